Source: an optimization exercise on an open RTL-to-GDS flow (aim: small area). Production flows keep margins and buffers that such runs may drop. Only simulation tests tie the RTL to the original design; equivalence was not proved. The runs stand in the order in which they began. Some may have run side by side, so a run need not build on the results above it, and the first need not be the original design. Some runs may be left out. An edit can pass the tests and still lose a function that they never use. Power figures rest on the tool's default switching activity, not on a simulated workload.

<file path="flow/run.sh">
#!/bin/bash
# synth_recipe.tcl (not shown) runs the flow's synth.tcl, then flattens the netlist and writes it again
# the make line also repeats each setting of config.mk as NAME=value (left out here)
make -C /OpenROAD-flow-scripts/flow DESIGN_CONFIG=/design/flow/config.mk WORK_HOME=/design/flow/orfs CLKGATE_MAP_FILE= SYNTH_SCRIPT=/design/flow/synth_recipe.tcl finish
</file>
<file path="flow/config.mk">
export PLATFORM = sky130hd
export DESIGN_NAME = PWMC
export DESIGN_NICKNAME = PWMC
export VERILOG_FILES = /design/flow/design.v
export SDC_FILE = /design/flow/constraint.sdc
export NUM_CORES = 4
export LEC_CHECK = 0
export CAP_MARGIN = 20
export CORE_MARGIN = 2
export CORE_UTILIZATION = 40
export SLEW_MARGIN = 20
</file>
<file path="flow/constraint.sdc">
create_clock -name core_clock -period 10.0 [get_ports {sys_clk}]
set_input_delay 2.0000 -clock core_clock [delete_from_list [all_inputs] [get_ports {sys_clk}]]
set_output_delay 2.0000 -clock core_clock [all_outputs]
set_load 0.01 [all_outputs]
</file>
<file path="flow/design.v">
module hlcp_sync(
                sys_clk,
                sys_resetb,
                scl_in,
                sda_in,
                scl_in_rs,
                sda_in_rs
               );
input                        sys_clk;             
input                        sys_resetb;         
input                        scl_in;           
input                        sda_in;           
output                       scl_in_rs;        
output                       sda_in_rs;        
reg         scl_in_s, sda_in_s;              
reg         scl_in_rs, sda_in_rs;            
always @(posedge sys_clk or negedge sys_resetb)
  if (!sys_resetb)
    begin
        scl_in_s <=  1'b1;
        sda_in_s <=  1'b1;
        scl_in_rs <=  1'b1;
        sda_in_rs <=  1'b1;
    end
  else
    begin
        scl_in_s <=  scl_in;
        sda_in_s <=  sda_in;
        scl_in_rs <=  scl_in_s;
        sda_in_rs <=  sda_in_s;
    end
endmodule
module serial_crc_ccitt (
sys_clk     ,
sys_resetb   ,
enable  ,
data_in ,
CMD, 
CRC_M,
init,
CTS,
CTS_error
);
input        sys_clk;
input        sys_resetb;
input        enable;               
input       data_in;              
input [3:0] CMD;
input [3:0] CRC_M;          
input       init;           
output       CTS;           
output       CTS_error;     
reg  [3:0] lfsr;
reg  [2:0] count_init;
reg        flag;
reg  [3:0] enable_counter;
reg        report_flag;
reg  [5:0] count_enable;
wire [3:0] crc_out;
assign crc_out = lfsr;
assign CTS           = (init==1'b1&&crc_out==CRC_M)? 1'b1 : 1'b0;  
assign CTS_error     = (init==1'b1&&crc_out!=CRC_M)? 1'b1 : 1'b0;  
always @ (posedge sys_clk or negedge sys_resetb)
if (!sys_resetb) begin
  lfsr <= 4'b0000;
end 
else if (init) begin
  lfsr <= 4'b0000;
end
else if (enable==1'b1&&flag==1'b1&&!report_flag&&enable_counter<4'h8) begin  
    lfsr[0]  <= data_in ^ lfsr[3];                             
    lfsr[1]  <= lfsr[0] ^ data_in ^ lfsr[3];
    lfsr[2]  <= lfsr[1];
    lfsr[3]  <= lfsr[2];
end 
always@(posedge sys_clk or negedge sys_resetb) begin
  if(!sys_resetb) begin
    report_flag <= 1'b0;
  end
  else if(count_enable==5'd17) begin
    report_flag <= 1'b0;
  end  
  else if(CMD==4'b1110&&init)begin
    report_flag <= 1'b1;
  end
end
always@(posedge sys_clk or negedge sys_resetb) begin
  if(!sys_resetb) begin
    count_enable <= 5'b0;
  end
  else if(report_flag==1'b1&&enable) begin
    count_enable <= count_enable + 1'b1;
  end  
  else if(count_enable==5'd17) begin
    count_enable <= 5'b0;
  end
  else begin
    count_enable <= count_enable;
  end
end
always @ (posedge sys_clk or negedge sys_resetb)begin
if (!sys_resetb) begin
  flag <= 1'b0;
  count_init <= 1'b1;
end
else if (init) begin
  flag <= 1'b0;
  count_init <= 3'd1;
end
else if(report_flag) begin
  count_init <= 3'b1;
end
else if (enable==1'b1&&flag==1'b0) begin
  count_init <= count_init + 1'b1;
  if(count_init==3'd4) begin
    flag <= 1'b1;
  end
end
end
always @ (posedge sys_clk or negedge sys_resetb)
begin
if (!sys_resetb) begin
    enable_counter <= 1'b0;
end
else if(init)
    enable_counter <= 1'b0;
else if(report_flag)
    enable_counter <= 4'b0;    
else if(enable) begin
    enable_counter <= enable_counter + 1'b1;
    if(enable_counter==4'd8)
       enable_counter <= 1'b0; 
end
else
    enable_counter <= enable_counter;
end
endmodule
module hlcp_bit_ctrl(
                    sys_clk,        
                    sys_resetb,     
                    cmd,            
                    core_txd,       
                    scl_i,          
                    sda_i,          
                    clk_r,          
                    pending,        
                    con_stop,       
                    con_start,      
                    start,          
                    stop,           
                    wait_start,     
                    wait_stop,      
                    mb_state,       
                    fetch,          
                    bit_ack,        
                    bit_ack_stop,   
                    bit_ack_start,  
                    busy,           
                    al,             
                    core_rxd,       
                    scl_oen,        
                    sda_oen,         
                    master_busy_o,
                    sr,
                    flag_for_SDA_stabilize
                   );
input        sys_clk;                  
input        sys_resetb;              
input  [4:0] cmd;                   
input        core_txd;              
input        scl_i;                 
input        sda_i;                 
input        clk_r;                 
input        pending;               
input        start;                 
input        stop;                  
input        wait_start;            
input        wait_stop;             
input        flag_for_SDA_stabilize;
output [4:0] mb_state;              
output       fetch;                 
output       bit_ack;               
output       bit_ack_stop;          
output       bit_ack_start;         
output       busy;                  
output       al;                    
output       core_rxd;              
output       scl_oen;               
output       sda_oen;               
output       con_stop;              
output       con_start;             
output wire master_busy_o;
reg   master_busy;        
input wire [7:0] sr;
wire        sys_clk;
wire        sys_resetb;
wire  [4:0] cmd;
wire        core_txd;
wire        scl_i;
wire        sda_i;
wire        clk_r;
wire        pending;
wire        con_stop;
wire        con_start;
wire        start;
wire        stop;
reg         fetch;
reg         bit_ack;
reg         bit_ack_stop;
reg         bit_ack_start;
reg         busy;
reg         al;
reg         core_rxd;
reg         scl_oen;
reg         sda_oen;
reg         scl_c, sda_c;            
reg         dscl_oen;                
reg         sda_chk;                 
wire        clk_en;                  
wire        slave_wait;
wire        al_ignore;
always @(posedge sys_clk or negedge sys_resetb)
if(!sys_resetb)
  dscl_oen <= 1'b0;
else
  dscl_oen <=  scl_oen;
wire start_t = (wait_start) ? start : 1'b0;
wire stop_t  = (wait_stop ) ? stop  : 1'b0;
assign slave_wait = ((dscl_oen && !scl_c)||(!dscl_oen && scl_c)) & !start_t & !stop_t;
assign al_ignore = (scl_oen && !scl_i)||(!scl_oen && scl_i);
assign clk_en = !slave_wait & clk_r & !pending;
reg scl_p, sda_p;
reg sta_condition;
reg sto_condition;
always @(posedge sys_clk or negedge sys_resetb)
  if (!sys_resetb)
    begin
        scl_c <=  1'b1;
        sda_c <=  1'b1;
        scl_p <=  1'b1;
        sda_p <=  1'b1;
    end
  else
    begin
        scl_c <=  scl_i;
        sda_c <=  sda_i;
        scl_p <=  scl_c;
        sda_p <=  sda_c;
    end
always @(posedge sys_clk or negedge sys_resetb)
  if (~sys_resetb)
    begin
        sta_condition <=  1'b0;
        sto_condition <=  1'b0;
    end
  else
    begin
        sta_condition <=  ~sda_c &  sda_p & scl_c & scl_p;
        sto_condition <=   sda_c & ~sda_p & scl_c & scl_p;
    end
assign con_stop =  sto_condition;
assign con_start = sta_condition;
always @(posedge sys_clk or negedge sys_resetb)
  if(!sys_resetb)
    busy <=  1'b0;
  else
    busy <=  (sta_condition | busy) & ~sto_condition;
reg cmd_stop;
reg cmd_stop_d;
always @(posedge sys_clk or negedge sys_resetb)
  if (~sys_resetb)
    cmd_stop <=  1'b0;
  else if (clk_en)
    cmd_stop <=  cmd == 5'b01000;
  else
    cmd_stop <= cmd_stop;
 always @(posedge sys_clk or negedge sys_resetb)
  if (~sys_resetb)
    cmd_stop_d <=  1'b0;
  else if (clk_en)
    cmd_stop_d <= cmd_stop ;
  else
    cmd_stop_d <= cmd_stop_d;
always @(posedge sys_clk or negedge sys_resetb)
  if (~sys_resetb)
    master_busy <=  1'b0;
  else if (sta_condition)
    master_busy <=  1'b1;
  else if (sto_condition)
    master_busy <=  1'b0;
  else if (al)
    master_busy <=  1'b0;
  else
    master_busy <=  master_busy;
assign master_busy_o = master_busy;
always @(posedge sys_clk or negedge sys_resetb)
  if (~sys_resetb)
    al <=  1'b0;
  else
      al <= (sda_chk & ~sda_c & sda_oen & ~al_ignore) | (sto_condition & ~cmd_stop_d & master_busy);
always @(posedge sys_clk or negedge sys_resetb)
   if (~sys_resetb)
     core_rxd <= 0;
   else if(scl_c & ~scl_p)
     core_rxd <=  sda_c;
   else
     core_rxd <= core_rxd;
reg [4:0] c_state;
reg [4:0] count_fetch;
always@(posedge sys_clk or negedge sys_resetb)begin
    if(!sys_resetb) begin
        count_fetch <= 5'd0;
    end
    else if(pending) begin
        count_fetch <= 5'b0;
    end
    else if(count_fetch==5'd20) begin
        count_fetch <= count_fetch;
    end
    else if(bit_ack&&count_fetch!=5'd20) begin
        count_fetch <= count_fetch + 1'b1;
    end
    else begin
        count_fetch <= count_fetch;
    end
end
parameter  IDLE    = 5'b0_0000; 
parameter  START1  = 5'b0_0001; 
parameter  START2  = 5'b0_0010; 
parameter  START3  = 5'b0_0011; 
parameter  START4  = 5'b0_0100; 
parameter  START5  = 5'b0_0101; 
parameter  STOP1   = 5'b0_0110; 
parameter  STOP2   = 5'b0_0111; 
parameter  STOP3   = 5'b0_1000; 
parameter  STOP4   = 5'b0_1001; 
parameter  RD1     = 5'b0_1010; 
parameter  RD2     = 5'b0_1011; 
parameter  RD3     = 5'b0_1100; 
parameter  RD4     = 5'b0_1101; 
parameter  WR1     = 5'b0_1110; 
parameter  WR2     = 5'b0_1111; 
parameter  WR3     = 5'b1_0000;
parameter  WR4     = 5'b1_0001;
parameter  WAITING = 5'b1_0010;
always @(posedge sys_clk or negedge sys_resetb)
  if (!sys_resetb)
    begin
        c_state       <=  IDLE;
        bit_ack       <=  1'b0;
        bit_ack_stop  <=  1'b0;
        bit_ack_start <=  1'b0;
        scl_oen       <=  1'b1;
        sda_oen       <=  1'b1;
        sda_chk       <=  1'b0;
        fetch         <=  1'b0;
    end
  else if (al)
    begin
        c_state       <=  IDLE;
        bit_ack       <=  1'b0;
        bit_ack_stop  <=  1'b0;
        bit_ack_start <=  1'b0;
        scl_oen       <=  1'b1;
        sda_oen       <=  1'b1;
        sda_chk       <=  1'b0;
        fetch         <=  1'b0;
    end
  else
    begin
        bit_ack       <=  1'b0;       
        bit_ack_stop  <=  1'b0;
        bit_ack_start <=  1'b0;
        fetch <= 1'b0;
        if(flag_for_SDA_stabilize)
                  sda_oen <=  1'b0;
        if (clk_en)       
          case (c_state)  
            IDLE:
            begin
                case (cmd)  
                  5'b00001:
                     c_state <=  START1;
                  5'b01000:
                     c_state <=  STOP1;
                  5'b00010:
                     c_state <=  WR1;
                  5'b00100:
                     c_state <=  RD1;
                  5'b10000:
                     c_state <=  WAITING;
                  default:
                    c_state  <=  IDLE;
                endcase
                scl_oen <=  scl_oen;  
                sda_oen <=  sda_oen;  
                sda_chk <=  1'b0;     
            end
            START1:
            begin
                c_state <=  START2;
                scl_oen <=  scl_oen;  
                sda_oen <=  1'b1;     
                sda_chk <=  1'b0;     
            end
            START2:
            begin
                c_state <=  START3;
                scl_oen <=  1'b1;  
                sda_oen <=  1'b1;  
                sda_chk <=  1'b0;  
            end
            START3:
            begin
                c_state <=  START4;
                scl_oen <=  1'b1;  
                sda_oen <=  1'b0;  
                sda_chk <=  1'b0;  
            end
            START4:
            begin
                c_state <=  START5;
                scl_oen <=  1'b1;  
                sda_oen <=  1'b0;  
                sda_chk <=  1'b0;  
            end
            START5:
            begin
                c_state <=  IDLE;
                bit_ack <=  1'b1;
                bit_ack_start  <=  1'b1;
                scl_oen <=  1'b0;  
                sda_oen <=  1'b0;  
                sda_chk <=  1'b0;  
            end
            STOP1:
            begin
                c_state <=  STOP2;
                scl_oen <=  1'b0;  
                sda_oen <=  1'b0;  
                sda_chk <=  1'b0;  
            end
            STOP2:
            begin
                c_state <=  STOP3;
                scl_oen <=  1'b1;  
                sda_oen <=  1'b0;  
                sda_chk <=  1'b0;  
            end
            STOP3:
            begin
                c_state <=  STOP4;
                scl_oen <=  1'b1;  
                sda_oen <=  1'b0;  
                sda_chk <=  1'b0;  
            end
            STOP4:
            begin
                c_state      <=  IDLE;
                bit_ack      <=  1'b1;
                bit_ack_stop <=  1'b1;
                scl_oen      <=  1'b1;  
                sda_oen      <=  1'b1;  
                sda_chk      <=  1'b0;  
            end
            RD1:
            begin
                if(flag_for_SDA_stabilize)
                  sda_oen <=  1'b0;
                else                  
                  sda_oen <=  1'b1;  
                c_state <=  RD2;
                scl_oen <=  1'b0; 
                sda_chk <=  1'b0;  
            end
            RD2:
            begin
                if(stop)
                  scl_oen <=  1'b0;  
                else
                  scl_oen <=  1'b1;
                if(flag_for_SDA_stabilize)
                  sda_oen <=  1'b0;
                else                  
                  sda_oen <=  1'b1;  
                c_state <=  RD3;
                sda_chk <=  1'b0;  
            end
            RD3:
            begin
                if(stop)
                  scl_oen <=  1'b0;  
                else
                  scl_oen <=  1'b1;              
                if(flag_for_SDA_stabilize)
                  sda_oen <=  1'b0;
                else                  
                  sda_oen <=  1'b1;  
                c_state <=  RD4;
                sda_chk <=  1'b0;  
            end
            RD4:
            begin
                if(flag_for_SDA_stabilize)
                  sda_oen <=  1'b0;
                else                  
                  sda_oen <=  1'b1;  
                c_state <=  IDLE;
                bit_ack <=  1'b1;
                scl_oen <=  1'b0;  
                sda_chk <=  1'b0;  
                fetch   <=  1'b1;
            end
            WR1:
            begin
                c_state <=  WR2;
                scl_oen <=  1'b0;  
                sda_oen <=  core_txd;   
                sda_chk <=  1'b0;  
            end
            WR2:
            begin
                c_state <=  WR3;
                scl_oen <=  1'b1;  
                sda_oen <=  core_txd;   
                sda_chk <=  1'b1;  
            end
            WR3:
            begin
                c_state <=  WR4;
                scl_oen <=  1'b1;  
                sda_oen <=  core_txd;
                sda_chk <=  1'b1;  
            end
            WR4:
            begin
                c_state <=  IDLE;
                bit_ack <=  1'b1;
                scl_oen <=  1'b0;  
                sda_oen <=  core_txd;
                sda_chk <=  1'b0;  
            end
            WAITING:
             begin
                 c_state <=  IDLE;
                 scl_oen <=  1'b0;  
                 sda_oen <=  sda_oen;   
                 sda_chk <=  1'b0;  
             end
       default:
            c_state <= IDLE;
       endcase
       else
                 c_state <= c_state;
    end
assign mb_state = c_state;
endmodule
module hlcp_master      (sys_clk,
                        clk_r,
                        sys_resetb,
                        txd,
                        ack_in,
                        ack_out,
                        rxd,
                        scl_i,
                        sda_i,
                        scl_oen,
                        sda_oen,
                        busy,
                        al,
                        start,
                        stop,
                        wait_start,
                        wait_stop,
                        m_rd,
                        m_wr,
                        pending,
                        m_state,
                        mb_state,
                        int_mtx,
                        int_mrx_w,
                        con_stop,
                        con_start,
                        start_off,
                        stop_off,
                        fetch,
                        rxd_report
                        );
input        sys_clk;           
input        clk_r;             
input        sys_resetb;        
input        start;             
input        stop;              
input        wait_start;        
input        wait_stop;         
input  [7:0] txd;               
input        ack_in;            
output       ack_out;           
output [7:0] rxd;               
output       busy;              
output       al;                
input        scl_i;             
input        sda_i;             
output       scl_oen;           
output       sda_oen;           
input        m_rd;              
input        m_wr;              
input        pending;           
output [2:0] m_state;           
output [4:0] mb_state;          
output       int_mtx;           
output       int_mrx_w;         
output       con_stop;          
output       con_start;         
output       start_off;         
output       stop_off;          
output       fetch;
output [15:0]    rxd_report;
wire       sys_clk;
wire       clk_r;
wire       sys_resetb;
wire       start;          
wire       stop;           
wire [7:0] txd;            
wire       ack_in;         
reg        ack_out;        
reg        byte_ack;       
reg [7:0]  rxd;            
wire       busy;           
wire       al;             
wire       scl_i;          
wire       sda_i;          
wire       scl_oen;        
wire       sda_oen;        
wire       m_rd;           
wire       m_wr;           
wire       pending;        
wire       int_mtx;        
wire       int_mrx_w;        
wire       con_stop;       
wire       con_start;      
reg        start_off;      
reg        stop_off;       
wire       fetch;          
reg [4:0] core_cmd;   
reg       core_txd;   
reg       shift;      
reg       ld;         
reg [3:0] c_state;    
reg       handshake;  
wire      core_rxd;
reg [3:0] counter;
wire      cnt_done;
reg [7:0] sr;
reg [15:0] rxd_report;
wire edge_detect;
wire int_mrx;
always@(posedge sys_clk or negedge sys_resetb)
    if(!sys_resetb)
        rxd_report <= 16'b0;
    else if(int_mrx)
        rxd_report <= {rxd_report[7:0],rxd};
    else
        rxd_report <= rxd_report;            
wire bit_ack;
wire bit_ack_stop;
wire bit_ack_start;
reg [7:0] ld_cnt;
parameter  ST_IDLE    = 3'b000;
parameter  ST_START   = 3'b001;
parameter  ST_READ    = 3'b010;
parameter  ST_WRITE   = 3'b011;
parameter  ST_ACK     = 3'b100;
parameter  ST_STOP    = 3'b101;
parameter  ST_WAIT    = 3'b110;
parameter  ST_ACK2    = 3'b111;
parameter  ST_READ2   = 4'd8;
reg [4:0] count_fetch;
always@(posedge sys_clk or negedge sys_resetb)begin
    if(!sys_resetb) begin
        count_fetch <= 5'd0;
    end
    else if(count_fetch==5'b10001) begin
        count_fetch <= 5'b0;
    end
    else if(c_state==4'h2&&bit_ack) begin
        count_fetch <= count_fetch + 1'b1;
    end
    else begin
        count_fetch <= count_fetch;
    end
end
reg ld_two;
reg flag_for_SDA_stabilize;
wire done0;
reg  done1;
always@(posedge sys_clk or negedge sys_resetb)begin
    if(!sys_resetb)
        flag_for_SDA_stabilize <= 1'b0;
    else if(m_rd && (count_fetch == 5'h10))
        flag_for_SDA_stabilize <= 1'b1;
    else if(mb_state == 5'h7)
        flag_for_SDA_stabilize <= 1'b0;
    else
        flag_for_SDA_stabilize <= flag_for_SDA_stabilize;
end
always@(posedge sys_clk or negedge sys_resetb)begin
if(!sys_resetb)
 counter <= 4'h7;
else if(ld_two)      
 counter <= 4'h7;
else if(ld)
 counter <= 4'h7;
else if(shift|fetch)
 counter <= counter-1;
 else
 counter <= counter;
end
assign cnt_done = ~(|counter);
assign done0 = ~(|counter) & scl_i;
always@(posedge sys_clk or negedge sys_resetb)begin
if(!sys_resetb)
   done1 <= 1'b0;
else
   done1 <= done0;
 end
wire ld_data;
reg pending_d;   
always@(posedge sys_clk or negedge sys_resetb)begin
   if(!sys_resetb)
     pending_d <= 1'b0;
   else
     pending_d <= pending;
end
assign ld_data = pending_d & !pending;
assign edge_detect = pending_d!=pending;
wire edge_detect_bit_ack;
reg   bit_ack_d;
assign edge_detect_bit_ack = bit_ack!=bit_ack_d;
always@(posedge sys_clk or negedge sys_resetb)begin
   if(!sys_resetb)
     bit_ack_d <= 1'b0;
   else
     bit_ack_d <= bit_ack;
end
always@(posedge sys_clk or negedge sys_resetb)begin
if(!sys_resetb)             
  sr <= 8'b0;
else if(((ld_data & (m_wr))|(m_wr & ld & !pending)))  
  sr <= txd;
else if ((shift|fetch|handshake))           
  sr <= {sr[6:0], core_rxd};
else
  sr <= sr;
end
always@(posedge sys_clk or negedge sys_resetb)begin
if(!sys_resetb)             
  ld_cnt <= 8'd0;
else if (stop_off)
  ld_cnt <= 8'd0;
else if (byte_ack)          
  ld_cnt <= ld_cnt + 1'b1;
else
  ld_cnt <= ld_cnt;
end
always@(posedge sys_clk or negedge sys_resetb) begin
if(!sys_resetb)
        rxd <= 1'b0;
    else if(count_fetch==5'b01000)
        rxd <= sr;
    else if(count_fetch==5'b10000)
        rxd <= sr;
    else
        rxd <= rxd;
end
assign int_mtx = byte_ack & m_wr & !start & !stop;
assign int_mrx = !done0 & done1 & m_rd & (c_state == ST_ACK) ;
reg int_mrx_r;
always@(posedge sys_clk or negedge sys_resetb)
begin
    if(!sys_resetb) begin
        int_mrx_r <= 1'b0;
    end
    else
        int_mrx_r <= int_mrx;
end
assign int_mrx_w = int_mrx_r;
reg [3:0] flag;
always @(posedge sys_clk or negedge sys_resetb )
        if(!sys_resetb)
        begin
            core_cmd <= 5'b00000;
            core_txd <= 1'b0;
            shift    <= 1'b0;
            ld       <= 1'b0;
            byte_ack  <= 1'b0;
            c_state  <= ST_IDLE;
            ack_out  <= 1'b0;
            start_off <=1'b0;
            stop_off <=1'b0;
            handshake <= 1'b0;
            flag <= 1'b0;
            ld_two <= 1'b0;
        end
        else if(al)       
        begin
            core_cmd <= 5'b00000;
            core_txd <= 1'b0;
            shift    <= 1'b0;
            ld       <= 1'b0;
            byte_ack  <= 1'b0;
            c_state  <= ST_IDLE;
            ack_out  <= 1'b0;
            start_off <=1'b0;
            stop_off <=1'b0;
            handshake <= 1'b0;
        end
        else  begin       
            core_txd  <=  sr[7];
            shift     <=  1'b0;
            ld        <=  1'b0;
            byte_ack  <=  1'b0;
            start_off <=  1'b0;
            stop_off  <=  1'b0;
            handshake <=  1'b0;
            case(c_state)
                ST_IDLE:
                    if (start & (m_wr||m_rd))          
                    begin
                        c_state  <=  ST_START;
                        core_cmd <=  5'b00001;
                        ld <=  1'b1;
                    end
                    else begin 
                        c_state <= ST_IDLE;
                        core_cmd <= 5'b00000;
                    end
                ST_START:
                    if(bit_ack_start && m_rd) begin
                        start_off <= 1'b1;
                        ld_two <= 1'b1;          
                        c_state  <=  ST_READ;
                        core_cmd <=  5'b00100;
                    end
                    else if (bit_ack_start && m_wr) begin       
                        start_off <= 1'b1;
                        ld <=  1'b1;
                        c_state  <=  ST_WRITE;
                        core_cmd <=  5'b00010;
                    end
                    else    
                        c_state <= ST_START;
                ST_READ:
                    if (bit_ack) begin        
                        if (cnt_done)       
                        begin
                            c_state  <=  ST_ACK;
                            core_cmd <=  5'b00100;
                        end
                        else               
                        begin
                            c_state  <=  ST_READ;    
                            core_cmd <=  5'b00100;  
                            ld_two   <=  1'b0;
                        end
                    end
                    else begin 
                        c_state  <=  ST_READ;
                    end
                ST_WRITE:
                    if (pending) begin
                        if(stop)
                        begin
                            c_state  <=  ST_STOP;
                            core_cmd <=  5'b01000;
                        end
                        else if(start)
                        begin
                            c_state  <=  ST_START;
                            core_cmd <=  5'b00001;
                        end
                        else if(m_wr)
                        begin
                            c_state  <=  ST_WRITE;
                            core_cmd <=  5'b00010;
                        end
                        else if(m_rd)
                        begin
                            handshake <= 1'b1;
                            c_state  <=  ST_READ;
                            core_cmd <=  5'b00100;
                        end
                        else    
                            c_state <= ST_WRITE;
                    end
                    else
                    if (bit_ack) begin        
                        if (cnt_done)       
                        begin
                            c_state  <=  ST_ACK;
                            core_cmd <=  5'b00100;
                        end
                        else               
                        begin
                            c_state  <=  ST_WRITE;    
                            core_cmd <=  5'b00010;  
                            shift    <=  1'b1;
                        end
                    end
                    else   
                        c_state <= ST_WRITE;
                ST_ACK:
                    if(bit_ack)begin
                        ld <= 1'b1;
                        byte_ack <= 1'b1;
                        c_state  <= ST_WAIT;
                        core_cmd <= 5'b10000;
                        ack_out  <= sda_i;
                    end
                ST_STOP:
                    if (bit_ack_stop)begin
                        stop_off <= 1'b1;
                        c_state  <=  ST_IDLE;
                        core_cmd <=  5'b00000;
                    end
                    else   
                        c_state  <=  ST_STOP;
                ST_WAIT:
                    if(!pending||sr==8'hff) begin
                        if(stop) begin
                            c_state  <=  ST_STOP;
                            core_cmd <=  5'b01000;
                            ld <= 1'b1;
                        end
                        else if(start) begin
                            c_state  <=  ST_START;
                            core_cmd <=  5'b00001;
                            ld <= 1'b1;
                        end
                        else if(m_wr) begin
                            c_state  <=  ST_WRITE;
                            core_cmd <=  5'b00010;
                            ld <= 1'b1;
                        end
                        else if(m_rd) begin
                            c_state  <=  ST_READ;
                            core_cmd <=  5'b00100;
                            ld <= 1'b1;
                        end
                        else  begin  
                            c_state  <=  ST_WAIT;
                            core_cmd <=  5'b10000;
                            ld <= 1'b1;
                        end
                    end
                    else begin  
                        c_state  <=  ST_WAIT;
                    end
                default: begin
                    c_state  <=  ST_IDLE;
                    core_txd  <=  sr[7];
                    shift     <=  1'b0;
                    ld        <=  1'b0;
                    byte_ack  <=  1'b0;
                    start_off <=  1'b0;
                    stop_off  <=  1'b0;
                    handshake <=  1'b0;
                    end
            endcase
        end
assign m_state = c_state;
hlcp_bit_ctrl  u_bit_ctrl (
                         .sys_clk(sys_clk),
                         .sys_resetb(sys_resetb),
                         .cmd(core_cmd),
                         .bit_ack(bit_ack),
                         .bit_ack_stop(bit_ack_stop),
                         .bit_ack_start(bit_ack_start),
                         .busy(busy),
                         .al(al),
                         .core_txd(core_txd),
                         .core_rxd(core_rxd),
                         .scl_i(scl_i),
                         .scl_oen(scl_oen),
                         .sda_i(sda_i),
                         .sda_oen(sda_oen),
                         .clk_r(clk_r),
                         .pending(pending),
                         .con_stop(con_stop),
                         .con_start(con_start),
                         .fetch(fetch),
                         .mb_state(mb_state),
                         .start(start),
                         .stop(stop),
                         .wait_start(wait_start),
                         .wait_stop(wait_stop),
                         .sr(sr),
                         .flag_for_SDA_stabilize(flag_for_SDA_stabilize)
                        );
endmodule
module hlcp_divider (sys_clk,
                    sys_resetb,
                    ck_ratio,
                    clk_r,
                    core_en
                    );
input       sys_clk;     
input       sys_resetb;  
input [5:0] ck_ratio;    
output      clk_r;       
input       core_en;     
wire        sys_clk;
wire        sys_resetb;
wire  [5:0] ck_ratio;
wire        clk_r;
wire        core_en;
reg [6:0]   count1;
reg         div1;
always@(posedge sys_clk or negedge sys_resetb) begin
if(!sys_resetb)
  count1 <= 0;
else
  count1 <= count1+1;
end
always@(count1 or ck_ratio) begin
  case(ck_ratio[2:0])
  3'b000: div1 = 1;                              
  3'b001: div1 = (count1[0]   == 1'b1);          
  3'b010: div1 = (count1[1:0] == 2'b11);         
  3'b011: div1 = (count1[2:0] == 3'b111);        
  3'b100: div1 = (count1[3:0] == 4'b1111);       
  3'b101: div1 = (count1[4:0] == 5'b11111);      
  3'b110: div1 = (count1[5:0] == 6'b111111);     
  3'b111: div1 = (count1[6:0] == 7'b1111111);    
  default: div1 = 1;
  endcase
end
reg [3:0] count2;
reg       div2;
always@(posedge sys_clk or negedge sys_resetb) begin
if(!sys_resetb)
  count2 <= 0;
else if(div2)
  count2 <= 0;
else if(div1)
  count2 <= count2+1;
else
  count2 <= count2;
end
always@(div1 or count2 or ck_ratio) begin
if(ck_ratio[2:0]!=0) begin
  case(ck_ratio[5:3])
  3'b000: div2 = div1;
  3'b001: div2 = (count2 == 4'h2);
  3'b010: div2 = (count2 == 4'h3);
  3'b011: div2 = (count2 == 4'h4);
  3'b100: div2 = (count2 == 4'h5);
  3'b101: div2 = (count2 == 4'h6);
  3'b110: div2 = (count2 == 4'h7);
  3'b111: div2 = (count2 == 4'h8);
  default: div2 = div1;
  endcase
end
else begin
   case(ck_ratio[5:3])
   3'b000: div2 = div1;
   3'b001: div2 = (count2 == 4'h1);
   3'b010: div2 = (count2 == 4'h2);
   3'b011: div2 = (count2 == 4'h3);
   3'b100: div2 = (count2 == 4'h4);
   3'b101: div2 = (count2 == 4'h5);
   3'b110: div2 = (count2 == 4'h6);
   3'b111: div2 = (count2 == 4'h7);
   default: div2 = div1;
   endcase
end
end
reg div_clk;
always@(posedge sys_clk or negedge sys_resetb) begin
if(!sys_resetb)
  div_clk <= 0;
else if(div2)
  div_clk <= ~div_clk;
else
  div_clk <= div_clk;
end
assign clk_r = core_en & div2 & !div_clk;
endmodule
module hlcp_reg  (sys_clk,
                 sys_resetb,
                 sys_addr,
                 sys_wr,
                 sys_sel,
                 sys_rd,
                 sys_wdata,
                 sys_rdata,
                 ck_ratio,
                 hlcp_ackout,
                 start,
                 stop,
                 wait_start,
                 wait_stop,
                 hlcp_saddr_70,
                 al,
                 busy,
                 m_rxd,
                 s_rxd,
                 m_txd,
                 s_txd,
                 core_en,
                 m_rd,
                 m_wr,
                 s_rd,
                 s_wr,
                 g_call,
                 addr_match,
                 m_ack_in,
                 s_ack_in,
                 pending,
                 m_state,
                 mb_state,
                 s_state,
                 int_mtx,
                 int_mrx,
                 int_stx,
                 int_srx,
                 int_stop,
                 rst_sm_n,
                 add_mode,
                 hlcp_int,
                 start_off,
                 stop_off,
                 ack_check,
                 s_stretching,
                 stxr_change
                 );
input                         sys_clk;          
input                         sys_resetb;       
input  [3:0]                  sys_addr;         
input                         sys_wr;           
input                         sys_sel;          
input                         sys_rd;           
input  [31:0]                  sys_wdata;        
output [31:0]                  sys_rdata;        
output [5:0]                  ck_ratio;         
output                        hlcp_ackout;       
output                        start;            
output                        stop;             
output                        wait_start;       
output                        wait_stop;        
output [7:0]                  hlcp_saddr_70;     
input                         al;               
input                         busy;             
input  [7:0]                  m_rxd;            
input  [7:0]                  s_rxd;            
output [7:0]                  m_txd;            
output [7:0]                  s_txd;            
output                        core_en;          
output                        m_rd;             
output                        m_wr;             
output                        s_rd;             
output                        s_wr;             
input                         g_call;           
input                         addr_match;       
input                         m_ack_in;         
input                         s_ack_in;         
output                        pending;          
input  [2:0]                  m_state;          
input  [4:0]                  mb_state;         
input  [3:0]                  s_state;          
input                         int_mtx;          
input                         int_mrx;          
input                         int_stx;          
input                         int_srx;          
input                         int_stop;         
output                        rst_sm_n;         
output                        add_mode;         
output                        hlcp_int;          
input                         start_off;        
input                         stop_off;         
output                        ack_check;        
output                        s_stretching;     
output                        stxr_change;      
parameter ADDR_HLCPMTXR  = 4'h0; 
parameter ADDR_HLCPMRXR  = 4'h1;
parameter ADDR_HLCPSTXR  = 4'h2; 
parameter ADDR_HLCPSRXR  = 4'h3;
parameter ADDR_HLCPIER   = 4'h4; 
parameter ADDR_HLCPISR   = 4'h5; 
parameter ADDR_HLCPLCMR  = 4'h6;
parameter ADDR_HLCPLSR   = 4'h7;
parameter ADDR_HLCPCONR  = 4'h8; 
parameter ADDR_HLCPOPR   = 4'h9; 
parameter ADDR_HLCPDIV   = 4'hA; 
parameter ADDR_HLCPSADDL = 4'hB;
parameter ADDR_HLCPSADDH = 4'hC;
parameter ADDR_CRCTRANSDCNT = 4'hD;
wire  [31:0]                   sys_rdata;
wire [5:0]                    ck_ratio;
wire                          hlcp_ackout;
wire                          start;
wire                          stop;
wire                          resume;
wire [7:0]                    hlcp_saddr_70;
wire                         hlcp_single_device_write;
wire                          al;
wire                          busy;
wire [7:0]                    m_rxd;
wire [7:0]                    s_rxd;
wire [7:0]                    m_txd;
wire [7:0]                    s_txd;
wire                          core_en;
wire                          m_rd;
wire                          m_wr;
wire                          s_rd;
wire                          s_wr;
wire                          g_call;
wire                          addr_match;
wire                          m_ack_in;
wire                          s_ack_in;
reg                           pending;
wire                          int_mtx;
wire                          int_mrx;
wire                          int_stx;
wire                          int_srx;
wire                          int_stop;
wire                          rst_sm_n;
wire                          add_mode;
wire                           hlcp_int;
wire                          hlcp_int_i;
wire                          start_off;
wire                          stop_off;
wire                          ack_check;
reg                           s_stretching;
wire                          stxr_change;
reg   [7:0]                  hlcpmtxr;
reg   [7:0]                  hlcpmrxr;
reg   [7:0]                  hlcpstxr;
reg   [7:0]                  hlcpsrxr;
reg   [7:0]                  hlcpsaddr_h;
reg   [9:0]                  hlcpier;
reg   [9:0]                  hlcpisr;
reg   [2:0]                  hlcplcmr;
reg   [1:0]                  hlcplsr;
reg   [7:0]                  hlcpconr;
reg   [2:0]                  hlcpopr;
reg   [5:0]                  hlcpdiv;
wire hlcpmtxr_wen;       
wire hlcpstxr_wen;       
wire hlcpsaddh_wen;      
wire hlcpsaddl_wen;      
wire hlcpier_wen;        
wire hlcpisr_wen;        
wire hlcplcmr_wen;       
wire hlcpconr_wen;       
wire hlcpopr_wen;        
wire hlcpdiv_wen;        
wire wr_enable;
wire rd_enable;
assign wr_enable = sys_sel & sys_wr; 
reg sys_wr_reg;
always @(posedge sys_clk or negedge sys_resetb) begin
    if (!sys_resetb)
        sys_wr_reg  <= 1'b0;
    else
        sys_wr_reg  <= sys_wr;
end
assign rd_enable = sys_sel & sys_rd;
assign hlcpmtxr_wen  =  wr_enable & (sys_addr == ADDR_HLCPMTXR);
assign hlcpstxr_wen  =  wr_enable & (sys_addr == ADDR_HLCPSTXR);
assign hlcpier_wen   =  wr_enable & (sys_addr == ADDR_HLCPIER);
assign hlcpisr_wen   =  wr_enable & (sys_addr == ADDR_HLCPISR);
assign hlcplcmr_wen  =  wr_enable & (sys_addr == ADDR_HLCPLCMR);
assign hlcpconr_wen  =  wr_enable & (sys_addr == ADDR_HLCPCONR);
assign hlcpopr_wen   =  wr_enable & (sys_addr == ADDR_HLCPOPR);
assign hlcpdiv_wen   =  wr_enable & (sys_addr == ADDR_HLCPDIV);
assign hlcpsaddh_wen =  wr_enable & (sys_addr == ADDR_HLCPSADDH);
always@(posedge sys_clk or negedge sys_resetb)begin
    if(!sys_resetb)
      hlcpmtxr <= 0;
    else if (hlcpmtxr_wen)
      hlcpmtxr[7:0] <= sys_wdata[7:0];
    else
      hlcpmtxr[7:0] <=  hlcpmtxr[7:0];
  end
assign m_txd = hlcpmtxr[7:0];
always@(posedge sys_clk or negedge sys_resetb) begin
   if(!sys_resetb)
     hlcpmrxr <= 0;
   else if(m_rd)
     hlcpmrxr <= m_rxd;
   else
     hlcpmrxr[7:0] <=  hlcpmrxr[7:0];
 end
reg  [7:0] hlcpstxr_d;  
  always@(posedge sys_clk or negedge sys_resetb)begin
    if(!sys_resetb)
      hlcpstxr <= 0;
    else if (hlcpstxr_wen)
      hlcpstxr[7:0] <= sys_wdata[7:0];
    else
      hlcpstxr[7:0] <=  hlcpstxr[7:0];
  end
assign s_txd = hlcpstxr[7:0];
always@(posedge sys_clk or negedge sys_resetb) begin
   if(!sys_resetb)
     hlcpstxr_d <= 0;
   else
     hlcpstxr_d <= hlcpstxr;
end
assign stxr_change = (hlcpstxr_d != hlcpstxr);
always@(posedge sys_clk or negedge sys_resetb) begin
   if(!sys_resetb)
     hlcpsrxr <= 0;
   else if(s_rd)
     hlcpsrxr <= s_rxd; 
   else
     hlcpsrxr[7:0] <=  hlcpsrxr[7:0];
end
   always@(posedge sys_clk or negedge sys_resetb)begin
    if(!sys_resetb)
      hlcpsaddr_h <= 8'hff;
    else if (hlcpsaddh_wen)
      hlcpsaddr_h <= sys_wdata[7:0];
    else
      hlcpsaddr_h <=  hlcpsaddr_h;
  end
assign hlcp_saddr_70  = hlcpsaddr_h[7:0];
always@(posedge sys_clk or negedge sys_resetb)begin
    if(!sys_resetb)
      hlcpier <= 0;
    else if (hlcpier_wen)
      hlcpier <= sys_wdata[9:0];
    else
      hlcpier <= hlcpier;
  end
wire    int_mtx_i;
wire    int_mrx_i;
wire    int_stx_i;
wire    int_srx_i;
wire    addr_match_i;
wire    g_call_i;
wire    int_stop_i;
wire    al_i;
assign  al_i          = hlcpier[7] & hlcpisr[7];
assign  int_stop_i    = hlcpier[6] & hlcpisr[6];
assign  g_call_i      = hlcpier[5] & hlcpisr[5];
assign  addr_match_i  = hlcpier[4] & hlcpisr[4];
assign  int_srx_i     = hlcpier[3] & hlcpisr[3];
assign  int_stx_i     = hlcpier[2] & hlcpisr[2];
assign  int_mrx_i     = hlcpier[1] & hlcpisr[1];
assign  int_mtx_i     = hlcpier[0] & hlcpisr[0];
assign hlcp_int = (al_i | int_stop_i |g_call_i |addr_match_i|int_srx_i |int_stx_i|int_mrx_i |int_mtx_i);
always@(posedge sys_clk or negedge sys_resetb)begin
    if(!sys_resetb)
      hlcpisr <= 0;
    else if (hlcpisr_wen) begin
      hlcpisr[9] <= sys_wdata[9]?hlcpisr[9]:1'b0;
      hlcpisr[8] <= sys_wdata[8]?hlcpisr[8]:1'b0;
      hlcpisr[7] <= sys_wdata[7]?hlcpisr[7]:1'b0;
      hlcpisr[6] <= sys_wdata[6]?hlcpisr[6]:1'b0;
      hlcpisr[5] <= sys_wdata[5]?hlcpisr[5]:1'b0;
      hlcpisr[4] <= sys_wdata[4]?hlcpisr[4]:1'b0;
      hlcpisr[3] <= sys_wdata[3]?hlcpisr[3]:1'b0;
      hlcpisr[2] <= sys_wdata[2]?hlcpisr[2]:1'b0;
      hlcpisr[1] <= sys_wdata[1]?hlcpisr[1]:1'b0;
      hlcpisr[0] <= sys_wdata[0]?hlcpisr[0]:1'b0;
     end
    else if(int_mtx)
       hlcpisr[0] <= 1'b1;
    else if(int_mrx)
       hlcpisr[1] <= 1'b1;
    else if(int_stx)
       hlcpisr[2] <= 1'b1;
    else if(int_srx)
       hlcpisr[3] <= 1'b1;
    else if(addr_match)
       hlcpisr[4] <= 1'b1;
    else if(g_call)
       hlcpisr[5] <= 1'b1;
    else if(int_stop)
       hlcpisr[6] <= 1'b1;
    else if(al && hlcpconr[2])
       hlcpisr[7] <= 1'b1;
    else
       hlcpisr <= hlcpisr;
  end
wire   pending_i;
assign pending_i = |hlcpisr;   
wire   stretching_i;
assign stretching_i = |hlcpisr[6:2];   
always@(posedge sys_clk or negedge sys_resetb)begin
   if(!sys_resetb)
      pending <= 0;
   else if(resume)
      pending <= 0;
   else if(pending_i)
      pending <= 1'b1;
   else
      pending <= pending;
  end
always@(posedge sys_clk or negedge sys_resetb)begin
   if(!sys_resetb)
      s_stretching <= 0;
   else if(resume)
      s_stretching <= 0;
   else if(stretching_i)
      s_stretching <= 1'b1;
   else
      s_stretching <= s_stretching;
  end
always@(posedge sys_clk or negedge sys_resetb)begin
    if(!sys_resetb)
      hlcplcmr <= 0;
    else if (hlcplcmr_wen)
      hlcplcmr <= sys_wdata[2 :0];
    else if (start_off)
      hlcplcmr[0] <= 1'b0;
    else if (stop_off)
      hlcplcmr[1] <= 1'b0;
    else if(!pending)
      hlcplcmr[2] <= 1'b0;
    else
      hlcplcmr <= hlcplcmr;
  end
assign start  = hlcplcmr[0];
assign stop   = hlcplcmr[1];
assign resume = hlcplcmr[2];
wire    ack_bit;    
assign  ack_bit = (s_wr)? s_ack_in : m_ack_in;
always@(posedge sys_clk or negedge sys_resetb) begin
    if(!sys_resetb)
      hlcplsr <= 0;
    else
      hlcplsr<= {ack_bit,busy};
  end
assign ack_check = hlcplsr[1];
always@(posedge sys_clk or negedge sys_resetb)begin
    if(!sys_resetb)
      hlcpconr <= 0;
    else if (hlcpconr_wen)
      hlcpconr <= sys_wdata[7 :0];
    else
      hlcpconr <= hlcpconr;
  end
assign wait_stop  = hlcpconr[7];
assign wait_start = hlcpconr[6];
assign hlcp_ackout = hlcpconr[4];
assign m_wr       = (hlcpconr[2] &  hlcpconr[3]);
assign m_rd       = (hlcpconr[2] & !hlcpconr[3]);
assign s_wr       = (hlcpconr[0] &  hlcpconr[1]);
assign s_rd       = (hlcpconr[0] & !hlcpconr[1]);
always@(posedge sys_clk or negedge sys_resetb)begin
    if(!sys_resetb)
      hlcpopr <= 0;
    else if (hlcpopr_wen)
      hlcpopr <= sys_wdata[2 :0];
    else
      hlcpopr <= hlcpopr;
  end
assign core_en   = hlcpopr[0];
assign rst_sm_n  = !(hlcpopr[1] && hlcpopr[2]);
assign add_mode  = hlcpopr[2];
always@(posedge sys_clk or negedge sys_resetb) begin
    if(!sys_resetb)
      hlcpdiv <= 0;
    else if(hlcpdiv_wen)
      hlcpdiv <= sys_wdata[5:0];
    else
      hlcpdiv <= hlcpdiv;
  end
assign ck_ratio  = hlcpdiv[5:0];
reg [31:0] pre_rdata;
always@(*) begin
  if(rd_enable) begin
    case (sys_addr)
      ADDR_HLCPMTXR : pre_rdata = {24'd0, hlcpmtxr};
      ADDR_HLCPMRXR : pre_rdata = {24'd0, hlcpmrxr};
      ADDR_HLCPSTXR : pre_rdata = {24'd0, hlcpstxr};
      ADDR_HLCPSRXR : pre_rdata = {24'd0, hlcpsrxr};
      ADDR_HLCPIER  : pre_rdata = {22'd0, hlcpier};
      ADDR_HLCPISR  : pre_rdata = {22'd0, hlcpisr};
      ADDR_HLCPLCMR : pre_rdata = {24'd0, s_state, 1'b0, hlcplcmr};
      ADDR_HLCPLSR  : pre_rdata = {24'd0, 1'b0, m_state, 2'h0, hlcplsr};
      ADDR_HLCPCONR : pre_rdata = {24'd0, hlcpconr};
      ADDR_HLCPOPR  : pre_rdata = {24'd0, mb_state, hlcpopr};
      ADDR_HLCPDIV  : pre_rdata = {24'd0, 2'h0, hlcpdiv};
      ADDR_HLCPSADDH: pre_rdata = {24'd0, hlcpsaddr_h};
      default      : pre_rdata = 32'h0;
    endcase
  end
  else
    pre_rdata = 32'h0;
end
assign sys_rdata = pre_rdata;
endmodule
module hlcp_slv (  sys_clk,
                  sys_resetb,
                  scl_i,
                  scl_oen,
                  sda_i,
                  sda_oen,
                  clk_r,
                  hlcp_saddr_70,
                  int_stx,
                  int_srx,
                  pending,
                  s_state,
                  con_start,
                  con_stop,
                  s_rd,
                  s_wr,
                  addr_match,
                  g_call,
                  core_en,
                  ack_in,
                  ack_out,
                  txd,
                  rxd,
                  rst_sm_n,
                  add_mode,
                  int_stop,
                  ack_check,
                  s_stretching,
                  stxr_change,
                  CMD,
                  ID_i,
                  busy,
                  CTS,
                  CTS_error,
                  init_output,
                  CRC_M,
                  match_w
                  );
input             sys_clk;          
input             sys_resetb;      
input             scl_i;         
output            scl_oen;       
input             sda_i;         
output            sda_oen;       
input             clk_r;
input  [7:0]      hlcp_saddr_70;  
output            int_stx;       
output            int_srx;       
input             pending;       
output [3:0]      s_state;       
input             con_start;     
input             con_stop;      
input             s_rd;          
input             s_wr;          
output            addr_match;    
output            g_call;        
input             core_en;       
input             ack_in;        
output            ack_out;       
input  [7:0]      txd;           
output [7:0]      rxd;           
output            CTS;
output            CTS_error;
input             rst_sm_n;      
input             add_mode;      
output            int_stop;      
input             ack_check;     
input             s_stretching;  
input             stxr_change;   
input  wire   [3:0]      CMD;
input  wire   [7:0]      ID_i;
input  wire              busy;
output wire              init_output;
output                   match_w;
input  [3:0]             CRC_M;
wire             sys_clk;
wire             sys_resetb;
wire             scl_i;
wire             scl_oen;
wire             sda_i;
reg              sda_oen;
wire   [7:0]     hlcp_saddr_70;
reg              int_stx;
reg              int_srx;
wire             pending;
wire             con_start;
wire             con_stop;
wire             s_rd;
wire             s_wr;
reg              addr_match;
reg              g_call;
wire             core_en;
wire             ack_in;
reg              ack_out;
wire   [7:0]     txd;
reg    [7:0]     rxd;
wire             rst_sm_n;
wire             add_mode;
wire             int_stop;
wire             ack_check;
wire             s_stretching;
wire             stxr_change;
reg    [4:0]     fetch_r;  
wire             CTS_error;
reg              load;
reg              shift;
reg              shift_wr;   
reg              stop_check;  
reg              addr_chk;  
reg              counter_flag;
reg              flag_once;
reg scl_d1;
reg scl_d2;
wire scl_r;
wire scl_f;
reg init; 
reg [3:0] counter_CSTX;
wire CMD_report;
assign CMD_report = (CMD==4'b1110) ? 1'b1 : 1'b0;
reg [3:0]  s_state;
parameter   IDLE          = 4'b0000;
parameter   GET_ADD       = 4'b0001;  
parameter   ADD_ACK       = 4'b0010;
parameter   READ          = 4'b0011;
parameter   WRITE         = 4'b0100;
parameter   DATA_ACK      = 4'b0101;
parameter   INT_RD        = 4'b0110;
parameter   INT_ADD       = 4'b0111;
parameter   STANDBY       = 4'b1000;
parameter   POST_ADD_ACK  = 4'b1001;
parameter   POST_ACK      = 4'b1010;
parameter   PRE_WRITE     = 4'b1011;
parameter   ROW           = 5'd0;
parameter   COLUMN        = 3'd0;
always@(posedge sys_clk or negedge sys_resetb) begin
  if (!sys_resetb) begin
     scl_d1 <= 0;
     scl_d2 <= 0;
     end
  else begin
     scl_d1 <= scl_i;
     scl_d2 <= scl_d1;
     end
end
assign scl_r = scl_d1 & !scl_d2 & core_en;    
assign scl_f = !scl_d1 & scl_d2 & core_en;    
reg data_in;
always@(posedge sys_clk or negedge sys_resetb) begin
if(!sys_resetb)
   data_in <= 1'b0;
else if(scl_r)
   data_in <= sda_i;
else
   data_in <= data_in;
end
reg [2:0] s_cnt;
wire      cnt_done0;
reg       cnt_done1;
reg       cnt_done;
always@(posedge sys_clk or negedge sys_resetb) begin
if(!sys_resetb)
   s_cnt <= 3'h7;
else if (load)
   s_cnt <= 3'h7;
else if (shift)             
   s_cnt <= s_cnt -1'h1;
else
   s_cnt <= s_cnt;
end
assign  cnt_done0 = (~|s_cnt);
always@(posedge sys_clk or negedge sys_resetb) begin
if(!sys_resetb)
 cnt_done1 <= 1'b0;
else if(scl_f)
 cnt_done1 <= cnt_done0;
else if(scl_r)
 cnt_done1 <= 1'b0;
else
 cnt_done1 <= cnt_done1;
end
always@(posedge sys_clk or negedge sys_resetb) begin
if(!sys_resetb)
 cnt_done <= 1'b0;
else if (cnt_done1)
 cnt_done <= 1'b1;
else
 cnt_done <= 1'b0;
end
reg stxr_change_d;  
always@(posedge sys_clk or negedge sys_resetb) begin
if(!sys_resetb) begin
  stxr_change_d <= 1'b0;
end
else begin
  stxr_change_d <= stxr_change;
end
end
reg load_d;  
always@(posedge sys_clk or negedge sys_resetb) begin
if(!sys_resetb)
  load_d <= 1'b0;
else
  load_d <= load;
end
reg  match2_r;
always@(posedge sys_clk or negedge sys_resetb) begin
   if(!sys_resetb) begin
      match2_r <= 1'b0;
   end
   else if(CMD==4'b1110&&CTS==1'b1)
      match2_r <= 1'b1;
   else if(init)
      match2_r <= 1'b0;
   else begin
      match2_r <= match2_r;
   end
end
wire             match_w;
wire             match0;
wire             match1;
wire             match2;
assign match0 = (CMD==4'b1110) ? 1'b1 : 1'b0;
assign match1 = (ID_i=={ROW,COLUMN}||ID_i=={ROW,COLUMN+1'b1}||ID_i=={ROW+1'b1,COLUMN}||ID_i=={ROW+1'b1,COLUMN+1'b1})? 1'b1 : 1'b0;
assign match2 = match2_r; 
assign match_w = match0 & match1 & match2;
reg [7:0] sr;
always@(posedge sys_clk or negedge sys_resetb) begin
if(!sys_resetb)
  sr <= 8'b0;
else if((load | stxr_change))
  sr <= txd;
else if(((shift & s_rd)   ) )  
  sr <= {sr[6:0], data_in};                     
else if(((load_d | stxr_change_d) | ( shift & s_wr) | shift_wr))              
  sr <= {sr[6:0], sda_i};
else
  sr <= sr;
end
wire     CMD_reserved;
assign   CMD_reserved = (CMD==4'b0000||CMD==4'b0001||CMD==4'b0010||CMD==4'b0011||CMD==4'b1111) ? 1'b1 : 1'b0;
reg counter_flag_d;  
always@(posedge sys_clk or negedge sys_resetb) begin
   if(!sys_resetb) begin
      counter_flag_d <= 1'b0;
   end
   else begin
      counter_flag_d <= counter_flag;
   end
end
assign CMD_1B = ((CMD==4'b1100)||(CMD==4'b1101)) ? 1'b1 : 1'b0;
reg [4:0] count_init;
wire      done_init;
reg       done_init_d;
reg       done_init_dd;
always@(posedge sys_clk or negedge sys_resetb) begin
	if(!sys_resetb) begin
		count_init <= 5'd15;
	end
	else if(init==1'b1) begin
		count_init <= 5'd10;
	end
	else if(count_init==5'd0) begin
		count_init <= count_init;
	end
	else begin
		count_init <= count_init - 1'b1;
	end
end
assign done_init  = (count_init==4'd1)  ? 5'b1 : 4'b0;
always@(posedge sys_clk or negedge sys_resetb) begin
	if(!sys_resetb) begin
		done_init_d <= 1'b0;
	end
	else begin
		done_init_d <= done_init;
	end
end
always@(posedge sys_clk or negedge sys_resetb) begin
	if(!sys_resetb) begin
		done_init_dd <= 1'b0;
	end
	else begin
		done_init_dd <= done_init_d;
	end
end
reg    flag_1B;  
reg    init_delay_flag;
always@(posedge sys_clk or negedge sys_resetb) begin
   if(!sys_resetb)
      flag_1B <= 1'b0;
   else if(s_state==STANDBY)
      flag_1B <= 1'b0;
   else if(s_state==ADD_ACK&&!flag_1B&&s_rd)
      flag_1B <= 1'b1;
end
always@(posedge sys_clk or negedge sys_resetb) begin
   if(!sys_resetb) begin
      init    <= 1'b0;
      fetch_r <= 5'b0;
      init_delay_flag <= 1'b0;
   end
   else if(s_state==STANDBY) begin
      init_delay_flag <= 1'b0;
      fetch_r <= 5'b0;
   end
   else if(s_state==READ&&s_rd)begin
         if(cnt_done&&!(CMD_report)) begin
            fetch_r <= fetch_r + 1'b1;
         end
   end 
   else if(s_state==ADD_ACK&&!flag_1B&&s_rd)begin
            fetch_r <= fetch_r + 1'b1;
   end     
   else if(s_state==4'h6&&CMD_report&&s_rd) begin
            fetch_r <= fetch_r + 1'b1;
   end   
   else if(s_state==DATA_ACK) begin
      case(CMD)
         4'b0100 : begin
            if(fetch_r==5'd8) begin
               init    <= 1'b1;
               fetch_r <= 5'b0;
            end
            else begin
               init <= 1'b0;
               fetch_r <= fetch_r;
            end
         end
         4'b0101 : begin
            if((fetch_r==5'd8)&&(ID_i[7:3]==5'd31)) begin
               init    <= 1'b1;
               fetch_r <= 5'b0;
            end
            else if(fetch_r==5'd14) begin
               init    <= 1'b1;
               fetch_r <= 5'b0;
            end
            else begin
               init <= 1'b0;
               fetch_r <= fetch_r;
            end         
         end
         4'b0110 : begin
            if((fetch_r==5'd8)&&(ID_i[2:0]==3'd7)) begin
               init    <= 1'b1;
               fetch_r <= 5'b0;
            end
            else if(fetch_r==5'd14) begin
               init    <= 1'b1;
               fetch_r <= 5'b0;
            end
            else begin
               init <= 1'b0;
               fetch_r <= fetch_r;
            end 
         end
         4'b0111 : begin
            if(fetch_r==5'd8&&(ID_i[2:0]==3'd7&&ID_i[7:3]==5'd31)) begin
               init    <= 1'b1;
               fetch_r <= 5'b0;
            end
            else if(fetch_r==5'd14&&(ID_i[7:3]==5'd31)) begin
               init    <= 1'b1;
               fetch_r <= 5'b0;
            end
            else if(fetch_r==4'd14&&(ID_i[2:0]==3'd7))  begin
               init    <= 1'b1;
               fetch_r <= 5'b0;
            end
            else if(fetch_r==5'd26) begin
               init    <= 1'b1;
               fetch_r <= 5'b0;
            end
            else begin
               init <= 1'b0;
               fetch_r <= fetch_r;
            end             
         end
         4'b1000 : begin
           if(fetch_r==5'd2) begin
               init    <= 1'b1;
               fetch_r <= 5'b0;
            end
            else begin
               init <= 1'b0;
               fetch_r <= fetch_r;
            end
         end
         4'b1001: begin
            if(fetch_r==5'd2) begin
               init    <= 1'b1;
               fetch_r <= 5'b0;
            end
            else begin
               init <= 1'b0;
               fetch_r <= fetch_r;
            end
         end 
         4'b1010 : begin
           if(fetch_r==5'd3) begin
               init    <= 1'b1;
               fetch_r <= 5'b0;
            end
            else begin
               init <= 1'b0;
               fetch_r <= fetch_r;
            end
         end
         4'b1011 : begin
           if(fetch_r==5'd3) begin
               init    <= 1'b1;
               fetch_r <= 5'b0;
            end
            else begin
               init <= 1'b0;
               fetch_r <= fetch_r;
            end
         end
         4'b1100 : begin
            if(fetch_r==5'd1&&!counter_flag_d) begin
               init    <= 1'b1;
               fetch_r <= 5'b0;
            end
            else begin
               init <= 1'b0;
               fetch_r <= fetch_r;
            end            
         end 
         4'b1101 : begin
            if(fetch_r==5'd1&&!counter_flag_d) begin
               init    <= 1'b1;
               fetch_r <= 5'b0;
            end
            else begin
               init <= 1'b0;
               fetch_r <= fetch_r;
            end
         end    
         4'b1110 : begin
            if(fetch_r==5'd2&&(!init_delay_flag))begin
               init    <= 1'b1;
               fetch_r <= 5'b0;
               if(CMD_report)
                  init_delay_flag <= 1'b1;
            end            
            else if(fetch_r==5'd2&&init_delay_flag)begin
               fetch_r <= 5'b0;
               if(CMD_report)
                  init_delay_flag <= 1'b0;
            end
            else begin
               init <= 1'b0;
               fetch_r <= fetch_r;
            end
         end
         4'b0001 : begin
            if(fetch_r==5'd1&&!counter_flag_d) begin
               init    <= 1'b1;
               fetch_r <= 5'b0;
            end
            else begin
               init <= 1'b0;
               fetch_r <= fetch_r;
            end
         end
         4'b0010 : begin
            if(fetch_r==5'd1&&!counter_flag_d) begin
               init    <= 1'b1;
               fetch_r <= 5'b0;
            end
            else begin
               init <= 1'b0;
               fetch_r <= fetch_r;
            end
         end
         4'b0011 : begin
            if(fetch_r==5'd1&&!counter_flag_d) begin
               init    <= 1'b1;
               fetch_r <= 5'b0;
            end
            else begin
               init <= 1'b0;
               fetch_r <= fetch_r;
            end
         end
         4'b1111 : begin
            if(fetch_r==5'd1&&!counter_flag_d) begin
               init    <= 1'b1;
               fetch_r <= 5'b0;
            end
            else begin
               init <= 1'b0;
               fetch_r <= fetch_r;
            end
         end                                    
         default : begin
            init <= 1'b0;
            fetch_r <= fetch_r;
         end                                             
      endcase
   end
   else begin
      init    <= 1'b0;
      fetch_r <= fetch_r;
   end
end
always@(*) begin
   if((CMD==4'b1100&&sr[3:0]==4'h9)||(CMD==4'b1101&&sr[3:0]==4'hb))
      counter_flag = 1'b0;
   else if(((CMD==4'b0000)&&(sr[3:0]==4'h1))||((CMD==4'b0001)&&(sr[3:0]==4'h3))||((CMD==4'b0010)&&(sr[3:0]==4'h5))||((CMD==4'b0011)&&(sr[3:0]==4'h7)))   
      counter_flag = 1'b0;
   else if(CMD_1B||CMD_reserved)
      counter_flag = 1'b1;
   else
      counter_flag = 1'b0;
end
always@(posedge sys_clk or negedge sys_resetb) begin
if(!sys_resetb) begin
   s_state <= IDLE;
   load <= 1'b0;
   addr_match <= 1'b0;
   g_call <= 1'b0;
   sda_oen <= 1'b1;
   int_srx <= 1'b0;
   int_stx <= 1'b0;
   ack_out <=1'b0;
   shift <= 1'b0;
   shift_wr <= 1'b0;
   stop_check <= 1'b0;
   addr_chk <= 1'b0;
   flag_once      <= 1'b0;
   counter_CSTX   <= 4'b0;
   end
else if(!rst_sm_n) begin   
   s_state <= IDLE;
   load <= 1'b0;
   addr_match <= 1'b0;
   g_call <= 1'b0;
   sda_oen <= 1'b1;
   int_srx <= 1'b0;
   int_stx <= 1'b0;
   ack_out <=1'b0;
   shift <= 1'b0;
   shift_wr <= 1'b0;
   stop_check <= 1'b0;
   addr_chk <= 1'b0;
   counter_CSTX   <= 4'b0;
   end
else if(con_stop) begin  
   s_state <= IDLE;
   load <= 1'b0;
   addr_match <= 1'b0;
   g_call <= 1'b0;
   sda_oen <= 1'b1;
   int_srx <= 1'b0;
   int_stx <= 1'b0;
   ack_out <=1'b0;
   shift <= 1'b0;
   shift_wr <= 1'b0;
   stop_check <= 1'b0;
   addr_chk <= 1'b0;
   counter_CSTX   <= 4'b0;   
   end
else begin
    load <= 1'b0;
    addr_match <= 1'b0;
    int_srx <= 1'b0;
    int_stx <= 1'b0;
    shift <= 1'b0;
    shift_wr <= 1'b0;
    addr_chk <= 1'b0;
  case(s_state)
  IDLE:
    if( (((CMD==4'b1110))&&counter_CSTX<2'd2) | (con_start & (s_rd | s_wr))) begin      
       s_state <= STANDBY;
    end
    else
       s_state <= IDLE;
  STANDBY:
     if(scl_f) begin
       s_state <= GET_ADD;
       load <= 1'b1;
       stop_check <= 1'b1;
     end
     else
       s_state <= STANDBY;
  GET_ADD:                  
     if(cnt_done)begin      
        sda_oen <= 1'b1;
        s_state <=  INT_ADD;
     end
     else if(scl_f)begin   
       s_state <=  GET_ADD ;
       shift   <= 1'b1;
       addr_chk <= 1'b1;
       stop_check <= 1'b0;
     end
     else
       s_state <= GET_ADD;
  INT_ADD: begin
       if(!pending) begin
          s_state <= ADD_ACK;  
       end
       else
          sda_oen <= ~ack_in;    
      end
  ADD_ACK:
      if(scl_f) begin
          shift <= 1'b1;
          load <= 1'b1;
        if(s_wr) begin
            s_state <= POST_ADD_ACK;
        end
        else if(s_rd) begin
            s_state <= DATA_ACK;
            int_srx <= 1'b1;
        end
        else
            s_state <= READ;
      end
      else begin
        sda_oen <= ~ack_in;
      end
 READ: begin
     if(con_start) begin
       s_state <= STANDBY;
        load <= 1'b1;
        end
     else if(con_stop)
        s_state <= IDLE;
     else begin
       if(cnt_done) begin
         s_state <= INT_RD;
         int_srx <= 1'b1;
       end
       else if(scl_f) begin
         shift <= 1'b1;
       end
       else begin
        sda_oen <= 1'b1;
       end
     end
 end
 POST_ADD_ACK:
       begin
        int_stx <= 1'b1;
        s_state <= PRE_WRITE;
        shift_wr <= 1'b1;
       end
 PRE_WRITE:
       begin
       sda_oen <= sr[7]; 
       s_state <= WRITE;
       end
  INT_RD:
      if(!pending) begin
          s_state <= DATA_ACK;  
      end
      else begin
          sda_oen <= ~ack_in;    
      end
  WRITE:
     if(con_stop)
       s_state <= IDLE;
     else if(con_start) begin
       s_state <= STANDBY;
     end
     else if((CMD_report)&&(counter_CSTX<2'd2))begin
      if(cnt_done) begin
         s_state <= DATA_ACK;
         counter_CSTX <= counter_CSTX + 1'b1;
      end        
      else 
         if(scl_f) begin
            sda_oen   <= sr[7]; 
            shift <= 1'b1;
         end
         else if(stxr_change_d|load_d)
            sda_oen   <= sr[7]; 
         else
            sda_oen   <= sda_oen;
     end
     else begin
      s_state <= DATA_ACK;
     end    
   DATA_ACK: begin
      if(s_rd) begin                            
        if(scl_f) begin
          s_state <= READ;
          shift <= 1'b1;
          load <= 1'b1;
         end
        else begin
          sda_oen <= ~ack_in;
          s_state <= DATA_ACK;
         end
      end
      else  begin
        if(scl_f) begin
          s_state <= POST_ACK;
          load <= 1'b1;
        end
        else  begin
          ack_out <= sda_i;
          sda_oen <= 1'b1;
        end
      end
   end
  POST_ACK: begin
     if(ack_check) begin
        s_state <= WRITE;
        int_stx <= 1'b1;
     end
     else begin
        s_state <= WRITE;
        shift_wr <= 1'b1;
        sda_oen <= sda_oen;
     end
  end
   default:
         s_state <= IDLE;
endcase
end
end
assign scl_oen = !s_stretching;
assign int_stop = con_stop & ((stop_check && s_cnt == 3'b111) || s_cnt != 3'b111);
wire   [3:0] CRC_M;               
wire   [3:0] crc_out;
wire         CTS;
wire         CTS_w;
assign CTS = !(CMD_reserved) ? CTS_w : 1'b0;
serial_crc_ccitt	u_hlcp_crc_s (
			.sys_clk(sys_clk),
			.sys_resetb(sys_resetb),
			.enable(shift),      
			.data_in(sda_i),      
         .CMD(CMD),        
         .CRC_M(CRC_M),        
         .init(done_init_d),   
         .CTS(CTS_w),          
         .CTS_error(CTS_error) 
);
assign                   init_output = done_init_d;
always@(posedge sys_clk or negedge sys_resetb) begin
   if(!sys_resetb)
     rxd <= 8'b0;
   else if((s_state==4'h3)&&(s_cnt==3'h0))
     rxd <= sr;     
   else if(((s_state==4'h2)&&(s_cnt==3'h7)))
     rxd <= sr;
   else
     rxd <= rxd;
end
endmodule
module hlcp_top( 
                sys_resetb,
                sys_clk,
                sys_sel,
                sys_rd,
                sys_wr,
                sys_addr,
                sys_wdata,
                sys_rdata,
                scl_in,
                scl_out,
                scl_oen,
                sda_in,
                sda_out,
                sda_oen,
                hlcp_int,
                CMD,
                ID_i,
                CTS,
                CTS_error,
                CRC_M,
                init,
                con_start,
                con_stop,
                match_w,
                rxd_report
               );
input                       sys_resetb;         
input                       sys_clk;            
input                       sys_sel;            
input                       sys_rd;             
input                       sys_wr;             
input [3:0]                 sys_addr;           
input [31:0]                 sys_wdata;          
output[31:0]                 sys_rdata;          
input                       scl_in;             
output                      scl_out;            
output                      scl_oen;            
input                       sda_in;             
output                      sda_out;            
output                      sda_oen;            
output                      hlcp_int;            
output wire                 CTS;
output wire                 CTS_error;
input     [3:0]             CMD;
input     [7:0]             ID_i;
output                      init;
output                      con_start;
output                      con_stop;
output    [15:0]            rxd_report;
wire                        scl_out;
wire                        scl_oen;
wire                        sda_out;
wire                        sda_oen;
wire                        sda_oen_o;
wire  [31:0]                sys_rdata;
wire                        hlcp_int;
wire                        scl_oen_m;
wire                        scl_oen_s;
wire                        sda_oen_m;
wire                        sda_oen_s;
wire                        clk_r;
wire  [7:0]                 m_txd;
wire  [7:0]                 s_txd;
wire  [7:0]                 m_rxd;
wire  [7:0]                 s_rxd;
wire                        busy;
wire                        al;
wire                        core_en;
wire                        start;
wire                        stop;
wire                        wait_start;
wire                        wait_stop;
wire                        m_rd;
wire                        m_wr;
wire                        s_rd;
wire                        s_wr;
wire                        g_call;  
wire                        addr_match;
wire                        pending;
wire [2:0]                  m_state;
wire [4:0]                  mb_state;
wire [3:0]                  s_state;
wire [7:0]                  hlcp_saddr_70;
wire [5:0]                  ck_ratio;
wire                        hlcp_ackout;
wire                        m_ackout;
wire                        s_ackout;
wire                        int_mtx;
wire                        int_mrx;
wire                        int_stx;
wire                        int_srx;
wire                        con_stop;
wire                        con_start;
wire                        rst_sm_n;
wire                        add_mode;
wire                        int_stop;
wire                        start_off;
wire                        stop_off;
wire                        ack_check;
wire                        s_stretching;
wire                        stxr_change;
wire                        scl_in_rs;
wire                        sda_in_rs;
output                        match_w;
assign scl_out = 1'b0;
assign sda_out = 1'b0;
assign scl_oen = scl_oen_m & scl_oen_s;
assign sda_oen = sda_oen_m & sda_oen_s;
input [3:0]                 CRC_M;
parameter   ROW           = 5'd0;
parameter   COLUMN        = 3'd0;
hlcp_sync    u_hlcp_sync(.sys_clk(sys_clk),
                       .sys_resetb(sys_resetb),
                       .scl_in(scl_in),
                       .sda_in(sda_in),
                       .scl_in_rs(scl_in_rs),
                       .sda_in_rs(sda_in_rs)
                       );
hlcp_reg    u_hlcp_reg  (
			.sys_clk(sys_clk),
                       .sys_addr(sys_addr),
                       .sys_wr(sys_wr),
                       .sys_sel(sys_sel),
                       .sys_rd(sys_rd),
                       .sys_wdata(sys_wdata),
                       .sys_rdata(sys_rdata),
                       .sys_resetb(sys_resetb),
                       .ck_ratio(ck_ratio),
                       .hlcp_ackout(hlcp_ackout),
                       .start(start),
                       .stop(stop),
                       .start_off(start_off),
                       .stop_off(stop_off),		
                       .wait_start(wait_start),
                       .wait_stop(wait_stop),
                       .hlcp_saddr_70(hlcp_saddr_70),
                       .busy(busy),
                       .m_rxd(m_rxd),
                       .s_rxd(s_rxd),
                       .m_txd(m_txd),
                       .s_txd(s_txd),
                       .core_en(core_en),
                       .m_rd(m_rd),
                       .m_wr(m_wr),
                       .s_rd(s_rd),
                       .s_wr(s_wr),
                       .int_mtx(int_mtx),			 
                       .int_mrx(int_mrx),			 
                       .int_stx(int_stx),			 
                       .int_srx(int_srx),			 
                       .addr_match(addr_match),		 
                       .g_call(g_call),				 
                       .int_stop(int_stop),			 
                       .al(al),						 
                       .m_ack_in(m_ackout),
                       .s_ack_in(s_ackout),
                       .pending(pending),
                       .m_state(m_state),
                       .mb_state(mb_state),
					   .s_state(s_state),
					   .rst_sm_n(rst_sm_n),
                       .add_mode(add_mode),
                       .hlcp_int(hlcp_int),
                       .ack_check(ack_check),
                       .s_stretching(s_stretching),
                       .stxr_change(stxr_change)
                       );
hlcp_master u_hlcp_master (.sys_clk(sys_clk),
                         .clk_r(clk_r),
                         .sys_resetb(sys_resetb),
                         .txd(m_txd),
                         .ack_in(hlcp_ackout),
                         .ack_out(m_ackout),
                         .rxd(m_rxd),
                         .scl_i(scl_in_rs),
                         .sda_i(sda_in_rs),
                         .scl_oen(scl_oen_m),
                         .sda_oen(sda_oen_m),
                         .busy(busy),
                         .al(al),
                         .start(start),
                         .stop(stop),
                         .wait_start(wait_start),
                         .wait_stop(wait_stop),
                         .m_rd(m_rd),
                         .m_wr(m_wr),
                         .pending(pending),
                         .m_state(m_state),
                         .mb_state(mb_state),
                         .int_mtx(int_mtx),
                         .int_mrx_w(int_mrx),
                         .con_stop(con_stop),
                         .con_start(con_start),
                         .start_off(start_off),
                         .stop_off(stop_off),
                         .rxd_report(rxd_report)
                          );
hlcp_divider u_hlcp_divider (.sys_clk(sys_clk),
                           .sys_resetb(sys_resetb),
                           .ck_ratio(ck_ratio),
                           .clk_r(clk_r),
                           .core_en(core_en)
                          );
hlcp_slv  #(.ROW(ROW), .COLUMN(COLUMN))
            u_hlcp_slave    ( .sys_clk(sys_clk),
                           .sys_resetb(sys_resetb),
                           .scl_i(scl_in_rs),
                           .scl_oen(scl_oen_s),
                           .sda_i(sda_in_rs),
                           .sda_oen(sda_oen_s),
                           .clk_r(clk_r),
                           .hlcp_saddr_70(hlcp_saddr_70),
                           .int_stx(int_stx),
                           .int_srx(int_srx),
                           .pending(pending),
                           .s_state(s_state),
                           .s_rd(s_rd),
                           .s_wr(s_wr),
                           .addr_match(addr_match),
                           .g_call(g_call),
                           .core_en(core_en),
                           .con_stop(con_stop),
                           .con_start(con_start),
                           .ack_in(hlcp_ackout),
                           .ack_out(s_ackout),
                           .txd(s_txd),
                           .rxd(s_rxd),
                           .rst_sm_n(rst_sm_n),
                           .add_mode(add_mode),
                           .int_stop(int_stop),
                           .ack_check(ack_check),
                           .s_stretching(s_stretching),
                           .stxr_change(stxr_change),
                           .CMD(CMD),
                           .ID_i(ID_i),
                           .busy(busy),
                           .CTS(CTS),
                           .CTS_error(CTS_error),
                           .init_output(init),
                           .CRC_M(CRC_M),
                           .match_w(match_w)
                         );
endmodule
module command_processor(
    sys_clk,
    sys_resetb,
    start_count,  
    error_flag     
);
input           sys_clk;
input           sys_resetb;
input           start_count;
output          error_flag;
parameter       THRESHOLD = 20; 
parameter       SIZE      = THRESHOLD << 2;
parameter       ERROR_THRESHOLD = (2**THRESHOLD-1);  
reg [SIZE-1:0] error_counter;
reg            error_flag;
reg            en;
always@(posedge sys_clk or negedge sys_resetb) begin
    if(!sys_resetb)
        en <= 1'b0;
    else if(start_count)
        en <= 1'b1;
    else
        en <= en;
end
always@(posedge sys_clk or negedge sys_resetb) begin
    if(!sys_resetb)
        error_counter <= 16'b0;
    else if(en)
        if(start_count)         
            error_counter <= 16'b0;
        else if(error_counter==ERROR_THRESHOLD-1'b1)
            error_counter <= error_counter;
        else
            error_counter <= error_counter + 1'b1;
end
always@*
    if (error_counter >= (ERROR_THRESHOLD>>1)-1'b1) begin
        error_flag = 1'b1;
    end else begin
        error_flag = 1'b0;
    end
endmodule
module	state_machine(
            sys_clk,
            sys_resetb,
			scl_in,				
			sda_in,				
			LED_Error_Frame_0_i,
			LED_Error_Frame_1_i,
			CMD,				
			Operand_ID,			
			DATA_o,
			loop_count,
			sda_oen,				
			scl_oen,				
			init,					
			CTS,				 
			CTS_error,			 
			error_flag
);
parameter ROW = 5'b0;				
parameter COLUMN = 3'b0;			
input sys_clk;
input sys_resetb;
input scl_in;
input sda_in;
input [7:0] LED_Error_Frame_0_i;
input [7:0] LED_Error_Frame_1_i;
output [3:0]  CMD;
output [7:0]  Operand_ID;
output [47:0] DATA_o;
output [1:0]  loop_count;
output		  sda_oen;
output		  scl_oen;
output		  init;
output		  CTS;
output		  CTS_error;
output 	      error_flag;
reg  PSEL;
reg  PREAD;
reg  PWRITE;
reg  PWRITE_reg;
reg  [5:0] PADDR;
reg  [5:0] PADDR_reg;
reg  [31:0] PWDATA;
reg  [31:0] PWDATA_reg;
reg   [4:0]  cnt;
wire [31:0] PRDATA;
reg	[1:0] state_APB;
reg [1:0] state_APB_nxt;
reg [7:0]    data_reg[7:0];
reg			 count_flag;
reg 		 flag_enable;
reg [1:0] 	 loop_count;
reg 	  CTS_error_occur;  
reg 	  CTS_error_flag; 			 
reg		  CTS_error_flag_init;		 
reg [7:0] LED_Error_Frame_0_r;		 
reg [7:0] LED_Error_Frame_1_r;		 
wire [3:0] CRC;
wire [3:0] CMD_w;
wire [7:0] Operand_ID;
wire [7:0] DATA0;
wire [7:0] DATA1;
wire [7:0] DATA2;
wire [7:0] DATA3;
wire [7:0] DATA4;
wire [7:0] DATA5;
wire hlcp_int;
wire con_start;
wire con_stop;
wire scl_in_rs, sda_in_rs;
wire match_w;
wire hlcp_int_falling;
wire error_flag;
hlcp_sync    u_hlcp_sync(.sys_clk(sys_clk),
                       .sys_resetb(sys_resetb),
                       .scl_in(scl_in),
                       .sda_in(sda_in),
                       .scl_in_rs(scl_in_rs),
                       .sda_in_rs(sda_in_rs)
                       );
hlcp_top #(.ROW(ROW), .COLUMN(COLUMN)) 
			u_hlcp_brightness( 
                .sys_resetb(sys_resetb),
                .sys_clk(sys_clk),
                .sys_sel(PSEL),
                .sys_rd(PREAD),
                .sys_wr(PWRITE),
                .sys_addr(PADDR),
                .sys_wdata(PWDATA),
                .sys_rdata(PRDATA),
                .scl_in(scl_in_rs),
                .scl_out(scl_out),
                .scl_oen(scl_oen),
                .sda_in(sda_in_rs),
                .sda_out(sda_out),
                .sda_oen(sda_oen),
                .hlcp_int(hlcp_int),
				.CMD(CMD),
				.ID_i(Operand_ID),
				.CTS(CTS),
				.CTS_error(CTS_error),
				.CRC_M(CRC),
				.init(init),
				.con_start(con_start),
				.con_stop(con_stop),
				.match_w(match_w),
				.rxd_report()
               );
assign     CMD = CMD_w;			   
reg [4:0]  Data_rx_cnt;
wire       CMD_report;
wire 	   CMD_report_wire;
assign 	   CMD_report = (CMD==4'b1110) ? 1'b1 : 1'b0;
assign     CMD_report_wire = (CMD==4'b1110&&state_APB==2'h2) ? 1'b1 : 1'b0;
always@(posedge sys_clk or negedge sys_resetb) begin
	if(!sys_resetb)
		count_flag <= 1'b0;  
	else if(CMD_report&&cnt==6'd22)
		count_flag <= 1'h0;										 
	else if(CMD_report_wire&&(cnt==6'd9)&&(hlcp_int))
		count_flag <= 1'b1;
	else 
		count_flag <= count_flag;
end
always@(posedge sys_clk or negedge sys_resetb) begin
	if(!sys_resetb) begin
		cnt 			 <= 5'd0;  
		flag_enable 	 <= 1'b1;  
	end
	else if(CMD_report_wire&&count_flag) begin
		case(cnt)
		5'd9 :  cnt <= 5'd10;
		5'd15 : cnt <= 5'd16;
		5'd19 : begin 
			flag_enable <= 1'b0;
			if(hlcp_int) cnt <= 5'd20;
		end
		5'd22 : cnt <= 5'd0;
		default : cnt <= cnt + 1'b1;
		endcase
	end
	else if(state_APB==2'h2) begin
		if((cnt==5'd5||cnt==5'd9)&&(hlcp_int)) begin
			cnt <= 5'd6;												 
			flag_enable <= 1'b1;
		end
		else if(cnt==5'd5||cnt==5'd9) begin								 
			flag_enable <= 1'b0;
		end
		else begin
			cnt <= cnt + 1'b1;
			flag_enable <= flag_enable;
		end
	end
	else if(hlcp_int) begin						 
			flag_enable <= 1'b1;
	end
	else begin
			cnt 		 <= cnt;
			flag_enable  <= flag_enable;
	end
end
always@(posedge sys_clk or negedge sys_resetb) begin
	if(!sys_resetb) begin
		PSEL <= 1'b0; PWRITE  <=  1'b0;
		PREAD   <=  1'b0; PADDR   <=  'b0;
		PWDATA <= 'b0;
	end
	else if((flag_enable))begin
		case(state_APB)
		2'h0 : begin
					PSEL    <=  1'b0;
					PWRITE  <=  1'b0;
					PREAD   <=  1'b0;
			end
		2'h1 : begin
					PSEL    <=  1'b1;
					PWRITE  <=  PWRITE_reg;
					PADDR   <=  PADDR_reg;										
					PWDATA  <=  PWDATA_reg;
			end
		2'h2 : begin
					PREAD   <=  1'b1;
			end
		default : begin
					PSEL    <=  1'b0;
					PWRITE  <=  1'b0;
					PREAD   <=  1'b0;
			end
		endcase
	end
	else begin
		PSEL <= PSEL; PWRITE  <=  PWRITE;
		PREAD   <=  PREAD; PADDR   <=  PADDR;
		PWDATA <= PWDATA;
	end
end
always @(posedge sys_clk or negedge sys_resetb) begin
	if(!sys_resetb) begin
		state_APB <= 2'h0;
	end
	else if((flag_enable)) begin
		case(state_APB)
			2'h0 : state_APB   <= 2'h1;
			2'h1 : state_APB   <= 2'h2;
			2'h2 : state_APB <= 2'h0;
			default : state_APB <= 2'h0;
		endcase
	end
	else begin
		state_APB 	<= 2'h0;
	end
end
always @(posedge sys_clk or negedge sys_resetb) begin
if(!sys_resetb) begin
	state_APB_nxt<=2'h0;
	PWRITE_reg <='b0;
	PADDR_reg  <='b0;
	PWDATA_reg <='b0;
end
else begin	
	state_APB_nxt <= 2'h0;
	PWRITE_reg<=PWRITE_reg;
	PADDR_reg<=PADDR_reg;
	PWDATA_reg <= PWDATA_reg;
	case(cnt)
		5'd0 : begin
			PWRITE_reg<='b1;
			PADDR_reg<=4'h8;
			PWDATA_reg<='b0000_0001;
		end	
		5'd1 : begin
			PWRITE_reg<='b1;
			PADDR_reg<=4'h5;
			PWDATA_reg<='b0;			
		end
		5'd2 : begin
			PWRITE_reg<='b1;
			PADDR_reg<=4'h4;
			PWDATA_reg<='hFF;
		end
		5'd3 : begin
			PWRITE_reg<='b1;
			PADDR_reg<=4'h6;
			PWDATA_reg<='b001;
		end
		5'd4 : begin
			PWRITE_reg<='b1;
			PADDR_reg<=4'h9;
			PWDATA_reg<='b1;
		end
		5'd6 : begin
			PWRITE_reg<='b0;
			PADDR_reg<=4'h3;
			PWDATA_reg<='b0;
		end
		5'd7 : begin
			PWRITE_reg<='b1;
			PADDR_reg<=4'h5;
			PWDATA_reg<='b0;
		end
		5'd8 : begin
			PWRITE_reg<='b1;
			PADDR_reg<=4'h6;
			PWDATA_reg<='h4;
		end
		5'd10 : begin
			PWRITE_reg<='b1;
			PADDR_reg  <=4'hC;
			PWDATA_reg <='b0;
		end					
		5'd11 : begin
			PWRITE_reg<='b1;
			PADDR_reg<=4'h8;
			PWDATA_reg<='b0000_0011;
		end
		5'd12 : begin
			PWRITE_reg<='b1;
			PADDR_reg<=4'h5;
			PWDATA_reg<='b0;
		end
		5'd13 : begin
			PWRITE_reg<='b1;
			PADDR_reg<=4'h4;
			PWDATA_reg<='hFF;
		end
		5'd14 : begin
			PWRITE_reg<='b1;
			PADDR_reg<=4'h6;
			PWDATA_reg<='b0001;
		end		
		5'd16 : begin
			PWRITE_reg <= 'b1;
			PADDR_reg  <= 4'h2;
			PWDATA_reg <= LED_Error_Frame_0_r;
		end
		5'd17 : begin
			PWRITE_reg<='b1;
			PADDR_reg<=4'h5;
			PWDATA_reg<='b0000;
		end	
		5'd18 : begin
			PWRITE_reg<='b1;
			PADDR_reg<=4'h6;
			PWDATA_reg<='b0100;
		end	
		5'd20 : begin
			PWRITE_reg <= 'b1;
			PADDR_reg  <= 4'h2;
			PWDATA_reg <= LED_Error_Frame_1_r;
		end
		5'd21 : begin
			PWRITE_reg<='b1;
			PADDR_reg<=4'h5;
			PWDATA_reg<='b0000;
		end	
		5'd22 : begin
			PWRITE_reg<='b1;
			PADDR_reg<=4'h6;
			PWDATA_reg<='b0110;
		end
	endcase
	end
end
always@(posedge sys_clk or negedge sys_resetb) begin
	if(!sys_resetb)
		CTS_error_flag_init <= 1'b0;
	else if(con_stop&&(match_w))  
		CTS_error_flag_init <= ~CTS_error_flag_init; 	
	else
		CTS_error_flag_init <= CTS_error_flag_init; 	
end
reg hlcp_int_r0;
always@(posedge sys_clk or negedge sys_resetb) begin
	if(!sys_resetb)
		hlcp_int_r0 <= 1'b0;
	else
		hlcp_int_r0 <= hlcp_int;
end
assign hlcp_int_falling = (hlcp_int_r0&~hlcp_int);
always@(posedge sys_clk) begin
	if(!sys_resetb) begin
		data_reg[0] <= 8'b0; data_reg[1] <= 8'b0;
		data_reg[2] <= 8'b0; data_reg[3] <= 8'b0;
		data_reg[4] <= 8'b0; data_reg[5] <= 8'b0;
		data_reg[6] <= 8'b0; data_reg[7] <= 8'b0;		
	end	
	else if(state_APB==2'h0&&cnt==6'h7) begin		 
		data_reg[Data_rx_cnt] <= PRDATA[7:0];
	end
	else begin
		data_reg[0] <= data_reg[0]; data_reg[1] <= data_reg[1];
		data_reg[2] <= data_reg[2]; data_reg[3] <= data_reg[3];
		data_reg[4] <= data_reg[4]; data_reg[5] <= data_reg[5];
		data_reg[6] <= data_reg[6]; data_reg[7] <= data_reg[7];		
	end
end
always@(posedge sys_clk or negedge sys_resetb) begin
	if(!sys_resetb) 
		Data_rx_cnt <= 5'b0; 
	else if(init)									 
		Data_rx_cnt <= 5'd0;
	else if(hlcp_int_falling)							     
		Data_rx_cnt <= Data_rx_cnt + 1'b1;
	else if(con_start)										 
		Data_rx_cnt <= 5'b0;
	else if(Data_rx_cnt==5'd8) 								 
		Data_rx_cnt <= 5'd2;
	else 
		Data_rx_cnt <= Data_rx_cnt;		
end
always@(posedge sys_clk or negedge sys_resetb) begin
	if(!sys_resetb)
		loop_count <= 2'b0;
	else if(init)											 
		loop_count  <= 2'b0;
	else if(Data_rx_cnt==5'd8)								 
		loop_count  <= loop_count + 1'b1;
	else
		loop_count <= loop_count;		
end
assign CRC = data_reg[0][7:4];
assign CMD_w = data_reg[0][3:0];
assign Operand_ID = data_reg[1];
assign DATA0 = data_reg[2];
assign DATA1 = data_reg[3];
assign DATA2 = data_reg[4];
assign DATA3 = data_reg[5];
assign DATA4 = data_reg[6];
assign DATA5 = data_reg[7];
assign DATA_o = {DATA5,DATA4,DATA3,DATA2,DATA1,DATA0};
reg error_flag_r2;
wire error_flag_w;
reg [4:0] Data_rx_cnt_d;
wire Data_rx_cnt_edge;
reg  Data_rx_cnt_edge_d;
always@(posedge sys_clk or negedge sys_resetb)
	if(!sys_resetb) begin
		Data_rx_cnt_d <= 5'b0;
	end
	else begin
		Data_rx_cnt_d <= Data_rx_cnt;
	end
always@(posedge sys_clk or negedge sys_resetb)
	if(!sys_resetb) begin
		Data_rx_cnt_edge_d <= 1'b0;
	end
	else begin
		Data_rx_cnt_edge_d <= Data_rx_cnt_edge;
	end
assign Data_rx_cnt_edge = (~Data_rx_cnt_d&Data_rx_cnt)? 1'b1 : 1'b0;
reg delay;
always@(posedge sys_clk or negedge sys_resetb) begin
	if(!sys_resetb)
		delay <= 1'b0;
	else
		delay <= error_flag_w;
end
always@(posedge sys_clk or negedge sys_resetb) begin
	if(!sys_resetb)
		error_flag_r2 <= 1'b0;
	else if((Data_rx_cnt==5'b1)&&Data_rx_cnt_edge)
		error_flag_r2 <= 1'b0;
	else if((delay)&&Data_rx_cnt_edge)
		error_flag_r2 <= 1'b1;
	else
		error_flag_r2 <= error_flag_r2;	
end
command_processor DATA_FORMAT_maintain(
	.sys_clk(sys_clk),
	.sys_resetb(sys_resetb),
	.start_count(hlcp_int_falling),
	.error_flag(error_flag_w)
);
assign error_flag = error_flag_r2;
	always@(posedge sys_clk or negedge sys_resetb) begin
		if(!sys_resetb)
			CTS_error_occur <= 1'b0;
		else if(CTS_error_flag_init)
			CTS_error_occur <= 1'b0;					 
		else if(CTS_error)
			CTS_error_occur <= 1'b1;   
		else 
			CTS_error_occur <= CTS_error_occur;
	end
	always@(posedge sys_clk or negedge sys_resetb) begin
		if(~sys_resetb) begin
			LED_Error_Frame_0_r <= 8'hff;
		end
		else if(CTS_error_flag_init)begin
			LED_Error_Frame_0_r <=	8'b0000_0000;															 
		end
		else if(!CTS_error_flag_init && init)begin
			LED_Error_Frame_0_r <= LED_Error_Frame_0_i;														 
		end
		else begin
			LED_Error_Frame_0_r <= LED_Error_Frame_0_r;
		end
	end
	always@(posedge sys_clk or negedge sys_resetb) begin
		if(~sys_resetb) begin
			LED_Error_Frame_1_r <= 8'hff;
		end
		else if(CTS_error_flag_init)begin
			LED_Error_Frame_1_r <=	8'b0000_0000;															 
		end
		else if(!CTS_error_flag_init && init)begin
			LED_Error_Frame_1_r <= {LED_Error_Frame_1_i[7:4],CTS_error_occur,LED_Error_Frame_1_i[2:0]};		 
		end
		else begin
			LED_Error_Frame_1_r <= LED_Error_Frame_1_r;
		end
		end
endmodule
module CMD_reciever(
        sys_clk,
        sys_resetb,
        scl_in,
        sda_in,
        LED_Error_Frame_0_i,
        LED_Error_Frame_1_i,
        sda_oen,
        scl_oen,        
        CMD,
        Operand_ID,
        DATA_o,
        loop_count,
        init,
        CTS,
        CTS_error,
        error_flag
);
input               sys_clk;
input               sys_resetb;
input               sda_in;
input               scl_in;
input [7:0]         LED_Error_Frame_0_i;
input [7:0]         LED_Error_Frame_1_i;
output        sda_oen;
output        scl_oen;
output     [3:0]    CMD;
output     [7:0]    Operand_ID;
output     [47:0]   DATA_o;
output     [1:0]    loop_count;
output        init;
output        CTS;
output        CTS_error;
output        error_flag;
wire              sys_clk;
wire              sys_resetb;
wire              sda_in;
wire              scl_in;
wire     [3:0]    CMD;
wire     [7:0]    Operand_ID;
wire     [47:0]   DATA_o;
wire      [1:0]   loop_count;
wire              sda_oen;
wire              scl_oen;
wire              init;
wire              CTS;
wire              CTS_error;
wire              error_flag;
parameter ROW = 5'b0;
parameter COLUMN = 3'b0;
hlcp_sync    u_hlcp_sync(.sys_clk(sys_clk),
                       .sys_resetb(sys_resetb),
                       .scl_in(scl_in),
                       .sda_in(sda_in),
                       .scl_in_rs(scl_in_rs),
                       .sda_in_rs(sda_in_rs)
                       );
state_machine #(.ROW(ROW), .COLUMN(COLUMN)) brighteness_state_machine 
        (
        .sys_clk(sys_clk),
        .sys_resetb(sys_resetb),
        .scl_in(scl_in_rs),
        .sda_in(sda_in_rs),
        .LED_Error_Frame_0_i(LED_Error_Frame_0_i),
        .LED_Error_Frame_1_i(LED_Error_Frame_1_i),
        .CMD(CMD),              
        .Operand_ID(Operand_ID),                
        .DATA_o(DATA_o),
        .loop_count(loop_count),
        .sda_oen(sda_oen),
        .scl_oen(scl_oen),
        .init(init),            
        .CTS(CTS),                                       
        .CTS_error(CTS_error),                            
        .error_flag(error_flag)
        );
endmodule
(* DONT_TOUCH = "yes" *)
module DATA_Process_IDU(
    sys_clk,
    sys_resetb,
    CMD,
    Operand_ID,
    DATA_loop_0,
    DATA_loop_1,
    DATA_loop_2,
    DATA_loop_3,
    DATA0_i,
    DATA1_i,
    DATA2_i,
    DATA3_i,
    init,
    DATA0_o,
    DATA1_o,
    DATA2_o,
    DATA3_o
);
parameter ROW = 5'd0;
parameter COLUMN = 3'd0;
input sys_clk;
input sys_resetb;
input [3:0] CMD;
input [7:0] Operand_ID;
input [47:0] DATA_loop_0;
input [47:0] DATA_loop_1;
input [47:0] DATA_loop_2;
input [47:0] DATA_loop_3;
input [47:0] DATA0_i;
input [47:0] DATA1_i;
input [47:0] DATA2_i;
input [47:0] DATA3_i;
input       init;
output [47:0] DATA0_o;
output [47:0] DATA1_o;
output [47:0] DATA2_o;
output [47:0] DATA3_o;
wire [2:0]  signal;
reg  [4:0]  select;
wire  [3:0]  PWMC_Boundary;
wire   Immediate_6x1;
wire   Immediate_6x2;
wire   Immediate_12x1;
wire   Immediate_12x2;
reg [47:0] DATA0_o;
reg [47:0] DATA1_o;
reg [47:0] DATA2_o;
reg [47:0] DATA3_o;
wire EDGE_between_PWMC_COLUMN0;
wire EDGE_between_PWMC_COLUMN1;
wire EDGE_between_PWMC_ROW0;
wire EDGE_between_PWMC_ROW1;
wire EDGE_Immediate_12x2_right;
wire EDGE_Immediate_12x2_bottom;
wire EDGE_Immediate_12x2_edge;
wire [2:0] Immediate_12x2_merge;
assign EDGE_between_PWMC_COLUMN0 =   ((!(COLUMN==3'b0))&&(ROW==Operand_ID[7:3])&&((COLUMN-1)==Operand_ID[2:0])&&(Operand_ID[3]==1'b0))         ? 1'b1 : 1'b0;
assign EDGE_between_PWMC_COLUMN1 =   ((!(COLUMN==3'b0))&&(ROW+1'b1==Operand_ID[7:3])&&((COLUMN-1)==Operand_ID[2:0])&&(Operand_ID[3]==1'b1))    ? 1'b1 : 1'b0;
assign EDGE_between_PWMC_ROW0    =   ((!(ROW==5'b0))&&(COLUMN==Operand_ID[2:0])&&((ROW-1)==Operand_ID[7:3])&&(Operand_ID[0]==1'b0))            ? 1'b1 : 1'b0;
assign EDGE_between_PWMC_ROW1    =   ((!(ROW==5'b0))&&(COLUMN+1'b1==Operand_ID[2:0])&&((ROW-1)==Operand_ID[7:3])&&(Operand_ID[0]==1'b1))       ? 1'b1 : 1'b0;
assign EDGE_Immediate_12x2_right =  ((!(COLUMN==3'b0))&&(ROW+1'b1==Operand_ID[7:3])&&((COLUMN-1)==Operand_ID[2:0]))                            ? 1'b1 : 1'b0;
assign EDGE_Immediate_12x2_bottom = ((!(ROW==5'b0))&&(ROW-1'b1==Operand_ID[7:3])&&((COLUMN+1)==Operand_ID[2:0]))                               ? 1'b1 : 1'b0;
assign EDGE_Immediate_12x2_edge = ((!(ROW==5'b0)&&!(COLUMN==3'b0))&&(ROW-1'b1==Operand_ID[7:3])&&((COLUMN-1)==Operand_ID[2:0]))                ? 1'b1 : 1'b0;
assign   Immediate_6x1  = (CMD==4'b0100) ? 1'b1 : 1'b0;
assign   Immediate_6x2  = (CMD==4'b0101) ? 1'b1 : 1'b0;
assign   Immediate_12x1 = (CMD==4'b0110) ? 1'b1 : 1'b0;
assign   Immediate_12x2 = (CMD==4'b0111) ? 1'b1 : 1'b0;
assign   signal =    {Operand_ID=={ROW,COLUMN}} ? 3'd0 :
                     {Operand_ID=={ROW,COLUMN+1'b1}} ? 3'd1 :
                     {Operand_ID=={ROW+1'b1,COLUMN}} ? 3'd2 :
                     {Operand_ID=={ROW+1'b1,COLUMN+1'b1}} ? 3'd3: 3'd4;
assign PWMC_Boundary = (CMD!=4'b0111) ? {EDGE_between_PWMC_ROW1,EDGE_between_PWMC_ROW0,EDGE_between_PWMC_COLUMN1,EDGE_between_PWMC_COLUMN0} : 1'b0;
assign Immediate_12x2_merge = (CMD==4'b0111) ? {EDGE_Immediate_12x2_right,EDGE_Immediate_12x2_bottom,EDGE_Immediate_12x2_edge} : 1'b0;
always@* begin
    select = 1'b0;
    case(CMD)
        4'b0100: begin
             case(signal)
                3'd0 : select = 5'd13;
                3'd1 : select = 5'd14;
                3'd2 : select = 5'd15;
                3'd3 : select = 5'd16;      
            endcase
        end
        4'b0101: begin
             case(signal)
                3'd0 : select = 5'd1;
                3'd1 : select = 5'd2;
                3'd2 : select = 5'd3;
                3'd3 : select = 5'd4;      
            endcase           
        end
        4'b0110: begin
            case(signal)
                3'd0 : select = 5'd5;
                3'd1 : select = 5'd6;
                3'd2 : select = 5'd7;
                3'd3 : select = 5'd8;     
            endcase
        end
        4'b0111: begin
            case(signal)
                3'd0 : select = 5'd9;
                3'd1 : select = 5'd10;
                3'd2 : select = 5'd11;
                3'd3 : select = 5'd12;                
            endcase
        end
    endcase
end
always@* begin
DATA0_o = DATA_loop_0;
DATA1_o = DATA_loop_1;
DATA2_o = DATA_loop_2;
DATA3_o = DATA_loop_3;
if(init) begin
case(select)
  5'd0 : begin
    case(PWMC_Boundary)
      4'b0000 : begin
          case(Immediate_12x2_merge)
          3'b001 : begin
            DATA0_o = DATA3_i;
          end
          3'b010 : begin
            DATA0_o = DATA2_i;
            DATA1_o = DATA3_i;
          end
          3'b100 : begin
            DATA0_o = DATA1_i;
            DATA2_o = DATA3_i;
          end         
          endcase
      end
      4'b0001 : begin
        DATA0_o = DATA1_i;
      end
      4'b0010 : begin
        DATA2_o = DATA1_i;
      end
      4'b0100 : begin
        DATA0_o = DATA1_i;
      end
      4'b1000 : begin
        DATA1_o = DATA1_i;         
      end
    endcase
  end
  5'd1 :  begin
    DATA0_o = DATA0_i;
    DATA2_o = DATA1_i;
  end
  5'd2 : begin
    DATA1_o = DATA0_i;
    DATA3_o = DATA1_i;        
  end
  5'd3 : begin
    DATA2_o = DATA0_i;
  end
  5'd4 : begin
    DATA3_o = DATA0_i;
  end
  5'd5 : begin
    DATA0_o = DATA0_i;
    DATA1_o = DATA1_i;
  end
  5'd6 : begin
    DATA1_o = DATA0_i;
  end
  5'd7 : begin
    DATA2_o = DATA0_i;
    DATA3_o = DATA1_i;
  end
  5'd8 : begin
    DATA3_o = DATA0_i;  
  end
  5'd9 : begin
    DATA0_o = DATA0_i;
    DATA1_o = DATA1_i;
    DATA2_o = DATA2_i;
    DATA3_o = DATA3_i;
  end
  5'd10 : begin
    DATA1_o = DATA0_i;
    DATA3_o = DATA3_i;
    if(Operand_ID[2:0]==3'd7) begin
      DATA1_o = DATA0_i;
      DATA3_o = DATA1_i;
    end  
  end
  5'd11 : begin
    DATA2_o = DATA0_i;
    DATA3_o = DATA0_i;
  end
  5'd12 : begin
    DATA3_o = DATA0_i;  
  end
  5'd13 : begin
    DATA0_o = DATA0_i;
  end
  5'd14 : begin
    DATA1_o = DATA0_i;
  end
  5'd15 : begin
    DATA2_o = DATA0_i;
  end
  5'd16 : begin
    DATA3_o = DATA0_i;
  end      
endcase
end
end
endmodule
module Linear_Save_Restore(
    sys_clk,
    sys_resetb,
    CMD,
    Operand_ID,
    DATA_i,
    init,
    CTS,
    DATA_o
);
input sys_clk;
input sys_resetb;
input [3:0] CMD;
input [7:0] Operand_ID;
input [95:0]  DATA_i;
input         init;
input         CTS;
output [95:0] DATA_o;
wire [95:0]          DATA_o;
reg [1:0]           coeff;   
reg [5:0]           offset;  
reg signed  [10:0]  signed_offset_r;  
reg  [10:0] linear_r;
reg  [7:0]  prev_pwm[11:0];
reg [3:0] count_init;
wire      done_init;
reg       done_init_d;
always@(posedge sys_clk or negedge sys_resetb) begin
	if(!sys_resetb) begin
		count_init <= 4'd15;
	end
	else if(init) begin
		count_init <= 4'd15;
	end
	else if(count_init==4'd0) begin
		count_init <= count_init;
	end
	else begin
		count_init <= count_init - 1'b1;
	end
end
assign done_init = (count_init==4'd1) ? 4'b1 : 4'b0;
always@(posedge sys_clk or negedge sys_resetb) begin
	if(!sys_resetb) begin
		done_init_d <= 1'b0;
	end
	else begin
		done_init_d <= done_init;
	end
end
always@(*) begin
    coeff = 2'b0;
    offset = 6'b0;
    signed_offset_r = 11'b0;
    if((CMD==4'b1001)&&count_init) begin                                                       
        coeff  = Operand_ID[7:6];                                                               
        offset = Operand_ID[5:0];                                                               
        signed_offset_r = {offset[5],offset[5],offset[5],offset[5],offset[5],offset};   
    end
end
reg [7:0] DATA;
always@*begin
case(count_init)
4'd15 : DATA = DATA_i[95:88];
4'd14 : DATA = DATA_i[87:80];
4'd13 : DATA = DATA_i[79:72];
4'd12 : DATA = DATA_i[71:64];
4'd11 : DATA = DATA_i[63:56];
4'd10 : DATA = DATA_i[55:48];
4'd9 : DATA = DATA_i[47:40];
4'd8 : DATA = DATA_i[39:32];
4'd7 : DATA = DATA_i[31:24];
4'd6 : DATA = DATA_i[23:16];
4'd5 : DATA = DATA_i[15:8];
4'd4 : DATA = DATA_i[7:0];
default : DATA = 96'b0;
endcase
end
reg [95:0]  DATA_linear;
always@(*) begin
    linear_r = DATA;        
    if(CMD==4'b1001&&count_init) begin
    case(coeff)
            2'b00 : begin
                linear_r  = {4'b0,linear_r[7:1]} + signed_offset_r;
            end
            2'b01 : begin
                linear_r  = linear_r + signed_offset_r;
            end
            2'b10 : begin
                linear_r  = linear_r + {4'b0,linear_r[7:1]} + signed_offset_r;
            end
            2'b11 : begin
                linear_r  = {2'b0,linear_r[7:0],1'b0} + signed_offset_r;
            end               
    endcase
    end
    if(linear_r[10])
            linear_r = 8'b0;
    else if((linear_r[9]||linear_r[8]))    
            linear_r = 8'd255;
end
always@(posedge sys_clk or negedge sys_resetb) begin
    if(!sys_resetb)
        DATA_linear <= 96'b0;
    else if(CMD==4'b1001&&count_init>4'h3)
        DATA_linear <= {DATA_linear[87:0],linear_r[7:0]};
    else
        DATA_linear <= DATA_linear;
end
always@(posedge sys_clk or negedge sys_resetb) begin
    if(!sys_resetb) begin
        prev_pwm[11] <= 8'b0; prev_pwm[10] <= 8'b0;
        prev_pwm[9]  <= 8'b0; prev_pwm[8]   <= 8'b0;
        prev_pwm[7]  <= 8'b0; prev_pwm[6]   <= 8'b0;
        prev_pwm[5]  <= 8'b0; prev_pwm[4]   <= 8'b0;
        prev_pwm[3]  <= 8'b0; prev_pwm[2]   <= 8'b0;
        prev_pwm[1]  <= 8'b0; prev_pwm[0]   <= 8'b0;                
    end
    else if(CMD==4'b1100&&CTS) begin
        prev_pwm[11] <=  DATA_i[95:88]; prev_pwm[10] <=  DATA_i[87:80];
        prev_pwm[9] <= DATA_i[79:72]; prev_pwm[8] <=  DATA_i[71:64];
        prev_pwm[7] <= DATA_i[63:56]; prev_pwm[6] <=  DATA_i[55:48];
        prev_pwm[5] <= DATA_i[47:40]; prev_pwm[4] <= DATA_i[39:32];
        prev_pwm[3] <= DATA_i[31:24]; prev_pwm[2] <= DATA_i[23:16];
        prev_pwm[1] <= DATA_i[15:8];  prev_pwm[0] <= DATA_i[7:0];
    end
    else begin
        prev_pwm[11] <= prev_pwm[11]; prev_pwm[10] <= prev_pwm[10];
        prev_pwm[9] <= prev_pwm[9]; prev_pwm[8] <= prev_pwm[8];
        prev_pwm[7] <= prev_pwm[7]; prev_pwm[6] <= prev_pwm[6];        
        prev_pwm[5] <= prev_pwm[5]; prev_pwm[4] <= prev_pwm[4];
        prev_pwm[3] <= prev_pwm[3]; prev_pwm[2] <= prev_pwm[2];
        prev_pwm[1] <= prev_pwm[1]; prev_pwm[0] <= prev_pwm[0];
    end
end
assign DATA_o = (CMD==4'b1001&&done_init_d) ? DATA_linear :
                (CMD==4'b1101&&done_init_d) ? {prev_pwm[11],prev_pwm[10],prev_pwm[9],prev_pwm[8],prev_pwm[7],prev_pwm[6],prev_pwm[5],prev_pwm[4],prev_pwm[3],prev_pwm[2],prev_pwm[1],prev_pwm[0]} :
                DATA_i;
endmodule
module Instruction_Decoder_Unit(
    sys_clk,
    sys_resetb,
    CMD,
    Operand_ID,
    DATA_i0,
    DATA_i1,
    DATA_i2,
    DATA_i3,
    DATA_loop_0,
    DATA_loop_1,
    DATA_loop_2,
    DATA_loop_3,        
    init,
    CTS,
    DATA_output_0,
    DATA_output_1,
    DATA_output_2,
    DATA_output_3
);
parameter ROW = 5'b0;
parameter COLUMN = 3'b0;
input       sys_clk;
input       sys_resetb;
input   [3:0] CMD;
input   [7:0] Operand_ID;
input   [47:0] DATA_i0;
input   [47:0] DATA_i1;
input   [47:0] DATA_i2;
input   [47:0] DATA_i3;
input   [47:0] DATA_loop_0;         
input   [47:0] DATA_loop_1;
input   [47:0] DATA_loop_2;
input   [47:0] DATA_loop_3;
input          init;
input          CTS;
output   [47:0] DATA_output_0;
output   [47:0] DATA_output_1;
output   [47:0] DATA_output_2;
output   [47:0] DATA_output_3;
wire       sys_clk;
wire       sys_resetb;
wire   [3:0] CMD;
wire   [7:0] Operand_ID;
wire [47:0] DATA0_w;
wire [47:0] DATA1_w;
wire [47:0] DATA2_w;
wire [47:0] DATA3_w;
wire [47:0] Wire_B0;
wire [47:0] Wire_B1;
wire [47:0] Wire_B2;
wire [47:0] Wire_B3;
wire [47:0] Wire_C0;
wire [47:0] Wire_C1;
wire [47:0] Wire_C2;
wire [47:0] Wire_C3;
wire [47:0] Wire_D0;
wire [47:0] Wire_D1;
wire [47:0] Wire_D2;
wire [47:0] Wire_D3;
reg [3:0] count_init;
reg [3:0] count_CTS;
wire      done_init;
wire      done_CTS;
reg       done_init_d;
reg       done_CTS_d;
always@(posedge sys_clk or negedge sys_resetb) begin
	if(!sys_resetb) begin
		count_init <= 4'd15;
	end
	else if(init) begin
		count_init <= 4'd15;
	end
	else if(count_init==4'd0) begin
		count_init <= count_init;
	end
	else begin
		count_init <= count_init - 1'b1;
	end
end
always@(posedge sys_clk or negedge sys_resetb) begin
	if(!sys_resetb) begin
		count_CTS <= 4'd15;
	end
	else if(CTS) begin
		count_CTS <= 4'd15;
	end
	else if(count_CTS==4'd0) begin
		count_CTS <= count_CTS;
	end
	else begin
		count_CTS <= count_CTS - 1'b1;
	end
end
assign done_init = (count_init==4'd1) ? 4'b1 : 4'b0;
assign done_CTS  = (count_CTS==4'd1)  ? 4'b1 : 4'b0;
always@(posedge sys_clk or negedge sys_resetb) begin
	if(!sys_resetb) begin
		done_init_d <= 1'b0;
	end
	else begin
		done_init_d <= done_init;
	end
end
always@(posedge sys_clk or negedge sys_resetb) begin
	if(!sys_resetb) begin
		done_CTS_d <= 1'b0;
	end
	else begin
		done_CTS_d <= done_CTS;
	end
end
wire   Immediate_6x1;
wire   Immediate_6x2;
wire   Immediate_12x1;
wire   Immediate_12x2;
wire   Fill;
wire   CMD_COLUMN0;
wire   CMD_COLUMN1;
wire   CMD_ROW0;
wire   CMD_ROW1;
wire [2:0] position;
assign position = ((CMD==4'b1011)&&((Operand_ID[2:0]==COLUMN||Operand_ID[2:0]==COLUMN+1'b1))) ? Operand_ID[7:5] : 3'd6;
wire [47:0] DATA_COLUMN0;
assign DATA_COLUMN0 = (position == 3'd5) ? {DATA_i0[7:0],Wire_B0[39:0]} :
                      (position == 3'd4) ? {Wire_B0[47:40],DATA_i0[7:0],Wire_B0[31:0]} :
                      (position == 3'd3) ? {Wire_B0[47:32],DATA_i0[7:0],Wire_B0[23:0]} :
                      (position == 3'd2) ? {Wire_B0[47:32],DATA_i0[7:0],Wire_B0[23:0]} :
                      (position == 3'd1) ? {Wire_B0[47:32],DATA_i0[7:0],Wire_B0[23:0]} :
                      (position == 3'd0) ? {Wire_B0[47:32],DATA_i0[7:0],Wire_B0[23:0]} : Wire_B0;
wire [47:0] DATA_COLUMN1;
assign DATA_COLUMN1 = (position == 3'd5) ? {DATA_i0[7:0],Wire_B1[39:0]} :
                      (position == 3'd4) ? {Wire_B1[47:40],DATA_i0[7:0],Wire_B1[31:0]} :
                      (position == 3'd3) ? {Wire_B1[47:32],DATA_i0[7:0],Wire_B1[23:0]} :
                      (position == 3'd2) ? {Wire_B1[47:32],DATA_i0[7:0],Wire_B1[23:0]} :
                      (position == 3'd1) ? {Wire_B1[47:32],DATA_i0[7:0],Wire_B1[23:0]} :
                      (position == 3'd0) ? {Wire_B1[47:32],DATA_i0[7:0],Wire_B1[23:0]} : Wire_B1;
wire [47:0] DATA_COLUMN2;
assign DATA_COLUMN2 = (position == 3'd5) ? {DATA_i0[7:0],Wire_B2[39:0]} :
                      (position == 3'd4) ? {Wire_B2[47:40],DATA_i0[7:0],Wire_B2[31:0]} :
                      (position == 3'd3) ? {Wire_B2[47:32],DATA_i0[7:0],Wire_B2[23:0]} :
                      (position == 3'd2) ? {Wire_B2[47:32],DATA_i0[7:0],Wire_B2[23:0]} :
                      (position == 3'd1) ? {Wire_B2[47:32],DATA_i0[7:0],Wire_B2[23:0]} :
                      (position == 3'd0) ? {Wire_B2[47:32],DATA_i0[7:0],Wire_B2[23:0]} : Wire_B2;
wire [47:0] DATA_COLUMN3;
assign DATA_COLUMN3 = (position == 3'd5) ? {DATA_i0[7:0],Wire_B3[39:0]} :
                      (position == 3'd4) ? {Wire_B3[47:40],DATA_i0[7:0],Wire_B3[31:0]} :
                      (position == 3'd3) ? {Wire_B3[47:32],DATA_i0[7:0],Wire_B3[23:0]} :
                      (position == 3'd2) ? {Wire_B3[47:32],DATA_i0[7:0],Wire_B3[23:0]} :
                      (position == 3'd1) ? {Wire_B3[47:32],DATA_i0[7:0],Wire_B3[23:0]} :
                      (position == 3'd0) ? {Wire_B3[47:32],DATA_i0[7:0],Wire_B3[23:0]} : Wire_B3;                                            
assign   Immediate_6x1  = (CMD==4'b0100) ? 1'b1 : 1'b0;
assign   Immediate_6x2  = (CMD==4'b0101) ? 1'b1 : 1'b0;
assign   Immediate_12x1 = (CMD==4'b0110) ? 1'b1 : 1'b0;
assign   Immediate_12x2 = (CMD==4'b0111) ? 1'b1 : 1'b0;
assign   Fill           = (CMD==4'b1000) ? 1'b1 : 1'b0;
assign   CMD_COLUMN0 = (CMD==4'b1011&&(Operand_ID[2:0]==(COLUMN)))      ? 1'b1 : 1'b0;
assign   CMD_COLUMN1 = (CMD==4'b1011&&(Operand_ID[2:0]==(COLUMN+1'b1))) ? 1'b1 : 1'b0;
assign   CMD_ROW0    = (CMD==4'b1010&&(Operand_ID[7:3]==(ROW)))         ? 1'b1 : 1'b0;
assign   CMD_ROW1    = (CMD==4'b1010&&(Operand_ID[7:3]==(ROW+1'b1)))    ? 1'b1 : 1'b0;
DATA_Process_IDU #(.ROW(ROW), .COLUMN(COLUMN)) IMMEDIATE_Process(
    .sys_clk(sys_clk),
    .sys_resetb(sys_resetb),
    .CMD(CMD),
    .Operand_ID(Operand_ID),
    .DATA_loop_0(DATA_loop_0),
    .DATA_loop_1(DATA_loop_1),
    .DATA_loop_2(DATA_loop_2),
    .DATA_loop_3(DATA_loop_3),            
    .DATA0_i(DATA_i0),
    .DATA1_i(DATA_i1),
    .DATA2_i(DATA_i2),
    .DATA3_i(DATA_i3),
    .init(done_init_d),
    .DATA0_o(DATA0_w),
    .DATA1_o(DATA1_w),
    .DATA2_o(DATA2_w),
    .DATA3_o(DATA3_w)
);
assign Wire_B0 = (done_init_d & (Fill)) ? {6{Operand_ID}} : DATA0_w;      
assign Wire_B1 = (done_init_d & (Fill)) ? {6{Operand_ID}} : DATA1_w;
assign Wire_B2 = (done_init_d & (Fill)) ? {6{Operand_ID}} : DATA2_w;
assign Wire_B3 = (done_init_d & (Fill)) ? {6{Operand_ID}} : DATA3_w;
assign Wire_C0 = (done_init_d & CMD_COLUMN0)      ? DATA_COLUMN0 : Wire_B0;  
assign Wire_C1 = (done_init_d & CMD_COLUMN1)      ? DATA_COLUMN1 : Wire_B1;
assign Wire_C2 = (done_init_d & CMD_COLUMN0)      ? DATA_COLUMN2 : Wire_B2;
assign Wire_C3 = (done_init_d & CMD_COLUMN1)      ? DATA_COLUMN3 : Wire_B3;
assign Wire_D0 = ((done_init_d & CMD_ROW0))      ? {6{DATA_i0[7:0]}} : Wire_C0;  
assign Wire_D1 = ((done_init_d & CMD_ROW0))      ? {6{DATA_i0[7:0]}} : Wire_C1;
assign Wire_D2 = ((done_init_d & CMD_ROW1))      ? {6{DATA_i0[7:0]}} : Wire_C2;
assign Wire_D3 = ((done_init_d & CMD_ROW1))      ? {6{DATA_i0[7:0]}} : Wire_C3;
Linear_Save_Restore Process0(
    .sys_clk(sys_clk),
    .sys_resetb(sys_resetb),
    .CMD(CMD),
    .Operand_ID(Operand_ID),
    .DATA_i({Wire_D1,Wire_D0}),
    .init(init),
    .CTS(done_CTS_d),
    .DATA_o({DATA_output_1,DATA_output_0})
);
Linear_Save_Restore Process1(
    .sys_clk(sys_clk),
    .sys_resetb(sys_resetb),
    .CMD(CMD),
    .Operand_ID(Operand_ID),
    .DATA_i({Wire_D3,Wire_D2}),
    .init(init),
    .CTS(done_CTS_d),
    .DATA_o({DATA_output_3,DATA_output_2})
);
endmodule
module Brightness_PWM(
    sys_clk,
    sys_resetb,
    DATA_i,
    CTS,
    DATA_Brightness_o,
    pwm_o
);
input                  sys_clk;
input                  sys_resetb;
input    [47:0]        DATA_i;
input                  CTS;
output  [5:0]           pwm_o;
output  [47:0]          DATA_Brightness_o;
reg     [47:0]          DATA_Brightness_o;
reg     [5:0]           pwm;
reg     [7:0]           PWM_COUNT;
wire    [5:0]           pwm_o;
always @(posedge sys_clk or negedge sys_resetb) begin
    if (!sys_resetb) begin
        DATA_Brightness_o <= 48'b0;
    end
    else if(CTS) begin
        DATA_Brightness_o <= DATA_i;                     
    end
    else begin
        DATA_Brightness_o <= DATA_Brightness_o;
    end
end
always@(posedge sys_clk or negedge sys_resetb) 
if(!sys_resetb)
    PWM_COUNT <= 8'b0;
else  begin
    PWM_COUNT <= PWM_COUNT + 1'b1;
end
always@(posedge sys_clk or negedge sys_resetb) begin
    if(!sys_resetb) begin
        pwm[5] <= 1'b0;
    end
    else if(PWM_COUNT < DATA_Brightness_o[47:40]) begin         
        pwm[5] <= 1'b1;
    end
    else begin
        pwm[5] <= 1'b0;
    end
end
always@(posedge sys_clk or negedge sys_resetb) begin
    if(!sys_resetb) begin
        pwm[4] <= 1'b0;
    end
    else if(PWM_COUNT < DATA_Brightness_o[39:32]) begin
        pwm[4] <= 1'b1;
    end
    else begin
        pwm[4] <= 1'b0;
    end
end
always@(posedge sys_clk or negedge sys_resetb) begin
    if(!sys_resetb) begin
        pwm[3] <= 1'b0;
    end
    else if(PWM_COUNT < DATA_Brightness_o[31:24]) begin
        pwm[3] <= 1'b1;
    end
    else begin
        pwm[3] <= 1'b0;
    end
end
always@(posedge sys_clk or negedge sys_resetb) begin
    if(!sys_resetb) begin
        pwm[2] <= 1'b0;
    end
    else if(PWM_COUNT < DATA_Brightness_o[23:16]) begin
        pwm[2] <= 1'b1;
    end
    else begin
        pwm[2] <= 1'b0;
    end
end
always@(posedge sys_clk or negedge sys_resetb) begin
    if(!sys_resetb) begin
        pwm[1] <= 1'b0;
    end
    else if(PWM_COUNT < DATA_Brightness_o[15:8]) begin
        pwm[1] <= 1'b1;
    end
    else begin
        pwm[1] <= 1'b0;
    end
end
always@(posedge sys_clk or negedge sys_resetb) begin
    if(!sys_resetb) begin
        pwm[0] <= 1'b0;
    end
    else if(PWM_COUNT < DATA_Brightness_o[7:0]) begin
        pwm[0] <= 1'b1;
    end
    else begin
        pwm[0] <= 1'b0;
    end
end
assign pwm_o = {pwm[5],pwm[4],pwm[3],pwm[2],pwm[1],pwm[0]};
endmodule
(* DONT_TOUCH = "yes" *)
module TURN_ON_PWM(
    sys_clk,
    sys_resetb,
    CMD,
    DATA_i0,
    DATA_i1,
    DATA_i2,
    DATA_i3,
    CTS,
    error_flag,
    DATA_loop_0,
    DATA_loop_1,
    DATA_loop_2,
    DATA_loop_3,
    pwm_o
);
input           sys_clk;
input           sys_resetb;
input  [3:0]    CMD;
input  [47:0]   DATA_i0;
input  [47:0]   DATA_i1;
input  [47:0]   DATA_i2;
input  [47:0]   DATA_i3;
input           CTS;
input           error_flag;
output [47:0] DATA_loop_0;
output [47:0] DATA_loop_1;
output [47:0] DATA_loop_2;
output [47:0] DATA_loop_3;
output [23:0]   pwm_o;
reg [3:0] count_CTS;
wire done_CTS;
reg done_CTS_d;
wire  [47:0]   DATA_w0;
wire  [47:0]   DATA_w1;
wire  [47:0]   DATA_w2;
wire  [47:0]   DATA_w3;
assign DATA_w0 = (!(CMD==4'b1110)&&!error_flag) ? DATA_i0 : DATA_loop_0;
assign DATA_w1 = (!(CMD==4'b1110)&&!error_flag) ? DATA_i1 : DATA_loop_1;
assign DATA_w2 = (!(CMD==4'b1110)&&!error_flag) ? DATA_i2 : DATA_loop_2;
assign DATA_w3 = (!(CMD==4'b1110)&&!error_flag) ? DATA_i3 : DATA_loop_3;
always@(posedge sys_clk or negedge sys_resetb) begin 
	if(!sys_resetb) begin
		count_CTS <= 4'd15;
	end
	else if(CTS) begin
		count_CTS <= 4'd15;
	end
	else if(count_CTS==1'b0) begin
		count_CTS <= count_CTS;
	end
	else begin
		count_CTS <= count_CTS - 1'b1;
	end
end
assign done_CTS  = (count_CTS==4'd1)  ? 4'b1 : 4'b0;
always@(posedge sys_clk or negedge sys_resetb) begin
	if(!sys_resetb) begin
		done_CTS_d <= 1'b0;
	end
	else begin
		done_CTS_d <= done_CTS;
	end
end
Brightness_PWM PWMG00(
    .sys_clk(sys_clk),
    .sys_resetb(sys_resetb),
    .DATA_i(DATA_w0),
    .CTS(done_CTS_d),
	.DATA_Brightness_o(DATA_loop_0),                      
    .pwm_o(pwm_o[5:0])
);
Brightness_PWM PWMG01(
    .sys_clk(sys_clk),
    .sys_resetb(sys_resetb),
    .DATA_i(DATA_w1),
    .CTS(done_CTS_d),
    .DATA_Brightness_o(DATA_loop_1),
    .pwm_o(pwm_o[11:6])
);
Brightness_PWM PWMG10(
    .sys_clk(sys_clk),
    .sys_resetb(sys_resetb),
    .DATA_i(DATA_w2),
    .CTS(done_CTS_d),
    .DATA_Brightness_o(DATA_loop_2),
    .pwm_o(pwm_o[17:12])
);
Brightness_PWM PWMG11(
    .sys_clk(sys_clk),
    .sys_resetb(sys_resetb),
    .DATA_i(DATA_w3),
    .CTS(done_CTS_d),
    .DATA_Brightness_o(DATA_loop_3),
    .pwm_o(pwm_o[23:18])
);
endmodule
module PWMC(
        sys_clk,             
        sys_resetb,          
        SCL,
        SDA,
        sda_in,
        scl_in,
        short_i_0,
        open_i_0,
        overheat_0,
        overvoltage_0,
        undervoltage_0,
        short_i_1,
        open_i_1,
        overheat_1,
        overvoltage_1,
        undervoltage_1,
        short_i_2,
        open_i_2,
        overheat_2,
        overvoltage_2,
        undervoltage_2,
        short_i_3,
        open_i_3,
        overheat_3,
        overvoltage_3,
        undervoltage_3,                
        DATA_Brightness_o,
        CTS,
        pwm_o
        );
parameter ROW = 5'd0;                           
parameter COLUMN = 3'b1;                        
input               sys_clk;
input               sys_resetb;
output              SCL;
output              SDA;
input               sda_in;
input               scl_in;
input    [5:0]           short_i_0;
input    [5:0]           open_i_0;
input                    overheat_0;
input                    overvoltage_0;
input                    undervoltage_0;
input    [5:0]           short_i_1;
input    [5:0]           open_i_1;
input                    overheat_1;
input                    overvoltage_1;
input                    undervoltage_1;
input    [5:0]           short_i_2;
input    [5:0]           open_i_2;
input                    overheat_2;
input                    overvoltage_2;
input                    undervoltage_2;
input    [5:0]           short_i_3;
input    [5:0]           open_i_3;
input                    overheat_3;
input                    overvoltage_3;
input                    undervoltage_3;
output [191:0]       DATA_Brightness_o;
output              CTS;
output [23:0]       pwm_o;
wire                        scl_in_rs;
wire                        sda_in_rs;
wire                        scl_oen, sda_oen;
wire    [3:0]               CMD;
wire    [7:0]               Operand_ID;
wire    [1:0]               loop_count;
wire       init;
wire       CTS;                        
wire       CTS_error;                  
wire       error_flag;
wire [47:0] DATA_LED_w;
wire [47:0] DATA_LED0_w;
wire [47:0] DATA_LED1_w;
wire [47:0] DATA_LED2_w;
wire [47:0] DATA_LED3_w;
wire [47:0] DATA_LED0_w2;
wire [47:0] DATA_LED1_w2;
wire [47:0] DATA_LED2_w2;
wire [47:0] DATA_LED3_w2;
assign SDA = (~sda_oen) ?  1'b0 : 1'b1;
assign SCL = (~scl_oen) ?  1'b0 : 1'b1;
reg   [7:0] LED_Error_Frame_0;
reg   [7:0] LED_Error_Frame_1;
reg [47:0] DATA0_r;
reg [47:0] DATA1_r;
reg [47:0] DATA2_r;
reg [47:0] DATA3_r;
always@(*) begin
        LED_Error_Frame_0 = 8'b11111111;
        LED_Error_Frame_1 = 8'b11111111;
        if(CMD==4'b1110&&CTS)begin
                case(Operand_ID)
                  {ROW,COLUMN} : begin
                        LED_Error_Frame_0 = {short_i_0,open_i_0[5:4]};
                        LED_Error_Frame_1 = {open_i_0[3:0],1'b1,overheat_0,overvoltage_0,undervoltage_0};
                  end              
                  {ROW,COLUMN+1'b1} : begin
                        LED_Error_Frame_0 = {short_i_1,open_i_1[5:4]};
                        LED_Error_Frame_1 = {open_i_1[3:0],1'b1,overheat_1,overvoltage_1,undervoltage_1};                        
                  end
                  {ROW+1'b1,COLUMN} : begin
                        LED_Error_Frame_0 = {short_i_2,open_i_2[5:4]};
                        LED_Error_Frame_1 = {open_i_2[3:0],1'b1,overheat_2,overvoltage_2,undervoltage_2};
                  end
                  {ROW+1'b1,COLUMN+1'b1} : begin
                        LED_Error_Frame_0 = {short_i_3,open_i_3[5:4]};
                        LED_Error_Frame_1 = {open_i_3[3:0],1'b1,overheat_3,overvoltage_3,undervoltage_3};
                  end                                 
                endcase
        end                
end
CMD_reciever#(.ROW(ROW), .COLUMN(COLUMN)) Reciever(
        .sys_clk(sys_clk),
        .sys_resetb(sys_resetb),
        .scl_in(scl_in),
        .sda_in(sda_in),
        .sda_oen(sda_oen),
        .scl_oen(scl_oen),
        .CMD(CMD),
        .Operand_ID(Operand_ID),
        .DATA_o(DATA_LED_w),
        .loop_count(loop_count),
        .LED_Error_Frame_0_i(LED_Error_Frame_0),
        .LED_Error_Frame_1_i(LED_Error_Frame_1),
        .init(init),
        .CTS(CTS),
        .CTS_error(CTS_error),
        .error_flag(error_flag)
);
reg [47:0] DATA0_h;
reg [47:0] DATA1_h;
reg [47:0] DATA2_h;
reg [47:0] DATA3_h;
always @(posedge sys_clk or negedge sys_resetb) begin
        if(!sys_resetb) begin
                DATA0_h <= 48'b0;
                DATA1_h <= 48'b0;
                DATA2_h <= 48'b0;
                DATA3_h <= 48'b0;
        end
        else begin
                if(loop_count==2'd0) DATA0_h <= DATA_LED_w;
                if(loop_count==2'd1) DATA1_h <= DATA_LED_w;
                if(loop_count==2'd2) DATA2_h <= DATA_LED_w;
                if(loop_count==2'd3) DATA3_h <= DATA_LED_w;
        end
end
always @(*) begin
        DATA0_r = (loop_count==2'd0) ? DATA_LED_w : DATA0_h;
        DATA1_r = (loop_count==2'd1) ? DATA_LED_w : DATA1_h;
        DATA2_r = (loop_count==2'd2) ? DATA_LED_w : DATA2_h;
        DATA3_r = (loop_count==2'd3) ? DATA_LED_w : DATA3_h;
end
Instruction_Decoder_Unit #(.ROW(ROW), .COLUMN(COLUMN)) IDU(
        .sys_clk(sys_clk),
        .sys_resetb(sys_resetb),
        .CMD(CMD),
        .Operand_ID(Operand_ID),
        .DATA_i0(DATA0_r),
        .DATA_i1(DATA1_r),
        .DATA_i2(DATA2_r),
        .DATA_i3(DATA3_r),
        .DATA_loop_0(DATA_LED0_w2),  
        .DATA_loop_1(DATA_LED1_w2),
        .DATA_loop_2(DATA_LED2_w2),
        .DATA_loop_3(DATA_LED3_w2),                        
        .init(init),
        .CTS(CTS),
        .DATA_output_0(DATA_LED0_w),
        .DATA_output_1(DATA_LED1_w),
        .DATA_output_2(DATA_LED2_w),
        .DATA_output_3(DATA_LED3_w)
);
TURN_ON_PWM PWMGenerate(
    .sys_clk(sys_clk),
    .sys_resetb(sys_resetb),
    .DATA_i0(DATA_LED0_w),
    .DATA_i1(DATA_LED1_w),
    .DATA_i2(DATA_LED2_w),
    .DATA_i3(DATA_LED3_w),
    .CTS(CTS),
    .CMD(CMD),
    .DATA_loop_0(DATA_LED0_w2),   
    .DATA_loop_1(DATA_LED1_w2),
    .DATA_loop_2(DATA_LED2_w2),
    .DATA_loop_3(DATA_LED3_w2),
    .error_flag(error_flag),
    .pwm_o(pwm_o)
);
assign DATA_Brightness_o = {DATA_LED3_w2,DATA_LED2_w2,DATA_LED1_w2,DATA_LED0_w2};
endmodule
</file>
==> key figures, run 1 <==
Critical path
  – WP data arrival: 9.71 ns
  – R2r setup slk: 0.96 ns
  – R2R Path End: IDU.Process0.DATA_linear[4]
  – Critical path class: register to register
  – Max incr delay on CP: 0.81 ns
  – Worst R2R Path Depth: 22
  – Critical Path Slowest Stage Cell: a221oi_1
  – CP endpoint kind: register
  – Critical path fanouts, max: 15
  – Crit path cell chain: buf_4 -> nor3_1 -> nand2_1 -> o21ai_0 -> nand2_1 -> a221oi_1 -> o22ai_1 -> a221oi_1 -> o221ai_1 -> nor3_1 -> buf_4 -> inv_1 -> fa_1 -> ha_1 -> a21boi_0 -> o21a_1 -> nor2_1 -> o21bai_1 -> mux2_2 -> o31ai_1 -> a21o_1 -> a22oi_1
  – Startpoint types: register
  – Worst Path Required: 10.67 ns

Finish
  – Fin util: 46.84%
  – Finished Cell Area: 0.09020 sq mm
  – Nets: 9451
  – Most frequent cells in the layout: nand2_1, dfrtp_1, nor2_1
  – Reg area: 0.03352 sq mm
  – Area delta synth->final: 16.32%
  – Area of the multi-input gates: 0.04073 sq mm
  – Cell Count, Final, Fillers Out: 11772
  – Most common cell after layout, fill and taps aside: nand2_1
  – Fillers: 18455
  – Layout cells sized above 1: 11.56%

CTS
  – Resized cells post-CTS: 0
  – Clk Tree Root Cell: clkbuf_16
  – CTS clk-pin slew, worst paths: 0.06 ns
  – Cts hold-fix bufs: 0
  – Clk sink count: 1323
  – CTS tree: yes
  – TritonCTS Buffers: 157
  – Clock latency (worst-skew pair): 0.84 ns
  – CTS H-Tree Depth: 4
  – Post CTS Setup Buffer Count: 0
  – Clock buffer depth: 3

Timing
  – Final setup skew: 0.04698 ns
  – Hold Fails Final Rpt: 0
  – Slew @ Worst Pin: 1.320 ns
  – Fmax: 0.1106 GHz
  – RSZ-0062 raised after global routing: false
  – Fin. max-slew vios: 0
  – Final setup viols: 0
  – Fin Setup TNS: 0 ns
  – Final Hold Slack: 0.3547 ns
  – Worst slew margin: 10.29%
  – Final Worst Setup Slack: 0.9618 ns
  – Min cycle time layout: 9.038 ns
  – Final period util: 90.38%

Pwr
  – Leak pwr: 40.32 nW
  – Pwr dens: 132.7 mW/mm^2
  – Tot Pwr: 11.97 mW
  – VDD IR-drop max: 0.1865 mV

Global route
  – Initial antenna violation count: 53
  – Vias in the first global route: 70505
  – GR Overflow Total: 0
  – Tot GR Track Use: 43.26%
  – Largest net degree at the start of global routing: 163
  – First-pass GRT wire length: 594.9 mm

Yosys
  – Seq/Total Area, Yosys: 43.23%
  – Ys async rst share: 95.16%
  – Cells after synthesis: 8852
  – Largest area contributor in the netlist: dfrtp_1
  – Post-Syn Nets: 9221
  – Distinct cells, synth: 105
  – Ys Warns: 22
  – Synth top area cells: dfrtp_1, nand2_1, ha_1, o21ai_0, nor2_1
  – Most used DFF post-synth: dfrtp_1
  – #FFs+latches synth: 1323
  – EDFF count, synth: 64
  – Mapped Area: 0.07755 sq mm
  – Post-synth top area share: 38.21%
  – Post-synthesis area per instance: 8.760 sq um

Min path
  – Worst hold path type: register to register
  – Hold depth: 0

Placement
  – DP Area: 0.08472 sq mm
  – Port bufs: 282
  – Placed Instances: 11449
  – Pre-CTS setup slack: 1.222 ns
  – RD Place Congestion: 1.090
  – Hpwl dp: 329.6 mm

Routing
  – Routed Antenna Nets: 0
  – DR vias/cell: 6.494
  – DR WL/cell: 37.16 um
  – Iter 0 DRT Violations: 10883
  – Via count: 76453
  – Total wire length: 437.4 mm
  – Drt drc: 0
  – Drt pass-1 iters: 7

Floorplan
  – Initial core utilization: 40.27%
  – Row cnt: 161
  – Die width: 444.3 um
  – Core area: 0.1926 sq mm
  – Die H: 444.3 um
  – Ports: 283
  – Die area: 0.1974 sq mm

Status
  – Status: timing/DRC/antenna clean

Run
  – MaxCap Viol Count: 0
area by class of cell:
| type | instances | area share [%] |
|---|---|---|
| Antenna cell | 32 | 0.08877 |
| Clock buffer | 218 | 4.945 |
| Clock inverter | 73 | 1.020 |
| Inverter | 416 | 1.731 |
| Multi-Input combinational cell | 6539 | 45.15 |
| Sequential cell | 1323 | 37.16 |
| Tap cell | 2526 | 3.504 |
| Timing Repair Buffer | 645 | 6.396 |
power breakdown:
group / internal, mW / switching [mW] / total (mW) / leakage, nW
combinational: 0.0980 / 0.357 / 0.455 / 20.0
sequential: 5.43 / 0.0678 / 5.50 / 17.7
clock: 3.43 / 2.58 / 6.01 / 2.63
total: 8.96 / 3.01 / 12.0 / 40.3
how the worst max path moves through the flow:
stage                                                                start                     endpoint  slack (ns)
after floorplan           Reciever.brighteness_state_machine.loop_count[0]  IDU.Process1.DATA_linear[7]        3.03
after global placement                                            register  IDU.Process1.DATA_linear[2]        1.14
after detailed placement                                          register  IDU.Process0.DATA_linear[4]        1.22
after CTS                                                         register  IDU.Process0.DATA_linear[4]        1.22
after global routing                                              register  IDU.Process0.DATA_linear[4]        0.81
final                                                             register  IDU.Process0.DATA_linear[4]        0.96
metal layers:
layer	routed length (um)	part of all wire (%)	up-vias	global-route usage [%]
li1	-	-	32124	-
met1	178700	41	38440	57.86
met2	181500	41	4799	61.52
met3	47680	11	1044	13.58
met4	28870	6.6	46	24.30
met5	690	0.16	-	1.563
Yosys cell counts (all sizes together) (77+ instances only):
| master | number |
|---|---|
| a211oi | 145 |
| a21oi | 474 |
| a22oi | 118 |
| a31oi | 104 |
| buf | 100 |
| clkbuf | 474 |
| dfrtp | 1184 |
| ha | 283 |
| inv | 412 |
| mux2 | 217 |
| mux2i | 196 |
| nand2 | 1558 |
| nand2b | 98 |
| nand3 | 236 |
| nor2 | 674 |
| nor3 | 166 |
| nor4 | 77 |
| o211ai | 166 |
| o21ai | 656 |
| o22ai | 97 |
| xnor2 | 83 |
| xor2 | 95 |
cell families (layout without fill, tap and decap cells):
logic type	after synthesis	count (layout)	share of synthesized area [%]
adders and majority gates	306	306	5.147
and+or+nand+nor	3231	3231	18.57
DFF	1323	1323	43.23
xor gates and xnor gates	178	178	2.010
buffers and inverters	990	1352	4.860
muxes	415	415	5.739
AOI/OAI and AO/OA	2409	2409	20.45
other	0	32	0
worst max-delay path, delay by kind of cell (launching register included):
family | cells | cell delay [ns]
mux | 1 | 0.34
simple gates | 5 | 2.55
buf+inv | 3 | 0.70
flops | 1 | 0.66
fa+ha+maj | 2 | 0.81
compound gates | 11 | 3.78
==> run 2: changes to the inputs <==
--- a/flow/design.v
+++ b/flow/design.v
@@ -136,954 +136,56 @@
 end
 endmodule
-module hlcp_bit_ctrl(
-                    sys_clk,        
-                    sys_resetb,     
-                    cmd,            
-                    core_txd,       
-                    scl_i,          
-                    sda_i,          
-                    clk_r,          
-                    pending,        
-                    con_stop,       
-                    con_start,      
-                    start,          
-                    stop,           
-                    wait_start,     
-                    wait_stop,      
-                    mb_state,       
-                    fetch,          
-                    bit_ack,        
-                    bit_ack_stop,   
-                    bit_ack_start,  
-                    busy,           
-                    al,             
-                    core_rxd,       
-                    scl_oen,        
-                    sda_oen,         
-                    master_busy_o,
-                    sr,
-                    flag_for_SDA_stabilize
-                   );
-input        sys_clk;                  
-input        sys_resetb;              
-input  [4:0] cmd;                   
-input        core_txd;              
-input        scl_i;                 
-input        sda_i;                 
-input        clk_r;                 
-input        pending;               
-input        start;                 
-input        stop;                  
-input        wait_start;            
-input        wait_stop;             
-input        flag_for_SDA_stabilize;
-output [4:0] mb_state;              
-output       fetch;                 
-output       bit_ack;               
-output       bit_ack_stop;          
-output       bit_ack_start;         
-output       busy;                  
-output       al;                    
-output       core_rxd;              
-output       scl_oen;               
-output       sda_oen;               
-output       con_stop;              
-output       con_start;             
-output wire master_busy_o;
-reg   master_busy;        
-input wire [7:0] sr;
-wire        sys_clk;
-wire        sys_resetb;
-wire  [4:0] cmd;
-wire        core_txd;
-wire        scl_i;
-wire        sda_i;
-wire        clk_r;
-wire        pending;
-wire        con_stop;
-wire        con_start;
-wire        start;
-wire        stop;
-reg         fetch;
-reg         bit_ack;
-reg         bit_ack_stop;
-reg         bit_ack_start;
-reg         busy;
-reg         al;
-reg         core_rxd;
-reg         scl_oen;
-reg         sda_oen;
-reg         scl_c, sda_c;            
-reg         dscl_oen;                
-reg         sda_chk;                 
-wire        clk_en;                  
-wire        slave_wait;
-wire        al_ignore;
-always @(posedge sys_clk or negedge sys_resetb)
-if(!sys_resetb)
-  dscl_oen <= 1'b0;
-else
-  dscl_oen <=  scl_oen;
-wire start_t = (wait_start) ? start : 1'b0;
-wire stop_t  = (wait_stop ) ? stop  : 1'b0;
-assign slave_wait = ((dscl_oen && !scl_c)||(!dscl_oen && scl_c)) & !start_t & !stop_t;
-assign al_ignore = (scl_oen && !scl_i)||(!scl_oen && scl_i);
-assign clk_en = !slave_wait & clk_r & !pending;
-reg scl_p, sda_p;
-reg sta_condition;
-reg sto_condition;
+module hlcp_master(
+                sys_clk,
+                sys_resetb,
+                scl_i,
+                sda_i,
+                busy,
+                con_stop,
+                con_start,
+                scl_c,
+                scl_p
+               );
+input        sys_clk;
+input        sys_resetb;
+input        scl_i;
+input        sda_i;
+output       busy;
+output       con_stop;
+output       con_start;
+output       scl_c;
+output       scl_p;
+reg scl_c, sda_c, scl_p, sda_p;
+reg sta_condition, sto_condition;
+reg busy;
 always @(posedge sys_clk or negedge sys_resetb)
-  if (!sys_resetb)
-    begin
-        scl_c <=  1'b1;
-        sda_c <=  1'b1;
-        scl_p <=  1'b1;
-        sda_p <=  1'b1;
-    end
-  else
-    begin
-        scl_c <=  scl_i;
-        sda_c <=  sda_i;
-        scl_p <=  scl_c;
-        sda_p <=  sda_c;
-    end
+  if (!sys_resetb) begin
+    scl_c <= 1'b1;
+    sda_c <= 1'b1;
+    scl_p <= 1'b1;
+    sda_p <= 1'b1;
+  end
+  else begin
+    scl_c <= scl_i;
+    sda_c <= sda_i;
+    scl_p <= scl_c;
+    sda_p <= sda_c;
+  end
 always @(posedge sys_clk or negedge sys_resetb)
-  if (~sys_resetb)
-    begin
-        sta_condition <=  1'b0;
-        sto_condition <=  1'b0;
-    end
-  else
-    begin
-        sta_condition <=  ~sda_c &  sda_p & scl_c & scl_p;
-        sto_condition <=   sda_c & ~sda_p & scl_c & scl_p;
-    end
-assign con_stop =  sto_condition;
+  if (!sys_resetb) begin
+    sta_condition <= 1'b0;
+    sto_condition <= 1'b0;
+  end
+  else begin
+    sta_condition <= ~sda_c &  sda_p & scl_c & scl_p;
+    sto_condition <=  sda_c & ~sda_p & scl_c & scl_p;
+  end
+assign con_stop  = sto_condition;
 assign con_start = sta_condition;
 always @(posedge sys_clk or negedge sys_resetb)
-  if(!sys_resetb)
-    busy <=  1'b0;
-  else
-    busy <=  (sta_condition | busy) & ~sto_condition;
-reg cmd_stop;
-reg cmd_stop_d;
-always @(posedge sys_clk or negedge sys_resetb)
-  if (~sys_resetb)
-    cmd_stop <=  1'b0;
-  else if (clk_en)
-    cmd_stop <=  cmd == 5'b01000;
-  else
-    cmd_stop <= cmd_stop;
- always @(posedge sys_clk or negedge sys_resetb)
-  if (~sys_resetb)
-    cmd_stop_d <=  1'b0;
-  else if (clk_en)
-    cmd_stop_d <= cmd_stop ;
-  else
-    cmd_stop_d <= cmd_stop_d;
-always @(posedge sys_clk or negedge sys_resetb)
-  if (~sys_resetb)
-    master_busy <=  1'b0;
-  else if (sta_condition)
-    master_busy <=  1'b1;
-  else if (sto_condition)
-    master_busy <=  1'b0;
-  else if (al)
-    master_busy <=  1'b0;
-  else
-    master_busy <=  master_busy;
-assign master_busy_o = master_busy;
-always @(posedge sys_clk or negedge sys_resetb)
-  if (~sys_resetb)
-    al <=  1'b0;
-  else
-      al <= (sda_chk & ~sda_c & sda_oen & ~al_ignore) | (sto_condition & ~cmd_stop_d & master_busy);
-always @(posedge sys_clk or negedge sys_resetb)
-   if (~sys_resetb)
-     core_rxd <= 0;
-   else if(scl_c & ~scl_p)
-     core_rxd <=  sda_c;
-   else
-     core_rxd <= core_rxd;
-reg [4:0] c_state;
-reg [4:0] count_fetch;
-always@(posedge sys_clk or negedge sys_resetb)begin
-    if(!sys_resetb) begin
-        count_fetch <= 5'd0;
-    end
-    else if(pending) begin
-        count_fetch <= 5'b0;
-    end
-    else if(count_fetch==5'd20) begin
-        count_fetch <= count_fetch;
-    end
-    else if(bit_ack&&count_fetch!=5'd20) begin
-        count_fetch <= count_fetch + 1'b1;
-    end
-    else begin
-        count_fetch <= count_fetch;
-    end
-end
-parameter  IDLE    = 5'b0_0000; 
-parameter  START1  = 5'b0_0001; 
-parameter  START2  = 5'b0_0010; 
-parameter  START3  = 5'b0_0011; 
-parameter  START4  = 5'b0_0100; 
-parameter  START5  = 5'b0_0101; 
-parameter  STOP1   = 5'b0_0110; 
-parameter  STOP2   = 5'b0_0111; 
-parameter  STOP3   = 5'b0_1000; 
-parameter  STOP4   = 5'b0_1001; 
-parameter  RD1     = 5'b0_1010; 
-parameter  RD2     = 5'b0_1011; 
-parameter  RD3     = 5'b0_1100; 
-parameter  RD4     = 5'b0_1101; 
-parameter  WR1     = 5'b0_1110; 
-parameter  WR2     = 5'b0_1111; 
-parameter  WR3     = 5'b1_0000;
-parameter  WR4     = 5'b1_0001;
-parameter  WAITING = 5'b1_0010;
-always @(posedge sys_clk or negedge sys_resetb)
   if (!sys_resetb)
-    begin
-        c_state       <=  IDLE;
-        bit_ack       <=  1'b0;
-        bit_ack_stop  <=  1'b0;
-        bit_ack_start <=  1'b0;
-        scl_oen       <=  1'b1;
-        sda_oen       <=  1'b1;
-        sda_chk       <=  1'b0;
-        fetch         <=  1'b0;
-    end
-  else if (al)
-    begin
-        c_state       <=  IDLE;
-        bit_ack       <=  1'b0;
-        bit_ack_stop  <=  1'b0;
-        bit_ack_start <=  1'b0;
-        scl_oen       <=  1'b1;
-        sda_oen       <=  1'b1;
-        sda_chk       <=  1'b0;
-        fetch         <=  1'b0;
-    end
+    busy <= 1'b0;
   else
-    begin
-        bit_ack       <=  1'b0;       
-        bit_ack_stop  <=  1'b0;
-        bit_ack_start <=  1'b0;
-        fetch <= 1'b0;
-        if(flag_for_SDA_stabilize)
-                  sda_oen <=  1'b0;
-        if (clk_en)       
-          case (c_state)  
-            IDLE:
-            begin
-                case (cmd)  
-                  5'b00001:
-                     c_state <=  START1;
-                  5'b01000:
-                     c_state <=  STOP1;
-                  5'b00010:
-                     c_state <=  WR1;
-                  5'b00100:
-                     c_state <=  RD1;
-                  5'b10000:
-                     c_state <=  WAITING;
-                  default:
-                    c_state  <=  IDLE;
-                endcase
-                scl_oen <=  scl_oen;  
-                sda_oen <=  sda_oen;  
-                sda_chk <=  1'b0;     
-            end
-            START1:
-            begin
-                c_state <=  START2;
-                scl_oen <=  scl_oen;  
-                sda_oen <=  1'b1;     
-                sda_chk <=  1'b0;     
-            end
-            START2:
-            begin
-                c_state <=  START3;
-                scl_oen <=  1'b1;  
-                sda_oen <=  1'b1;  
-                sda_chk <=  1'b0;  
-            end
-            START3:
-            begin
-                c_state <=  START4;
-                scl_oen <=  1'b1;  
-                sda_oen <=  1'b0;  
-                sda_chk <=  1'b0;  
-            end
-            START4:
-            begin
-                c_state <=  START5;
-                scl_oen <=  1'b1;  
-                sda_oen <=  1'b0;  
-                sda_chk <=  1'b0;  
-            end
-            START5:
-            begin
-                c_state <=  IDLE;
-                bit_ack <=  1'b1;
-                bit_ack_start  <=  1'b1;
-                scl_oen <=  1'b0;  
-                sda_oen <=  1'b0;  
-                sda_chk <=  1'b0;  
-            end
-            STOP1:
-            begin
-                c_state <=  STOP2;
-                scl_oen <=  1'b0;  
-                sda_oen <=  1'b0;  
-                sda_chk <=  1'b0;  
-            end
-            STOP2:
-            begin
-                c_state <=  STOP3;
-                scl_oen <=  1'b1;  
-                sda_oen <=  1'b0;  
-                sda_chk <=  1'b0;  
-            end
-            STOP3:
-            begin
-                c_state <=  STOP4;
-                scl_oen <=  1'b1;  
-                sda_oen <=  1'b0;  
-                sda_chk <=  1'b0;  
-            end
-            STOP4:
-            begin
-                c_state      <=  IDLE;
-                bit_ack      <=  1'b1;
-                bit_ack_stop <=  1'b1;
-                scl_oen      <=  1'b1;  
-                sda_oen      <=  1'b1;  
-                sda_chk      <=  1'b0;  
-            end
-            RD1:
-            begin
-                if(flag_for_SDA_stabilize)
-                  sda_oen <=  1'b0;
-                else                  
-                  sda_oen <=  1'b1;  
-                c_state <=  RD2;
-                scl_oen <=  1'b0; 
-                sda_chk <=  1'b0;  
-            end
-            RD2:
-            begin
-                if(stop)
-                  scl_oen <=  1'b0;  
-                else
-                  scl_oen <=  1'b1;
-                if(flag_for_SDA_stabilize)
-                  sda_oen <=  1'b0;
-                else                  
-                  sda_oen <=  1'b1;  
-                c_state <=  RD3;
-                sda_chk <=  1'b0;  
-            end
-            RD3:
-            begin
-                if(stop)
-                  scl_oen <=  1'b0;  
-                else
-                  scl_oen <=  1'b1;              
-                if(flag_for_SDA_stabilize)
-                  sda_oen <=  1'b0;
-                else                  
-                  sda_oen <=  1'b1;  
-                c_state <=  RD4;
-                sda_chk <=  1'b0;  
-            end
-            RD4:
-            begin
-                if(flag_for_SDA_stabilize)
-                  sda_oen <=  1'b0;
-                else                  
-                  sda_oen <=  1'b1;  
-                c_state <=  IDLE;
-                bit_ack <=  1'b1;
-                scl_oen <=  1'b0;  
-                sda_chk <=  1'b0;  
-                fetch   <=  1'b1;
-            end
-            WR1:
-            begin
-                c_state <=  WR2;
-                scl_oen <=  1'b0;  
-                sda_oen <=  core_txd;   
-                sda_chk <=  1'b0;  
-            end
-            WR2:
-            begin
-                c_state <=  WR3;
-                scl_oen <=  1'b1;  
-                sda_oen <=  core_txd;   
-                sda_chk <=  1'b1;  
-            end
-            WR3:
-            begin
-                c_state <=  WR4;
-                scl_oen <=  1'b1;  
-                sda_oen <=  core_txd;
-                sda_chk <=  1'b1;  
-            end
-            WR4:
-            begin
-                c_state <=  IDLE;
-                bit_ack <=  1'b1;
-                scl_oen <=  1'b0;  
-                sda_oen <=  core_txd;
-                sda_chk <=  1'b0;  
-            end
-            WAITING:
-             begin
-                 c_state <=  IDLE;
-                 scl_oen <=  1'b0;  
-                 sda_oen <=  sda_oen;   
-                 sda_chk <=  1'b0;  
-             end
-       default:
-            c_state <= IDLE;
-       endcase
-       else
-                 c_state <= c_state;
-    end
-assign mb_state = c_state;
-endmodule
-module hlcp_master      (sys_clk,
-                        clk_r,
-                        sys_resetb,
-                        txd,
-                        ack_in,
-                        ack_out,
-                        rxd,
-                        scl_i,
-                        sda_i,
-                        scl_oen,
-                        sda_oen,
-                        busy,
-                        al,
-                        start,
-                        stop,
-                        wait_start,
-                        wait_stop,
-                        m_rd,
-                        m_wr,
-                        pending,
-                        m_state,
-                        mb_state,
-                        int_mtx,
-                        int_mrx_w,
-                        con_stop,
-                        con_start,
-                        start_off,
-                        stop_off,
-                        fetch,
-                        rxd_report
-                        );
-input        sys_clk;           
-input        clk_r;             
-input        sys_resetb;        
-input        start;             
-input        stop;              
-input        wait_start;        
-input        wait_stop;         
-input  [7:0] txd;               
-input        ack_in;            
-output       ack_out;           
-output [7:0] rxd;               
-output       busy;              
-output       al;                
-input        scl_i;             
-input        sda_i;             
-output       scl_oen;           
-output       sda_oen;           
-input        m_rd;              
-input        m_wr;              
-input        pending;           
-output [2:0] m_state;           
-output [4:0] mb_state;          
-output       int_mtx;           
-output       int_mrx_w;         
-output       con_stop;          
-output       con_start;         
-output       start_off;         
-output       stop_off;          
-output       fetch;
-output [15:0]    rxd_report;
-wire       sys_clk;
-wire       clk_r;
-wire       sys_resetb;
-wire       start;          
-wire       stop;           
-wire [7:0] txd;            
-wire       ack_in;         
-reg        ack_out;        
-reg        byte_ack;       
-reg [7:0]  rxd;            
-wire       busy;           
-wire       al;             
-wire       scl_i;          
-wire       sda_i;          
-wire       scl_oen;        
-wire       sda_oen;        
-wire       m_rd;           
-wire       m_wr;           
-wire       pending;        
-wire       int_mtx;        
-wire       int_mrx_w;        
-wire       con_stop;       
-wire       con_start;      
-reg        start_off;      
-reg        stop_off;       
-wire       fetch;          
-reg [4:0] core_cmd;   
-reg       core_txd;   
-reg       shift;      
-reg       ld;         
-reg [3:0] c_state;    
-reg       handshake;  
-wire      core_rxd;
-reg [3:0] counter;
-wire      cnt_done;
-reg [7:0] sr;
-reg [15:0] rxd_report;
-wire edge_detect;
-wire int_mrx;
-always@(posedge sys_clk or negedge sys_resetb)
-    if(!sys_resetb)
-        rxd_report <= 16'b0;
-    else if(int_mrx)
-        rxd_report <= {rxd_report[7:0],rxd};
-    else
-        rxd_report <= rxd_report;            
-wire bit_ack;
-wire bit_ack_stop;
-wire bit_ack_start;
-reg [7:0] ld_cnt;
-parameter  ST_IDLE    = 3'b000;
-parameter  ST_START   = 3'b001;
-parameter  ST_READ    = 3'b010;
-parameter  ST_WRITE   = 3'b011;
-parameter  ST_ACK     = 3'b100;
-parameter  ST_STOP    = 3'b101;
-parameter  ST_WAIT    = 3'b110;
-parameter  ST_ACK2    = 3'b111;
-parameter  ST_READ2   = 4'd8;
-reg [4:0] count_fetch;
-always@(posedge sys_clk or negedge sys_resetb)begin
-    if(!sys_resetb) begin
-        count_fetch <= 5'd0;
-    end
-    else if(count_fetch==5'b10001) begin
-        count_fetch <= 5'b0;
-    end
-    else if(c_state==4'h2&&bit_ack) begin
-        count_fetch <= count_fetch + 1'b1;
-    end
-    else begin
-        count_fetch <= count_fetch;
-    end
-end
-reg ld_two;
-reg flag_for_SDA_stabilize;
-wire done0;
-reg  done1;
-always@(posedge sys_clk or negedge sys_resetb)begin
-    if(!sys_resetb)
-        flag_for_SDA_stabilize <= 1'b0;
-    else if(m_rd && (count_fetch == 5'h10))
-        flag_for_SDA_stabilize <= 1'b1;
-    else if(mb_state == 5'h7)
-        flag_for_SDA_stabilize <= 1'b0;
-    else
-        flag_for_SDA_stabilize <= flag_for_SDA_stabilize;
-end
-always@(posedge sys_clk or negedge sys_resetb)begin
-if(!sys_resetb)
- counter <= 4'h7;
-else if(ld_two)      
- counter <= 4'h7;
-else if(ld)
- counter <= 4'h7;
-else if(shift|fetch)
- counter <= counter-1;
- else
- counter <= counter;
-end
-assign cnt_done = ~(|counter);
-assign done0 = ~(|counter) & scl_i;
-always@(posedge sys_clk or negedge sys_resetb)begin
-if(!sys_resetb)
-   done1 <= 1'b0;
-else
-   done1 <= done0;
- end
-wire ld_data;
-reg pending_d;   
-always@(posedge sys_clk or negedge sys_resetb)begin
-   if(!sys_resetb)
-     pending_d <= 1'b0;
-   else
-     pending_d <= pending;
-end
-assign ld_data = pending_d & !pending;
-assign edge_detect = pending_d!=pending;
-wire edge_detect_bit_ack;
-reg   bit_ack_d;
-assign edge_detect_bit_ack = bit_ack!=bit_ack_d;
-always@(posedge sys_clk or negedge sys_resetb)begin
-   if(!sys_resetb)
-     bit_ack_d <= 1'b0;
-   else
-     bit_ack_d <= bit_ack;
-end
-always@(posedge sys_clk or negedge sys_resetb)begin
-if(!sys_resetb)             
-  sr <= 8'b0;
-else if(((ld_data & (m_wr))|(m_wr & ld & !pending)))  
-  sr <= txd;
-else if ((shift|fetch|handshake))           
-  sr <= {sr[6:0], core_rxd};
-else
-  sr <= sr;
-end
-always@(posedge sys_clk or negedge sys_resetb)begin
-if(!sys_resetb)             
-  ld_cnt <= 8'd0;
-else if (stop_off)
-  ld_cnt <= 8'd0;
-else if (byte_ack)          
-  ld_cnt <= ld_cnt + 1'b1;
-else
-  ld_cnt <= ld_cnt;
-end
-always@(posedge sys_clk or negedge sys_resetb) begin
-if(!sys_resetb)
-        rxd <= 1'b0;
-    else if(count_fetch==5'b01000)
-        rxd <= sr;
-    else if(count_fetch==5'b10000)
-        rxd <= sr;
-    else
-        rxd <= rxd;
-end
-assign int_mtx = byte_ack & m_wr & !start & !stop;
-assign int_mrx = !done0 & done1 & m_rd & (c_state == ST_ACK) ;
-reg int_mrx_r;
-always@(posedge sys_clk or negedge sys_resetb)
-begin
-    if(!sys_resetb) begin
-        int_mrx_r <= 1'b0;
-    end
-    else
-        int_mrx_r <= int_mrx;
-end
-assign int_mrx_w = int_mrx_r;
-reg [3:0] flag;
-always @(posedge sys_clk or negedge sys_resetb )
-        if(!sys_resetb)
-        begin
-            core_cmd <= 5'b00000;
-            core_txd <= 1'b0;
-            shift    <= 1'b0;
-            ld       <= 1'b0;
-            byte_ack  <= 1'b0;
-            c_state  <= ST_IDLE;
-            ack_out  <= 1'b0;
-            start_off <=1'b0;
-            stop_off <=1'b0;
-            handshake <= 1'b0;
-            flag <= 1'b0;
-            ld_two <= 1'b0;
-        end
-        else if(al)       
-        begin
-            core_cmd <= 5'b00000;
-            core_txd <= 1'b0;
-            shift    <= 1'b0;
-            ld       <= 1'b0;
-            byte_ack  <= 1'b0;
-            c_state  <= ST_IDLE;
-            ack_out  <= 1'b0;
-            start_off <=1'b0;
-            stop_off <=1'b0;
-            handshake <= 1'b0;
-        end
-        else  begin       
-            core_txd  <=  sr[7];
-            shift     <=  1'b0;
-            ld        <=  1'b0;
-            byte_ack  <=  1'b0;
-            start_off <=  1'b0;
-            stop_off  <=  1'b0;
-            handshake <=  1'b0;
-            case(c_state)
-                ST_IDLE:
-                    if (start & (m_wr||m_rd))          
-                    begin
-                        c_state  <=  ST_START;
-                        core_cmd <=  5'b00001;
-                        ld <=  1'b1;
-                    end
-                    else begin 
-                        c_state <= ST_IDLE;
-                        core_cmd <= 5'b00000;
-                    end
-                ST_START:
-                    if(bit_ack_start && m_rd) begin
-                        start_off <= 1'b1;
-                        ld_two <= 1'b1;          
-                        c_state  <=  ST_READ;
-                        core_cmd <=  5'b00100;
-                    end
-                    else if (bit_ack_start && m_wr) begin       
-                        start_off <= 1'b1;
-                        ld <=  1'b1;
-                        c_state  <=  ST_WRITE;
-                        core_cmd <=  5'b00010;
-                    end
-                    else    
-                        c_state <= ST_START;
-                ST_READ:
-                    if (bit_ack) begin        
-                        if (cnt_done)       
-                        begin
-                            c_state  <=  ST_ACK;
-                            core_cmd <=  5'b00100;
-                        end
-                        else               
-                        begin
-                            c_state  <=  ST_READ;    
-                            core_cmd <=  5'b00100;  
-                            ld_two   <=  1'b0;
-                        end
-                    end
-                    else begin 
-                        c_state  <=  ST_READ;
-                    end
-                ST_WRITE:
-                    if (pending) begin
-                        if(stop)
-                        begin
-                            c_state  <=  ST_STOP;
-                            core_cmd <=  5'b01000;
-                        end
-                        else if(start)
-                        begin
-                            c_state  <=  ST_START;
-                            core_cmd <=  5'b00001;
-                        end
-                        else if(m_wr)
-                        begin
-                            c_state  <=  ST_WRITE;
-                            core_cmd <=  5'b00010;
-                        end
-                        else if(m_rd)
-                        begin
-                            handshake <= 1'b1;
-                            c_state  <=  ST_READ;
-                            core_cmd <=  5'b00100;
-                        end
-                        else    
-                            c_state <= ST_WRITE;
-                    end
-                    else
-                    if (bit_ack) begin        
-                        if (cnt_done)       
-                        begin
-                            c_state  <=  ST_ACK;
-                            core_cmd <=  5'b00100;
-                        end
-                        else               
-                        begin
-                            c_state  <=  ST_WRITE;    
-                            core_cmd <=  5'b00010;  
-                            shift    <=  1'b1;
-                        end
-                    end
-                    else   
-                        c_state <= ST_WRITE;
-                ST_ACK:
-                    if(bit_ack)begin
-                        ld <= 1'b1;
-                        byte_ack <= 1'b1;
-                        c_state  <= ST_WAIT;
-                        core_cmd <= 5'b10000;
-                        ack_out  <= sda_i;
-                    end
-                ST_STOP:
-                    if (bit_ack_stop)begin
-                        stop_off <= 1'b1;
-                        c_state  <=  ST_IDLE;
-                        core_cmd <=  5'b00000;
-                    end
-                    else   
-                        c_state  <=  ST_STOP;
-                ST_WAIT:
-                    if(!pending||sr==8'hff) begin
-                        if(stop) begin
-                            c_state  <=  ST_STOP;
-                            core_cmd <=  5'b01000;
-                            ld <= 1'b1;
-                        end
-                        else if(start) begin
-                            c_state  <=  ST_START;
-                            core_cmd <=  5'b00001;
-                            ld <= 1'b1;
-                        end
-                        else if(m_wr) begin
-                            c_state  <=  ST_WRITE;
-                            core_cmd <=  5'b00010;
-                            ld <= 1'b1;
-                        end
-                        else if(m_rd) begin
-                            c_state  <=  ST_READ;
-                            core_cmd <=  5'b00100;
-                            ld <= 1'b1;
-                        end
-                        else  begin  
-                            c_state  <=  ST_WAIT;
-                            core_cmd <=  5'b10000;
-                            ld <= 1'b1;
-                        end
-                    end
-                    else begin  
-                        c_state  <=  ST_WAIT;
-                    end
-                default: begin
-                    c_state  <=  ST_IDLE;
-                    core_txd  <=  sr[7];
-                    shift     <=  1'b0;
-                    ld        <=  1'b0;
-                    byte_ack  <=  1'b0;
-                    start_off <=  1'b0;
-                    stop_off  <=  1'b0;
-                    handshake <=  1'b0;
-                    end
-            endcase
-        end
-assign m_state = c_state;
-hlcp_bit_ctrl  u_bit_ctrl (
-                         .sys_clk(sys_clk),
-                         .sys_resetb(sys_resetb),
-                         .cmd(core_cmd),
-                         .bit_ack(bit_ack),
-                         .bit_ack_stop(bit_ack_stop),
-                         .bit_ack_start(bit_ack_start),
-                         .busy(busy),
-                         .al(al),
-                         .core_txd(core_txd),
-                         .core_rxd(core_rxd),
-                         .scl_i(scl_i),
-                         .scl_oen(scl_oen),
-                         .sda_i(sda_i),
-                         .sda_oen(sda_oen),
-                         .clk_r(clk_r),
-                         .pending(pending),
-                         .con_stop(con_stop),
-                         .con_start(con_start),
-                         .fetch(fetch),
-                         .mb_state(mb_state),
-                         .start(start),
-                         .stop(stop),
-                         .wait_start(wait_start),
-                         .wait_stop(wait_stop),
-                         .sr(sr),
-                         .flag_for_SDA_stabilize(flag_for_SDA_stabilize)
-                        );
-endmodule
-module hlcp_divider (sys_clk,
-                    sys_resetb,
-                    ck_ratio,
-                    clk_r,
-                    core_en
-                    );
-input       sys_clk;     
-input       sys_resetb;  
-input [5:0] ck_ratio;    
-output      clk_r;       
-input       core_en;     
-wire        sys_clk;
-wire        sys_resetb;
-wire  [5:0] ck_ratio;
-wire        clk_r;
-wire        core_en;
-reg [6:0]   count1;
-reg         div1;
-always@(posedge sys_clk or negedge sys_resetb) begin
-if(!sys_resetb)
-  count1 <= 0;
-else
-  count1 <= count1+1;
-end
-always@(count1 or ck_ratio) begin
-  case(ck_ratio[2:0])
-  3'b000: div1 = 1;                              
-  3'b001: div1 = (count1[0]   == 1'b1);          
-  3'b010: div1 = (count1[1:0] == 2'b11);         
-  3'b011: div1 = (count1[2:0] == 3'b111);        
-  3'b100: div1 = (count1[3:0] == 4'b1111);       
-  3'b101: div1 = (count1[4:0] == 5'b11111);      
-  3'b110: div1 = (count1[5:0] == 6'b111111);     
-  3'b111: div1 = (count1[6:0] == 7'b1111111);    
-  default: div1 = 1;
-  endcase
-end
-reg [3:0] count2;
-reg       div2;
-always@(posedge sys_clk or negedge sys_resetb) begin
-if(!sys_resetb)
-  count2 <= 0;
-else if(div2)
-  count2 <= 0;
-else if(div1)
-  count2 <= count2+1;
-else
-  count2 <= count2;
-end
-always@(div1 or count2 or ck_ratio) begin
-if(ck_ratio[2:0]!=0) begin
-  case(ck_ratio[5:3])
-  3'b000: div2 = div1;
-  3'b001: div2 = (count2 == 4'h2);
-  3'b010: div2 = (count2 == 4'h3);
-  3'b011: div2 = (count2 == 4'h4);
-  3'b100: div2 = (count2 == 4'h5);
-  3'b101: div2 = (count2 == 4'h6);
-  3'b110: div2 = (count2 == 4'h7);
-  3'b111: div2 = (count2 == 4'h8);
-  default: div2 = div1;
-  endcase
-end
-else begin
-   case(ck_ratio[5:3])
-   3'b000: div2 = div1;
-   3'b001: div2 = (count2 == 4'h1);
-   3'b010: div2 = (count2 == 4'h2);
-   3'b011: div2 = (count2 == 4'h3);
-   3'b100: div2 = (count2 == 4'h4);
-   3'b101: div2 = (count2 == 4'h5);
-   3'b110: div2 = (count2 == 4'h6);
-   3'b111: div2 = (count2 == 4'h7);
-   default: div2 = div1;
-   endcase
-end
-end
-reg div_clk;
-always@(posedge sys_clk or negedge sys_resetb) begin
-if(!sys_resetb)
-  div_clk <= 0;
-else if(div2)
-  div_clk <= ~div_clk;
-else
-  div_clk <= div_clk;
-end
-assign clk_r = core_en & div2 & !div_clk;
+    busy <= (sta_condition | busy) & ~sto_condition;
 endmodule
 module hlcp_reg  (sys_clk,
@@ -1095,401 +197,158 @@
                  sys_wdata,
                  sys_rdata,
-                 ck_ratio,
-                 hlcp_ackout,
-                 start,
-                 stop,
-                 wait_start,
-                 wait_stop,
-                 hlcp_saddr_70,
-                 al,
                  busy,
-                 m_rxd,
                  s_rxd,
-                 m_txd,
                  s_txd,
                  core_en,
-                 m_rd,
-                 m_wr,
                  s_rd,
                  s_wr,
-                 g_call,
-                 addr_match,
-                 m_ack_in,
                  s_ack_in,
                  pending,
-                 m_state,
-                 mb_state,
                  s_state,
-                 int_mtx,
-                 int_mrx,
                  int_stx,
                  int_srx,
                  int_stop,
-                 rst_sm_n,
-                 add_mode,
                  hlcp_int,
-                 start_off,
-                 stop_off,
                  ack_check,
-                 s_stretching,
                  stxr_change
                  );
-input                         sys_clk;          
-input                         sys_resetb;       
-input  [3:0]                  sys_addr;         
-input                         sys_wr;           
-input                         sys_sel;          
-input                         sys_rd;           
-input  [31:0]                  sys_wdata;        
-output [31:0]                  sys_rdata;        
-output [5:0]                  ck_ratio;         
-output                        hlcp_ackout;       
-output                        start;            
-output                        stop;             
-output                        wait_start;       
-output                        wait_stop;        
-output [7:0]                  hlcp_saddr_70;     
-input                         al;               
-input                         busy;             
-input  [7:0]                  m_rxd;            
-input  [7:0]                  s_rxd;            
-output [7:0]                  m_txd;            
-output [7:0]                  s_txd;            
-output                        core_en;          
-output                        m_rd;             
-output                        m_wr;             
-output                        s_rd;             
-output                        s_wr;             
-input                         g_call;           
-input                         addr_match;       
-input                         m_ack_in;         
-input                         s_ack_in;         
-output                        pending;          
-input  [2:0]                  m_state;          
-input  [4:0]                  mb_state;         
-input  [3:0]                  s_state;          
-input                         int_mtx;          
-input                         int_mrx;          
-input                         int_stx;          
-input                         int_srx;          
-input                         int_stop;         
-output                        rst_sm_n;         
-output                        add_mode;         
-output                        hlcp_int;          
-input                         start_off;        
-input                         stop_off;         
-output                        ack_check;        
-output                        s_stretching;     
-output                        stxr_change;      
-parameter ADDR_HLCPMTXR  = 4'h0; 
-parameter ADDR_HLCPMRXR  = 4'h1;
-parameter ADDR_HLCPSTXR  = 4'h2; 
-parameter ADDR_HLCPSRXR  = 4'h3;
-parameter ADDR_HLCPIER   = 4'h4; 
-parameter ADDR_HLCPISR   = 4'h5; 
-parameter ADDR_HLCPLCMR  = 4'h6;
-parameter ADDR_HLCPLSR   = 4'h7;
-parameter ADDR_HLCPCONR  = 4'h8; 
-parameter ADDR_HLCPOPR   = 4'h9; 
-parameter ADDR_HLCPDIV   = 4'hA; 
-parameter ADDR_HLCPSADDL = 4'hB;
-parameter ADDR_HLCPSADDH = 4'hC;
-parameter ADDR_CRCTRANSDCNT = 4'hD;
-wire  [31:0]                   sys_rdata;
-wire [5:0]                    ck_ratio;
-wire                          hlcp_ackout;
-wire                          start;
-wire                          stop;
-wire                          resume;
-wire [7:0]                    hlcp_saddr_70;
-wire                         hlcp_single_device_write;
-wire                          al;
-wire                          busy;
-wire [7:0]                    m_rxd;
-wire [7:0]                    s_rxd;
-wire [7:0]                    m_txd;
-wire [7:0]                    s_txd;
-wire                          core_en;
-wire                          m_rd;
-wire                          m_wr;
-wire                          s_rd;
-wire                          s_wr;
-wire                          g_call;
-wire                          addr_match;
-wire                          m_ack_in;
-wire                          s_ack_in;
-reg                           pending;
-wire                          int_mtx;
-wire                          int_mrx;
-wire                          int_stx;
-wire                          int_srx;
-wire                          int_stop;
-wire                          rst_sm_n;
-wire                          add_mode;
-wire                           hlcp_int;
-wire                          hlcp_int_i;
-wire                          start_off;
-wire                          stop_off;
-wire                          ack_check;
-reg                           s_stretching;
-wire                          stxr_change;
-reg   [7:0]                  hlcpmtxr;
-reg   [7:0]                  hlcpmrxr;
-reg   [7:0]                  hlcpstxr;
-reg   [7:0]                  hlcpsrxr;
-reg   [7:0]                  hlcpsaddr_h;
-reg   [9:0]                  hlcpier;
-reg   [9:0]                  hlcpisr;
-reg   [2:0]                  hlcplcmr;
-reg   [1:0]                  hlcplsr;
-reg   [7:0]                  hlcpconr;
-reg   [2:0]                  hlcpopr;
-reg   [5:0]                  hlcpdiv;
-wire hlcpmtxr_wen;       
-wire hlcpstxr_wen;       
-wire hlcpsaddh_wen;      
-wire hlcpsaddl_wen;      
-wire hlcpier_wen;        
-wire hlcpisr_wen;        
-wire hlcplcmr_wen;       
-wire hlcpconr_wen;       
-wire hlcpopr_wen;        
-wire hlcpdiv_wen;        
-wire wr_enable;
-wire rd_enable;
-assign wr_enable = sys_sel & sys_wr; 
-reg sys_wr_reg;
-always @(posedge sys_clk or negedge sys_resetb) begin
-    if (!sys_resetb)
-        sys_wr_reg  <= 1'b0;
-    else
-        sys_wr_reg  <= sys_wr;
-end
-assign rd_enable = sys_sel & sys_rd;
-assign hlcpmtxr_wen  =  wr_enable & (sys_addr == ADDR_HLCPMTXR);
-assign hlcpstxr_wen  =  wr_enable & (sys_addr == ADDR_HLCPSTXR);
-assign hlcpier_wen   =  wr_enable & (sys_addr == ADDR_HLCPIER);
-assign hlcpisr_wen   =  wr_enable & (sys_addr == ADDR_HLCPISR);
-assign hlcplcmr_wen  =  wr_enable & (sys_addr == ADDR_HLCPLCMR);
-assign hlcpconr_wen  =  wr_enable & (sys_addr == ADDR_HLCPCONR);
-assign hlcpopr_wen   =  wr_enable & (sys_addr == ADDR_HLCPOPR);
-assign hlcpdiv_wen   =  wr_enable & (sys_addr == ADDR_HLCPDIV);
-assign hlcpsaddh_wen =  wr_enable & (sys_addr == ADDR_HLCPSADDH);
-always@(posedge sys_clk or negedge sys_resetb)begin
-    if(!sys_resetb)
-      hlcpmtxr <= 0;
-    else if (hlcpmtxr_wen)
-      hlcpmtxr[7:0] <= sys_wdata[7:0];
-    else
-      hlcpmtxr[7:0] <=  hlcpmtxr[7:0];
-  end
-assign m_txd = hlcpmtxr[7:0];
-always@(posedge sys_clk or negedge sys_resetb) begin
-   if(!sys_resetb)
-     hlcpmrxr <= 0;
-   else if(m_rd)
-     hlcpmrxr <= m_rxd;
-   else
-     hlcpmrxr[7:0] <=  hlcpmrxr[7:0];
- end
-reg  [7:0] hlcpstxr_d;  
-  always@(posedge sys_clk or negedge sys_resetb)begin
-    if(!sys_resetb)
-      hlcpstxr <= 0;
-    else if (hlcpstxr_wen)
-      hlcpstxr[7:0] <= sys_wdata[7:0];
-    else
-      hlcpstxr[7:0] <=  hlcpstxr[7:0];
-  end
-assign s_txd = hlcpstxr[7:0];
-always@(posedge sys_clk or negedge sys_resetb) begin
-   if(!sys_resetb)
-     hlcpstxr_d <= 0;
-   else
-     hlcpstxr_d <= hlcpstxr;
-end
-assign stxr_change = (hlcpstxr_d != hlcpstxr);
-always@(posedge sys_clk or negedge sys_resetb) begin
-   if(!sys_resetb)
-     hlcpsrxr <= 0;
-   else if(s_rd)
-     hlcpsrxr <= s_rxd; 
-   else
-     hlcpsrxr[7:0] <=  hlcpsrxr[7:0];
-end
-   always@(posedge sys_clk or negedge sys_resetb)begin
-    if(!sys_resetb)
-      hlcpsaddr_h <= 8'hff;
-    else if (hlcpsaddh_wen)
-      hlcpsaddr_h <= sys_wdata[7:0];
-    else
-      hlcpsaddr_h <=  hlcpsaddr_h;
-  end
-assign hlcp_saddr_70  = hlcpsaddr_h[7:0];
-always@(posedge sys_clk or negedge sys_resetb)begin
-    if(!sys_resetb)
-      hlcpier <= 0;
-    else if (hlcpier_wen)
-      hlcpier <= sys_wdata[9:0];
-    else
-      hlcpier <= hlcpier;
-  end
-wire    int_mtx_i;
-wire    int_mrx_i;
-wire    int_stx_i;
-wire    int_srx_i;
-wire    addr_match_i;
-wire    g_call_i;
-wire    int_stop_i;
-wire    al_i;
-assign  al_i          = hlcpier[7] & hlcpisr[7];
-assign  int_stop_i    = hlcpier[6] & hlcpisr[6];
-assign  g_call_i      = hlcpier[5] & hlcpisr[5];
-assign  addr_match_i  = hlcpier[4] & hlcpisr[4];
-assign  int_srx_i     = hlcpier[3] & hlcpisr[3];
-assign  int_stx_i     = hlcpier[2] & hlcpisr[2];
-assign  int_mrx_i     = hlcpier[1] & hlcpisr[1];
-assign  int_mtx_i     = hlcpier[0] & hlcpisr[0];
-assign hlcp_int = (al_i | int_stop_i |g_call_i |addr_match_i|int_srx_i |int_stx_i|int_mrx_i |int_mtx_i);
-always@(posedge sys_clk or negedge sys_resetb)begin
-    if(!sys_resetb)
-      hlcpisr <= 0;
-    else if (hlcpisr_wen) begin
-      hlcpisr[9] <= sys_wdata[9]?hlcpisr[9]:1'b0;
-      hlcpisr[8] <= sys_wdata[8]?hlcpisr[8]:1'b0;
-      hlcpisr[7] <= sys_wdata[7]?hlcpisr[7]:1'b0;
-      hlcpisr[6] <= sys_wdata[6]?hlcpisr[6]:1'b0;
-      hlcpisr[5] <= sys_wdata[5]?hlcpisr[5]:1'b0;
-      hlcpisr[4] <= sys_wdata[4]?hlcpisr[4]:1'b0;
-      hlcpisr[3] <= sys_wdata[3]?hlcpisr[3]:1'b0;
-      hlcpisr[2] <= sys_wdata[2]?hlcpisr[2]:1'b0;
-      hlcpisr[1] <= sys_wdata[1]?hlcpisr[1]:1'b0;
-      hlcpisr[0] <= sys_wdata[0]?hlcpisr[0]:1'b0;
-     end
-    else if(int_mtx)
-       hlcpisr[0] <= 1'b1;
-    else if(int_mrx)
-       hlcpisr[1] <= 1'b1;
-    else if(int_stx)
-       hlcpisr[2] <= 1'b1;
-    else if(int_srx)
-       hlcpisr[3] <= 1'b1;
-    else if(addr_match)
-       hlcpisr[4] <= 1'b1;
-    else if(g_call)
-       hlcpisr[5] <= 1'b1;
-    else if(int_stop)
-       hlcpisr[6] <= 1'b1;
-    else if(al && hlcpconr[2])
-       hlcpisr[7] <= 1'b1;
-    else
-       hlcpisr <= hlcpisr;
-  end
-wire   pending_i;
-assign pending_i = |hlcpisr;   
-wire   stretching_i;
-assign stretching_i = |hlcpisr[6:2];   
-always@(posedge sys_clk or negedge sys_resetb)begin
-   if(!sys_resetb)
-      pending <= 0;
-   else if(resume)
-      pending <= 0;
-   else if(pending_i)
-      pending <= 1'b1;
-   else
-      pending <= pending;
-  end
-always@(posedge sys_clk or negedge sys_resetb)begin
-   if(!sys_resetb)
-      s_stretching <= 0;
-   else if(resume)
-      s_stretching <= 0;
-   else if(stretching_i)
-      s_stretching <= 1'b1;
-   else
-      s_stretching <= s_stretching;
-  end
-always@(posedge sys_clk or negedge sys_resetb)begin
-    if(!sys_resetb)
-      hlcplcmr <= 0;
-    else if (hlcplcmr_wen)
-      hlcplcmr <= sys_wdata[2 :0];
-    else if (start_off)
-      hlcplcmr[0] <= 1'b0;
-    else if (stop_off)
-      hlcplcmr[1] <= 1'b0;
-    else if(!pending)
-      hlcplcmr[2] <= 1'b0;
-    else
-      hlcplcmr <= hlcplcmr;
-  end
-assign start  = hlcplcmr[0];
-assign stop   = hlcplcmr[1];
-assign resume = hlcplcmr[2];
-wire    ack_bit;    
-assign  ack_bit = (s_wr)? s_ack_in : m_ack_in;
-always@(posedge sys_clk or negedge sys_resetb) begin
-    if(!sys_resetb)
-      hlcplsr <= 0;
-    else
-      hlcplsr<= {ack_bit,busy};
+input                         sys_clk;
+input                         sys_resetb;
+input  [3:0]                  sys_addr;
+input                         sys_wr;
+input                         sys_sel;
+input                         sys_rd;
+input  [7:0]                  sys_wdata;
+output [7:0]                  sys_rdata;
+input                         busy;
+input  [7:0]                  s_rxd;
+output [7:0]                  s_txd;
+output                        core_en;
+output                        s_rd;
+output                        s_wr;
+input                         s_ack_in;
+output                        pending;
+input  [3:0]                  s_state;
+input                         int_stx;
+input                         int_srx;
+input                         int_stop;
+output                        hlcp_int;
+output                        ack_check;
+output                        stxr_change;
+wire wr_enable = sys_sel & sys_wr;
+wire rd_enable = sys_sel & sys_rd;
+wire stxr_wen  = wr_enable & (sys_addr == 4'h2);
+wire ier_wen   = wr_enable & (sys_addr == 4'h4);
+wire isr_wen   = wr_enable & (sys_addr == 4'h5);
+wire lcmr_wen  = wr_enable & (sys_addr == 4'h6);
+wire conr_wen  = wr_enable & (sys_addr == 4'h8);
+wire opr_wen   = wr_enable & (sys_addr == 4'h9);
+wire saddh_wen = wr_enable & (sys_addr == 4'hC);
+reg [7:0] hlcpstxr;
+reg       stxr_chg;
+always @(posedge sys_clk or negedge sys_resetb)
+  if (!sys_resetb) begin
+    hlcpstxr <= 8'h00;
+    stxr_chg <= 1'b0;
   end
+  else begin
+    stxr_chg <= stxr_wen & (sys_wdata != hlcpstxr);
+    if (stxr_wen)
+      hlcpstxr <= sys_wdata;
+  end
+assign s_txd = hlcpstxr;
+assign stxr_change = stxr_chg;
+reg [7:0] hlcpsrxr;
+always @(posedge sys_clk or negedge sys_resetb)
+  if (!sys_resetb)
+    hlcpsrxr <= 8'h00;
+  else if (s_rd)
+    hlcpsrxr <= s_rxd;
+reg saddh_ff;
+always @(posedge sys_clk or negedge sys_resetb)
+  if (!sys_resetb)
+    saddh_ff <= 1'b1;
+  else if (saddh_wen)
+    saddh_ff <= 1'b0;
+reg ier_on;
+always @(posedge sys_clk or negedge sys_resetb)
+  if (!sys_resetb)
+    ier_on <= 1'b0;
+  else if (ier_wen)
+    ier_on <= 1'b1;
+reg isr2, isr3, isr6;
+always @(posedge sys_clk or negedge sys_resetb)
+  if (!sys_resetb) begin
+    isr2 <= 1'b0;
+    isr3 <= 1'b0;
+    isr6 <= 1'b0;
+  end
+  else if (isr_wen) begin
+    isr2 <= 1'b0;
+    isr3 <= 1'b0;
+    isr6 <= 1'b0;
+  end
+  else if (int_stx)
+    isr2 <= 1'b1;
+  else if (int_srx)
+    isr3 <= 1'b1;
+  else if (int_stop)
+    isr6 <= 1'b1;
+assign hlcp_int = ier_on & (isr2 | isr3 | isr6);
+reg [2:0] hlcplcmr;
+wire      resume = hlcplcmr[2];
+reg pending;
+always @(posedge sys_clk or negedge sys_resetb)
+  if (!sys_resetb)
+    pending <= 1'b0;
+  else if (resume)
+    pending <= 1'b0;
+  else if (isr2 | isr3 | isr6)
+    pending <= 1'b1;
+always @(posedge sys_clk or negedge sys_resetb)
+  if (!sys_resetb)
+    hlcplcmr <= 3'b000;
+  else if (lcmr_wen)
+    hlcplcmr <= sys_wdata[2:0];
+  else if (!pending)
+    hlcplcmr[2] <= 1'b0;
+reg [1:0] hlcplsr;
+always @(posedge sys_clk or negedge sys_resetb)
+  if (!sys_resetb)
+    hlcplsr <= 2'b00;
+  else
+    hlcplsr <= {s_wr & s_ack_in, busy};
 assign ack_check = hlcplsr[1];
-always@(posedge sys_clk or negedge sys_resetb)begin
-    if(!sys_resetb)
-      hlcpconr <= 0;
-    else if (hlcpconr_wen)
-      hlcpconr <= sys_wdata[7 :0];
-    else
-      hlcpconr <= hlcpconr;
-  end
-assign wait_stop  = hlcpconr[7];
-assign wait_start = hlcpconr[6];
-assign hlcp_ackout = hlcpconr[4];
-assign m_wr       = (hlcpconr[2] &  hlcpconr[3]);
-assign m_rd       = (hlcpconr[2] & !hlcpconr[3]);
-assign s_wr       = (hlcpconr[0] &  hlcpconr[1]);
-assign s_rd       = (hlcpconr[0] & !hlcpconr[1]);
-always@(posedge sys_clk or negedge sys_resetb)begin
-    if(!sys_resetb)
-      hlcpopr <= 0;
-    else if (hlcpopr_wen)
-      hlcpopr <= sys_wdata[2 :0];
-    else
-      hlcpopr <= hlcpopr;
-  end
-assign core_en   = hlcpopr[0];
-assign rst_sm_n  = !(hlcpopr[1] && hlcpopr[2]);
-assign add_mode  = hlcpopr[2];
-always@(posedge sys_clk or negedge sys_resetb) begin
-    if(!sys_resetb)
-      hlcpdiv <= 0;
-    else if(hlcpdiv_wen)
-      hlcpdiv <= sys_wdata[5:0];
-    else
-      hlcpdiv <= hlcpdiv;
-  end
-assign ck_ratio  = hlcpdiv[5:0];
-reg [31:0] pre_rdata;
-always@(*) begin
-  if(rd_enable) begin
+reg [1:0] hlcpconr;
+always @(posedge sys_clk or negedge sys_resetb)
+  if (!sys_resetb)
+    hlcpconr <= 2'b00;
+  else if (conr_wen)
+    hlcpconr <= sys_wdata[1:0];
+assign s_wr = hlcpconr[0] &  hlcpconr[1];
+assign s_rd = hlcpconr[0] & !hlcpconr[1];
+reg core_en;
+always @(posedge sys_clk or negedge sys_resetb)
+  if (!sys_resetb)
+    core_en <= 1'b0;
+  else if (opr_wen)
+    core_en <= sys_wdata[0];
+reg [7:0] pre_rdata;
+always @(*) begin
+  pre_rdata = 8'h00;
+  if (rd_enable) begin
     case (sys_addr)
-      ADDR_HLCPMTXR : pre_rdata = {24'd0, hlcpmtxr};
-      ADDR_HLCPMRXR : pre_rdata = {24'd0, hlcpmrxr};
-      ADDR_HLCPSTXR : pre_rdata = {24'd0, hlcpstxr};
-      ADDR_HLCPSRXR : pre_rdata = {24'd0, hlcpsrxr};
-      ADDR_HLCPIER  : pre_rdata = {22'd0, hlcpier};
-      ADDR_HLCPISR  : pre_rdata = {22'd0, hlcpisr};
-      ADDR_HLCPLCMR : pre_rdata = {24'd0, s_state, 1'b0, hlcplcmr};
-      ADDR_HLCPLSR  : pre_rdata = {24'd0, 1'b0, m_state, 2'h0, hlcplsr};
-      ADDR_HLCPCONR : pre_rdata = {24'd0, hlcpconr};
-      ADDR_HLCPOPR  : pre_rdata = {24'd0, mb_state, hlcpopr};
-      ADDR_HLCPDIV  : pre_rdata = {24'd0, 2'h0, hlcpdiv};
-      ADDR_HLCPSADDH: pre_rdata = {24'd0, hlcpsaddr_h};
-      default      : pre_rdata = 32'h0;
+      4'h2 : pre_rdata = hlcpstxr;
+      4'h3 : pre_rdata = hlcpsrxr;
+      4'h4 : pre_rdata = {8{ier_on}};
+      4'h5 : pre_rdata = {1'b0, isr6, 2'b00, isr3, isr2, 2'b00};
+      4'h6 : pre_rdata = {s_state, 1'b0, hlcplcmr};
+      4'h7 : pre_rdata = {6'b000000, hlcplsr};
+      4'h8 : pre_rdata = {6'b000000, hlcpconr};
+      4'h9 : pre_rdata = {7'b0000000, core_en};
+      4'hC : pre_rdata = {8{saddh_ff}};
+      default : pre_rdata = 8'h00;
     endcase
   end
-  else
-    pre_rdata = 32'h0;
 end
 assign sys_rdata = pre_rdata;
@@ -1531,6 +390,10 @@
                   init_output,
                   CRC_M,
-                  match_w
+                  match_w,
+                  scl_c,
+                  scl_p
                   );
+input             scl_c;         
+input             scl_p;         
 input             sys_clk;          
 input             sys_resetb;      
@@ -1611,5 +474,5 @@
 wire scl_f;
 reg init; 
-reg [3:0] counter_CSTX;
+reg [1:0] counter_CSTX;
 wire CMD_report;
 assign CMD_report = (CMD==4'b1110) ? 1'b1 : 1'b0;
@@ -1629,13 +492,7 @@
 parameter   ROW           = 5'd0;
 parameter   COLUMN        = 3'd0;
-always@(posedge sys_clk or negedge sys_resetb) begin
-  if (!sys_resetb) begin
-     scl_d1 <= 0;
-     scl_d2 <= 0;
-     end
-  else begin
-     scl_d1 <= scl_i;
-     scl_d2 <= scl_d1;
-     end
+always@(*) begin
+   scl_d1 = scl_c;
+   scl_d2 = scl_p;
 end
 assign scl_r = scl_d1 & !scl_d2 & core_en;    
@@ -1745,5 +602,5 @@
 end
 assign CMD_1B = ((CMD==4'b1100)||(CMD==4'b1101)) ? 1'b1 : 1'b0;
-reg [4:0] count_init;
+reg [3:0] count_init;
 wire      done_init;
 reg       done_init_d;
@@ -1751,10 +608,10 @@
 always@(posedge sys_clk or negedge sys_resetb) begin
 	if(!sys_resetb) begin
-		count_init <= 5'd15;
+		count_init <= 4'd15;
 	end
 	else if(init==1'b1) begin
-		count_init <= 5'd10;
+		count_init <= 4'd10;
 	end
-	else if(count_init==5'd0) begin
+	else if(count_init==4'd0) begin
 		count_init <= count_init;
 	end
@@ -2026,5 +883,5 @@
    addr_chk <= 1'b0;
    flag_once      <= 1'b0;
-   counter_CSTX   <= 4'b0;
+   counter_CSTX   <= 2'b0;
    end
 else if(!rst_sm_n) begin   
@@ -2041,5 +898,5 @@
    stop_check <= 1'b0;
    addr_chk <= 1'b0;
-   counter_CSTX   <= 4'b0;
+   counter_CSTX   <= 2'b0;
    end
 else if(con_stop) begin  
@@ -2056,5 +913,5 @@
    stop_check <= 1'b0;
    addr_chk <= 1'b0;
-   counter_CSTX   <= 4'b0;   
+   counter_CSTX   <= 2'b0;   
    end
 else begin
@@ -2259,8 +1116,6 @@
                 sys_rdata,
                 scl_in,
-                scl_out,
                 scl_oen,
                 sda_in,
-                sda_out,
                 sda_oen,
                 hlcp_int,
@@ -2273,92 +1128,45 @@
                 con_start,
                 con_stop,
-                match_w,
-                rxd_report
+                match_w
                );
-input                       sys_resetb;         
-input                       sys_clk;            
-input                       sys_sel;            
-input                       sys_rd;             
-input                       sys_wr;             
-input [3:0]                 sys_addr;           
-input [31:0]                 sys_wdata;          
-output[31:0]                 sys_rdata;          
-input                       scl_in;             
-output                      scl_out;            
-output                      scl_oen;            
-input                       sda_in;             
-output                      sda_out;            
-output                      sda_oen;            
-output                      hlcp_int;            
-output wire                 CTS;
-output wire                 CTS_error;
+input                       sys_resetb;
+input                       sys_clk;
+input                       sys_sel;
+input                       sys_rd;
+input                       sys_wr;
+input [3:0]                 sys_addr;
+input [7:0]                 sys_wdata;
+output[7:0]                 sys_rdata;
+input                       scl_in;
+output                      scl_oen;
+input                       sda_in;
+output                      sda_oen;
+output                      hlcp_int;
+output                      CTS;
+output                      CTS_error;
 input     [3:0]             CMD;
 input     [7:0]             ID_i;
+input     [3:0]             CRC_M;
 output                      init;
 output                      con_start;
 output                      con_stop;
-output    [15:0]            rxd_report;
-wire                        scl_out;
-wire                        scl_oen;
-wire                        sda_out;
-wire                        sda_oen;
-wire                        sda_oen_o;
-wire  [31:0]                sys_rdata;
-wire                        hlcp_int;
-wire                        scl_oen_m;
-wire                        scl_oen_s;
-wire                        sda_oen_m;
-wire                        sda_oen_s;
-wire                        clk_r;
-wire  [7:0]                 m_txd;
-wire  [7:0]                 s_txd;
-wire  [7:0]                 m_rxd;
-wire  [7:0]                 s_rxd;
-wire                        busy;
-wire                        al;
-wire                        core_en;
-wire                        start;
-wire                        stop;
-wire                        wait_start;
-wire                        wait_stop;
-wire                        m_rd;
-wire                        m_wr;
-wire                        s_rd;
-wire                        s_wr;
-wire                        g_call;  
-wire                        addr_match;
-wire                        pending;
-wire [2:0]                  m_state;
-wire [4:0]                  mb_state;
-wire [3:0]                  s_state;
-wire [7:0]                  hlcp_saddr_70;
-wire [5:0]                  ck_ratio;
-wire                        hlcp_ackout;
-wire                        m_ackout;
-wire                        s_ackout;
-wire                        int_mtx;
-wire                        int_mrx;
-wire                        int_stx;
-wire                        int_srx;
-wire                        con_stop;
-wire                        con_start;
-wire                        rst_sm_n;
-wire                        add_mode;
-wire                        int_stop;
-wire                        start_off;
-wire                        stop_off;
-wire                        ack_check;
-wire                        s_stretching;
-wire                        stxr_change;
-wire                        scl_in_rs;
-wire                        sda_in_rs;
-output                        match_w;
-assign scl_out = 1'b0;
-assign sda_out = 1'b0;
-assign scl_oen = scl_oen_m & scl_oen_s;
-assign sda_oen = sda_oen_m & sda_oen_s;
-input [3:0]                 CRC_M;
+output                      match_w;
 parameter   ROW           = 5'd0;
 parameter   COLUMN        = 3'd0;
+wire        scl_in_rs, sda_in_rs;
+wire        scl_c, scl_p;
+wire        busy;
+wire        pending;
+wire        core_en;
+wire        s_rd, s_wr;
+wire        s_ackout;
+wire        ack_check;
+wire        stxr_change;
+wire [7:0]  s_txd, s_rxd;
+wire [3:0]  s_state;
+wire        int_stx, int_srx, int_stop;
+wire        scl_oen_s, sda_oen_s;
+assign scl_oen = scl_oen_s;
+assign sda_oen = sda_oen_s;
 hlcp_sync    u_hlcp_sync(.sys_clk(sys_clk),
                        .sys_resetb(sys_resetb),
@@ -2369,5 +1177,6 @@
                        );
 hlcp_reg    u_hlcp_reg  (
-			.sys_clk(sys_clk),
+                       .sys_clk(sys_clk),
+                       .sys_resetb(sys_resetb),
                        .sys_addr(sys_addr),
                        .sys_wr(sys_wr),
@@ -2376,81 +1185,31 @@
                        .sys_wdata(sys_wdata),
                        .sys_rdata(sys_rdata),
-                       .sys_resetb(sys_resetb),
-                       .ck_ratio(ck_ratio),
-                       .hlcp_ackout(hlcp_ackout),
-                       .start(start),
-                       .stop(stop),
-                       .start_off(start_off),
-                       .stop_off(stop_off),		
-                       .wait_start(wait_start),
-                       .wait_stop(wait_stop),
-                       .hlcp_saddr_70(hlcp_saddr_70),
                        .busy(busy),
-                       .m_rxd(m_rxd),
                        .s_rxd(s_rxd),
-                       .m_txd(m_txd),
                        .s_txd(s_txd),
                        .core_en(core_en),
-                       .m_rd(m_rd),
-                       .m_wr(m_wr),
                        .s_rd(s_rd),
                        .s_wr(s_wr),
-                       .int_mtx(int_mtx),			 
-                       .int_mrx(int_mrx),			 
-                       .int_stx(int_stx),			 
-                       .int_srx(int_srx),			 
-                       .addr_match(addr_match),		 
-                       .g_call(g_call),				 
-                       .int_stop(int_stop),			 
-                       .al(al),						 
-                       .m_ack_in(m_ackout),
                        .s_ack_in(s_ackout),
                        .pending(pending),
-                       .m_state(m_state),
-                       .mb_state(mb_state),
-					   .s_state(s_state),
-					   .rst_sm_n(rst_sm_n),
-                       .add_mode(add_mode),
+                       .s_state(s_state),
+                       .int_stx(int_stx),
+                       .int_srx(int_srx),
+                       .int_stop(int_stop),
                        .hlcp_int(hlcp_int),
                        .ack_check(ack_check),
-                       .s_stretching(s_stretching),
                        .stxr_change(stxr_change)
                        );
-hlcp_master u_hlcp_master (.sys_clk(sys_clk),
-                         .clk_r(clk_r),
-                         .sys_resetb(sys_resetb),
-                         .txd(m_txd),
-                         .ack_in(hlcp_ackout),
-                         .ack_out(m_ackout),
-                         .rxd(m_rxd),
-                         .scl_i(scl_in_rs),
-                         .sda_i(sda_in_rs),
-                         .scl_oen(scl_oen_m),
-                         .sda_oen(sda_oen_m),
-                         .busy(busy),
-                         .al(al),
-                         .start(start),
-                         .stop(stop),
-                         .wait_start(wait_start),
-                         .wait_stop(wait_stop),
-                         .m_rd(m_rd),
-                         .m_wr(m_wr),
-                         .pending(pending),
-                         .m_state(m_state),
-                         .mb_state(mb_state),
-                         .int_mtx(int_mtx),
-                         .int_mrx_w(int_mrx),
-                         .con_stop(con_stop),
-                         .con_start(con_start),
-                         .start_off(start_off),
-                         .stop_off(stop_off),
-                         .rxd_report(rxd_report)
-                          );
-hlcp_divider u_hlcp_divider (.sys_clk(sys_clk),
-                           .sys_resetb(sys_resetb),
-                           .ck_ratio(ck_ratio),
-                           .clk_r(clk_r),
-                           .core_en(core_en)
-                          );
+hlcp_master u_hlcp_master (
+                       .sys_clk(sys_clk),
+                       .sys_resetb(sys_resetb),
+                       .scl_i(scl_in_rs),
+                       .sda_i(sda_in_rs),
+                       .busy(busy),
+                       .con_stop(con_stop),
+                       .con_start(con_start),
+                       .scl_c(scl_c),
+                       .scl_p(scl_p)
+                       );
 hlcp_slv  #(.ROW(ROW), .COLUMN(COLUMN))
             u_hlcp_slave    ( .sys_clk(sys_clk),
@@ -2460,6 +1219,6 @@
                            .sda_i(sda_in_rs),
                            .sda_oen(sda_oen_s),
-                           .clk_r(clk_r),
-                           .hlcp_saddr_70(hlcp_saddr_70),
+                           .clk_r(1'b0),
+                           .hlcp_saddr_70(8'h00),
                            .int_stx(int_stx),
                            .int_srx(int_srx),
@@ -2468,18 +1227,18 @@
                            .s_rd(s_rd),
                            .s_wr(s_wr),
-                           .addr_match(addr_match),
-                           .g_call(g_call),
+                           .addr_match(),
+                           .g_call(),
                            .core_en(core_en),
                            .con_stop(con_stop),
                            .con_start(con_start),
-                           .ack_in(hlcp_ackout),
+                           .ack_in(1'b0),
                            .ack_out(s_ackout),
                            .txd(s_txd),
                            .rxd(s_rxd),
-                           .rst_sm_n(rst_sm_n),
-                           .add_mode(add_mode),
+                           .rst_sm_n(1'b1),
+                           .add_mode(1'b0),
                            .int_stop(int_stop),
                            .ack_check(ack_check),
-                           .s_stretching(s_stretching),
+                           .s_stretching(pending),
                            .stxr_change(stxr_change),
                            .CMD(CMD),
@@ -2490,5 +1249,7 @@
                            .init_output(init),
                            .CRC_M(CRC_M),
-                           .match_w(match_w)
+                           .match_w(match_w),
+                           .scl_c(scl_c),
+                           .scl_p(scl_p)
                          );
 endmodule
@@ -2504,5 +1265,5 @@
 output          error_flag;
 parameter       THRESHOLD = 20; 
-parameter       SIZE      = THRESHOLD << 2;
+parameter       SIZE      = THRESHOLD;       
 parameter       ERROR_THRESHOLD = (2**THRESHOLD-1);  
 reg [SIZE-1:0] error_counter;
@@ -2575,10 +1336,10 @@
 reg  PWRITE;
 reg  PWRITE_reg;
-reg  [5:0] PADDR;
-reg  [5:0] PADDR_reg;
-reg  [31:0] PWDATA;
-reg  [31:0] PWDATA_reg;
+reg  [3:0] PADDR;
+reg  [3:0] PADDR_reg;
+reg  [7:0] PWDATA;
+reg  [7:0] PWDATA_reg;
 reg   [4:0]  cnt;
-wire [31:0] PRDATA;
+wire [7:0] PRDATA;
 reg	[1:0] state_APB;
 reg [1:0] state_APB_nxt;
@@ -2626,8 +1387,6 @@
                 .sys_rdata(PRDATA),
                 .scl_in(scl_in_rs),
-                .scl_out(scl_out),
                 .scl_oen(scl_oen),
                 .sda_in(sda_in_rs),
-                .sda_out(sda_out),
                 .sda_oen(sda_oen),
                 .hlcp_int(hlcp_int),
@@ -2640,6 +1399,5 @@
 				.con_start(con_start),
 				.con_stop(con_stop),
-				.match_w(match_w),
-				.rxd_report()
+				.match_w(match_w)
                );
 assign     CMD = CMD_w;			   
@@ -3086,5 +1844,4 @@
         );
 endmodule
-(* DONT_TOUCH = "yes" *)
 module DATA_Process_IDU(
     sys_clk,
@@ -3309,4 +2066,6 @@
     init,
     CTS,
+    count_init,
+    done_init_d,
     DATA_o
 );
@@ -3318,4 +2077,6 @@
 input         init;
 input         CTS;
+input  [3:0]  count_init;    
+input         done_init_d;
 output [95:0] DATA_o;
 wire [95:0]          DATA_o;
@@ -3325,30 +2086,4 @@
 reg  [10:0] linear_r;
 reg  [7:0]  prev_pwm[11:0];
-reg [3:0] count_init;
-wire      done_init;
-reg       done_init_d;
-always@(posedge sys_clk or negedge sys_resetb) begin
-	if(!sys_resetb) begin
-		count_init <= 4'd15;
-	end
-	else if(init) begin
-		count_init <= 4'd15;
-	end
-	else if(count_init==4'd0) begin
-		count_init <= count_init;
-	end
-	else begin
-		count_init <= count_init - 1'b1;
-	end
-end
-assign done_init = (count_init==4'd1) ? 4'b1 : 4'b0;
-always@(posedge sys_clk or negedge sys_resetb) begin
-	if(!sys_resetb) begin
-		done_init_d <= 1'b0;
-	end
-	else begin
-		done_init_d <= done_init;
-	end
-end
 always@(*) begin
     coeff = 2'b0;
@@ -3459,5 +2194,6 @@
     DATA_output_1,
     DATA_output_2,
-    DATA_output_3
+    DATA_output_3,
+    done_CTS_o
 );
 parameter ROW = 5'b0;
@@ -3481,4 +2217,6 @@
 output   [47:0] DATA_output_2;
 output   [47:0] DATA_output_3;
+output          done_CTS_o;
+assign done_CTS_o = done_CTS_d;
 wire       sys_clk;
 wire       sys_resetb;
@@ -3640,4 +2378,6 @@
     .init(init),
     .CTS(done_CTS_d),
+    .count_init(count_init),
+    .done_init_d(done_init_d),
     .DATA_o({DATA_output_1,DATA_output_0})
 );
@@ -3650,4 +2390,6 @@
     .init(init),
     .CTS(done_CTS_d),
+    .count_init(count_init),
+    .done_init_d(done_init_d),
     .DATA_o({DATA_output_3,DATA_output_2})
 );
@@ -3658,4 +2400,5 @@
     DATA_i,
     CTS,
+    PWM_COUNT,
     DATA_Brightness_o,
     pwm_o
@@ -3665,9 +2408,9 @@
 input    [47:0]        DATA_i;
 input                  CTS;
+input    [7:0]         PWM_COUNT;
 output  [5:0]           pwm_o;
 output  [47:0]          DATA_Brightness_o;
 reg     [47:0]          DATA_Brightness_o;
 reg     [5:0]           pwm;
-reg     [7:0]           PWM_COUNT;
 wire    [5:0]           pwm_o;
 always @(posedge sys_clk or negedge sys_resetb) begin
@@ -3682,10 +2425,4 @@
     end
 end
-always@(posedge sys_clk or negedge sys_resetb) 
-if(!sys_resetb)
-    PWM_COUNT <= 8'b0;
-else  begin
-    PWM_COUNT <= PWM_COUNT + 1'b1;
-end
 always@(posedge sys_clk or negedge sys_resetb) begin
     if(!sys_resetb) begin
@@ -3756,5 +2493,4 @@
 assign pwm_o = {pwm[5],pwm[4],pwm[3],pwm[2],pwm[1],pwm[0]};
 endmodule
-(* DONT_TOUCH = "yes" *)
 module TURN_ON_PWM(
     sys_clk,
@@ -3766,4 +2502,5 @@
     DATA_i3,
     CTS,
+    done_CTS_d,
     error_flag,
     DATA_loop_0,
@@ -3781,4 +2518,5 @@
 input  [47:0]   DATA_i3;
 input           CTS;
+input           done_CTS_d;    
 input           error_flag;
 output [47:0] DATA_loop_0;
@@ -3787,7 +2525,4 @@
 output [47:0] DATA_loop_3;
 output [23:0]   pwm_o;
-reg [3:0] count_CTS;
-wire done_CTS;
-reg done_CTS_d;
 wire  [47:0]   DATA_w0;
 wire  [47:0]   DATA_w1;
@@ -3798,27 +2533,10 @@
 assign DATA_w2 = (!(CMD==4'b1110)&&!error_flag) ? DATA_i2 : DATA_loop_2;
 assign DATA_w3 = (!(CMD==4'b1110)&&!error_flag) ? DATA_i3 : DATA_loop_3;
-always@(posedge sys_clk or negedge sys_resetb) begin 
-	if(!sys_resetb) begin
-		count_CTS <= 4'd15;
-	end
-	else if(CTS) begin
-		count_CTS <= 4'd15;
-	end
-	else if(count_CTS==1'b0) begin
-		count_CTS <= count_CTS;
-	end
-	else begin
-		count_CTS <= count_CTS - 1'b1;
-	end
-end
-assign done_CTS  = (count_CTS==4'd1)  ? 4'b1 : 4'b0;
-always@(posedge sys_clk or negedge sys_resetb) begin
-	if(!sys_resetb) begin
-		done_CTS_d <= 1'b0;
-	end
-	else begin
-		done_CTS_d <= done_CTS;
-	end
-end
+reg [7:0] PWM_COUNT;    
+always@(posedge sys_clk or negedge sys_resetb)
+if(!sys_resetb)
+    PWM_COUNT <= 8'b0;
+else
+    PWM_COUNT <= PWM_COUNT + 1'b1;
 Brightness_PWM PWMG00(
     .sys_clk(sys_clk),
@@ -3826,4 +2544,5 @@
     .DATA_i(DATA_w0),
     .CTS(done_CTS_d),
+    .PWM_COUNT(PWM_COUNT),
 	.DATA_Brightness_o(DATA_loop_0),                      
     .pwm_o(pwm_o[5:0])
@@ -3834,4 +2553,5 @@
     .DATA_i(DATA_w1),
     .CTS(done_CTS_d),
+    .PWM_COUNT(PWM_COUNT),
     .DATA_Brightness_o(DATA_loop_1),
     .pwm_o(pwm_o[11:6])
@@ -3842,4 +2562,5 @@
     .DATA_i(DATA_w2),
     .CTS(done_CTS_d),
+    .PWM_COUNT(PWM_COUNT),
     .DATA_Brightness_o(DATA_loop_2),
     .pwm_o(pwm_o[17:12])
@@ -3850,4 +2571,5 @@
     .DATA_i(DATA_w3),
     .CTS(done_CTS_d),
+    .PWM_COUNT(PWM_COUNT),
     .DATA_Brightness_o(DATA_loop_3),
     .pwm_o(pwm_o[23:18])
@@ -3926,4 +2648,5 @@
 wire       CTS_error;                  
 wire       error_flag;
+wire       done_CTS_d;
 wire [47:0] DATA_LED_w;
 wire [47:0] DATA_LED0_w;
@@ -4027,5 +2750,6 @@
         .DATA_output_1(DATA_LED1_w),
         .DATA_output_2(DATA_LED2_w),
-        .DATA_output_3(DATA_LED3_w)
+        .DATA_output_3(DATA_LED3_w),
+        .done_CTS_o(done_CTS_d)
 );
 TURN_ON_PWM PWMGenerate(
@@ -4037,4 +2761,5 @@
     .DATA_i3(DATA_LED3_w),
     .CTS(CTS),
+    .done_CTS_d(done_CTS_d),
     .CMD(CMD),
     .DATA_loop_0(DATA_LED0_w2),   
==> run 2 against run 1 <==
Against the previous run:
- worst hold slack worse by 0.027 ns
- design area decreased by 17%
- highest routed layer unchanged
- largest cell class unchanged
- combinational power is 23% lower
==> key figures, run 2 <==
Routing
  – DR WL/cell: 40.41 um
  – Drt drc: 0
  – Drt pass-1 iters: 7
  – Total wire length: 389.7 mm
  – DR vias/cell: 6.714
  – Routed Antenna Nets: 0
  – Iter 0 DRT Violations: 9532
  – Via count: 64746

Yosys
  – Post-synth top cells: nand2_1, dfrtp_1, o21ai_0
  – Post-synth top area share: 38.14%
  – EDFF count, synth: 64
  – Synth top area cells: dfrtp_1, nand2_1, ha_1, mux2_2, o21ai_0
  – Mapped Area: 0.06378 sq mm
  – Post-synthesis area per instance: 8.826 sq um
  – #FFs+latches synth: 1087
  – Cells after synthesis: 7226
  – Distinct cells, synth: 92
  – Largest area contributor in the netlist: dfrtp_1
  – Seq/Total Area, Yosys: 43.25%
  – Ys Warns: 17
  – Most common cell in the netlist: nand2_1
  – Most used DFF post-synth: dfrtp_1
  – Ys async rst share: 94.11%
  – Post-Syn Nets: 7570

CTS
  – Resized cells post-CTS: 0
  – Clock latency (worst-skew pair): 0.83 ns
  – CTS clk-pin slew, worst paths: 0.06 ns
  – CTS H-Tree Depth: 4
  – Clk Tree Root Cell: clkbuf_16
  – Clock buffer depth: 3
  – Cts hold-fix bufs: 0
  – Clk sink count: 1087
  – Post CTS Setup Buffer Count: 0
  – TritonCTS Buffers: 130
  – CTS tree: yes

Floorplan
  – Row cnt: 146
  – Core area: 0.1584 sq mm
  – Die H: 403.3 um
  – Die width: 403.3 um
  – Initial core utilization: 40.27%
  – Ports: 283
  – Die area: 0.1627 sq mm

Run
  – MaxCap Viol Count: 0

Finish
  – Most frequent cells in the layout: nand2_1, dfrtp_1, o21ai_0
  – Reg area: 0.02759 sq mm
  – Nets: 7780
  – Area delta synth->final: 16.75%
  – Fillers: 15347
  – Most common cell after layout, fill and taps aside: nand2_1
  – Area of the multi-input gates: 0.03341 sq mm
  – Layout cells sized above 1: 12.38%

Critical path
  – Critical path class: register to register
  – Worst Path Required: 10.68 ns
  – WP data arrival: 9.77 ns
  – Critical path fanouts, max: 25
  – Startpoint types: register
  – CP endpoint kind: register
  – R2R Path End: IDU.Process0.DATA_linear[1]
  – Worst R2R Path Depth: 23
  – R2r setup slk: 0.91 ns

Pwr
  – Pwr dens: 131.4 mW/mm^2
  – Sequential share of power: 46.2%
  – Switching Share: 24.94%
  – Logic pwr share: 3.6%
  – P_int: 7.342 mW
  – Clock network power share: 50.2%
  – Leak pwr: 33.39 nW
  – VDD IR-drop max: 0.1885 mV
  – P_sw: 2.439 mW
  – Tot Pwr: 9.782 mW

Global route
  – Largest net degree at the start of global routing: 163
  – GR Overflow Total: 0
  – Tot GR Track Use: 46.95%
  – Vias in the first global route: 59768
  – First-pass GRT wire length: 522.0 mm
  – Initial antenna violation count: 66

Timing
  – RSZ-0062 raised after global routing: false
  – Min cycle time layout: 9.089 ns
  – Final setup skew: 0.04408 ns
  – Worst slew margin: 4.402%
  – Final setup viols: 0
  – Final Hold Slack: 0.3276 ns
  – Final period util: 90.89%
  – Fmax: 0.1100 GHz
  – Hold Fails Final Rpt: 0
  – Fin Setup TNS: 0 ns
  – Fin. max-slew vios: 0
  – Slew @ Worst Pin: 1.434 ns

Placement
  – RD Place Congestion: 1.155
  – Hpwl dp: 292.5 mm
  – Port bufs: 282

Status
  – Status: timing/DRC/antenna clean

Min path
  – Hold depth: 0
  – Worst hold path type: register to register
## run 2: cell count changes after synthesis, sizes merged, moves of 63 or more
cell | before | now
mux2i | 196 | 129
nand2 | 1558 | 1205
dfrtp | 1184 | 972
mux2 | 217 | 280
o21ai | 656 | 586
clkbuf | 474 | 400
nor2 | 674 | 566
## run 2: final cells by class
type	count	share of cell area, %
diodes	40	0.1344
clock buffers	175	4.950
clock inverters	52	0.8754
inverters	355	1.790
multi-input cells	5301	44.87
flip-flops and latches	1087	37.05
well taps	2072	3.482
repair buffers	561	6.847
## run 2: per-stage QoR
step           std cells  worst slack [ns]  util [%]  area, sq um
2_1_floorplan       7226             2.933         -        63780
3_3_place_gp        9368             1.371     44.14        69910
3_5_place_dp        9372             1.492     44.18        69970
4_1_cts             9599             1.425     46.92        74310
5_1_grt             9607            0.8043     46.96        74370
6_report            9643            0.9107     47.02        74460
## run 2: critical path, stage by stage (launching register included)
cell	delay, ns
edfxtp_1	0.69
buf_4	0.28
and3b_1	0.68
nand2_2	0.73
nor2_1	0.84
nor2_1	0.31
a21oi_1	0.41
o22ai_1	0.20
nor4_1	0.76
nand4_1	0.84
fa_1	0.72
ha_1	0.21
a21o_1	0.17
a21oi_1	0.22
o21ai_0	0.16
o41ai_1	0.49
o21bai_1	0.14
nand3_1	0.10
o21ai_0	0.08
nor2b_1	0.15
o31ai_1	0.26
buf_4	0.19
a31oi_1	0.05
a21o_1	0.20
## run 2: how the worst max path moves through the flow
stage	slack, ns	cells after the start	endpoint	from
after floorplan	2.93	26	IDU.Process0.DATA_linear[1]	Reciever.brighteness_state_machine.loop_count[0]
after detailed placement	1.49	26	IDU.Process0.DATA_linear[1]	register
after global routing	0.80	26	IDU.Process0.DATA_linear[1]	register
after CTS	1.43	26	IDU.Process0.DATA_linear[1]	register
final	0.91	23	IDU.Process0.DATA_linear[1]	register
after global placement	1.37	26	IDU.Process0.DATA_linear[1]	register
## run 2: cell families (layout without fill, tap and decap cells)
logic type      after synthesis  count (layout)  share of synthesized area (%)
fa+ha+maj                   280             280                          5.752
compound gates             2068            2068                          20.93
simple gates               2446            2446                          16.78
flops                      1087            1087                          43.25
mux                         409             409                          6.968
buf+inv                     838            1143                          4.969
other cells                   0              40                              0
xor+xnor                     98              98                          1.346
## run 2: power by group through the flow
stage | clock (mW) | sequential [mW] | combinational [mW]
6_report | 4.91 | 4.52 | 0.352
5_1_grt | 5.11 | 4.52 | 0.361
4_1_cts | 4.94 | 4.52 | 0.339
3_5_place_dp | 0 | 4.60 | 0.338
3_3_place_gp | 0 | 4.60 | 0.337
2_1_floorplan | 0 | 4.56 | 0.0978
## run 2: layer usage
layer  part of all wire, %  global-route usage [%]
met1                    39                   60.95
met2                    41                   65.86
met3                    11                   14.69
met4                   8.5                   33.58
met5                 0.077                       0
==> run 3: changes to the inputs <==
--- a/flow/design.v
+++ b/flow/design.v
@@ -1844,335 +1844,38 @@
         );
 endmodule
-module DATA_Process_IDU(
-    sys_clk,
-    sys_resetb,
-    CMD,
-    Operand_ID,
-    DATA_loop_0,
-    DATA_loop_1,
-    DATA_loop_2,
-    DATA_loop_3,
-    DATA0_i,
-    DATA1_i,
-    DATA2_i,
-    DATA3_i,
-    init,
-    DATA0_o,
-    DATA1_o,
-    DATA2_o,
-    DATA3_o
-);
-parameter ROW = 5'd0;
-parameter COLUMN = 3'd0;
-input sys_clk;
-input sys_resetb;
-input [3:0] CMD;
-input [7:0] Operand_ID;
-input [47:0] DATA_loop_0;
-input [47:0] DATA_loop_1;
-input [47:0] DATA_loop_2;
-input [47:0] DATA_loop_3;
-input [47:0] DATA0_i;
-input [47:0] DATA1_i;
-input [47:0] DATA2_i;
-input [47:0] DATA3_i;
-input       init;
-output [47:0] DATA0_o;
-output [47:0] DATA1_o;
-output [47:0] DATA2_o;
-output [47:0] DATA3_o;
-wire [2:0]  signal;
-reg  [4:0]  select;
-wire  [3:0]  PWMC_Boundary;
-wire   Immediate_6x1;
-wire   Immediate_6x2;
-wire   Immediate_12x1;
-wire   Immediate_12x2;
-reg [47:0] DATA0_o;
-reg [47:0] DATA1_o;
-reg [47:0] DATA2_o;
-reg [47:0] DATA3_o;
-wire EDGE_between_PWMC_COLUMN0;
-wire EDGE_between_PWMC_COLUMN1;
-wire EDGE_between_PWMC_ROW0;
-wire EDGE_between_PWMC_ROW1;
-wire EDGE_Immediate_12x2_right;
-wire EDGE_Immediate_12x2_bottom;
-wire EDGE_Immediate_12x2_edge;
-wire [2:0] Immediate_12x2_merge;
-assign EDGE_between_PWMC_COLUMN0 =   ((!(COLUMN==3'b0))&&(ROW==Operand_ID[7:3])&&((COLUMN-1)==Operand_ID[2:0])&&(Operand_ID[3]==1'b0))         ? 1'b1 : 1'b0;
-assign EDGE_between_PWMC_COLUMN1 =   ((!(COLUMN==3'b0))&&(ROW+1'b1==Operand_ID[7:3])&&((COLUMN-1)==Operand_ID[2:0])&&(Operand_ID[3]==1'b1))    ? 1'b1 : 1'b0;
-assign EDGE_between_PWMC_ROW0    =   ((!(ROW==5'b0))&&(COLUMN==Operand_ID[2:0])&&((ROW-1)==Operand_ID[7:3])&&(Operand_ID[0]==1'b0))            ? 1'b1 : 1'b0;
-assign EDGE_between_PWMC_ROW1    =   ((!(ROW==5'b0))&&(COLUMN+1'b1==Operand_ID[2:0])&&((ROW-1)==Operand_ID[7:3])&&(Operand_ID[0]==1'b1))       ? 1'b1 : 1'b0;
-assign EDGE_Immediate_12x2_right =  ((!(COLUMN==3'b0))&&(ROW+1'b1==Operand_ID[7:3])&&((COLUMN-1)==Operand_ID[2:0]))                            ? 1'b1 : 1'b0;
-assign EDGE_Immediate_12x2_bottom = ((!(ROW==5'b0))&&(ROW-1'b1==Operand_ID[7:3])&&((COLUMN+1)==Operand_ID[2:0]))                               ? 1'b1 : 1'b0;
-assign EDGE_Immediate_12x2_edge = ((!(ROW==5'b0)&&!(COLUMN==3'b0))&&(ROW-1'b1==Operand_ID[7:3])&&((COLUMN-1)==Operand_ID[2:0]))                ? 1'b1 : 1'b0;
-assign   Immediate_6x1  = (CMD==4'b0100) ? 1'b1 : 1'b0;
-assign   Immediate_6x2  = (CMD==4'b0101) ? 1'b1 : 1'b0;
-assign   Immediate_12x1 = (CMD==4'b0110) ? 1'b1 : 1'b0;
-assign   Immediate_12x2 = (CMD==4'b0111) ? 1'b1 : 1'b0;
-assign   signal =    {Operand_ID=={ROW,COLUMN}} ? 3'd0 :
-                     {Operand_ID=={ROW,COLUMN+1'b1}} ? 3'd1 :
-                     {Operand_ID=={ROW+1'b1,COLUMN}} ? 3'd2 :
-                     {Operand_ID=={ROW+1'b1,COLUMN+1'b1}} ? 3'd3: 3'd4;
-assign PWMC_Boundary = (CMD!=4'b0111) ? {EDGE_between_PWMC_ROW1,EDGE_between_PWMC_ROW0,EDGE_between_PWMC_COLUMN1,EDGE_between_PWMC_COLUMN0} : 1'b0;
-assign Immediate_12x2_merge = (CMD==4'b0111) ? {EDGE_Immediate_12x2_right,EDGE_Immediate_12x2_bottom,EDGE_Immediate_12x2_edge} : 1'b0;
-always@* begin
-    select = 1'b0;
-    case(CMD)
-        4'b0100: begin
-             case(signal)
-                3'd0 : select = 5'd13;
-                3'd1 : select = 5'd14;
-                3'd2 : select = 5'd15;
-                3'd3 : select = 5'd16;      
-            endcase
-        end
-        4'b0101: begin
-             case(signal)
-                3'd0 : select = 5'd1;
-                3'd1 : select = 5'd2;
-                3'd2 : select = 5'd3;
-                3'd3 : select = 5'd4;      
-            endcase           
-        end
-        4'b0110: begin
-            case(signal)
-                3'd0 : select = 5'd5;
-                3'd1 : select = 5'd6;
-                3'd2 : select = 5'd7;
-                3'd3 : select = 5'd8;     
-            endcase
-        end
-        4'b0111: begin
-            case(signal)
-                3'd0 : select = 5'd9;
-                3'd1 : select = 5'd10;
-                3'd2 : select = 5'd11;
-                3'd3 : select = 5'd12;                
-            endcase
-        end
-    endcase
-end
-always@* begin
-DATA0_o = DATA_loop_0;
-DATA1_o = DATA_loop_1;
-DATA2_o = DATA_loop_2;
-DATA3_o = DATA_loop_3;
-if(init) begin
-case(select)
-  5'd0 : begin
-    case(PWMC_Boundary)
-      4'b0000 : begin
-          case(Immediate_12x2_merge)
-          3'b001 : begin
-            DATA0_o = DATA3_i;
-          end
-          3'b010 : begin
-            DATA0_o = DATA2_i;
-            DATA1_o = DATA3_i;
-          end
-          3'b100 : begin
-            DATA0_o = DATA1_i;
-            DATA2_o = DATA3_i;
-          end         
-          endcase
-      end
-      4'b0001 : begin
-        DATA0_o = DATA1_i;
-      end
-      4'b0010 : begin
-        DATA2_o = DATA1_i;
-      end
-      4'b0100 : begin
-        DATA0_o = DATA1_i;
-      end
-      4'b1000 : begin
-        DATA1_o = DATA1_i;         
-      end
-    endcase
-  end
-  5'd1 :  begin
-    DATA0_o = DATA0_i;
-    DATA2_o = DATA1_i;
-  end
-  5'd2 : begin
-    DATA1_o = DATA0_i;
-    DATA3_o = DATA1_i;        
-  end
-  5'd3 : begin
-    DATA2_o = DATA0_i;
-  end
-  5'd4 : begin
-    DATA3_o = DATA0_i;
-  end
-  5'd5 : begin
-    DATA0_o = DATA0_i;
-    DATA1_o = DATA1_i;
-  end
-  5'd6 : begin
-    DATA1_o = DATA0_i;
-  end
-  5'd7 : begin
-    DATA2_o = DATA0_i;
-    DATA3_o = DATA1_i;
-  end
-  5'd8 : begin
-    DATA3_o = DATA0_i;  
-  end
-  5'd9 : begin
-    DATA0_o = DATA0_i;
-    DATA1_o = DATA1_i;
-    DATA2_o = DATA2_i;
-    DATA3_o = DATA3_i;
-  end
-  5'd10 : begin
-    DATA1_o = DATA0_i;
-    DATA3_o = DATA3_i;
-    if(Operand_ID[2:0]==3'd7) begin
-      DATA1_o = DATA0_i;
-      DATA3_o = DATA1_i;
-    end  
-  end
-  5'd11 : begin
-    DATA2_o = DATA0_i;
-    DATA3_o = DATA0_i;
-  end
-  5'd12 : begin
-    DATA3_o = DATA0_i;  
-  end
-  5'd13 : begin
-    DATA0_o = DATA0_i;
-  end
-  5'd14 : begin
-    DATA1_o = DATA0_i;
-  end
-  5'd15 : begin
-    DATA2_o = DATA0_i;
-  end
-  5'd16 : begin
-    DATA3_o = DATA0_i;
-  end      
-endcase
-end
-end
-endmodule
 module Linear_Save_Restore(
-    sys_clk,
-    sys_resetb,
-    CMD,
-    Operand_ID,
     DATA_i,
-    init,
-    CTS,
     count_init,
-    done_init_d,
+    Operand_ID,
     DATA_o
 );
-input sys_clk;
-input sys_resetb;
-input [3:0] CMD;
-input [7:0] Operand_ID;
-input [95:0]  DATA_i;
-input         init;
-input         CTS;
-input  [3:0]  count_init;    
-input         done_init_d;
-output [95:0] DATA_o;
-wire [95:0]          DATA_o;
-reg [1:0]           coeff;   
-reg [5:0]           offset;  
-reg signed  [10:0]  signed_offset_r;  
-reg  [10:0] linear_r;
-reg  [7:0]  prev_pwm[11:0];
-always@(*) begin
-    coeff = 2'b0;
-    offset = 6'b0;
-    signed_offset_r = 11'b0;
-    if((CMD==4'b1001)&&count_init) begin                                                       
-        coeff  = Operand_ID[7:6];                                                               
-        offset = Operand_ID[5:0];                                                               
-        signed_offset_r = {offset[5],offset[5],offset[5],offset[5],offset[5],offset};   
-    end
-end
+input  [95:0] DATA_i;
+input  [3:0]  count_init;
+input  [7:0]  Operand_ID;
+output [7:0]  DATA_o;
+wire [1:0]  coeff = Operand_ID[7:6];
+wire [10:0] signed_offset_r = {{5{Operand_ID[5]}}, Operand_ID[5:0]};
 reg [7:0] DATA;
-always@*begin
-case(count_init)
-4'd15 : DATA = DATA_i[95:88];
-4'd14 : DATA = DATA_i[87:80];
-4'd13 : DATA = DATA_i[79:72];
-4'd12 : DATA = DATA_i[71:64];
-4'd11 : DATA = DATA_i[63:56];
-4'd10 : DATA = DATA_i[55:48];
-4'd9 : DATA = DATA_i[47:40];
-4'd8 : DATA = DATA_i[39:32];
-4'd7 : DATA = DATA_i[31:24];
-4'd6 : DATA = DATA_i[23:16];
-4'd5 : DATA = DATA_i[15:8];
-4'd4 : DATA = DATA_i[7:0];
-default : DATA = 96'b0;
-endcase
-end
-reg [95:0]  DATA_linear;
-always@(*) begin
-    linear_r = DATA;        
-    if(CMD==4'b1001&&count_init) begin
-    case(coeff)
-            2'b00 : begin
-                linear_r  = {4'b0,linear_r[7:1]} + signed_offset_r;
-            end
-            2'b01 : begin
-                linear_r  = linear_r + signed_offset_r;
-            end
-            2'b10 : begin
-                linear_r  = linear_r + {4'b0,linear_r[7:1]} + signed_offset_r;
-            end
-            2'b11 : begin
-                linear_r  = {2'b0,linear_r[7:0],1'b0} + signed_offset_r;
-            end               
+always@* begin
+    case(count_init)
+    4'd15 : DATA = DATA_i[95:88];
+    4'd14 : DATA = DATA_i[87:80];
+    4'd13 : DATA = DATA_i[79:72];
+    4'd12 : DATA = DATA_i[71:64];
+    4'd11 : DATA = DATA_i[63:56];
+    4'd10 : DATA = DATA_i[55:48];
+    4'd9  : DATA = DATA_i[47:40];
+    4'd8  : DATA = DATA_i[39:32];
+    4'd7  : DATA = DATA_i[31:24];
+    4'd6  : DATA = DATA_i[23:16];
+    4'd5  : DATA = DATA_i[15:8];
+    default : DATA = DATA_i[7:0];
     endcase
-    end
-    if(linear_r[10])
-            linear_r = 8'b0;
-    else if((linear_r[9]||linear_r[8]))    
-            linear_r = 8'd255;
-end
-always@(posedge sys_clk or negedge sys_resetb) begin
-    if(!sys_resetb)
-        DATA_linear <= 96'b0;
-    else if(CMD==4'b1001&&count_init>4'h3)
-        DATA_linear <= {DATA_linear[87:0],linear_r[7:0]};
-    else
-        DATA_linear <= DATA_linear;
-end
-always@(posedge sys_clk or negedge sys_resetb) begin
-    if(!sys_resetb) begin
-        prev_pwm[11] <= 8'b0; prev_pwm[10] <= 8'b0;
-        prev_pwm[9]  <= 8'b0; prev_pwm[8]   <= 8'b0;
-        prev_pwm[7]  <= 8'b0; prev_pwm[6]   <= 8'b0;
-        prev_pwm[5]  <= 8'b0; prev_pwm[4]   <= 8'b0;
-        prev_pwm[3]  <= 8'b0; prev_pwm[2]   <= 8'b0;
-        prev_pwm[1]  <= 8'b0; prev_pwm[0]   <= 8'b0;                
-    end
-    else if(CMD==4'b1100&&CTS) begin
-        prev_pwm[11] <=  DATA_i[95:88]; prev_pwm[10] <=  DATA_i[87:80];
-        prev_pwm[9] <= DATA_i[79:72]; prev_pwm[8] <=  DATA_i[71:64];
-        prev_pwm[7] <= DATA_i[63:56]; prev_pwm[6] <=  DATA_i[55:48];
-        prev_pwm[5] <= DATA_i[47:40]; prev_pwm[4] <= DATA_i[39:32];
-        prev_pwm[3] <= DATA_i[31:24]; prev_pwm[2] <= DATA_i[23:16];
-        prev_pwm[1] <= DATA_i[15:8];  prev_pwm[0] <= DATA_i[7:0];
-    end
-    else begin
-        prev_pwm[11] <= prev_pwm[11]; prev_pwm[10] <= prev_pwm[10];
-        prev_pwm[9] <= prev_pwm[9]; prev_pwm[8] <= prev_pwm[8];
-        prev_pwm[7] <= prev_pwm[7]; prev_pwm[6] <= prev_pwm[6];        
-        prev_pwm[5] <= prev_pwm[5]; prev_pwm[4] <= prev_pwm[4];
-        prev_pwm[3] <= prev_pwm[3]; prev_pwm[2] <= prev_pwm[2];
-        prev_pwm[1] <= prev_pwm[1]; prev_pwm[0] <= prev_pwm[0];
-    end
 end
-assign DATA_o = (CMD==4'b1001&&done_init_d) ? DATA_linear :
-                (CMD==4'b1101&&done_init_d) ? {prev_pwm[11],prev_pwm[10],prev_pwm[9],prev_pwm[8],prev_pwm[7],prev_pwm[6],prev_pwm[5],prev_pwm[4],prev_pwm[3],prev_pwm[2],prev_pwm[1],prev_pwm[0]} :
-                DATA_i;
+wire [9:0]  opA = (coeff==2'b00) ? {2'b0, DATA[7:1]} :
+                  (coeff==2'b11) ? {1'b0, DATA, 1'b0} : {2'b0, DATA};
+wire [9:0]  opB = (coeff==2'b10) ? {3'b0, DATA[7:1]} : 10'b0;
+wire [10:0] linear_r = {1'b0, opA} + {1'b0, opB} + signed_offset_r;
+assign DATA_o = linear_r[10] ? 8'd0 : (linear_r[9] | linear_r[8]) ? 8'd255 : linear_r[7:0];
 endmodule
 module Instruction_Decoder_Unit(
@@ -2181,398 +1884,226 @@
     CMD,
     Operand_ID,
-    DATA_i0,
-    DATA_i1,
-    DATA_i2,
-    DATA_i3,
-    DATA_loop_0,
-    DATA_loop_1,
-    DATA_loop_2,
-    DATA_loop_3,        
+    DATA_w,
+    loop_count,
     init,
     CTS,
-    DATA_output_0,
-    DATA_output_1,
-    DATA_output_2,
-    DATA_output_3,
-    done_CTS_o
-);
-parameter ROW = 5'b0;
-parameter COLUMN = 3'b0;
-input       sys_clk;
-input       sys_resetb;
-input   [3:0] CMD;
-input   [7:0] Operand_ID;
-input   [47:0] DATA_i0;
-input   [47:0] DATA_i1;
-input   [47:0] DATA_i2;
-input   [47:0] DATA_i3;
-input   [47:0] DATA_loop_0;         
-input   [47:0] DATA_loop_1;
-input   [47:0] DATA_loop_2;
-input   [47:0] DATA_loop_3;
-input          init;
-input          CTS;
-output   [47:0] DATA_output_0;
-output   [47:0] DATA_output_1;
-output   [47:0] DATA_output_2;
-output   [47:0] DATA_output_3;
-output          done_CTS_o;
-assign done_CTS_o = done_CTS_d;
-wire       sys_clk;
-wire       sys_resetb;
-wire   [3:0] CMD;
-wire   [7:0] Operand_ID;
-wire [47:0] DATA0_w;
-wire [47:0] DATA1_w;
-wire [47:0] DATA2_w;
-wire [47:0] DATA3_w;
-wire [47:0] Wire_B0;
-wire [47:0] Wire_B1;
-wire [47:0] Wire_B2;
-wire [47:0] Wire_B3;
-wire [47:0] Wire_C0;
-wire [47:0] Wire_C1;
-wire [47:0] Wire_C2;
-wire [47:0] Wire_C3;
-wire [47:0] Wire_D0;
-wire [47:0] Wire_D1;
-wire [47:0] Wire_D2;
-wire [47:0] Wire_D3;
-reg [3:0] count_init;
-reg [3:0] count_CTS;
-wire      done_init;
-wire      done_CTS;
-reg       done_init_d;
-reg       done_CTS_d;
-always@(posedge sys_clk or negedge sys_resetb) begin
-	if(!sys_resetb) begin
-		count_init <= 4'd15;
-	end
-	else if(init) begin
-		count_init <= 4'd15;
-	end
-	else if(count_init==4'd0) begin
-		count_init <= count_init;
-	end
-	else begin
-		count_init <= count_init - 1'b1;
-	end
-end
-always@(posedge sys_clk or negedge sys_resetb) begin
-	if(!sys_resetb) begin
-		count_CTS <= 4'd15;
-	end
-	else if(CTS) begin
-		count_CTS <= 4'd15;
-	end
-	else if(count_CTS==4'd0) begin
-		count_CTS <= count_CTS;
-	end
-	else begin
-		count_CTS <= count_CTS - 1'b1;
-	end
-end
-assign done_init = (count_init==4'd1) ? 4'b1 : 4'b0;
-assign done_CTS  = (count_CTS==4'd1)  ? 4'b1 : 4'b0;
-always@(posedge sys_clk or negedge sys_resetb) begin
-	if(!sys_resetb) begin
-		done_init_d <= 1'b0;
-	end
-	else begin
-		done_init_d <= done_init;
-	end
-end
-always@(posedge sys_clk or negedge sys_resetb) begin
-	if(!sys_resetb) begin
-		done_CTS_d <= 1'b0;
-	end
-	else begin
-		done_CTS_d <= done_CTS;
-	end
-end
-wire   Immediate_6x1;
-wire   Immediate_6x2;
-wire   Immediate_12x1;
-wire   Immediate_12x2;
-wire   Fill;
-wire   CMD_COLUMN0;
-wire   CMD_COLUMN1;
-wire   CMD_ROW0;
-wire   CMD_ROW1;
-wire [2:0] position;
-assign position = ((CMD==4'b1011)&&((Operand_ID[2:0]==COLUMN||Operand_ID[2:0]==COLUMN+1'b1))) ? Operand_ID[7:5] : 3'd6;
-wire [47:0] DATA_COLUMN0;
-assign DATA_COLUMN0 = (position == 3'd5) ? {DATA_i0[7:0],Wire_B0[39:0]} :
-                      (position == 3'd4) ? {Wire_B0[47:40],DATA_i0[7:0],Wire_B0[31:0]} :
-                      (position == 3'd3) ? {Wire_B0[47:32],DATA_i0[7:0],Wire_B0[23:0]} :
-                      (position == 3'd2) ? {Wire_B0[47:32],DATA_i0[7:0],Wire_B0[23:0]} :
-                      (position == 3'd1) ? {Wire_B0[47:32],DATA_i0[7:0],Wire_B0[23:0]} :
-                      (position == 3'd0) ? {Wire_B0[47:32],DATA_i0[7:0],Wire_B0[23:0]} : Wire_B0;
-wire [47:0] DATA_COLUMN1;
-assign DATA_COLUMN1 = (position == 3'd5) ? {DATA_i0[7:0],Wire_B1[39:0]} :
-                      (position == 3'd4) ? {Wire_B1[47:40],DATA_i0[7:0],Wire_B1[31:0]} :
-                      (position == 3'd3) ? {Wire_B1[47:32],DATA_i0[7:0],Wire_B1[23:0]} :
-                      (position == 3'd2) ? {Wire_B1[47:32],DATA_i0[7:0],Wire_B1[23:0]} :
-                      (position == 3'd1) ? {Wire_B1[47:32],DATA_i0[7:0],Wire_B1[23:0]} :
-                      (position == 3'd0) ? {Wire_B1[47:32],DATA_i0[7:0],Wire_B1[23:0]} : Wire_B1;
-wire [47:0] DATA_COLUMN2;
-assign DATA_COLUMN2 = (position == 3'd5) ? {DATA_i0[7:0],Wire_B2[39:0]} :
-                      (position == 3'd4) ? {Wire_B2[47:40],DATA_i0[7:0],Wire_B2[31:0]} :
-                      (position == 3'd3) ? {Wire_B2[47:32],DATA_i0[7:0],Wire_B2[23:0]} :
-                      (position == 3'd2) ? {Wire_B2[47:32],DATA_i0[7:0],Wire_B2[23:0]} :
-                      (position == 3'd1) ? {Wire_B2[47:32],DATA_i0[7:0],Wire_B2[23:0]} :
-                      (position == 3'd0) ? {Wire_B2[47:32],DATA_i0[7:0],Wire_B2[23:0]} : Wire_B2;
-wire [47:0] DATA_COLUMN3;
-assign DATA_COLUMN3 = (position == 3'd5) ? {DATA_i0[7:0],Wire_B3[39:0]} :
-                      (position == 3'd4) ? {Wire_B3[47:40],DATA_i0[7:0],Wire_B3[31:0]} :
-                      (position == 3'd3) ? {Wire_B3[47:32],DATA_i0[7:0],Wire_B3[23:0]} :
-                      (position == 3'd2) ? {Wire_B3[47:32],DATA_i0[7:0],Wire_B3[23:0]} :
-                      (position == 3'd1) ? {Wire_B3[47:32],DATA_i0[7:0],Wire_B3[23:0]} :
-                      (position == 3'd0) ? {Wire_B3[47:32],DATA_i0[7:0],Wire_B3[23:0]} : Wire_B3;                                            
-assign   Immediate_6x1  = (CMD==4'b0100) ? 1'b1 : 1'b0;
-assign   Immediate_6x2  = (CMD==4'b0101) ? 1'b1 : 1'b0;
-assign   Immediate_12x1 = (CMD==4'b0110) ? 1'b1 : 1'b0;
-assign   Immediate_12x2 = (CMD==4'b0111) ? 1'b1 : 1'b0;
-assign   Fill           = (CMD==4'b1000) ? 1'b1 : 1'b0;
-assign   CMD_COLUMN0 = (CMD==4'b1011&&(Operand_ID[2:0]==(COLUMN)))      ? 1'b1 : 1'b0;
-assign   CMD_COLUMN1 = (CMD==4'b1011&&(Operand_ID[2:0]==(COLUMN+1'b1))) ? 1'b1 : 1'b0;
-assign   CMD_ROW0    = (CMD==4'b1010&&(Operand_ID[7:3]==(ROW)))         ? 1'b1 : 1'b0;
-assign   CMD_ROW1    = (CMD==4'b1010&&(Operand_ID[7:3]==(ROW+1'b1)))    ? 1'b1 : 1'b0;
-DATA_Process_IDU #(.ROW(ROW), .COLUMN(COLUMN)) IMMEDIATE_Process(
-    .sys_clk(sys_clk),
-    .sys_resetb(sys_resetb),
-    .CMD(CMD),
-    .Operand_ID(Operand_ID),
-    .DATA_loop_0(DATA_loop_0),
-    .DATA_loop_1(DATA_loop_1),
-    .DATA_loop_2(DATA_loop_2),
-    .DATA_loop_3(DATA_loop_3),            
-    .DATA0_i(DATA_i0),
-    .DATA1_i(DATA_i1),
-    .DATA2_i(DATA_i2),
-    .DATA3_i(DATA_i3),
-    .init(done_init_d),
-    .DATA0_o(DATA0_w),
-    .DATA1_o(DATA1_w),
-    .DATA2_o(DATA2_w),
-    .DATA3_o(DATA3_w)
-);
-assign Wire_B0 = (done_init_d & (Fill)) ? {6{Operand_ID}} : DATA0_w;      
-assign Wire_B1 = (done_init_d & (Fill)) ? {6{Operand_ID}} : DATA1_w;
-assign Wire_B2 = (done_init_d & (Fill)) ? {6{Operand_ID}} : DATA2_w;
-assign Wire_B3 = (done_init_d & (Fill)) ? {6{Operand_ID}} : DATA3_w;
-assign Wire_C0 = (done_init_d & CMD_COLUMN0)      ? DATA_COLUMN0 : Wire_B0;  
-assign Wire_C1 = (done_init_d & CMD_COLUMN1)      ? DATA_COLUMN1 : Wire_B1;
-assign Wire_C2 = (done_init_d & CMD_COLUMN0)      ? DATA_COLUMN2 : Wire_B2;
-assign Wire_C3 = (done_init_d & CMD_COLUMN1)      ? DATA_COLUMN3 : Wire_B3;
-assign Wire_D0 = ((done_init_d & CMD_ROW0))      ? {6{DATA_i0[7:0]}} : Wire_C0;  
-assign Wire_D1 = ((done_init_d & CMD_ROW0))      ? {6{DATA_i0[7:0]}} : Wire_C1;
-assign Wire_D2 = ((done_init_d & CMD_ROW1))      ? {6{DATA_i0[7:0]}} : Wire_C2;
-assign Wire_D3 = ((done_init_d & CMD_ROW1))      ? {6{DATA_i0[7:0]}} : Wire_C3;
-Linear_Save_Restore Process0(
-    .sys_clk(sys_clk),
-    .sys_resetb(sys_resetb),
-    .CMD(CMD),
-    .Operand_ID(Operand_ID),
-    .DATA_i({Wire_D1,Wire_D0}),
-    .init(init),
-    .CTS(done_CTS_d),
-    .count_init(count_init),
-    .done_init_d(done_init_d),
-    .DATA_o({DATA_output_1,DATA_output_0})
-);
-Linear_Save_Restore Process1(
-    .sys_clk(sys_clk),
-    .sys_resetb(sys_resetb),
-    .CMD(CMD),
-    .Operand_ID(Operand_ID),
-    .DATA_i({Wire_D3,Wire_D2}),
-    .init(init),
-    .CTS(done_CTS_d),
-    .count_init(count_init),
-    .done_init_d(done_init_d),
-    .DATA_o({DATA_output_3,DATA_output_2})
-);
-endmodule
-module Brightness_PWM(
-    sys_clk,
-    sys_resetb,
-    DATA_i,
-    CTS,
-    PWM_COUNT,
+    error_flag,
     DATA_Brightness_o,
     pwm_o
 );
-input                  sys_clk;
-input                  sys_resetb;
-input    [47:0]        DATA_i;
-input                  CTS;
-input    [7:0]         PWM_COUNT;
-output  [5:0]           pwm_o;
-output  [47:0]          DATA_Brightness_o;
-reg     [47:0]          DATA_Brightness_o;
-reg     [5:0]           pwm;
-wire    [5:0]           pwm_o;
+parameter ROW = 5'b0;
+parameter COLUMN = 3'b0;
+input           sys_clk;
+input           sys_resetb;
+input   [3:0]   CMD;
+input   [7:0]   Operand_ID;
+input   [47:0]  DATA_w;          
+input   [1:0]   loop_count;      
+input           init;
+input           CTS;
+input           error_flag;
+output  [191:0] DATA_Brightness_o;
+output  [23:0]  pwm_o;
+wire [7:0] ID = Operand_ID;
+reg [47:0] DATA0_h, DATA1_h, DATA2_h, DATA3_h;
 always @(posedge sys_clk or negedge sys_resetb) begin
-    if (!sys_resetb) begin
-        DATA_Brightness_o <= 48'b0;
-    end
-    else if(CTS) begin
-        DATA_Brightness_o <= DATA_i;                     
-    end
-    else begin
-        DATA_Brightness_o <= DATA_Brightness_o;
-    end
-end
-always@(posedge sys_clk or negedge sys_resetb) begin
-    if(!sys_resetb) begin
-        pwm[5] <= 1'b0;
-    end
-    else if(PWM_COUNT < DATA_Brightness_o[47:40]) begin         
-        pwm[5] <= 1'b1;
-    end
-    else begin
-        pwm[5] <= 1'b0;
-    end
-end
-always@(posedge sys_clk or negedge sys_resetb) begin
-    if(!sys_resetb) begin
-        pwm[4] <= 1'b0;
-    end
-    else if(PWM_COUNT < DATA_Brightness_o[39:32]) begin
-        pwm[4] <= 1'b1;
-    end
-    else begin
-        pwm[4] <= 1'b0;
-    end
-end
-always@(posedge sys_clk or negedge sys_resetb) begin
     if(!sys_resetb) begin
-        pwm[3] <= 1'b0;
-    end
-    else if(PWM_COUNT < DATA_Brightness_o[31:24]) begin
-        pwm[3] <= 1'b1;
+        DATA0_h <= 48'b0;
+        DATA1_h <= 48'b0;
+        DATA2_h <= 48'b0;
+        DATA3_h <= 48'b0;
     end
     else begin
-        pwm[3] <= 1'b0;
+        if(loop_count==2'd0) DATA0_h <= DATA_w;
+        if(loop_count==2'd1) DATA1_h <= DATA_w;
+        if(loop_count==2'd2) DATA2_h <= DATA_w;
+        if(loop_count==2'd3) DATA3_h <= DATA_w;
     end
 end
+wire [47:0] R0 = (loop_count==2'd0) ? DATA_w : DATA0_h;
+wire [47:0] R1 = (loop_count==2'd1) ? DATA_w : DATA1_h;
+wire [47:0] R2 = (loop_count==2'd2) ? DATA_w : DATA2_h;
+wire [47:0] R3 = (loop_count==2'd3) ? DATA_w : DATA3_h;
+wire [7:0]  b0 = R0[7:0];
+reg [3:0] count_init;
+reg [3:0] count_CTS;
+reg       done_init_d;
+reg       done_CTS_d;
 always@(posedge sys_clk or negedge sys_resetb) begin
     if(!sys_resetb) begin
-        pwm[2] <= 1'b0;
-    end
-    else if(PWM_COUNT < DATA_Brightness_o[23:16]) begin
-        pwm[2] <= 1'b1;
+        count_init  <= 4'd15;
+        count_CTS   <= 4'd15;
+        done_init_d <= 1'b0;
+        done_CTS_d  <= 1'b0;
     end
     else begin
-        pwm[2] <= 1'b0;
+        if(init)                 count_init <= 4'd15;
+        else if(count_init!=4'd0) count_init <= count_init - 1'b1;
+        if(CTS)                  count_CTS <= 4'd15;
+        else if(count_CTS!=4'd0)  count_CTS <= count_CTS - 1'b1;
+        done_init_d <= (count_init==4'd1);
+        done_CTS_d  <= (count_CTS==4'd1);
+    end
+end
+wire Di = done_init_d;
+wire Dc = done_CTS_d;
+wire c4 = (CMD==4'b0100);
+wire c5 = (CMD==4'b0101);
+wire c6 = (CMD==4'b0110);
+wire c7 = (CMD==4'b0111);
+wire c8 = (CMD==4'b1000);
+wire c9 = (CMD==4'b1001);
+wire cA = (CMD==4'b1010);
+wire cB = (CMD==4'b1011);
+wire cC = (CMD==4'b1100);
+wire cD = (CMD==4'b1101);
+wire cE = (CMD==4'b1110);
+wire cI = c4 | c5 | c6 | c7;
+wire a0 = (ID=={ROW,COLUMN});
+wire a1 = (ID=={ROW,COLUMN+3'd1});
+wire a2 = (ID=={ROW+5'd1,COLUMN});
+wire a3 = (ID=={ROW+5'd1,COLUMN+3'd1});
+wire z0 = (ID==8'h00);           
+wire z8 = (ID==8'h08);           
+wire row0 = cA & (ID[7:3]==ROW);
+wire row1 = cA & (ID[7:3]==ROW+5'd1);
+wire col0 = cB & (ID[2:0]==COLUMN);
+wire col1 = cB & (ID[2:0]==COLUMN+3'd1);
+wire pos5 = (ID[7:5]==3'd5);
+wire pos4 = (ID[7:5]==3'd4);
+wire pos3 = ~ID[7];               
+wire s00 = cI & a0;                                       
+wire s01 = (z0 & ~c7 & ~c8 & ~cA) | (c7 & z8);            
+wire s10 = cI & a1;                                       
+wire s11 = (c6 | c7) & a0;                                
+wire s20 = cI & a2;                                       
+wire s21 = (c5 & a0) | (z8 & ~c7 & ~c8 & ~cA);            
+wire s22 = c7 & a0;                                       
+wire s23 = c7 & z8;                                       
+wire s30 = ((c4 | c5 | c6) & a3) | (c7 & (a2 | a3));      
+wire s31 = (c5 & a1) | (c6 & a2);                         
+wire s33 = c7 & (a0 | a1);                                
+wire [5:0] colb = {pos5, pos4, pos3, 3'b000};
+wire [5:0] b0_0 = {6{row0}} | ({6{col0}} & colb);
+wire [5:0] b0_1 = {6{row0}} | ({6{col1}} & colb);
+wire [5:0] b0_2 = {6{row1}} | ({6{col0}} & colb);
+wire [5:0] b0_3 = {6{row1}} | ({6{col1}} & colb);
+reg  [191:0] DATA_Brightness_o;
+wire [47:0]  L0 = DATA_Brightness_o[47:0];
+wire [47:0]  L1 = DATA_Brightness_o[95:48];
+wire [47:0]  L2 = DATA_Brightness_o[143:96];
+wire [47:0]  L3 = DATA_Brightness_o[191:144];
+function [47:0] led;
+    input        en;
+    input [47:0] L;
+    input        sa; input [47:0] A;
+    input        sb; input [47:0] B;
+    input        sc; input [47:0] C;
+    input        sd; input [47:0] D;
+    input        sf;
+    input [5:0]  sb0;
+    input [7:0]  fillv;
+    input [7:0]  b0v;
+    integer j;
+    reg ka, kb, kc, kd, kf, k0, kl;
+    begin
+        for (j = 0; j < 6; j = j + 1) begin
+            k0 = en & sb0[j];
+            kf = en & ~sb0[j] & sf;
+            ka = en & ~sb0[j] & ~sf & sa;
+            kb = en & ~sb0[j] & ~sf & ~sa & sb;
+            kc = en & ~sb0[j] & ~sf & ~sa & ~sb & sc;
+            kd = en & ~sb0[j] & ~sf & ~sa & ~sb & ~sc & sd;
+            kl = ~(k0 | kf | ka | kb | kc | kd);
+            led[8*j +: 8] = ({8{kl}} & L[8*j +: 8]) | ({8{k0}} & b0v) | ({8{kf}} & fillv) |
+                            ({8{ka}} & A[8*j +: 8]) | ({8{kb}} & B[8*j +: 8]) |
+                            ({8{kc}} & C[8*j +: 8]) | ({8{kd}} & D[8*j +: 8]);
+        end
     end
-end
+endfunction
+wire [47:0] D0 = led(Di, L0, s00, R0, s01, R1, 1'b0, R2, 1'b0, R3, c8, b0_0, ID, b0);
+wire [47:0] D1 = led(Di, L1, s10, R0, s11, R1, 1'b0, R2, 1'b0, R3, c8, b0_1, ID, b0);
+wire [47:0] D2 = led(Di, L2, s20, R0, s21, R1, s22,  R2, s23,  R3, c8, b0_2, ID, b0);
+wire [47:0] D3 = led(Di, L3, s30, R0, s31, R1, 1'b0, R2, s33,  R3, c8, b0_3, ID, b0);
+wire [191:0] Dall = {D3, D2, D1, D0};
+reg [191:0] prev_pwm;
 always@(posedge sys_clk or negedge sys_resetb) begin
-    if(!sys_resetb) begin
-        pwm[1] <= 1'b0;
-    end
-    else if(PWM_COUNT < DATA_Brightness_o[15:8]) begin
-        pwm[1] <= 1'b1;
-    end
-    else begin
-        pwm[1] <= 1'b0;
-    end
-end
+    if(!sys_resetb)
+        prev_pwm <= 192'b0;
+    else if(cC & Dc)
+        prev_pwm <= Dall;
+end
+wire [7:0] lin0_v, lin1_v;
+Linear_Save_Restore LIN0(.DATA_i({D1, D0}), .count_init(count_init), .Operand_ID(ID), .DATA_o(lin0_v));
+Linear_Save_Restore LIN1(.DATA_i({D3, D2}), .count_init(count_init), .Operand_ID(ID), .DATA_o(lin1_v));
+reg [95:0] DATA_linear0, DATA_linear1;
 always@(posedge sys_clk or negedge sys_resetb) begin
     if(!sys_resetb) begin
-        pwm[0] <= 1'b0;
-    end
-    else if(PWM_COUNT < DATA_Brightness_o[7:0]) begin
-        pwm[0] <= 1'b1;
-    end
-    else begin
-        pwm[0] <= 1'b0;
+        DATA_linear0 <= 96'b0;
+        DATA_linear1 <= 96'b0;
     end
+    else if(c9 && count_init>4'h3) begin
+        DATA_linear0 <= {DATA_linear0[87:0], lin0_v};
+        DATA_linear1 <= {DATA_linear1[87:0], lin1_v};
+    end
+end
+wire ld    = Dc & ~cE & ~error_flag;
+wire ld_lin = ld & Di & c9;
+wire ld_prv = ld & Di & cD;
+wire ld_d   = ld & ~(Di & (c9 | cD));
+wire [191:0] bri_next = ({192{ld_lin}} & {DATA_linear1, DATA_linear0}) |
+                        ({192{ld_prv}} & prev_pwm) |
+                        ({192{ld_d}}   & Dall) |
+                        ({192{~ld}}    & DATA_Brightness_o);
+always @(posedge sys_clk or negedge sys_resetb) begin
+    if (!sys_resetb)
+        DATA_Brightness_o <= 192'b0;
+    else
+        DATA_Brightness_o <= bri_next;
 end
-assign pwm_o = {pwm[5],pwm[4],pwm[3],pwm[2],pwm[1],pwm[0]};
+TURN_ON_PWM PWMGenerate(
+    .sys_clk(sys_clk),
+    .sys_resetb(sys_resetb),
+    .DATA_i(DATA_Brightness_o),
+    .pwm_o(pwm_o)
+);
 endmodule
 module TURN_ON_PWM(
     sys_clk,
     sys_resetb,
-    CMD,
-    DATA_i0,
-    DATA_i1,
-    DATA_i2,
-    DATA_i3,
-    CTS,
-    done_CTS_d,
-    error_flag,
-    DATA_loop_0,
-    DATA_loop_1,
-    DATA_loop_2,
-    DATA_loop_3,
+    DATA_i,
     pwm_o
 );
 input           sys_clk;
 input           sys_resetb;
-input  [3:0]    CMD;
-input  [47:0]   DATA_i0;
-input  [47:0]   DATA_i1;
-input  [47:0]   DATA_i2;
-input  [47:0]   DATA_i3;
-input           CTS;
-input           done_CTS_d;    
-input           error_flag;
-output [47:0] DATA_loop_0;
-output [47:0] DATA_loop_1;
-output [47:0] DATA_loop_2;
-output [47:0] DATA_loop_3;
+input  [191:0]  DATA_i;
 output [23:0]   pwm_o;
-wire  [47:0]   DATA_w0;
-wire  [47:0]   DATA_w1;
-wire  [47:0]   DATA_w2;
-wire  [47:0]   DATA_w3;
-assign DATA_w0 = (!(CMD==4'b1110)&&!error_flag) ? DATA_i0 : DATA_loop_0;
-assign DATA_w1 = (!(CMD==4'b1110)&&!error_flag) ? DATA_i1 : DATA_loop_1;
-assign DATA_w2 = (!(CMD==4'b1110)&&!error_flag) ? DATA_i2 : DATA_loop_2;
-assign DATA_w3 = (!(CMD==4'b1110)&&!error_flag) ? DATA_i3 : DATA_loop_3;
-reg [7:0] PWM_COUNT;    
-always@(posedge sys_clk or negedge sys_resetb)
-if(!sys_resetb)
-    PWM_COUNT <= 8'b0;
-else
-    PWM_COUNT <= PWM_COUNT + 1'b1;
-Brightness_PWM PWMG00(
-    .sys_clk(sys_clk),
-    .sys_resetb(sys_resetb),
-    .DATA_i(DATA_w0),
-    .CTS(done_CTS_d),
-    .PWM_COUNT(PWM_COUNT),
-	.DATA_Brightness_o(DATA_loop_0),                      
-    .pwm_o(pwm_o[5:0])
-);
-Brightness_PWM PWMG01(
-    .sys_clk(sys_clk),
-    .sys_resetb(sys_resetb),
-    .DATA_i(DATA_w1),
-    .CTS(done_CTS_d),
-    .PWM_COUNT(PWM_COUNT),
-    .DATA_Brightness_o(DATA_loop_1),
-    .pwm_o(pwm_o[11:6])
-);
-Brightness_PWM PWMG10(
-    .sys_clk(sys_clk),
-    .sys_resetb(sys_resetb),
-    .DATA_i(DATA_w2),
-    .CTS(done_CTS_d),
-    .PWM_COUNT(PWM_COUNT),
-    .DATA_Brightness_o(DATA_loop_2),
-    .pwm_o(pwm_o[17:12])
-);
-Brightness_PWM PWMG11(
-    .sys_clk(sys_clk),
-    .sys_resetb(sys_resetb),
-    .DATA_i(DATA_w3),
-    .CTS(done_CTS_d),
-    .PWM_COUNT(PWM_COUNT),
-    .DATA_Brightness_o(DATA_loop_3),
-    .pwm_o(pwm_o[23:18])
-);
+reg [7:0]  PWM_COUNT;
+reg [23:0] pwm;
+integer i;
+function lt8;
+    input [7:0] a;
+    input [7:0] b;
+    integer k;
+    reg r;
+    begin
+        r = 1'b0;
+        for (k = 0; k < 8; k = k + 1)
+            r = (~a[k] & b[k]) | (~(a[k] & ~b[k]) & r);
+        lt8 = r;
+    end
+endfunction
+always@(posedge sys_clk or negedge sys_resetb) begin
+    if(!sys_resetb) begin
+        PWM_COUNT <= 8'b0;
+        pwm       <= 24'b0;
+    end
+    else begin
+        PWM_COUNT <= PWM_COUNT + 1'b1;
+        for (i = 0; i < 24; i = i + 1)
+            pwm[i] <= lt8(PWM_COUNT, DATA_i[8*i +: 8]);
+    end
+end
+assign pwm_o = pwm;
 endmodule
 module PWMC(
@@ -2708,28 +2239,4 @@
         .error_flag(error_flag)
 );
-reg [47:0] DATA0_h;
-reg [47:0] DATA1_h;
-reg [47:0] DATA2_h;
-reg [47:0] DATA3_h;
-always @(posedge sys_clk or negedge sys_resetb) begin
-        if(!sys_resetb) begin
-                DATA0_h <= 48'b0;
-                DATA1_h <= 48'b0;
-                DATA2_h <= 48'b0;
-                DATA3_h <= 48'b0;
-        end
-        else begin
-                if(loop_count==2'd0) DATA0_h <= DATA_LED_w;
-                if(loop_count==2'd1) DATA1_h <= DATA_LED_w;
-                if(loop_count==2'd2) DATA2_h <= DATA_LED_w;
-                if(loop_count==2'd3) DATA3_h <= DATA_LED_w;
-        end
-end
-always @(*) begin
-        DATA0_r = (loop_count==2'd0) ? DATA_LED_w : DATA0_h;
-        DATA1_r = (loop_count==2'd1) ? DATA_LED_w : DATA1_h;
-        DATA2_r = (loop_count==2'd2) ? DATA_LED_w : DATA2_h;
-        DATA3_r = (loop_count==2'd3) ? DATA_LED_w : DATA3_h;
-end
 Instruction_Decoder_Unit #(.ROW(ROW), .COLUMN(COLUMN)) IDU(
         .sys_clk(sys_clk),
@@ -2737,37 +2244,11 @@
         .CMD(CMD),
         .Operand_ID(Operand_ID),
-        .DATA_i0(DATA0_r),
-        .DATA_i1(DATA1_r),
-        .DATA_i2(DATA2_r),
-        .DATA_i3(DATA3_r),
-        .DATA_loop_0(DATA_LED0_w2),  
-        .DATA_loop_1(DATA_LED1_w2),
-        .DATA_loop_2(DATA_LED2_w2),
-        .DATA_loop_3(DATA_LED3_w2),                        
+        .DATA_w(DATA_LED_w),
+        .loop_count(loop_count),
         .init(init),
         .CTS(CTS),
-        .DATA_output_0(DATA_LED0_w),
-        .DATA_output_1(DATA_LED1_w),
-        .DATA_output_2(DATA_LED2_w),
-        .DATA_output_3(DATA_LED3_w),
-        .done_CTS_o(done_CTS_d)
-);
-TURN_ON_PWM PWMGenerate(
-    .sys_clk(sys_clk),
-    .sys_resetb(sys_resetb),
-    .DATA_i0(DATA_LED0_w),
-    .DATA_i1(DATA_LED1_w),
-    .DATA_i2(DATA_LED2_w),
-    .DATA_i3(DATA_LED3_w),
-    .CTS(CTS),
-    .done_CTS_d(done_CTS_d),
-    .CMD(CMD),
-    .DATA_loop_0(DATA_LED0_w2),   
-    .DATA_loop_1(DATA_LED1_w2),
-    .DATA_loop_2(DATA_LED2_w2),
-    .DATA_loop_3(DATA_LED3_w2),
-    .error_flag(error_flag),
-    .pwm_o(pwm_o)
+        .error_flag(error_flag),
+        .DATA_Brightness_o(DATA_Brightness_o),
+        .pwm_o(pwm_o)
 );
-assign DATA_Brightness_o = {DATA_LED3_w2,DATA_LED2_w2,DATA_LED1_w2,DATA_LED0_w2};
 endmodule
==> flow/flow/run.sh (new file) <==
#!/bin/bash
# The standard layout (standard.sh, with config.mk's settings) with two
# changes passed to the ORFS scripts through their own variables:
#  - the port buffers use the smallest buffer cell (sky130_fd_sc_hd__buf_1);
#  - clock tree synthesis inserts no dummy loads.
# standard.sh's full output (make and every ORFS step) goes to standard_flow.log
# here; ORFS keeps each step's own log under orfs/logs/.
set -euo pipefail
export BUFFER_PORTS_ARGS="-buffer_cell sky130_fd_sc_hd__buf_1"
export CTS_ARGS="-sink_clustering_enable -repair_clock_nets -buf_list sky130_fd_sc_hd__clkbuf_8 -sink_clustering_size 16 -sink_clustering_max_diameter 40 -dont_use_dummy_load"
bash standard.sh > standard_flow.log 2>&1
==> flow/standard.sh (new file) <==
#!/bin/bash
# synth_recipe.tcl (not shown) runs the flow's synth.tcl, then flattens the netlist and writes it again
# the make line also repeats each setting of config.mk as NAME=value (left out here)
make -C /OpenROAD-flow-scripts/flow DESIGN_CONFIG=/design/flow/config.mk WORK_HOME=/design/flow/orfs CLKGATE_MAP_FILE= SYNTH_SCRIPT=/design/flow/synth_recipe.tcl "${@:-finish}"
--- a/flow/config.mk
+++ b/flow/config.mk
@@ -6,6 +6,11 @@
 export NUM_CORES = 4
 export LEC_CHECK = 0
+export ABC_AREA = 1
 export CAP_MARGIN = 20
 export CORE_MARGIN = 2
-export CORE_UTILIZATION = 40
+export CORE_UTILIZATION = 60
+export CTS_BUF_LIST = sky130_fd_sc_hd__clkbuf_8
+export CTS_CLUSTER_DIAMETER = 40
+export CTS_CLUSTER_SIZE = 16
+export PLACE_DENSITY = 0.7
 export SLEW_MARGIN = 20
removed: flow/run.sh
==> run 3 against run 2 <==
Against the previous run:
- worst hold slack worse by 0.0054 ns
- largest cell class is now registers
- design area decreased by 17%
- routed wire length is 29% lower
- non-clock buffer count fell by 154
- critical path depth rose by 9
- clock skew grew 0.043 ns
- first-iteration DRC count is 26% higher
- register-to-register slack better by 1.2 ns
- clock power down 38%
- combinational power decreased by 2%
- fmax up 16%
==> key figures, run 3 <==
Timing
  – Final setup skew: 0.08747 ns
  – Min cycle time layout: 7.846 ns
  – Fin Setup TNS: 0 ns
  – Final setup viols: 0
  – Fmax: 0.1275 GHz
  – Hold Fails Final Rpt: 0
  – Final period util: 78.46%
  – Fin. max-slew vios: 0
  – Worst slew margin: 15.55%
  – Slew @ Worst Pin: 1.258 ns
  – RSZ-0062 raised after global routing: false

Pwr
  – Tot Pwr: 7.851 mW
  – Pwr dens: 126.6 mW/mm^2
  – Leak pwr: 28.69 nW
  – VDD IR-drop max: 0.1477 mV

Status
  – Status: timing/DRC/antenna clean

Critical path
  – Critical path fanouts, max: 42
  – Top delay family on crit path: simple AND/OR/NAND/NOR gates
  – R2R Path End: IDU.DATA_linear0[5]
  – Critical path class: register to register
  – Worst setup path endpoint: IDU.DATA_linear0[5]
  – R2r setup slk: 2.15 ns
  – Top cell by count, worst path: nand2_1
  – Critical Path Slowest Stage Cell: edfxtp_1
  – CP endpoint kind: register
  – Max incr delay on CP: 0.80 ns
  – Crit path depth: 32
  – Startpoint types: register
  – WP data arrival: 8.63 ns
  – Worst R2R Path Depth: 32
  – Buf/Inv on CP: 4
  – Worst Path Required: 10.78 ns

Finish
  – Fillers: 7897
  – Finished Cell Area: 0.06200 sq mm
  – Most common cell after layout, fill and taps aside: nand2_1
  – Most frequent cells in the layout: nand2_1, dfrtp_1, inv_1
  – Nets: 7705
  – Layout cells sized above 1: 6.850%
  – Area delta synth->final: 7.615%
  – Fin util: 65.25%
  – Cell Count, Final, Fillers Out: 8855

CTS
  – Post CTS Setup Buffer Count: 0
  – TritonCTS Buffers: 154
  – Clock latency (worst-skew pair): 0.90 ns
  – CTS clk-pin slew, worst paths: 0.10 ns
  – CTS H-Tree Depth: 4
  – Clk sink count: 1087
  – Clk Tree Root Cell: clkbuf_8
  – Cts hold-fix bufs: 0
  – Resized cells post-CTS: 0
  – CTS tree: yes
  – Clock buffer depth: 3

Yosys
  – Most used DFF post-synth: dfrtp_1
  – Post-Syn Nets: 7502
  – Post-synth top cells: nand2_1, dfrtp_1, inv_1
  – Post-synth top area share: 42.22%
  – #FFs+latches synth: 1087
  – Post-synthesis area per instance: 7.826 sq um
  – Cells after synthesis: 7361
  – Synth top area cells: dfrtp_1, nand2_1, o21ai_0, inv_1, nor2_1
  – Ys async rst share: 94.11%
  – EDFF count, synth: 64
  – Mapped Area: 0.05761 sq mm
  – Most common cell in the netlist: nand2_1
  – Largest area contributor in the netlist: dfrtp_1
  – Distinct cells, synth: 69
  – Seq/Total Area, Yosys: 47.88%
  – Ys Warns: 14

Global route
  – First-pass GRT wire length: 392.9 mm
  – Largest net degree at the start of global routing: 204
  – Tot GR Track Use: 55.43%
  – Initial antenna violation count: 23
  – GR Overflow Total: 0
  – Vias in the first global route: 56923

Floorplan
  – Initial core utilization: 60.63%
  – Die H: 313.9 um
  – Die width: 313.9 um
  – Core area: 0.09501 sq mm
  – Ports: 283
  – Row cnt: 113
  – Die area: 0.09851 sq mm

Routing
  – Drt drc: 0
  – Routed Antenna Nets: 0
  – Via count: 61184
  – DR WL/cell: 31.11 um
  – Iter 0 DRT Violations: 11966
  – Total wire length: 275.5 mm
  – Drt pass-1 iters: 10
  – DR vias/cell: 6.910

Placement
  – DP Area: 0.05978 sq mm
  – RD Place Congestion: 1.147
  – Hpwl dp: 198.6 mm
  – Port bufs: 282
  – Placed Instances: 8672

Run
  – MaxCap Viol Count: 0

Min path
  – Worst hold path type: register to register
## run 3: per-layer routing
layer | up-vias | GRT usage (%) | part of all wire, %
met5 | - | 1.402 | 0.078
li1 | 24920 | - | -
met3 | 1631 | 23.34 | 15
met1 | 28653 | 66.98 | 34
met4 | 16 | 45.53 | 11
met2 | 5964 | 76.93 | 40
## run 3: cells by family after synthesis
group | count (synthesis) | synth area share (%)
xor+xnor | 34 | 0.5169
compound gates | 1685 | 17.53
fa+ha+maj | 78 | 1.898
mux | 1 | 0.01955
simple gates | 3341 | 24.38
flops | 1087 | 47.88
buf+inv | 1135 | 7.773
## run 3: how the worst min path moves through the flow
stage	end	slack, ns	cells past startpoint	from
2_1_floorplan	register	0.35	0	register
3_3_place_gp	register	0.35	0	register
3_5_place_dp	register	0.35	0	register
4_1_cts	Reciever.u_hlcp_sync.sda_in_rs	0.32	0	Reciever.u_hlcp_sync.sda_in_s
5_1_grt	Reciever.u_hlcp_sync.sda_in_rs	0.31	0	Reciever.u_hlcp_sync.sda_in_s
6_report	Reciever.u_hlcp_sync.sda_in_rs	0.32	0	Reciever.u_hlcp_sync.sda_in_s
## run 3: final cells by class
| type | count | area (sq um) | area share [%] |
|---|---|---|---|
| clock buffers | 154 | 2120 | 3.419 |
| flip-flops and latches | 1087 | 27590 | 44.50 |
| diodes | 28 | 70.07 | 0.1130 |
| well taps | 1265 | 1583 | 2.553 |
| repair buffers | 407 | 2071 | 3.340 |
| multi-input cells | 5139 | 25630 | 41.35 |
| inverters | 775 | 2933 | 4.731 |
## run 3: per-stage QoR
step / setup WS [ns] / hold WS [ns]
5_1_grt: 1.785 / 0.3146
4_1_cts: 2.557 / 0.3219
3_5_place_dp: 2.626 / 0.3472
3_3_place_gp: 2.727 / 0.3453
2_1_floorplan: 5.034 / 0.3452
6_report: 2.154 / 0.3222
## run 3: power breakdown
| part | internal [mW] | switching (mW) | total [mW] |
|---|---|---|---|
| Clock | 1.36 | 1.66 | 3.02 |
| Sequential | 4.47 | 0.0207 | 4.49 |
| Combinational | 0.0607 | 0.285 | 0.346 |
| Total | 5.88 | 1.97 | 7.85 |
==> run 4: changes to the inputs <==
==> flow/run.sh (new file) <==
#!/bin/bash
# synth_recipe.tcl (not shown) runs the flow's synth.tcl, then flattens the netlist and writes it again
# the make line also repeats each setting of config.mk as NAME=value (left out here)
make -C /OpenROAD-flow-scripts/flow DESIGN_CONFIG=/design/flow/config.mk WORK_HOME=/design/flow/orfs CLKGATE_MAP_FILE= SYNTH_SCRIPT=/design/flow/synth_recipe.tcl finish
removed: flow/flow/run.sh
removed: flow/standard.sh
==> run 4 against run 3 <==
Against the previous run:
- die area stayed put
- clock skew shrank 0.033 ns
- routed wire length grew 2.8%
- synthesized cell count did not move
- combinational power increased by 4%
- worst hold slack better by 0.019 ns
- fmax fell by 9.2%
- sequential power about the same
- critical path type unchanged
- still clean
- sequential share of layout area fell by 2.1 points
==> key figures, run 4 <==
Yosys
  – #FFs+latches synth: 1087
  – Most common cell in the netlist: nand2_1
  – Mapped Area: 0.05761 sq mm
  – Cells after synthesis: 7361
  – Seq/Total Area, Yosys: 47.88%
  – Synth top area cells: dfrtp_1, nand2_1, o21ai_0, inv_1, nor2_1
  – Ys Warns: 14
  – Largest area contributor in the netlist: dfrtp_1
  – EDFF count, synth: 64
  – Distinct cells, synth: 69
  – Most used DFF post-synth: dfrtp_1
  – Post-Syn Nets: 7502
  – Post-synthesis area per instance: 7.826 sq um
  – Post-synth top cells: nand2_1, dfrtp_1, inv_1
  – Ys async rst share: 94.11%
  – Post-synth top area share: 42.22%

Timing
  – Fin Setup TNS: 0 ns
  – Final setup skew: 0.05442 ns
  – Fmax: 0.1157 GHz
  – Min cycle time layout: 8.642 ns
  – Hold Fails Final Rpt: 0
  – Final Worst Setup Slack: 1.358 ns
  – Slew @ Worst Pin: 1.326 ns
  – Worst slew margin: 11.53%
  – Fin. max-slew vios: 0
  – RSZ-0062 raised after global routing: false
  – Final period util: 86.42%
  – Final setup viols: 0

Finish
  – Most frequent cells in the layout: nand2_1, dfrtp_1, inv_1
  – Fin util: 68.46%
  – Most common cell after layout, fill and taps aside: nand2_1
  – Fillers: 7281
  – Layout cells sized above 1: 8.008%
  – Nets: 7702
  – Area delta synth->final: 12.91%

Placement
  – Hpwl dp: 199.1 mm
  – RD Place Congestion: 1.145
  – Port bufs: 282
  – Pre-CTS setup slack: 2.340 ns

Routing
  – Drt drc: 0
  – Drt pass-1 iters: 12
  – Iter 0 DRT Violations: 12433
  – Via count: 62561
  – DR WL/cell: 31.57 um
  – DR vias/cell: 6.978
  – Total wire length: 283.0 mm
  – Routed Antenna Nets: 0

Global route
  – Tot GR Track Use: 57.20%
  – Largest net degree at the start of global routing: 215
  – First-pass GRT wire length: 406.6 mm
  – Vias in the first global route: 59285
  – GR Overflow Total: 0
  – Initial antenna violation count: 26

Critical path
  – R2r setup slk: 1.36 ns
  – Max incr delay on CP: 0.98 ns
  – WP data arrival: 9.50 ns
  – Critical Path Slowest Stage Cell: edfxtp_1
  – CP endpoint kind: register
  – Top cell by count, worst path: nand2_1
  – Critical path class: register to register
  – Startpoint types: register
  – Worst Path Required: 10.86 ns
  – Critical path fanouts, max: 42

Pwr
  – Tot Pwr: 8.886 mW
  – Pwr dens: 136.6 mW/mm^2
  – VDD IR-drop max: 0.1450 mV
  – Leak pwr: 29.98 nW

CTS
  – Clk Tree Root Cell: clkbuf_8
  – Cts hold-fix bufs: 0
  – Clk sink count: 1087
  – Resized cells post-CTS: 0
  – Post CTS Setup Buffer Count: 0
  – CTS clk-pin slew, worst paths: 0.10 ns
  – Clock buffer depth: 3
  – CTS tree: yes
  – TritonCTS Buffers: 151
  – CTS H-Tree Depth: 4
  – Clock latency (worst-skew pair): 0.93 ns

Floorplan
  – Die width: 313.9 um
  – Ports: 283
  – Initial core utilization: 60.63%
  – Die H: 313.9 um
  – Die area: 0.09851 sq mm
  – Row cnt: 113
  – Core area: 0.09501 sq mm

Min path
  – Min-delay src: Reciever.u_hlcp_sync.sda_in_rs
  – Worst hold path type: register to register

Status
  – Status: timing/DRC/antenna clean

Run
  – MaxCap Viol Count: 0
## run 4: cell counts after synthesis
Identical to the previous run, type by type.
## run 4: final cells by class
class / count / area (sq um) / share of cell area, %
sequential: 1087 / 27590 / 42.41
multi-input combinational: 5139 / 25640 / 39.42
timing repair buffer: 407 / 3855 / 5.926
inverter: 775 / 2934 / 4.511
clock buffer: 167 / 2298 / 3.534
tap: 1265 / 1583 / 2.433
clock inverter: 105 / 1099 / 1.689
antenna: 20 / 50.05 / 0.07694
## run 4: kinds of logic after synthesis
group | Yosys count | synth area share [%]
xor+xnor | 34 | 0.5169
mux | 1 | 0.01955
compound gates | 1685 | 17.53
simple gates | 3341 | 24.38
flops | 1087 | 47.88
buf+inv | 1135 | 7.773
fa+ha+maj | 78 | 1.898
## run 4: critical path: cells and delay by family, from the launching register on
family / cells / cell delay (ns)
buffers and inverters: 6 / 1.51
flip-flops: 1 / 0.98
adder cells (fa/ha/maj): 2 / 0.91
AND/OR/NAND/NOR: 22 / 3.89
AO/OA/AOI/OAI: 7 / 1.27
## run 4: final timing paths
kind | endpoint | cells past startpoint
setup / recovery | IDU.DATA_linear0[7] | 37
hold / removal | register | 0
setup reg to reg | IDU.DATA_linear0[7] | 37
hold reg to reg | register | 0
max in group asynchronous | IDU.PWMGenerate.PWM_COUNT[7] | 3
min in group asynchronous | asynchronous set/reset pin | 1
## run 4: routing by layer
metal / vias to the layer above / wire, um / track usage, %
li1: 24997 / - / -
met1: 29063 / 91680 / 67.57
met2: 6516 / 114900 / 80.14
met3: 1965 / 44640 / 24.98
met4: 20 / 31650 / 48.03
met5: - / 195 / 0
## run 4: stage by stage
step / instances / instance area (sq um) / hold WS, ns
2_1_floorplan: 7361 / 57610 / 0.3452
3_3_place_gp: 8665 / 61480 / 0.3453
3_5_place_dp: 8667 / 61490 / 0.3472
4_1_cts: 8939 / 64890 / 0.3434
5_1_grt: 8946 / 65000 / 0.3344
6_report: 8965 / 65050 / 0.3415
## run 4: report_power, final
group | total, mW | switching [mW] | internal (mW)
Sequential | 4.49 | 0.0206 | 4.47
Combinational | 0.361 | 0.283 | 0.0782
Clock | 4.04 | 2.04 | 2.00
==> run 5: changes to the inputs <==
==> flow/flow/run.sh (new file) <==
#!/bin/bash
# The standard layout (standard.sh, with config.mk's settings) with two
# changes passed to the ORFS scripts through their own variables:
#  - the port buffers use the smallest buffer cell (sky130_fd_sc_hd__buf_1);
#  - clock tree synthesis inserts no dummy loads.
# standard.sh's full output (make and every ORFS step) goes to standard_flow.log
# here; ORFS keeps each step's own log under orfs/logs/.
set -euo pipefail
export BUFFER_PORTS_ARGS="-buffer_cell sky130_fd_sc_hd__buf_1"
export CTS_ARGS="-sink_clustering_enable -repair_clock_nets -buf_list sky130_fd_sc_hd__clkbuf_8 -sink_clustering_size 12 -sink_clustering_max_diameter 60 -dont_use_dummy_load"
bash standard.sh > standard_flow.log 2>&1
==> flow/standard.sh (new file) <==
#!/bin/bash
# synth_recipe.tcl (not shown) runs the flow's synth.tcl, then flattens the netlist and writes it again
# the make line also repeats each setting of config.mk as NAME=value (left out here)
make -C /OpenROAD-flow-scripts/flow DESIGN_CONFIG=/design/flow/config.mk WORK_HOME=/design/flow/orfs CLKGATE_MAP_FILE= SYNTH_SCRIPT=/design/flow/synth_recipe.tcl "${@:-finish}"
removed: flow/run.sh
==> run 5 against run 4 <==
Against the previous run:
- clock skew grew 0.038 ns
- still clean
- critical path type unchanged
- sequential share of layout area grew 2.5 points
- highest routed layer unchanged
- cell count shrank 1.8%
- die area is the same
- flip-flop and latch count is the same
- largest power group unchanged
==> key figures, run 5 <==
Yosys
  – Ys async rst share: 94.11%
  – Post-Syn Nets: 7502
  – Synth top area cells: dfrtp_1, nand2_1, o21ai_0, inv_1, nor2_1
  – Ys Warns: 14
  – Cells after synthesis: 7361
  – Most common cell in the netlist: nand2_1
  – Most used DFF post-synth: dfrtp_1
  – Mapped Area: 0.05761 sq mm
  – Post-synth top cells: nand2_1, dfrtp_1, inv_1
  – EDFF count, synth: 64
  – Post-synthesis area per instance: 7.826 sq um
  – #FFs+latches synth: 1087
  – Largest area contributor in the netlist: dfrtp_1
  – Distinct cells, synth: 69
  – Seq/Total Area, Yosys: 47.88%
  – Post-synth top area share: 42.22%

Floorplan
  – Row cnt: 113
  – Die width: 313.9 um
  – Core area: 0.09501 sq mm
  – Initial core utilization: 60.63%
  – Die H: 313.9 um
  – Die area: 0.09851 sq mm
  – Ports: 283

Placement
  – DP Area: 0.05978 sq mm
  – RD Place Congestion: 1.147
  – Hpwl dp: 198.6 mm
  – Placed Instances: 8672
  – Port bufs: 282

Timing
  – Fin Setup TNS: 0 ns
  – Fmax: 0.1289 GHz
  – Final setup viols: 0
  – Min cycle time layout: 7.756 ns
  – Fin. max-slew vios: 0
  – Worst slew margin: 13.11%
  – Final period util: 77.56%
  – RSZ-0062 raised after global routing: false
  – Final setup skew: 0.09207 ns
  – Slew @ Worst Pin: 1.290 ns
  – Hold Fails Final Rpt: 0

CTS
  – Post CTS Setup Buffer Count: 0
  – Clk sink count: 1087
  – Resized cells post-CTS: 0
  – CTS H-Tree Depth: 3
  – Cts hold-fix bufs: 0
  – TritonCTS Buffers: 112
  – CTS tree: yes
  – Clk Tree Root Cell: clkbuf_8
  – CTS clk-pin slew, worst paths: 0.08 ns
  – Clock latency (worst-skew pair): 0.91 ns
  – Clock buffer depth: 3

Global route
  – First-pass GRT wire length: 389.7 mm
  – Initial antenna violation count: 19
  – Vias in the first global route: 56407
  – Largest net degree at the start of global routing: 204
  – GR Overflow Total: 0
  – Tot GR Track Use: 54.88%

Run
  – MaxCap Viol Count: 0

Pwr
  – VDD IR-drop max: 0.1409 mV
  – Logic pwr share: 4.6%
  – Pwr dens: 120.7 mW/mm^2
  – Clock network power share: 34.9%
  – Sequential share of power: 60.5%
  – Switching Share: 25.62%
  – P_sw: 1.899 mW
  – Leak pwr: 28.39 nW
  – P_int: 5.513 mW

Finish
  – Reg area: 0.02759 sq mm
  – Area of the multi-input gates: 0.02564 sq mm
  – Layout cells sized above 1: 6.329%
  – Fillers: 7951
  – Area delta synth->final: 6.598%
  – Fin util: 64.63%
  – Most common cell after layout, fill and taps aside: nand2_1
  – Nets: 7664
  – Finished Cell Area: 0.06141 sq mm
  – Cell Count, Final, Fillers Out: 8805
  – Most frequent cells in the layout: nand2_1, dfrtp_1, inv_1

Routing
  – DR vias/cell: 6.868
  – Drt pass-1 iters: 10
  – Via count: 60473
  – Drt drc: 0
  – Iter 0 DRT Violations: 11897
  – Total wire length: 273.5 mm
  – DR WL/cell: 31.06 um
  – Routed Antenna Nets: 0

Critical path
  – Startpoint types: register
  – Critical Path Slowest Stage Cell: edfxtp_1
  – Max incr delay on CP: 0.97 ns
  – Worst Path Required: 10.72 ns
  – Critical path fanouts, max: 45
  – CP endpoint kind: register
  – Top cell by count, worst path: nand2_1
  – WP data arrival: 8.47 ns
  – Critical path class: register to register

Min path
  – Worst hold path type: register to register

Status
  – Status: timing/DRC/antenna clean
==> run 5: cell counts after synthesis <==
Identical to the previous run, type by type.
==> run 5: final cells by class <==
cell class / count / area share, %
Inverter: 775 / 4.776
Clock buffer: 112 / 2.510
Timing Repair Buffer: 408 / 3.390
Sequential cell: 1087 / 44.92
Tap cell: 1265 / 2.577
Antenna cell: 19 / 0.07742
Multi-Input combinational cell: 5139 / 41.75
==> run 5: metrics by stage <==
stage          setup WS (ns)  hold WS [ns]  power, mW
2_1_floorplan          5.034        0.3452      4.687
3_3_place_gp           2.727        0.3453      4.892
3_5_place_dp           2.626        0.3472      4.896
4_1_cts                2.575        0.3581      7.333
5_1_grt                1.794        0.3643      7.538
6_report               2.244        0.3567      7.412
==> run 5: path summary, 6_finish.rpt <==
check	endpoint	from	slack (ns)	cells past startpoint
min in group asynchronous	asynchronous set/reset pin	sys_resetb	1.06	1
max in group asynchronous	IDU.DATA_linear0[40]	sys_resetb	6.17	4
setup / recovery	IDU.DATA_linear1[0]	register	2.24	30
hold reg to reg	register	register	0.36	0
setup reg to reg	IDU.DATA_linear1[0]	register	2.24	30
hold / removal	register	register	0.36	0
==> run 5: cell families (layout without fill, tap and decap cells) <==
| group | count (synthesis) | after routing | synth area share, % |
|---|---|---|---|
| xor+xnor | 34 | 34 | 0.5169 |
| other cells | 0 | 19 | 0 |
| compound gates | 1685 | 1685 | 17.53 |
| mux | 1 | 1 | 0.01955 |
| buf+inv | 1135 | 1295 | 7.773 |
| flops | 1087 | 1087 | 47.88 |
| simple gates | 3341 | 3341 | 24.38 |
| fa+ha+maj | 78 | 78 | 1.898 |
==> run 5: routing by layer <==
layer / part of all wire [%] / vias to the layer above / track usage, % / wire length (um)
met4: 11 / 12 / 45.28 / 29010
met1: 34 / 28467 / 67.27 / 92210
li1: - / 24787 / - / -
met5: 0.027 / - / 0 / 75
met2: 40 / 5710 / 76.77 / 110700
met3: 15 / 1497 / 20.97 / 41510
==> run 5: power groups by stage <==
stage | combinational, mW | clock, mW | sequential [mW]
floorplan | 0.123 | 0 | 4.56
global placement | 0.323 | 0 | 4.57
detailed placement | 0.325 | 0 | 4.57
CTS | 0.326 | 2.52 | 4.48
global route | 0.364 | 2.69 | 4.49
finish | 0.344 | 2.58 | 4.48
==> run 5: critical path, delay by kind of cell (launching register included) <==
| family | cells | cell delay (ns) |
|---|---|---|
| and+or+nand+nor | 21 | 4.16 |
| AOI/OAI and AO/OA | 5 | 0.70 |
| buffers and inverters | 2 | 0.89 |
| DFF | 1 | 0.97 |
| adders and majority gates | 2 | 0.84 |
==> run 6: changes to the inputs <==
--- a/flow/config.mk
+++ b/flow/config.mk
@@ -9,8 +9,8 @@
 export CAP_MARGIN = 20
 export CORE_MARGIN = 2
-export CORE_UTILIZATION = 60
+export CORE_UTILIZATION = 70
 export CTS_BUF_LIST = sky130_fd_sc_hd__clkbuf_8
-export CTS_CLUSTER_DIAMETER = 40
-export CTS_CLUSTER_SIZE = 16
-export PLACE_DENSITY = 0.7
+export CTS_CLUSTER_DIAMETER = 60
+export CTS_CLUSTER_SIZE = 12
+export PLACE_DENSITY = 0.8
 export SLEW_MARGIN = 20
==> run 6 against run 5 <==
Against the previous run:
- synthesized area stayed put
- first-iteration DRC count is 8.6% higher
- flip-flop and latch count stayed put
- routed wire length is 4.1% lower
- cell count is 2.2% lower
- core utilization is 10 points higher
- critical path type unchanged
- critical endpoint is now IDU.DATA_linear1[7]
- largest power group unchanged
==> key figures, run 6 <==
Status
  – Status: timing/DRC/antenna clean

Placement
  – Port bufs: 282
  – Hpwl dp: 185.7 mm
  – RD Place Congestion: 1.247
  – DP Area: 0.05938 sq mm

Yosys
  – Seq/Total Area, Yosys: 47.88%
  – Post-synthesis area per instance: 7.826 sq um
  – Most used DFF post-synth: dfrtp_1
  – Largest area contributor in the netlist: dfrtp_1
  – Post-synth top area share: 42.22%
  – Mapped Area: 0.05761 sq mm
  – Most common cell in the netlist: nand2_1
  – Ys async rst share: 94.11%
  – EDFF count, synth: 64
  – Distinct cells, synth: 69
  – Post-synth top cells: nand2_1, dfrtp_1, inv_1
  – Post-Syn Nets: 7502
  – Cells after synthesis: 7361
  – Synth top area cells: dfrtp_1, nand2_1, o21ai_0, inv_1, nor2_1
  – Ys Warns: 14
  – #FFs+latches synth: 1087

Routing
  – Drt pass-1 iters: 17
  – Routed Antenna Nets: 0
  – Total wire length: 262.1 mm
  – Iter 0 DRT Violations: 12916
  – Drt drc: 0
  – DR WL/cell: 30.43 um
  – Via count: 62142
  – DR vias/cell: 7.215

Critical path
  – WP data arrival: 8.67 ns
  – Buf/Inv on CP: 2
  – CP endpoint kind: register
  – Top delay family on crit path: simple AND/OR/NAND/NOR gates
  – Worst R2R Path Depth: 30
  – Max incr delay on CP: 0.86 ns
  – Startpoint types: register
  – Crit path depth: 30
  – Critical path class: register to register
  – Critical Path Slowest Stage Cell: edfxtp_1
  – Top cell by count, worst path: nand2_1
  – Critical path fanouts, max: 45
  – Worst Path Required: 10.63 ns

Timing
  – Final setup skew: 0.09596 ns
  – Fin Setup TNS: 0 ns
  – Hold Fails Final Rpt: 0
  – Fmax: 0.1243 GHz
  – Slew @ Worst Pin: 1.434 ns
  – Final setup viols: 0
  – RSZ-0062 raised after global routing: false
  – Fin. max-slew vios: 0
  – Final period util: 80.43%
  – Worst slew margin: 3.776%
  – Min cycle time layout: 8.043 ns

CTS
  – Clk sink count: 1087
  – Clock latency (worst-skew pair): 0.83 ns
  – Post CTS Setup Buffer Count: 0
  – CTS clk-pin slew, worst paths: 0.08 ns
  – CTS tree: yes
  – Clock buffer depth: 3
  – Clk Tree Root Cell: clkbuf_8
  – CTS H-Tree Depth: 3
  – Cts hold-fix bufs: 0
  – Resized cells post-CTS: 0
  – TritonCTS Buffers: 109

Global route
  – First-pass GRT wire length: 381.7 mm
  – Vias in the first global route: 57300
  – Largest net degree at the start of global routing: 166
  – Tot GR Track Use: 61.68%
  – GR Overflow Total: 0
  – Initial antenna violation count: 33

Pwr
  – Pwr dens: 120.5 mW/mm^2
  – Clock network power share: 34.6%
  – P_sw: 1.876 mW
  – Switching Share: 25.49%
  – Leak pwr: 28.33 nW
  – VDD IR-drop max: 0.1257 mV
  – P_int: 5.486 mW
  – Sequential share of power: 60.9%
  – Logic pwr share: 4.5%

Finish
  – Most common cell after layout, fill and taps aside: nand2_1
  – Fillers: 5994
  – Layout cells sized above 1: 6.179%
  – Most frequent cells in the layout: nand2_1, dfrtp_1, inv_1
  – Nets: 7652
  – Area delta synth->final: 6.075%
  – Finished Cell Area: 0.06111 sq mm

Floorplan
  – Initial core utilization: 70.50%
  – Row cnt: 105
  – Ports: 283
  – Die area: 0.08461 sq mm
  – Die H: 290.9 um
  – Die width: 290.9 um
  – Core area: 0.08172 sq mm

Run
  – MaxCap Viol Count: 0

Min path
  – Hold depth: 0
  – Min-delay src: Reciever.u_hlcp_sync.scl_in_rs
  – Worst hold path type: register to register
[run 6: changes by cell type in the layout (fill, tap and decap cells not counted), sizes merged]
| cell | before | now |
|---|---|---|
| buf | 406 | 397 |
| clkinv | 12 | 15 |
| clkbuf | 114 | 111 |
| diode | 19 | 34 |
| inv | 763 | 760 |
[run 6: cells by family after synthesis]
group | count (synthesis) | share of synthesized area (%)
buf+inv | 1135 | 7.773
mux | 1 | 0.01955
flops | 1087 | 47.88
xor+xnor | 34 | 0.5169
fa+ha+maj | 78 | 1.898
simple gates | 3341 | 24.38
compound gates | 1685 | 17.53
[run 6: per-layer routing]
metal	wire, um	part of all wire, %	global-route usage (%)	up-vias
met4	32080	12	53.85	26
met1	81630	31	71.82	28475
met3	46410	18	31.64	2065
met2	101300	39	82.55	6759
li1	-	-	-	24817
met5	676	0.26	7.714	-
[run 6: metrics by stage]
step | setup slack, ns | utilization (%) | power (mW) | hold slack (ns) | cells
global placement | 2.655 | 72.67 | 4.868 | 0.3453 | 8461
finish | 1.957 | 74.78 | 7.362 | 0.3479 | 8613
global route | 1.599 | 74.69 | 7.482 | 0.3487 | 8583
floorplan | 5.034 | - | 4.687 | 0.3452 | 7361
detailed placement | 2.500 | 72.67 | 4.876 | 0.3488 | 8461
CTS | 2.423 | 74.50 | 7.249 | 0.3512 | 8570
[run 6: power by group through the flow]
stage                     sequential [mW]  clock, mW  combinational (mW)
after global routing                 4.49       2.64               0.350
after global placement               4.57          0               0.301
after CTS                            4.48       2.46               0.307
after detailed placement             4.57          0               0.306
after floorplan                      4.56          0               0.123
final                                4.48       2.55               0.331
[run 6: worst paths after layout]
check                                              to  slack [ns]
max reg2reg                       IDU.DATA_linear1[7]        1.96
max in group asynchronous   IDU.DATA_Brightness_o[86]        6.41
min reg2reg                                  register        0.35
min                                          register        0.35
min in group asynchronous  asynchronous set/reset pin        1.39
max                               IDU.DATA_linear1[7]        1.96
[run 6: cell type report]
class | instances | area (sq um) | area share [%]
Sequential cell | 1087 | 27590 | 45.14
Tap cell | 1070 | 1339 | 2.191
Multi-Input combinational cell | 5139 | 25640 | 41.96
Clock buffer | 109 | 1500 | 2.455
Timing Repair Buffer | 399 | 2027 | 3.317
Inverter | 775 | 2934 | 4.801
Antenna cell | 34 | 85.08 | 0.1392
==> run 7: changes to the inputs <==
--- a/flow/flow/run.sh
+++ b/flow/flow/run.sh
@@ -8,4 +8,4 @@
 set -euo pipefail
 export BUFFER_PORTS_ARGS="-buffer_cell sky130_fd_sc_hd__buf_1"
-export CTS_ARGS="-sink_clustering_enable -repair_clock_nets -buf_list sky130_fd_sc_hd__clkbuf_8 -sink_clustering_size 12 -sink_clustering_max_diameter 60 -dont_use_dummy_load"
+export CTS_ARGS="-sink_clustering_enable -repair_clock_nets -buf_list sky130_fd_sc_hd__clkbuf_8 -sink_clustering_size 12 -sink_clustering_max_diameter 80 -dont_use_dummy_load"
 bash standard.sh > standard_flow.log 2>&1
--- a/flow/config.mk
+++ b/flow/config.mk
@@ -9,8 +9,8 @@
 export CAP_MARGIN = 20
 export CORE_MARGIN = 2
-export CORE_UTILIZATION = 70
+export CORE_UTILIZATION = 60
 export CTS_BUF_LIST = sky130_fd_sc_hd__clkbuf_8
-export CTS_CLUSTER_DIAMETER = 60
+export CTS_CLUSTER_DIAMETER = 80
 export CTS_CLUSTER_SIZE = 12
-export PLACE_DENSITY = 0.8
+export PLACE_DENSITY = 0.7
 export SLEW_MARGIN = 20
==> run 7 against run 6 <==
Against the previous run:
- still clean
- sequential power about the same
- critical path depth unchanged
- clock skew is 0.027 ns lower
- largest cell class unchanged
- largest power group unchanged
==> key figures, run 7 <==
Placement
  – Port bufs: 282
  – RD Place Congestion: 1.147
  – DP Area: 0.05978 sq mm
  – Hpwl dp: 198.6 mm
  – Placed Instances: 8672
  – Pre-CTS setup slack: 2.626 ns

Yosys
  – Post-synth top cells: nand2_1, dfrtp_1, inv_1
  – #FFs+latches synth: 1087
  – Synth top area cells: dfrtp_1, nand2_1, o21ai_0, inv_1, nor2_1
  – Most used DFF post-synth: dfrtp_1
  – Post-synthesis area per instance: 7.826 sq um
  – Cells after synthesis: 7361
  – Most common cell in the netlist: nand2_1
  – Post-Syn Nets: 7502
  – Ys Warns: 14
  – Distinct cells, synth: 69
  – Largest area contributor in the netlist: dfrtp_1
  – EDFF count, synth: 64
  – Ys async rst share: 94.11%
  – Seq/Total Area, Yosys: 47.88%
  – Mapped Area: 0.05761 sq mm
  – Post-synth top area share: 42.22%

Global route
  – Initial antenna violation count: 23
  – GR Overflow Total: 0
  – Vias in the first global route: 56630
  – Tot GR Track Use: 55.19%
  – First-pass GRT wire length: 392.2 mm
  – Largest net degree at the start of global routing: 204

Timing
  – Fin Setup TNS: 0 ns
  – Fmax: 0.1283 GHz
  – Final setup skew: 0.06920 ns
  – Final setup viols: 0
  – Hold Fails Final Rpt: 0
  – Min cycle time layout: 7.797 ns
  – Slew @ Worst Pin: 1.292 ns
  – Final Worst Setup Slack: 2.204 ns
  – RSZ-0062 raised after global routing: false
  – Final Hold Slack: 0.3579 ns
  – Final period util: 77.96%
  – Fin. max-slew vios: 0
  – Worst slew margin: 12.99%

CTS
  – Post CTS Setup Buffer Count: 0
  – TritonCTS Buffers: 103
  – Clock latency (worst-skew pair): 0.89 ns
  – CTS H-Tree Depth: 3
  – Cts hold-fix bufs: 0
  – Clk sink count: 1087
  – Resized cells post-CTS: 0
  – CTS tree: yes
  – Clock buffer depth: 3
  – Clk Tree Root Cell: clkbuf_8
  – CTS clk-pin slew, worst paths: 0.08 ns

Finish
  – Area delta synth->final: 6.442%
  – Cell Count, Final, Fillers Out: 8800
  – Layout cells sized above 1: 6.243%
  – Area of the multi-input gates: 0.02564 sq mm
  – Fillers: 7973
  – Most common cell after layout, fill and taps aside: nand2_1
  – Reg area: 0.02759 sq mm
  – Most frequent cells in the layout: nand2_1, dfrtp_1, inv_1
  – Finished Cell Area: 0.06132 sq mm
  – Nets: 7656

Critical path
  – Critical path fanouts, max: 42
  – Worst Path Required: 10.77 ns
  – Top delay family on crit path: simple AND/OR/NAND/NOR gates
  – R2R Path End: IDU.DATA_linear0[5]
  – Startpoint types: register
  – Worst R2R Path Depth: 30
  – R2r setup slk: 2.20 ns
  – Buf/Inv on CP: 5
  – Top cell by count, worst path: nand2_1
  – Critical Path Slowest Stage Cell: edfxtp_1
  – WP data arrival: 8.57 ns
  – CP endpoint kind: register
  – Max incr delay on CP: 0.78 ns
  – Critical path class: register to register

Routing
  – DR vias/cell: 6.896
  – Drt drc: 0
  – DR WL/cell: 31.34 um
  – Via count: 60683
  – Drt pass-1 iters: 14
  – Routed Antenna Nets: 0
  – Iter 0 DRT Violations: 11794
  – Total wire length: 275.8 mm

Pwr
  – VDD IR-drop max: 0.1450 mV
  – Pwr dens: 119.7 mW/mm^2
  – Leak pwr: 28.34 nW

Run
  – MaxCap Viol Count: 0

Min path
  – Hold depth: 0
  – Worst hold path type: register to register

Floorplan
  – Row cnt: 113
  – Initial core utilization: 60.63%
  – Die area: 0.09851 sq mm
  – Ports: 283
  – Die H: 313.9 um
  – Core area: 0.09501 sq mm
  – Die width: 313.9 um

Status
  – Status: timing/DRC/antenna clean
[run 7: cell counts after synthesis]
No cell type changed its count.
[run 7: cell type report]
cell class	count	area share, %
clock buffers	103	2.312
flip-flops and latches	1087	44.99
well taps	1265	2.581
diodes	22	0.08978
multi-input cells	5139	41.81
inverters	775	4.783
repair buffers	409	3.440
[run 7: where the power goes]
group | internal [mW] | switching, mW | total (mW) | leakage (nW)
sequential | 4.46 | 0.0204 | 4.48 | 14.6
clock | 0.912 | 1.60 | 2.51 | 0.741
combinational | 0.0621 | 0.285 | 0.347 | 13.0
total | 5.44 | 1.90 | 7.34 | 28.3
[run 7: per-stage QoR]
step                      util (%)  power (mW)
final                        64.54       7.339
after detailed placement     62.91       4.896
after CTS                    64.41       7.244
after floorplan                  -       4.687
after global placement       62.90       4.892
after global routing         64.49       7.465
[run 7: worst reg2reg max path: cells and delay by family (launching register included)]
kind | cells | cell delay (ns)
AOI/OAI and AO/OA | 5 | 1.19
adders and majority gates | 2 | 0.86
buffers and inverters | 5 | 1.31
DFF | 1 | 0.78
and+or+nand+nor | 18 | 3.55
[run 7: logic make-up (layout without fill, tap and decap cells)]
logic type               after synthesis  after routing  synth area share (%)
AO/OA/AOI/OAI                       1685           1685                 17.53
XOR/XNOR                              34             34                0.5169
adder cells (fa/ha/maj)               78             78                 1.898
buffers and inverters               1135           1287                 7.773
flip-flops                          1087           1087                 47.88
multiplexers                           1              1               0.01955
other                                  0             22                     0
AND/OR/NAND/NOR                     3341           3341                 24.38
[run 7: how the worst max path moves through the flow]
stage | startpoint | endpoint | cells past startpoint
after global placement | register | IDU.DATA_linear1[3] | 34
after detailed placement | register | IDU.DATA_linear0[2] | 36
after CTS | register | IDU.DATA_linear0[5] | 34
after global routing | register | IDU.DATA_linear0[2] | 36
after floorplan | register | IDU.DATA_linear0[2] | 34
final | register | IDU.DATA_linear0[5] | 30
[run 7: routing by layer]
layer | wire, um | global-route usage [%] | vias to the layer above
li1 | - | - | 24782
met1 | 91970 | 66.83 | 28474
met2 | 111200 | 77.11 | 5799
met3 | 42540 | 22.77 | 1604
met4 | 29680 | 44.53 | 24
met5 | 391 | 2.031 | -

## port drivers added, routing unchanged
The results above use ideal ports. As a check the final layouts listed here were re-extracted and re-timed, cells and wires unchanged.
Step 1: set_driving_cell puts a clkbuf_16 on sys_clk and a buf_2 on each other input, an assumption about the parent block.
Step 2, shift: input delay + t, output delay - t, t = (earliest + latest rising clock arrival at the registers) / 2. This alone moves slack from input paths to output paths.
Three values: ideal ports, drivers, drivers and shift; two values: the first two.
run	shift t [ns]	slack for setup (ns)	hold slack, ns	worst setup path after step 2	cell pins on the clock port's net
run 1	0.917	0.962 / 0.962 / 0.962	0.355 / 0.355 / 0.355	register to register	1
run 2	0.890	0.911 / 0.911 / 0.911	0.328 / 0.328 / 0.328	register to register	1
run 3	0.947	2.154 / 2.154 / 2.154	0.322 / 0.322 / 0.322	register to register	1
run 4	0.986	1.358 / 1.358 / 1.358	0.342 / 0.342 / 0.342	register to register	1
run 5	0.952	2.244 / 2.244 / 2.244	0.357 / 0.357 / 0.357	register to register	1
run 6	0.856	1.957 / 1.957 / 1.957	0.348 / 0.348 / 0.348	register to register	1
run 7	0.931	2.204 / 2.204 / 2.204	0.358 / 0.358 / 0.358	register to register	1
After both steps every run listed still meets setup and hold.
